This design comes from an exercise in tuning for small area, a short achievable clock period and few clock cycles per item on the open sky130 flow, not from production work.
RTL that was checked went through simulation tests only; none was proved equivalent to the original.
The runs stand in the order in which they began. Some may have run side by side, so a run need not build on the results above it, and the first need not be the original design.
The series may have gaps, and a smaller design here may also do less where the tests do not look.
For runs 3, 4, 8, 15, 18, 21 to 23, 27 and 35, only the layout was checked, not whether the RTL still works.
Power and IR drop assume default switching activity.

## flow/config.mk

```make
export PLATFORM = sky130hd
export DESIGN_NAME = el2_exu_div_ctl
export DESIGN_NICKNAME = el2_exu_div_ctl
export VERILOG_FILES = /design/flow/design.v
export SDC_FILE = /design/flow/constraint.sdc
export NUM_CORES = 4
export LEC_CHECK = 0
export CAP_MARGIN = 20
export CORE_MARGIN = 2
export CORE_UTILIZATION = 30
export PLACE_DENSITY = 0.5
export SLEW_MARGIN = 20
```

## flow/constraint.sdc

```tcl
create_clock -name core_clock -period 15.0 [get_ports {clk}]
set_input_delay 3.0000 -clock core_clock [delete_from_list [all_inputs] [get_ports {clk}]]
set_output_delay 3.0000 -clock core_clock [all_outputs]
set_load 0.01 [all_outputs]
```

## flow/design.v

```verilog
module rvdff #( parameter WIDTH=1, SHORT=0 )
   (
     input logic [WIDTH-1:0] din,
     input logic           clk,
     input logic                   rst_l,
     output logic [WIDTH-1:0] dout
     );
if (SHORT == 1) begin
   assign dout = din;
end
else begin
   always_ff @(posedge clk or negedge rst_l) begin
      if (rst_l == 0)
        dout[WIDTH-1:0] <= 0;
      else
        dout[WIDTH-1:0] <= din[WIDTH-1:0];
   end
end
endmodule
module rvdffs #( parameter WIDTH=1, SHORT=0 )
   (
     input logic [WIDTH-1:0] din,
     input logic             en,
     input logic           clk,
     input logic                   rst_l,
     output logic [WIDTH-1:0] dout
     );
if (SHORT == 1) begin : genblock
   assign dout = din;
end
else begin : genblock
   rvdff #(WIDTH) dffs (.din((en) ? din[WIDTH-1:0] : dout[WIDTH-1:0]), .*);
end
endmodule
module rvdffe #( parameter WIDTH=1, SHORT=0, OVERRIDE=0 )
   (
     input  logic [WIDTH-1:0] din,
     input  logic           en,
     input  logic           clk,
     input  logic           rst_l,
     input  logic             scan_mode,
     output logic [WIDTH-1:0] dout
     );
if (SHORT == 1) begin : genblock
   if (1) begin : genblock
      assign dout = din;
   end
end
else begin : genblock
   if (1) begin: genblock
      rvdffs #(WIDTH) dff ( .* );
   end
end  
endmodule  
module rvtwoscomp #( parameter WIDTH=32 )
   (
     input logic [WIDTH-1:0] din,
     output logic [WIDTH-1:0] dout
     );
   logic [WIDTH-1:1]          dout_temp;    
   genvar                     i;
   for ( i = 1; i < WIDTH; i++ )  begin : flip_after_first_one
      assign dout_temp[i] = (|din[i-1:0]) ? ~din[i] : din[i];
   end : flip_after_first_one
   assign dout[WIDTH-1:0]  = { dout_temp[WIDTH-1:1], din[0] };
endmodule   
module el2_exu_div_ctl
  (
   input logic           clk,                        
   input logic           rst_l,                      
   input logic           valid,                      
   input logic           unsign,                     
   input logic           rem,                        
   input logic  [31:0]   dividend,                   
   input logic  [31:0]   divisor,                    
   input logic           cancel,                     
   output logic          finish_dly,                 
   output logic [31:0]   out                         
  );
   logic [31:0]          out_raw;
   logic                 scan_mode;
   assign scan_mode = 1'b0;
   assign out[31:0] = {32{finish_dly}} & out_raw[31:0];      
        el2_exu_div_new_4bit_fullshortq         i_new_4bit_div_fullshortq       (
            .clk              ( clk                      ),    
            .rst_l            ( rst_l                    ),    
            .scan_mode        ( scan_mode                ),    
            .cancel           ( cancel                   ),    
            .valid_in         ( valid                    ),    
            .signed_in        (~unsign                   ),    
            .rem_in           ( rem                      ),    
            .dividend_in      ( dividend[31:0]           ),    
            .divisor_in       ( divisor[31:0]            ),    
            .valid_out        ( finish_dly               ),    
            .data_out         ( out_raw[31:0]            ));   
endmodule  
module el2_exu_div_new_4bit_fullshortq
  (
   input  logic            clk,                        
   input  logic            rst_l,                      
   input  logic            scan_mode,                  
   input  logic            cancel,                     
   input  logic            valid_in,
   input  logic            signed_in,
   input  logic            rem_in,
   input  logic [31:0]     dividend_in,
   input  logic [31:0]     divisor_in,
   output logic            valid_out,
   output logic [31:0]     data_out
  );
   logic                   valid_ff_in, valid_ff;
   logic                   finish_raw, finish, finish_ff;
   logic                   running_state;
   logic                   misc_enable;
   logic         [2:0]     control_in, control_ff;
   logic                   dividend_sign_ff, divisor_sign_ff, rem_ff;
   logic                   count_enable;
   logic         [6:0]     count_in, count_ff;
   logic                   smallnum_case;
   logic         [3:0]     smallnum;
   logic                   a_enable, a_shift;
   logic        [31:0]     a_in, a_ff;
   logic                   b_enable, b_twos_comp;
   logic        [32:0]     b_in;
   logic        [37:0]     b_ff;
   logic        [31:0]     q_in, q_ff;
   logic                   rq_enable;
   logic                   r_sign_sel;
   logic                   r_restore_sel;
   logic                   r_adder01_sel, r_adder02_sel, r_adder03_sel;
   logic                   r_adder04_sel, r_adder05_sel, r_adder06_sel, r_adder07_sel;
   logic                   r_adder08_sel, r_adder09_sel, r_adder10_sel, r_adder11_sel;
   logic                   r_adder12_sel, r_adder13_sel, r_adder14_sel, r_adder15_sel;
   logic        [32:0]     r_in, r_ff;
   logic                   twos_comp_q_sel, twos_comp_b_sel;
   logic        [31:0]     twos_comp_in, twos_comp_out;
   logic        [15:1]     quotient_raw;
   logic         [3:0]     quotient_new;
   logic        [34:0]     adder01_out;
   logic        [35:0]     adder02_out;
   logic        [36:0]     adder03_out;
   logic        [37:0]     adder04_out;
   logic        [37:0]     adder05_out;
   logic        [37:0]     adder06_out;
   logic        [37:0]     adder07_out;
   logic        [37:0]     adder08_out;
   logic        [37:0]     adder09_out;
   logic        [37:0]     adder10_out;
   logic        [37:0]     adder11_out;
   logic        [37:0]     adder12_out;
   logic        [37:0]     adder13_out;
   logic        [37:0]     adder14_out;
   logic        [37:0]     adder15_out;
   logic        [64:0]     ar_shifted;
   logic         [5:0]     shortq;
   logic         [4:0]     shortq_shift;
   logic         [4:0]     shortq_decode;
   logic         [4:0]     shortq_shift_ff;
   logic                   shortq_enable;
   logic                   shortq_enable_ff;
   logic        [32:0]     shortq_dividend;
   logic                   by_zero_case;
   logic                   by_zero_case_ff;
   rvdffe #(19) i_misc_ff        (.*, .clk(clk), .en(misc_enable),     .din ({valid_ff_in, control_in[2:0], by_zero_case,    shortq_enable,    shortq_shift[4:0],    finish,    count_in[6:0]}),
                                                                       .dout({valid_ff,    control_ff[2:0], by_zero_case_ff, shortq_enable_ff, shortq_shift_ff[4:0], finish_ff, count_ff[6:0]}));  
   rvdffe #(32) i_a_ff           (.*, .clk(clk), .en(a_enable),        .din(a_in[31:0]),           .dout(a_ff[31:0]));
   rvdffe #(33) i_b_ff           (.*, .clk(clk), .en(b_enable),        .din(b_in[32:0]),           .dout(b_ff[32:0]));
   rvdffe #(33) i_r_ff           (.*, .clk(clk), .en(rq_enable),       .din(r_in[32:0]),           .dout(r_ff[32:0]));
   rvdffe #(32) i_q_ff           (.*, .clk(clk), .en(rq_enable),       .din(q_in[31:0]),           .dout(q_ff[31:0]));
   assign valid_ff_in            =  valid_in  & ~cancel;
   assign control_in[2]          = (~valid_in & control_ff[2]) | (valid_in & signed_in  & dividend_in[31]);
   assign control_in[1]          = (~valid_in & control_ff[1]) | (valid_in & signed_in  &  divisor_in[31]);
   assign control_in[0]          = (~valid_in & control_ff[0]) | (valid_in & rem_in);
   assign dividend_sign_ff       =  control_ff[2];
   assign divisor_sign_ff        =  control_ff[1];
   assign rem_ff                 =  control_ff[0];
   assign by_zero_case           =  valid_ff & (b_ff[31:0] == 32'b0);
   assign misc_enable            =  valid_in | valid_ff | cancel | running_state | finish_ff;
   assign running_state          = (| count_ff[6:0]) | shortq_enable_ff;
   assign finish_raw             =   smallnum_case      |
                                     by_zero_case       |
                                    (count_ff[6:0] == 7'd32);
   assign finish                 =  finish_raw & ~cancel;
   assign count_enable           = (valid_ff | running_state) & ~finish & ~finish_ff & ~cancel & ~shortq_enable;
   assign count_in[6:0]          = {7{count_enable}} & (count_ff[6:0] + 7'd4 + {2'b0,shortq_shift_ff[4:0]});
   assign a_enable               =  valid_in | running_state;
   assign a_shift                =  running_state & ~shortq_enable_ff;
   assign ar_shifted[64:0]       = { {33{dividend_sign_ff}} , a_ff[31:0]} << {shortq_shift_ff[4:0]};
   assign a_in[31:0]             = ( {32{~a_shift & ~shortq_enable_ff}} &  dividend_in[31:0] ) |
                                   ( {32{ a_shift                    }} & {a_ff[27:0],4'b0}  ) |
                                   ( {32{            shortq_enable_ff}} &  ar_shifted[31:0]  );
   assign b_enable               =    valid_in | b_twos_comp;
   assign b_twos_comp            =    valid_ff & ~(dividend_sign_ff ^ divisor_sign_ff);
   assign b_in[32:0]             = ( {33{~b_twos_comp}} & { (signed_in & divisor_in[31]),divisor_in[31:0] } ) |
                                   ( {33{ b_twos_comp}} & {~divisor_sign_ff,twos_comp_out[31:0] } );
   assign rq_enable              =  valid_in | valid_ff | running_state;
   assign r_sign_sel             =  valid_ff      &  dividend_sign_ff & ~by_zero_case;
   assign r_restore_sel          =  running_state & (quotient_new[3:0] == 4'd00) & ~shortq_enable_ff;
   assign r_adder01_sel          =  running_state & (quotient_new[3:0] == 4'd01) & ~shortq_enable_ff;
   assign r_adder02_sel          =  running_state & (quotient_new[3:0] == 4'd02) & ~shortq_enable_ff;
   assign r_adder03_sel          =  running_state & (quotient_new[3:0] == 4'd03) & ~shortq_enable_ff;
   assign r_adder04_sel          =  running_state & (quotient_new[3:0] == 4'd04) & ~shortq_enable_ff;
   assign r_adder05_sel          =  running_state & (quotient_new[3:0] == 4'd05) & ~shortq_enable_ff;
   assign r_adder06_sel          =  running_state & (quotient_new[3:0] == 4'd06) & ~shortq_enable_ff;
   assign r_adder07_sel          =  running_state & (quotient_new[3:0] == 4'd07) & ~shortq_enable_ff;
   assign r_adder08_sel          =  running_state & (quotient_new[3:0] == 4'd08) & ~shortq_enable_ff;
   assign r_adder09_sel          =  running_state & (quotient_new[3:0] == 4'd09) & ~shortq_enable_ff;
   assign r_adder10_sel          =  running_state & (quotient_new[3:0] == 4'd10) & ~shortq_enable_ff;
   assign r_adder11_sel          =  running_state & (quotient_new[3:0] == 4'd11) & ~shortq_enable_ff;
   assign r_adder12_sel          =  running_state & (quotient_new[3:0] == 4'd12) & ~shortq_enable_ff;
   assign r_adder13_sel          =  running_state & (quotient_new[3:0] == 4'd13) & ~shortq_enable_ff;
   assign r_adder14_sel          =  running_state & (quotient_new[3:0] == 4'd14) & ~shortq_enable_ff;
   assign r_adder15_sel          =  running_state & (quotient_new[3:0] == 4'd15) & ~shortq_enable_ff;
   assign r_in[32:0]             = ( {33{r_sign_sel      }} & {33{1'b1}}               ) |
                                   ( {33{r_restore_sel   }} & {r_ff[28:0],a_ff[31:28]} ) |
                                   ( {33{r_adder01_sel   }} &  adder01_out[32:0]       ) |
                                   ( {33{r_adder02_sel   }} &  adder02_out[32:0]       ) |
                                   ( {33{r_adder03_sel   }} &  adder03_out[32:0]       ) |
                                   ( {33{r_adder04_sel   }} &  adder04_out[32:0]       ) |
                                   ( {33{r_adder05_sel   }} &  adder05_out[32:0]       ) |
                                   ( {33{r_adder06_sel   }} &  adder06_out[32:0]       ) |
                                   ( {33{r_adder07_sel   }} &  adder07_out[32:0]       ) |
                                   ( {33{r_adder08_sel   }} &  adder08_out[32:0]       ) |
                                   ( {33{r_adder09_sel   }} &  adder09_out[32:0]       ) |
                                   ( {33{r_adder10_sel   }} &  adder10_out[32:0]       ) |
                                   ( {33{r_adder11_sel   }} &  adder11_out[32:0]       ) |
                                   ( {33{r_adder12_sel   }} &  adder12_out[32:0]       ) |
                                   ( {33{r_adder13_sel   }} &  adder13_out[32:0]       ) |
                                   ( {33{r_adder14_sel   }} &  adder14_out[32:0]       ) |
                                   ( {33{r_adder15_sel   }} &  adder15_out[32:0]       ) |
                                   ( {33{shortq_enable_ff}} &  ar_shifted[64:32]       ) |
                                   ( {33{by_zero_case    }} & {1'b0,a_ff[31:0]}        );
   assign q_in[31:0]             = ( {32{~valid_ff     }} & {q_ff[27:0], quotient_new[3:0]} ) |
                                   ( {32{ smallnum_case}} & {28'b0     , smallnum[3:0]}     ) |
                                   ( {32{ by_zero_case }} & {32{1'b1}}                      );
   assign b_ff[37:33]            = {b_ff[32],b_ff[32],b_ff[32],b_ff[32],b_ff[32]};
   assign adder01_out[34:0]      = {         r_ff[30:0],a_ff[31:28]}  +                                                                   b_ff[34:0];
   assign adder02_out[35:0]      = {         r_ff[31:0],a_ff[31:28]}  +                                             {b_ff[34:0],1'b0};
   assign adder03_out[36:0]      = {         r_ff[32:0],a_ff[31:28]}  +                                             {b_ff[35:0],1'b0}  +  b_ff[36:0];
   assign adder04_out[37:0]      = {r_ff[32],r_ff[32:0],a_ff[31:28]}  +                       {b_ff[35:0],2'b0};
   assign adder05_out[37:0]      = {r_ff[32],r_ff[32:0],a_ff[31:28]}  +                       {b_ff[35:0],2'b0}  +                        b_ff[37:0];
   assign adder06_out[37:0]      = {r_ff[32],r_ff[32:0],a_ff[31:28]}  +                       {b_ff[35:0],2'b0}  +  {b_ff[36:0],1'b0};
   assign adder07_out[37:0]      = {r_ff[32],r_ff[32:0],a_ff[31:28]}  +                       {b_ff[35:0],2'b0}  +  {b_ff[36:0],1'b0}  +  b_ff[37:0];
   assign adder08_out[37:0]      = {r_ff[32],r_ff[32:0],a_ff[31:28]}  +  {b_ff[34:0],3'b0};
   assign adder09_out[37:0]      = {r_ff[32],r_ff[32:0],a_ff[31:28]}  +  {b_ff[34:0],3'b0} +                                              b_ff[37:0];
   assign adder10_out[37:0]      = {r_ff[32],r_ff[32:0],a_ff[31:28]}  +  {b_ff[34:0],3'b0} +                        {b_ff[36:0],1'b0};
   assign adder11_out[37:0]      = {r_ff[32],r_ff[32:0],a_ff[31:28]}  +  {b_ff[34:0],3'b0} +                        {b_ff[36:0],1'b0}  +  b_ff[37:0];
   assign adder12_out[37:0]      = {r_ff[32],r_ff[32:0],a_ff[31:28]}  +  {b_ff[34:0],3'b0} +  {b_ff[35:0],2'b0};
   assign adder13_out[37:0]      = {r_ff[32],r_ff[32:0],a_ff[31:28]}  +  {b_ff[34:0],3'b0} +  {b_ff[35:0],2'b0}  +                        b_ff[37:0];
   assign adder14_out[37:0]      = {r_ff[32],r_ff[32:0],a_ff[31:28]}  +  {b_ff[34:0],3'b0} +  {b_ff[35:0],2'b0}  +  {b_ff[36:0],1'b0};
   assign adder15_out[37:0]      = {r_ff[32],r_ff[32:0],a_ff[31:28]}  +  {b_ff[34:0],3'b0} +  {b_ff[35:0],2'b0}  +  {b_ff[36:0],1'b0}  +  b_ff[37:0];
   assign quotient_raw[01]       = (~adder01_out[34] ^ dividend_sign_ff) | ( (a_ff[27:0] == 28'b0) & (adder01_out[34:0] == 35'b0) );
   assign quotient_raw[02]       = (~adder02_out[35] ^ dividend_sign_ff) | ( (a_ff[27:0] == 28'b0) & (adder02_out[35:0] == 36'b0) );
   assign quotient_raw[03]       = (~adder03_out[36] ^ dividend_sign_ff) | ( (a_ff[27:0] == 28'b0) & (adder03_out[36:0] == 37'b0) );
   assign quotient_raw[04]       = (~adder04_out[37] ^ dividend_sign_ff) | ( (a_ff[27:0] == 28'b0) & (adder04_out[37:0] == 38'b0) );
   assign quotient_raw[05]       = (~adder05_out[37] ^ dividend_sign_ff) | ( (a_ff[27:0] == 28'b0) & (adder05_out[37:0] == 38'b0) );
   assign quotient_raw[06]       = (~adder06_out[37] ^ dividend_sign_ff) | ( (a_ff[27:0] == 28'b0) & (adder06_out[37:0] == 38'b0) );
   assign quotient_raw[07]       = (~adder07_out[37] ^ dividend_sign_ff) | ( (a_ff[27:0] == 28'b0) & (adder07_out[37:0] == 38'b0) );
   assign quotient_raw[08]       = (~adder08_out[37] ^ dividend_sign_ff) | ( (a_ff[27:0] == 28'b0) & (adder08_out[37:0] == 38'b0) );
   assign quotient_raw[09]       = (~adder09_out[37] ^ dividend_sign_ff) | ( (a_ff[27:0] == 28'b0) & (adder09_out[37:0] == 38'b0) );
   assign quotient_raw[10]       = (~adder10_out[37] ^ dividend_sign_ff) | ( (a_ff[27:0] == 28'b0) & (adder10_out[37:0] == 38'b0) );
   assign quotient_raw[11]       = (~adder11_out[37] ^ dividend_sign_ff) | ( (a_ff[27:0] == 28'b0) & (adder11_out[37:0] == 38'b0) );
   assign quotient_raw[12]       = (~adder12_out[37] ^ dividend_sign_ff) | ( (a_ff[27:0] == 28'b0) & (adder12_out[37:0] == 38'b0) );
   assign quotient_raw[13]       = (~adder13_out[37] ^ dividend_sign_ff) | ( (a_ff[27:0] == 28'b0) & (adder13_out[37:0] == 38'b0) );
   assign quotient_raw[14]       = (~adder14_out[37] ^ dividend_sign_ff) | ( (a_ff[27:0] == 28'b0) & (adder14_out[37:0] == 38'b0) );
   assign quotient_raw[15]       = (~adder15_out[37] ^ dividend_sign_ff) | ( (a_ff[27:0] == 28'b0) & (adder15_out[37:0] == 38'b0) );
   assign quotient_new[0]        = ( quotient_raw[15:01] == 15'b000_0000_0000_0001 ) |   
                                   ( quotient_raw[15:03] == 13'b000_0000_0000_01   ) |   
                                   ( quotient_raw[15:05] == 11'b000_0000_0001      ) |   
                                   ( quotient_raw[15:07] ==  9'b000_0000_01        ) |   
                                   ( quotient_raw[15:09] ==  7'b000_0001           ) |   
                                   ( quotient_raw[15:11] ==  5'b000_01             ) |   
                                   ( quotient_raw[15:13] ==  3'b001                ) |   
                                   ( quotient_raw[   15] ==  1'b1                  );    
   assign quotient_new[1]        = ( quotient_raw[15:02] == 14'b000_0000_0000_001  ) |   
                                   ( quotient_raw[15:03] == 13'b000_0000_0000_01   ) |   
                                   ( quotient_raw[15:06] == 10'b000_0000_001       ) |   
                                   ( quotient_raw[15:07] ==  9'b000_0000_01        ) |   
                                   ( quotient_raw[15:10] ==  6'b000_001            ) |   
                                   ( quotient_raw[15:11] ==  5'b000_01             ) |   
                                   ( quotient_raw[15:14] ==  2'b01                 ) |   
                                   ( quotient_raw[   15] ==  1'b1                  );    
   assign quotient_new[2]        = ( quotient_raw[15:04] == 12'b000_0000_0000_1    ) |   
                                   ( quotient_raw[15:05] == 11'b000_0000_0001      ) |   
                                   ( quotient_raw[15:06] == 10'b000_0000_001       ) |   
                                   ( quotient_raw[15:07] ==  9'b000_0000_01        ) |   
                                   ( quotient_raw[15:12] ==  4'b000_1              ) |   
                                   ( quotient_raw[15:13] ==  3'b001                ) |   
                                   ( quotient_raw[15:14] ==  2'b01                 ) |   
                                   ( quotient_raw[   15] ==  1'b1                  );    
   assign quotient_new[3]        = ( quotient_raw[15:08] ==  8'b000_0000_1         ) |   
                                   ( quotient_raw[15:09] ==  7'b000_0001           ) |   
                                   ( quotient_raw[15:10] ==  6'b000_001            ) |   
                                   ( quotient_raw[15:11] ==  5'b000_01             ) |   
                                   ( quotient_raw[15:12] ==  4'b000_1              ) |   
                                   ( quotient_raw[15:13] ==  3'b001                ) |   
                                   ( quotient_raw[15:14] ==  2'b01                 ) |   
                                   ( quotient_raw[   15] ==  1'b1                  );    
   assign twos_comp_b_sel        =  valid_ff           & ~(dividend_sign_ff ^ divisor_sign_ff);
   assign twos_comp_q_sel        = ~valid_ff & ~rem_ff &  (dividend_sign_ff ^ divisor_sign_ff) & ~by_zero_case_ff;
   assign twos_comp_in[31:0]     = ( {32{twos_comp_q_sel}} & q_ff[31:0] ) |
                                   ( {32{twos_comp_b_sel}} & b_ff[31:0] );
   rvtwoscomp #(32) i_twos_comp  (.din(twos_comp_in[31:0]), .dout(twos_comp_out[31:0]));
   assign valid_out              =  finish_ff & ~cancel;
   assign data_out[31:0]         = ( {32{~rem_ff & ~twos_comp_q_sel}} & q_ff[31:0]          ) |
                                   ( {32{ rem_ff                   }} & r_ff[31:0]          ) |
                                   ( {32{           twos_comp_q_sel}} & twos_comp_out[31:0] );
   assign smallnum_case          = ( (a_ff[31:4]  == 28'b0) & (b_ff[31:4] == 28'b0) & ~by_zero_case & ~rem_ff & valid_ff & ~cancel) |
                                   ( (a_ff[31:0]  == 32'b0) &                         ~by_zero_case & ~rem_ff & valid_ff & ~cancel);
   assign smallnum[3]            = ( a_ff[3] &                                  ~b_ff[3] & ~b_ff[2] & ~b_ff[1]           );
   assign smallnum[2]            = ( a_ff[3] &                                  ~b_ff[3] & ~b_ff[2] &            ~b_ff[0]) |
                                   (            a_ff[2] &                       ~b_ff[3] & ~b_ff[2] & ~b_ff[1]           ) |
                                   ( a_ff[3] &  a_ff[2] &                       ~b_ff[3] & ~b_ff[2]                      );
   assign smallnum[1]            = (            a_ff[2] &                       ~b_ff[3] & ~b_ff[2] &            ~b_ff[0]) |
                                   (                       a_ff[1] &            ~b_ff[3] & ~b_ff[2] & ~b_ff[1]           ) |
                                   ( a_ff[3] &                                  ~b_ff[3] &            ~b_ff[1] & ~b_ff[0]) |
                                   ( a_ff[3] & ~a_ff[2] &                       ~b_ff[3] & ~b_ff[2] &  b_ff[1] &  b_ff[0]) |
                                   (~a_ff[3] &  a_ff[2] &  a_ff[1] &            ~b_ff[3] & ~b_ff[2]                      ) |
                                   ( a_ff[3] &  a_ff[2] &                       ~b_ff[3] &                       ~b_ff[0]) |
                                   ( a_ff[3] &  a_ff[2] &                       ~b_ff[3] &  b_ff[2] & ~b_ff[1]           ) |
                                   ( a_ff[3] &             a_ff[1] &            ~b_ff[3] &            ~b_ff[1]           ) |
                                   ( a_ff[3] &  a_ff[2] &  a_ff[1] &            ~b_ff[3] &  b_ff[2]                      );
   assign smallnum[0]            = (            a_ff[2] &  a_ff[1] &  a_ff[0] & ~b_ff[3] &            ~b_ff[1]           ) |
                                   ( a_ff[3] & ~a_ff[2] &             a_ff[0] & ~b_ff[3] &             b_ff[1] &  b_ff[0]) |
                                   (            a_ff[2] &                       ~b_ff[3] &            ~b_ff[1] & ~b_ff[0]) |
                                   (                       a_ff[1] &            ~b_ff[3] & ~b_ff[2] &            ~b_ff[0]) |
                                   (                                  a_ff[0] & ~b_ff[3] & ~b_ff[2] & ~b_ff[1]           ) |
                                   (~a_ff[3] &  a_ff[2] & ~a_ff[1] &            ~b_ff[3] & ~b_ff[2] &  b_ff[1] &  b_ff[0]) |
                                   (~a_ff[3] &  a_ff[2] &  a_ff[1] &            ~b_ff[3] &                       ~b_ff[0]) |
                                   ( a_ff[3] &                                             ~b_ff[2] & ~b_ff[1] & ~b_ff[0]) |
                                   ( a_ff[3] & ~a_ff[2] &                       ~b_ff[3] &  b_ff[2] &  b_ff[1]           ) |
                                   (~a_ff[3] &  a_ff[2] &  a_ff[1] &            ~b_ff[3] &  b_ff[2] & ~b_ff[1]           ) |
                                   (~a_ff[3] &  a_ff[2] &             a_ff[0] & ~b_ff[3] &            ~b_ff[1]           ) |
                                   ( a_ff[3] & ~a_ff[2] & ~a_ff[1] &            ~b_ff[3] &  b_ff[2] &             b_ff[0]) |
                                   (           ~a_ff[2] &  a_ff[1] &  a_ff[0] & ~b_ff[3] & ~b_ff[2]                      ) |
                                   ( a_ff[3] &  a_ff[2] &                                             ~b_ff[1] & ~b_ff[0]) |
                                   ( a_ff[3] &             a_ff[1] &                       ~b_ff[2] &            ~b_ff[0]) |
                                   (~a_ff[3] &  a_ff[2] &  a_ff[1] &  a_ff[0] & ~b_ff[3] &  b_ff[2]                      ) |
                                   ( a_ff[3] &  a_ff[2] &                        b_ff[3] & ~b_ff[2]                      ) |
                                   ( a_ff[3] &             a_ff[1] &             b_ff[3] & ~b_ff[2] & ~b_ff[1]           ) |
                                   ( a_ff[3] &                        a_ff[0] &            ~b_ff[2] & ~b_ff[1]           ) |
                                   ( a_ff[3] &            ~a_ff[1] &            ~b_ff[3] &  b_ff[2] &  b_ff[1] &  b_ff[0]) |
                                   ( a_ff[3] &  a_ff[2] &  a_ff[1] &             b_ff[3] &                       ~b_ff[0]) |
                                   ( a_ff[3] &  a_ff[2] &  a_ff[1] &             b_ff[3] &            ~b_ff[1]           ) |
                                   ( a_ff[3] &  a_ff[2] &             a_ff[0] &  b_ff[3] &            ~b_ff[1]           ) |
                                   ( a_ff[3] & ~a_ff[2] &  a_ff[1] &            ~b_ff[3] &             b_ff[1]           ) |
                                   ( a_ff[3] &             a_ff[1] &  a_ff[0] &            ~b_ff[2]                      ) |
                                   ( a_ff[3] &  a_ff[2] &  a_ff[1] &  a_ff[0] &  b_ff[3]                                 );
   assign shortq_dividend[32:0]   = {dividend_sign_ff,a_ff[31:0]};
   logic [5:0]  dw_a_enc;
   logic [5:0]  dw_b_enc;
   logic [6:0]  dw_shortq_raw;
   el2_exu_div_cls i_a_cls  (
       .operand  ( shortq_dividend[32:0]  ),
       .cls      ( dw_a_enc[4:0]          ));
   el2_exu_div_cls i_b_cls  (
       .operand  ( b_ff[32:0]             ),
       .cls      ( dw_b_enc[4:0]          ));
   assign dw_a_enc[5]             =  1'b0;
   assign dw_b_enc[5]             =  1'b0;
   assign dw_shortq_raw[6:0]      =  {1'b0,dw_b_enc[5:0]} - {1'b0,dw_a_enc[5:0]} + 7'd1;
   assign shortq[5:0]             =  dw_shortq_raw[6]  ?  6'd0  :  dw_shortq_raw[5:0];
   assign shortq_enable           =  valid_ff & ~shortq[5] & ~(shortq[4:2] ==  3'b111) & ~cancel;
   assign shortq_decode[4:0]      = ( {5{shortq[4:0] == 5'd31}} & 5'd00) |
                                    ( {5{shortq[4:0] == 5'd30}} & 5'd00) |
                                    ( {5{shortq[4:0] == 5'd29}} & 5'd00) |
                                    ( {5{shortq[4:0] == 5'd28}} & 5'd00) |
                                    ( {5{shortq[4:0] == 5'd27}} & 5'd04) |
                                    ( {5{shortq[4:0] == 5'd26}} & 5'd04) |
                                    ( {5{shortq[4:0] == 5'd25}} & 5'd04) |
                                    ( {5{shortq[4:0] == 5'd24}} & 5'd04) |
                                    ( {5{shortq[4:0] == 5'd23}} & 5'd08) |
                                    ( {5{shortq[4:0] == 5'd22}} & 5'd08) |
                                    ( {5{shortq[4:0] == 5'd21}} & 5'd08) |
                                    ( {5{shortq[4:0] == 5'd20}} & 5'd08) |
                                    ( {5{shortq[4:0] == 5'd19}} & 5'd12) |
                                    ( {5{shortq[4:0] == 5'd18}} & 5'd12) |
                                    ( {5{shortq[4:0] == 5'd17}} & 5'd12) |
                                    ( {5{shortq[4:0] == 5'd16}} & 5'd12) |
                                    ( {5{shortq[4:0] == 5'd15}} & 5'd16) |
                                    ( {5{shortq[4:0] == 5'd14}} & 5'd16) |
                                    ( {5{shortq[4:0] == 5'd13}} & 5'd16) |
                                    ( {5{shortq[4:0] == 5'd12}} & 5'd16) |
                                    ( {5{shortq[4:0] == 5'd11}} & 5'd20) |
                                    ( {5{shortq[4:0] == 5'd10}} & 5'd20) |
                                    ( {5{shortq[4:0] == 5'd09}} & 5'd20) |
                                    ( {5{shortq[4:0] == 5'd08}} & 5'd20) |
                                    ( {5{shortq[4:0] == 5'd07}} & 5'd24) |
                                    ( {5{shortq[4:0] == 5'd06}} & 5'd24) |
                                    ( {5{shortq[4:0] == 5'd05}} & 5'd24) |
                                    ( {5{shortq[4:0] == 5'd04}} & 5'd24) |
                                    ( {5{shortq[4:0] == 5'd03}} & 5'd28) |
                                    ( {5{shortq[4:0] == 5'd02}} & 5'd28) |
                                    ( {5{shortq[4:0] == 5'd01}} & 5'd28) |
                                    ( {5{shortq[4:0] == 5'd00}} & 5'd28);
   assign shortq_shift[4:0]       = ~shortq_enable     ?  5'd0  :  shortq_decode[4:0];
endmodule  
module el2_exu_div_cls
  (
   input  logic [32:0] operand,
   output logic [4:0]  cls                   
   );
   logic [4:0]   cls_zeros;
   logic [4:0]   cls_ones;
assign cls_zeros[4:0]             = ({5{operand[31]    ==  {           1'b1} }} & 5'd00) |
                                    ({5{operand[31:30] ==  {{ 1{1'b0}},1'b1} }} & 5'd01) |
                                    ({5{operand[31:29] ==  {{ 2{1'b0}},1'b1} }} & 5'd02) |
                                    ({5{operand[31:28] ==  {{ 3{1'b0}},1'b1} }} & 5'd03) |
                                    ({5{operand[31:27] ==  {{ 4{1'b0}},1'b1} }} & 5'd04) |
                                    ({5{operand[31:26] ==  {{ 5{1'b0}},1'b1} }} & 5'd05) |
                                    ({5{operand[31:25] ==  {{ 6{1'b0}},1'b1} }} & 5'd06) |
                                    ({5{operand[31:24] ==  {{ 7{1'b0}},1'b1} }} & 5'd07) |
                                    ({5{operand[31:23] ==  {{ 8{1'b0}},1'b1} }} & 5'd08) |
                                    ({5{operand[31:22] ==  {{ 9{1'b0}},1'b1} }} & 5'd09) |
                                    ({5{operand[31:21] ==  {{10{1'b0}},1'b1} }} & 5'd10) |
                                    ({5{operand[31:20] ==  {{11{1'b0}},1'b1} }} & 5'd11) |
                                    ({5{operand[31:19] ==  {{12{1'b0}},1'b1} }} & 5'd12) |
                                    ({5{operand[31:18] ==  {{13{1'b0}},1'b1} }} & 5'd13) |
                                    ({5{operand[31:17] ==  {{14{1'b0}},1'b1} }} & 5'd14) |
                                    ({5{operand[31:16] ==  {{15{1'b0}},1'b1} }} & 5'd15) |
                                    ({5{operand[31:15] ==  {{16{1'b0}},1'b1} }} & 5'd16) |
                                    ({5{operand[31:14] ==  {{17{1'b0}},1'b1} }} & 5'd17) |
                                    ({5{operand[31:13] ==  {{18{1'b0}},1'b1} }} & 5'd18) |
                                    ({5{operand[31:12] ==  {{19{1'b0}},1'b1} }} & 5'd19) |
                                    ({5{operand[31:11] ==  {{20{1'b0}},1'b1} }} & 5'd20) |
                                    ({5{operand[31:10] ==  {{21{1'b0}},1'b1} }} & 5'd21) |
                                    ({5{operand[31:09] ==  {{22{1'b0}},1'b1} }} & 5'd22) |
                                    ({5{operand[31:08] ==  {{23{1'b0}},1'b1} }} & 5'd23) |
                                    ({5{operand[31:07] ==  {{24{1'b0}},1'b1} }} & 5'd24) |
                                    ({5{operand[31:06] ==  {{25{1'b0}},1'b1} }} & 5'd25) |
                                    ({5{operand[31:05] ==  {{26{1'b0}},1'b1} }} & 5'd26) |
                                    ({5{operand[31:04] ==  {{27{1'b0}},1'b1} }} & 5'd27) |
                                    ({5{operand[31:03] ==  {{28{1'b0}},1'b1} }} & 5'd28) |
                                    ({5{operand[31:02] ==  {{29{1'b0}},1'b1} }} & 5'd29) |
                                    ({5{operand[31:01] ==  {{30{1'b0}},1'b1} }} & 5'd30) |
                                    ({5{operand[31:00] ==  {{31{1'b0}},1'b1} }} & 5'd31) |
                                    ({5{operand[31:00] ==  {{32{1'b0}}     } }} & 5'd00);     
assign cls_ones[4:0]              = ({5{operand[31:30] ==  {{ 1{1'b1}},1'b0} }} & 5'd00) |
                                    ({5{operand[31:29] ==  {{ 2{1'b1}},1'b0} }} & 5'd01) |
                                    ({5{operand[31:28] ==  {{ 3{1'b1}},1'b0} }} & 5'd02) |
                                    ({5{operand[31:27] ==  {{ 4{1'b1}},1'b0} }} & 5'd03) |
                                    ({5{operand[31:26] ==  {{ 5{1'b1}},1'b0} }} & 5'd04) |
                                    ({5{operand[31:25] ==  {{ 6{1'b1}},1'b0} }} & 5'd05) |
                                    ({5{operand[31:24] ==  {{ 7{1'b1}},1'b0} }} & 5'd06) |
                                    ({5{operand[31:23] ==  {{ 8{1'b1}},1'b0} }} & 5'd07) |
                                    ({5{operand[31:22] ==  {{ 9{1'b1}},1'b0} }} & 5'd08) |
                                    ({5{operand[31:21] ==  {{10{1'b1}},1'b0} }} & 5'd09) |
                                    ({5{operand[31:20] ==  {{11{1'b1}},1'b0} }} & 5'd10) |
                                    ({5{operand[31:19] ==  {{12{1'b1}},1'b0} }} & 5'd11) |
                                    ({5{operand[31:18] ==  {{13{1'b1}},1'b0} }} & 5'd12) |
                                    ({5{operand[31:17] ==  {{14{1'b1}},1'b0} }} & 5'd13) |
                                    ({5{operand[31:16] ==  {{15{1'b1}},1'b0} }} & 5'd14) |
                                    ({5{operand[31:15] ==  {{16{1'b1}},1'b0} }} & 5'd15) |
                                    ({5{operand[31:14] ==  {{17{1'b1}},1'b0} }} & 5'd16) |
                                    ({5{operand[31:13] ==  {{18{1'b1}},1'b0} }} & 5'd17) |
                                    ({5{operand[31:12] ==  {{19{1'b1}},1'b0} }} & 5'd18) |
                                    ({5{operand[31:11] ==  {{20{1'b1}},1'b0} }} & 5'd19) |
                                    ({5{operand[31:10] ==  {{21{1'b1}},1'b0} }} & 5'd20) |
                                    ({5{operand[31:09] ==  {{22{1'b1}},1'b0} }} & 5'd21) |
                                    ({5{operand[31:08] ==  {{23{1'b1}},1'b0} }} & 5'd22) |
                                    ({5{operand[31:07] ==  {{24{1'b1}},1'b0} }} & 5'd23) |
                                    ({5{operand[31:06] ==  {{25{1'b1}},1'b0} }} & 5'd24) |
                                    ({5{operand[31:05] ==  {{26{1'b1}},1'b0} }} & 5'd25) |
                                    ({5{operand[31:04] ==  {{27{1'b1}},1'b0} }} & 5'd26) |
                                    ({5{operand[31:03] ==  {{28{1'b1}},1'b0} }} & 5'd27) |
                                    ({5{operand[31:02] ==  {{29{1'b1}},1'b0} }} & 5'd28) |
                                    ({5{operand[31:01] ==  {{30{1'b1}},1'b0} }} & 5'd29) |
                                    ({5{operand[31:00] ==  {{31{1'b1}},1'b0} }} & 5'd30) |
                                    ({5{operand[31:00] ==  {{32{1'b1}}     } }} & 5'd31);
assign cls[4:0]                   =  operand[32]  ?  cls_ones[4:0]  :  cls_zeros[4:0];
endmodule  
```

## flow/run.sh

```bash
#!/bin/bash
# synth_recipe.tcl (not shown) runs the flow's synth.tcl, then flattens the netlist and writes it again
# the make line also repeats each setting of config.mk as NAME=value (left out here)
make -C /OpenROAD-flow-scripts/flow DESIGN_CONFIG=/design/flow/config.mk WORK_HOME=/design/flow/orfs CLKGATE_MAP_FILE= SYNTH_SCRIPT=/design/flow/synth_recipe.tcl finish
```

==> impl_metrics.json, run 1 <==
{
  "grt_overflow": 0,
  "drtIter0Drc": 9793,
  "fmax_ghz": 0.0687,
  "yosys_most_used_dff": "sky130_fd_sc_hd__dfrtp_1",
  "grt_start_max_net_pins": 75,
  "drt_drc_violations_left": 0,
  "die-height_microns": 418,
  "area.growth.synth_to_final_pct": 11.4,
  "criticalPathCategory": "flip-flop to flip-flop",
  "clkLatencyLatePin_ns": 0.54,
  "cts_max_path_buffers": 2,
  "route.antenna.remaining_nets": 0,
  "crit_path_end_kind": "flip-flop",
  "clock_skew_ns": 0.0236,
  "setup_viol": 0,
  "post_synth.cell_area_avg_sq_um": 6.88,
  "fin_area_sq_um": 57400,
  "cts_repair_resize_count": 0,
  "instances_no_fill": 9818,
  "hp-class": "flip-flop to flip-flop",
  "cp.required_ns": 15.45,
  "worst_path_max_delay_cell": "sky130_fd_sc_hd__xnor2_1",
  "cts_tree": "yes",
  "maxCapViolCount": 0,
  "layout-drive-gt1-share_pct": 7.93,
  "ys_ff_latch": 147,
  "maximum_level_of_the_cts_h_tree": 4,
  "syn_inst": 7489,
  "global_route.usage.total_pct": 42.9,
  "drt-wirelength-per-cell_microns": 39.8,
  "clk_pin_slew_ns": 0.10,
  "syn-cell-area_sq_um": 51500,
  "outcome": "timing/DRC/antenna clean",
  "timing.critical_path.buf_inv": 4,
  "postCtsSetupBuffers": 0,
  "dieArea_sq_um": 175000,
  "synthMuxAreaShare_pct": 2.88,
  "antenna_violations_before_repair": 60,
  "synth-adder-area-share_pct": 14.5,
  "design.core.area_sq_um": 171000,
  "synthDistinctLibCells": 116,
  "initial_utilization_pct": 30.1,
  "global_placer_s_final_weighted_congestion": 1.15,
  "fp.dieW_microns": 418,
  "placed_cells": 9753,
  "crit_fanout": 21,
  "synthesized_area_fraction_occupied_by_ao_oa_aoi_and_oai_cells_pct": 38.3,
  "tightestPinTransition_ns": 1.42,
  "critPathMaxStageDelay_ns": 0.95,
  "totalWireLength_microns": 391000,
  "drt-vias-per-instance": 6.99,
  "synth_top_family_by_area": "compound AO/OA/AOI/OAI gates",
  "ys_warn_count": 3,
  "first_global_vias": 62500,
  "via_count": 68700,
  "post_synth_edffs": 0,
  "post_detail_place_hpwl_microns": 319000,
  "fin_util_pct": 33.5,
  "io_buffers": 102,
  "mappedNetlistNets": 8129,
  "timing.final.hold_violations": 0,
  "worst_setup_path_start_kind": "flip-flop",
  "simple_gate_fraction_of_synth_area_pct": 25.4,
  "cp.arrival_ns": 15.01,
  "unrepaired_setup_endpoints_after_global_routing": "false",
  "cts-buffers-inserted": 17,
  "asyncSetResetFlopFracSynth_pct": 100,
  "post_cts_hold_buffer_count": 0,
  "layout_commonest_cell": "sky130_fd_sc_hd__nand2_1",
  "max_slew_margin_vs_limit_pct": 4.44,
  "num-nets-final": 8180,
  "most-common-layout-cells": "776 x sky130_fd_sc_hd__nand2_1, 753 x sky130_fd_sc_hd__a21oi_1, 687 x sky130_fd_sc_hd__nor2_1",
  "fill_cells": 18700,
  "core.rowCount": 152,
  "timing.final.crit_share_pct": 97.1,
  "final_max_slew_viol_count": 0,
  "placement.cell_area_sq_um": 56600,
  "period_needed_ns": 14.56,
  "cts_root_buffer": "sky130_fd_sc_hd__clkbuf_16",
  "seq_area_frac_synth_pct": 7.14,
  "cp_top_family": "compound AO/OA/AOI/OAI gates",
  "final.setup.tns_ns": 0,
  "cts_sinks": 147,
  "grt_first_pass_wirelength_microns": 525000,
  "io_pins": 103,
  "synth_xor_xnor_area_share_pct": 7.01,
  "1st_pass_router_iterations": 12
}
[metal layers]
layer,vias to the layer above,share of wire [%],routed length [microns],track usage [%]
li1,29000,-,-,-
met1,33700,39,153000,53.2
met2,4750,40,156000,61.1
met3,1254,11,44300,13.2
met4,30,9.7,37800,33.7
met5,-,0.058,227,0.194
[cell type report]
| type | count | area, sq um | area share, % |
|---|---|---|---|
| inverters | 220 | 826 | 1.44 |
| repair buffers | 450 | 3720 | 6.48 |
| clock buffers | 17 | 425 | 0.741 |
| clock inverters | 15 | 201 | 0.351 |
| diodes | 32 | 80.1 | 0.140 |
| well taps | 2233 | 2790 | 4.87 |
| multi-input cells | 6704 | 45600 | 79.5 |
| flip-flops and latches | 147 | 3700 | 6.45 |
[Yosys cell counts, types with 28 or more instances]
library cell	instances	share of area (%)
sky130_fd_sc_hd__a2111oi_0	46	0.78
sky130_fd_sc_hd__a31oi_1	109	1.3
sky130_fd_sc_hd__nor4_1	107	1.3
sky130_fd_sc_hd__a21o_1	177	2.6
sky130_fd_sc_hd__a21boi_0	38	0.55
sky130_fd_sc_hd__o21a_1	117	1.7
sky130_fd_sc_hd__and3_1	62	0.75
sky130_fd_sc_hd__a211o_1	42	0.71
sky130_fd_sc_hd__a21oi_1	754	7.3
sky130_fd_sc_hd__and2_1	86	1.0
sky130_fd_sc_hd__o21bai_1	62	0.90
sky130_fd_sc_hd__o22ai_1	42	0.51
sky130_fd_sc_hd__o2111ai_1	50	0.85
sky130_fd_sc_hd__nand3_1	175	1.7
sky130_fd_sc_hd__a221oi_1	96	1.6
sky130_fd_sc_hd__dfrtp_1	147	7.1
sky130_fd_sc_hd__or4_1	41	0.60
sky130_fd_sc_hd__and4_1	39	0.66
sky130_fd_sc_hd__nor3_1	206	2.0
sky130_fd_sc_hd__a211oi_1	134	2.0
sky130_fd_sc_hd__nand4_1	136	1.7
sky130_fd_sc_hd__or3_1	62	0.75
sky130_fd_sc_hd__ha_1	526	13
sky130_fd_sc_hd__o21ai_0	497	4.8
sky130_fd_sc_hd__nor3b_1	28	0.41
sky130_fd_sc_hd__a22o_1	30	0.51
sky130_fd_sc_hd__nand2b_1	67	0.81
sky130_fd_sc_hd__xor2_1	194	3.3
sky130_fd_sc_hd__mux2i_1	118	2.3
sky130_fd_sc_hd__nor2_1	693	5.1
sky130_fd_sc_hd__fa_1	44	1.7
sky130_fd_sc_hd__o22a_1	33	0.56
sky130_fd_sc_hd__nor2b_1	56	0.68
sky130_fd_sc_hd__o31ai_1	61	0.89
sky130_fd_sc_hd__inv_1	217	1.6
sky130_fd_sc_hd__or2_2	34	0.41
sky130_fd_sc_hd__clkbuf_1	346	2.5
sky130_fd_sc_hd__nand2_1	778	5.7
sky130_fd_sc_hd__a221o_1	41	0.80
sky130_fd_sc_hd__a22oi_1	81	1.2
sky130_fd_sc_hd__buf_2	39	0.38
sky130_fd_sc_hd__xnor2_1	213	3.6
sky130_fd_sc_hd__buf_1	28	0.20
sky130_fd_sc_hd__o211ai_1	118	1.7
[kinds of logic (layout without fill, tap and decap cells)]
| logic type | after synthesis | in the layout |
|---|---|---|
| AOI/OAI and AO/OA | 2907 | 2907 |
| buffers and inverters | 638 | 702 |
| other | 0 | 32 |
| adders and majority gates | 570 | 570 |
| and+or+nand+nor | 2674 | 2674 |
| muxes | 144 | 144 |
| xor gates and xnor gates | 409 | 409 |
| DFF | 147 | 147 |
[stage by stage]
stage                     hold WS, ns  setup WS (ns)
after floorplan                 0.465           5.18
after global placement          0.497           1.32
after detailed placement        0.502           1.26
after CTS                       0.529           1.22
after global routing            0.550          0.355
final                           0.517          0.438
[path summary, 6_finish.rpt]
check / from / to / slack (ns) / depth (start not counted)
setup / recovery: flip-flop / flip-flop / 0.44 / 41
hold / removal: flip-flop / flip-flop / 0.52 / 1
setup reg to reg: flip-flop / flip-flop / 0.44 / 41
hold reg to reg: flip-flop / flip-flop / 0.52 / 1
max in group asynchronous: rst_l / async pin / 10.28 / 3
min in group asynchronous: rst_l / async pin / 2.37 / 1
Testbench counts, summed over its fixed seeds: cycles 19,892, items 3,200.
Power of run 1 is left out: the tool's default activity adds up to more than one toggle a clock period on the data nets, which glitch-free logic cannot reach.
==> inputs of run 2 (changes only) <==
==> flow/design.v (replaced) <==
module rvdff #( parameter WIDTH=1, SHORT=0 )
   (
     input logic [WIDTH-1:0] din,
     input logic           clk,
     input logic                   rst_l,
     output logic [WIDTH-1:0] dout
     );
if (SHORT == 1) begin
   assign dout = din;
end
else begin
   always_ff @(posedge clk or negedge rst_l) begin
      if (rst_l == 0)
        dout[WIDTH-1:0] <= 0;
      else
        dout[WIDTH-1:0] <= din[WIDTH-1:0];
   end
end
endmodule
module rvdffs #( parameter WIDTH=1, SHORT=0 )
   (
     input logic [WIDTH-1:0] din,
     input logic             en,
     input logic           clk,
     input logic                   rst_l,
     output logic [WIDTH-1:0] dout
     );
if (SHORT == 1) begin : genblock
   assign dout = din;
end
else begin : genblock
   rvdff #(WIDTH) dffs (.din((en) ? din[WIDTH-1:0] : dout[WIDTH-1:0]), .*);
end
endmodule
module rvdffe #( parameter WIDTH=1, SHORT=0, OVERRIDE=0 )
   (
     input  logic [WIDTH-1:0] din,
     input  logic           en,
     input  logic           clk,
     input  logic           rst_l,
     input  logic             scan_mode,
     output logic [WIDTH-1:0] dout
     );
if (SHORT == 1) begin : genblock
   if (1) begin : genblock
      assign dout = din;
   end
end
else begin : genblock
   if (1) begin: genblock
      rvdffs #(WIDTH) dff ( .* );
   end
end  
endmodule  
module rvtwoscomp #( parameter WIDTH=32 )
   (
     input logic [WIDTH-1:0] din,
     output logic [WIDTH-1:0] dout
     );
   logic [WIDTH-1:1]          dout_temp;    
   genvar                     i;
   for ( i = 1; i < WIDTH; i++ )  begin : flip_after_first_one
      assign dout_temp[i] = (|din[i-1:0]) ? ~din[i] : din[i];
   end : flip_after_first_one
   assign dout[WIDTH-1:0]  = { dout_temp[WIDTH-1:1], din[0] };
endmodule   
module el2_exu_div_ctl
  (
   input logic           clk,                        
   input logic           rst_l,                      
   input logic           valid,                      
   input logic           unsign,                     
   input logic           rem,                        
   input logic  [31:0]   dividend,                   
   input logic  [31:0]   divisor,                    
   input logic           cancel,                     
   output logic          finish_dly,                 
   output logic [31:0]   out                         
  );
   function automatic logic [5:0] clz32(input logic [31:0] x);
      logic [31:0] v;
      logic [4:0]  z;
      v = x;
      z[4] = (v[31:16] == 16'b0);  v = z[4] ? {v[15:0], 16'b0} : v;
      z[3] = (v[31:24] ==  8'b0);  v = z[3] ? {v[23:0],  8'b0} : v;
      z[2] = (v[31:28] ==  4'b0);  v = z[2] ? {v[27:0],  4'b0} : v;
      z[1] = (v[31:30] ==  2'b0);  v = z[1] ? {v[29:0],  2'b0} : v;
      z[0] = ~v[31];
      clz32 = (x == 32'b0) ? 6'd32 : {1'b0, z};
   endfunction
   logic        a_neg, b_neg;
   logic [31:0] a_abs, b_abs;
   logic [5:0]  za, zb;
   logic [6:0]  t;
   logic        dz, quick;
   logic [4:0]  shift;
   logic [32:0] d_init;
   logic        busy_ff, fin_ff;
   logic [3:0]  cnt_ff;
   logic        rem_ff, negq_ff, negr_ff;
   logic [31:0] r_ff, q_ff;
   logic [32:0] d_ff;
   logic [33:0] diff1, diff2;
   logic        ge1, ge2;
   logic [31:0] r1, r2;
   assign a_neg  = ~unsign & dividend[31];
   assign b_neg  = ~unsign & divisor[31];
   assign a_abs  = a_neg ? -dividend : dividend;
   assign b_abs  = b_neg ? -divisor  : divisor;
   assign za     = clz32(dividend ^ {32{a_neg}});
   assign zb     = clz32((divisor ^ {32{b_neg}}) | 32'b1);
   assign t      = {1'b0, zb} - {1'b0, za} + {6'b0, a_neg};    
   assign dz     = (divisor == 32'b0);
   assign quick  = dz | t[6];
   assign shift  = {t[4:1], 1'b0};
   assign d_init = {1'b0, b_abs} << shift;
   assign diff1  = {2'b0, r_ff} - {d_ff, 1'b0};
   assign ge1    = ~diff1[33];
   assign r1     = ge1 ? diff1[31:0] : r_ff;
   assign diff2  = {2'b0, r1} - {1'b0, d_ff};
   assign ge2    = ~diff2[33];
   assign r2     = ge2 ? diff2[31:0] : r1;
   always_ff @(posedge clk or negedge rst_l) begin
      if (!rst_l) begin
         busy_ff <= 1'b0;
         fin_ff  <= 1'b0;
      end
      else begin
         busy_ff <= ~cancel & (valid ? ~quick : (busy_ff & (cnt_ff != 4'd0)));
         fin_ff  <= ~cancel & (valid ? quick  : (busy_ff & (cnt_ff == 4'd0)));
      end
   end
   always_ff @(posedge clk) begin
      if (valid) begin
         cnt_ff  <= t[4:1];
         rem_ff  <= rem;
         negq_ff <= ~unsign & (dividend[31] ^ divisor[31]) & ~dz;
         negr_ff <= a_neg;
         r_ff    <= a_abs;
         q_ff    <= {32{dz}};
         d_ff    <= d_init;
      end
      else begin
         cnt_ff  <= cnt_ff - 4'd1;
         r_ff    <= r2;
         q_ff    <= {q_ff[29:0], ge1, ge2};
         d_ff    <= {2'b0, d_ff[32:2]};
      end
   end
   logic [31:0] res;
   logic        neg;
   assign res        = rem_ff ? r_ff : q_ff;
   assign neg        = rem_ff ? negr_ff : negq_ff;
   assign finish_dly = fin_ff & ~cancel;
   assign out        = {32{finish_dly}} & ((res ^ {32{neg}}) + {31'b0, neg});
endmodule  
==> run 2 against run 1 <==
Net effect:
- synthesized cell count decreased by 74%
- via count decreased by 80%
- core utilization increased by 0.66 points
- highest routed layer is now met4
- die area decreased by 73%
- sequential share of layout area increased by 7.9 points
- count of clock-buffer cells in the layout decreased by 8
- cell count decreased by 74%
- critical path depth decreased by 17
- setup slack improved by 3.9 ns
- clock skew decreased by 0.011 ns
- still clean
- sequential cell count decreased by 41
- global-route usage decreased by 22 points
==> impl_metrics.json, run 2 <==
{
  "outcome": "timing/DRC/antenna clean",
  "grt_start_max_net_pins": 63,
  "fill_cells": 4817,
  "cts-buffers-inserted": 9,
  "grt_overflow": 0,
  "max_slew_margin_vs_limit_pct": 33.4,
  "largest_register": "d_ff",
  "cts_repair_resize_count": 0,
  "setup_viol": 0,
  "post_detail_place_hpwl_microns": 38500,
  "unrepaired_setup_endpoints_after_global_routing": "false",
  "global_route.usage.total_pct": 20.6,
  "drtIter0Drc": 1053,
  "post-synth-top-area-fraction_pct": 14.8,
  "cts_max_path_buffers": 2,
  "global_placer_s_final_weighted_congestion": 0.925,
  "drt-wirelength-per-cell_microns": 19.6,
  "die-height_microns": 216,
  "critPathLaunch": "unsign",
  "simple_gate_fraction_of_synth_area_pct": 22.5,
  "layout.area.seq_sq_um": 2170,
  "synth_xor_xnor_area_share_pct": 10.6,
  "via_count": 14000,
  "maximum_level_of_the_cts_h_tree": 3,
  "post_cts_hold_buffer_count": 0,
  "synth_top_family_by_area": "compound AO/OA/AOI/OAI gates",
  "initial_utilization_pct": 30.4,
  "crit_fanout": 51,
  "timing.final.hold_violations": 0,
  "postCtsSetupBuffers": 0,
  "clock_skew_ns": 0.0124,
  "timing.final.crit_share_pct": 71.1,
  "seq_area_frac_synth_pct": 16.1,
  "drt-vias-per-instance": 5.59,
  "totalWireLength_microns": 49000,
  "syn_inst": 1911,
  "min_from": "q_ff[28]",
  "route.antenna.remaining_nets": 0,
  "flip_flop_count_of_the_largest_register_after_layout": 33,
  "cts_tree": "yes",
  "num-nets-final": 2054,
  "dieArea_sq_um": 46700,
  "antenna_violations_before_repair": 0,
  "multi_input_area_sq_um": 10300,
  "1st_pass_router_iterations": 7,
  "crit_path_end_kind": "flip-flop",
  "criticalPathCategory": "input pin to flip-flop",
  "worst_setup_path_start_kind": "input pin",
  "grt_first_pass_wirelength_microns": 77000,
  "tightestPinTransition_ns": 0.992,
  "synthesized_area_fraction_occupied_by_ao_oa_aoi_and_oai_cells_pct": 29.6,
  "asyncSetResetFlopFracSynth_pct": 1.89,
  "reg_top3": "d_ff (33), q_ff (32), r_ff (32)",
  "fin_util_pct": 34.2,
  "dp_worst_setup_slack_ns": 4.07,
  "hp-class": "flip-flop to flip-flop",
  "ys_ff_latch": 106,
  "cp.required_ns": 15.23,
  "clk_pin_slew_ns": 0.09,
  "maxCapViolCount": 0,
  "timing.rr.start": "r_ff[1]",
  "yosys_most_used_dff": "sky130_fd_sc_hd__dfxtp_1",
  "drt_drc_violations_left": 0,
  "synthMuxAreaShare_pct": 6.09,
  "ys_warn_count": 1,
  "io_pins": 103,
  "most-common-layout-cells": "183 x sky130_fd_sc_hd__nor2_1, 151 x sky130_fd_sc_hd__nand2_1, 150 x sky130_fd_sc_hd__o21ai_0",
  "yosys.area.top_type": "sky130_fd_sc_hd__dfxtp_1",
  "synthDistinctLibCells": 87,
  "first_global_vias": 13200,
  "netlist_top_cells_area": "sky130_fd_sc_hd__dfxtp_1 15%, sky130_fd_sc_hd__xnor2_1 7.4%, sky130_fd_sc_hd__ha_1 7.1%",
  "period_needed_ns": 10.67,
  "io_buffers": 102,
  "synthTopCellsByCount": "183 x sky130_fd_sc_hd__nor2_1, 151 x sky130_fd_sc_hd__nand2_1, 150 x sky130_fd_sc_hd__o21ai_0",
  "fp.dieW_microns": 216,
  "final.setup.worst_slack_ns": 4.34,
  "core.rowCount": 77,
  "post_synth.cell_area_avg_sq_um": 7.06,
  "area.growth.synth_to_final_pct": 12.3,
  "clkLatencyLatePin_ns": 0.37,
  "synth-adder-area-share_pct": 7.44,
  "syn-cell-area_sq_um": 13500,
  "cts_root_buffer": "sky130_fd_sc_hd__clkbuf_16",
  "cts_sinks": 106,
  "post_synth_edffs": 4,
  "design.core.area_sq_um": 44300,
  "layout-drive-gt1-share_pct": 5.24,
  "fmax_ghz": 0.0938,
  "mappedNetlistNets": 2060,
  "layout_commonest_cell": "sky130_fd_sc_hd__nor2_1",
  "final.setup.tns_ns": 0,
  "cp.arrival_ns": 10.90,
  "most_common_cell_in_the_netlist": "sky130_fd_sc_hd__nor2_1",
  "final_max_slew_viol_count": 0
}
-- run 2: changes by cell type in the layout (fill, tap and decap cells not counted), moves of 320 or more --
| cell | delta |
|---|---|
| sky130_fd_sc_hd__a21oi_1 | -616 |
| sky130_fd_sc_hd__buf_4 | -320 |
| sky130_fd_sc_hd__ha_1 | -449 |
| sky130_fd_sc_hd__o21ai_0 | -344 |
| sky130_fd_sc_hd__nor2_1 | -504 |
| sky130_fd_sc_hd__nand2_1 | -625 |
-- run 2: per-layer routing --
metal | GRT usage, % | routed length, microns | up-vias
met5 | 0 | 0 | -
met4 | 5.09 | 1080 | 0
met3 | 2.20 | 2700 | 38
met2 | 31.8 | 21000 | 463
met1 | 30.3 | 24200 | 6592
li1 | - | - | 6911
-- run 2: cells by family (layout without fill, tap and decap cells) --
kind of cell    Yosys count  after routing
xor+xnor                162            162
flops                   106            106
other cells               0              2
simple gates            618            618
fa+ha+maj                79             79
compound gates          613            613
buf+inv                 254            253
mux                      79             79
-- run 2: final timing paths --
check,depth (start not counted),slack [ns],endpoint
max,24,4.34,d_ff[29]
min reg2reg,2,0.46,q_ff[30]
max in group asynchronous,1,12.10,fin_ff
min,2,0.46,q_ff[30]
max reg2reg,25,7.33,r_ff[24]
min in group asynchronous,1,2.79,busy_ff
-- run 2: cell type report --
cell class,count,area share (%)
antenna,2,0.0330
clock inverter,7,0.611
clock buffer,9,1.49
inverter,115,2.85
timing repair buffer,122,7.75
multi-input combinational,1551,68.0
sequential,106,14.3
tap,592,4.89
-- run 2: through the flow --
step / std cells / area [sq um] / hold slack (ns)
global placement: 2485 / 14800 / 0.436
detailed placement: 2486 / 14800 / 0.444
global route: 2502 / 15100 / 0.487
floorplan: 1911 / 13500 / 0.429
finish: 2504 / 15100 / 0.458
CTS: 2502 / 15100 / 0.456
-- run 2: critical path, cell delays in order --
cell	delay, ns
sky130_fd_sc_hd__clkdlybuf4s50_1	0.74
sky130_fd_sc_hd__nand2b_1	0.65
sky130_fd_sc_hd__inv_2	0.52
sky130_fd_sc_hd__and3_1	0.33
sky130_fd_sc_hd__o22ai_1	0.70
sky130_fd_sc_hd__or2_1	0.44
sky130_fd_sc_hd__nor2_1	0.08
sky130_fd_sc_hd__or3_1	0.31
sky130_fd_sc_hd__o22ai_1	0.16
sky130_fd_sc_hd__o221ai_1	0.21
sky130_fd_sc_hd__a2111oi_0	0.46
sky130_fd_sc_hd__a211oi_1	0.11
sky130_fd_sc_hd__ha_1	0.32
sky130_fd_sc_hd__nor3b_2	0.44
sky130_fd_sc_hd__xnor2_2	0.16
sky130_fd_sc_hd__buf_4	0.45
sky130_fd_sc_hd__nand2_1	0.52
sky130_fd_sc_hd__a21oi_1	0.26
sky130_fd_sc_hd__nor3_1	0.09
sky130_fd_sc_hd__mux2_2	0.29
sky130_fd_sc_hd__mux2i_1	0.21
sky130_fd_sc_hd__nor2_1	0.07
sky130_fd_sc_hd__o21ai_0	0.19
sky130_fd_sc_hd__o221ai_1	0.13
Testbench counts for the RTL of run 2, summed over its fixed seeds: cycles 16,481, items 3,200.
Power of run 2 is not shown: the default activity estimate is doubtful for this run.
==> inputs of run 3 (changes only) <==
--- a/flow/design.v
+++ b/flow/design.v
@@ -89,23 +89,52 @@
       clz32 = (x == 32'b0) ? 6'd32 : {1'b0, z};
    endfunction
+   function automatic logic [31:0] cneg32(input logic [31:0] x, input logic n);
+      logic [31:0] o;
+      integer d, i;
+      o = x;
+      for (d = 1; d < 32; d = d * 2)
+         for (i = 0; i < 32; i = i + 1)
+            if ((i / d) % 2 == 1)
+               o[i] = o[i] | o[(i / d) * d - 1];
+      cneg32 = x ^ ({o[30:0], 1'b0} & {32{n}});
+   endfunction
+   function automatic logic [32:0] add32(input logic [31:0] a, input logic [31:0] b, input logic ci);
+      logic [31:0] g, p, gg, pp;
+      logic [32:0] c;
+      integer d, i;
+      g  = a & b;
+      p  = a ^ b;
+      gg = g;
+      pp = p;
+      gg[0] = g[0] | (p[0] & ci);
+      for (d = 1; d < 32; d = d * 2)
+         for (i = 2 * d - 1; i < 32; i = i + 2 * d) begin
+            gg[i] = gg[i] | (pp[i] & gg[i - d]);
+            pp[i] = pp[i] & pp[i - d];
+         end
+      for (d = 8; d >= 1; d = d / 2)
+         for (i = 3 * d - 1; i < 32; i = i + 2 * d) begin
+            gg[i] = gg[i] | (pp[i] & gg[i - d]);
+            pp[i] = pp[i] & pp[i - d];
+         end
+      c = {gg, ci};
+      add32 = {c[32], p ^ c[31:0]};
+   endfunction
    logic        a_neg, b_neg;
-   logic [31:0] a_abs, b_abs;
    logic [5:0]  za, zb;
    logic [6:0]  t;
    logic        dz, quick;
    logic [4:0]  shift;
-   logic [32:0] d_init;
+   logic [33:0] e_init;
    logic        busy_ff, fin_ff;
    logic [3:0]  cnt_ff;
-   logic        rem_ff, negq_ff, negr_ff;
+   logic        rem_ff, neg_ff, bneg_ff;
    logic [31:0] r_ff, q_ff;
-   logic [32:0] d_ff;
-   logic [33:0] diff1, diff2;
+   logic [32:0] e_ff;                                    
+   logic [32:0] s1, s2;
    logic        ge1, ge2;
    logic [31:0] r1, r2;
    assign a_neg  = ~unsign & dividend[31];
    assign b_neg  = ~unsign & divisor[31];
-   assign a_abs  = a_neg ? -dividend : dividend;
-   assign b_abs  = b_neg ? -divisor  : divisor;
    assign za     = clz32(dividend ^ {32{a_neg}});
    assign zb     = clz32((divisor ^ {32{b_neg}}) | 32'b1);
@@ -114,11 +143,11 @@
    assign quick  = dz | t[6];
    assign shift  = {t[4:1], 1'b0};
-   assign d_init = {1'b0, b_abs} << shift;
-   assign diff1  = {2'b0, r_ff} - {d_ff, 1'b0};
-   assign ge1    = ~diff1[33];
-   assign r1     = ge1 ? diff1[31:0] : r_ff;
-   assign diff2  = {2'b0, r1} - {1'b0, d_ff};
-   assign ge2    = ~diff2[33];
-   assign r2     = ge2 ? diff2[31:0] : r1;
+   assign e_init = ({{2{b_neg}}, divisor} ^ {34{~b_neg}}) << shift | ~({34{1'b1}} << shift) & {34{~b_neg}};
+   assign s1     = add32(r_ff, {e_ff[30:0], ~bneg_ff}, ~bneg_ff);
+   assign ge1    = e_ff[32] & e_ff[31] & s1[32];
+   assign r1     = ge1 ? s1[31:0] : r_ff;
+   assign s2     = add32(r1, e_ff[31:0], ~bneg_ff);
+   assign ge2    = e_ff[32] & s2[32];
+   assign r2     = ge2 ? s2[31:0] : r1;
    always_ff @(posedge clk or negedge rst_l) begin
       if (!rst_l) begin
@@ -135,9 +164,9 @@
          cnt_ff  <= t[4:1];
          rem_ff  <= rem;
-         negq_ff <= ~unsign & (dividend[31] ^ divisor[31]) & ~dz;
-         negr_ff <= a_neg;
-         r_ff    <= a_abs;
+         neg_ff  <= rem ? a_neg : (~unsign & (dividend[31] ^ divisor[31]) & ~dz);
+         bneg_ff <= b_neg;
+         r_ff    <= cneg32(dividend, a_neg);
          q_ff    <= {32{dz}};
-         d_ff    <= d_init;
+         e_ff    <= e_init[32:0];
       end
       else begin
@@ -145,12 +174,8 @@
          r_ff    <= r2;
          q_ff    <= {q_ff[29:0], ge1, ge2};
-         d_ff    <= {2'b0, d_ff[32:2]};
+         e_ff    <= {2'b11, e_ff[32:2]};
       end
    end
-   logic [31:0] res;
-   logic        neg;
-   assign res        = rem_ff ? r_ff : q_ff;
-   assign neg        = rem_ff ? negr_ff : negq_ff;
    assign finish_dly = fin_ff & ~cancel;
-   assign out        = {32{finish_dly}} & ((res ^ {32{neg}}) + {31'b0, neg});
+   assign out        = {32{finish_dly}} & cneg32(rem_ff ? r_ff : q_ff, neg_ff);
 endmodule  
--- a/flow/config.mk
+++ b/flow/config.mk
@@ -10,3 +10,4 @@
 export CORE_UTILIZATION = 30
 export PLACE_DENSITY = 0.5
+export SETUP_SLACK_MARGIN = 5
 export SLEW_MARGIN = 20
==> run 3 against run 2 <==
Net effect:
- routed wire length shrank 13%
- worst hold slack got worse by 0.0049 ns
- non-clock buffer count up 1
- die area is 9.0% lower
- final area down 7.0%
- synthesized cell count decreased by 19%
- setup slack gained 1.1 ns
- sequential cell count unchanged
- critical path depth decreased by 2
- still clean on timing, DRC and antenna
- fmax up 11%
==> impl_metrics.json, run 3 <==
{
  "cp.required_ns": 15.23,
  "die-height_microns": 206,
  "seq_area_frac_synth_pct": 17.7,
  "io_pins": 103,
  "drt-wirelength-per-cell_microns": 20.2,
  "totalWireLength_microns": 42700,
  "yosys.area.top_type": "sky130_fd_sc_hd__dfxtp_1",
  "ys_warn_count": 1,
  "layout-drive-gt1-share_pct": 7.44,
  "io_buffers": 102,
  "area.growth.synth_to_final_pct": 14.9,
  "reg2reg_slack_ns": 7.05,
  "post_synth.cell_area_avg_sq_um": 7.90,
  "global_placer_s_final_weighted_congestion": 0.917,
  "period_needed_ns": 9.57,
  "fmax_ghz": 0.104,
  "worst_ir_drop_vdd_mv": 0.0951,
  "global_route.usage.met1_pct": 29.0,
  "syn-cell-area_sq_um": 12300,
  "instances_no_fill": 2119,
  "num-nets-final": 1761,
  "asyncSetResetFlopFracSynth_pct": 1.89,
  "cts_sinks": 106,
  "maximum_level_of_the_cts_h_tree": 3,
  "final.setup.worst_slack_ns": 5.43,
  "syn_inst": 1551,
  "cts_root_buffer": "sky130_fd_sc_hd__clkbuf_16",
  "ys_ff_latch": 106,
  "cp.arrival_ns": 9.81,
  "grt_first_pass_wirelength_microns": 66200,
  "fin_util_pct": 34.7,
  "number_of_antenna_repair_diodes": 0,
  "1st_pass_router_iterations": 5,
  "clkLatencyLatePin_ns": 0.37,
  "hp-class": "flip-flop to flip-flop",
  "hold-worst-slack_ns": 0.453,
  "drt-vias-per-instance": 5.52,
  "drt_drc_violations_left": 0,
  "clk_pin_slew_ns": 0.07,
  "route.antenna.remaining_nets": 0,
  "ff2ff_path_depth": 22,
  "worst_setup_path_start_kind": "input pin",
  "timing.rr.start": "e_ff[8]",
  "post_synth_edffs": 4,
  "drtIter0Drc": 693,
  "dp_worst_setup_slack_ns": 4.31,
  "cts_max_path_buffers": 2,
  "yosys_most_used_dff": "sky130_fd_sc_hd__dfxtp_1",
  "setup_viol": 0,
  "final.setup.tns_ns": 0,
  "netlist_top_cells_area": "sky130_fd_sc_hd__dfxtp_1 16%, sky130_fd_sc_hd__xnor2_1 7.9%, sky130_fd_sc_hd__ha_1 7.6%",
  "multi_input_area_sq_um": 9370,
  "grt_start_max_net_pins": 71,
  "cts-buffers-inserted": 9,
  "placed_cells": 2104,
  "design.core.area_sq_um": 40600,
  "final_max_slew_viol_count": 0,
  "synthDistinctLibCells": 94,
  "post_cts_hold_buffer_count": 0,
  "hold_end": "q_ff[5]",
  "timing.final.crit_share_pct": 63.8,
  "post_detail_place_hpwl_microns": 33900,
  "global_route.usage.total_pct": 20.2,
  "hold_path_depth": 2,
  "synthTopCellsByCount": "122 x sky130_fd_sc_hd__o21ai_0, 121 x sky130_fd_sc_hd__nand2_1, 110 x sky130_fd_sc_hd__xnor2_1",
  "crit_path_end_kind": "flip-flop",
  "crit_fanout": 42,
  "r2r-end": "r_ff[26]",
  "layout.area.seq_sq_um": 2170,
  "dieArea_sq_um": 42500,
  "initial_utilization_pct": 30.2,
  "clock_skew_ns": 0.0113,
  "flip_flop_count_of_the_largest_register_after_layout": 33,
  "fill_cells": 4275,
  "most_common_cell_in_the_netlist": "sky130_fd_sc_hd__o21ai_0",
  "min_from": "q_ff[3]",
  "core.rowCount": 74,
  "grt_most_used_layer": "met2",
  "p_per_area_nw_per_um2": 230,
  "reg_top3": "e_ff (33), q_ff (32), r_ff (31)",
  "fp.dieW_microns": 206,
  "outcome": "timing/DRC/antenna clean",
  "grt_use_met2_pct": 31.9,
  "layout_commonest_cell": "sky130_fd_sc_hd__o21ai_0",
  "unrepaired_setup_endpoints_after_global_routing": "false",
  "most-common-layout-cells": "122 x sky130_fd_sc_hd__o21ai_0, 121 x sky130_fd_sc_hd__nand2_1, 107 x sky130_fd_sc_hd__nor2_1, 107 x sky130_fd_sc_hd__xnor2_1, 104 x sky130_fd_sc_hd__inv_1",
  "grt_overflow": 0,
  "timing.final.hold_violations": 0,
  "groute.layer.met3.usage_pct": 2.35,
  "mappedNetlistNets": 1729,
  "tightestPinTransition_ns": 1.01,
  "first_global_vias": 11000,
  "antenna_violations_before_repair": 0,
  "p_leak_nw": 5.49,
  "cts_tree": "yes",
  "largest_register": "e_ff",
  "maxCapViolCount": 0,
  "post-synth-top-area-fraction_pct": 16.3,
  "criticalPathCategory": "input pin to flip-flop",
  "max_slew_margin_vs_limit_pct": 32.9,
  "via_count": 11700
}
## run 3: area by class of cell
| cell class | count | area share, % |
|---|---|---|
| Clock inverter | 5 | 0.275 |
| Clock buffer | 10 | 1.70 |
| Tap cell | 532 | 4.73 |
| Multi-Input combinational cell | 1235 | 66.5 |
| Inverter | 108 | 2.91 |
| Sequential cell | 106 | 15.4 |
| Timing Repair Buffer | 123 | 8.42 |
## run 3: critical path, stage by stage
cell and delay, ns:
sky130_fd_sc_hd__clkdlybuf4s50_1 0.54, sky130_fd_sc_hd__nand2b_4 0.30, sky130_fd_sc_hd__inv_6 0.30, sky130_fd_sc_hd__nor2_1 0.14
sky130_fd_sc_hd__a41oi_4 0.49, sky130_fd_sc_hd__o31ai_1 0.21, sky130_fd_sc_hd__a221oi_4 0.55, sky130_fd_sc_hd__a22oi_1 0.15
sky130_fd_sc_hd__o311a_1 0.35, sky130_fd_sc_hd__a221o_1 0.33, sky130_fd_sc_hd__a211oi_1 0.40, sky130_fd_sc_hd__ha_1 0.31
sky130_fd_sc_hd__nor3b_1 0.37, sky130_fd_sc_hd__fa_1 0.38, sky130_fd_sc_hd__xnor2_2 0.13, sky130_fd_sc_hd__buf_4 0.33
sky130_fd_sc_hd__mux4_2 0.56, sky130_fd_sc_hd__xnor2_1 0.15, sky130_fd_sc_hd__nand2_1 0.08, sky130_fd_sc_hd__o21ai_0 0.12
sky130_fd_sc_hd__a2111oi_0 0.51, sky130_fd_sc_hd__a21oi_1 0.08
## run 3: repair_timing
action / CTS / global route
setup endpoints to repair: 18 / 26
pin swaps: 0 / 0
setup buffers: 0 / 0
gates resized for setup: 3 / 10
## run 3: cell families after synthesis
kind of cell,synth area share [%]
mux,9.49
fa+ha+maj,13.1
simple gates,17.4
xor+xnor,10.4
compound gates,25.0
buf+inv,6.83
flops,17.7
## run 3: worst max path at each step
stage	slack, ns	endpoint	start	cells after the start
after CTS	5.01	e_ff[21]	dividend[31]	22
after global placement	4.42	e_ff[26]	unsign	25
after floorplan	6.66	e_ff[25]	dividend[29]	23
final	5.43	e_ff[21]	unsign	22
after global routing	5.01	e_ff[21]	unsign	22
after detailed placement	4.31	e_ff[21]	dividend[31]	22
## run 3: power breakdown
| part | internal (mW) | total (mW) | switching [mW] |
|---|---|---|---|
| registers | 0.387 | 0.534 | 0.147 |
| logic | 1.06 | 2.47 | 1.40 |
| clock network | 0.118 | 0.234 | 0.116 |
| total | 1.57 | 3.24 | 1.67 |
## run 3: through the flow
stage	area, sq um	power [mW]
after detailed placement	13700	2.98
final	14100	3.24
after CTS	14000	3.24
after global routing	14100	3.58
after global placement	13700	2.98
after floorplan	12300	2.36
## run 3: per-layer routing
layer	vias up	share of wire [%]
met4	0	2.2
met5	-	0
met1	5606	48
li1	5716	-
met3	48	5.0
met2	320	45
==> inputs of run 4 (changes only) <==
--- a/flow/config.mk
+++ b/flow/config.mk
@@ -6,4 +6,5 @@
 export NUM_CORES = 4
 export LEC_CHECK = 0
+export ABC_AREA = 1
 export CAP_MARGIN = 20
 export CORE_MARGIN = 2
==> run 4 against run 3 <==
Net effect:
- highest routed layer unchanged
- setup slack gained 0.43 ns
- final area shrank 5.5%
- synthesized cell count increased by 20%
- sequential share of layout area grew 0.90 points
- still clean on timing, DRC and antenna
- die area shrank 5.8%
- sequential power fell by 4.7%
- non-clock buffer count is 9 lower
- largest power group unchanged
- clock power grew about 10%
- largest cell class unchanged
- count of clock-buffer cells in the layout increased by 2
- global-route usage grew 0.71 points
==> impl_metrics.json, run 4 <==
{
  "outcome": "timing/DRC/antenna clean",
  "largest_register": "e_ff",
  "synthTopCellsByCount": "555 x sky130_fd_sc_hd__nand2_1, 239 x sky130_fd_sc_hd__inv_1, 192 x sky130_fd_sc_hd__o21ai_0",
  "seq_area_frac_synth_pct": 18.8,
  "ys_warn_count": 1,
  "most-common-layout-cells": "554 x sky130_fd_sc_hd__nand2_1, 238 x sky130_fd_sc_hd__inv_1, 192 x sky130_fd_sc_hd__o21ai_0",
  "dp_worst_setup_slack_ns": 4.48,
  "grt_overflow": 0,
  "timing.final.hold_violations": 0,
  "dieArea_sq_um": 40000,
  "cts_max_path_buffers": 2,
  "worst_ir_drop_vdd_mv": 0.118,
  "clkLatencyLatePin_ns": 0.36,
  "maxCapViolCount": 0,
  "cp_top_family": "simple AND/OR/NAND/NOR gates",
  "number_of_antenna_repair_diodes": 0,
  "layout-drive-gt1-share_pct": 3.96,
  "setup_viol": 0,
  "instances_no_fill": 2428,
  "design.core.area_sq_um": 37800,
  "route.antenna.remaining_nets": 0,
  "timing.final.crit_share_pct": 61.0,
  "most_common_cell_in_the_netlist": "sky130_fd_sc_hd__nand2_1",
  "crit_path_end_kind": "flip-flop",
  "hp-class": "flip-flop to flip-flop",
  "syn_inst": 1862,
  "grt_start_max_net_pins": 65,
  "yosys.area.top_type": "sky130_fd_sc_hd__nand2_1",
  "period_needed_ns": 9.15,
  "cts_root_buffer": "sky130_fd_sc_hd__clkbuf_16",
  "worst_path_max_delay_cell": "sky130_fd_sc_hd__clkdlybuf4s50_1",
  "syn-cell-area_sq_um": 11500,
  "layout_commonest_cell": "sky130_fd_sc_hd__nand2_1",
  "first_global_vias": 11700,
  "post_cts_hold_buffer_count": 0,
  "power.share.combinational_pct": 73.6,
  "num-nets-final": 2090,
  "p_leak_nw": 6.42,
  "cts-buffers-inserted": 9,
  "reg2reg_slack_ns": 8.72,
  "drt_drc_violations_left": 0,
  "worst_setup_path_start_kind": "input pin",
  "global_placer_s_final_weighted_congestion": 0.931,
  "p_seq_share_pct": 17.5,
  "criticalPathCategory": "input pin to flip-flop",
  "total_power_mw": 2.91,
  "mappedNetlistNets": 2040,
  "critPathMaxStageDelay_ns": 0.49,
  "core.rowCount": 71,
  "max_slew_margin_vs_limit_pct": 35.2,
  "synthDistinctLibCells": 56,
  "clk_pin_slew_ns": 0.07,
  "critical_path.most_common_cell": "sky130_fd_sc_hd__nand2_1",
  "clock_skew_ns": 0.00933,
  "netlist_top_cells_area": "sky130_fd_sc_hd__nand2_1 18%, sky130_fd_sc_hd__dfxtp_1 17%, sky130_fd_sc_hd__o21ai_0 8.3%",
  "fin_util_pct": 35.2,
  "grt_first_pass_wirelength_microns": 64700,
  "maximum_level_of_the_cts_h_tree": 3,
  "crit_fanout": 33,
  "antenna_violations_before_repair": 0,
  "cts_sinks": 106,
  "drtIter0Drc": 891,
  "fp.dieW_microns": 200,
  "flip_flop_count_of_the_largest_register_after_layout": 33,
  "p_int_mw": 1.35,
  "1st_pass_router_iterations": 7,
  "unrepaired_setup_endpoints_after_global_routing": "false",
  "hold-worst-slack_ns": 0.446,
  "drt-vias-per-instance": 4.95,
  "post_synth.cell_area_avg_sq_um": 6.19,
  "yosys_most_used_dff": "sky130_fd_sc_hd__dfxtp_1",
  "asyncSetResetFlopFracSynth_pct": 1.89,
  "ys_ff_latch": 106,
  "p_per_area_nw_per_um2": 219,
  "power_switching_share_pct": 53.6,
  "reg_top3": "e_ff (33), q_ff (32), r_ff (31)",
  "io_pins": 103,
  "area.growth.synth_to_final_pct": 15.4,
  "tightestPinTransition_ns": 0.970,
  "io_buffers": 102,
  "timing.critical_path.buf_inv": 5,
  "post-synth-top-area-fraction_pct": 18.1,
  "final.setup.worst_slack_ns": 5.85,
  "placement.cell_area_sq_um": 13000,
  "cts_tree": "yes",
  "totalWireLength_microns": 40300,
  "fmax_ghz": 0.109,
  "placed_cells": 2412,
  "postCtsSetupBuffers": 0,
  "final.setup.tns_ns": 0,
  "post_synth_edffs": 4,
  "initial_utilization_pct": 30.5,
  "net_switching_power_figure_mw": 1.56,
  "fin_area_sq_um": 13300,
  "global_route.usage.total_pct": 20.9,
  "final_max_slew_viol_count": 0,
  "via_count": 12000,
  "die-height_microns": 200,
  "power.clock.fraction_pct": 8.9,
  "post_detail_place_hpwl_microns": 32900,
  "drt-wirelength-per-cell_microns": 16.6,
  "cp.arrival_ns": 9.43,
  "cp.required_ns": 15.28
}
[run 4: cell count changes after synthesis, moves of 22 or more]
cell                       previous run  this run
sky130_fd_sc_hd__a21o_1              42        10
sky130_fd_sc_hd__a22oi_1             36         1
sky130_fd_sc_hd__clkbuf_1            70        44
sky130_fd_sc_hd__inv_1              104       239
sky130_fd_sc_hd__mux2_2              23         1
sky130_fd_sc_hd__mux2i_1             44         7
sky130_fd_sc_hd__nand2_1            121       555
sky130_fd_sc_hd__nand3_1             20       108
sky130_fd_sc_hd__nor3_1              41        14
sky130_fd_sc_hd__o21ai_0            122       192
sky130_fd_sc_hd__xnor2_1            110        28
[run 4: worst min-delay path, stage by stage (launching register included)]
cell and delay, ns:
sky130_fd_sc_hd__dfxtp_1 0.31, sky130_fd_sc_hd__nand2_1 0.06, sky130_fd_sc_hd__nand2_1 0.04
[run 4: final timing paths]
| check | from | cells past startpoint | end |
|---|---|---|---|
| max | unsign | 32 | e_ff[28] |
| min | q_ff[11] | 2 | q_ff[13] |
| max reg2reg | bneg_ff | 30 | r_ff[28] |
| min reg2reg | q_ff[11] | 2 | q_ff[13] |
| max in group asynchronous | rst_l | 1 | busy_ff |
| min in group asynchronous | rst_l | 1 | fin_ff |
[run 4: what timing repair did]
item,CTS,global route
setup endpoints to repair,4,22
resized for setup,1,4
hold endpoints to repair,0,0
[run 4: area by class of cell]
class | instances | area, sq um
Fill cell | 4235 | 24400
Multi-Input combinational cell | 1437 | 8150
Sequential cell | 106 | 2170
Timing Repair Buffer | 114 | 1110
Inverter | 244 | 916
Tap cell | 511 | 639
Clock buffer | 12 | 268
Clock inverter | 4 | 56.3
[run 4: power by group through the flow]
| stage | Combinational, mW | Clock [mW] | Sequential, mW |
|---|---|---|---|
| global placement | 2.08 | 0 | 0.516 |
| CTS | 2.14 | 0.268 | 0.509 |
| detailed placement | 2.12 | 0 | 0.515 |
| floorplan | 1.62 | 0 | 0.464 |
| global route | 2.48 | 0.278 | 0.523 |
| finish | 2.14 | 0.258 | 0.509 |
[run 4: kinds of logic (layout without fill, tap and decap cells)]
kind of cell | after synthesis | count (layout) | share of synthesized area [%]
buf+inv | 319 | 374 | 10.9
mux | 8 | 8 | 0.706
flops | 106 | 106 | 18.8
compound gates | 381 | 381 | 18.6
simple gates | 876 | 876 | 32.0
fa+ha+maj | 108 | 108 | 13.9
xor+xnor | 64 | 64 | 4.99
[run 4: routing by layer]
layer | track usage (%) | up-vias | wire length, microns
li1 | - | 6177 | -
met1 | 29.6 | 5507 | 20000
met2 | 34.1 | 291 | 17800
met3 | 2.25 | 48 | 1750
met4 | 4.99 | 0 | 746
met5 | 0 | - | 0
==> inputs of run 5 (changes only) <==
--- a/flow/design.v
+++ b/flow/design.v
@@ -121,15 +121,17 @@
       add32 = {c[32], p ^ c[31:0]};
    endfunction
-   logic        a_neg, b_neg;
+   logic        a_neg, b_neg, a_top, b_top;
+   logic [31:0] wa, wb;
    logic [5:0]  za, zb;
    logic [6:0]  t;
    logic        dz, quick;
-   logic [4:0]  shift;
-   logic [33:0] e_init;
+   logic [32:0] e_init;
    logic        busy_ff, fin_ff;
    logic [3:0]  cnt_ff;
+   logic [1:0]  crs_ff;
    logic        rem_ff, neg_ff, bneg_ff;
    logic [31:0] r_ff, q_ff;
    logic [32:0] e_ff;                                    
+   logic [32:0] e_cur;
    logic [32:0] s1, s2;
    logic        ge1, ge2;
@@ -137,16 +139,36 @@
    assign a_neg  = ~unsign & dividend[31];
    assign b_neg  = ~unsign & divisor[31];
-   assign za     = clz32(dividend ^ {32{a_neg}});
-   assign zb     = clz32((divisor ^ {32{b_neg}}) | 32'b1);
+   assign a_top  =  unsign & dividend[31];
+   assign b_top  =  unsign & divisor[31];
+   assign wa     = {a_top, {31{~a_top}} & (dividend[31:1] ^ dividend[30:0])};
+   assign wb     = {b_top, {30{~b_top}} & (divisor[31:2] ^ divisor[30:1]), 1'b1};
+   assign za     = clz32(wa);                            
+   assign zb     = clz32(wb);                            
    assign t      = {1'b0, zb} - {1'b0, za} + {6'b0, a_neg};    
    assign dz     = (divisor == 32'b0);
    assign quick  = dz | t[6];
-   assign shift  = {t[4:1], 1'b0};
-   assign e_init = ({{2{b_neg}}, divisor} ^ {34{~b_neg}}) << shift | ~({34{1'b1}} << shift) & {34{~b_neg}};
-   assign s1     = add32(r_ff, {e_ff[30:0], ~bneg_ff}, ~bneg_ff);
-   assign ge1    = e_ff[32] & e_ff[31] & s1[32];
+   logic [33:0] b_x;
+   assign b_x    = {{2{b_neg}}, divisor} ^ {34{~b_neg}};
+   always_comb begin
+      case (t[2:1])
+         2'd0: e_init = b_x[32:0];
+         2'd1: e_init = {b_x[30:0], {2{~b_neg}}};
+         2'd2: e_init = {b_x[28:0], {4{~b_neg}}};
+         default: e_init = {b_x[26:0], {6{~b_neg}}};
+      endcase
+   end
+   always_comb begin
+      case (crs_ff)
+         2'd0: e_cur = e_ff;
+         2'd1: e_cur = {e_ff[24:0], {8{~bneg_ff}}};
+         2'd2: e_cur = {e_ff[16:0], {16{~bneg_ff}}};
+         default: e_cur = {e_ff[8:0], {24{~bneg_ff}}};
+      endcase
+   end
+   assign s1     = add32(r_ff, {e_cur[30:0], ~bneg_ff}, ~bneg_ff);
+   assign ge1    = e_cur[32] & e_cur[31] & s1[32];
    assign r1     = ge1 ? s1[31:0] : r_ff;
-   assign s2     = add32(r1, e_ff[31:0], ~bneg_ff);
-   assign ge2    = e_ff[32] & s2[32];
+   assign s2     = add32(r1, e_cur[31:0], ~bneg_ff);
+   assign ge2    = e_cur[32] & s2[32];
    assign r2     = ge2 ? s2[31:0] : r1;
    always_ff @(posedge clk or negedge rst_l) begin
@@ -163,4 +185,5 @@
       if (valid) begin
          cnt_ff  <= t[4:1];
+         crs_ff  <= t[4:3];
          rem_ff  <= rem;
          neg_ff  <= rem ? a_neg : (~unsign & (dividend[31] ^ divisor[31]) & ~dz);
@@ -168,11 +191,12 @@
          r_ff    <= cneg32(dividend, a_neg);
          q_ff    <= {32{dz}};
-         e_ff    <= e_init[32:0];
+         e_ff    <= e_init;
       end
       else begin
          cnt_ff  <= cnt_ff - 4'd1;
+         crs_ff  <= 2'd0;
          r_ff    <= r2;
          q_ff    <= {q_ff[29:0], ge1, ge2};
-         e_ff    <= {2'b11, e_ff[32:2]};
+         e_ff    <= {2'b11, e_cur[32:2]};
       end
    end
==> flow/flow/run.sh (new file) <==
#!/bin/bash
set -e
echo "export SETUP_SLACK_MARGIN = 7.5" >> config.mk
echo "export BUFFER_PORTS_ARGS = -buffer_cell sky130_fd_sc_hd__buf_2" >> config.mk
cp config.mk config_used.log
bash standard.sh > standard.log 2>&1
==> flow/standard.sh (new file) <==
#!/bin/bash
# synth_recipe.tcl (not shown) runs the flow's synth.tcl, then flattens the netlist and writes it again
# the make line also repeats each setting of config.mk as NAME=value (left out here)
make -C /OpenROAD-flow-scripts/flow DESIGN_CONFIG=/design/flow/config.mk WORK_HOME=/design/flow/orfs CLKGATE_MAP_FILE= SYNTH_SCRIPT=/design/flow/synth_recipe.tcl "${@:-finish}"
--- a/flow/config.mk
+++ b/flow/config.mk
@@ -11,4 +11,5 @@
 export CORE_UTILIZATION = 30
 export PLACE_DENSITY = 0.5
-export SETUP_SLACK_MARGIN = 5
 export SLEW_MARGIN = 20
+export SETUP_SLACK_MARGIN = 7.5
+export BUFFER_PORTS_ARGS = -buffer_cell sky130_fd_sc_hd__buf_2
removed: flow/run.sh
==> run 5 against run 4 <==
Net effect:
- clock skew is 0.00062 ns lower
- routed wire length grew 9.8%
- synthesized cell count rose by 1.7%
- sequential cell count grew 2
- critical path type is now input pin to output pin
- worst hold slack got worse by 0.0021 ns
- global-route usage about the same
- die area increased by 5.2%
==> impl_metrics.json, run 5 <==
{
  "max_slew_margin_vs_limit_pct": 37.8,
  "cts_root_buffer": "sky130_fd_sc_hd__clkbuf_16",
  "cp.required_ns": 12.00,
  "route.antenna.remaining_nets": 0,
  "grt_start_max_net_pins": 69,
  "ys_ff_latch": 108,
  "period_needed_ns": 7.31,
  "cts_max_path_buffers": 2,
  "number_of_antenna_repair_diodes": 0,
  "hold_path_depth": 1,
  "maximum_level_of_the_cts_h_tree": 3,
  "syn-cell-area_sq_um": 12100,
  "critPathMaxStageDelay_ns": 0.27,
  "cts_sinks": 108,
  "final_max_slew_viol_count": 0,
  "criticalPathCategory": "input pin to output pin",
  "cp.arrival_ns": 4.31,
  "maxCapViolCount": 0,
  "synthTopCellsByCount": "476 x sky130_fd_sc_hd__nand2_1, 279 x sky130_fd_sc_hd__inv_1, 134 x sky130_fd_sc_hd__a21oi_1",
  "die-height_microns": 205,
  "timing.final.hold_violations": 0,
  "synthDistinctLibCells": 62,
  "drt-wirelength-per-cell_microns": 17.6,
  "worst_setup_path_start_kind": "input pin",
  "fp.dieW_microns": 205,
  "global_route.usage.total_pct": 20.9,
  "most_common_cell_in_the_netlist": "sky130_fd_sc_hd__nand2_1",
  "crit_path_end_kind": "output pin",
  "worst_path_max_delay_cell": "sky130_fd_sc_hd__nand2_2",
  "hp-class": "flip-flop to flip-flop",
  "drt-vias-per-instance": 5.08,
  "clock_skew_ns": 0.00872,
  "critical_path.most_common_cell": "sky130_fd_sc_hd__buf_2",
  "post-synth-top-area-fraction_pct": 17.0,
  "largest_register": "e_ff",
  "dieArea_sq_um": 42100,
  "fmax_ghz": 0.137,
  "antenna_violations_before_repair": 0,
  "post_synth_edffs": 3,
  "grt_first_pass_wirelength_microns": 68200,
  "post_synth.cell_area_avg_sq_um": 6.41,
  "initial_utilization_pct": 30.5,
  "layout_commonest_cell": "sky130_fd_sc_hd__nand2_1",
  "ys_warn_count": 1,
  "cts_tree": "yes",
  "seq_area_frac_synth_pct": 18.1,
  "clkLatencyLatePin_ns": 0.37,
  "crit_fanout": 19,
  "clk_pin_slew_ns": 0.08,
  "tightestPinTransition_ns": 0.924,
  "io_buffers": 102,
  "global_placer_s_final_weighted_congestion": 0.927,
  "yosys.area.top_type": "sky130_fd_sc_hd__dfxtp_1",
  "first_global_vias": 11900,
  "fill_cells": 4484,
  "outcome": "timing/DRC/antenna clean",
  "drt_drc_violations_left": 0,
  "reg_top3": "e_ff (33), q_ff (32), r_ff (32)",
  "timing.final.crit_share_pct": 48.7,
  "post_detail_place_hpwl_microns": 35300,
  "grt_overflow": 0,
  "netlist_top_cells_area": "sky130_fd_sc_hd__dfxtp_1 17%, sky130_fd_sc_hd__nand2_1 15%, sky130_fd_sc_hd__ha_1 11%",
  "totalWireLength_microns": 44300,
  "via_count": 12800,
  "drtIter0Drc": 945,
  "core.rowCount": 73,
  "ff2ff_path_depth": 37,
  "asyncSetResetFlopFracSynth_pct": 1.85,
  "yosys_most_used_dff": "sky130_fd_sc_hd__dfxtp_1",
  "flip_flop_count_of_the_largest_register_after_layout": 33,
  "most-common-layout-cells": "467 x sky130_fd_sc_hd__nand2_1, 268 x sky130_fd_sc_hd__inv_1, 131 x sky130_fd_sc_hd__a21oi_1",
  "cts-buffers-inserted": 9,
  "setup_viol": 0,
  "mappedNetlistNets": 2100,
  "final.setup.tns_ns": 0,
  "unrepaired_setup_endpoints_after_global_routing": "true",
  "area.growth.synth_to_final_pct": 14.2,
  "io_pins": 103,
  "num-nets-final": 2193,
  "design.core.area_sq_um": 39800,
  "syn_inst": 1893,
  "layout-drive-gt1-share_pct": 13.5,
  "crit_chain": "buf_2 > inv_1 > nand2_2 > clkinvlp_4 > buf_4 > o21ai_0 > a21oi_1 > buf_2",
  "1st_pass_router_iterations": 6
}
[run 5: changes by cell type in the layout (fill, tap and decap cells not counted), moves of 12 or more]
cell | before | now
sky130_fd_sc_hd__a21oi_1 | 84 | 131
sky130_fd_sc_hd__clkdlybuf4s50_1 | 100 | 0
sky130_fd_sc_hd__o21ai_0 | 192 | 125
sky130_fd_sc_hd__ha_1 | 74 | 103
sky130_fd_sc_hd__xor2_1 | 33 | 64
sky130_fd_sc_hd__o22ai_1 | 9 | 27
sky130_fd_sc_hd__buf_4 | 12 | 43
sky130_fd_sc_hd__nor2_1 | 118 | 89
sky130_fd_sc_hd__o211ai_1 | 25 | 11
sky130_fd_sc_hd__o21ai_1 | 10 | 22
sky130_fd_sc_hd__buf_2 | 1 | 104
sky130_fd_sc_hd__inv_1 | 238 | 268
sky130_fd_sc_hd__nand2_1 | 554 | 467
[run 5: routing by layer]
metal	GRT usage, %	vias to the layer above	part of all wire (%)
met5	0	-	0
met3	1.80	55	4.8
met4	6.17	0	2.6
li1	-	6404	-
met1	30.8	5928	49
met2	32.3	391	43
[run 5: cell type report]
class	count	area, sq um	share of cell area, %
clock buffer	10	239	1.72
clock inverter	6	46.3	0.334
tap	525	657	4.74
sequential	108	2200	15.9
multi-input combinational	1429	8710	62.9
timing repair buffer	149	870	6.28
inverter	286	1100	7.96
timing repair inverter	3	22.5	0.163
[run 5: critical path: cells and delay by family]
family	cells	cell delay, ns
buf+inv	5	0.72
simple gates	1	0.27
compound gates	2	0.30
[run 5: kinds of logic after synthesis]
kind of cell	count (synthesis)	share of synthesized area [%]
simple gates	797	28.4
compound gates	405	19.3
buf+inv	358	11.6
fa+ha+maj	137	16.2
flops	108	18.1
xor+xnor	85	6.13
mux	3	0.247
[run 5: final timing paths]
check,slack (ns),start,endpoint
max,7.69,cancel,out[6]
min,0.44,cnt_ff[0],cnt_ff[0]
max reg2reg,8.01,crs_ff[1],r_ff[23]
min reg2reg,0.44,cnt_ff[0],cnt_ff[0]
max in group asynchronous,12.47,rst_l,fin_ff
min in group asynchronous,2.42,rst_l,busy_ff
[run 5: timing repair]
| action | in CTS | in global routing |
|---|---|---|
| endpoints found under the setup margin | 84 | 76 |
| gates resized for setup | 20 | 56 |
| pin swaps | 2 | 6 |
| gates cloned | 1 | 5 |
| hold buffers | 0 | 0 |
| buffers inserted | 7 | 20 |
[run 5: metrics by stage]
| stage | utilization [%] | cells | instance area [sq um] | hold WS [ns] | setup WS, ns |
|---|---|---|---|---|---|
| finish | 34.8 | 2516 | 13900 | 0.443 | 7.69 |
| global route | 34.8 | 2516 | 13900 | 0.468 | 7.47 |
| CTS | 34.0 | 2491 | 13500 | 0.447 | 7.54 |
| detailed placement | 33.0 | 2467 | 13100 | 0.434 | 6.21 |
| global placement | 33.0 | 2467 | 13100 | 0.427 | 6.35 |
| floorplan | - | 1893 | 12100 | 0.411 | 7.88 |
Testbench counts for the RTL of run 5, summed over its fixed seeds: cycles 16,481, items 3,200.
Power of run 5 is not shown: the default activity estimate is doubtful for this run.
==> inputs of run 6 (changes only) <==
==> flow/flow/run.sh (replaced) <==
#!/bin/bash
set -e
echo "export SETUP_SLACK_MARGIN = 8.0" >> config.mk
echo "export BUFFER_PORTS_ARGS = -buffer_cell sky130_fd_sc_hd__buf_2" >> config.mk
cp config.mk config_used.log
bash standard.sh > standard.log 2>&1
--- a/flow/config.mk
+++ b/flow/config.mk
@@ -9,7 +9,7 @@
 export CAP_MARGIN = 20
 export CORE_MARGIN = 2
-export CORE_UTILIZATION = 30
-export PLACE_DENSITY = 0.5
+export CORE_UTILIZATION = 50
+export PLACE_DENSITY = 0.7
 export SLEW_MARGIN = 20
-export SETUP_SLACK_MARGIN = 7.5
+export SETUP_SLACK_MARGIN = 8.0
 export BUFFER_PORTS_ARGS = -buffer_cell sky130_fd_sc_hd__buf_2
==> run 6 against run 5 <==
Net effect:
- area after synthesis unchanged
- die area is 39% lower
- first-iteration DRC count rose by 33%
- critical endpoint is now out[10]
==> impl_metrics.json, run 6 <==
{
  "asyncSetResetFlopFracSynth_pct": 1.85,
  "cts_max_path_buffers": 2,
  "global_route.usage.met1_pct": 42.5,
  "grt_use_met2_pct": 47.9,
  "post_synth_edffs": 3,
  "grt_overflow": 0,
  "yosys.area.top_type": "sky130_fd_sc_hd__dfxtp_1",
  "tightestPinTransition_ns": 1.17,
  "yosys_most_used_dff": "sky130_fd_sc_hd__dfxtp_1",
  "synth_xor_xnor_area_share_pct": 6.13,
  "die-height_microns": 160,
  "num-nets-final": 2202,
  "initial_utilization_pct": 50.3,
  "fmax_ghz": 0.144,
  "timing.final.crit_share_pct": 46.2,
  "criticalPathCategory": "input pin to output pin",
  "1st_pass_router_iterations": 6,
  "seq_area_frac_synth_pct": 18.1,
  "crit_chain": "buf_2 > inv_1 > nand2_4 > clkinvlp_4 > buf_4 > o21ai_0 > a21oi_1 > buf_2",
  "hp-class": "flip-flop to flip-flop",
  "global_placer_s_final_weighted_congestion": 1.01,
  "reg_top3": "e_ff (33), q_ff (32), r_ff (32)",
  "grt_most_used_layer": "met2",
  "timing.final.hold_violations": 0,
  "groute.layer.met3.usage_pct": 3.17,
  "fin_area_sq_um": 14500,
  "post_detail_place_hpwl_microns": 30900,
  "maximum_level_of_the_cts_h_tree": 3,
  "most-common-layout-cells": "442 x sky130_fd_sc_hd__nand2_1, 239 x sky130_fd_sc_hd__inv_1, 119 x sky130_fd_sc_hd__a21oi_1",
  "cp.required_ns": 12.00,
  "syn-cell-area_sq_um": 12100,
  "synthTopCellsByCount": "476 x sky130_fd_sc_hd__nand2_1, 279 x sky130_fd_sc_hd__inv_1, 134 x sky130_fd_sc_hd__a21oi_1",
  "grt_first_pass_wirelength_microns": 62500,
  "io_buffers": 102,
  "critical_path.most_common_cell": "sky130_fd_sc_hd__buf_2",
  "placement.cell_area_sq_um": 12800,
  "first_global_vias": 12000,
  "final.setup.tns_ns": 0,
  "flip_flop_count_of_the_largest_register_after_layout": 33,
  "drtIter0Drc": 1261,
  "most_common_cell_in_the_netlist": "sky130_fd_sc_hd__nand2_1",
  "cp_top_family": "buffers and inverters",
  "clk_pin_slew_ns": 0.08,
  "outcome": "timing/DRC/antenna clean",
  "synthesized_area_fraction_occupied_by_ao_oa_aoi_and_oai_cells_pct": 19.3,
  "max_slew_margin_vs_limit_pct": 21.2,
  "number_of_antenna_repair_diodes": 0,
  "cts_root_buffer": "sky130_fd_sc_hd__clkbuf_16",
  "synth-adder-area-share_pct": 16.2,
  "maxCapViolCount": 0,
  "clkLatencyLatePin_ns": 0.37,
  "route.antenna.remaining_nets": 0,
  "layout_commonest_cell": "sky130_fd_sc_hd__nand2_1",
  "antenna_violations_before_repair": 1,
  "drt-vias-per-instance": 5.65,
  "cp.arrival_ns": 3.94,
  "simple_gate_fraction_of_synth_area_pct": 28.4,
  "cts-buffers-inserted": 9,
  "crit_path_end_kind": "output pin",
  "mappedNetlistNets": 2100,
  "crit_fanout": 5,
  "ys_warn_count": 1,
  "worst_setup_path_start_kind": "input pin",
  "setup_viol": 0,
  "unrepaired_setup_endpoints_after_global_routing": "false",
  "grt_start_max_net_pins": 69,
  "ys_ff_latch": 108,
  "critPathMaxStageDelay_ns": 0.16,
  "netlist_top_cells_area": "sky130_fd_sc_hd__dfxtp_1 17%, sky130_fd_sc_hd__nand2_1 15%, sky130_fd_sc_hd__ha_1 11%",
  "dieArea_sq_um": 25500,
  "final_max_slew_viol_count": 0,
  "post-synth-top-area-fraction_pct": 17.0,
  "design.core.area_sq_um": 24100,
  "syn_inst": 1893,
  "post_synth.cell_area_avg_sq_um": 6.41,
  "timing.critical_path.buf_inv": 5,
  "fill_cells": 2370,
  "synthDistinctLibCells": 62,
  "drt-wirelength-per-cell_microns": 17.5,
  "post_cts_hold_buffer_count": 0,
  "layout-drive-gt1-share_pct": 19.7,
  "period_needed_ns": 6.94,
  "via_count": 13100,
  "cts_sinks": 108,
  "core.rowCount": 57,
  "global_route.usage.total_pct": 30.4,
  "cts_tree": "yes",
  "io_pins": 103,
  "synthMuxAreaShare_pct": 0.247,
  "clock_skew_ns": 0.00843,
  "area.growth.synth_to_final_pct": 19.4,
  "worst_path_max_delay_cell": "sky130_fd_sc_hd__a21oi_1",
  "largest_register": "e_ff",
  "totalWireLength_microns": 40700,
  "fp.dieW_microns": 160,
  "drt_drc_violations_left": 0,
  "synth_top_family_by_area": "simple AND/OR/NAND/NOR gates"
}
run 6: cell counts after synthesis:
Identical to the previous run, type by type.
run 6: kinds of logic (layout without fill, tap and decap cells):
| kind of cell | after synthesis | after routing |
|---|---|---|
| compound gates | 405 | 405 |
| xor+xnor | 85 | 85 |
| fa+ha+maj | 137 | 137 |
| buf+inv | 358 | 462 |
| flops | 108 | 108 |
| mux | 3 | 3 |
| simple gates | 797 | 800 |
run 6: cell type report:
cell class	instances	area, sq um	share of cell area, %
clock inverters	6	62.6	0.432
multi-input cells	1430	9340	64.5
repair inverters	3	22.5	0.155
inverters	286	1130	7.81
flip-flops and latches	108	2210	15.2
clock buffers	10	239	1.65
well taps	324	405	2.80
repair buffers	157	1080	7.46
run 6: through the flow:
step / cells / utilization [%] / hold slack (ns) / worst slack, ns
2_1_floorplan: 1893 / - / 0.411 / 7.99
3_3_place_gp: 2256 / 53.1 / 0.426 / 6.56
3_5_place_dp: 2256 / 53.1 / 0.434 / 6.51
4_1_cts: 2290 / 55.7 / 0.448 / 8.01
5_1_grt: 2324 / 60.1 / 0.461 / 7.91
6_report: 2324 / 60.1 / 0.447 / 8.06
run 6: timing repair:
item	4_1_cts	5_1_grt
setup endpoints to repair	95	74
hold endpoints to repair	0	0
resized for setup	55	209
gates cloned	3	5
pin swaps	9	59
buffers inserted	15	28
run 6: per-layer routing:
| layer | part of all wire (%) | vias to the layer above |
|---|---|---|
| met3 | 7.6 | 90 |
| met5 | 0.034 | - |
| li1 | - | 6434 |
| met1 | 44 | 6028 |
| met2 | 45 | 587 |
| met4 | 4.2 | 2 |
run 6: worst paths after layout:
kind | cells after the start | end | slack [ns] | from
max | 8 | out[10] | 8.06 | cancel
min | 2 | q_ff[26] | 0.45 | q_ff[24]
max reg2reg | 39 | r_ff[31] | 8.50 | crs_ff[0]
min reg2reg | 2 | q_ff[26] | 0.45 | q_ff[24]
max in group asynchronous | 1 | fin_ff | 12.46 | rst_l
min in group asynchronous | 1 | busy_ff | 2.42 | rst_l
run 6: worst register-to-register path, delay by kind of cell, from the launching register on:
| family | cells | cell delay (ns) |
|---|---|---|
| AND/OR/NAND/NOR | 22 | 2.34 |
| XOR/XNOR | 1 | 0.16 |
| buffers and inverters | 5 | 0.71 |
| AO/OA/AOI/OAI | 7 | 1.15 |
| adder cells (fa/ha/maj) | 4 | 1.58 |
| flip-flops | 1 | 0.44 |
Power of run 6 is not shown: the default activity estimate is doubtful for this run.
==> inputs of run 7 (changes only) <==
==> flow/flow/run.sh (replaced) <==
#!/bin/bash
set -e
echo "export SETUP_SLACK_MARGIN = 7.5" >> config.mk
echo "export BUFFER_PORTS_ARGS = -buffer_cell sky130_fd_sc_hd__buf_2" >> config.mk
cp config.mk config_used.log
bash standard.sh > standard.log 2>&1
--- a/flow/config.mk
+++ b/flow/config.mk
@@ -12,4 +12,4 @@
 export PLACE_DENSITY = 0.7
 export SLEW_MARGIN = 20
-export SETUP_SLACK_MARGIN = 8.0
+export SETUP_SLACK_MARGIN = 7.5
 export BUFFER_PORTS_ARGS = -buffer_cell sky130_fd_sc_hd__buf_2
==> run 7 against run 6 <==
Net effect:
- still clean
- sequential share of layout area increased by 0.91 points
- register-to-register slack worse by 0.29 ns
- non-clock buffer count is 22 lower
- setup slack lost 0.42 ns
- global-route usage shrank 0.35 points
- clock skew is 0.00096 ns lower
- fmax shrank 5.7%
- via count fell by 0.77%
- largest cell class unchanged
==> impl_metrics.json, run 7 <==
{
  "outcome": "timing/DRC/antenna clean",
  "num-nets-final": 2179,
  "dieArea_sq_um": 25500,
  "synthDistinctLibCells": 62,
  "clk_pin_slew_ns": 0.07,
  "number_of_antenna_repair_diodes": 0,
  "drt-vias-per-instance": 5.67,
  "seq_area_frac_synth_pct": 18.1,
  "grt_first_pass_wirelength_microns": 62100,
  "hold-worst-slack_ns": 0.446,
  "most_common_cell_in_the_netlist": "sky130_fd_sc_hd__nand2_1",
  "cts_root_buffer": "sky130_fd_sc_hd__clkbuf_16",
  "cts_tree": "yes",
  "ys_ff_latch": 108,
  "ys_warn_count": 1,
  "asyncSetResetFlopFracSynth_pct": 1.85,
  "syn_inst": 1893,
  "global_route.usage.total_pct": 30.0,
  "placement.cell_area_sq_um": 12800,
  "post_synth_edffs": 3,
  "io_pins": 103,
  "first_global_vias": 12000,
  "drt_drc_violations_left": 0,
  "netlist_top_cells_area": "sky130_fd_sc_hd__dfxtp_1 17%, sky130_fd_sc_hd__nand2_1 15%, sky130_fd_sc_hd__ha_1 11%",
  "antenna_violations_before_repair": 0,
  "fill_cells": 2419,
  "cp.required_ns": 12.00,
  "synthTopCellsByCount": "476 x sky130_fd_sc_hd__nand2_1, 279 x sky130_fd_sc_hd__inv_1, 134 x sky130_fd_sc_hd__a21oi_1",
  "route.antenna.remaining_nets": 0,
  "drtIter0Drc": 1011,
  "layout_commonest_cell": "sky130_fd_sc_hd__nand2_1",
  "grt_start_max_net_pins": 104,
  "hp-class": "flip-flop to flip-flop",
  "worst_setup_path_start_kind": "input pin",
  "timing.critical_path.buf_inv": 4,
  "crit_path_end_kind": "output pin",
  "io_buffers": 102,
  "criticalPathCategory": "input pin to output pin",
  "totalWireLength_microns": 39500,
  "fin_area_sq_um": 13600,
  "critPathMaxStageDelay_ns": 0.43,
  "largest_register": "e_ff",
  "post-synth-top-area-fraction_pct": 17.0,
  "final.setup.tns_ns": 0,
  "1st_pass_router_iterations": 11,
  "fp.dieW_microns": 160,
  "reg_top3": "e_ff (33), q_ff (32), r_ff (32)",
  "post_detail_place_hpwl_microns": 31000,
  "yosys_most_used_dff": "sky130_fd_sc_hd__dfxtp_1",
  "crit_fanout": 19,
  "layout-drive-gt1-share_pct": 13.2,
  "timing.final.hold_violations": 0,
  "crit_chain": "buf_2 > inv_1 > nand2_2 > clkinvlp_4 > o21ai_0 > a21oi_1 > buf_2",
  "die-height_microns": 160,
  "fmax_ghz": 0.136,
  "yosys.area.top_type": "sky130_fd_sc_hd__dfxtp_1",
  "max_slew_margin_vs_limit_pct": 23.6,
  "via_count": 13000,
  "cts_sinks": 108,
  "clkLatencyLatePin_ns": 0.36,
  "grt_overflow": 0,
  "maximum_level_of_the_cts_h_tree": 3,
  "area.growth.synth_to_final_pct": 12.4,
  "global_placer_s_final_weighted_congestion": 1.01,
  "post_cts_hold_buffer_count": 0,
  "mappedNetlistNets": 2100,
  "cts_max_path_buffers": 2,
  "syn-cell-area_sq_um": 12100,
  "drt-wirelength-per-cell_microns": 17.2,
  "design.core.area_sq_um": 24100,
  "timing.final.crit_share_pct": 49.1,
  "initial_utilization_pct": 50.3,
  "cp_top_family": "buffers and inverters",
  "period_needed_ns": 7.36,
  "final_max_slew_viol_count": 0,
  "worst_path_max_delay_cell": "sky130_fd_sc_hd__clkinvlp_4",
  "cts-buffers-inserted": 9,
  "tightestPinTransition_ns": 1.15,
  "most-common-layout-cells": "466 x sky130_fd_sc_hd__nand2_1, 269 x sky130_fd_sc_hd__inv_1, 130 x sky130_fd_sc_hd__a21oi_1",
  "post_synth.cell_area_avg_sq_um": 6.41,
  "maxCapViolCount": 0,
  "fin_util_pct": 56.6,
  "flip_flop_count_of_the_largest_register_after_layout": 33,
  "cp.arrival_ns": 4.36,
  "unrepaired_setup_endpoints_after_global_routing": "false",
  "setup_viol": 0,
  "critical_path.most_common_cell": "sky130_fd_sc_hd__buf_2",
  "core.rowCount": 57,
  "clock_skew_ns": 0.00747
}
[run 7: cell types whose count changed in the layout (fill, tap and decap cells not counted), moves of 15 or more]
cell,delta
sky130_fd_sc_hd__buf_2,+15
sky130_fd_sc_hd__buf_4,-27
sky130_fd_sc_hd__inv_1,+30
sky130_fd_sc_hd__inv_2,-19
sky130_fd_sc_hd__nand2_1,+24
sky130_fd_sc_hd__nand2_2,-20
[run 7: worst min-delay path, cell delays in order (launching register included)]
cell                      delay, ns
sky130_fd_sc_hd__dfxtp_1       0.31
sky130_fd_sc_hd__nand2_1       0.06
sky130_fd_sc_hd__nand2_1       0.04
[run 7: logic make-up (layout without fill, tap and decap cells)]
kind of cell / after synthesis / in the layout / synth area share (%)
compound gates: 405 / 405 / 19.3
xor+xnor: 85 / 85 / 6.13
fa+ha+maj: 137 / 137 / 16.2
buf+inv: 358 / 441 / 11.6
flops: 108 / 108 / 18.1
mux: 3 / 3 / 0.247
simple gates: 797 / 798 / 28.4
[run 7: worst paths after layout]
path                                start        to  slack (ns)  cells after the start
min in group asynchronous           rst_l    fin_ff        2.42                      1
worst min register to register   q_ff[23]  q_ff[25]        0.45                      2
max in group asynchronous           rst_l   busy_ff       12.47                      1
worst max-delay path               cancel   out[10]        7.64                      7
worst max register to register  crs_ff[0]  r_ff[29]        8.21                     36
worst min-delay path             q_ff[23]  q_ff[25]        0.45                      2
[run 7: what timing repair did]
item                                    CTS  global route
cloned                                    3             3
buffers inserted                         10            11
endpoints found under the setup margin   83            65
pin swaps                                 3             6
gates resized for setup                  27            59
[run 7: cell type report]
| type | instances | area, sq um | share of cell area (%) |
|---|---|---|---|
| flip-flops and latches | 108 | 2200 | 16.2 |
| multi-input cells | 1428 | 8780 | 64.4 |
| well taps | 324 | 405 | 2.97 |
| clock inverters | 6 | 76.3 | 0.560 |
| repair inverters | 4 | 30.0 | 0.220 |
| clock buffers | 10 | 250 | 1.84 |
| repair buffers | 135 | 788 | 5.78 |
| inverters | 286 | 1100 | 8.07 |
[run 7: metal layers]
metal	routed length (microns)	vias to the layer above	GRT usage [%]
met5	0	-	0
met4	1380	0	10.6
met3	2900	112	3.38
met2	17900	585	49.3
met1	17300	5958	41.1
li1	-	6385	-
[run 7: stage by stage]
step	setup slack, ns	instances
floorplan	7.88	1893
global placement	5.87	2257
detailed placement	5.93	2257
CTS	7.50	2286
global route	7.52	2301
finish	7.64	2301
Power of run 7 is not shown: the default activity estimate is doubtful for this run.
==> inputs of run 8 (changes only) <==
--- a/flow/design.v
+++ b/flow/design.v
@@ -79,13 +79,19 @@
   );
    function automatic logic [5:0] clz32(input logic [31:0] x);
-      logic [31:0] v;
-      logic [4:0]  z;
+      logic [31:0]      v;
+      logic [31:0][4:0] c;
+      integer l, i, n;
       v = x;
-      z[4] = (v[31:16] == 16'b0);  v = z[4] ? {v[15:0], 16'b0} : v;
-      z[3] = (v[31:24] ==  8'b0);  v = z[3] ? {v[23:0],  8'b0} : v;
-      z[2] = (v[31:28] ==  4'b0);  v = z[2] ? {v[27:0],  4'b0} : v;
-      z[1] = (v[31:30] ==  2'b0);  v = z[1] ? {v[29:0],  2'b0} : v;
-      z[0] = ~v[31];
-      clz32 = (x == 32'b0) ? 6'd32 : {1'b0, z};
+      c = '0;
+      n = 32;
+      for (l = 0; l < 5; l = l + 1) begin
+         for (i = 0; i < 16; i = i + 1)
+            if (i < n / 2) begin
+               c[i] = v[2*i+1] ? c[2*i+1] : (c[2*i] | (5'd1 << l));
+               v[i] = v[2*i+1] | v[2*i];
+            end
+         n = n / 2;
+      end
+      clz32 = v[0] ? {1'b0, c[0]} : 6'd32;
    endfunction
    function automatic logic [31:0] cneg32(input logic [31:0] x, input logic n);
@@ -129,5 +135,5 @@
    logic        busy_ff, fin_ff;
    logic [3:0]  cnt_ff;
-   logic [1:0]  crs_ff;
+   logic [3:0]  crs_ff;                                  
    logic        rem_ff, neg_ff, bneg_ff;
    logic [31:0] r_ff, q_ff;
@@ -158,12 +164,8 @@
       endcase
    end
-   always_comb begin
-      case (crs_ff)
-         2'd0: e_cur = e_ff;
-         2'd1: e_cur = {e_ff[24:0], {8{~bneg_ff}}};
-         2'd2: e_cur = {e_ff[16:0], {16{~bneg_ff}}};
-         default: e_cur = {e_ff[8:0], {24{~bneg_ff}}};
-      endcase
-   end
+   assign e_cur  = ({33{crs_ff[0]}} &  e_ff                           ) |
+                   ({33{crs_ff[1]}} & {e_ff[24:0], {8{~bneg_ff}}}  ) |
+                   ({33{crs_ff[2]}} & {e_ff[16:0], {16{~bneg_ff}}} ) |
+                   ({33{crs_ff[3]}} & {e_ff[8:0], {24{~bneg_ff}}}  );
    assign s1     = add32(r_ff, {e_cur[30:0], ~bneg_ff}, ~bneg_ff);
    assign ge1    = e_cur[32] & e_cur[31] & s1[32];
@@ -185,5 +187,5 @@
       if (valid) begin
          cnt_ff  <= t[4:1];
-         crs_ff  <= t[4:3];
+         crs_ff  <= 4'b1 << t[4:3];
          rem_ff  <= rem;
          neg_ff  <= rem ? a_neg : (~unsign & (dividend[31] ^ divisor[31]) & ~dz);
@@ -195,5 +197,5 @@
       else begin
          cnt_ff  <= cnt_ff - 4'd1;
-         crs_ff  <= 2'd0;
+         crs_ff  <= 4'b0001;
          r_ff    <= r2;
          q_ff    <= {q_ff[29:0], ge1, ge2};
@@ -202,4 +204,4 @@
    end
    assign finish_dly = fin_ff & ~cancel;
-   assign out        = {32{finish_dly}} & cneg32(rem_ff ? r_ff : q_ff, neg_ff);
+   assign out        = {32{~cancel}} & ({32{fin_ff}} & cneg32(rem_ff ? r_ff : q_ff, neg_ff));
 endmodule  
--- a/flow/config.mk
+++ b/flow/config.mk
@@ -9,6 +9,6 @@
 export CAP_MARGIN = 20
 export CORE_MARGIN = 2
-export CORE_UTILIZATION = 50
-export PLACE_DENSITY = 0.7
+export CORE_UTILIZATION = 30
+export PLACE_DENSITY = 0.5
 export SLEW_MARGIN = 20
 export SETUP_SLACK_MARGIN = 7.5
==> run 8 against run 7 <==
Net effect:
- still clean on timing, DRC and antenna
- routed wire length is 6.2% higher
- highest routed layer is now met5
- die area is 67% higher
- via count is 2.7% lower
==> impl_metrics.json, run 8 <==
{
  "outcome": "timing/DRC/antenna clean",
  "clock_skew_ns": 0.0183,
  "final_max_slew_viol_count": 0,
  "flip_flop_count_of_the_largest_register_after_layout": 33,
  "placement.cell_area_sq_um": 13300,
  "timing.final.hold_violations": 0,
  "die-height_microns": 207,
  "p_int_mw": 1.38,
  "io_buffers": 102,
  "met3RoutedLength_microns": 2470,
  "drt-vias-per-instance": 4.98,
  "criticalPathCategory": "input pin to output pin",
  "antenna_violations_before_repair": 1,
  "global_placer_s_final_weighted_congestion": 0.901,
  "post_synth.cell_area_avg_sq_um": 6.32,
  "crit_fanout": 28,
  "drt-wirelength-per-cell_microns": 16.4,
  "post_cts_hold_buffer_count": 0,
  "asyncSetResetFlopFracSynth_pct": 1.82,
  "num-nets-final": 2219,
  "first_global_vias": 12000,
  "grt_start_max_net_pins": 77,
  "post_detail_place_hpwl_microns": 33100,
  "reg_top3": "e_ff (33), q_ff (32), r_ff (32)",
  "power.clock.fraction_pct": 7.8,
  "fill_cells": 4563,
  "clk_pin_slew_ns": 0.07,
  "worst_setup_path_start_kind": "input pin",
  "cts_sinks": 110,
  "p_per_area_nw_per_um2": 228,
  "hp-class": "flip-flop to flip-flop",
  "critPathMaxStageDelay_ns": 0.37,
  "layout-drive-gt1-share_pct": 10.0,
  "yosys.area.top_type": "sky130_fd_sc_hd__dfxtp_1",
  "syn-cell-area_sq_um": 12300,
  "power.share.combinational_pct": 75.9,
  "dieArea_sq_um": 42700,
  "dr_wl_met2_microns": 17900,
  "initial_utilization_pct": 30.3,
  "global_route.usage.total_pct": 19.7,
  "post_synth_edffs": 3,
  "fin_util_pct": 33.6,
  "ys_ff_latch": 110,
  "drt_drc_violations_left": 0,
  "timing.final.crit_share_pct": 48.7,
  "cts-buffers-inserted": 9,
  "timing.critical_path.buf_inv": 4,
  "cp_top_family": "buffers and inverters",
  "io_pins": 103,
  "max_slew_margin_vs_limit_pct": 33.6,
  "power_switching_share_pct": 55.6,
  "maximum_level_of_the_cts_h_tree": 3,
  "crit_path_end_kind": "output pin",
  "worst_ir_drop_vdd_mv": 0.133,
  "critical_path.most_common_cell": "sky130_fd_sc_hd__buf_2",
  "largest_register": "e_ff",
  "number_of_antenna_repair_diodes": 0,
  "unrepaired_setup_endpoints_after_global_routing": "false",
  "fmax_ghz": 0.137,
  "totalWireLength_microns": 41900,
  "yosys_most_used_dff": "sky130_fd_sc_hd__dfxtp_1",
  "synthDistinctLibCells": 58,
  "cp.required_ns": 12.00,
  "fp.dieW_microns": 207,
  "crit_chain": "buf_2 > inv_1 > nand2_1 > inv_4 > o21ai_0 > a21oi_1 > buf_2",
  "ys_warn_count": 1,
  "cts_tree": "yes",
  "cp.arrival_ns": 4.31,
  "maxCapViolCount": 0,
  "instances_no_fill": 2549,
  "synthTopCellsByCount": "434 x sky130_fd_sc_hd__nand2_1, 286 x sky130_fd_sc_hd__inv_1, 193 x sky130_fd_sc_hd__nor2_1",
  "via_count": 12700,
  "mappedNetlistNets": 2155,
  "final.setup.tns_ns": 0,
  "route.antenna.remaining_nets": 0,
  "grt_overflow": 0,
  "grt_first_pass_wirelength_microns": 65700,
  "setup_viol": 0,
  "syn_inst": 1948,
  "layout_commonest_cell": "sky130_fd_sc_hd__nand2_1",
  "worst_path_max_delay_cell": "sky130_fd_sc_hd__inv_4",
  "core.rowCount": 74,
  "p_leak_nw": 6.99,
  "placed_cells": 2527,
  "p_seq_share_pct": 16.3,
  "net_switching_power_figure_mw": 1.73,
  "drtIter0Drc": 964,
  "post-synth-top-area-fraction_pct": 17.1,
  "area.growth.synth_to_final_pct": 11.0,
  "m1WireLength_microns": 20800,
  "clkLatencyLatePin_ns": 0.38,
  "cts_max_path_buffers": 2,
  "period_needed_ns": 7.31,
  "most-common-layout-cells": "430 x sky130_fd_sc_hd__nand2_1, 282 x sky130_fd_sc_hd__inv_1, 191 x sky130_fd_sc_hd__nor2_1",
  "seq_area_frac_synth_pct": 18.2,
  "top_routing_layer_in_use": "met5",
  "cts_root_buffer": "sky130_fd_sc_hd__clkbuf_16",
  "netlist_top_cells_area": "sky130_fd_sc_hd__dfxtp_1 17%, sky130_fd_sc_hd__nand2_1 13%, sky130_fd_sc_hd__ha_1 10%",
  "most_common_cell_in_the_netlist": "sky130_fd_sc_hd__nand2_1",
  "1st_pass_router_iterations": 5,
  "design.core.area_sq_um": 40600,
  "fin_area_sq_um": 13700,
  "tightestPinTransition_ns": 0.997
}
## run 8: cell count changes after synthesis, sizes merged, moves of 7 or more
cell	delta
a21oi	+25
a31oi	-7
buf	+15
clkbuf	-14
nand2	-44
nand3	+30
nand3b	-7
nand4	-18
nor2	+84
o2111ai	-8
o211ai	-7
o22ai	+8
or2	-8
xnor2	+8
## run 8: metal layers
| layer | GRT usage [%] | up-vias |
|---|---|---|
| met5 | 0 | - |
| met2 | 30.8 | 374 |
| met4 | 4.59 | 2 |
| met1 | 28.7 | 5806 |
| li1 | - | 6473 |
| met3 | 2.42 | 30 |
## run 8: logic make-up after synthesis
kind of cell             after synthesis  synth area share [%]
AND/OR/NAND/NOR                      823                  27.8
XOR/XNOR                              94                  6.69
flip-flops                           110                  18.2
AO/OA/AOI/OAI                        415                  19.2
multiplexers                           1                0.0915
adder cells (fa/ha/maj)              137                  16.0
buffers and inverters                368                  12.0
## run 8: per-stage QoR
stage	setup WS, ns	total power, mW	hold WS, ns
final	7.69	3.12	0.451
after global routing	7.51	3.50	0.486
after CTS	7.52	3.10	0.447
after detailed placement	7.03	2.83	0.435
after global placement	7.01	2.80	0.432
after floorplan	8.14	2.22	0.411
## run 8: worst register-to-register path: cells and delay by family, from the launching register on
family                   cells  cell delay (ns)
buffers and inverters        6             1.17
AND/OR/NAND/NOR             20             2.32
adder cells (fa/ha/maj)      4             1.46
AO/OA/AOI/OAI                4             1.01
XOR/XNOR                     1             0.21
flip-flops                   1             0.51
## run 8: worst paths after layout
path                           start   endpoint  slack, ns  cells after the start
max reg2reg                crs_ff[2]   r_ff[27]       8.22                     35
min                        cnt_ff[0]  cnt_ff[0]       0.45                      1
min in group asynchronous      rst_l    busy_ff       2.43                      1
max in group asynchronous      rst_l     fin_ff      12.45                      1
max                           cancel     out[8]       7.69                      7
min reg2reg                cnt_ff[0]  cnt_ff[0]       0.45                      1
## run 8: area by class of cell
class | count | area (sq um) | area share [%]
clock buffers | 9 | 225 | 1.65
clock inverters | 7 | 58.8 | 0.431
inverters | 295 | 1130 | 8.27
multi-input cells | 1471 | 8650 | 63.3
flip-flops and latches | 110 | 2240 | 16.4
well taps | 532 | 666 | 4.87
repair buffers | 124 | 676 | 4.95
repair inverters | 1 | 7.51 | 0.0550
## run 8: power by group through the flow
stage	sequential, mW	combinational, mW	clock (mW)
finish	0.508	2.37	0.243
global route	0.521	2.72	0.261
CTS	0.506	2.34	0.249
detailed placement	0.512	2.32	0
global placement	0.515	2.28	0
floorplan	0.464	1.75	0
## run 8: repair_timing
action / 4_1_cts / 5_1_grt
cloned: 0 / 2
endpoints found under the setup margin: 43 / 46
buffers inserted: 0 / 4
pin swaps: 0 / 2
gates resized for setup: 6 / 13
==> inputs of run 9 (changes only) <==
--- a/flow/design.v
+++ b/flow/design.v
@@ -135,5 +135,5 @@
    logic        busy_ff, fin_ff;
    logic [3:0]  cnt_ff;
-   logic [3:0]  crs_ff;                                  
+   logic [1:0]  crs_ff;
    logic        rem_ff, neg_ff, bneg_ff;
    logic [31:0] r_ff, q_ff;
@@ -164,8 +164,12 @@
       endcase
    end
-   assign e_cur  = ({33{crs_ff[0]}} &  e_ff                           ) |
-                   ({33{crs_ff[1]}} & {e_ff[24:0], {8{~bneg_ff}}}  ) |
-                   ({33{crs_ff[2]}} & {e_ff[16:0], {16{~bneg_ff}}} ) |
-                   ({33{crs_ff[3]}} & {e_ff[8:0], {24{~bneg_ff}}}  );
+   always_comb begin
+      case (crs_ff)
+         2'd0: e_cur = e_ff;
+         2'd1: e_cur = {e_ff[24:0], {8{~bneg_ff}}};
+         2'd2: e_cur = {e_ff[16:0], {16{~bneg_ff}}};
+         default: e_cur = {e_ff[8:0], {24{~bneg_ff}}};
+      endcase
+   end
    assign s1     = add32(r_ff, {e_cur[30:0], ~bneg_ff}, ~bneg_ff);
    assign ge1    = e_cur[32] & e_cur[31] & s1[32];
@@ -187,5 +191,5 @@
       if (valid) begin
          cnt_ff  <= t[4:1];
-         crs_ff  <= 4'b1 << t[4:3];
+         crs_ff  <= t[4:3];
          rem_ff  <= rem;
          neg_ff  <= rem ? a_neg : (~unsign & (dividend[31] ^ divisor[31]) & ~dz);
@@ -197,5 +201,5 @@
       else begin
          cnt_ff  <= cnt_ff - 4'd1;
-         crs_ff  <= 4'b0001;
+         crs_ff  <= 2'd0;
          r_ff    <= r2;
          q_ff    <= {q_ff[29:0], ge1, ge2};
@@ -204,4 +208,4 @@
    end
    assign finish_dly = fin_ff & ~cancel;
-   assign out        = {32{~cancel}} & ({32{fin_ff}} & cneg32(rem_ff ? r_ff : q_ff, neg_ff));
+   assign out        = {32{finish_dly}} & cneg32(rem_ff ? r_ff : q_ff, neg_ff);
 endmodule  
==> run 9 against run 8 <==
Net effect:
- combinational power is essentially flat
- synthesized cell count is 3.3% higher
- critical path depth unchanged
- global-route usage decreased by 0.32 points
- sequential power shrank 3%
- largest cell class unchanged
==> impl_metrics.json, run 9 <==
{
  "worst_path_max_delay_cell": "sky130_fd_sc_hd__clkinvlp_4",
  "most-common-layout-cells": "546 x sky130_fd_sc_hd__nand2_1, 285 x sky130_fd_sc_hd__inv_1, 156 x sky130_fd_sc_hd__a21oi_1",
  "reg2reg_slack_ns": 8.00,
  "ys_ff_latch": 108,
  "layout_commonest_cell": "sky130_fd_sc_hd__nand2_1",
  "grt_overflow": 0,
  "post_synth_edffs": 3,
  "cp.arrival_ns": 4.23,
  "fin_util_pct": 33.5,
  "grt_start_max_net_pins": 101,
  "cts_sinks": 108,
  "met3RoutedLength_microns": 2540,
  "via_count": 12900,
  "period_needed_ns": 7.23,
  "cts_max_path_buffers": 2,
  "cp_top_family": "buffers and inverters",
  "first_global_vias": 12100,
  "synthTopCellsByCount": "549 x sky130_fd_sc_hd__nand2_1, 287 x sky130_fd_sc_hd__inv_1, 157 x sky130_fd_sc_hd__a21oi_1",
  "global_placer_s_final_weighted_congestion": 0.887,
  "design.core.area_sq_um": 41000,
  "mappedNetlistNets": 2219,
  "worst_ir_drop_vdd_mv": 0.132,
  "setup_viol": 0,
  "critical_path.most_common_cell": "sky130_fd_sc_hd__buf_2",
  "post-synth-top-area-fraction_pct": 16.4,
  "dp_worst_setup_slack_ns": 7.06,
  "netlist_top_cells_area": "sky130_fd_sc_hd__dfxtp_1 16%, sky130_fd_sc_hd__nand2_1 16%, sky130_fd_sc_hd__ha_1 10%",
  "io_pins": 103,
  "clk_pin_slew_ns": 0.07,
  "dr_wl_met2_microns": 17900,
  "syn-cell-area_sq_um": 12500,
  "drt-vias-per-instance": 4.95,
  "timing.final.hold_violations": 0,
  "synthDistinctLibCells": 55,
  "criticalPathCategory": "input pin to output pin",
  "fmax_ghz": 0.138,
  "largest_register": "e_ff",
  "route.antenna.remaining_nets": 0,
  "most_common_cell_in_the_netlist": "sky130_fd_sc_hd__nand2_1",
  "maximum_level_of_the_cts_h_tree": 3,
  "worstSetupEndpoint": "out[6]",
  "synthesized_area_fraction_occupied_by_ao_oa_aoi_and_oai_cells_pct": 18.2,
  "cts_tree": "yes",
  "worst_setup_path_start_kind": "input pin",
  "drt-wirelength-per-cell_microns": 16.4,
  "unrepaired_setup_endpoints_after_global_routing": "true",
  "synth_xor_xnor_area_share_pct": 6.01,
  "cp.depth": 7,
  "yosys.area.top_type": "sky130_fd_sc_hd__dfxtp_1",
  "cts_root_buffer": "sky130_fd_sc_hd__clkbuf_16",
  "drtIter0Drc": 1024,
  "flip_flop_count_of_the_largest_register_after_layout": 33,
  "clock_skew_ns": 0.0112,
  "ys_warn_count": 1,
  "cts-buffers-inserted": 9,
  "io_buffers": 102,
  "outcome": "timing/DRC/antenna clean",
  "r2r-end": "r_ff[31]",
  "core.rowCount": 74,
  "post_cts_hold_buffer_count": 0,
  "tightestPinTransition_ns": 0.948,
  "synth-adder-area-share_pct": 15.7,
  "maxCapViolCount": 0,
  "post_synth.cell_area_avg_sq_um": 6.23,
  "hp-class": "flip-flop to flip-flop",
  "ff2ff_path_depth": 37,
  "syn_inst": 2012,
  "p_leak_nw": 7.15,
  "post_detail_place_hpwl_microns": 34300,
  "timing.critical_path.buf_inv": 4,
  "total_power_mw": 3.08,
  "antenna_violations_before_repair": 1,
  "cp.required_ns": 12.00,
  "layout-drive-gt1-share_pct": 9.62,
  "global_route.usage.total_pct": 19.4,
  "crit_fanout": 13,
  "final.setup.worst_slack_ns": 7.77,
  "drt_drc_violations_left": 0,
  "crit_path_end_kind": "output pin",
  "final_max_slew_viol_count": 0,
  "num-nets-final": 2270,
  "m1WireLength_microns": 21300,
  "die-height_microns": 208,
  "area.growth.synth_to_final_pct": 9.73,
  "critPathLaunch": "cancel",
  "grt_first_pass_wirelength_microns": 67000,
  "hold-worst-slack_ns": 0.443,
  "final.setup.tns_ns": 0,
  "yosys_most_used_dff": "sky130_fd_sc_hd__dfxtp_1",
  "top_routing_layer_in_use": "met5",
  "p_per_area_nw_per_um2": 224,
  "number_of_antenna_repair_diodes": 0,
  "initial_utilization_pct": 30.6,
  "reg_top3": "e_ff (33), q_ff (32), r_ff (32)",
  "simple_gate_fraction_of_synth_area_pct": 30.4,
  "max_slew_margin_vs_limit_pct": 36.8,
  "synth_top_family_by_area": "simple AND/OR/NAND/NOR gates",
  "asyncSetResetFlopFracSynth_pct": 1.85,
  "timing.final.crit_share_pct": 48.2,
  "totalWireLength_microns": 42500,
  "1st_pass_router_iterations": 5,
  "fp.dieW_microns": 208,
  "clkLatencyLatePin_ns": 0.37,
  "crit_chain": "buf_2 > inv_1 > nand2_2 > clkinvlp_4 > o21ai_0 > a21oi_1 > buf_2",
  "critPathMaxStageDelay_ns": 0.28,
  "timing.rr.start": "crs_ff[0]",
  "dieArea_sq_um": 43400,
  "postCtsSetupBuffers": 0,
  "synthMuxAreaShare_pct": 0,
  "seq_area_frac_synth_pct": 17.6
}
==> run 9: area by class of cell <==
type | count | area [sq um]
flip-flops and latches | 108 | 2200
well taps | 532 | 666
multi-input cells | 1532 | 8830
clock buffers | 10 | 239
clock inverters | 6 | 51.3
repair buffers | 119 | 651
inverters | 292 | 1110
repair inverters | 1 | 7.51
fillers | 4606 | 27300
==> run 9: cell families after synthesis <==
logic type               Yosys count
AO/OA/AOI/OAI                    398
XOR/XNOR                          86
adder cells (fa/ha/maj)          137
buffers and inverters            372
flip-flops                       108
AND/OR/NAND/NOR                  911
==> run 9: how the worst min path moves through the flow <==
stage,cells after the start,endpoint,start
2_1_floorplan,1,cnt_ff[0],cnt_ff[0]
3_3_place_gp,1,cnt_ff[0],cnt_ff[0]
3_5_place_dp,1,cnt_ff[0],cnt_ff[0]
4_1_cts,1,cnt_ff[0],cnt_ff[0]
5_1_grt,1,cnt_ff[0],cnt_ff[0]
6_report,1,cnt_ff[0],cnt_ff[0]
==> run 9: per-layer routing <==
metal	up-vias	global-route usage, %
li1	6614	-
met1	5845	28.4
met2	370	29.5
met3	43	2.57
met4	2	5.46
met5	-	0
==> run 9: power breakdown <==
part	leakage [nW]	switching, mW	internal, mW
sequential	0.913	0.0995	0.392
combinational	6.09	1.50	0.844
clock	0.142	0.124	0.120
total	7.15	1.73	1.36
==> run 9: worst register-to-register path, delay by kind of cell, from the launching register on <==
kind | cells | cell delay, ns
and+or+nand+nor | 23 | 3.12
buffers and inverters | 5 | 0.92
DFF | 1 | 0.66
adders and majority gates | 4 | 1.52
AOI/OAI and AO/OA | 5 | 0.62
==> run 9: repair_timing <==
action	CTS	global route
hold endpoints to repair	0	0
endpoints found under the setup margin	22	86
cloned	0	1
gates resized for setup	2	8
==> run 9: stage by stage <==
step	std cells	area (sq um)
2_1_floorplan	2012	12500
3_3_place_gp	2582	13400
3_5_place_dp	2582	13400
4_1_cts	2598	13700
5_1_grt	2600	13800
6_report	2600	13800
Testbench counts for the RTL of run 9, summed over its fixed seeds: cycles 16,481, items 3,200.
==> inputs of run 10 (changes only) <==
==> flow/flow/run.sh (replaced) <==
#!/bin/bash
set -e
echo "export SETUP_SLACK_MARGIN = 8.0" >> config.mk
echo "export BUFFER_PORTS_ARGS = -buffer_cell sky130_fd_sc_hd__buf_2" >> config.mk
cp config.mk config_used.log
bash standard.sh > standard.log 2>&1
--- a/flow/config.mk
+++ b/flow/config.mk
@@ -12,4 +12,4 @@
 export PLACE_DENSITY = 0.5
 export SLEW_MARGIN = 20
-export SETUP_SLACK_MARGIN = 7.5
+export SETUP_SLACK_MARGIN = 8.0
 export BUFFER_PORTS_ARGS = -buffer_cell sky130_fd_sc_hd__buf_2
==> run 10 against run 9 <==
Net effect:
- sequential share of layout area shrank 0.25 points
- largest power group unchanged
- sequential power hardly changed
- setup slack better by 0.29 ns
- final area grew 1.7%
- synthesized cell count unchanged
- clock power about the same
==> impl_metrics.json, run 10 <==
{
  "num-nets-final": 2286,
  "die-height_microns": 208,
  "r2r-end": "r_ff[31]",
  "1st_pass_router_iterations": 5,
  "drt-wirelength-per-cell_microns": 16.5,
  "setup_viol": 0,
  "outcome": "timing/DRC/antenna clean",
  "fin_util_pct": 34.1,
  "tightestPinTransition_ns": 0.949,
  "min_from": "cnt_ff[0]",
  "syn_inst": 2012,
  "dieArea_sq_um": 43400,
  "antenna_violations_before_repair": 1,
  "post_cts_hold_buffer_count": 0,
  "timing.final.crit_share_pct": 46.3,
  "global_placer_s_final_weighted_congestion": 0.887,
  "reg2reg_slack_ns": 8.45,
  "synthTopCellsByCount": "549 x sky130_fd_sc_hd__nand2_1, 287 x sky130_fd_sc_hd__inv_1, 157 x sky130_fd_sc_hd__a21oi_1",
  "critPathMaxStageDelay_ns": 0.15,
  "p_per_area_nw_per_um2": 225,
  "post_synth_edffs": 3,
  "criticalPathCategory": "input pin to output pin",
  "maxCapViolCount": 0,
  "period_needed_ns": 6.95,
  "crit_chain": "buf_2 > clkinv_4 > nand2_8 > clkinvlp_4 > buf_12 > nand2_1 > nor2_1 > buf_2",
  "flip_flop_count_of_the_largest_register_after_layout": 33,
  "final.setup.worst_slack_ns": 8.05,
  "max_slew_margin_vs_limit_pct": 36.7,
  "most_common_cell_in_the_netlist": "sky130_fd_sc_hd__nand2_1",
  "clkLatencyLatePin_ns": 0.37,
  "initial_utilization_pct": 30.6,
  "p_leak_nw": 7.20,
  "cts_max_path_buffers": 2,
  "global_route.usage.total_pct": 19.5,
  "timing.critical_path.buf_inv": 5,
  "timing.final.hold_violations": 0,
  "hp-class": "flip-flop to flip-flop",
  "largest_register": "e_ff",
  "yosys.area.top_type": "sky130_fd_sc_hd__dfxtp_1",
  "cp_top_family": "buffers and inverters",
  "asyncSetResetFlopFracSynth_pct": 1.85,
  "cts_sinks": 108,
  "drt_drc_violations_left": 0,
  "hold_path_depth": 1,
  "ys_ff_latch": 108,
  "final.setup.tns_ns": 0,
  "post-synth-top-area-fraction_pct": 16.4,
  "netlist_top_cells_area": "sky130_fd_sc_hd__dfxtp_1 16%, sky130_fd_sc_hd__nand2_1 16%, sky130_fd_sc_hd__ha_1 10%",
  "fp.dieW_microns": 208,
  "cts_root_buffer": "sky130_fd_sc_hd__clkbuf_16",
  "cts_tree": "yes",
  "core.rowCount": 74,
  "grt_first_pass_wirelength_microns": 67200,
  "layout_commonest_cell": "sky130_fd_sc_hd__nand2_1",
  "crit_fanout": 11,
  "dp_worst_setup_slack_ns": 7.06,
  "critical_path.most_common_cell": "sky130_fd_sc_hd__buf_2",
  "ys_warn_count": 1,
  "io_pins": 103,
  "synthDistinctLibCells": 55,
  "clk_pin_slew_ns": 0.07,
  "totalWireLength_microns": 43100,
  "yosys_most_used_dff": "sky130_fd_sc_hd__dfxtp_1",
  "worst_path_max_delay_cell": "sky130_fd_sc_hd__buf_2",
  "first_global_vias": 12100,
  "io_buffers": 102,
  "syn-cell-area_sq_um": 12500,
  "area.growth.synth_to_final_pct": 11.6,
  "clock_skew_ns": 0.0131,
  "drtIter0Drc": 1055,
  "post_detail_place_hpwl_microns": 34300,
  "ff2ff_path_depth": 37,
  "mappedNetlistNets": 2219,
  "cp.required_ns": 12.00,
  "hold_end": "cnt_ff[0]",
  "via_count": 13000,
  "most-common-layout-cells": "542 x sky130_fd_sc_hd__nand2_1, 281 x sky130_fd_sc_hd__inv_1, 156 x sky130_fd_sc_hd__a21oi_1",
  "final_max_slew_viol_count": 0,
  "unrepaired_setup_endpoints_after_global_routing": "true",
  "grt_start_max_net_pins": 101,
  "route.antenna.remaining_nets": 0,
  "worst_setup_path_start_kind": "input pin",
  "grt_overflow": 0,
  "crit_path_end_kind": "output pin",
  "worst_ir_drop_vdd_mv": 0.105,
  "number_of_antenna_repair_diodes": 0,
  "reg_top3": "e_ff (33), q_ff (32), r_ff (32)",
  "cts-buffers-inserted": 9,
  "fmax_ghz": 0.144,
  "layout-drive-gt1-share_pct": 10.8,
  "drt-vias-per-instance": 4.98,
  "timing.rr.start": "crs_ff[1]",
  "seq_area_frac_synth_pct": 17.6,
  "maximum_level_of_the_cts_h_tree": 3,
  "post_synth.cell_area_avg_sq_um": 6.23,
  "cp.arrival_ns": 3.95,
  "design.core.area_sq_um": 41000
}
run 10: cell counts after synthesis:
Identical to the previous run, type by type.
run 10: through the flow:
step / cells / cell area [sq um] / power, mW / hold slack (ns)
finish: 2616 / 14000 / 3.15 / 0.444
floorplan: 2012 / 12500 / 2.23 / 0.411
global placement: 2582 / 13400 / 2.79 / 0.433
detailed placement: 2582 / 13400 / 2.82 / 0.435
CTS: 2601 / 13800 / 3.09 / 0.448
global route: 2616 / 14000 / 3.52 / 0.460
run 10: worst max-delay path by stage:
| stage | cells past startpoint | end | startpoint | slack [ns] |
|---|---|---|---|---|
| 2_1_floorplan | 6 | out[12] | cancel | 8.35 |
| 3_3_place_gp | 22 | e_ff[29] | unsign | 7.34 |
| 3_5_place_dp | 22 | e_ff[29] | unsign | 7.06 |
| 4_1_cts | 8 | out[19] | cancel | 8.01 |
| 5_1_grt | 37 | r_ff[31] | crs_ff[1] | 7.96 |
| 6_report | 8 | out[19] | cancel | 8.05 |
run 10: worst reg2reg max path, delay by kind of cell (launching register included):
family	cells	cell delay, ns
fa+ha+maj	4	1.51
simple gates	23	2.86
compound gates	5	0.62
flops	1	0.52
buf+inv	5	0.89
run 10: per-layer routing:
metal | vias up | GRT usage (%) | wire length, microns
met5 | - | 0 | 9
li1 | 6650 | - | -
met2 | 373 | 29.8 | 18300
met4 | 2 | 5.46 | 854
met1 | 5968 | 28.4 | 21500
met3 | 45 | 2.57 | 2440
run 10: repair_timing:
item	CTS	global route
buffers inserted	1	10
resized for setup	12	23
endpoints found under the setup margin	79	87
cloned	2	4
pin swaps	1	0
run 10: logic make-up (layout without fill, tap and decap cells):
family          count (synthesis)  in the layout  share of synthesized area [%]
compound gates                398            398                           18.2
xor+xnor                       86             86                           6.01
simple gates                  911            911                           30.4
buf+inv                       372            444                           12.1
flops                         108            108                           17.6
fa+ha+maj                     137            137                           15.7
run 10: report_power, final:
group / internal [mW] / switching, mW / total, mW
logic: 0.881 / 1.54 / 2.42
registers: 0.392 / 0.0997 / 0.492
clock network: 0.121 / 0.125 / 0.246
total: 1.39 / 1.76 / 3.15
run 10: final cells by class:
cell class	instances	area, sq um
fillers	4586	27000
clock buffers	10	239
flip-flops and latches	108	2200
multi-input cells	1532	8890
well taps	532	666
repair buffers	130	778
inverters	292	1120
repair inverters	6	40.0
clock inverters	6	51.3
==> inputs of run 11 (changes only) <==
==> flow/flow/run.sh (replaced) <==
#!/bin/bash
set -e
echo "export SETUP_SLACK_MARGIN = 7.5" >> config.mk
echo "export BUFFER_PORTS_ARGS = -buffer_cell sky130_fd_sc_hd__buf_2" >> config.mk
cp config.mk config_used.log
bash standard.sh > standard.log 2>&1
--- a/flow/config.mk
+++ b/flow/config.mk
@@ -12,4 +12,5 @@
 export PLACE_DENSITY = 0.5
 export SLEW_MARGIN = 20
-export SETUP_SLACK_MARGIN = 8.0
+export TNS_END_PERCENT = 0
+export SETUP_SLACK_MARGIN = 7.5
 export BUFFER_PORTS_ARGS = -buffer_cell sky130_fd_sc_hd__buf_2
==> run 11 against run 10 <==
Net effect:
- non-clock buffer count is 11 lower
- fmax down 4.0%
- still clean
- count of clock-buffer cells in the layout unchanged
- clock skew fell by 0.0021 ns
- worst hold slack worse by 0.00061 ns
- first-iteration DRC count down 3.8%
- global-route usage decreased by 0.071 points
- critical path depth fell by 1
- critical path type unchanged
- critical endpoint is now out[6]
- area after synthesis unchanged
- routed wire length decreased by 1.4%
==> impl_metrics.json, run 11 <==
{
  "first_global_vias": 12100,
  "clkLatencyLatePin_ns": 0.37,
  "cts_tree": "yes",
  "fmax_ghz": 0.138,
  "criticalPathCategory": "input pin to output pin",
  "min_from": "cnt_ff[0]",
  "power_switching_share_pct": 56.0,
  "maximum_level_of_the_cts_h_tree": 3,
  "grt_start_max_net_pins": 101,
  "hold_path_depth": 1,
  "largest_register": "e_ff",
  "p_int_mw": 1.36,
  "design.core.area_sq_um": 41000,
  "p_leak_nw": 7.15,
  "io_pins": 103,
  "grt_overflow": 0,
  "timing.final.hold_violations": 0,
  "asyncSetResetFlopFracSynth_pct": 1.85,
  "timing.final.crit_share_pct": 48.2,
  "worst_ir_drop_vdd_mv": 0.133,
  "number_of_antenna_repair_diodes": 0,
  "post_detail_place_hpwl_microns": 34300,
  "cts-buffers-inserted": 9,
  "p_per_area_nw_per_um2": 224,
  "worst_setup_path_start_kind": "input pin",
  "power.clock.fraction_pct": 8.0,
  "1st_pass_router_iterations": 5,
  "maxCapViolCount": 0,
  "cp.arrival_ns": 4.24,
  "ys_ff_latch": 108,
  "global_placer_s_final_weighted_congestion": 0.887,
  "ys_warn_count": 1,
  "most_common_cell_in_the_netlist": "sky130_fd_sc_hd__nand2_1",
  "most-common-layout-cells": "547 x sky130_fd_sc_hd__nand2_1, 285 x sky130_fd_sc_hd__inv_1, 156 x sky130_fd_sc_hd__a21oi_1",
  "drt-wirelength-per-cell_microns": 16.3,
  "clk_pin_slew_ns": 0.07,
  "die-height_microns": 208,
  "crit_fanout": 13,
  "crit_path_end_kind": "output pin",
  "clock_skew_ns": 0.0110,
  "p_seq_share_pct": 15.9,
  "reg_top3": "e_ff (33), q_ff (32), r_ff (32)",
  "route.antenna.remaining_nets": 0,
  "mappedNetlistNets": 2219,
  "r2r-end": "r_ff[31]",
  "cts_sinks": 108,
  "seq_area_frac_synth_pct": 17.6,
  "yosys.area.top_type": "sky130_fd_sc_hd__dfxtp_1",
  "grt_first_pass_wirelength_microns": 67000,
  "tightestPinTransition_ns": 0.950,
  "outcome": "timing/DRC/antenna clean",
  "global_route.usage.total_pct": 19.4,
  "critPathMaxStageDelay_ns": 0.28,
  "totalWireLength_microns": 42500,
  "period_needed_ns": 7.24,
  "layout-drive-gt1-share_pct": 9.53,
  "via_count": 12900,
  "synthDistinctLibCells": 55,
  "fp.dieW_microns": 208,
  "post_synth_edffs": 3,
  "ff2ff_path_depth": 37,
  "hp-class": "flip-flop to flip-flop",
  "crit_chain": "buf_2 > inv_1 > nand2_2 > clkinvlp_4 > o21ai_0 > a21oi_1 > buf_2",
  "dieArea_sq_um": 43400,
  "initial_utilization_pct": 30.6,
  "max_slew_margin_vs_limit_pct": 36.7,
  "syn_inst": 2012,
  "reg2reg_slack_ns": 7.91,
  "final_max_slew_viol_count": 0,
  "drt-vias-per-instance": 4.97,
  "num-nets-final": 2270,
  "flip_flop_count_of_the_largest_register_after_layout": 33,
  "drtIter0Drc": 1015,
  "core.rowCount": 74,
  "cp.required_ns": 12.00,
  "io_buffers": 102,
  "final.setup.tns_ns": 0,
  "hold-worst-slack_ns": 0.443,
  "netlist_top_cells_area": "sky130_fd_sc_hd__dfxtp_1 16%, sky130_fd_sc_hd__nand2_1 16%, sky130_fd_sc_hd__ha_1 10%",
  "antenna_violations_before_repair": 1,
  "area.growth.synth_to_final_pct": 9.70,
  "total_power_mw": 3.08,
  "net_switching_power_figure_mw": 1.73,
  "hold_end": "cnt_ff[0]",
  "post_synth.cell_area_avg_sq_um": 6.23,
  "yosys_most_used_dff": "sky130_fd_sc_hd__dfxtp_1",
  "drt_drc_violations_left": 0,
  "setup_viol": 0,
  "synthTopCellsByCount": "549 x sky130_fd_sc_hd__nand2_1, 287 x sky130_fd_sc_hd__inv_1, 157 x sky130_fd_sc_hd__a21oi_1",
  "cts_root_buffer": "sky130_fd_sc_hd__clkbuf_16",
  "layout_commonest_cell": "sky130_fd_sc_hd__nand2_1",
  "critical_path.most_common_cell": "sky130_fd_sc_hd__buf_2",
  "syn-cell-area_sq_um": 12500,
  "power.share.combinational_pct": 76.1,
  "timing.rr.start": "crs_ff[1]",
  "post-synth-top-area-fraction_pct": 16.4,
  "cts_max_path_buffers": 2,
  "unrepaired_setup_endpoints_after_global_routing": "true",
  "worst_path_max_delay_cell": "sky130_fd_sc_hd__clkinvlp_4"
}
==> run 11: kinds of logic after synthesis <==
| logic type | after synthesis | share of synthesized area (%) |
|---|---|---|
| DFF | 108 | 17.6 |
| xor gates and xnor gates | 86 | 6.01 |
| and+or+nand+nor | 911 | 30.4 |
| buffers and inverters | 372 | 12.1 |
| adders and majority gates | 137 | 15.7 |
| AOI/OAI and AO/OA | 398 | 18.2 |
==> run 11: final cells by class <==
class                           count  area, sq um
Fill cell                        4607        27300
Multi-Input combinational cell   1532         8830
Sequential cell                   108         2200
Inverter                          292         1110
Tap cell                          532          666
Timing Repair Buffer              119          651
Clock buffer                       10          239
Clock inverter                      6         51.3
Timing Repair inverter              1         7.51
==> run 11: power groups by stage <==
| stage | logic (mW) | clock network, mW | registers, mW |
|---|---|---|---|
| after global placement | 2.29 | 0 | 0.497 |
| final | 2.35 | 0.246 | 0.491 |
| after CTS | 2.34 | 0.253 | 0.489 |
| after floorplan | 1.78 | 0 | 0.453 |
| after global routing | 2.68 | 0.260 | 0.503 |
| after detailed placement | 2.32 | 0 | 0.496 |
==> run 11: how the worst max path moves through the flow <==
stage          endpoint  cells after the start  slack (ns)      start
4_1_cts          out[6]                      7        7.48     cancel
5_1_grt        r_ff[31]                     37        7.32  crs_ff[1]
3_3_place_gp   e_ff[29]                     22        7.34     unsign
3_5_place_dp   e_ff[29]                     22        7.06     unsign
6_report         out[6]                      7        7.76     cancel
2_1_floorplan   out[12]                      6        8.35     cancel
==> run 11: worst max-delay path: cells and delay by family <==
kind / cells / cell delay, ns
buffers and inverters: 4 / 0.73
AND/OR/NAND/NOR: 1 / 0.26
AO/OA/AOI/OAI: 2 / 0.24
==> run 11: metrics by stage <==
| step | setup slack, ns | area [sq um] | cells | utilization, % |
|---|---|---|---|---|
| after CTS | 7.48 | 13700 | 2598 | 33.4 |
| after detailed placement | 7.06 | 13400 | 2582 | 32.7 |
| after global placement | 7.34 | 13400 | 2582 | 32.7 |
| after floorplan | 8.35 | 12500 | 2012 | - |
| after global routing | 7.32 | 13800 | 2600 | 33.5 |
| final | 7.76 | 13800 | 2600 | 33.5 |
==> run 11: what timing repair did <==
action	in CTS	in global routing
gates cloned	0	1
hold buffers	0	0
setup endpoints to repair	22	86
resized for setup	2	6
hold endpoints to repair	0	0
setup buffers	0	0
==> run 11: per-layer routing <==
layer  global-route usage [%]  up-vias  wire length (microns)
met5                        0        -                      9
met4                     5.46        2                    839
met3                     2.57       43                   2400
met2                     29.5      359                  17900
met1                     28.4     5898                  21300
li1                         -     6623                      -
==> inputs of run 12 (changes only) <==
--- a/flow/design.v
+++ b/flow/design.v
@@ -78,5 +78,5 @@
    output logic [31:0]   out                         
   );
-   function automatic logic [5:0] clz32(input logic [31:0] x);
+   function automatic logic [5:0] lzc32(input logic [31:0] x);
       logic [31:0]      v;
       logic [31:0][4:0] c;
@@ -93,5 +93,5 @@
          n = n / 2;
       end
-      clz32 = v[0] ? {1'b0, c[0]} : 6'd32;
+      lzc32 = {v[0], c[0]};
    endfunction
    function automatic logic [31:0] cneg32(input logic [31:0] x, input logic n);
@@ -127,7 +127,7 @@
       add32 = {c[32], p ^ c[31:0]};
    endfunction
-   logic        a_neg, b_neg, a_top, b_top;
-   logic [31:0] wa, wb;
-   logic [5:0]  za, zb;
+   logic        a_neg, b_neg, a_top;
+   logic [31:0] wa;
+   logic [5:0]  za, zb, la, lb;
    logic [6:0]  t;
    logic        dz, quick;
@@ -146,14 +146,14 @@
    assign b_neg  = ~unsign & divisor[31];
    assign a_top  =  unsign & dividend[31];
-   assign b_top  =  unsign & divisor[31];
-   assign wa     = {a_top, {31{~a_top}} & (dividend[31:1] ^ dividend[30:0])};
-   assign wb     = {b_top, {30{~b_top}} & (divisor[31:2] ^ divisor[30:1]), 1'b1};
-   assign za     = clz32(wa);                            
-   assign zb     = clz32(wb);                            
-   assign t      = {1'b0, zb} - {1'b0, za} + {6'b0, a_neg};    
-   assign dz     = (divisor == 32'b0);
-   assign quick  = dz | t[6];
    logic [33:0] b_x;
    assign b_x    = {{2{b_neg}}, divisor} ^ {34{~b_neg}};
+   assign wa     = {a_top, dividend[31:1] ^ dividend[30:0]};
+   assign la     = lzc32(wa);
+   assign za     = la[5] ? {1'b0, la[4:0]} : 6'd32;                            
+   assign lb     = lzc32(~b_x[31:0]);
+   assign zb     = {1'b0, lb[4:0]};                      
+   assign t      = {1'b0, zb} - {1'b0, za} + {6'b0, a_neg};    
+   assign dz     = ~lb[5] & ~b_neg;
+   assign quick  = dz | t[6];
    always_comb begin
       case (t[2:1])
@@ -193,8 +193,8 @@
          crs_ff  <= t[4:3];
          rem_ff  <= rem;
-         neg_ff  <= rem ? a_neg : (~unsign & (dividend[31] ^ divisor[31]) & ~dz);
+         neg_ff  <= rem ? a_neg : (dz | (~unsign & (dividend[31] ^ divisor[31])));
          bneg_ff <= b_neg;
          r_ff    <= cneg32(dividend, a_neg);
-         q_ff    <= {32{dz}};
+         q_ff    <= {31'b0, dz};                      
          e_ff    <= e_init;
       end
==> flow/flow/run.sh (replaced) <==
#!/bin/bash
set -e
echo "export SETUP_SLACK_MARGIN = 8.5" >> config.mk
echo "export BUFFER_PORTS_ARGS = -buffer_cell sky130_fd_sc_hd__buf_2" >> config.mk
cp config.mk config_used.log
bash standard.sh > standard.log 2>&1
--- a/flow/config.mk
+++ b/flow/config.mk
@@ -12,5 +12,4 @@
 export PLACE_DENSITY = 0.5
 export SLEW_MARGIN = 20
-export TNS_END_PERCENT = 0
-export SETUP_SLACK_MARGIN = 7.5
+export SETUP_SLACK_MARGIN = 8.5
 export BUFFER_PORTS_ARGS = -buffer_cell sky130_fd_sc_hd__buf_2
==> run 12 against run 11 <==
Net effect:
- first-iteration DRC count grew 1.6%
- register-to-register slack better by 1.0 ns
- area after synthesis is 5.3% lower
- sequential share of layout area decreased by 0.28 points
- global-route usage rose by 2.1 points
- combinational power about the same
- sequential cell count unchanged
- total power is 2.4% higher
- final area is 2.1% higher
- critical path type unchanged
==> impl_metrics.json, run 12 <==
{
  "via_count": 12500,
  "timing.critical_path.buf_inv": 4,
  "maximum_level_of_the_cts_h_tree": 3,
  "synthDistinctLibCells": 57,
  "asyncSetResetFlopFracSynth_pct": 1.85,
  "cp.arrival_ns": 3.75,
  "post_cts_hold_buffer_count": 0,
  "total_power_mw": 3.16,
  "grt_first_pass_wirelength_microns": 68300,
  "timing.final.crit_share_pct": 45.0,
  "mappedNetlistNets": 2049,
  "cts_root_buffer": "sky130_fd_sc_hd__clkbuf_16",
  "first_global_vias": 11700,
  "grt_overflow": 0,
  "clk_pin_slew_ns": 0.09,
  "p_leak_nw": 6.84,
  "global_route.usage.total_pct": 21.5,
  "drt_drc_violations_left": 0,
  "ys_ff_latch": 108,
  "fp.dieW_microns": 203,
  "layout-drive-gt1-share_pct": 17.8,
  "crit_chain": "buf_8 > inv_8 > nand2_8 > inv_12 > o21ai_2 > a21oi_2 > buf_2",
  "grt_start_max_net_pins": 64,
  "final.setup.tns_ns": 0,
  "min_from": "q_ff[3]",
  "criticalPathCategory": "input pin to output pin",
  "hold_path_depth": 2,
  "drt-wirelength-per-cell_microns": 17.8,
  "hp-class": "flip-flop to flip-flop",
  "route.antenna.remaining_nets": 0,
  "yosys_most_used_dff": "sky130_fd_sc_hd__dfxtp_1",
  "worst_ir_drop_vdd_mv": 0.106,
  "global_placer_s_final_weighted_congestion": 0.965,
  "drtIter0Drc": 1031,
  "totalWireLength_microns": 44200,
  "num-nets-final": 2153,
  "p_per_area_nw_per_um2": 225,
  "syn-cell-area_sq_um": 11900,
  "antenna_violations_before_repair": 0,
  "netlist_top_cells_area": "sky130_fd_sc_hd__dfxtp_1 17%, sky130_fd_sc_hd__nand2_1 14%, sky130_fd_sc_hd__ha_1 9.3%",
  "io_pins": 103,
  "syn_inst": 1857,
  "cts_sinks": 108,
  "most_common_cell_in_the_netlist": "sky130_fd_sc_hd__nand2_1",
  "outcome": "timing/DRC/antenna clean",
  "most-common-layout-cells": "427 x sky130_fd_sc_hd__nand2_1, 267 x sky130_fd_sc_hd__inv_1, 145 x sky130_fd_sc_hd__a21oi_1",
  "worst_path_max_delay_cell": "sky130_fd_sc_hd__buf_2",
  "cts_tree": "yes",
  "cts-buffers-inserted": 9,
  "crit_path_end_kind": "output pin",
  "cp_top_family": "buffers and inverters",
  "die-height_microns": 203,
  "r2r-end": "r_ff[31]",
  "fmax_ghz": 0.148,
  "post_detail_place_hpwl_microns": 33400,
  "synthTopCellsByCount": "441 x sky130_fd_sc_hd__nand2_1, 274 x sky130_fd_sc_hd__inv_1, 154 x sky130_fd_sc_hd__nor2_1",
  "yosys.area.top_type": "sky130_fd_sc_hd__dfxtp_1",
  "drt-vias-per-instance": 5.02,
  "final_max_slew_viol_count": 0,
  "tightestPinTransition_ns": 0.778,
  "area.growth.synth_to_final_pct": 18.3,
  "post_synth.cell_area_avg_sq_um": 6.40,
  "io_buffers": 102,
  "instances_no_fill": 2484,
  "hold_end": "q_ff[5]",
  "clock_skew_ns": 0.0133,
  "post-synth-top-area-fraction_pct": 17.4,
  "ff2ff_path_depth": 36,
  "setup_viol": 0,
  "ys_warn_count": 1,
  "worst_setup_path_start_kind": "input pin",
  "max_slew_margin_vs_limit_pct": 47.6,
  "flip_flop_count_of_the_largest_register_after_layout": 33,
  "crit_fanout": 6,
  "number_of_antenna_repair_diodes": 0,
  "initial_utilization_pct": 30.6,
  "cts_max_path_buffers": 2,
  "critPathMaxStageDelay_ns": 0.14,
  "core.rowCount": 72,
  "placed_cells": 2427,
  "fill_cells": 4303,
  "period_needed_ns": 6.75,
  "clkLatencyLatePin_ns": 0.39,
  "largest_register": "e_ff",
  "timing.rr.start": "crs_ff[1]",
  "cp.required_ns": 12.00,
  "unrepaired_setup_endpoints_after_global_routing": "true",
  "post_synth_edffs": 3,
  "reg_top3": "e_ff (33), q_ff (32), r_ff (32)",
  "layout_commonest_cell": "sky130_fd_sc_hd__nand2_1",
  "design.core.area_sq_um": 38800,
  "1st_pass_router_iterations": 5,
  "reg2reg_slack_ns": 8.91,
  "timing.final.hold_violations": 0,
  "dieArea_sq_um": 41200,
  "maxCapViolCount": 0,
  "seq_area_frac_synth_pct": 18.5
}
run 12: cell count changes in the layout (fill, tap and decap cells not counted), moves of 11 or more:
cell                      delta
sky130_fd_sc_hd__nor2_2     +27
sky130_fd_sc_hd__xor2_1     -29
sky130_fd_sc_hd__a21oi_1    -11
sky130_fd_sc_hd__o21ai_0    -44
sky130_fd_sc_hd__ha_1       -15
sky130_fd_sc_hd__inv_1      -18
sky130_fd_sc_hd__nand2_1   -120
sky130_fd_sc_hd__buf_4      +24
sky130_fd_sc_hd__nor2_1     -19
sky130_fd_sc_hd__xor2_2     +20
run 12: worst reg2reg max path: cells and delay by family (launching register included):
family	cells	cell delay, ns
adders and majority gates	4	1.53
and+or+nand+nor	24	2.65
xor gates and xnor gates	1	0.16
DFF	1	0.43
buffers and inverters	5	0.87
AOI/OAI and AO/OA	2	0.37
run 12: worst max path at each step:
| stage | from | endpoint | cells past startpoint |
|---|---|---|---|
| floorplan | cancel | out[16] | 6 |
| global placement | unsign | e_ff[3] | 20 |
| detailed placement | unsign | e_ff[12] | 19 |
| CTS | cancel | out[8] | 7 |
| global route | cancel | out[24] | 7 |
| finish | cancel | out[5] | 7 |
run 12: kinds of logic (layout without fill, tap and decap cells):
kind of cell / after synthesis / in the layout / share of synthesized area [%]
and+or+nand+nor: 812 / 817 / 29.1
AOI/OAI and AO/OA: 373 / 373 / 18.1
buffers and inverters: 352 / 456 / 12.3
adders and majority gates: 122 / 122 / 15.0
DFF: 108 / 108 / 18.5
xor gates and xnor gates: 89 / 89 / 6.88
muxes: 1 / 1 / 0.0948
run 12: metrics by stage:
step | cell area (sq um) | hold WS [ns] | setup WS [ns] | utilization (%)
global route | 14000 | 0.444 | 8.22 | 36.2
floorplan | 12000 | 0.399 | 8.49 | -
global placement | 12900 | 0.409 | 7.26 | 33.1
finish | 14000 | 0.409 | 8.25 | 36.2
detailed placement | 12900 | 0.410 | 7.23 | 33.1
CTS | 13700 | 0.413 | 8.25 | 35.3
run 12: final cells by class:
type,count,area [sq um],area share (%)
multi-input combinational,1402,8800,62.6
sequential,108,2210,15.7
inverter,285,1110,7.93
timing repair buffer,149,893,6.36
tap,518,648,4.61
clock buffer,9,225,1.60
clock inverter,7,106,0.757
timing repair inverter,6,52.6,0.374
run 12: routing by layer:
| metal | share of wire [%] | global-route usage [%] | vias to the layer above |
|---|---|---|---|
| met3 | 6.0 | 2.39 | 50 |
| met5 | 0 | 0 | - |
| li1 | - | - | 6220 |
| met2 | 42 | 33.2 | 443 |
| met4 | 2.3 | 6.33 | 0 |
| met1 | 49 | 31.2 | 5758 |
run 12: what timing repair did:
action / 4_1_cts / 5_1_grt
gates resized for setup: 87 / 45
pin swaps: 6 / 7
setup buffers: 11 / 17
endpoints found under the hold margin: 0 / 0
setup endpoints to repair: 99 / 98
cloned: 9 / 4
run 12: power breakdown:
| group | total (mW) | internal (mW) | switching [mW] |
|---|---|---|---|
| logic | 2.37 | 0.861 | 1.51 |
| registers | 0.501 | 0.388 | 0.112 |
| clock network | 0.289 | 0.150 | 0.139 |
| total | 3.16 | 1.40 | 1.76 |
Testbench counts for the RTL of run 12, summed over its fixed seeds: cycles 16,481, items 3,200.
==> inputs of run 13 (changes only) <==
==> flow/flow/run.sh (replaced) <==
#!/bin/bash
set -e
echo "export SETUP_SLACK_MARGIN = 8.0" >> config.mk
echo "export BUFFER_PORTS_ARGS = -buffer_cell sky130_fd_sc_hd__buf_2" >> config.mk
cp config.mk config_used.log
bash standard.sh > standard.log 2>&1
--- a/flow/config.mk
+++ b/flow/config.mk
@@ -12,4 +12,4 @@
 export PLACE_DENSITY = 0.5
 export SLEW_MARGIN = 20
-export SETUP_SLACK_MARGIN = 8.5
+export SETUP_SLACK_MARGIN = 8.0
 export BUFFER_PORTS_ARGS = -buffer_cell sky130_fd_sc_hd__buf_2
==> run 13 against run 12 <==
Net effect:
- via count is 1.9% lower
- die area stayed put
- still clean on timing, DRC and antenna
- critical path depth is 1 higher
- sequential share of layout area is 0.76 points higher
==> impl_metrics.json, run 13 <==
{
  "outcome": "timing/DRC/antenna clean",
  "layout-drive-gt1-share_pct": 13.0,
  "global_placer_s_final_weighted_congestion": 0.919,
  "cp.required_ns": 12.00,
  "period_needed_ns": 6.91,
  "placed_cells": 2427,
  "synth_top_family_by_area": "simple AND/OR/NAND/NOR gates",
  "antenna_violations_before_repair": 0,
  "most_common_cell_in_the_netlist": "sky130_fd_sc_hd__nand2_1",
  "global_route.usage.total_pct": 20.3,
  "drtIter0Drc": 1169,
  "maximum_level_of_the_cts_h_tree": 3,
  "ys_ff_latch": 108,
  "io_pins": 103,
  "asyncSetResetFlopFracSynth_pct": 1.85,
  "netlist_top_cells_area": "sky130_fd_sc_hd__dfxtp_1 17%, sky130_fd_sc_hd__nand2_1 14%, sky130_fd_sc_hd__ha_1 9.3%",
  "initial_utilization_pct": 30.6,
  "yosys.area.top_type": "sky130_fd_sc_hd__dfxtp_1",
  "final.setup.tns_ns": 0,
  "clk_pin_slew_ns": 0.09,
  "p_leak_nw": 6.65,
  "syn-cell-area_sq_um": 11900,
  "criticalPathCategory": "input pin to output pin",
  "fmax_ghz": 0.145,
  "layout_commonest_cell": "sky130_fd_sc_hd__nand2_1",
  "hp-class": "flip-flop to flip-flop",
  "design.core.area_sq_um": 38800,
  "cts_root_buffer": "sky130_fd_sc_hd__clkbuf_16",
  "number_of_antenna_repair_diodes": 0,
  "clkLatencyLatePin_ns": 0.37,
  "critical_path.most_common_cell": "sky130_fd_sc_hd__buf_2",
  "ys_warn_count": 1,
  "synth_xor_xnor_area_share_pct": 6.88,
  "grt_start_max_net_pins": 83,
  "route.antenna.remaining_nets": 0,
  "largest_register": "e_ff",
  "area.growth.synth_to_final_pct": 12.6,
  "post_synth_edffs": 3,
  "post_detail_place_hpwl_microns": 33000,
  "cts_tree": "yes",
  "core.rowCount": 72,
  "seq_area_frac_synth_pct": 18.5,
  "total_power_mw": 3.07,
  "p_per_area_nw_per_um2": 229,
  "most-common-layout-cells": "438 x sky130_fd_sc_hd__nand2_1, 268 x sky130_fd_sc_hd__inv_1, 150 x sky130_fd_sc_hd__a21oi_1",
  "syn_inst": 1857,
  "post_synth.cell_area_avg_sq_um": 6.40,
  "crit_path_end_kind": "output pin",
  "drt_drc_violations_left": 0,
  "worst_ir_drop_vdd_mv": 0.0975,
  "yosys_most_used_dff": "sky130_fd_sc_hd__dfxtp_1",
  "synthMuxAreaShare_pct": 0.0948,
  "clock_skew_ns": 0.0207,
  "tightestPinTransition_ns": 0.983,
  "final_max_slew_viol_count": 0,
  "simple_gate_fraction_of_synth_area_pct": 29.1,
  "dieArea_sq_um": 41200,
  "1st_pass_router_iterations": 6,
  "io_buffers": 102,
  "cp.arrival_ns": 3.91,
  "critPathMaxStageDelay_ns": 0.16,
  "grt_first_pass_wirelength_microns": 64900,
  "layout.area.seq_sq_um": 2200,
  "grt_overflow": 0,
  "synthDistinctLibCells": 57,
  "post_cts_hold_buffer_count": 0,
  "synthTopCellsByCount": "441 x sky130_fd_sc_hd__nand2_1, 274 x sky130_fd_sc_hd__inv_1, 154 x sky130_fd_sc_hd__nor2_1",
  "flip_flop_count_of_the_largest_register_after_layout": 33,
  "drt-wirelength-per-cell_microns": 17.1,
  "maxCapViolCount": 0,
  "die-height_microns": 203,
  "fill_cells": 4281,
  "mappedNetlistNets": 2049,
  "fp.dieW_microns": 203,
  "drt-vias-per-instance": 4.96,
  "unrepaired_setup_endpoints_after_global_routing": "true",
  "crit_fanout": 8,
  "totalWireLength_microns": 42100,
  "timing.final.crit_share_pct": 46.0,
  "synth-adder-area-share_pct": 15.0,
  "timing.critical_path.buf_inv": 5,
  "multi_input_area_sq_um": 8310,
  "crit_chain": "buf_2 > inv_2 > nand2_8 > clkinvlp_4 > buf_4 > nand2_1 > nor2_1 > buf_2",
  "worst_path_max_delay_cell": "sky130_fd_sc_hd__buf_4",
  "reg_top3": "e_ff (33), q_ff (32), r_ff (32)",
  "via_count": 12200,
  "first_global_vias": 11400,
  "synthesized_area_fraction_occupied_by_ao_oa_aoi_and_oai_cells_pct": 18.1,
  "setup_viol": 0,
  "cp_top_family": "buffers and inverters",
  "cts_sinks": 108,
  "instances_no_fill": 2464,
  "num-nets-final": 2133,
  "cts-buffers-inserted": 9,
  "max_slew_margin_vs_limit_pct": 33.6,
  "post-synth-top-area-fraction_pct": 17.4,
  "cts_max_path_buffers": 2,
  "timing.final.hold_violations": 0,
  "worst_setup_path_start_kind": "input pin"
}
==> run 13: routing by layer <==
metal,routed length (microns),global-route usage (%)
met4,1260,6.96
met3,2900,3.21
met1,20400,29.0
met2,17600,30.9
met5,0,0
==> run 13: timing repair <==
item / 4_1_cts / 5_1_grt
buffers inserted: 4 / 13
resized for setup: 11 / 28
setup endpoints to repair: 89 / 79
pin swaps: 0 / 3
gates cloned: 1 / 3
==> run 13: cell families after synthesis <==
group	after synthesis
AND/OR/NAND/NOR	812
multiplexers	1
flip-flops	108
buffers and inverters	352
XOR/XNOR	89
AO/OA/AOI/OAI	373
adder cells (fa/ha/maj)	122
==> run 13: final timing paths <==
kind                            from        to  slack (ns)  cells past startpoint
min reg2reg                 q_ff[19]  q_ff[21]        0.41                      2
max                           cancel    out[1]        8.09                      8
min                         q_ff[19]  q_ff[21]        0.41                      2
min in group asynchronous      rst_l    fin_ff        2.39                      1
max reg2reg                crs_ff[1]  r_ff[30]        8.55                     36
max in group asynchronous      rst_l   busy_ff       12.52                      1
==> run 13: worst min-delay path: cells and delay by family, from the launching register on <==
kind	cells	cell delay (ns)
buffers and inverters	1	0.05
flip-flops	1	0.32
AND/OR/NAND/NOR	1	0.03
==> run 13: power breakdown <==
| part | switching [mW] | internal (mW) | leakage, nW |
|---|---|---|---|
| Clock | 0.127 | 0.143 | 0.158 |
| Sequential | 0.111 | 0.388 | 0.913 |
| Combinational | 1.47 | 0.826 | 5.58 |
==> run 13: stage by stage <==
step / util [%] / instance area, sq um / setup WS, ns / hold WS (ns)
2_1_floorplan: - / 11900 / 8.24 / 0.399
3_3_place_gp: 32.9 / 12800 / 7.16 / 0.409
3_5_place_dp: 32.9 / 12800 / 7.08 / 0.411
4_1_cts: 33.9 / 13200 / 7.96 / 0.419
5_1_grt: 34.4 / 13400 / 7.93 / 0.443
6_report: 34.4 / 13400 / 8.09 / 0.413
==> run 13: cell type report <==
type / instances / area share (%)
Clock buffer: 11 / 1.90
Inverter: 285 / 8.12
Multi-Input combinational cell: 1397 / 62.2
Timing Repair Buffer: 137 / 5.82
Timing Repair inverter: 3 / 0.168
Clock inverter: 5 / 0.487
Sequential cell: 108 / 16.5
Tap cell: 518 / 4.85
==> inputs of run 14 (changes only) <==
==> flow/flow/run.sh (replaced) <==
#!/bin/bash
set -e
echo "export SETUP_SLACK_MARGIN = 8.0" >> config.mk
echo "export BUFFER_PORTS_ARGS = -buffer_cell sky130_fd_sc_hd__buf_1" >> config.mk
cp config.mk config_used.log
bash standard.sh > standard.log 2>&1
--- a/flow/config.mk
+++ b/flow/config.mk
@@ -13,3 +13,3 @@
 export SLEW_MARGIN = 20
 export SETUP_SLACK_MARGIN = 8.0
-export BUFFER_PORTS_ARGS = -buffer_cell sky130_fd_sc_hd__buf_2
+export BUFFER_PORTS_ARGS = -buffer_cell sky130_fd_sc_hd__buf_1
==> run 14 against run 13 <==
Net effect:
- count of clock-buffer cells in the layout stayed put
- still clean on timing, DRC and antenna
- via count rose by 1.1%
- synthesized cell count stayed put
- clock skew decreased by 0.013 ns
- final area is 0.90% lower
==> impl_metrics.json, run 14 <==
{
  "most-common-layout-cells": "437 x sky130_fd_sc_hd__nand2_1, 268 x sky130_fd_sc_hd__inv_1, 150 x sky130_fd_sc_hd__a21oi_1",
  "fp.dieW_microns": 203,
  "post_cts_hold_buffer_count": 0,
  "criticalPathCategory": "input pin to output pin",
  "post_detail_place_hpwl_microns": 33300,
  "fmax_ghz": 0.144,
  "ys_warn_count": 1,
  "mappedNetlistNets": 2049,
  "seq_area_frac_synth_pct": 18.5,
  "multi_input_area_sq_um": 8350,
  "initial_utilization_pct": 30.6,
  "final_max_slew_viol_count": 0,
  "ys_ff_latch": 108,
  "post_synth.cell_area_avg_sq_um": 6.40,
  "drt_drc_violations_left": 0,
  "drt-vias-per-instance": 5.03,
  "clk_pin_slew_ns": 0.07,
  "cts_root_buffer": "sky130_fd_sc_hd__clkbuf_16",
  "1st_pass_router_iterations": 6,
  "grt_first_pass_wirelength_microns": 65400,
  "tightestPinTransition_ns": 0.988,
  "first_global_vias": 11400,
  "post_synth_edffs": 3,
  "design.core.area_sq_um": 38800,
  "final.setup.tns_ns": 0,
  "via_count": 12400,
  "layout-drive-gt1-share_pct": 7.74,
  "cp.arrival_ns": 3.94,
  "hp-class": "flip-flop to flip-flop",
  "dieArea_sq_um": 41200,
  "period_needed_ns": 6.94,
  "grt_overflow": 0,
  "post-synth-top-area-fraction_pct": 17.4,
  "reg_top3": "e_ff (33), q_ff (32), r_ff (32)",
  "syn_inst": 1857,
  "clock_skew_ns": 0.00786,
  "syn-cell-area_sq_um": 11900,
  "io_pins": 103,
  "crit_path_end_kind": "output pin",
  "worst_setup_path_start_kind": "input pin",
  "core.rowCount": 72,
  "fill_cells": 4307,
  "largest_register": "e_ff",
  "area.growth.synth_to_final_pct": 11.6,
  "grt_start_max_net_pins": 85,
  "asyncSetResetFlopFracSynth_pct": 1.85,
  "unrepaired_setup_endpoints_after_global_routing": "true",
  "global_route.usage.total_pct": 20.3,
  "synthTopCellsByCount": "441 x sky130_fd_sc_hd__nand2_1, 274 x sky130_fd_sc_hd__inv_1, 154 x sky130_fd_sc_hd__nor2_1",
  "flip_flop_count_of_the_largest_register_after_layout": 33,
  "synthDistinctLibCells": 57,
  "cts_sinks": 108,
  "global_placer_s_final_weighted_congestion": 0.939,
  "layout_commonest_cell": "sky130_fd_sc_hd__nand2_1",
  "antenna_violations_before_repair": 0,
  "yosys.area.top_type": "sky130_fd_sc_hd__dfxtp_1",
  "cp.required_ns": 12.00,
  "die-height_microns": 203,
  "route.antenna.remaining_nets": 0,
  "cts_tree": "yes",
  "num-nets-final": 2126,
  "most_common_cell_in_the_netlist": "sky130_fd_sc_hd__nand2_1",
  "maximum_level_of_the_cts_h_tree": 3,
  "crit_fanout": 12,
  "setup_viol": 0,
  "outcome": "timing/DRC/antenna clean",
  "io_buffers": 102,
  "cts_max_path_buffers": 2,
  "totalWireLength_microns": 42200,
  "timing.final.hold_violations": 0,
  "clkLatencyLatePin_ns": 0.37,
  "maxCapViolCount": 0,
  "max_slew_margin_vs_limit_pct": 34.2,
  "layout.area.seq_sq_um": 2200,
  "drtIter0Drc": 1164,
  "number_of_antenna_repair_diodes": 0,
  "yosys_most_used_dff": "sky130_fd_sc_hd__dfxtp_1",
  "drt-wirelength-per-cell_microns": 17.2,
  "cts-buffers-inserted": 9,
  "timing.final.crit_share_pct": 46.2,
  "netlist_top_cells_area": "sky130_fd_sc_hd__dfxtp_1 17%, sky130_fd_sc_hd__nand2_1 14%, sky130_fd_sc_hd__ha_1 9.3%"
}
-- run 14: cell counts after synthesis --
Identical to the previous run, type by type.
-- run 14: worst max-delay path: stages --
cell and delay [ns]:
sky130_fd_sc_hd__buf_1 0.10, sky130_fd_sc_hd__inv_2 0.10, sky130_fd_sc_hd__nand2_8 0.10, sky130_fd_sc_hd__clkinvlp_4 0.11, sky130_fd_sc_hd__buf_8 0.14, sky130_fd_sc_hd__o21ai_0 0.09
sky130_fd_sc_hd__a21oi_1 0.12, sky130_fd_sc_hd__clkbuf_2 0.15
-- run 14: path summary, 6_finish.rpt --
| kind | from | endpoint | slack, ns | cells past startpoint |
|---|---|---|---|---|
| setup / recovery | cancel | out[8] | 8.06 | 8 |
| hold reg to reg | q_ff[15] | q_ff[17] | 0.42 | 2 |
| setup reg to reg | crs_ff[1] | r_ff[31] | 8.48 | 31 |
| max in group asynchronous | rst_l | fin_ff | 12.47 | 1 |
| hold / removal | q_ff[15] | q_ff[17] | 0.42 | 2 |
| min in group asynchronous | rst_l | busy_ff | 2.41 | 1 |
-- run 14: routing by layer --
layer / vias to the layer above / part of all wire [%] / GRT usage [%]
met1: 5636 / 48 / 29.6
li1: 6168 / - / -
met2: 504 / 42 / 30.7
met4: 0 / 2.4 / 5.87
met5: - / 0 / 0
met3: 53 / 7.3 / 2.95
-- run 14: final cells by class --
class / count / share of cell area, %
flip-flops and latches: 108 / 16.6
multi-input cells: 1398 / 63.0
clock buffers: 11 / 1.83
repair inverters: 3 / 0.170
well taps: 518 / 4.89
repair buffers: 129 / 4.61
inverters: 285 / 8.21
clock inverters: 5 / 0.633
-- run 14: repair_timing --
action | 4_1_cts | 5_1_grt
cloned | 3 | 2
pin swaps | 0 | 2
endpoints found under the setup margin | 90 | 69
setup buffers | 5 | 5
gates resized for setup | 26 | 27
-- run 14: through the flow --
step           util (%)  setup slack, ns  instance area (sq um)  hold slack, ns  instances
2_1_floorplan         -             8.24                  11900           0.399       1857
3_3_place_gp       32.6             7.11                  12600           0.407       2426
3_5_place_dp       32.6             6.96                  12600           0.411       2426
4_1_cts            33.8             8.01                  13100           0.421       2450
5_1_grt            34.1             7.97                  13300           0.438       2457
6_report           34.1             8.06                  13300           0.418       2457
-- run 14: kinds of logic after synthesis --
kind of cell	after synthesis	share of synthesized area, %
muxes	1	0.0948
AOI/OAI and AO/OA	373	18.1
xor gates and xnor gates	89	6.88
and+or+nand+nor	812	29.1
adders and majority gates	122	15.0
DFF	108	18.5
buffers and inverters	352	12.3
Power of run 14 is not shown: the default activity estimate is doubtful for this run.
==> inputs of run 15 (changes only) <==
--- a/flow/design.v
+++ b/flow/design.v
@@ -207,5 +207,8 @@
       end
    end
+   logic [31:0] res;
+   assign res        = ({32{fin_ff &  rem_ff}} & r_ff) |
+                       ({32{fin_ff & ~rem_ff}} & q_ff);
    assign finish_dly = fin_ff & ~cancel;
-   assign out        = {32{finish_dly}} & cneg32(rem_ff ? r_ff : q_ff, neg_ff);
+   assign out        = {32{~cancel}} & cneg32(res, fin_ff & neg_ff);
 endmodule  
==> run 15 against run 14 <==
Net effect:
- area after synthesis grew 1.3%
- largest cell class unchanged
- sequential cell count is the same
- register-to-register slack hardly changed
- first-iteration DRC count decreased by 4.3%
- routed wire length grew 0.99%
- synthesized cell count increased by 0.92%
- critical path depth shrank 3
- clock skew is 0.0027 ns higher
- via count is 0.38% lower
- critical path type unchanged
- still clean
==> impl_metrics.json, run 15 <==
{
  "yosys.area.top_type": "sky130_fd_sc_hd__dfxtp_1",
  "1st_pass_router_iterations": 6,
  "drt_drc_violations_left": 0,
  "first_global_vias": 11400,
  "antenna_violations_before_repair": 0,
  "io_pins": 103,
  "criticalPathCategory": "input pin to output pin",
  "post_synth_edffs": 3,
  "global_route.usage.total_pct": 20.3,
  "timing.final.hold_violations": 0,
  "mappedNetlistNets": 2066,
  "drt-vias-per-instance": 4.98,
  "dieArea_sq_um": 41700,
  "route.antenna.remaining_nets": 0,
  "unrepaired_setup_endpoints_after_global_routing": "true",
  "ff2ff_path_depth": 33,
  "final.setup.tns_ns": 0,
  "cp.required_ns": 12.00,
  "totalWireLength_microns": 42600,
  "grt_first_pass_wirelength_microns": 65400,
  "instances_no_fill": 2471,
  "post_detail_place_hpwl_microns": 33500,
  "clk_pin_slew_ns": 0.07,
  "grt_start_max_net_pins": 92,
  "maximum_level_of_the_cts_h_tree": 3,
  "fin_util_pct": 33.7,
  "max_slew_margin_vs_limit_pct": 28.3,
  "crit_fanout": 27,
  "num-nets-final": 2134,
  "global_placer_s_final_weighted_congestion": 0.943,
  "final_max_slew_viol_count": 0,
  "synthTopCellsByCount": "436 x sky130_fd_sc_hd__nand2_1, 286 x sky130_fd_sc_hd__inv_1, 164 x sky130_fd_sc_hd__a21oi_1",
  "largest_register": "e_ff",
  "reg_top3": "e_ff (33), q_ff (32), r_ff (32)",
  "cp.arrival_ns": 3.89,
  "ys_ff_latch": 108,
  "number_of_antenna_repair_diodes": 0,
  "cts-buffers-inserted": 9,
  "io_buffers": 102,
  "cts_root_buffer": "sky130_fd_sc_hd__clkbuf_16",
  "most_common_cell_in_the_netlist": "sky130_fd_sc_hd__nand2_1",
  "drtIter0Drc": 1114,
  "tightestPinTransition_ns": 1.08,
  "fp.dieW_microns": 204,
  "hold_path_depth": 2,
  "worst_setup_path_start_kind": "input pin",
  "fmax_ghz": 0.145,
  "flip_flop_count_of_the_largest_register_after_layout": 33,
  "fill_cells": 4438,
  "layout-drive-gt1-share_pct": 7.61,
  "post-synth-top-area-fraction_pct": 17.1,
  "final.setup.worst_slack_ns": 8.11,
  "syn_inst": 1874,
  "cts_tree": "yes",
  "outcome": "timing/DRC/antenna clean",
  "crit_path_end_kind": "output pin",
  "drt-wirelength-per-cell_microns": 17.3,
  "cts_sinks": 108,
  "most-common-layout-cells": "431 x sky130_fd_sc_hd__nand2_1, 283 x sky130_fd_sc_hd__inv_1, 162 x sky130_fd_sc_hd__a21oi_1",
  "yosys_most_used_dff": "sky130_fd_sc_hd__dfxtp_1",
  "core.rowCount": 73,
  "via_count": 12300,
  "clkLatencyLatePin_ns": 0.36,
  "initial_utilization_pct": 30.3,
  "layout_commonest_cell": "sky130_fd_sc_hd__nand2_1",
  "period_needed_ns": 6.89,
  "setup_viol": 0,
  "post_synth.cell_area_avg_sq_um": 6.42,
  "die-height_microns": 204,
  "asyncSetResetFlopFracSynth_pct": 1.85,
  "placed_cells": 2446,
  "seq_area_frac_synth_pct": 18.3,
  "dp_worst_setup_slack_ns": 6.37,
  "grt_overflow": 0,
  "maxCapViolCount": 0,
  "ys_warn_count": 1,
  "cts_max_path_buffers": 2,
  "area.growth.synth_to_final_pct": 11.1,
  "netlist_top_cells_area": "sky130_fd_sc_hd__dfxtp_1 17%, sky130_fd_sc_hd__nand2_1 14%, sky130_fd_sc_hd__ha_1 9.2%",
  "syn-cell-area_sq_um": 12000,
  "design.core.area_sq_um": 39600,
  "timing.final.crit_share_pct": 46.0,
  "hp-class": "flip-flop to flip-flop",
  "clock_skew_ns": 0.0105,
  "synthDistinctLibCells": 57
}
==> run 15: layer usage <==
| layer | global-route usage, % | routed length, microns | part of all wire [%] |
|---|---|---|---|
| met5 | 0 | 0 | 0 |
| met4 | 6.55 | 1270 | 3.0 |
| met3 | 3.94 | 3370 | 7.9 |
| met2 | 30.3 | 17600 | 41 |
| met1 | 29.0 | 20400 | 48 |
==> run 15: area by class of cell <==
type                       count  area (sq um)  area share, %
clock buffer                  10           229           1.71
timing repair inverter         1          7.51         0.0561
clock inverter                 5          61.3          0.459
sequential                   108          2200           16.5
timing repair buffer         124           566           4.23
multi-input combinational   1399          8500           63.6
tap                          525           657           4.91
inverter                     299          1150           8.57
==> run 15: kinds of logic (layout without fill, tap and decap cells) <==
family / Yosys count / count (layout) / share of synthesized area (%)
adders and majority gates: 122 / 122 / 14.8
AOI/OAI and AO/OA: 387 / 387 / 19.0
and+or+nand+nor: 802 / 803 / 28.6
DFF: 108 / 108 / 18.3
buffers and inverters: 368 / 439 / 12.7
xor gates and xnor gates: 87 / 87 / 6.52
==> run 15: what timing repair did <==
item | in CTS | in global routing
setup endpoints to repair | 70 | 66
gates resized for setup | 22 | 27
buffers inserted | 3 | 4
hold buffers | 0 | 0
pin swaps | 1 | 2
gates cloned | 2 | 1
==> run 15: per-stage QoR <==
step,instance area (sq um),hold WS [ns]
finish,13400,0.431
global route,13400,0.459
CTS,13200,0.435
detailed placement,12800,0.423
global placement,12800,0.417
floorplan,12000,0.405
==> run 15: critical path, cell delays in order <==
cell and delay (ns):
sky130_fd_sc_hd__buf_2 0.29, sky130_fd_sc_hd__clkinv_4 0.26, sky130_fd_sc_hd__o21ai_0 0.14, sky130_fd_sc_hd__a21oi_1 0.06, sky130_fd_sc_hd__buf_1 0.14
==> run 15: final timing paths <==
| check | start | endpoint | slack (ns) |
|---|---|---|---|
| min in group asynchronous | rst_l | busy_ff | 2.44 |
| worst max-delay path | cancel | out[8] | 8.11 |
| worst min-delay path | q_ff[6] | q_ff[8] | 0.43 |
| max in group asynchronous | rst_l | fin_ff | 12.40 |
| worst min register to register | q_ff[6] | q_ff[8] | 0.43 |
| worst max register to register | crs_ff[0] | r_ff[27] | 8.49 |
Power of run 15 is not shown: the default activity estimate is doubtful for this run.
==> inputs of run 16 (changes only) <==
--- a/flow/design.v
+++ b/flow/design.v
@@ -207,8 +207,5 @@
       end
    end
-   logic [31:0] res;
-   assign res        = ({32{fin_ff &  rem_ff}} & r_ff) |
-                       ({32{fin_ff & ~rem_ff}} & q_ff);
    assign finish_dly = fin_ff & ~cancel;
-   assign out        = {32{~cancel}} & cneg32(res, fin_ff & neg_ff);
+   assign out        = {32{finish_dly}} & cneg32(rem_ff ? r_ff : q_ff, neg_ff);
 endmodule  
--- a/flow/config.mk
+++ b/flow/config.mk
@@ -6,5 +6,4 @@
 export NUM_CORES = 4
 export LEC_CHECK = 0
-export ABC_AREA = 1
 export CAP_MARGIN = 20
 export CORE_MARGIN = 2
==> run 16 against run 15 <==
Net effect:
- core utilization up 0.90 points
- area after synthesis down 0.83%
- clock skew grew 0.0015 ns
- non-clock buffer count rose by 14
- cell count fell by 15%
- count of clock-buffer cells in the layout decreased by 1
- setup slack worse by 0.021 ns
- register-to-register slack lost 0.26 ns
- via count decreased by 10%
- worst hold slack improved by 0.037 ns
- critical path depth did not move
- synthesized cell count down 20%
==> impl_metrics.json, run 16 <==
{
  "seq_area_frac_synth_pct": 18.5,
  "period_needed_ns": 6.91,
  "clkLatencyLatePin_ns": 0.38,
  "reg2reg_slack_ns": 8.23,
  "initial_utilization_pct": 30.2,
  "cts_tree": "yes",
  "worst_path_max_delay_cell": "sky130_fd_sc_hd__nor3b_1",
  "final_max_slew_viol_count": 0,
  "global_placer_s_final_weighted_congestion": 0.898,
  "core.rowCount": 73,
  "drt-wirelength-per-cell_microns": 18.8,
  "post_synth_edffs": 3,
  "design.core.area_sq_um": 39500,
  "post_cts_hold_buffer_count": 0,
  "reg_top3": "e_ff (33), q_ff (32), r_ff (32)",
  "synthMuxAreaShare_pct": 12.0,
  "ff2ff_path_depth": 25,
  "fmax_ghz": 0.145,
  "post_detail_place_hpwl_microns": 31500,
  "fp.dieW_microns": 203,
  "crit_path_end_kind": "output pin",
  "outcome": "timing/DRC/antenna clean",
  "cts-buffers-inserted": 9,
  "cts_max_path_buffers": 2,
  "drt-vias-per-instance": 5.28,
  "asyncSetResetFlopFracSynth_pct": 1.85,
  "criticalPathCategory": "input pin to output pin",
  "clock_skew_ns": 0.0121,
  "critical_path.most_common_cell": "sky130_fd_sc_hd__buf_1",
  "totalWireLength_microns": 39500,
  "final.setup.tns_ns": 0,
  "setup_viol": 0,
  "instances_no_fill": 2101,
  "simple_gate_fraction_of_synth_area_pct": 17.5,
  "via_count": 11100,
  "grt_start_max_net_pins": 86,
  "layout-drive-gt1-share_pct": 11.7,
  "p_leak_nw": 5.84,
  "cts_root_buffer": "sky130_fd_sc_hd__clkbuf_16",
  "ys_warn_count": 1,
  "netlist_top_cells_area": "sky130_fd_sc_hd__dfxtp_1 17%, sky130_fd_sc_hd__ha_1 9.2%, sky130_fd_sc_hd__xnor2_1 8.1%",
  "maxCapViolCount": 0,
  "crit_chain": "buf_1 > nand2b_1 > buf_8 > nor3b_1 > buf_1",
  "synth-adder-area-share_pct": 14.9,
  "yosys.area.top_type": "sky130_fd_sc_hd__dfxtp_1",
  "placed_cells": 2070,
  "mappedNetlistNets": 1692,
  "synthDistinctLibCells": 73,
  "critPathMaxStageDelay_ns": 0.21,
  "area.growth.synth_to_final_pct": 14.5,
  "io_buffers": 102,
  "syn-cell-area_sq_um": 11900,
  "timing.final.hold_violations": 0,
  "most-common-layout-cells": "137 x sky130_fd_sc_hd__nor2_1, 121 x sky130_fd_sc_hd__inv_1, 109 x sky130_fd_sc_hd__xnor2_1",
  "largest_register": "e_ff",
  "synthTopCellsByCount": "141 x sky130_fd_sc_hd__nor2_1, 122 x sky130_fd_sc_hd__inv_1, 110 x sky130_fd_sc_hd__xnor2_1",
  "yosys_most_used_dff": "sky130_fd_sc_hd__dfxtp_1",
  "dieArea_sq_um": 41400,
  "post-synth-top-area-fraction_pct": 17.3,
  "layout_commonest_cell": "sky130_fd_sc_hd__nor2_1",
  "hold_end": "q_ff[24]",
  "synth_xor_xnor_area_share_pct": 10.1,
  "placement.cell_area_sq_um": 12900,
  "crit_fanout": 32,
  "num-nets-final": 1763,
  "io_pins": 103,
  "drtIter0Drc": 816,
  "synth_top_family_by_area": "compound AO/OA/AOI/OAI gates",
  "post_synth.cell_area_avg_sq_um": 7.95,
  "cts_sinks": 108,
  "synthesized_area_fraction_occupied_by_ao_oa_aoi_and_oai_cells_pct": 20.4,
  "worst_setup_path_start_kind": "input pin",
  "tightestPinTransition_ns": 1.09,
  "worst_ir_drop_vdd_mv": 0.0955,
  "cp.required_ns": 12.00,
  "cp_top_family": "buffers and inverters",
  "clk_pin_slew_ns": 0.08,
  "drt_drc_violations_left": 0,
  "fin_area_sq_um": 13700,
  "flip_flop_count_of_the_largest_register_after_layout": 33,
  "cp.arrival_ns": 3.91,
  "grt_overflow": 0,
  "route.antenna.remaining_nets": 0,
  "maximum_level_of_the_cts_h_tree": 3,
  "r2r-end": "r_ff[31]",
  "antenna_violations_before_repair": 0,
  "max_slew_margin_vs_limit_pct": 27.5,
  "timing.critical_path.buf_inv": 3,
  "cp.depth": 5,
  "global_route.usage.total_pct": 18.8,
  "grt_first_pass_wirelength_microns": 60400,
  "timing.rr.start": "crs_ff[0]",
  "syn_inst": 1500,
  "unrepaired_setup_endpoints_after_global_routing": "true",
  "die-height_microns": 203,
  "min_from": "q_ff[22]",
  "p_per_area_nw_per_um2": 218,
  "hold_path_depth": 1,
  "1st_pass_router_iterations": 5,
  "ys_ff_latch": 108,
  "first_global_vias": 10100,
  "number_of_antenna_repair_diodes": 0,
  "most_common_cell_in_the_netlist": "sky130_fd_sc_hd__nor2_1",
  "hp-class": "flip-flop to flip-flop",
  "timing.final.crit_share_pct": 46.1
}
[run 16: changes by cell type in the layout (fill, tap and decap cells not counted), sizes merged, moves of 35 or more]
cell and change:
nand2 -356, inv -170, nor2b +35, a21oi -83
a21o +40, mux2 +57, xnor2 +84, nand3 -126
o22ai -37, mux2i +68
[run 16: report_power, final]
group / leakage (nW) / switching, mW / total (mW) / internal, mW
Combinational: 4.78 / 1.24 / 2.23 / 0.989
Sequential: 0.912 / 0.111 / 0.498 / 0.387
Clock: 0.145 / 0.133 / 0.251 / 0.118
Total: 5.84 / 1.49 / 2.98 / 1.49
[run 16: worst reg2reg max path, stage by stage (launching register included)]
cell,delay [ns]
sky130_fd_sc_hd__dfxtp_1,0.33
sky130_fd_sc_hd__clkbuf_8,0.29
sky130_fd_sc_hd__mux2_2,0.42
sky130_fd_sc_hd__o21ai_2,0.28
sky130_fd_sc_hd__inv_1,0.24
sky130_fd_sc_hd__ha_1,0.33
sky130_fd_sc_hd__nand2_1,0.08
sky130_fd_sc_hd__nor3_1,0.17
sky130_fd_sc_hd__or3b_2,0.52
sky130_fd_sc_hd__a211oi_2,0.29
sky130_fd_sc_hd__nor2_4,0.12
sky130_fd_sc_hd__mux2_2,0.26
sky130_fd_sc_hd__inv_1,0.05
sky130_fd_sc_hd__fa_1,0.37
sky130_fd_sc_hd__fa_1,0.44
sky130_fd_sc_hd__a211oi_2,0.27
sky130_fd_sc_hd__o211ai_1,0.14
sky130_fd_sc_hd__and3_1,0.23
sky130_fd_sc_hd__o21ai_2,0.26
sky130_fd_sc_hd__nand2_1,0.16
sky130_fd_sc_hd__a311o_1,0.38
sky130_fd_sc_hd__a31o_2,0.27
sky130_fd_sc_hd__fa_1,0.38
sky130_fd_sc_hd__xor2_1,0.16
sky130_fd_sc_hd__nand2_1,0.06
sky130_fd_sc_hd__o221ai_1,0.19
[run 16: final cells by class]
cell class                      count  area, sq um
Sequential cell                   108         2200
Timing Repair Buffer              138          788
Tap cell                          525          657
Fill cell                        4203        25800
Multi-Input combinational cell   1190         9250
Clock buffer                        9          225
Clock inverter                      7         67.6
Inverter                          124          472
[run 16: worst max-delay path by stage]
stage / startpoint / end / slack [ns]
5_1_grt: crs_ff[0] / r_ff[31] / 7.96
6_report: cancel / out[4] / 8.09
3_3_place_gp: unsign / e_ff[5] / 6.99
3_5_place_dp: unsign / e_ff[5] / 6.91
2_1_floorplan: divisor[31] / e_ff[27] / 8.04
4_1_cts: crs_ff[0] / r_ff[31] / 7.99
[run 16: cell families (layout without fill, tap and decap cells)]
family | Yosys count | after routing
xor gates and xnor gates | 138 | 138
buffers and inverters | 202 | 278
muxes | 130 | 130
AOI/OAI and AO/OA | 366 | 366
DFF | 108 | 108
and+or+nand+nor | 434 | 434
adders and majority gates | 122 | 122
[run 16: routing by layer]
layer	global-route usage, %	wire, microns	vias up
met3	1.55	1780	33
met4	4.48	691	0
met2	28.7	17200	275
li1	-	-	5445
met5	0	0	-
met1	28.5	19800	5334
[run 16: per-stage QoR]
stage               hold slack, ns  total power, mW  worst slack, ns  util (%)
detailed placement           0.457             2.62             6.91      32.6
global placement             0.448             2.60             6.99      32.6
global route                 0.484             3.29             7.96      34.6
floorplan                    0.434             2.09             8.04         -
CTS                          0.472             2.91             7.99      33.6
finish                       0.468             2.98             8.09      34.6
[run 16: timing repair]
action	4_1_cts	5_1_grt
endpoints found under the setup margin	69	49
resized for setup	37	52
pin swaps	1	10
buffers inserted	0	12
gates cloned	0	3
Testbench counts for the RTL of run 16, summed over its fixed seeds: cycles 16,481, items 3,200.
==> inputs of run 17 (changes only) <==
--- a/flow/config.mk
+++ b/flow/config.mk
@@ -6,7 +6,10 @@
 export NUM_CORES = 4
 export LEC_CHECK = 0
+export ABC_AREA = 1
 export CAP_MARGIN = 20
 export CORE_MARGIN = 2
 export CORE_UTILIZATION = 30
+export CTS_BUF_LIST = sky130_fd_sc_hd__clkbuf_8
+export CTS_CLUSTER_SIZE = 30
 export PLACE_DENSITY = 0.5
 export SLEW_MARGIN = 20
==> run 17 against run 16 <==
Net effect:
- non-clock buffer count down 9
- register-to-register slack improved by 0.26 ns
- global-route usage grew 1.4 points
- sequential share of layout area rose by 0.63 points
- sequential cell count unchanged
- die area fell by 0.42%
- synthesized cell count grew 24%
- via count is 12% higher
- core utilization down 0.77 points
==> impl_metrics.json, run 17 <==
{
  "io_pins": 103,
  "crit_fanout": 8,
  "post_synth_edffs": 3,
  "flip_flop_count_of_the_largest_register_after_layout": 33,
  "post_detail_place_hpwl_microns": 33300,
  "hp-class": "flip-flop to flip-flop",
  "drt-vias-per-instance": 5.03,
  "crit_path_end_kind": "output pin",
  "number_of_antenna_repair_diodes": 0,
  "post_synth.cell_area_avg_sq_um": 6.40,
  "clock_skew_ns": 0.0115,
  "timing.final.hold_violations": 0,
  "clkLatencyLatePin_ns": 0.40,
  "netlist_top_cells_area": "sky130_fd_sc_hd__dfxtp_1 17%, sky130_fd_sc_hd__nand2_1 14%, sky130_fd_sc_hd__ha_1 9.3%",
  "drt_drc_violations_left": 0,
  "most-common-layout-cells": "437 x sky130_fd_sc_hd__nand2_1, 269 x sky130_fd_sc_hd__inv_1, 150 x sky130_fd_sc_hd__a21oi_1",
  "fp.dieW_microns": 203,
  "fmax_ghz": 0.144,
  "num-nets-final": 2126,
  "crit_chain": "buf_1 > inv_2 > nand2_8 > buf_4 > buf_4 > nor3_1 > buf_1",
  "syn_inst": 1857,
  "cts_root_buffer": "sky130_fd_sc_hd__clkbuf_8",
  "final_max_slew_viol_count": 0,
  "multi_input_area_sq_um": 8350,
  "critPathMaxStageDelay_ns": 0.17,
  "reg_top3": "e_ff (33), q_ff (32), r_ff (32)",
  "1st_pass_router_iterations": 7,
  "largest_register": "e_ff",
  "global_route.usage.total_pct": 20.2,
  "layout-drive-gt1-share_pct": 7.63,
  "cts_sinks": 108,
  "maxCapViolCount": 0,
  "drt-wirelength-per-cell_microns": 17.1,
  "fill_cells": 4319,
  "max_slew_margin_vs_limit_pct": 34.0,
  "area.growth.synth_to_final_pct": 10.7,
  "outcome": "timing/DRC/antenna clean",
  "fin_util_pct": 33.9,
  "most_common_cell_in_the_netlist": "sky130_fd_sc_hd__nand2_1",
  "syn-cell-area_sq_um": 11900,
  "cts-buffers-inserted": 9,
  "cp.arrival_ns": 3.94,
  "dieArea_sq_um": 41200,
  "period_needed_ns": 6.94,
  "grt_first_pass_wirelength_microns": 65300,
  "cts_max_path_buffers": 2,
  "route.antenna.remaining_nets": 0,
  "design.core.area_sq_um": 38800,
  "layout_commonest_cell": "sky130_fd_sc_hd__nand2_1",
  "unrepaired_setup_endpoints_after_global_routing": "true",
  "asyncSetResetFlopFracSynth_pct": 1.85,
  "initial_utilization_pct": 30.6,
  "global_placer_s_final_weighted_congestion": 0.939,
  "ys_warn_count": 1,
  "maximum_level_of_the_cts_h_tree": 3,
  "worst_path_max_delay_cell": "sky130_fd_sc_hd__buf_4",
  "antenna_violations_before_repair": 0,
  "post-synth-top-area-fraction_pct": 17.4,
  "timing.final.crit_share_pct": 46.3,
  "clk_pin_slew_ns": 0.10,
  "cts_tree": "yes",
  "cp.required_ns": 12.00,
  "yosys_most_used_dff": "sky130_fd_sc_hd__dfxtp_1",
  "final.setup.tns_ns": 0,
  "ys_ff_latch": 108,
  "mappedNetlistNets": 2049,
  "via_count": 12400,
  "totalWireLength_microns": 42100,
  "worst_setup_path_start_kind": "input pin",
  "grt_overflow": 0,
  "yosys.area.top_type": "sky130_fd_sc_hd__dfxtp_1",
  "synthDistinctLibCells": 57,
  "layout.area.seq_sq_um": 2200,
  "seq_area_frac_synth_pct": 18.5,
  "die-height_microns": 203,
  "tightestPinTransition_ns": 0.990,
  "hold-worst-slack_ns": 0.426,
  "setup_viol": 0,
  "synthTopCellsByCount": "441 x sky130_fd_sc_hd__nand2_1, 274 x sky130_fd_sc_hd__inv_1, 154 x sky130_fd_sc_hd__nor2_1",
  "drtIter0Drc": 1089,
  "grt_start_max_net_pins": 85,
  "io_buffers": 102,
  "core.rowCount": 72,
  "criticalPathCategory": "input pin to output pin",
  "first_global_vias": 11400
}
[run 17: cell type report]
class / instances / share of cell area (%)
Inverter: 285 / 8.28
Tap cell: 518 / 4.93
Timing Repair Buffer: 129 / 4.65
Timing Repair inverter: 3 / 0.171
Clock inverter: 6 / 0.666
Clock buffer: 10 / 1.05
Sequential cell: 108 / 16.7
Multi-Input combinational cell: 1398 / 63.5
[run 17: metrics by stage]
step / setup WS [ns] / area (sq um) / std cells
2_1_floorplan: 8.24 / 11900 / 1857
3_3_place_gp: 7.11 / 12600 / 2426
3_5_place_dp: 6.96 / 12600 / 2426
4_1_cts: 8.01 / 13000 / 2448
5_1_grt: 7.97 / 13200 / 2457
6_report: 8.06 / 13200 / 2457
[run 17: cell families after synthesis]
family | Yosys count | synth area share (%)
adder cells (fa/ha/maj) | 122 | 15.0
multiplexers | 1 | 0.0948
flip-flops | 108 | 18.5
AO/OA/AOI/OAI | 373 | 18.1
buffers and inverters | 352 | 12.3
AND/OR/NAND/NOR | 812 | 29.1
XOR/XNOR | 89 | 6.88
[run 17: repair_timing]
action	CTS	global route
pin swaps	0	3
endpoints found under the setup margin	90	73
buffers inserted	3	8
cloned	3	1
hold buffers	0	0
gates resized for setup	22	29
[run 17: layer usage]
metal	up-vias	wire length, microns	GRT usage [%]
met5	-	0	0
met4	0	1070	5.74
met3	51	3210	3.02
met2	510	17600	30.6
met1	5645	20200	29.6
li1	6161	-	-
[run 17: critical path, delay by kind of cell]
| family | cells | cell delay [ns] |
|---|---|---|
| buffers and inverters | 5 | 0.66 |
| AND/OR/NAND/NOR | 2 | 0.27 |
[run 17: worst paths after layout]
path,start,end,slack (ns),depth (start not counted)
worst max-delay path,cancel,out[7],8.06,7
worst min-delay path,q_ff[26],q_ff[28],0.43,2
worst max register to register,crs_ff[1],r_ff[31],8.49,31
worst min register to register,q_ff[26],q_ff[28],0.43,2
max in group asynchronous,rst_l,busy_ff,12.52,1
min in group asynchronous,rst_l,busy_ff,2.36,1
Power of run 17 is not shown: the default activity estimate is doubtful for this run.
==> inputs of run 18 (changes only) <==
--- a/flow/design.v
+++ b/flow/design.v
@@ -127,13 +127,11 @@
       add32 = {c[32], p ^ c[31:0]};
    endfunction
-   logic        a_neg, b_neg, a_top;
-   logic [31:0] wa;
+   logic        a_neg, b_neg;
+   logic [31:0] a_abs;
    logic [5:0]  za, zb, la, lb;
    logic [6:0]  t;
    logic        dz, quick;
-   logic [32:0] e_init;
    logic        busy_ff, fin_ff;
    logic [3:0]  cnt_ff;
-   logic [1:0]  crs_ff;
    logic        rem_ff, neg_ff, bneg_ff;
    logic [31:0] r_ff, q_ff;
@@ -145,31 +143,15 @@
    assign a_neg  = ~unsign & dividend[31];
    assign b_neg  = ~unsign & divisor[31];
-   assign a_top  =  unsign & dividend[31];
+   assign a_abs  = cneg32(dividend, a_neg);
    logic [33:0] b_x;
    assign b_x    = {{2{b_neg}}, divisor} ^ {34{~b_neg}};
-   assign wa     = {a_top, dividend[31:1] ^ dividend[30:0]};
-   assign la     = lzc32(wa);
-   assign za     = la[5] ? {1'b0, la[4:0]} : 6'd32;                            
+   assign la     = lzc32(a_abs);
+   assign za     = la[5] ? {1'b0, la[4:0]} : 6'd32;        
    assign lb     = lzc32(~b_x[31:0]);
    assign zb     = {1'b0, lb[4:0]};                      
-   assign t      = {1'b0, zb} - {1'b0, za} + {6'b0, a_neg};    
+   assign t      = {1'b0, zb} - {1'b0, za};              
    assign dz     = ~lb[5] & ~b_neg;
    assign quick  = dz | t[6];
-   always_comb begin
-      case (t[2:1])
-         2'd0: e_init = b_x[32:0];
-         2'd1: e_init = {b_x[30:0], {2{~b_neg}}};
-         2'd2: e_init = {b_x[28:0], {4{~b_neg}}};
-         default: e_init = {b_x[26:0], {6{~b_neg}}};
-      endcase
-   end
-   always_comb begin
-      case (crs_ff)
-         2'd0: e_cur = e_ff;
-         2'd1: e_cur = {e_ff[24:0], {8{~bneg_ff}}};
-         2'd2: e_cur = {e_ff[16:0], {16{~bneg_ff}}};
-         default: e_cur = {e_ff[8:0], {24{~bneg_ff}}};
-      endcase
-   end
+   assign e_cur  = (e_ff << {cnt_ff, 1'b0}) | (~({33{1'b1}} << {cnt_ff, 1'b0}) & {33{~bneg_ff}});
    assign s1     = add32(r_ff, {e_cur[30:0], ~bneg_ff}, ~bneg_ff);
    assign ge1    = e_cur[32] & e_cur[31] & s1[32];
@@ -191,18 +173,15 @@
       if (valid) begin
          cnt_ff  <= t[4:1];
-         crs_ff  <= t[4:3];
          rem_ff  <= rem;
          neg_ff  <= rem ? a_neg : (dz | (~unsign & (dividend[31] ^ divisor[31])));
          bneg_ff <= b_neg;
-         r_ff    <= cneg32(dividend, a_neg);
+         r_ff    <= a_abs;
          q_ff    <= {31'b0, dz};                      
-         e_ff    <= e_init;
+         e_ff    <= b_x[32:0];
       end
       else begin
          cnt_ff  <= cnt_ff - 4'd1;
-         crs_ff  <= 2'd0;
          r_ff    <= r2;
          q_ff    <= {q_ff[29:0], ge1, ge2};
-         e_ff    <= {2'b11, e_cur[32:2]};
       end
    end
--- a/flow/config.mk
+++ b/flow/config.mk
@@ -10,6 +10,4 @@
 export CORE_MARGIN = 2
 export CORE_UTILIZATION = 30
-export CTS_BUF_LIST = sky130_fd_sc_hd__clkbuf_8
-export CTS_CLUSTER_SIZE = 30
 export PLACE_DENSITY = 0.5
 export SLEW_MARGIN = 20
==> run 18 against run 17 <==
Net effect:
- register-to-register slack got worse by 0.07 ns
- fmax about the same
- via count decreased by 4.4%
- highest routed layer unchanged
==> impl_metrics.json, run 18 <==
{
  "outcome": "timing/DRC/antenna clean",
  "grt_start_max_net_pins": 67,
  "netlist_top_cells_area": "sky130_fd_sc_hd__nand2_1 17%, sky130_fd_sc_hd__dfxtp_1 12%, sky130_fd_sc_hd__edfxtp_1 9.1%",
  "tightestPinTransition_ns": 0.865,
  "post_cts_hold_buffer_count": 0,
  "drtIter0Drc": 952,
  "most-common-layout-cells": "509 x sky130_fd_sc_hd__nand2_1, 225 x sky130_fd_sc_hd__inv_1, 126 x sky130_fd_sc_hd__nand3_1, 126 x sky130_fd_sc_hd__o21ai_0, 123 x sky130_fd_sc_hd__nor2_1",
  "drt-wirelength-per-cell_microns": 16.0,
  "ff2ff_path_depth": 32,
  "post_synth_edffs": 35,
  "timing.rr.start": "cnt_ff[0]",
  "fmax_ghz": 0.144,
  "critPathLaunch": "cancel",
  "hp-class": "flip-flop to flip-flop",
  "timing.final.hold_violations": 0,
  "max_slew_margin_vs_limit_pct": 42.3,
  "cts_max_path_buffers": 2,
  "fin_area_sq_um": 13000,
  "syn_inst": 1780,
  "yosys_most_used_dff": "sky130_fd_sc_hd__dfxtp_1",
  "design.core.area_sq_um": 37800,
  "asyncSetResetFlopFracSynth_pct": 1.90,
  "crit_path_end_kind": "output pin",
  "antenna_violations_before_repair": 0,
  "worstSetupEndpoint": "out[15]",
  "global_route.usage.total_pct": 19.0,
  "final_max_slew_viol_count": 0,
  "clkLatencyLatePin_ns": 0.37,
  "1st_pass_router_iterations": 5,
  "unrepaired_setup_endpoints_after_global_routing": "true",
  "maxCapViolCount": 0,
  "most_common_cell_in_the_netlist": "sky130_fd_sc_hd__nand2_1",
  "dp_worst_setup_slack_ns": 6.41,
  "cts_root_buffer": "sky130_fd_sc_hd__clkbuf_16",
  "post_synth.cell_area_avg_sq_um": 6.47,
  "core.rowCount": 71,
  "fp.dieW_microns": 200,
  "global_placer_s_final_weighted_congestion": 0.965,
  "cp.required_ns": 12.00,
  "dieArea_sq_um": 40000,
  "placement.cell_area_sq_um": 12200,
  "reg_top3": "e_ff (32), q_ff (32), r_ff (32)",
  "drt_drc_violations_left": 0,
  "period_needed_ns": 6.95,
  "cts_tree": "yes",
  "cp.arrival_ns": 3.95,
  "post_detail_place_hpwl_microns": 29800,
  "hold_path_depth": 2,
  "criticalPathCategory": "input pin to output pin",
  "cts_sinks": 105,
  "ys_ff_latch": 105,
  "crit_chain": "buf_2 > inv_4 > nand2_8 > clkinvlp_4 > clkbuf_16 > o21ai_0 > a21oi_1 > buf_1",
  "crit_fanout": 7,
  "final.setup.tns_ns": 0,
  "grt_first_pass_wirelength_microns": 59300,
  "maximum_level_of_the_cts_h_tree": 3,
  "io_buffers": 102,
  "worst_setup_path_start_kind": "input pin",
  "totalWireLength_microns": 38100,
  "mappedNetlistNets": 1952,
  "io_pins": 103,
  "area.growth.synth_to_final_pct": 13.1,
  "clock_skew_ns": 0.0168,
  "die-height_microns": 200,
  "yosys.area.top_type": "sky130_fd_sc_hd__nand2_1",
  "worst_path_max_delay_cell": "sky130_fd_sc_hd__buf_1",
  "timing.final.crit_share_pct": 46.3,
  "r2r-end": "r_ff[23]",
  "synthTopCellsByCount": "512 x sky130_fd_sc_hd__nand2_1, 231 x sky130_fd_sc_hd__inv_1, 131 x sky130_fd_sc_hd__o21ai_0",
  "first_global_vias": 10900,
  "route.antenna.remaining_nets": 0,
  "synthDistinctLibCells": 61,
  "seq_area_frac_synth_pct": 21.4,
  "via_count": 11800,
  "layout_commonest_cell": "sky130_fd_sc_hd__nand2_1",
  "clk_pin_slew_ns": 0.07,
  "ys_warn_count": 1,
  "cts-buffers-inserted": 9,
  "fill_cells": 4158,
  "post-synth-top-area-fraction_pct": 16.7,
  "setup_viol": 0,
  "grt_overflow": 0,
  "syn-cell-area_sq_um": 11500,
  "drt-vias-per-instance": 4.97,
  "reg2reg_slack_ns": 8.42,
  "timing.critical_path.buf_inv": 5,
  "num-nets-final": 2038,
  "number_of_antenna_repair_diodes": 0,
  "layout-drive-gt1-share_pct": 8.98,
  "cp.depth": 8,
  "hold-worst-slack_ns": 0.421,
  "cp_top_family": "buffers and inverters",
  "critPathMaxStageDelay_ns": 0.17,
  "initial_utilization_pct": 30.5,
  "final.setup.worst_slack_ns": 8.05
}
-- run 18: changes by cell type after synthesis, moves of 26 or more --
cell / delta
sky130_fd_sc_hd__a21oi_1: -52
sky130_fd_sc_hd__dfxtp_1: -35
sky130_fd_sc_hd__edfxtp_1: +32
sky130_fd_sc_hd__inv_1: -43
sky130_fd_sc_hd__nand2_1: +71
sky130_fd_sc_hd__nor2_1: -26
sky130_fd_sc_hd__o21ai_0: +36
sky130_fd_sc_hd__xor2_1: -31
-- run 18: kinds of logic (layout without fill, tap and decap cells) --
logic type | count (synthesis) | count (layout) | synth area share, %
simple gates | 852 | 854 | 31.7
fa+ha+maj | 102 | 102 | 13.3
flops | 105 | 105 | 21.4
xor+xnor | 54 | 54 | 4.17
buf+inv | 306 | 395 | 11.1
compound gates | 356 | 356 | 17.9
mux | 5 | 5 | 0.435
-- run 18: what timing repair did --
action                                  in CTS  in global routing
pin swaps                                    5                  3
resized for setup                           33                 42
gates cloned                                 3                  3
endpoints found under the setup margin      66                 53
setup buffers                                8                 19
-- run 18: metrics by stage --
| step | cells | util, % |
|---|---|---|
| after global placement | 2333 | 32.4 |
| after global routing | 2382 | 34.5 |
| final | 2382 | 34.5 |
| after floorplan | 1780 | - |
| after CTS | 2360 | 33.7 |
| after detailed placement | 2333 | 32.4 |
-- run 18: final cells by class --
class | count | area (sq um) | area share [%]
multi-input combinational | 1371 | 7940 | 60.9
sequential | 105 | 2470 | 19.0
inverter | 240 | 930 | 7.14
timing repair buffer | 137 | 744 | 5.72
tap | 511 | 639 | 4.91
clock buffer | 10 | 229 | 1.76
clock inverter | 6 | 57.6 | 0.442
timing repair inverter | 2 | 12.5 | 0.0961
-- run 18: per-layer routing --
layer,track usage (%),part of all wire [%]
met5,0,0
met4,4.50,2.1
met3,1.78,4.7
met1,28.4,51
met2,29.4,42
-- run 18: worst min path at each step --
stage	startpoint	end	slack [ns]
floorplan	q_ff[15]	q_ff[17]	0.40
global placement	q_ff[11]	q_ff[13]	0.41
detailed placement	q_ff[28]	q_ff[30]	0.41
CTS	q_ff[15]	q_ff[17]	0.42
global route	q_ff[15]	q_ff[17]	0.44
finish	q_ff[28]	q_ff[30]	0.42
-- run 18: worst register-to-register path, delay by kind of cell, from the launching register on --
| kind | cells | cell delay, ns |
|---|---|---|
| AOI/OAI and AO/OA | 16 | 3.48 |
| adders and majority gates | 4 | 1.28 |
| buffers and inverters | 4 | 0.50 |
| DFF | 1 | 0.39 |
| and+or+nand+nor | 8 | 0.83 |
Power of run 18 is not shown: the default activity estimate is doubtful for this run.
==> inputs of run 19 (changes only) <==
--- a/flow/design.v
+++ b/flow/design.v
@@ -134,4 +134,5 @@
    logic        busy_ff, fin_ff;
    logic [3:0]  cnt_ff;
+   logic [3:0]  sh_ff;                                   
    logic        rem_ff, neg_ff, bneg_ff;
    logic [31:0] r_ff, q_ff;
@@ -153,5 +154,5 @@
    assign dz     = ~lb[5] & ~b_neg;
    assign quick  = dz | t[6];
-   assign e_cur  = (e_ff << {cnt_ff, 1'b0}) | (~({33{1'b1}} << {cnt_ff, 1'b0}) & {33{~bneg_ff}});
+   assign e_cur  = (e_ff << {sh_ff, 1'b0}) | (~({33{1'b1}} << {sh_ff, 1'b0}) & {33{~bneg_ff}});
    assign s1     = add32(r_ff, {e_cur[30:0], ~bneg_ff}, ~bneg_ff);
    assign ge1    = e_cur[32] & e_cur[31] & s1[32];
@@ -173,4 +174,5 @@
       if (valid) begin
          cnt_ff  <= t[4:1];
+         sh_ff   <= t[4:1];
          rem_ff  <= rem;
          neg_ff  <= rem ? a_neg : (dz | (~unsign & (dividend[31] ^ divisor[31])));
@@ -182,6 +184,8 @@
       else begin
          cnt_ff  <= cnt_ff - 4'd1;
+         sh_ff   <= 4'd0;
          r_ff    <= r2;
          q_ff    <= {q_ff[29:0], ge1, ge2};
+         e_ff    <= {2'b11, e_cur[32:2]};
       end
    end
==> run 19 against run 18 <==
Net effect:
- first-iteration DRC count down 11%
- critical path depth unchanged
- synthesized cell count grew 1.7%
- critical endpoint is now out[26]
==> impl_metrics.json, run 19 <==
{
  "design.core.area_sq_um": 37600,
  "maxCapViolCount": 0,
  "timing.critical_path.buf_inv": 5,
  "syn-cell-area_sq_um": 11400,
  "fp.dieW_microns": 199,
  "crit_path_end_kind": "output pin",
  "io_pins": 103,
  "fin_area_sq_um": 13000,
  "timing.final.crit_share_pct": 46.3,
  "synth-adder-area-share_pct": 13.2,
  "die-height_microns": 199,
  "simple_gate_fraction_of_synth_area_pct": 33.9,
  "post_cts_hold_buffer_count": 0,
  "post_synth.cell_area_avg_sq_um": 6.29,
  "instances_no_fill": 2411,
  "placed_cells": 2372,
  "placement.cell_area_sq_um": 12200,
  "fmax_ghz": 0.144,
  "cts_root_buffer": "sky130_fd_sc_hd__clkbuf_16",
  "criticalPathCategory": "input pin to output pin",
  "layout-drive-gt1-share_pct": 10.7,
  "dp_worst_setup_slack_ns": 6.13,
  "totalWireLength_microns": 39900,
  "seq_area_frac_synth_pct": 19.5,
  "post_detail_place_hpwl_microns": 31400,
  "post_synth_edffs": 3,
  "most-common-layout-cells": "523 x sky130_fd_sc_hd__nand2_1, 197 x sky130_fd_sc_hd__inv_1, 144 x sky130_fd_sc_hd__o21ai_0",
  "grt_overflow": 0,
  "p_leak_nw": 6.18,
  "clkLatencyLatePin_ns": 0.38,
  "synthDistinctLibCells": 56,
  "num-nets-final": 2065,
  "p_per_area_nw_per_um2": 202,
  "drt-wirelength-per-cell_microns": 16.5,
  "synthesized_area_fraction_occupied_by_ao_oa_aoi_and_oai_cells_pct": 17.4,
  "period_needed_ns": 6.94,
  "crit_fanout": 19,
  "global_placer_s_final_weighted_congestion": 0.890,
  "drt_drc_violations_left": 0,
  "initial_utilization_pct": 30.3,
  "clk_pin_slew_ns": 0.08,
  "setup_viol": 0,
  "reg_top3": "e_ff (32), q_ff (32), r_ff (32)",
  "outcome": "timing/DRC/antenna clean",
  "global_route.usage.total_pct": 20.2,
  "final.setup.worst_slack_ns": 8.06,
  "yosys.area.top_type": "sky130_fd_sc_hd__dfxtp_1",
  "final.setup.tns_ns": 0,
  "synth_top_family_by_area": "simple AND/OR/NAND/NOR gates",
  "clock_skew_ns": 0.0130,
  "grt_start_max_net_pins": 84,
  "cts-buffers-inserted": 9,
  "synthMuxAreaShare_pct": 0.439,
  "1st_pass_router_iterations": 5,
  "worst_path_max_delay_cell": "sky130_fd_sc_hd__a21oi_1",
  "layout_commonest_cell": "sky130_fd_sc_hd__nand2_1",
  "ys_warn_count": 1,
  "first_global_vias": 11200,
  "dieArea_sq_um": 39600,
  "most_common_cell_in_the_netlist": "sky130_fd_sc_hd__nand2_1",
  "number_of_antenna_repair_diodes": 0,
  "cp.required_ns": 12.00,
  "total_power_mw": 2.63,
  "route.antenna.remaining_nets": 0,
  "core.rowCount": 71,
  "asyncSetResetFlopFracSynth_pct": 1.83,
  "fill_cells": 4117,
  "via_count": 11800,
  "antenna_violations_before_repair": 0,
  "syn_inst": 1811,
  "final_max_slew_viol_count": 0,
  "drt-vias-per-instance": 4.89,
  "tightestPinTransition_ns": 0.872,
  "mappedNetlistNets": 1981,
  "synthTopCellsByCount": "525 x sky130_fd_sc_hd__nand2_1, 203 x sky130_fd_sc_hd__inv_1, 155 x sky130_fd_sc_hd__o21ai_0",
  "cts_sinks": 109,
  "unrepaired_setup_endpoints_after_global_routing": "true",
  "worst_ir_drop_vdd_mv": 0.0780,
  "cp.arrival_ns": 3.94,
  "maximum_level_of_the_cts_h_tree": 3,
  "grt_first_pass_wirelength_microns": 61600,
  "io_buffers": 102,
  "hp-class": "flip-flop to flip-flop",
  "timing.final.hold_violations": 0,
  "critPathMaxStageDelay_ns": 0.15,
  "cts_tree": "yes",
  "area.growth.synth_to_final_pct": 14.2,
  "netlist_top_cells_area": "sky130_fd_sc_hd__dfxtp_1 18%, sky130_fd_sc_hd__nand2_1 17%, sky130_fd_sc_hd__ha_1 7.2%",
  "crit_chain": "buf_1 > inv_2 > nand2_8 > clkinvlp_4 > buf_12 > o21ai_0 > a21oi_1 > buf_2",
  "cp_top_family": "buffers and inverters",
  "post-synth-top-area-fraction_pct": 18.3,
  "yosys_most_used_dff": "sky130_fd_sc_hd__dfxtp_1",
  "cts_max_path_buffers": 2,
  "ys_ff_latch": 109,
  "worst_setup_path_start_kind": "input pin",
  "max_slew_margin_vs_limit_pct": 41.8,
  "drtIter0Drc": 850,
  "synth_xor_xnor_area_share_pct": 5.14
}
## run 19: cell types whose count changed in the layout (fill, tap and decap cells not counted), moves of 9 or more
cell                       before  now
sky130_fd_sc_hd__a21oi_1       95   83
sky130_fd_sc_hd__xnor2_1       26   43
sky130_fd_sc_hd__inv_1        225  197
sky130_fd_sc_hd__nand2_1      509  523
sky130_fd_sc_hd__o21ai_0      126  144
sky130_fd_sc_hd__inv_2          5   15
sky130_fd_sc_hd__dfxtp_1       64  100
sky130_fd_sc_hd__nand3_1      126  113
sky130_fd_sc_hd__a21o_1        13    4
sky130_fd_sc_hd__edfxtp_1      35    3
## run 19: stage by stage
stage | hold slack (ns) | utilization [%]
floorplan | 0.399 | -
global placement | 0.401 | 32.5
detailed placement | 0.407 | 32.5
CTS | 0.418 | 33.7
global route | 0.425 | 34.6
finish | 0.416 | 34.6
## run 19: final cells by class
type	count	area (sq um)	area share, %
Clock inverter	6	48.8	0.375
Timing Repair Buffer	140	805	6.18
Clock buffer	10	229	1.76
Sequential cell	109	2240	17.2
Inverter	220	856	6.58
Timing Repair inverter	3	20.0	0.154
Multi-Input combinational cell	1412	8180	62.8
Tap cell	511	639	4.91
## run 19: path summary, 6_finish.rpt
| kind | start | end | slack (ns) | cells past startpoint |
|---|---|---|---|---|
| min | q_ff[27] | q_ff[29] | 0.42 | 2 |
| min in group asynchronous | rst_l | fin_ff | 2.41 | 1 |
| min reg2reg | q_ff[27] | q_ff[29] | 0.42 | 2 |
| max in group asynchronous | rst_l | busy_ff | 12.46 | 1 |
| max reg2reg | sh_ff[0] | r_ff[23] | 8.42 | 38 |
| max | cancel | out[26] | 8.06 | 8 |
## run 19: where the power goes
part | switching [mW] | internal, mW | total (mW)
logic | 1.19 | 0.745 | 1.93
registers | 0.0896 | 0.372 | 0.461
clock network | 0.121 | 0.114 | 0.235
## run 19: cells by family (layout without fill, tap and decap cells)
kind of cell / count (synthesis) / count (layout)
flip-flops: 109 / 109
AND/OR/NAND/NOR: 887 / 887
AO/OA/AOI/OAI: 354 / 354
multiplexers: 5 / 5
buffers and inverters: 290 / 379
adder cells (fa/ha/maj): 100 / 100
XOR/XNOR: 66 / 66
## run 19: timing repair
action / in CTS / in global routing
setup endpoints to repair: 66 / 51
cloned: 2 / 4
gates resized for setup: 41 / 65
pin swaps: 2 / 4
setup buffers: 6 / 11
## run 19: layer usage
metal  share of wire [%]  GRT usage (%)
met5                   0              0
met4                 3.6           8.51
met3                 4.9           2.59
met2                  46           33.6
met1                  45           26.4
## run 19: worst register-to-register path: cells and delay by family, from the launching register on
kind	cells	cell delay, ns
DFF	1	0.40
adders and majority gates	4	1.48
xor gates and xnor gates	1	0.15
and+or+nand+nor	12	1.21
AOI/OAI and AO/OA	14	2.28
buffers and inverters	7	0.96
Testbench counts for the RTL of run 19, summed over its fixed seeds: cycles 16,266, items 3,200.
==> inputs of run 20 (changes only) <==
--- a/flow/config.mk
+++ b/flow/config.mk
@@ -10,4 +10,6 @@
 export CORE_MARGIN = 2
 export CORE_UTILIZATION = 30
+export CTS_BUF_LIST = sky130_fd_sc_hd__clkbuf_8
+export CTS_CLUSTER_SIZE = 20
 export PLACE_DENSITY = 0.5
 export SLEW_MARGIN = 20
==> run 20 against run 19 <==
Net effect:
- largest cell class unchanged
- clock power shrank 25%
- clock skew grew 0.0064 ns
- setup slack lost 0.026 ns
- sequential cell count is the same
- synthesized cell count is the same
- sequential power is essentially flat
- fmax shrank 0.37%
- critical endpoint is now out[17]
==> impl_metrics.json, run 20 <==
{
  "p_per_area_nw_per_um2": 198,
  "cts_root_buffer": "sky130_fd_sc_hd__clkbuf_8",
  "global_route.usage.total_pct": 20.2,
  "dieArea_sq_um": 39600,
  "area.growth.synth_to_final_pct": 14.4,
  "placed_cells": 2372,
  "mappedNetlistNets": 1981,
  "antenna_violations_before_repair": 0,
  "max_slew_margin_vs_limit_pct": 41.5,
  "grt_overflow": 0,
  "final.setup.tns_ns": 0,
  "first_global_vias": 11200,
  "1st_pass_router_iterations": 5,
  "post_synth.cell_area_avg_sq_um": 6.29,
  "timing.final.hold_violations": 0,
  "instances_no_fill": 2420,
  "drt-vias-per-instance": 4.91,
  "ys_ff_latch": 109,
  "num-nets-final": 2074,
  "tightestPinTransition_ns": 0.878,
  "initial_utilization_pct": 30.3,
  "outcome": "timing/DRC/antenna clean",
  "most_common_cell_in_the_netlist": "sky130_fd_sc_hd__nand2_1",
  "hold_path_depth": 2,
  "criticalPathCategory": "input pin to output pin",
  "post_detail_place_hpwl_microns": 31400,
  "synthTopCellsByCount": "525 x sky130_fd_sc_hd__nand2_1, 203 x sky130_fd_sc_hd__inv_1, 155 x sky130_fd_sc_hd__o21ai_0",
  "totalWireLength_microns": 40100,
  "multi_input_area_sq_um": 8200,
  "fill_cells": 4133,
  "seq_area_frac_synth_pct": 19.5,
  "cp.arrival_ns": 3.97,
  "via_count": 11900,
  "worst_setup_path_start_kind": "input pin",
  "final.setup.worst_slack_ns": 8.03,
  "ys_warn_count": 1,
  "io_buffers": 102,
  "p_leak_nw": 6.19,
  "route.antenna.remaining_nets": 0,
  "post-synth-top-area-fraction_pct": 18.3,
  "die-height_microns": 199,
  "yosys_most_used_dff": "sky130_fd_sc_hd__dfxtp_1",
  "clock_skew_ns": 0.0195,
  "worst_ir_drop_vdd_mv": 0.0770,
  "cts_sinks": 109,
  "core.rowCount": 71,
  "netlist_top_cells_area": "sky130_fd_sc_hd__dfxtp_1 18%, sky130_fd_sc_hd__nand2_1 17%, sky130_fd_sc_hd__ha_1 7.2%",
  "maxCapViolCount": 0,
  "number_of_antenna_repair_diodes": 0,
  "asyncSetResetFlopFracSynth_pct": 1.83,
  "global_placer_s_final_weighted_congestion": 0.890,
  "layout-drive-gt1-share_pct": 11.7,
  "crit_path_end_kind": "output pin",
  "hp-class": "flip-flop to flip-flop",
  "synthDistinctLibCells": 56,
  "syn_inst": 1811,
  "unrepaired_setup_endpoints_after_global_routing": "true",
  "clk_pin_slew_ns": 0.12,
  "layout_commonest_cell": "sky130_fd_sc_hd__nand2_1",
  "ff2ff_path_depth": 37,
  "timing.final.crit_share_pct": 46.4,
  "io_pins": 103,
  "grt_first_pass_wirelength_microns": 61500,
  "crit_fanout": 5,
  "fmax_ghz": 0.144,
  "cts-buffers-inserted": 9,
  "syn-cell-area_sq_um": 11400,
  "cp.required_ns": 12.00,
  "drt_drc_violations_left": 0,
  "grt_start_max_net_pins": 84,
  "drt-wirelength-per-cell_microns": 16.6,
  "design.core.area_sq_um": 37600,
  "cts_max_path_buffers": 2,
  "maximum_level_of_the_cts_h_tree": 3,
  "most-common-layout-cells": "522 x sky130_fd_sc_hd__nand2_1, 198 x sky130_fd_sc_hd__inv_1, 130 x sky130_fd_sc_hd__nor2_1",
  "cts_tree": "yes",
  "period_needed_ns": 6.97,
  "dp_worst_setup_slack_ns": 6.13,
  "drtIter0Drc": 821,
  "setup_viol": 0,
  "reg_top3": "e_ff (32), q_ff (32), r_ff (32)",
  "layout.area.seq_sq_um": 2240,
  "post_synth_edffs": 3,
  "fp.dieW_microns": 199,
  "yosys.area.top_type": "sky130_fd_sc_hd__dfxtp_1",
  "final_max_slew_viol_count": 0,
  "clkLatencyLatePin_ns": 0.43
}
[run 20: cell types whose count changed in the layout (fill, tap and decap cells not counted), sizes merged]
cell,previous run,this run
buf,131,141
clkbuf,19,17
inv,215,216
[run 20: worst max-delay path, stage by stage]
cell	delay, ns
sky130_fd_sc_hd__buf_6	0.10
sky130_fd_sc_hd__inv_4	0.06
sky130_fd_sc_hd__nand2_8	0.07
sky130_fd_sc_hd__clkinvlp_4	0.19
sky130_fd_sc_hd__clkbuf_16	0.17
sky130_fd_sc_hd__o21ai_0	0.07
sky130_fd_sc_hd__a21oi_1	0.14
sky130_fd_sc_hd__buf_2	0.15
[run 20: cell families (layout without fill, tap and decap cells)]
kind of cell    after synthesis  after routing  share of synthesized area (%)
compound gates              354            354                           17.4
mux                           5              5                          0.439
buf+inv                     290            388                           10.4
simple gates                887            887                           33.9
flops                       109            109                           19.5
fa+ha+maj                   100            100                           13.2
xor+xnor                     66             66                           5.14
[run 20: per-stage QoR]
step / util (%) / cell area, sq um / hold WS, ns / power [mW]
CTS: 33.4 / 12600 / 0.424 / 2.48
global route: 34.7 / 13000 / 0.431 / 2.85
floorplan: - / 11400 / 0.399 / 1.77
global placement: 32.5 / 12200 / 0.401 / 2.26
finish: 34.7 / 13000 / 0.414 / 2.57
detailed placement: 32.5 / 12200 / 0.407 / 2.25
[run 20: final timing paths]
check / slack [ns] / endpoint / start
worst max register to register: 8.35 / r_ff[23] / sh_ff[0]
max in group asynchronous: 12.51 / busy_ff / rst_l
min in group asynchronous: 2.36 / fin_ff / rst_l
worst min register to register: 0.41 / q_ff[29] / q_ff[27]
worst max-delay path: 8.03 / out[17] / cancel
worst min-delay path: 0.41 / q_ff[29] / q_ff[27]
[run 20: layout make-up]
type | instances | area share (%)
Clock buffer | 9 | 0.950
Clock inverter | 7 | 0.403
Inverter | 220 | 6.57
Multi-Input combinational cell | 1412 | 62.9
Sequential cell | 109 | 17.2
Tap cell | 511 | 4.90
Timing Repair Buffer | 149 | 6.97
Timing Repair inverter | 3 | 0.134
[run 20: repair_timing]
| item | 4_1_cts | 5_1_grt |
|---|---|---|
| hold buffers | 0 | 0 |
| resized for setup | 40 | 96 |
| setup buffers | 5 | 19 |
| pin swaps | 2 | 1 |
| gates cloned | 2 | 6 |
| setup endpoints to repair | 66 | 51 |
[run 20: report_power, final]
| part | switching (mW) | internal, mW |
|---|---|---|
| combinational | 1.19 | 0.746 |
| clock | 0.116 | 0.0609 |
| sequential | 0.0885 | 0.371 |
| total | 1.40 | 1.18 |
[run 20: layer usage]
metal,up-vias,GRT usage (%),share of wire (%)
met2,311,33.6,46
met4,0,8.26,3.4
met1,5444,26.4,46
li1,6065,-,-
met3,56,2.58,4.9
met5,-,0,0
==> inputs of run 21 (changes only) <==
--- a/flow/design.v
+++ b/flow/design.v
@@ -134,8 +134,7 @@
    logic        busy_ff, fin_ff;
    logic [3:0]  cnt_ff;
-   logic [3:0]  sh_ff;                                   
    logic        rem_ff, neg_ff, bneg_ff;
    logic [31:0] r_ff, q_ff;
-   logic [32:0] e_ff;                                    
+   logic [31:0] e_ff;                                    
    logic [32:0] e_cur;
    logic [32:0] s1, s2;
@@ -154,5 +153,5 @@
    assign dz     = ~lb[5] & ~b_neg;
    assign quick  = dz | t[6];
-   assign e_cur  = (e_ff << {sh_ff, 1'b0}) | (~({33{1'b1}} << {sh_ff, 1'b0}) & {33{~bneg_ff}});
+   assign e_cur  = ({1'b1, e_ff} << {cnt_ff, 1'b0}) | (~({33{1'b1}} << {cnt_ff, 1'b0}) & {33{~bneg_ff}});
    assign s1     = add32(r_ff, {e_cur[30:0], ~bneg_ff}, ~bneg_ff);
    assign ge1    = e_cur[32] & e_cur[31] & s1[32];
@@ -174,5 +173,4 @@
       if (valid) begin
          cnt_ff  <= t[4:1];
-         sh_ff   <= t[4:1];
          rem_ff  <= rem;
          neg_ff  <= rem ? a_neg : (dz | (~unsign & (dividend[31] ^ divisor[31])));
@@ -180,12 +178,10 @@
          r_ff    <= a_abs;
          q_ff    <= {31'b0, dz};                      
-         e_ff    <= b_x[32:0];
+         e_ff    <= b_x[31:0];
       end
       else begin
          cnt_ff  <= cnt_ff - 4'd1;
-         sh_ff   <= 4'd0;
          r_ff    <= r2;
          q_ff    <= {q_ff[29:0], ge1, ge2};
-         e_ff    <= {2'b11, e_cur[32:2]};
       end
    end
--- a/flow/config.mk
+++ b/flow/config.mk
@@ -10,6 +10,4 @@
 export CORE_MARGIN = 2
 export CORE_UTILIZATION = 30
-export CTS_BUF_LIST = sky130_fd_sc_hd__clkbuf_8
-export CTS_CLUSTER_SIZE = 20
 export PLACE_DENSITY = 0.5
 export SLEW_MARGIN = 20
==> run 21 against run 20 <==
Net effect:
- non-clock buffer count down 22
- largest cell class unchanged
- sequential cell count down 4
- count of clock-buffer cells in the layout unchanged
- clock skew down 0.0018 ns
- final area up 1.1%
- still clean
- die area up 3.0%
- routed wire length down 4.6%
- first-iteration DRC count up 7.8%
- register-to-register slack better by 0.11 ns
- setup slack better by 0.0073 ns
- area after synthesis up 3.1%
==> impl_metrics.json, run 21 <==
{
  "final.setup.tns_ns": 0,
  "dp_worst_setup_slack_ns": 6.60,
  "post_detail_place_hpwl_microns": 30400,
  "clk_pin_slew_ns": 0.08,
  "clock_skew_ns": 0.0177,
  "syn_inst": 1776,
  "criticalPathCategory": "input pin to output pin",
  "mappedNetlistNets": 1948,
  "period_needed_ns": 6.96,
  "syn-cell-area_sq_um": 11700,
  "tightestPinTransition_ns": 0.894,
  "most-common-layout-cells": "472 x sky130_fd_sc_hd__nand2_1, 225 x sky130_fd_sc_hd__inv_1, 124 x sky130_fd_sc_hd__nor2_1",
  "cts_max_path_buffers": 2,
  "clkLatencyLatePin_ns": 0.39,
  "global_route.usage.total_pct": 18.7,
  "grt_use_met2_pct": 28.5,
  "grt_first_pass_wirelength_microns": 60300,
  "post-synth-top-area-fraction_pct": 15.2,
  "crit_fanout": 11,
  "cts_root_buffer": "sky130_fd_sc_hd__clkbuf_16",
  "ys_warn_count": 1,
  "timing.final.hold_violations": 0,
  "grt_overflow": 0,
  "setup_viol": 0,
  "post_synth_edffs": 35,
  "post_synth.cell_area_avg_sq_um": 6.62,
  "drtIter0Drc": 885,
  "io_buffers": 102,
  "critPathLaunch": "cancel",
  "reg2reg_slack_ns": 8.46,
  "global_placer_s_final_weighted_congestion": 0.902,
  "cts_tree": "yes",
  "dieArea_sq_um": 40800,
  "design.core.area_sq_um": 38600,
  "min_from": "q_ff[29]",
  "layout_commonest_cell": "sky130_fd_sc_hd__nand2_1",
  "core.rowCount": 72,
  "final_max_slew_viol_count": 0,
  "synthTopCellsByCount": "476 x sky130_fd_sc_hd__nand2_1, 230 x sky130_fd_sc_hd__inv_1, 128 x sky130_fd_sc_hd__nor2_1",
  "num-nets-final": 2024,
  "outcome": "timing/DRC/antenna clean",
  "layout-drive-gt1-share_pct": 10.8,
  "fin_util_pct": 34.1,
  "totalWireLength_microns": 38300,
  "1st_pass_router_iterations": 5,
  "ys_ff_latch": 105,
  "area.growth.synth_to_final_pct": 12.2,
  "reg_top3": "e_ff (32), q_ff (32), r_ff (32)",
  "seq_area_frac_synth_pct": 21.0,
  "grt_start_max_net_pins": 69,
  "initial_utilization_pct": 30.4,
  "asyncSetResetFlopFracSynth_pct": 1.90,
  "cts-buffers-inserted": 9,
  "crit_path_end_kind": "output pin",
  "drt-wirelength-per-cell_microns": 16.1,
  "drt-vias-per-instance": 4.88,
  "max_slew_margin_vs_limit_pct": 39.8,
  "worst_setup_path_start_kind": "input pin",
  "via_count": 11600,
  "final.setup.worst_slack_ns": 8.04,
  "hp-class": "flip-flop to flip-flop",
  "yosys_most_used_dff": "sky130_fd_sc_hd__dfxtp_1",
  "first_global_vias": 10900,
  "synthDistinctLibCells": 65,
  "fp.dieW_microns": 202,
  "timing.final.crit_share_pct": 46.4,
  "cp.required_ns": 12.00,
  "io_pins": 103,
  "cts_sinks": 105,
  "die-height_microns": 202,
  "global_route.usage.met1_pct": 27.5,
  "maximum_level_of_the_cts_h_tree": 3,
  "unrepaired_setup_endpoints_after_global_routing": "true",
  "fmax_ghz": 0.144,
  "cp.arrival_ns": 3.96,
  "yosys.area.top_type": "sky130_fd_sc_hd__nand2_1",
  "groute.layer.met3.usage_pct": 2.55,
  "timing.rr.start": "cnt_ff[0]",
  "netlist_top_cells_area": "sky130_fd_sc_hd__nand2_1 15%, sky130_fd_sc_hd__dfxtp_1 12%, sky130_fd_sc_hd__edfxtp_1 8.9%",
  "number_of_antenna_repair_diodes": 0,
  "drt_drc_violations_left": 0,
  "grt_most_used_layer": "met2",
  "antenna_violations_before_repair": 0,
  "most_common_cell_in_the_netlist": "sky130_fd_sc_hd__nand2_1",
  "post_cts_hold_buffer_count": 0,
  "route.antenna.remaining_nets": 0,
  "maxCapViolCount": 0
}
-- run 21: cell types whose count changed after synthesis, moves of 7 or more --
cell	previous run	this run
sky130_fd_sc_hd__o21a_1	9	19
sky130_fd_sc_hd__o21ai_2	2	17
sky130_fd_sc_hd__dfxtp_1	104	68
sky130_fd_sc_hd__buf_2	21	9
sky130_fd_sc_hd__inv_1	203	230
sky130_fd_sc_hd__o21ai_0	155	121
sky130_fd_sc_hd__or2_2	14	7
sky130_fd_sc_hd__xnor2_1	43	32
sky130_fd_sc_hd__a21o_1	4	12
sky130_fd_sc_hd__nand2_1	525	476
sky130_fd_sc_hd__a21oi_1	87	96
sky130_fd_sc_hd__edfxtp_1	3	35
sky130_fd_sc_hd__nor2_1	137	128
-- run 21: area by class of cell --
type | instances | area, sq um
multi-input combinational | 1363 | 8160
tap | 518 | 648
timing repair inverter | 1 | 5.00
sequential | 105 | 2470
clock inverter | 7 | 88.8
clock buffer | 9 | 225
inverter | 245 | 948
timing repair buffer | 127 | 629
fill | 4274 | 25500
-- run 21: repair_timing --
| item | in CTS | in global routing |
|---|---|---|
| gates cloned | 2 | 2 |
| endpoints found under the setup margin | 66 | 43 |
| gates resized for setup | 41 | 36 |
| setup buffers | 11 | 7 |
| pin swaps | 4 | 6 |
-- run 21: cells by family after synthesis --
family / Yosys count / share of synthesized area [%]
AO/OA/AOI/OAI: 355 / 17.8
XOR/XNOR: 56 / 4.43
adder cells (fa/ha/maj): 102 / 13.0
buffers and inverters: 310 / 11.1
flip-flops: 105 / 21.0
multiplexers: 6 / 0.511
AND/OR/NAND/NOR: 842 / 32.2
-- run 21: path summary, 6_finish.rpt --
| path | end | cells past startpoint |
|---|---|---|
| worst max-delay path | out[1] | 9 |
| worst min-delay path | q_ff[31] | 2 |
| worst max register to register | r_ff[23] | 35 |
| worst min register to register | q_ff[31] | 2 |
| max in group asynchronous | busy_ff | 1 |
| min in group asynchronous | fin_ff | 1 |
-- run 21: layer usage --
layer / vias up / share of wire (%)
met1: 5281 / 50
li1: 5950 / -
met3: 53 / 5.4
met2: 302 / 43
met5: - / 0
met4: 0 / 2.1
-- run 21: critical path, cell delays in order --
cell                         delay, ns
sky130_fd_sc_hd__buf_2            0.14
sky130_fd_sc_hd__inv_4            0.08
sky130_fd_sc_hd__nand2_8          0.08
sky130_fd_sc_hd__clkinvlp_4       0.11
sky130_fd_sc_hd__buf_6            0.13
sky130_fd_sc_hd__buf_4            0.11
sky130_fd_sc_hd__nand2_1          0.04
sky130_fd_sc_hd__nor2_1           0.08
sky130_fd_sc_hd__buf_1            0.17
-- run 21: through the flow --
step	hold WS, ns	instances	cell area [sq um]
floorplan	0.399	1776	11700
global placement	0.403	2337	12500
detailed placement	0.411	2337	12500
CTS	0.423	2366	13000
global route	0.453	2375	13200
finish	0.421	2375	13200
Power of run 21 is not shown: the default activity estimate is doubtful for this run.
==> inputs of run 22 (changes only) <==
--- a/flow/config.mk
+++ b/flow/config.mk
@@ -10,5 +10,5 @@
 export CORE_MARGIN = 2
 export CORE_UTILIZATION = 30
-export PLACE_DENSITY = 0.5
+export PLACE_DENSITY = 0.65
 export SLEW_MARGIN = 20
 export SETUP_SLACK_MARGIN = 8.0
==> run 22 against run 21 <==
Net effect:
- still clean on timing, DRC and antenna
- first-iteration DRC count rose by 22%
- critical path depth fell by 1
- final area barely moved
- area after synthesis did not move
- cell count rose by 0.25%
- register-to-register slack barely moved
- routed wire length fell by 4.7%
- critical endpoint is now out[11]
- largest cell class unchanged
- highest routed layer unchanged
==> impl_metrics.json, run 22 <==
{
  "synth_top_family_by_area": "simple AND/OR/NAND/NOR gates",
  "met3RoutedLength_microns": 3030,
  "cts_max_path_buffers": 2,
  "cts_tree": "yes",
  "tightestPinTransition_ns": 0.879,
  "drt-vias-per-instance": 5.01,
  "clock_skew_ns": 0.0151,
  "post_synth_edffs": 35,
  "initial_utilization_pct": 30.4,
  "cts_sinks": 105,
  "clk_pin_slew_ns": 0.08,
  "most_common_cell_in_the_netlist": "sky130_fd_sc_hd__nand2_1",
  "syn_inst": 1776,
  "dr_wl_met2_microns": 15200,
  "post_detail_place_hpwl_microns": 29000,
  "worst_path_max_delay_cell": "sky130_fd_sc_hd__buf_1",
  "num-nets-final": 2030,
  "via_count": 11900,
  "antenna_violations_before_repair": 0,
  "asyncSetResetFlopFracSynth_pct": 1.90,
  "max_slew_margin_vs_limit_pct": 41.4,
  "layout_commonest_cell": "sky130_fd_sc_hd__nand2_1",
  "criticalPathCategory": "input pin to output pin",
  "number_of_antenna_repair_diodes": 0,
  "syn-cell-area_sq_um": 11700,
  "maximum_level_of_the_cts_h_tree": 3,
  "crit_path_end_kind": "output pin",
  "route.antenna.remaining_nets": 0,
  "hp-class": "flip-flop to flip-flop",
  "cp.arrival_ns": 3.95,
  "layout-drive-gt1-share_pct": 10.5,
  "top_routing_layer_in_use": "met4",
  "post_synth.cell_area_avg_sq_um": 6.62,
  "synthMuxAreaShare_pct": 0.511,
  "ys_warn_count": 1,
  "maxCapViolCount": 0,
  "totalWireLength_microns": 36500,
  "fmax_ghz": 0.144,
  "fp.dieW_microns": 202,
  "ys_ff_latch": 105,
  "core.rowCount": 72,
  "timing.rr.start": "cnt_ff[0]",
  "seq_area_frac_synth_pct": 21.0,
  "global_route.usage.total_pct": 17.8,
  "setup_viol": 0,
  "design.core.area_sq_um": 38600,
  "r2r-end": "r_ff[27]",
  "synth_xor_xnor_area_share_pct": 4.43,
  "yosys.area.top_type": "sky130_fd_sc_hd__nand2_1",
  "grt_start_max_net_pins": 71,
  "most-common-layout-cells": "474 x sky130_fd_sc_hd__nand2_1, 225 x sky130_fd_sc_hd__inv_1, 123 x sky130_fd_sc_hd__nor2_1",
  "grt_overflow": 0,
  "cp.required_ns": 12.00,
  "1st_pass_router_iterations": 5,
  "synthDistinctLibCells": 65,
  "clkLatencyLatePin_ns": 0.37,
  "m1WireLength_microns": 17000,
  "final_max_slew_viol_count": 0,
  "die-height_microns": 202,
  "reg_top3": "e_ff (32), q_ff (32), r_ff (32)",
  "mappedNetlistNets": 1948,
  "timing.final.hold_violations": 0,
  "synthesized_area_fraction_occupied_by_ao_oa_aoi_and_oai_cells_pct": 17.8,
  "simple_gate_fraction_of_synth_area_pct": 32.2,
  "area.growth.synth_to_final_pct": 12.1,
  "hold_path_depth": 2,
  "reg2reg_slack_ns": 8.46,
  "yosys_most_used_dff": "sky130_fd_sc_hd__dfxtp_1",
  "crit_fanout": 5,
  "min_from": "q_ff[29]",
  "outcome": "timing/DRC/antenna clean",
  "drt-wirelength-per-cell_microns": 15.3,
  "unrepaired_setup_endpoints_after_global_routing": "true",
  "drt_drc_violations_left": 0,
  "first_global_vias": 11100,
  "hold_end": "q_ff[31]",
  "global_placer_s_final_weighted_congestion": 0.916,
  "drtIter0Drc": 1077,
  "final.setup.tns_ns": 0,
  "critPathMaxStageDelay_ns": 0.17,
  "timing.final.crit_share_pct": 46.3,
  "cts-buffers-inserted": 9,
  "cts_root_buffer": "sky130_fd_sc_hd__clkbuf_16",
  "crit_chain": "buf_2 > inv_4 > nand2_8 > clkinvlp_4 > buf_4 > o21ai_0 > a21oi_1 > buf_1",
  "grt_first_pass_wirelength_microns": 58600,
  "ff2ff_path_depth": 34,
  "worst_setup_path_start_kind": "input pin",
  "period_needed_ns": 6.95,
  "netlist_top_cells_area": "sky130_fd_sc_hd__nand2_1 15%, sky130_fd_sc_hd__dfxtp_1 12%, sky130_fd_sc_hd__edfxtp_1 8.9%",
  "synth-adder-area-share_pct": 13.0,
  "fill_cells": 4184,
  "post-synth-top-area-fraction_pct": 15.2,
  "dieArea_sq_um": 40800,
  "io_buffers": 102,
  "io_pins": 103,
  "synthTopCellsByCount": "476 x sky130_fd_sc_hd__nand2_1, 230 x sky130_fd_sc_hd__inv_1, 128 x sky130_fd_sc_hd__nor2_1"
}
==> run 22: kinds of logic (layout without fill, tap and decap cells) <==
group / Yosys count / count (layout)
XOR/XNOR: 56 / 56
AND/OR/NAND/NOR: 842 / 844
AO/OA/AOI/OAI: 355 / 355
adder cells (fa/ha/maj): 102 / 102
flip-flops: 105 / 105
multiplexers: 6 / 6
buffers and inverters: 310 / 395
==> run 22: worst max-delay path by stage <==
stage                    from       end  slack [ns]  depth (start not counted)
finish                 cancel   out[11]        8.05                          8
CTS                 cnt_ff[0]  r_ff[30]        8.02                         37
detailed placement  cnt_ff[1]  r_ff[21]        7.25                         36
global route        cnt_ff[0]  r_ff[27]        7.91                         41
global placement       cancel   out[11]        7.36                          7
floorplan              cancel   out[18]        8.05                          6
==> run 22: timing repair <==
item	in CTS	in global routing
buffers inserted	5	17
pin swaps	3	8
resized for setup	23	42
cloned	2	2
setup endpoints to repair	66	45
hold buffers	0	0
==> run 22: cell type report <==
| class | instances | area [sq um] | share of cell area (%) |
|---|---|---|---|
| Clock buffer | 10 | 229 | 1.74 |
| Clock inverter | 6 | 48.8 | 0.370 |
| Inverter | 245 | 946 | 7.18 |
| Multi-Input combinational cell | 1363 | 8170 | 62.0 |
| Sequential cell | 105 | 2470 | 18.8 |
| Tap cell | 518 | 648 | 4.92 |
| Timing Repair Buffer | 133 | 658 | 5.00 |
| Timing Repair inverter | 1 | 5.00 | 0.0380 |
==> run 22: per-layer routing <==
layer | GRT usage [%] | vias to the layer above
met2 | 26.9 | 456
met5 | 0 | -
met3 | 2.77 | 65
met4 | 6.09 | 0
met1 | 25.7 | 5450
li1 | - | 5957
==> run 22: critical path: cells and delay by family <==
| family | cells | cell delay (ns) |
|---|---|---|
| buf+inv | 5 | 0.64 |
| compound gates | 2 | 0.22 |
| simple gates | 1 | 0.08 |
==> run 22: per-stage QoR <==
| stage | instances | area, sq um | setup WS [ns] | utilization (%) | hold WS, ns |
|---|---|---|---|---|---|
| CTS | 2362 | 12900 | 8.02 | 33.3 | 0.424 |
| finish | 2381 | 13200 | 8.05 | 34.1 | 0.421 |
| floorplan | 1776 | 11700 | 8.05 | - | 0.399 |
| detailed placement | 2339 | 12500 | 7.25 | 32.3 | 0.412 |
| global route | 2381 | 13200 | 7.91 | 34.1 | 0.441 |
| global placement | 2339 | 12500 | 7.36 | 32.3 | 0.406 |
Power of run 22 is not shown: the default activity estimate is doubtful for this run.
==> inputs of run 23 (changes only) <==
==> flow/flow/run.sh (replaced) <==
#!/bin/bash
set -e
echo "export SETUP_SLACK_MARGIN = 8.25" >> config.mk
echo "export BUFFER_PORTS_ARGS = -buffer_cell sky130_fd_sc_hd__buf_1" >> config.mk
cp config.mk config_used.log
bash standard.sh > standard.log 2>&1
--- a/flow/config.mk
+++ b/flow/config.mk
@@ -10,6 +10,6 @@
 export CORE_MARGIN = 2
 export CORE_UTILIZATION = 30
-export PLACE_DENSITY = 0.65
+export PLACE_DENSITY = 0.5
 export SLEW_MARGIN = 20
-export SETUP_SLACK_MARGIN = 8.0
+export SETUP_SLACK_MARGIN = 8.25
 export BUFFER_PORTS_ARGS = -buffer_cell sky130_fd_sc_hd__buf_1
==> run 23 against run 22 <==
Net effect:
- critical path type unchanged
- setup slack gained 0.18 ns
- clock skew grew 0.0044 ns
- area after synthesis is the same
- global-route usage grew 0.72 points
- routed wire length grew 4.7%
- worst hold slack lost 0.0019 ns
- fmax grew 2.7%
- final area grew 3.2%
- synthesized cell count is the same
- cell count grew 0.34%
- first-iteration DRC count shrank 24%
==> impl_metrics.json, run 23 <==
{
  "synthDistinctLibCells": 65,
  "crit_path_end_kind": "output pin",
  "critical_path.most_common_cell": "sky130_fd_sc_hd__clkinv_8",
  "synth_top_family_by_area": "simple AND/OR/NAND/NOR gates",
  "crit_fanout": 5,
  "drt_drc_violations_left": 0,
  "grt_start_max_net_pins": 67,
  "ff2ff_path_depth": 35,
  "io_pins": 103,
  "worst_setup_path_start_kind": "input pin",
  "synthMuxAreaShare_pct": 0.511,
  "post_synth.cell_area_avg_sq_um": 6.62,
  "timing.final.hold_violations": 0,
  "clkLatencyLatePin_ns": 0.37,
  "die-height_microns": 202,
  "criticalPathCategory": "input pin to output pin",
  "drtIter0Drc": 822,
  "critPathMaxStageDelay_ns": 0.15,
  "fmax_ghz": 0.148,
  "mappedNetlistNets": 1948,
  "route.antenna.remaining_nets": 0,
  "cts_root_buffer": "sky130_fd_sc_hd__clkbuf_16",
  "fp.dieW_microns": 202,
  "core.rowCount": 72,
  "maximum_level_of_the_cts_h_tree": 3,
  "multi_input_area_sq_um": 8380,
  "clock_skew_ns": 0.0195,
  "tightestPinTransition_ns": 0.944,
  "timing.final.crit_share_pct": 45.1,
  "yosys_most_used_dff": "sky130_fd_sc_hd__dfxtp_1",
  "syn-cell-area_sq_um": 11700,
  "totalWireLength_microns": 38200,
  "dieArea_sq_um": 40800,
  "post_synth_edffs": 35,
  "cts_tree": "yes",
  "drt-vias-per-instance": 4.90,
  "layout-drive-gt1-share_pct": 14.7,
  "cp.arrival_ns": 3.77,
  "1st_pass_router_iterations": 5,
  "post-synth-top-area-fraction_pct": 15.2,
  "simple_gate_fraction_of_synth_area_pct": 32.2,
  "layout.area.seq_sq_um": 2470,
  "max_slew_margin_vs_limit_pct": 37.1,
  "global_placer_s_final_weighted_congestion": 0.923,
  "fill_cells": 4178,
  "period_needed_ns": 6.77,
  "final.setup.tns_ns": 0,
  "clk_pin_slew_ns": 0.08,
  "r2r-end": "r_ff[23]",
  "outcome": "timing/DRC/antenna clean",
  "synthesized_area_fraction_occupied_by_ao_oa_aoi_and_oai_cells_pct": 17.8,
  "synthTopCellsByCount": "476 x sky130_fd_sc_hd__nand2_1, 230 x sky130_fd_sc_hd__inv_1, 128 x sky130_fd_sc_hd__nor2_1",
  "synth-adder-area-share_pct": 13.0,
  "reg_top3": "e_ff (32), q_ff (32), r_ff (32)",
  "io_buffers": 102,
  "seq_area_frac_synth_pct": 21.0,
  "crit_chain": "buf_12 > clkinv_8 > nand2_8 > clkinv_8 > o21ai_2 > a21oi_1 > buf_2",
  "most_common_cell_in_the_netlist": "sky130_fd_sc_hd__nand2_1",
  "cts_max_path_buffers": 2,
  "post_detail_place_hpwl_microns": 29900,
  "syn_inst": 1776,
  "via_count": 11700,
  "worst_path_max_delay_cell": "sky130_fd_sc_hd__buf_2",
  "initial_utilization_pct": 30.4,
  "timing.rr.start": "cnt_ff[0]",
  "cp.required_ns": 12.00,
  "area.growth.synth_to_final_pct": 15.7,
  "drt-wirelength-per-cell_microns": 16.0,
  "grt_overflow": 0,
  "ys_ff_latch": 105,
  "unrepaired_setup_endpoints_after_global_routing": "true",
  "hp-class": "flip-flop to flip-flop",
  "reg2reg_slack_ns": 8.65,
  "first_global_vias": 10900,
  "yosys.area.top_type": "sky130_fd_sc_hd__nand2_1",
  "cts-buffers-inserted": 9,
  "synth_xor_xnor_area_share_pct": 4.43,
  "final_max_slew_viol_count": 0,
  "worstSetupEndpoint": "out[21]",
  "global_route.usage.total_pct": 18.5,
  "num-nets-final": 2037,
  "maxCapViolCount": 0,
  "asyncSetResetFlopFracSynth_pct": 1.90,
  "design.core.area_sq_um": 38600,
  "netlist_top_cells_area": "sky130_fd_sc_hd__nand2_1 15%, sky130_fd_sc_hd__dfxtp_1 12%, sky130_fd_sc_hd__edfxtp_1 8.9%",
  "layout_commonest_cell": "sky130_fd_sc_hd__nand2_1",
  "critPathLaunch": "cancel",
  "grt_first_pass_wirelength_microns": 59800,
  "cts_sinks": 105,
  "setup_viol": 0,
  "antenna_violations_before_repair": 1,
  "ys_warn_count": 1,
  "most-common-layout-cells": "472 x sky130_fd_sc_hd__nand2_1, 224 x sky130_fd_sc_hd__inv_1, 119 x sky130_fd_sc_hd__nor2_1"
}
[run 23: layout make-up]
type,count,area share (%)
Tap cell,518,4.77
Timing Repair inverter,3,0.239
Timing Repair Buffer,136,5.76
Clock buffer,10,1.76
Multi-Input combinational cell,1365,61.7
Clock inverter,6,0.414
Sequential cell,105,18.2
Inverter,245,7.14
Antenna cell,1,0.0184
[run 23: worst min path at each step]
stage	from	end	slack, ns	cells after the start
after floorplan	q_ff[19]	q_ff[21]	0.40	2
after global placement	q_ff[28]	q_ff[30]	0.41	2
after detailed placement	q_ff[28]	q_ff[30]	0.41	2
after CTS	q_ff[28]	q_ff[30]	0.42	2
after global routing	q_ff[18]	q_ff[20]	0.44	2
final	q_ff[28]	q_ff[30]	0.42	2
[run 23: what timing repair did]
action / CTS / global route
endpoints found under the setup margin: 66 / 67
gates resized for setup: 107 / 73
pin swaps: 12 / 11
cloned: 6 / 2
hold buffers: 0 / 0
buffers inserted: 9 / 18
[run 23: metal layers]
metal  GRT usage (%)  vias to the layer above  wire length (microns)
met3            2.68                       46                   2230
met4            5.44                        0                    927
met1            27.4                     5363                  19100
met2            27.8                      320                  16000
met5               0                        -                      0
li1                -                     5986                      -
[run 23: through the flow]
| step | utilization (%) | hold WS, ns | setup WS (ns) | std cells | instance area [sq um] |
|---|---|---|---|---|---|
| 3_3_place_gp | 32.2 | 0.410 | 7.31 | 2337 | 12500 |
| 6_report | 35.2 | 0.419 | 8.23 | 2389 | 13600 |
| 5_1_grt | 35.2 | 0.436 | 8.19 | 2388 | 13600 |
| 4_1_cts | 34.1 | 0.421 | 8.22 | 2368 | 13200 |
| 3_5_place_dp | 32.2 | 0.409 | 7.15 | 2337 | 12500 |
| 2_1_floorplan | - | 0.399 | 8.29 | 1776 | 11800 |
[run 23: logic make-up after synthesis]
logic type	Yosys count
xor+xnor	56
mux	6
compound gates	355
buf+inv	310
simple gates	842
fa+ha+maj	102
flops	105
[run 23: critical path: cells and delay by family]
kind	cells	cell delay (ns)
buffers and inverters	4	0.45
AO/OA/AOI/OAI	2	0.17
AND/OR/NAND/NOR	1	0.12
Power of run 23 is not shown: the default activity estimate is doubtful for this run.
==> inputs of run 24 (changes only) <==
--- a/flow/design.v
+++ b/flow/design.v
@@ -186,5 +186,8 @@
       end
    end
+   logic [31:0] res;
+   assign res        = ({32{fin_ff &  rem_ff}} & r_ff) |
+                       ({32{fin_ff & ~rem_ff}} & q_ff);
    assign finish_dly = fin_ff & ~cancel;
-   assign out        = {32{finish_dly}} & cneg32(rem_ff ? r_ff : q_ff, neg_ff);
+   assign out        = {32{~cancel}} & cneg32(res, fin_ff & neg_ff);
 endmodule  
==> flow/flow/run.sh (replaced) <==
#!/bin/bash
set -e
echo "export SETUP_SLACK_MARGIN = 8.0" >> config.mk
echo "export BUFFER_PORTS_ARGS = -buffer_cell sky130_fd_sc_hd__buf_1" >> config.mk
cp config.mk config_used.log
bash standard.sh > standard.log 2>&1
--- a/flow/config.mk
+++ b/flow/config.mk
@@ -12,4 +12,4 @@
 export PLACE_DENSITY = 0.5
 export SLEW_MARGIN = 20
-export SETUP_SLACK_MARGIN = 8.25
+export SETUP_SLACK_MARGIN = 8.0
 export BUFFER_PORTS_ARGS = -buffer_cell sky130_fd_sc_hd__buf_1
==> run 24 against run 23 <==
Net effect:
- sequential cell count is the same
- clock skew decreased by 0.0027 ns
- area after synthesis shrank 1.2%
- cell count is 0.80% lower
- sequential share of layout area grew 0.74 points
- first-iteration DRC count rose by 9.5%
- global-route usage up 0.58 points
- routed wire length rose by 1.5%
- worst hold slack gained 0.0093 ns
- setup slack worse by 0.11 ns
- largest cell class unchanged
==> impl_metrics.json, run 24 <==
{
  "fp.dieW_microns": 201,
  "io_buffers": 102,
  "drt_drc_violations_left": 0,
  "drt-wirelength-per-cell_microns": 16.4,
  "synthTopCellsByCount": "453 x sky130_fd_sc_hd__nand2_1, 249 x sky130_fd_sc_hd__inv_1, 138 x sky130_fd_sc_hd__nand3_1",
  "ys_warn_count": 1,
  "grt_first_pass_wirelength_microns": 60900,
  "global_placer_s_final_weighted_congestion": 0.955,
  "via_count": 11600,
  "crit_path_end_kind": "output pin",
  "tightestPinTransition_ns": 0.964,
  "global_route.usage.met1_pct": 29.2,
  "cp.required_ns": 12.00,
  "first_global_vias": 10900,
  "cts_root_buffer": "sky130_fd_sc_hd__clkbuf_16",
  "hold_path_depth": 2,
  "seq_area_frac_synth_pct": 21.2,
  "yosys_most_used_dff": "sky130_fd_sc_hd__dfxtp_1",
  "final_max_slew_viol_count": 0,
  "crit_fanout": 17,
  "post_synth.cell_area_avg_sq_um": 6.56,
  "clk_pin_slew_ns": 0.08,
  "drtIter0Drc": 900,
  "groute.layer.met3.usage_pct": 2.19,
  "clkLatencyLatePin_ns": 0.37,
  "area.growth.synth_to_final_pct": 12.4,
  "initial_utilization_pct": 30.2,
  "mappedNetlistNets": 1940,
  "most-common-layout-cells": "448 x sky130_fd_sc_hd__nand2_1, 244 x sky130_fd_sc_hd__inv_1, 137 x sky130_fd_sc_hd__nand3_1",
  "cts_max_path_buffers": 2,
  "ys_ff_latch": 105,
  "layout-drive-gt1-share_pct": 9.23,
  "grt_use_met2_pct": 28.2,
  "antenna_violations_before_repair": 0,
  "dieArea_sq_um": 40300,
  "timing.final.hold_violations": 0,
  "asyncSetResetFlopFracSynth_pct": 1.90,
  "totalWireLength_microns": 38800,
  "period_needed_ns": 6.88,
  "worst_setup_path_start_kind": "input pin",
  "unrepaired_setup_endpoints_after_global_routing": "true",
  "grt_start_max_net_pins": 67,
  "min_from": "q_ff[13]",
  "multi_input_area_sq_um": 8000,
  "cts_sinks": 105,
  "route.antenna.remaining_nets": 0,
  "layout_commonest_cell": "sky130_fd_sc_hd__nand2_1",
  "timing.final.crit_share_pct": 45.9,
  "outcome": "timing/DRC/antenna clean",
  "post_cts_hold_buffer_count": 0,
  "fill_cells": 4289,
  "post_detail_place_hpwl_microns": 31000,
  "clock_skew_ns": 0.0168,
  "setup_viol": 0,
  "netlist_top_cells_area": "sky130_fd_sc_hd__nand2_1 15%, sky130_fd_sc_hd__dfxtp_1 12%, sky130_fd_sc_hd__edfxtp_1 9.1%",
  "num-nets-final": 2019,
  "syn_inst": 1768,
  "hp-class": "flip-flop to flip-flop",
  "max_slew_margin_vs_limit_pct": 35.0,
  "io_pins": 103,
  "ff2ff_path_depth": 37,
  "synthDistinctLibCells": 58,
  "syn-cell-area_sq_um": 11600,
  "post_synth_edffs": 35,
  "final.setup.tns_ns": 0,
  "global_route.usage.total_pct": 19.1,
  "cp.arrival_ns": 3.88,
  "drt-vias-per-instance": 4.91,
  "number_of_antenna_repair_diodes": 0,
  "fmax_ghz": 0.145,
  "criticalPathCategory": "input pin to output pin",
  "timing.rr.start": "cnt_ff[0]",
  "die-height_microns": 201,
  "maximum_level_of_the_cts_h_tree": 3,
  "1st_pass_router_iterations": 5,
  "grt_most_used_layer": "met1",
  "post-synth-top-area-fraction_pct": 14.7,
  "most_common_cell_in_the_netlist": "sky130_fd_sc_hd__nand2_1",
  "grt_overflow": 0,
  "maxCapViolCount": 0,
  "reg_top3": "e_ff (32), q_ff (32), r_ff (32)",
  "cts_tree": "yes",
  "yosys.area.top_type": "sky130_fd_sc_hd__nand2_1",
  "critPathLaunch": "cancel",
  "layout.area.seq_sq_um": 2470,
  "cts-buffers-inserted": 9,
  "core.rowCount": 72,
  "design.core.area_sq_um": 38400
}
==> run 24: layout make-up <==
cell class	instances	share of cell area [%]
Clock buffer	10	1.76
Timing Repair Buffer	126	4.61
Clock inverter	6	0.556
Timing Repair inverter	4	0.192
Sequential cell	105	18.9
Inverter	259	7.65
Multi-Input combinational cell	1342	61.3
Tap cell	518	4.97
==> run 24: worst paths after layout <==
kind | endpoint | slack [ns]
max | out[19] | 8.12
min | q_ff[15] | 0.43
max reg2reg | r_ff[27] | 8.41
min reg2reg | q_ff[15] | 0.43
max in group asynchronous | fin_ff | 12.22
min in group asynchronous | busy_ff | 2.51
==> run 24: cell families (layout without fill, tap and decap cells) <==
logic type / after synthesis / in the layout / share of synthesized area (%)
AOI/OAI and AO/OA: 363 / 363 / 18.1
xor gates and xnor gates: 57 / 57 / 4.56
adders and majority gates: 102 / 102 / 13.2
buffers and inverters: 323 / 405 / 11.8
DFF: 105 / 105 / 21.2
muxes: 5 / 5 / 0.431
and+or+nand+nor: 813 / 815 / 30.6
==> run 24: timing repair <==
item,in CTS,in global routing
setup endpoints to repair,55,40
gates cloned,5,2
resized for setup,19,48
buffers inserted,4,13
pin swaps,1,9
==> run 24: critical path, stage by stage <==
cell	delay, ns
sky130_fd_sc_hd__buf_4	0.19
sky130_fd_sc_hd__clkinvlp_4	0.09
sky130_fd_sc_hd__buf_4	0.17
sky130_fd_sc_hd__o21ai_0	0.11
sky130_fd_sc_hd__a21oi_1	0.14
sky130_fd_sc_hd__buf_1	0.17
==> run 24: layer usage <==
metal / up-vias / part of all wire [%]
met5: - / 0
met4: 0 / 2.0
met3: 40 / 6.0
met2: 346 / 41
met1: 5312 / 51
li1: 5941 / -
==> run 24: stage by stage <==
stage	util, %	setup WS (ns)	hold slack [ns]	cells	area [sq um]
floorplan	-	8.38	0.405	1768	11600
detailed placement	32.0	7.28	0.418	2330	12300
finish	34.0	8.12	0.428	2370	13000
global placement	32.0	7.46	0.417	2330	12300
global route	34.0	7.91	0.447	2370	13000
CTS	33.1	8.00	0.429	2355	12700
Testbench counts for the RTL of run 24, summed over its fixed seeds: cycles 16,266, items 3,200.
Power of run 24 is not shown: the default activity estimate is doubtful for this run.
==> inputs of run 25 (changes only) <==
==> flow/flow/run.sh (replaced) <==
#!/bin/bash
set -e
echo "export SETUP_SLACK_MARGIN = 8.5" >> config.mk
echo "export BUFFER_PORTS_ARGS = -buffer_cell sky130_fd_sc_hd__buf_1" >> config.mk
cp config.mk config_used.log
bash standard.sh > standard.log 2>&1
--- a/flow/config.mk
+++ b/flow/config.mk
@@ -12,4 +12,4 @@
 export PLACE_DENSITY = 0.5
 export SLEW_MARGIN = 20
-export SETUP_SLACK_MARGIN = 8.0
+export SETUP_SLACK_MARGIN = 8.5
 export BUFFER_PORTS_ARGS = -buffer_cell sky130_fd_sc_hd__buf_1
==> run 25 against run 24 <==
Net effect:
- count of clock-buffer cells in the layout fell by 1
- final area rose by 5.2%
- register-to-register slack improved by 0.39 ns
- first-iteration DRC count fell by 11%
- core utilization rose by 1.8 points
- worst hold slack got worse by 0.0079 ns
- clock skew fell by 0.0055 ns
- routed wire length rose by 2.2%
- cell count rose by 0.76%
- sequential cell count did not move
- non-clock buffer count rose by 18
- global-route usage rose by 0.21 points
==> impl_metrics.json, run 25 <==
{
  "outcome": "timing/DRC/antenna clean",
  "route.antenna.remaining_nets": 0,
  "final.setup.worst_slack_ns": 8.44,
  "hp-class": "flip-flop to flip-flop",
  "num-nets-final": 2038,
  "syn-cell-area_sq_um": 11600,
  "initial_utilization_pct": 30.2,
  "post_synth.cell_area_avg_sq_um": 6.56,
  "yosys_most_used_dff": "sky130_fd_sc_hd__dfxtp_1",
  "layout_commonest_cell": "sky130_fd_sc_hd__nand2_1",
  "final_max_slew_viol_count": 0,
  "seq_area_frac_synth_pct": 21.2,
  "number_of_antenna_repair_diodes": 0,
  "cts_tree": "yes",
  "period_needed_ns": 6.56,
  "setup_viol": 0,
  "tightestPinTransition_ns": 0.863,
  "fmax_ghz": 0.153,
  "cp.required_ns": 12.00,
  "crit_chain": "buf_16 > clkinv_8 > o21ai_2 > a21oi_1 > buf_2",
  "worst_path_max_delay_cell": "sky130_fd_sc_hd__buf_2",
  "fin_area_sq_um": 13700,
  "ys_ff_latch": 105,
  "layout-drive-gt1-share_pct": 15.1,
  "dieArea_sq_um": 40300,
  "synthTopCellsByCount": "453 x sky130_fd_sc_hd__nand2_1, 249 x sky130_fd_sc_hd__inv_1, 138 x sky130_fd_sc_hd__nand3_1",
  "via_count": 11900,
  "global_route.usage.total_pct": 19.3,
  "post_synth_edffs": 35,
  "drtIter0Drc": 801,
  "cts-buffers-inserted": 9,
  "clkLatencyLatePin_ns": 0.37,
  "critPathMaxStageDelay_ns": 0.15,
  "post-synth-top-area-fraction_pct": 14.7,
  "final.setup.tns_ns": 0,
  "drt-vias-per-instance": 4.97,
  "most-common-layout-cells": "441 x sky130_fd_sc_hd__nand2_1, 242 x sky130_fd_sc_hd__inv_1, 136 x sky130_fd_sc_hd__nand3_1",
  "synthDistinctLibCells": 58,
  "unrepaired_setup_endpoints_after_global_routing": "true",
  "max_slew_margin_vs_limit_pct": 41.8,
  "cp_top_family": "buffers and inverters",
  "timing.critical_path.buf_inv": 3,
  "io_buffers": 102,
  "mappedNetlistNets": 1940,
  "cts_max_path_buffers": 2,
  "drt-wirelength-per-cell_microns": 16.6,
  "grt_start_max_net_pins": 67,
  "syn_inst": 1768,
  "antenna_violations_before_repair": 0,
  "fp.dieW_microns": 201,
  "die-height_microns": 201,
  "clock_skew_ns": 0.0113,
  "crit_fanout": 8,
  "timing.final.hold_violations": 0,
  "ys_warn_count": 1,
  "core.rowCount": 72,
  "yosys.area.top_type": "sky130_fd_sc_hd__nand2_1",
  "global_placer_s_final_weighted_congestion": 0.951,
  "maxCapViolCount": 0,
  "first_global_vias": 11100,
  "1st_pass_router_iterations": 5,
  "clk_pin_slew_ns": 0.08,
  "dp_worst_setup_slack_ns": 7.20,
  "worst_setup_path_start_kind": "input pin",
  "netlist_top_cells_area": "sky130_fd_sc_hd__nand2_1 15%, sky130_fd_sc_hd__dfxtp_1 12%, sky130_fd_sc_hd__edfxtp_1 9.1%",
  "cts_root_buffer": "sky130_fd_sc_hd__clkbuf_16",
  "io_pins": 103,
  "grt_overflow": 0,
  "asyncSetResetFlopFracSynth_pct": 1.90,
  "reg_top3": "e_ff (32), q_ff (32), r_ff (32)",
  "most_common_cell_in_the_netlist": "sky130_fd_sc_hd__nand2_1",
  "cp.arrival_ns": 3.56,
  "criticalPathCategory": "input pin to output pin",
  "cts_sinks": 105,
  "crit_path_end_kind": "output pin",
  "placement.cell_area_sq_um": 12300,
  "drt_drc_violations_left": 0,
  "post_cts_hold_buffer_count": 0,
  "post_detail_place_hpwl_microns": 30900,
  "design.core.area_sq_um": 38400,
  "area.growth.synth_to_final_pct": 18.3,
  "grt_first_pass_wirelength_microns": 61500,
  "timing.final.crit_share_pct": 43.7,
  "totalWireLength_microns": 39600,
  "maximum_level_of_the_cts_h_tree": 3
}
[run 25: cell counts after synthesis]
Identical to the previous run, type by type.
[run 25: metrics by stage]
step | utilization, % | std cells | hold slack, ns
detailed placement | 32.0 | 2330 | 0.416
floorplan | - | 1768 | 0.405
finish | 35.8 | 2388 | 0.420
global route | 35.8 | 2388 | 0.446
global placement | 32.0 | 2330 | 0.421
CTS | 34.2 | 2372 | 0.425
[run 25: layer usage]
metal / vias to the layer above / global-route usage, % / share of wire [%]
li1: 5988 / - / -
met1: 5472 / 28.2 / 49
met2: 365 / 29.4 / 42
met3: 48 / 3.23 / 6.3
met4: 0 / 5.00 / 2.4
met5: - / 0 / 0
[run 25: cell type report]
cell class	count	area, sq um
timing repair inverter	5	53.8
sequential	105	2470
multi-input combinational	1342	8350
timing repair buffer	144	876
inverter	259	1020
clock buffer	9	225
tap	518	648
fill	4229	24700
clock inverter	6	80.1
[run 25: worst register-to-register path, delay by kind of cell (launching register included)]
family | cells | cell delay [ns]
AO/OA/AOI/OAI | 15 | 2.92
adder cells (fa/ha/maj) | 3 | 1.11
buffers and inverters | 4 | 0.67
flip-flops | 1 | 0.37
AND/OR/NAND/NOR | 9 | 1.04
[run 25: cell families after synthesis]
logic type	share of synthesized area, %
buffers and inverters	11.8
xor gates and xnor gates	4.56
AOI/OAI and AO/OA	18.1
muxes	0.431
and+or+nand+nor	30.6
adders and majority gates	13.2
DFF	21.2
[run 25: repair_timing]
action                                  in CTS  in global routing
pin swaps                                   13                 14
endpoints found under the setup margin      66                 65
resized for setup                          119                104
endpoints found under the hold margin        0                  0
gates cloned                                 9                  1
setup buffers                               18                 15
[run 25: final timing paths]
check                           from        to  slack [ns]  cells past startpoint
setup / recovery              cancel   out[27]        8.44                      5
hold / removal              q_ff[16]  q_ff[18]        0.42                      2
setup reg to reg           cnt_ff[0]  r_ff[29]        8.80                     31
hold reg to reg             q_ff[16]  q_ff[18]        0.42                      2
max in group asynchronous      rst_l    fin_ff       12.29                      1
min in group asynchronous      rst_l    fin_ff        2.47                      1
Power of run 25 is not shown: the default activity estimate is doubtful for this run.
==> inputs of run 26 (changes only) <==
==> flow/flow/run.sh (replaced) <==
#!/bin/bash
set -e
echo "export SETUP_SLACK_MARGIN = 8.25" >> config.mk
echo "export BUFFER_PORTS_ARGS = -buffer_cell sky130_fd_sc_hd__buf_1" >> config.mk
cp config.mk config_used.log
bash standard.sh > standard.log 2>&1
--- a/flow/config.mk
+++ b/flow/config.mk
@@ -12,4 +12,4 @@
 export PLACE_DENSITY = 0.5
 export SLEW_MARGIN = 20
-export SETUP_SLACK_MARGIN = 8.5
+export SETUP_SLACK_MARGIN = 8.25
 export BUFFER_PORTS_ARGS = -buffer_cell sky130_fd_sc_hd__buf_1
==> run 26 against run 25 <==
Net effect:
- still clean on timing, DRC and antenna
- count of clock-buffer cells in the layout is 1 higher
- first-iteration DRC count increased by 17%
- clock skew is 0.0066 ns higher
- cell count down 0.29%
- via count fell by 1.4%
- final area fell by 3.2%
- critical path depth grew 1
- routed wire length decreased by 0.59%
- register-to-register slack got worse by 0.13 ns
==> impl_metrics.json, run 26 <==
{
  "outcome": "timing/DRC/antenna clean",
  "crit_path_end_kind": "output pin",
  "dieArea_sq_um": 40300,
  "first_global_vias": 11000,
  "syn-cell-area_sq_um": 11600,
  "drt-vias-per-instance": 4.91,
  "ys_warn_count": 1,
  "asyncSetResetFlopFracSynth_pct": 1.90,
  "most_common_cell_in_the_netlist": "sky130_fd_sc_hd__nand2_1",
  "period_needed_ns": 6.74,
  "clkLatencyLatePin_ns": 0.38,
  "mappedNetlistNets": 1940,
  "unrepaired_setup_endpoints_after_global_routing": "true",
  "fmax_ghz": 0.148,
  "post-synth-top-area-fraction_pct": 14.7,
  "grt_start_max_net_pins": 67,
  "post_detail_place_hpwl_microns": 31000,
  "grt_overflow": 0,
  "hold-worst-slack_ns": 0.428,
  "drtIter0Drc": 937,
  "critPathMaxStageDelay_ns": 0.15,
  "timing.critical_path.buf_inv": 4,
  "route.antenna.remaining_nets": 0,
  "via_count": 11700,
  "synthDistinctLibCells": 58,
  "final.setup.worst_slack_ns": 8.26,
  "drt_drc_violations_left": 0,
  "yosys_most_used_dff": "sky130_fd_sc_hd__dfxtp_1",
  "cts_sinks": 105,
  "maxCapViolCount": 0,
  "number_of_antenna_repair_diodes": 0,
  "criticalPathCategory": "input pin to output pin",
  "crit_chain": "buf_16 > clkinvlp_4 > buf_4 > o21ai_0 > a21oi_1 > buf_2",
  "tightestPinTransition_ns": 0.938,
  "fin_area_sq_um": 13300,
  "fill_cells": 4263,
  "design.core.area_sq_um": 38400,
  "num-nets-final": 2030,
  "cp.required_ns": 12.00,
  "core.rowCount": 72,
  "totalWireLength_microns": 39400,
  "cts-buffers-inserted": 9,
  "seq_area_frac_synth_pct": 21.2,
  "area.growth.synth_to_final_pct": 14.5,
  "timing.final.hold_violations": 0,
  "global_route.usage.total_pct": 19.2,
  "most-common-layout-cells": "447 x sky130_fd_sc_hd__nand2_1, 243 x sky130_fd_sc_hd__inv_1, 137 x sky130_fd_sc_hd__nand3_1",
  "post_synth.cell_area_avg_sq_um": 6.56,
  "synthTopCellsByCount": "453 x sky130_fd_sc_hd__nand2_1, 249 x sky130_fd_sc_hd__inv_1, 138 x sky130_fd_sc_hd__nand3_1",
  "layout_commonest_cell": "sky130_fd_sc_hd__nand2_1",
  "layout-drive-gt1-share_pct": 11.1,
  "antenna_violations_before_repair": 0,
  "final_max_slew_viol_count": 0,
  "1st_pass_router_iterations": 5,
  "ys_ff_latch": 105,
  "crit_fanout": 8,
  "io_buffers": 102,
  "reg_top3": "e_ff (32), q_ff (32), r_ff (32)",
  "placement.cell_area_sq_um": 12300,
  "yosys.area.top_type": "sky130_fd_sc_hd__nand2_1",
  "final.setup.tns_ns": 0,
  "post_cts_hold_buffer_count": 0,
  "worst_setup_path_start_kind": "input pin",
  "die-height_microns": 201,
  "cp.arrival_ns": 3.74,
  "hp-class": "flip-flop to flip-flop",
  "cts_max_path_buffers": 2,
  "worst_path_max_delay_cell": "sky130_fd_sc_hd__buf_4",
  "syn_inst": 1768,
  "post_synth_edffs": 35,
  "netlist_top_cells_area": "sky130_fd_sc_hd__nand2_1 15%, sky130_fd_sc_hd__dfxtp_1 12%, sky130_fd_sc_hd__edfxtp_1 9.1%",
  "drt-wirelength-per-cell_microns": 16.5,
  "io_pins": 103,
  "maximum_level_of_the_cts_h_tree": 3,
  "global_placer_s_final_weighted_congestion": 0.955,
  "clock_skew_ns": 0.0179,
  "timing.final.crit_share_pct": 44.9,
  "cts_root_buffer": "sky130_fd_sc_hd__clkbuf_16",
  "cts_tree": "yes",
  "dp_worst_setup_slack_ns": 7.28,
  "clk_pin_slew_ns": 0.07,
  "setup_viol": 0,
  "grt_first_pass_wirelength_microns": 61000,
  "max_slew_margin_vs_limit_pct": 36.8,
  "fp.dieW_microns": 201,
  "initial_utilization_pct": 30.2,
  "cp_top_family": "buffers and inverters"
}
[run 26: cell count changes in the layout (fill, tap and decap cells not counted), sizes merged]
cell      previous run  this run
buf                139       133
bufbuf               2         0
bufinv               2         1
clkbuf              12        14
clkinv               6         3
clkinvlp             6         9
[run 26: timing repair]
| action | in CTS | in global routing |
|---|---|---|
| resized for setup | 43 | 70 |
| buffers inserted | 7 | 19 |
| endpoints found under the hold margin | 0 | 0 |
| gates cloned | 5 | 4 |
| pin swaps | 2 | 13 |
| endpoints found under the setup margin | 66 | 50 |
[run 26: area by class of cell]
class                   instances  area [sq um]  area share, %
multi-input cells            1342          8070           60.7
flip-flops and latches        105          2470           18.6
inverters                     259          1000           7.56
repair buffers                137           759           5.72
well taps                     518           648           4.88
clock buffers                  10           229           1.72
clock inverters                 6          72.6          0.546
repair inverters                4          27.5          0.207
[run 26: worst register-to-register path, delay by kind of cell, from the launching register on]
| kind | cells | cell delay [ns] |
|---|---|---|
| adders and majority gates | 4 | 1.58 |
| and+or+nand+nor | 16 | 1.40 |
| buffers and inverters | 6 | 0.75 |
| AOI/OAI and AO/OA | 12 | 2.16 |
| DFF | 1 | 0.41 |
[run 26: path summary, 6_finish.rpt]
| kind | from | to | slack (ns) | cells past startpoint |
|---|---|---|---|---|
| setup / recovery | cancel | out[15] | 8.26 | 6 |
| max in group asynchronous | rst_l | fin_ff | 12.23 | 1 |
| hold reg to reg | q_ff[1] | q_ff[3] | 0.43 | 2 |
| hold / removal | q_ff[1] | q_ff[3] | 0.43 | 2 |
| setup reg to reg | cnt_ff[0] | r_ff[30] | 8.67 | 38 |
| min in group asynchronous | rst_l | busy_ff | 2.50 | 1 |
[run 26: stage by stage]
stage | utilization [%] | instances
floorplan | - | 1768
global placement | 32.0 | 2330
detailed placement | 32.0 | 2330
CTS | 33.4 | 2358
global route | 34.6 | 2381
finish | 34.6 | 2381
[run 26: routing by layer]
metal	GRT usage (%)	routed length [microns]	up-vias
met3	2.40	2540	50
li1	-	-	5970
met2	28.3	16100	346
met5	0	0	-
met4	5.19	875	0
met1	29.1	19900	5336
[run 26: kinds of logic (layout without fill, tap and decap cells)]
family                   Yosys count  in the layout  share of synthesized area, %
AND/OR/NAND/NOR                  813            815                          30.6
AO/OA/AOI/OAI                    363            363                          18.1
buffers and inverters            323            416                          11.8
flip-flops                       105            105                          21.2
adder cells (fa/ha/maj)          102            102                          13.2
XOR/XNOR                          57             57                          4.56
multiplexers                       5              5                         0.431
Power of run 26 is not shown: the default activity estimate is doubtful for this run.
==> inputs of run 27 (changes only) <==
--- a/flow/design.v
+++ b/flow/design.v
@@ -100,7 +100,9 @@
       o = x;
       for (d = 1; d < 32; d = d * 2)
-         for (i = 0; i < 32; i = i + 1)
-            if ((i / d) % 2 == 1)
-               o[i] = o[i] | o[(i / d) * d - 1];
+         for (i = 2 * d - 1; i < 32; i = i + 2 * d)
+            o[i] = o[i] | o[i - d];
+      for (d = 8; d >= 1; d = d / 2)
+         for (i = 3 * d - 1; i < 32; i = i + 2 * d)
+            o[i] = o[i] | o[i - d];
       cneg32 = x ^ ({o[30:0], 1'b0} & {32{n}});
    endfunction
==> run 27 against run 26 <==
Net effect:
- still clean on timing, DRC and antenna
- cell count decreased by 0.42%
- sequential cell count unchanged
- worst hold slack got worse by 0.0026 ns
- core utilization increased by 0.94 points
- area after synthesis decreased by 1.3%
- clock skew increased by 0.0013 ns
- setup slack got worse by 0.085 ns
- synthesized cell count decreased by 0.90%
- final area increased by 0.82%
- count of clock-buffer cells in the layout decreased by 1
==> impl_metrics.json, run 27 <==
{
  "dieArea_sq_um": 39700,
  "drt-wirelength-per-cell_microns": 16.3,
  "grt_first_pass_wirelength_microns": 60100,
  "post_cts_hold_buffer_count": 0,
  "cp.required_ns": 12.00,
  "cp.arrival_ns": 3.83,
  "worst_setup_path_start_kind": "input pin",
  "timing.final.crit_share_pct": 45.5,
  "design.core.area_sq_um": 37700,
  "io_pins": 103,
  "tightestPinTransition_ns": 0.782,
  "die-height_microns": 199,
  "clock_skew_ns": 0.0192,
  "post_synth_edffs": 35,
  "post_detail_place_hpwl_microns": 29800,
  "drt_drc_violations_left": 0,
  "timing.final.hold_violations": 0,
  "ys_ff_latch": 105,
  "number_of_antenna_repair_diodes": 0,
  "grt_start_max_net_pins": 63,
  "netlist_top_cells_area": "sky130_fd_sc_hd__nand2_1 15%, sky130_fd_sc_hd__dfxtp_1 12%, sky130_fd_sc_hd__edfxtp_1 9.2%",
  "drtIter0Drc": 738,
  "max_slew_margin_vs_limit_pct": 47.9,
  "yosys_most_used_dff": "sky130_fd_sc_hd__dfxtp_1",
  "critPathMaxStageDelay_ns": 0.15,
  "clk_pin_slew_ns": 0.08,
  "criticalPathCategory": "input pin to output pin",
  "outcome": "timing/DRC/antenna clean",
  "setup_viol": 0,
  "cts_root_buffer": "sky130_fd_sc_hd__clkbuf_16",
  "io_buffers": 102,
  "clkLatencyLatePin_ns": 0.37,
  "reg_top3": "e_ff (32), q_ff (32), r_ff (32)",
  "hp-class": "flip-flop to flip-flop",
  "synthDistinctLibCells": 59,
  "crit_chain": "buf_8 > buf_12 > clkinvlp_4 > buf_6 > o21ai_0 > a21oi_1 > buf_2",
  "layout_commonest_cell": "sky130_fd_sc_hd__nand2_1",
  "cp_top_family": "buffers and inverters",
  "route.antenna.remaining_nets": 0,
  "global_placer_s_final_weighted_congestion": 0.912,
  "drt-vias-per-instance": 4.91,
  "cts_tree": "yes",
  "grt_overflow": 0,
  "totalWireLength_microns": 38700,
  "num-nets-final": 2027,
  "fp.dieW_microns": 199,
  "worst_path_max_delay_cell": "sky130_fd_sc_hd__buf_2",
  "synthTopCellsByCount": "444 x sky130_fd_sc_hd__nand2_1, 251 x sky130_fd_sc_hd__inv_1, 156 x sky130_fd_sc_hd__nor2_1",
  "antenna_violations_before_repair": 3,
  "final.setup.tns_ns": 0,
  "final_max_slew_viol_count": 0,
  "yosys.area.top_type": "sky130_fd_sc_hd__nand2_1",
  "post-synth-top-area-fraction_pct": 14.6,
  "post_synth.cell_area_avg_sq_um": 6.53,
  "maximum_level_of_the_cts_h_tree": 3,
  "initial_utilization_pct": 30.4,
  "syn_inst": 1752,
  "most_common_cell_in_the_netlist": "sky130_fd_sc_hd__nand2_1",
  "period_needed_ns": 6.83,
  "asyncSetResetFlopFracSynth_pct": 1.90,
  "crit_path_end_kind": "output pin",
  "maxCapViolCount": 0,
  "most-common-layout-cells": "439 x sky130_fd_sc_hd__nand2_1, 245 x sky130_fd_sc_hd__inv_1, 150 x sky130_fd_sc_hd__nor2_1",
  "ys_warn_count": 1,
  "1st_pass_router_iterations": 5,
  "fmax_ghz": 0.147,
  "cts_sinks": 105,
  "first_global_vias": 10800,
  "syn-cell-area_sq_um": 11400,
  "global_route.usage.total_pct": 19.6,
  "unrepaired_setup_endpoints_after_global_routing": "true",
  "via_count": 11600,
  "cts_max_path_buffers": 2,
  "timing.critical_path.buf_inv": 5,
  "cts-buffers-inserted": 9,
  "layout-drive-gt1-share_pct": 12.4,
  "seq_area_frac_synth_pct": 21.5,
  "core.rowCount": 71,
  "area.growth.synth_to_final_pct": 17.0,
  "crit_fanout": 7,
  "mappedNetlistNets": 1924
}
## run 27: area by class of cell
type | count | area [sq um]
Multi-Input combinational cell | 1325 | 8040
Clock buffer | 9 | 225
Tap cell | 511 | 639
Timing Repair Buffer | 150 | 902
Timing Repair inverter | 4 | 27.5
Clock inverter | 7 | 83.8
Inverter | 260 | 998
Fill cell | 4150 | 24300
Sequential cell | 105 | 2470
## run 27: metal layers
layer	wire [microns]	GRT usage, %
met2	16600	30.7
met5	0	0
met3	2340	2.19
met1	18900	28.4
met4	860	5.13
## run 27: timing repair
action,4_1_cts,5_1_grt
gates resized for setup,67,96
gates cloned,8,2
setup buffers,12,23
pin swaps,5,11
hold endpoints to repair,0,0
endpoints found under the setup margin,53,66
## run 27: worst reg2reg max path, delay by kind of cell (launching register included)
family | cells | cell delay [ns]
buffers and inverters | 10 | 1.14
XOR/XNOR | 1 | 0.15
adder cells (fa/ha/maj) | 3 | 1.16
AO/OA/AOI/OAI | 9 | 1.80
flip-flops | 1 | 0.41
AND/OR/NAND/NOR | 14 | 1.70
## run 27: worst paths after layout
check	start	to	slack [ns]	depth (start not counted)
worst min register to register	q_ff[22]	q_ff[24]	0.43	2
worst min-delay path	q_ff[22]	q_ff[24]	0.43	2
worst max-delay path	cancel	out[26]	8.17	7
max in group asynchronous	rst_l	fin_ff	12.33	1
min in group asynchronous	rst_l	busy_ff	2.45	1
worst max register to register	cnt_ff[0]	r_ff[31]	8.57	37
## run 27: logic make-up (layout without fill, tap and decap cells)
kind of cell               after synthesis  count (layout)  share of synthesized area [%]
and+or+nand+nor                        820             822                           31.2
AOI/OAI and AO/OA                      333             333                           16.8
buffers and inverters                  324             430                           11.4
DFF                                    105             105                           21.5
adders and majority gates              102             102                           13.4
xor gates and xnor gates                63              63                           5.28
muxes                                    5               5                          0.437
## run 27: per-stage QoR
step | utilization [%] | hold WS [ns] | setup slack (ns) | cells | area [sq um]
floorplan | - | 0.405 | 8.27 | 1752 | 11400
global placement | 32.4 | 0.416 | 7.12 | 2310 | 12200
detailed placement | 32.4 | 0.417 | 6.87 | 2310 | 12200
CTS | 34.2 | 0.428 | 8.17 | 2346 | 12900
global route | 35.6 | 0.446 | 8.10 | 2371 | 13400
finish | 35.6 | 0.425 | 8.17 | 2371 | 13400
Power of run 27 is not shown: the default activity estimate is doubtful for this run.
==> inputs of run 28 (changes only) <==
--- a/flow/design.v
+++ b/flow/design.v
@@ -100,9 +100,7 @@
       o = x;
       for (d = 1; d < 32; d = d * 2)
-         for (i = 2 * d - 1; i < 32; i = i + 2 * d)
-            o[i] = o[i] | o[i - d];
-      for (d = 8; d >= 1; d = d / 2)
-         for (i = 3 * d - 1; i < 32; i = i + 2 * d)
-            o[i] = o[i] | o[i - d];
+         for (i = 0; i < 32; i = i + 1)
+            if ((i / d) % 2 == 1)
+               o[i] = o[i] | o[(i / d) * d - 1];
       cneg32 = x ^ ({o[30:0], 1'b0} & {32{n}});
    endfunction
==> flow/flow/run.sh (replaced) <==
#!/bin/bash
set -e
cp -r "$FLOW_HOME/scripts" scripts_mod
cp flow/abc_area.script scripts_mod/abc_area.script
export SCRIPTS_DIR="$PWD/scripts_mod"
echo "export SETUP_SLACK_MARGIN = 8.25" >> config.mk
echo "export BUFFER_PORTS_ARGS = -buffer_cell sky130_fd_sc_hd__buf_1" >> config.mk
cp config.mk config_used.log
bash standard.sh > standard.log 2>&1
==> flow/flow/abc_area.script (new file) <==
strash
dch -f
map -a
topo
stime -c
buffer -c
upsize -c
dnsize -c
==> run 28 against run 27 <==
Net effect:
- routed wire length is 3.5% lower
- setup slack worse by 1.7 ns
- cell count is 10% lower
- first-iteration DRC count is 31% higher
- non-clock buffer count is 64 higher
- highest routed layer is now met5
==> impl_metrics.json, run 28 <==
{
  "outcome": "timing/DRC/antenna clean",
  "global_route.usage.total_pct": 20.6,
  "unrepaired_setup_endpoints_after_global_routing": "true",
  "1st_pass_router_iterations": 5,
  "post_synth_edffs": 35,
  "io_pins": 103,
  "grt_overflow": 0,
  "cts_root_buffer": "sky130_fd_sc_hd__clkbuf_16",
  "crit_path_end_kind": "flip-flop",
  "mappedNetlistNets": 1667,
  "cp.required_ns": 15.30,
  "route.antenna.remaining_nets": 0,
  "maxCapViolCount": 0,
  "post-synth-top-area-fraction_pct": 13.0,
  "first_global_vias": 10200,
  "ys_ff_latch": 105,
  "final.setup.tns_ns": 0,
  "cts-buffers-inserted": 9,
  "tightestPinTransition_ns": 1.03,
  "max_slew_margin_vs_limit_pct": 31.5,
  "clk_pin_slew_ns": 0.08,
  "period_needed_ns": 8.49,
  "criticalPathCategory": "input pin to flip-flop",
  "antenna_violations_before_repair": 2,
  "yosys_most_used_dff": "sky130_fd_sc_hd__dfxtp_1",
  "asyncSetResetFlopFracSynth_pct": 1.90,
  "core.rowCount": 68,
  "initial_utilization_pct": 30.4,
  "cts_max_path_buffers": 2,
  "timing.final.crit_share_pct": 56.6,
  "fp.dieW_microns": 191,
  "totalWireLength_microns": 37400,
  "seq_area_frac_synth_pct": 23.4,
  "netlist_top_cells_area": "sky130_fd_sc_hd__dfxtp_1 13%, sky130_fd_sc_hd__edfxtp_1 10%, sky130_fd_sc_hd__ha_1 8.1%",
  "design.core.area_sq_um": 34500,
  "post_synth.cell_area_avg_sq_um": 7.03,
  "num-nets-final": 1838,
  "timing.final.hold_violations": 0,
  "area.growth.synth_to_final_pct": 26.8,
  "cts_tree": "yes",
  "fmax_ghz": 0.118,
  "drtIter0Drc": 970,
  "clkLatencyLatePin_ns": 0.38,
  "worst_setup_path_start_kind": "input pin",
  "most_common_cell_in_the_netlist": "sky130_fd_sc_hd__inv_1",
  "drt_drc_violations_left": 0,
  "maximum_level_of_the_cts_h_tree": 3,
  "setup_viol": 0,
  "die-height_microns": 191,
  "cts_sinks": 105,
  "critPathMaxStageDelay_ns": 0.39,
  "synthDistinctLibCells": 54,
  "layout_commonest_cell": "sky130_fd_sc_hd__nand2_1",
  "ys_warn_count": 1,
  "most-common-layout-cells": "204 x sky130_fd_sc_hd__nand2_1, 202 x sky130_fd_sc_hd__inv_1, 134 x sky130_fd_sc_hd__o21ai_0",
  "post_detail_place_hpwl_microns": 28200,
  "syn_inst": 1495,
  "io_buffers": 102,
  "syn-cell-area_sq_um": 10500,
  "synthTopCellsByCount": "221 x sky130_fd_sc_hd__inv_1, 212 x sky130_fd_sc_hd__nand2_1, 165 x sky130_fd_sc_hd__o21ai_0",
  "layout-drive-gt1-share_pct": 20.6,
  "grt_first_pass_wirelength_microns": 58400,
  "clock_skew_ns": 0.0161,
  "grt_start_max_net_pins": 66,
  "drt-vias-per-instance": 5.09,
  "via_count": 10800,
  "critical_path.most_common_cell": "sky130_fd_sc_hd__nor2_4",
  "global_placer_s_final_weighted_congestion": 0.926,
  "hp-class": "flip-flop to flip-flop",
  "crit_fanout": 6,
  "final_max_slew_viol_count": 0,
  "reg_top3": "e_ff (32), q_ff (32), r_ff (32)",
  "dieArea_sq_um": 36500,
  "worst_path_max_delay_cell": "sky130_fd_sc_hd__xor2_1",
  "cp.arrival_ns": 8.79,
  "drt-wirelength-per-cell_microns": 17.6,
  "yosys.area.top_type": "sky130_fd_sc_hd__dfxtp_1"
}
## run 28: metrics by stage
| stage | cells | hold slack [ns] | util (%) | worst slack [ns] | instance area (sq um) |
|---|---|---|---|---|---|
| 3_5_place_dp | 2003 | 0.412 | 33.5 | 4.68 | 11600 |
| 6_report | 2127 | 0.419 | 38.6 | 6.51 | 13300 |
| 5_1_grt | 2126 | 0.439 | 38.6 | 6.02 | 13300 |
| 2_1_floorplan | 1495 | 0.403 | - | 6.56 | 10800 |
| 3_3_place_gp | 2003 | 0.408 | 33.5 | 4.93 | 11600 |
| 4_1_cts | 2098 | 0.424 | 37.0 | 6.50 | 12800 |
## run 28: worst paths after layout
| path | startpoint | endpoint | slack (ns) | cells past startpoint |
|---|---|---|---|---|
| max | unsign | busy_ff | 6.51 | 45 |
| min | q_ff[20] | q_ff[22] | 0.42 | 2 |
| max reg2reg | cnt_ff[3] | r_ff[15] | 6.98 | 40 |
| min reg2reg | q_ff[20] | q_ff[22] | 0.42 | 2 |
| max in group asynchronous | rst_l | busy_ff | 12.38 | 1 |
| min in group asynchronous | rst_l | fin_ff | 2.44 | 1 |
## run 28: timing repair
action | in CTS | in global routing
buffers inserted | 76 | 27
hold buffers | 0 | 0
resized for setup | 94 | 86
cloned | 3 | 1
pin swaps | 42 | 60
setup endpoints to repair | 72 | 57
## run 28: layout make-up
| type | count | area, sq um |
|---|---|---|
| clock inverter | 5 | 45.0 |
| timing repair inverter | 1 | 5.00 |
| antenna | 1 | 2.50 |
| multi-input combinational | 1099 | 7680 |
| timing repair buffer | 214 | 1370 |
| fill | 3663 | 21200 |
| inverter | 236 | 943 |
| sequential | 105 | 2470 |
| tap | 455 | 569 |
| clock buffer | 11 | 243 |
## run 28: cell families (layout without fill, tap and decap cells)
| group | after synthesis | count (layout) | share of synthesized area [%] |
|---|---|---|---|
| flops | 105 | 105 | 23.4 |
| xor+xnor | 90 | 90 | 7.65 |
| simple gates | 486 | 489 | 20.1 |
| other cells | 0 | 1 | 0 |
| buf+inv | 294 | 467 | 10.5 |
| mux | 2 | 2 | 0.191 |
| fa+ha+maj | 102 | 102 | 14.6 |
| compound gates | 416 | 416 | 23.5 |
## run 28: routing by layer
layer | vias up | global-route usage, % | wire length [microns]
met5 | - | 0 | 11
met4 | 2 | 5.27 | 658
met3 | 49 | 2.52 | 2180
met2 | 341 | 33.0 | 17300
met1 | 5090 | 29.1 | 17200
li1 | 5336 | - | -
## run 28: critical path: cells and delay by family
| family | cells | cell delay [ns] |
|---|---|---|
| buf+inv | 14 | 1.38 |
| compound gates | 10 | 1.29 |
| simple gates | 16 | 1.79 |
| xor+xnor | 4 | 0.96 |
| fa+ha+maj | 1 | 0.33 |
Testbench counts for the RTL of run 28, summed over its fixed seeds: cycles 16,266, items 3,200.
Power of run 28 is not shown: the default activity estimate is doubtful for this run.
==> inputs of run 29 (changes only) <==
==> flow/flow/abc_area.script (replaced) <==
strash
dc2
dch -f
amap
topo
stime -c
buffer -c
upsize -c
dnsize -c
==> run 29 against run 28 <==
Net effect:
- still clean
- sequential cell count is the same
- final area grew 23%
- routed wire length grew 21%
- highest routed layer is now met4
==> impl_metrics.json, run 29 <==
{
  "fmax_ghz": 0.104,
  "crit_path_end_kind": "output pin",
  "first_global_vias": 11300,
  "worstSetupEndpoint": "out[30]",
  "reg2reg_slack_ns": 5.71,
  "outcome": "timing/DRC/antenna clean",
  "instances_no_fill": 2216,
  "grt_use_met2_pct": 39.3,
  "clkLatencyLatePin_ns": 0.38,
  "final.setup.tns_ns": 0,
  "syn-cell-area_sq_um": 9850,
  "grt_first_pass_wirelength_microns": 64400,
  "criticalPathCategory": "flip-flop to output pin",
  "worst_path_max_delay_cell": "sky130_fd_sc_hd__dfrtp_2",
  "maxCapViolCount": 0,
  "netlist_top_cells_area": "sky130_fd_sc_hd__dfxtp_1 14%, sky130_fd_sc_hd__edfxtp_1 11%, sky130_fd_sc_hd__ha_1 8.6%",
  "ys_ff_latch": 105,
  "crit_fanout": 5,
  "post_synth.cell_area_avg_sq_um": 7.42,
  "critical_path.most_common_cell": "sky130_fd_sc_hd__o21ai_2",
  "fin_area_sq_um": 16400,
  "ff2ff_path_depth": 72,
  "yosys.area.top_type": "sky130_fd_sc_hd__dfxtp_1",
  "1st_pass_router_iterations": 5,
  "placed_cells": 1819,
  "drt_drc_violations_left": 0,
  "post_synth_edffs": 35,
  "via_count": 12000,
  "yosys_most_used_dff": "sky130_fd_sc_hd__dfxtp_1",
  "synthTopCellsByCount": "210 x sky130_fd_sc_hd__nor2_1, 142 x sky130_fd_sc_hd__a21oi_1, 137 x sky130_fd_sc_hd__inv_1",
  "asyncSetResetFlopFracSynth_pct": 1.90,
  "global_route.usage.total_pct": 24.5,
  "initial_utilization_pct": 30.3,
  "period_needed_ns": 9.63,
  "global_placer_s_final_weighted_congestion": 0.919,
  "cts_sinks": 105,
  "global_route.usage.met1_pct": 33.7,
  "groute.layer.met3.usage_pct": 3.58,
  "cp.required_ns": 12.00,
  "cp.arrival_ns": 6.63,
  "p_per_area_nw_per_um2": 239,
  "totalWireLength_microns": 45400,
  "fp.dieW_microns": 185,
  "hp-class": "flip-flop to flip-flop",
  "p_leak_nw": 6.79,
  "cts-buffers-inserted": 9,
  "io_buffers": 102,
  "grt_most_used_layer": "met2",
  "hold-worst-slack_ns": 0.434,
  "unrepaired_setup_endpoints_after_global_routing": "true",
  "cts_max_path_buffers": 2,
  "route.antenna.remaining_nets": 0,
  "max_slew_margin_vs_limit_pct": 31.8,
  "antenna_violations_before_repair": 0,
  "ys_warn_count": 1,
  "clock_skew_ns": 0.0205,
  "reg_top3": "e_ff (32), q_ff (32), r_ff (32)",
  "design.core.area_sq_um": 32500,
  "final.setup.worst_slack_ns": 5.37,
  "num-nets-final": 1941,
  "setup_viol": 0,
  "area.growth.synth_to_final_pct": 66.4,
  "worst_setup_path_start_kind": "flip-flop",
  "layout_commonest_cell": "sky130_fd_sc_hd__buf_4",
  "timing.final.crit_share_pct": 64.2,
  "core.rowCount": 66,
  "grt_start_max_net_pins": 74,
  "layout-drive-gt1-share_pct": 42.2,
  "seq_area_frac_synth_pct": 25.0,
  "maximum_level_of_the_cts_h_tree": 3,
  "post_detail_place_hpwl_microns": 25400,
  "r2r-end": "r_ff[11]",
  "worst_ir_drop_vdd_mv": 0.158,
  "syn_inst": 1327,
  "drtIter0Drc": 1086,
  "most_common_cell_in_the_netlist": "sky130_fd_sc_hd__nor2_1",
  "tightestPinTransition_ns": 1.01,
  "synthDistinctLibCells": 67,
  "total_power_mw": 3.92,
  "dieArea_sq_um": 34300,
  "io_pins": 103,
  "dp_worst_setup_slack_ns": 2.49,
  "most-common-layout-cells": "231 x sky130_fd_sc_hd__buf_4, 180 x sky130_fd_sc_hd__nor2_1, 132 x sky130_fd_sc_hd__buf_6",
  "critPathLaunch": "fin_ff",
  "timing.rr.start": "cnt_ff[0]",
  "cts_tree": "yes",
  "drt-vias-per-instance": 5.42,
  "number_of_antenna_repair_diodes": 0,
  "placement.cell_area_sq_um": 10900,
  "drt-wirelength-per-cell_microns": 20.5,
  "cts_root_buffer": "sky130_fd_sc_hd__clkbuf_16",
  "grt_overflow": 0,
  "final_max_slew_viol_count": 0,
  "die-height_microns": 185,
  "mappedNetlistNets": 1499,
  "critPathMaxStageDelay_ns": 0.43,
  "post-synth-top-area-fraction_pct": 13.8,
  "fin_util_pct": 50.5,
  "timing.final.hold_violations": 0,
  "clk_pin_slew_ns": 0.09
}
run 29: changes by cell type after synthesis, moves of 36 or more:
cell and delta:
sky130_fd_sc_hd__inv_1 -84, sky130_fd_sc_hd__nand2_1 -125, sky130_fd_sc_hd__o22a_1 +36, sky130_fd_sc_hd__o21ai_0 -86, sky130_fd_sc_hd__o22ai_1 +72, sky130_fd_sc_hd__a21oi_1 +37
sky130_fd_sc_hd__nor2_1 +62, sky130_fd_sc_hd__xor2_1 -69
run 29: worst max-delay path: cells and delay by family, from the launching register on:
family                 cells  cell delay, ns
AND/OR/NAND/NOR            5            0.53
buffers and inverters      9            0.96
AO/OA/AOI/OAI             29            4.31
flip-flops                 1            0.43
run 29: final cells by class:
| cell class | instances | area [sq um] |
|---|---|---|
| Fill cell | 2956 | 16100 |
| Timing Repair Buffer | 486 | 4170 |
| Timing Repair inverter | 7 | 110 |
| Sequential cell | 105 | 2480 |
| Multi-Input combinational cell | 1002 | 8040 |
| Clock buffer | 9 | 225 |
| Clock inverter | 7 | 86.3 |
| Inverter | 158 | 722 |
| Tap cell | 442 | 553 |
run 29: worst min path at each step:
stage | from | end | slack, ns | cells after the start
after detailed placement | q_ff[3] | q_ff[5] | 0.42 | 2
after global routing | q_ff[10] | q_ff[12] | 0.45 | 2
after CTS | q_ff[6] | q_ff[8] | 0.44 | 2
after floorplan | q_ff[9] | q_ff[11] | 0.41 | 2
final | q_ff[16] | q_ff[18] | 0.43 | 2
after global placement | q_ff[3] | q_ff[5] | 0.42 | 2
run 29: logic make-up (layout without fill, tap and decap cells):
family,after synthesis,count (layout),synth area share (%)
xor gates and xnor gates,1,1,0.0890
adders and majority gates,102,102,15.6
AOI/OAI and AO/OA,503,503,32.9
and+or+nand+nor,395,396,17.6
buffers and inverters,221,667,8.91
DFF,105,105,25.0
run 29: metal layers:
layer	vias to the layer above	wire length (microns)
li1	5661	-
met1	5699	20000
met2	552	20700
met3	93	3300
met4	0	1400
met5	-	0
run 29: power breakdown:
part | total, mW | switching, mW | internal, mW
Clock | 0.256 | 0.136 | 0.120
Combinational | 3.20 | 1.72 | 1.48
Sequential | 0.459 | 0.0950 | 0.364
run 29: repair_timing:
item	4_1_cts	5_1_grt
buffers inserted	304	59
setup endpoints to repair	62	71
pin swaps	114	101
hold buffers	0	0
resized for setup	288	221
gates cloned	17	1
==> inputs of run 30 (changes only) <==
==> flow/flow/run.sh (replaced) <==
#!/bin/bash
set -e
echo "export SETUP_SLACK_MARGIN = 8.25" >> config.mk
echo "export BUFFER_PORTS_ARGS = -buffer_cell sky130_fd_sc_hd__buf_1" >> config.mk
cp config.mk config_used.log
bash standard.sh > standard.log 2>&1
--- a/flow/config.mk
+++ b/flow/config.mk
@@ -9,6 +9,6 @@
 export CAP_MARGIN = 20
 export CORE_MARGIN = 2
-export CORE_UTILIZATION = 30
-export PLACE_DENSITY = 0.5
+export CORE_UTILIZATION = 40
+export PLACE_DENSITY = 0.6
 export SLEW_MARGIN = 20
 export SETUP_SLACK_MARGIN = 8.25
removed: flow/flow/abc_area.script
==> run 30 against run 29 <==
Net effect:
- worst hold slack worse by 0.0097 ns
- via count down 2.2%
- area after synthesis up 18%
- register-to-register slack better by 2.9 ns
- final area down 20%
==> impl_metrics.json, run 30 <==
{
  "global_placer_s_final_weighted_congestion": 0.993,
  "post_detail_place_hpwl_microns": 28900,
  "cts_max_path_buffers": 2,
  "unrepaired_setup_endpoints_after_global_routing": "true",
  "hold-worst-slack_ns": 0.424,
  "yosys.area.top_type": "sky130_fd_sc_hd__nand2_1",
  "grt_most_used_layer": "met1",
  "reg2reg_slack_ns": 8.65,
  "cp.required_ns": 12.00,
  "drtIter0Drc": 1032,
  "via_count": 11700,
  "global_route.usage.total_pct": 23.9,
  "clock_skew_ns": 0.0112,
  "synthDistinctLibCells": 58,
  "asyncSetResetFlopFracSynth_pct": 1.90,
  "ys_ff_latch": 105,
  "hp-class": "flip-flop to flip-flop",
  "setup_viol": 0,
  "timing.final.hold_violations": 0,
  "final.setup.tns_ns": 0,
  "drt_drc_violations_left": 0,
  "design.core.area_sq_um": 28600,
  "netlist_top_cells_area": "sky130_fd_sc_hd__nand2_1 15%, sky130_fd_sc_hd__dfxtp_1 12%, sky130_fd_sc_hd__edfxtp_1 9.1%",
  "layout-drive-gt1-share_pct": 10.8,
  "post_synth.cell_area_avg_sq_um": 6.56,
  "antenna_violations_before_repair": 0,
  "max_slew_margin_vs_limit_pct": 37.9,
  "drt-wirelength-per-cell_microns": 16.3,
  "route.antenna.remaining_nets": 0,
  "maximum_level_of_the_cts_h_tree": 3,
  "fp.dieW_microns": 174,
  "mappedNetlistNets": 1940,
  "area.growth.synth_to_final_pct": 12.6,
  "cts-buffers-inserted": 9,
  "period_needed_ns": 6.72,
  "clk_pin_slew_ns": 0.09,
  "most-common-layout-cells": "444 x sky130_fd_sc_hd__nand2_1, 242 x sky130_fd_sc_hd__inv_1, 137 x sky130_fd_sc_hd__nand3_1",
  "worst_setup_path_start_kind": "input pin",
  "initial_utilization_pct": 40.5,
  "crit_fanout": 17,
  "timing.final.crit_share_pct": 44.8,
  "dieArea_sq_um": 30400,
  "worst_path_max_delay_cell": "sky130_fd_sc_hd__buf_1",
  "grt_use_met2_pct": 33.9,
  "grt_overflow": 0,
  "io_buffers": 102,
  "1st_pass_router_iterations": 7,
  "cts_sinks": 105,
  "outcome": "timing/DRC/antenna clean",
  "syn-cell-area_sq_um": 11600,
  "ys_warn_count": 1,
  "fmax_ghz": 0.149,
  "most_common_cell_in_the_netlist": "sky130_fd_sc_hd__nand2_1",
  "post_cts_hold_buffer_count": 0,
  "cts_tree": "yes",
  "synthTopCellsByCount": "453 x sky130_fd_sc_hd__nand2_1, 249 x sky130_fd_sc_hd__inv_1, 138 x sky130_fd_sc_hd__nand3_1",
  "core.rowCount": 62,
  "number_of_antenna_repair_diodes": 0,
  "tightestPinTransition_ns": 0.922,
  "cp.arrival_ns": 3.72,
  "crit_chain": "buf_12 > clkinvlp_4 > buf_6 > o21ai_0 > a21oi_1 > buf_1",
  "post_synth_edffs": 35,
  "first_global_vias": 10600,
  "criticalPathCategory": "input pin to output pin",
  "final_max_slew_viol_count": 0,
  "totalWireLength_microns": 36500,
  "grt_start_max_net_pins": 67,
  "num-nets-final": 2022,
  "drt-vias-per-instance": 5.24,
  "clkLatencyLatePin_ns": 0.36,
  "maxCapViolCount": 0,
  "crit_path_end_kind": "output pin",
  "io_pins": 103,
  "grt_first_pass_wirelength_microns": 57700,
  "layout_commonest_cell": "sky130_fd_sc_hd__nand2_1",
  "seq_area_frac_synth_pct": 21.2,
  "global_route.usage.met1_pct": 37.1,
  "yosys_most_used_dff": "sky130_fd_sc_hd__dfxtp_1",
  "critPathMaxStageDelay_ns": 0.16,
  "cts_root_buffer": "sky130_fd_sc_hd__clkbuf_16",
  "die-height_microns": 174,
  "groute.layer.met3.usage_pct": 3.06,
  "syn_inst": 1768,
  "post-synth-top-area-fraction_pct": 14.7,
  "reg_top3": "e_ff (32), q_ff (32), r_ff (32)"
}
==> run 30: cell count changes after synthesis, moves of 15 or more <==
| cell | change |
|---|---|
| sky130_fd_sc_hd__o22ai_1 | -57 |
| sky130_fd_sc_hd__o22a_1 | -36 |
| sky130_fd_sc_hd__clkbuf_1 | -21 |
| sky130_fd_sc_hd__inv_1 | +112 |
| sky130_fd_sc_hd__nand3_1 | +120 |
| sky130_fd_sc_hd__o21ai_0 | +46 |
| sky130_fd_sc_hd__nand2_1 | +366 |
| sky130_fd_sc_hd__xnor2_1 | +29 |
| sky130_fd_sc_hd__a21oi_1 | -43 |
| sky130_fd_sc_hd__nor2_1 | -73 |
| sky130_fd_sc_hd__o32a_1 | -15 |
| sky130_fd_sc_hd__xor2_1 | +23 |
==> run 30: final timing paths <==
check                                from  cells past startpoint       end
worst min-delay path              q_ff[3]                      2   q_ff[5]
worst min register to register    q_ff[3]                      2   q_ff[5]
worst max register to register  cnt_ff[0]                     36  r_ff[29]
min in group asynchronous           rst_l                      1    fin_ff
max in group asynchronous           rst_l                      1   busy_ff
worst max-delay path               cancel                      6   out[10]
==> run 30: logic make-up after synthesis <==
family                   Yosys count  synth area share [%]
AO/OA/AOI/OAI                    363                  18.1
XOR/XNOR                          57                  4.56
adder cells (fa/ha/maj)          102                  13.2
buffers and inverters            323                  11.8
flip-flops                       105                  21.2
multiplexers                       5                 0.431
AND/OR/NAND/NOR                  813                  30.6
==> run 30: critical path: cells and delay by family <==
kind / cells / cell delay (ns)
buffers and inverters: 4 / 0.50
AO/OA/AOI/OAI: 2 / 0.21
==> run 30: stage by stage <==
| step | instances | area (sq um) | util (%) | setup WS (ns) |
|---|---|---|---|---|
| detailed placement | 2196 | 12100 | 42.4 | 7.32 |
| CTS | 2224 | 12600 | 44.1 | 8.25 |
| finish | 2239 | 13100 | 45.6 | 8.28 |
| global route | 2239 | 13100 | 45.6 | 8.17 |
| global placement | 2196 | 12100 | 42.4 | 7.52 |
| floorplan | 1768 | 11600 | - | 8.38 |
==> run 30: timing repair <==
action / CTS / global route
setup buffers: 7 / 12
gates cloned: 5 / 3
endpoints found under the setup margin: 66 / 47
pin swaps: 3 / 16
gates resized for setup: 36 / 80
==> run 30: layout make-up <==
| class | count | area, sq um |
|---|---|---|
| fillers | 3005 | 15600 |
| multi-input cells | 1342 | 8120 |
| flip-flops and latches | 105 | 2470 |
| inverters | 259 | 995 |
| repair buffers | 129 | 666 |
| well taps | 384 | 480 |
| clock buffers | 9 | 225 |
| clock inverters | 7 | 77.6 |
| repair inverters | 4 | 27.5 |
==> run 30: routing by layer <==
layer	wire [microns]	vias to the layer above
met3	2780	39
met4	907	0
met5	0	-
li1	-	5958
met2	14700	408
met1	18100	5331
Power of run 30 is not shown: the default activity estimate is doubtful for this run.
==> inputs of run 31 (changes only) <==
--- a/flow/config.mk
+++ b/flow/config.mk
@@ -10,4 +10,5 @@
 export CORE_MARGIN = 2
 export CORE_UTILIZATION = 40
+export GPL_ROUTABILITY_DRIVEN = 0
 export PLACE_DENSITY = 0.6
 export SLEW_MARGIN = 20
==> run 31 against run 30 <==
Net effect:
- clock skew rose by 0.0039 ns
- sequential cell count unchanged
- global-route usage is 1.0 points lower
- count of clock-buffer cells in the layout stayed put
- first-iteration DRC count up 14%
- worst hold slack gained 0.0054 ns
- largest cell class unchanged
==> impl_metrics.json, run 31 <==
{
  "yosys.area.top_type": "sky130_fd_sc_hd__nand2_1",
  "drtIter0Drc": 1180,
  "crit_path_end_kind": "output pin",
  "ff2ff_path_depth": 39,
  "clock_skew_ns": 0.0151,
  "maxCapViolCount": 0,
  "dieArea_sq_um": 30400,
  "timing.rr.start": "cnt_ff[0]",
  "hold_end": "q_ff[28]",
  "first_global_vias": 10300,
  "route.antenna.remaining_nets": 0,
  "cp.required_ns": 12.00,
  "totalWireLength_microns": 35300,
  "most-common-layout-cells": "446 x sky130_fd_sc_hd__nand2_1, 245 x sky130_fd_sc_hd__inv_1, 136 x sky130_fd_sc_hd__nand3_1",
  "reg_top3": "e_ff (32), q_ff (32), r_ff (32)",
  "ys_warn_count": 1,
  "fill_cells": 2973,
  "reg2reg_slack_ns": 8.62,
  "fmax_ghz": 0.147,
  "layout_commonest_cell": "sky130_fd_sc_hd__nand2_1",
  "layout-drive-gt1-share_pct": 11.2,
  "setup_viol": 0,
  "ys_ff_latch": 105,
  "hold_path_depth": 2,
  "grt_start_max_net_pins": 67,
  "drt_drc_violations_left": 0,
  "via_count": 11700,
  "syn-cell-area_sq_um": 11600,
  "hp-class": "flip-flop to flip-flop",
  "core.rowCount": 62,
  "io_pins": 103,
  "post_cts_hold_buffer_count": 0,
  "synthTopCellsByCount": "453 x sky130_fd_sc_hd__nand2_1, 249 x sky130_fd_sc_hd__inv_1, 138 x sky130_fd_sc_hd__nand3_1",
  "post_detail_place_hpwl_microns": 27800,
  "yosys_most_used_dff": "sky130_fd_sc_hd__dfxtp_1",
  "cts_root_buffer": "sky130_fd_sc_hd__clkbuf_16",
  "tightestPinTransition_ns": 0.922,
  "design.core.area_sq_um": 28600,
  "max_slew_margin_vs_limit_pct": 37.9,
  "fp.dieW_microns": 174,
  "asyncSetResetFlopFracSynth_pct": 1.90,
  "io_buffers": 102,
  "crit_fanout": 6,
  "worst_path_max_delay_cell": "sky130_fd_sc_hd__clkinvlp_4",
  "drt-vias-per-instance": 5.20,
  "antenna_violations_before_repair": 1,
  "mappedNetlistNets": 1940,
  "number_of_antenna_repair_diodes": 0,
  "unrepaired_setup_endpoints_after_global_routing": "true",
  "clkLatencyLatePin_ns": 0.37,
  "clk_pin_slew_ns": 0.07,
  "final.setup.tns_ns": 0,
  "post_synth.cell_area_avg_sq_um": 6.56,
  "seq_area_frac_synth_pct": 21.2,
  "1st_pass_router_iterations": 8,
  "num-nets-final": 2026,
  "post-synth-top-area-fraction_pct": 14.7,
  "crit_chain": "buf_1 > buf_6 > clkinvlp_4 > o21ai_1 > a21oi_1 > buf_2",
  "netlist_top_cells_area": "sky130_fd_sc_hd__nand2_1 15%, sky130_fd_sc_hd__dfxtp_1 12%, sky130_fd_sc_hd__edfxtp_1 9.1%",
  "timing.final.crit_share_pct": 45.3,
  "most_common_cell_in_the_netlist": "sky130_fd_sc_hd__nand2_1",
  "outcome": "timing/DRC/antenna clean",
  "r2r-end": "r_ff[27]",
  "die-height_microns": 174,
  "drt-wirelength-per-cell_microns": 15.7,
  "post_synth_edffs": 35,
  "cts_tree": "yes",
  "synthDistinctLibCells": 58,
  "cts_max_path_buffers": 2,
  "cts_sinks": 105,
  "timing.final.hold_violations": 0,
  "criticalPathCategory": "input pin to output pin",
  "area.growth.synth_to_final_pct": 11.8,
  "cp.arrival_ns": 3.79,
  "cts-buffers-inserted": 9,
  "worst_setup_path_start_kind": "input pin",
  "critPathMaxStageDelay_ns": 0.19,
  "grt_overflow": 0,
  "syn_inst": 1768,
  "period_needed_ns": 6.79,
  "global_route.usage.total_pct": 22.8,
  "initial_utilization_pct": 40.5,
  "grt_first_pass_wirelength_microns": 55300,
  "maximum_level_of_the_cts_h_tree": 3,
  "min_from": "q_ff[26]",
  "final_max_slew_viol_count": 0
}
==> run 31: worst max-delay path by stage <==
| stage | cells past startpoint | startpoint | end |
|---|---|---|---|
| after floorplan | 4 | cancel | out[19] |
| after CTS | 6 | cancel | out[11] |
| after detailed placement | 36 | cnt_ff[0] | r_ff[15] |
| after global routing | 6 | cancel | out[16] |
| after global placement | 36 | cnt_ff[0] | r_ff[29] |
| final | 6 | cancel | out[12] |
==> run 31: routing by layer <==
metal	global-route usage [%]	share of wire, %	vias to the layer above
met5	0	0.043	-
met4	8.30	2.8	2
met3	3.43	8.0	45
met2	32.3	40	466
met1	34.7	49	5191
li1	-	-	5964
==> run 31: worst max-delay path, delay by kind of cell <==
family,cells,cell delay (ns)
compound gates,2,0.19
buf+inv,4,0.59
==> run 31: timing repair <==
action,4_1_cts,5_1_grt
cloned,5,3
resized for setup,27,96
pin swaps,1,9
setup endpoints to repair,60,64
buffers inserted,5,17
endpoints found under the hold margin,0,0
==> run 31: cell type report <==
cell class / instances / area (sq um) / share of cell area, %
repair buffers: 132 / 687 / 5.29
multi-input cells: 1342 / 8020 / 61.8
flip-flops and latches: 105 / 2470 / 19.0
repair inverters: 5 / 35.0 / 0.270
inverters: 259 / 995 / 7.67
clock buffers: 9 / 225 / 1.74
clock inverters: 7 / 67.6 / 0.521
well taps: 384 / 480 / 3.70
==> run 31: kinds of logic after synthesis <==
kind of cell | Yosys count | share of synthesized area (%)
DFF | 105 | 21.2
xor gates and xnor gates | 57 | 4.56
adders and majority gates | 102 | 13.2
AOI/OAI and AO/OA | 363 | 18.1
buffers and inverters | 323 | 11.8
and+or+nand+nor | 813 | 30.6
muxes | 5 | 0.431
==> run 31: stage by stage <==
| step | hold WS (ns) | worst slack [ns] | utilization, % | instances | area, sq um |
|---|---|---|---|---|---|
| 2_1_floorplan | 0.405 | 8.38 | - | 1768 | 11600 |
| 3_3_place_gp | 0.416 | 7.58 | 42.4 | 2197 | 12100 |
| 3_5_place_dp | 0.421 | 7.40 | 42.4 | 2197 | 12100 |
| 4_1_cts | 0.433 | 8.21 | 43.9 | 2223 | 12600 |
| 5_1_grt | 0.448 | 8.17 | 45.3 | 2243 | 13000 |
| 6_report | 0.429 | 8.21 | 45.3 | 2243 | 13000 |
Power of run 31 is not shown: the default activity estimate is doubtful for this run.
==> inputs of run 32 (changes only) <==
==> flow/flow/run.sh (replaced) <==
#!/bin/bash
set -e
echo "export SETUP_SLACK_MARGIN = 8.5" >> config.mk
echo "export BUFFER_PORTS_ARGS = -buffer_cell sky130_fd_sc_hd__buf_1" >> config.mk
cp config.mk config_used.log
bash standard.sh > standard.log 2>&1
--- a/flow/config.mk
+++ b/flow/config.mk
@@ -13,4 +13,4 @@
 export PLACE_DENSITY = 0.6
 export SLEW_MARGIN = 20
-export SETUP_SLACK_MARGIN = 8.25
+export SETUP_SLACK_MARGIN = 8.5
 export BUFFER_PORTS_ARGS = -buffer_cell sky130_fd_sc_hd__buf_1
==> run 32 against run 31 <==
Net effect:
- die area did not move
- first-iteration DRC count is 9.0% lower
- cell count is 0.53% higher
- non-clock buffer count grew 11
- sequential share of layout area fell by 0.44 points
- clock skew is 0.0024 ns lower
- final area rose by 2.7%
- still clean
- worst hold slack better by 0.00098 ns
- critical endpoint is now out[31]
- routed wire length increased by 1.9%
- critical path depth shrank 1
- global-route usage up 0.41 points
==> impl_metrics.json, run 32 <==
{
  "via_count": 11800,
  "min_from": "q_ff[15]",
  "maxCapViolCount": 0,
  "fmax_ghz": 0.151,
  "clk_pin_slew_ns": 0.08,
  "final.setup.tns_ns": 0,
  "fp.dieW_microns": 174,
  "groute.layer.met3.usage_pct": 3.96,
  "area.growth.synth_to_final_pct": 14.8,
  "reg2reg_slack_ns": 8.71,
  "cts_max_path_buffers": 2,
  "outcome": "timing/DRC/antenna clean",
  "drt_drc_violations_left": 0,
  "max_slew_margin_vs_limit_pct": 44.2,
  "syn-cell-area_sq_um": 11600,
  "period_needed_ns": 6.61,
  "cts-buffers-inserted": 9,
  "cts_sinks": 105,
  "hold_path_depth": 2,
  "ys_ff_latch": 105,
  "num-nets-final": 2038,
  "drt-wirelength-per-cell_microns": 15.9,
  "post_synth_edffs": 35,
  "post_detail_place_hpwl_microns": 27700,
  "timing.final.crit_share_pct": 44.0,
  "cp_top_family": "buffers and inverters",
  "post_synth.cell_area_avg_sq_um": 6.56,
  "crit_fanout": 5,
  "clkLatencyLatePin_ns": 0.37,
  "asyncSetResetFlopFracSynth_pct": 1.90,
  "clock_skew_ns": 0.0127,
  "timing.final.hold_violations": 0,
  "drt-vias-per-instance": 5.24,
  "cts_tree": "yes",
  "unrepaired_setup_endpoints_after_global_routing": "true",
  "1st_pass_router_iterations": 5,
  "crit_path_end_kind": "output pin",
  "ys_warn_count": 1,
  "initial_utilization_pct": 40.5,
  "grt_use_met2_pct": 34.3,
  "grt_most_used_layer": "met1",
  "first_global_vias": 10700,
  "timing.critical_path.buf_inv": 3,
  "synthDistinctLibCells": 58,
  "timing.rr.start": "cnt_ff[0]",
  "dieArea_sq_um": 30400,
  "cp.required_ns": 12.00,
  "r2r-end": "r_ff[29]",
  "placed_cells": 2196,
  "core.rowCount": 62,
  "route.antenna.remaining_nets": 0,
  "instances_no_fill": 2255,
  "syn_inst": 1768,
  "io_buffers": 102,
  "worst_setup_path_start_kind": "input pin",
  "criticalPathCategory": "input pin to output pin",
  "setup_viol": 0,
  "seq_area_frac_synth_pct": 21.2,
  "number_of_antenna_repair_diodes": 0,
  "reg_top3": "e_ff (32), q_ff (32), r_ff (32)",
  "ff2ff_path_depth": 35,
  "fill_cells": 2923,
  "grt_start_max_net_pins": 70,
  "maximum_level_of_the_cts_h_tree": 3,
  "crit_chain": "buf_16 > clkinvlp_4 > o21ai_1 > a21oi_1 > buf_2",
  "hp-class": "flip-flop to flip-flop",
  "critPathMaxStageDelay_ns": 0.15,
  "grt_overflow": 0,
  "design.core.area_sq_um": 28600,
  "cts_root_buffer": "sky130_fd_sc_hd__clkbuf_16",
  "global_route.usage.met1_pct": 34.5,
  "layout-drive-gt1-share_pct": 13.3,
  "grt_first_pass_wirelength_microns": 56600,
  "layout_commonest_cell": "sky130_fd_sc_hd__nand2_1",
  "drtIter0Drc": 1074,
  "netlist_top_cells_area": "sky130_fd_sc_hd__nand2_1 15%, sky130_fd_sc_hd__dfxtp_1 12%, sky130_fd_sc_hd__edfxtp_1 9.1%",
  "hold_end": "q_ff[17]",
  "worst_path_max_delay_cell": "sky130_fd_sc_hd__buf_2",
  "tightestPinTransition_ns": 0.828,
  "synthTopCellsByCount": "453 x sky130_fd_sc_hd__nand2_1, 249 x sky130_fd_sc_hd__inv_1, 138 x sky130_fd_sc_hd__nand3_1",
  "antenna_violations_before_repair": 1,
  "mappedNetlistNets": 1940,
  "yosys.area.top_type": "sky130_fd_sc_hd__nand2_1",
  "most-common-layout-cells": "451 x sky130_fd_sc_hd__nand2_1, 244 x sky130_fd_sc_hd__inv_1, 137 x sky130_fd_sc_hd__nand3_1",
  "die-height_microns": 174,
  "hold-worst-slack_ns": 0.430,
  "final_max_slew_viol_count": 0,
  "post-synth-top-area-fraction_pct": 14.7,
  "most_common_cell_in_the_netlist": "sky130_fd_sc_hd__nand2_1",
  "io_pins": 103,
  "global_route.usage.total_pct": 23.3,
  "cp.arrival_ns": 3.61,
  "yosys_most_used_dff": "sky130_fd_sc_hd__dfxtp_1",
  "totalWireLength_microns": 35900,
  "post_cts_hold_buffer_count": 0
}
==> run 32: cell counts after synthesis <==
Identical to the previous run, type by type.
==> run 32: layer usage <==
layer	routed length [microns]	share of wire, %
met4	1260	3.5
met3	2710	7.5
met2	14700	41
met1	17300	48
met5	0	0
==> run 32: how the worst max path moves through the flow <==
stage,from,end,slack (ns),cells after the start
floorplan,cancel,out[13],8.49,2
detailed placement,cnt_ff[0],r_ff[21],7.51,37
global placement,cnt_ff[0],r_ff[13],7.62,36
finish,cancel,out[31],8.39,5
global route,cnt_ff[0],r_ff[29],8.32,38
CTS,cancel,out[10],8.42,5
==> run 32: what timing repair did <==
item,4_1_cts,5_1_grt
gates resized for setup,78,87
pin swaps,8,10
gates cloned,8,4
endpoints found under the hold margin,0,0
endpoints found under the setup margin,66,64
setup buffers,10,21
==> run 32: cells by family after synthesis <==
kind of cell               Yosys count  share of synthesized area (%)
AOI/OAI and AO/OA                  363                           18.1
xor gates and xnor gates            57                           4.56
adders and majority gates          102                           13.2
buffers and inverters              323                           11.8
DFF                                105                           21.2
muxes                                5                          0.431
and+or+nand+nor                    813                           30.6
==> run 32: metrics by stage <==
stage	utilization (%)	cell area, sq um	worst slack [ns]
2_1_floorplan	-	11600	8.49
3_3_place_gp	42.4	12100	7.62
3_5_place_dp	42.4	12100	7.51
4_1_cts	44.6	12800	8.42
5_1_grt	46.6	13300	8.32
6_report	46.6	13300	8.39
==> run 32: layout make-up <==
class | count | area [sq um] | share of cell area [%]
Multi-Input combinational cell | 1342 | 8160 | 61.2
Sequential cell | 105 | 2480 | 18.6
Inverter | 259 | 1010 | 7.60
Timing Repair Buffer | 143 | 867 | 6.51
Tap cell | 384 | 480 | 3.61
Clock buffer | 10 | 229 | 1.72
Clock inverter | 6 | 55.1 | 0.413
Timing Repair inverter | 6 | 42.5 | 0.319
==> run 32: tightest hold or removal path: cells and delay by family, from the launching register on <==
family                 cells  cell delay [ns]
buffers and inverters      1             0.06
and+or+nand+nor            1             0.04
DFF                        1             0.30
Power of run 32 is not shown: the default activity estimate is doubtful for this run.
==> inputs of run 33 (changes only) <==
==> flow/flow/run.sh (replaced) <==
#!/bin/bash
set -e
echo "export SETUP_SLACK_MARGIN = 8.25" >> config.mk
echo "export BUFFER_PORTS_ARGS = -buffer_cell sky130_fd_sc_hd__buf_1" >> config.mk
cp config.mk config_used.log
bash standard.sh > standard.log 2>&1
--- a/flow/config.mk
+++ b/flow/config.mk
@@ -9,8 +9,8 @@
 export CAP_MARGIN = 20
 export CORE_MARGIN = 2
-export CORE_UTILIZATION = 40
+export CORE_UTILIZATION = 30
 export GPL_ROUTABILITY_DRIVEN = 0
-export PLACE_DENSITY = 0.6
+export PLACE_DENSITY = 0.5
 export SLEW_MARGIN = 20
-export SETUP_SLACK_MARGIN = 8.5
+export SETUP_SLACK_MARGIN = 8.25
 export BUFFER_PORTS_ARGS = -buffer_cell sky130_fd_sc_hd__buf_1
==> run 33 against run 32 <==
Net effect:
- still clean
- final area fell by 0.85%
- die area rose by 33%
- via count fell by 0.22%
- critical path depth rose by 1
- critical path type unchanged
- largest cell class unchanged
==> impl_metrics.json, run 33 <==
{
  "reg_top3": "e_ff (32), q_ff (32), r_ff (32)",
  "fin_area_sq_um": 13200,
  "antenna_violations_before_repair": 0,
  "maximum_level_of_the_cts_h_tree": 3,
  "initial_utilization_pct": 30.2,
  "timing.final.hold_violations": 0,
  "num-nets-final": 2028,
  "layout-drive-gt1-share_pct": 10.5,
  "ys_warn_count": 1,
  "layout_commonest_cell": "sky130_fd_sc_hd__nand2_1",
  "dp_worst_setup_slack_ns": 7.35,
  "criticalPathCategory": "input pin to output pin",
  "setup_viol": 0,
  "dieArea_sq_um": 40300,
  "mappedNetlistNets": 1940,
  "number_of_antenna_repair_diodes": 0,
  "syn-cell-area_sq_um": 11600,
  "via_count": 11800,
  "maxCapViolCount": 0,
  "synthDistinctLibCells": 58,
  "clkLatencyLatePin_ns": 0.38,
  "outcome": "timing/DRC/antenna clean",
  "design.core.area_sq_um": 38400,
  "worst_setup_path_start_kind": "input pin",
  "route.antenna.remaining_nets": 0,
  "grt_first_pass_wirelength_microns": 60300,
  "cts_max_path_buffers": 2,
  "yosys.area.top_type": "sky130_fd_sc_hd__nand2_1",
  "cts_sinks": 105,
  "area.growth.synth_to_final_pct": 13.9,
  "unrepaired_setup_endpoints_after_global_routing": "false",
  "final.setup.worst_slack_ns": 8.30,
  "cts_tree": "yes",
  "hp-class": "flip-flop to flip-flop",
  "critPathMaxStageDelay_ns": 0.15,
  "grt_overflow": 0,
  "io_buffers": 102,
  "fill_cells": 4211,
  "crit_fanout": 12,
  "layout.area.seq_sq_um": 2470,
  "placement.cell_area_sq_um": 12300,
  "crit_path_end_kind": "output pin",
  "ys_ff_latch": 105,
  "yosys_most_used_dff": "sky130_fd_sc_hd__dfxtp_1",
  "multi_input_area_sq_um": 8020,
  "post_detail_place_hpwl_microns": 30600,
  "first_global_vias": 10800,
  "fmax_ghz": 0.149,
  "max_slew_margin_vs_limit_pct": 40.6,
  "timing.final.crit_share_pct": 44.7,
  "clk_pin_slew_ns": 0.07,
  "drt-wirelength-per-cell_microns": 16.3,
  "post_synth_edffs": 35,
  "seq_area_frac_synth_pct": 21.2,
  "post_synth.cell_area_avg_sq_um": 6.56,
  "final_max_slew_viol_count": 0,
  "cp.arrival_ns": 3.70,
  "cts-buffers-inserted": 9,
  "netlist_top_cells_area": "sky130_fd_sc_hd__nand2_1 15%, sky130_fd_sc_hd__dfxtp_1 12%, sky130_fd_sc_hd__edfxtp_1 9.1%",
  "fp.dieW_microns": 201,
  "cts_root_buffer": "sky130_fd_sc_hd__clkbuf_16",
  "drt_drc_violations_left": 0,
  "tightestPinTransition_ns": 0.882,
  "period_needed_ns": 6.70,
  "post-synth-top-area-fraction_pct": 14.7,
  "worst_path_max_delay_cell": "sky130_fd_sc_hd__buf_2",
  "core.rowCount": 72,
  "synthTopCellsByCount": "453 x sky130_fd_sc_hd__nand2_1, 249 x sky130_fd_sc_hd__inv_1, 138 x sky130_fd_sc_hd__nand3_1",
  "grt_start_max_net_pins": 67,
  "drt-vias-per-instance": 4.95,
  "most_common_cell_in_the_netlist": "sky130_fd_sc_hd__nand2_1",
  "clock_skew_ns": 0.0110,
  "totalWireLength_microns": 38800,
  "hold-worst-slack_ns": 0.425,
  "global_route.usage.total_pct": 18.9,
  "asyncSetResetFlopFracSynth_pct": 1.90,
  "die-height_microns": 201,
  "post_cts_hold_buffer_count": 0,
  "1st_pass_router_iterations": 6,
  "cp.required_ns": 12.00,
  "crit_chain": "buf_16 > clkinvlp_4 > buf_4 > o21ai_0 > a21oi_1 > buf_2",
  "syn_inst": 1768,
  "drtIter0Drc": 1078,
  "final.setup.tns_ns": 0,
  "io_pins": 103,
  "most-common-layout-cells": "448 x sky130_fd_sc_hd__nand2_1, 244 x sky130_fd_sc_hd__inv_1, 136 x sky130_fd_sc_hd__nand3_1"
}
[run 33: per-layer routing]
layer | wire (microns) | GRT usage, % | vias to the layer above
li1 | - | - | 5962
met1 | 19100 | 28.5 | 5383
met2 | 15500 | 26.9 | 394
met3 | 2980 | 3.36 | 44
met4 | 1140 | 5.93 | 0
met5 | 0 | 0 | -
[run 33: path summary, 6_finish.rpt]
kind / start / endpoint / slack (ns) / cells past startpoint
max: cancel / out[16] / 8.30 / 6
min: q_ff[26] / q_ff[28] / 0.43 / 2
max reg2reg: cnt_ff[0] / r_ff[19] / 8.63 / 33
min reg2reg: q_ff[26] / q_ff[28] / 0.43 / 2
max in group asynchronous: rst_l / fin_ff / 12.18 / 1
min in group asynchronous: rst_l / busy_ff / 2.53 / 1
[run 33: per-stage QoR]
step | util (%) | instances
after floorplan | - | 1768
after global placement | 32.0 | 2329
after detailed placement | 32.0 | 2329
after CTS | 33.4 | 2357
after global routing | 34.4 | 2379
final | 34.4 | 2379
[run 33: final cells by class]
cell class / count / share of cell area (%)
multi-input combinational: 1342 / 60.7
tap: 518 / 4.91
clock buffer: 12 / 2.03
timing repair buffer: 136 / 5.51
timing repair inverter: 3 / 0.152
clock inverter: 4 / 0.426
sequential: 105 / 18.7
inverter: 259 / 7.58
[run 33: kinds of logic after synthesis]
family / synth area share, %
simple gates: 30.6
xor+xnor: 4.56
buf+inv: 11.8
flops: 21.2
fa+ha+maj: 13.2
mux: 0.431
compound gates: 18.1
[run 33: timing repair]
action,CTS,global route
gates cloned,4,3
endpoints found under the setup margin,66,53
resized for setup,38,65
pin swaps,1,9
buffers inserted,8,19
[run 33: critical path, delay by kind of cell]
kind                   cells  cell delay [ns]
buffers and inverters      4             0.48
AOI/OAI and AO/OA          2             0.22
Power of run 33 is not shown: the default activity estimate is doubtful for this run.
==> inputs of run 34 (changes only) <==
==> flow/flow/run.sh (replaced) <==
#!/bin/bash
set -e
echo "export SETUP_SLACK_MARGIN = 8.5" >> config.mk
echo "export BUFFER_PORTS_ARGS = -buffer_cell sky130_fd_sc_hd__buf_1" >> config.mk
cp config.mk config_used.log
bash standard.sh > standard.log 2>&1
--- a/flow/config.mk
+++ b/flow/config.mk
@@ -13,4 +13,4 @@
 export PLACE_DENSITY = 0.5
 export SLEW_MARGIN = 20
-export SETUP_SLACK_MARGIN = 8.25
+export SETUP_SLACK_MARGIN = 8.5
 export BUFFER_PORTS_ARGS = -buffer_cell sky130_fd_sc_hd__buf_1
==> run 34 against run 33 <==
Net effect:
- fmax is 2.1% higher
- sequential cell count unchanged
- core utilization increased by 1.3 points
- sequential share of layout area is 0.65 points lower
- via count up 0.33%
- register-to-register slack better by 0.14 ns
- clock skew about the same
==> impl_metrics.json, run 34 <==
{
  "final_max_slew_viol_count": 0,
  "num-nets-final": 2042,
  "timing.final.crit_share_pct": 43.8,
  "drt_drc_violations_left": 0,
  "global_route.usage.total_pct": 18.8,
  "number_of_antenna_repair_diodes": 0,
  "crit_fanout": 6,
  "setup_viol": 0,
  "route.antenna.remaining_nets": 0,
  "1st_pass_router_iterations": 7,
  "ys_warn_count": 1,
  "layout.area.seq_sq_um": 2480,
  "syn-cell-area_sq_um": 11600,
  "post_detail_place_hpwl_microns": 29900,
  "design.core.area_sq_um": 38400,
  "drt-wirelength-per-cell_microns": 16.2,
  "syn_inst": 1768,
  "simple_gate_fraction_of_synth_area_pct": 30.6,
  "post_cts_hold_buffer_count": 0,
  "tightestPinTransition_ns": 0.826,
  "max_slew_margin_vs_limit_pct": 44.9,
  "cp.required_ns": 12.00,
  "outcome": "timing/DRC/antenna clean",
  "io_pins": 103,
  "fill_cells": 4225,
  "synthesized_area_fraction_occupied_by_ao_oa_aoi_and_oai_cells_pct": 18.1,
  "antenna_violations_before_repair": 0,
  "period_needed_ns": 6.56,
  "most-common-layout-cells": "441 x sky130_fd_sc_hd__nand2_1, 242 x sky130_fd_sc_hd__inv_1, 138 x sky130_fd_sc_hd__nand3_1",
  "ys_ff_latch": 105,
  "worst_setup_path_start_kind": "input pin",
  "synth-adder-area-share_pct": 13.2,
  "mappedNetlistNets": 1940,
  "clk_pin_slew_ns": 0.07,
  "grt_first_pass_wirelength_microns": 59700,
  "initial_utilization_pct": 30.2,
  "cts_tree": "yes",
  "fp.dieW_microns": 201,
  "most_common_cell_in_the_netlist": "sky130_fd_sc_hd__nand2_1",
  "crit_path_end_kind": "output pin",
  "post-synth-top-area-fraction_pct": 14.7,
  "synth_xor_xnor_area_share_pct": 4.56,
  "unrepaired_setup_endpoints_after_global_routing": "true",
  "cts_root_buffer": "sky130_fd_sc_hd__clkbuf_16",
  "cts_max_path_buffers": 2,
  "critPathLaunch": "cancel",
  "synth_top_family_by_area": "simple AND/OR/NAND/NOR gates",
  "criticalPathCategory": "input pin to output pin",
  "synthDistinctLibCells": 58,
  "clock_skew_ns": 0.0112,
  "cts-buffers-inserted": 9,
  "final.setup.tns_ns": 0,
  "timing.rr.start": "cnt_ff[0]",
  "clkLatencyLatePin_ns": 0.38,
  "post_synth.cell_area_avg_sq_um": 6.56,
  "hp-class": "flip-flop to flip-flop",
  "grt_start_max_net_pins": 67,
  "drt-vias-per-instance": 4.94,
  "cp.arrival_ns": 3.56,
  "min_from": "q_ff[11]",
  "asyncSetResetFlopFracSynth_pct": 1.90,
  "io_buffers": 102,
  "yosys_most_used_dff": "sky130_fd_sc_hd__dfxtp_1",
  "netlist_top_cells_area": "sky130_fd_sc_hd__nand2_1 15%, sky130_fd_sc_hd__dfxtp_1 12%, sky130_fd_sc_hd__edfxtp_1 9.1%",
  "fmax_ghz": 0.152,
  "die-height_microns": 201,
  "timing.final.hold_violations": 0,
  "cts_sinks": 105,
  "yosys.area.top_type": "sky130_fd_sc_hd__nand2_1",
  "dieArea_sq_um": 40300,
  "maxCapViolCount": 0,
  "first_global_vias": 10800,
  "grt_overflow": 0,
  "reg_top3": "e_ff (32), q_ff (32), r_ff (32)",
  "core.rowCount": 72,
  "multi_input_area_sq_um": 8290,
  "drtIter0Drc": 1025,
  "synthMuxAreaShare_pct": 0.431,
  "via_count": 11800,
  "synthTopCellsByCount": "453 x sky130_fd_sc_hd__nand2_1, 249 x sky130_fd_sc_hd__inv_1, 138 x sky130_fd_sc_hd__nand3_1",
  "seq_area_frac_synth_pct": 21.2,
  "post_synth_edffs": 35,
  "maximum_level_of_the_cts_h_tree": 3,
  "area.growth.synth_to_final_pct": 18.1,
  "layout-drive-gt1-share_pct": 14.9,
  "layout_commonest_cell": "sky130_fd_sc_hd__nand2_1",
  "totalWireLength_microns": 38900
}
-- run 34: worst paths after layout --
| kind | cells past startpoint | slack [ns] | to |
|---|---|---|---|
| setup / recovery | 5 | 8.44 | out[16] |
| hold / removal | 2 | 0.43 | q_ff[13] |
| setup reg to reg | 38 | 8.77 | r_ff[31] |
| hold reg to reg | 2 | 0.43 | q_ff[13] |
| max in group asynchronous | 1 | 12.33 | fin_ff |
| min in group asynchronous | 1 | 2.46 | busy_ff |
-- run 34: worst max-delay path: stages --
cell,delay (ns)
sky130_fd_sc_hd__buf_16,0.14
sky130_fd_sc_hd__inv_12,0.08
sky130_fd_sc_hd__o21ai_2,0.05
sky130_fd_sc_hd__a21oi_1,0.14
sky130_fd_sc_hd__buf_2,0.15
-- run 34: cell families (layout without fill, tap and decap cells) --
logic type / after synthesis / after routing
adders and majority gates: 102 / 102
xor gates and xnor gates: 57 / 57
AOI/OAI and AO/OA: 363 / 363
buffers and inverters: 323 / 428
and+or+nand+nor: 813 / 815
muxes: 5 / 5
DFF: 105 / 105
-- run 34: metrics by stage --
step,std cells,util [%],setup WS (ns),instance area (sq um),hold WS (ns)
final,2393,35.7,8.44,13700,0.427
after global routing,2393,35.7,8.40,13700,0.446
after CTS,2370,34.0,8.45,13100,0.429
after detailed placement,2329,32.0,6.79,12300,0.420
after global placement,2329,32.0,6.97,12300,0.416
after floorplan,1768,-,8.49,11600,0.405
-- run 34: per-layer routing --
metal,global-route usage [%],part of all wire [%]
met1,26.5,48
met2,29.2,43
met3,3.70,6.5
met4,5.58,2.4
met5,0,0
-- run 34: cell type report --
cell class	count	area share, %
clock buffers	9	1.64
clock inverters	7	0.402
inverters	259	7.42
multi-input cells	1342	60.4
flip-flops and latches	105	18.1
well taps	518	4.73
repair buffers	147	6.78
repair inverters	6	0.502
-- run 34: timing repair --
item,CTS,global route
setup buffers,15,20
resized for setup,107,111
setup endpoints to repair,66,63
cloned,10,3
pin swaps,10,15
Power of run 34 is not shown: the default activity estimate is doubtful for this run.
==> inputs of run 35 (changes only) <==
--- a/flow/design.v
+++ b/flow/design.v
@@ -134,7 +134,8 @@
    logic        busy_ff, fin_ff;
    logic [3:0]  cnt_ff;
+   logic [3:0]  sh_ff;                                   
    logic        rem_ff, neg_ff, bneg_ff;
    logic [31:0] r_ff, q_ff;
-   logic [31:0] e_ff;                                    
+   logic [32:0] e_ff;                                    
    logic [32:0] e_cur;
    logic [32:0] s1, s2;
@@ -153,5 +154,5 @@
    assign dz     = ~lb[5] & ~b_neg;
    assign quick  = dz | t[6];
-   assign e_cur  = ({1'b1, e_ff} << {cnt_ff, 1'b0}) | (~({33{1'b1}} << {cnt_ff, 1'b0}) & {33{~bneg_ff}});
+   assign e_cur  = (e_ff << {sh_ff, 1'b0}) | (~({33{1'b1}} << {sh_ff, 1'b0}) & {33{~bneg_ff}});
    assign s1     = add32(r_ff, {e_cur[30:0], ~bneg_ff}, ~bneg_ff);
    assign ge1    = e_cur[32] & e_cur[31] & s1[32];
@@ -173,4 +174,5 @@
       if (valid) begin
          cnt_ff  <= t[4:1];
+         sh_ff   <= t[4:1];
          rem_ff  <= rem;
          neg_ff  <= rem ? a_neg : (dz | (~unsign & (dividend[31] ^ divisor[31])));
@@ -178,10 +180,12 @@
          r_ff    <= a_abs;
          q_ff    <= {31'b0, dz};                      
-         e_ff    <= b_x[31:0];
+         e_ff    <= b_x[32:0];
       end
       else begin
          cnt_ff  <= cnt_ff - 4'd1;
+         sh_ff   <= 4'd0;
          r_ff    <= r2;
          q_ff    <= {q_ff[29:0], ge1, ge2};
+         e_ff    <= {2'b11, e_cur[32:2]};
       end
    end
==> flow/flow/run.sh (replaced) <==
#!/bin/bash
set -e
echo "export SETUP_SLACK_MARGIN = 8.25" >> config.mk
echo "export BUFFER_PORTS_ARGS = -buffer_cell sky130_fd_sc_hd__buf_1" >> config.mk
cp config.mk config_used.log
bash standard.sh > standard.log 2>&1
--- a/flow/config.mk
+++ b/flow/config.mk
@@ -13,4 +13,4 @@
 export PLACE_DENSITY = 0.5
 export SLEW_MARGIN = 20
-export SETUP_SLACK_MARGIN = 8.5
+export SETUP_SLACK_MARGIN = 8.25
 export BUFFER_PORTS_ARGS = -buffer_cell sky130_fd_sc_hd__buf_1
==> run 35 against run 34 <==
Net effect:
- still clean
- setup slack got worse by 0.17 ns
- sequential share of layout area decreased by 1.0 points
- area after synthesis down 1.4%
- final area shrank 4.4%
- cell count rose by 0.96%
- fmax is 2.5% lower
- sequential cell count rose by 4
- first-iteration DRC count up 0.68%
- via count rose by 2.2%
- critical path type unchanged
- largest cell class unchanged
==> impl_metrics.json, run 35 <==
{
  "outcome": "timing/DRC/antenna clean",
  "power.clock.fraction_pct": 9.4,
  "route.antenna.remaining_nets": 0,
  "1st_pass_router_iterations": 5,
  "clk_pin_slew_ns": 0.08,
  "grt_first_pass_wirelength_microns": 62600,
  "p_seq_share_pct": 17.7,
  "p_int_mw": 1.21,
  "power_switching_share_pct": 53.2,
  "drtIter0Drc": 1032,
  "final_max_slew_viol_count": 0,
  "post_detail_place_hpwl_microns": 31100,
  "num-nets-final": 2069,
  "placed_cells": 2366,
  "max_slew_margin_vs_limit_pct": 27.1,
  "unrepaired_setup_endpoints_after_global_routing": "true",
  "cts_tree": "yes",
  "maxCapViolCount": 0,
  "cts_max_path_buffers": 2,
  "core.rowCount": 71,
  "crit_chain": "buf_16 > clkinvlp_4 > buf_6 > o21ai_1 > a21oi_1 > buf_2",
  "cts-buffers-inserted": 9,
  "hp-class": "flip-flop to flip-flop",
  "post-synth-top-area-fraction_pct": 18.2,
  "most-common-layout-cells": "468 x sky130_fd_sc_hd__nand2_1, 230 x sky130_fd_sc_hd__inv_1, 140 x sky130_fd_sc_hd__o21ai_0",
  "total_power_mw": 2.59,
  "netlist_top_cells_area": "sky130_fd_sc_hd__dfxtp_1 18%, sky130_fd_sc_hd__nand2_1 15%, sky130_fd_sc_hd__inv_1 7.8%",
  "fp.dieW_microns": 199,
  "seq_area_frac_synth_pct": 19.4,
  "post_cts_hold_buffer_count": 0,
  "area.growth.synth_to_final_pct": 14.6,
  "ys_ff_latch": 109,
  "cts_root_buffer": "sky130_fd_sc_hd__clkbuf_16",
  "crit_fanout": 6,
  "most_common_cell_in_the_netlist": "sky130_fd_sc_hd__nand2_1",
  "drt_drc_violations_left": 0,
  "syn_inst": 1806,
  "worst_setup_path_start_kind": "input pin",
  "die-height_microns": 199,
  "grt_start_max_net_pins": 67,
  "post_synth_edffs": 3,
  "io_buffers": 102,
  "dieArea_sq_um": 39700,
  "via_count": 12100,
  "totalWireLength_microns": 40600,
  "setup_viol": 0,
  "layout-drive-gt1-share_pct": 10.5,
  "clock_skew_ns": 0.00666,
  "worst_ir_drop_vdd_mv": 0.0840,
  "critPathMaxStageDelay_ns": 0.16,
  "timing.final.crit_share_pct": 44.9,
  "p_leak_nw": 6.19,
  "final.setup.tns_ns": 0,
  "fin_area_sq_um": 13100,
  "first_global_vias": 11400,
  "mappedNetlistNets": 1976,
  "asyncSetResetFlopFracSynth_pct": 1.83,
  "crit_path_end_kind": "output pin",
  "post_synth.cell_area_avg_sq_um": 6.33,
  "yosys.area.top_type": "sky130_fd_sc_hd__dfxtp_1",
  "placement.cell_area_sq_um": 12200,
  "design.core.area_sq_um": 37600,
  "clkLatencyLatePin_ns": 0.37,
  "layout_commonest_cell": "sky130_fd_sc_hd__nand2_1",
  "criticalPathCategory": "input pin to output pin",
  "tightestPinTransition_ns": 1.09,
  "cp.required_ns": 12.00,
  "cp.arrival_ns": 3.73,
  "net_switching_power_figure_mw": 1.38,
  "fin_util_pct": 34.9,
  "ys_warn_count": 1,
  "yosys_most_used_dff": "sky130_fd_sc_hd__dfxtp_1",
  "synthTopCellsByCount": "471 x sky130_fd_sc_hd__nand2_1, 237 x sky130_fd_sc_hd__inv_1, 160 x sky130_fd_sc_hd__o21ai_0",
  "global_route.usage.total_pct": 20.4,
  "synthDistinctLibCells": 53,
  "cts_sinks": 109,
  "grt_overflow": 0,
  "p_per_area_nw_per_um2": 197,
  "antenna_violations_before_repair": 2,
  "syn-cell-area_sq_um": 11400,
  "drt-wirelength-per-cell_microns": 16.8,
  "power.share.combinational_pct": 72.8,
  "initial_utilization_pct": 30.4,
  "io_pins": 103,
  "maximum_level_of_the_cts_h_tree": 3,
  "worst_path_max_delay_cell": "sky130_fd_sc_hd__a21oi_1",
  "instances_no_fill": 2416,
  "reg_top3": "e_ff (32), q_ff (32), r_ff (32)",
  "period_needed_ns": 6.73,
  "fmax_ghz": 0.148,
  "drt-vias-per-instance": 5.00,
  "timing.final.hold_violations": 0
}
[run 35: critical path, delay by kind of cell]
| kind | cells | cell delay, ns |
|---|---|---|
| AOI/OAI and AO/OA | 2 | 0.23 |
| buffers and inverters | 4 | 0.50 |
[run 35: cell families after synthesis]
kind of cell / share of synthesized area (%)
buf+inv: 11.3
xor+xnor: 5.27
flops: 19.4
compound gates: 18.1
simple gates: 32.4
fa+ha+maj: 13.2
mux: 0.350
[run 35: path summary, 6_finish.rpt]
kind	startpoint	to	slack (ns)	cells past startpoint
max	cancel	out[31]	8.27	6
max reg2reg	sh_ff[3]	r_ff[23]	8.59	37
min reg2reg	q_ff[20]	q_ff[22]	0.42	2
max in group asynchronous	rst_l	busy_ff	12.42	1
min in group asynchronous	rst_l	fin_ff	2.42	1
min	q_ff[20]	q_ff[22]	0.42	2
[run 35: area by class of cell]
cell class,count,area [sq um]
diodes,1,2.50
fillers,4187,24500
multi-input cells,1384,8170
clock inverters,6,48.8
repair buffers,146,812
flip-flops and latches,109,2240
inverters,246,952
well taps,511,639
clock buffers,10,229
repair inverters,3,20.0
[run 35: power by group through the flow]
stage	Clock, mW	Combinational (mW)	Sequential (mW)
after detailed placement	0	1.72	0.460
after global routing	0.259	2.14	0.468
final	0.244	1.88	0.459
after floorplan	0	1.31	0.421
after global placement	0	1.71	0.461
after CTS	0.250	1.79	0.457
[run 35: per-layer routing]
layer | track usage (%) | vias up | wire length [microns]
li1 | - | 6072 | -
met1 | 27.1 | 5587 | 18600
met2 | 34.6 | 356 | 18900
met3 | 1.89 | 64 | 1840
met4 | 6.94 | 2 | 1280
met5 | 0 | - | 12
[run 35: repair_timing]
action                                  CTS  global route
buffers inserted                          7            18
gates resized for setup                  55            65
pin swaps                                 2             7
endpoints found under the setup margin   66            50
gates cloned                              6             2
endpoints found under the hold margin     0             0
[run 35: per-stage QoR]
step / setup WS (ns) / hold WS, ns
floorplan: 8.38 / 0.405
global placement: 7.02 / 0.406
detailed placement: 6.90 / 0.413
CTS: 8.27 / 0.425
global route: 8.17 / 0.440
finish: 8.27 / 0.418
==> inputs of run 36 (changes only) <==
--- a/flow/design.v
+++ b/flow/design.v
@@ -134,8 +134,7 @@
    logic        busy_ff, fin_ff;
    logic [3:0]  cnt_ff;
-   logic [3:0]  sh_ff;                                   
    logic        rem_ff, neg_ff, bneg_ff;
    logic [31:0] r_ff, q_ff;
-   logic [32:0] e_ff;                                    
+   logic [31:0] e_ff;                                    
    logic [32:0] e_cur;
    logic [32:0] s1, s2;
@@ -154,5 +153,5 @@
    assign dz     = ~lb[5] & ~b_neg;
    assign quick  = dz | t[6];
-   assign e_cur  = (e_ff << {sh_ff, 1'b0}) | (~({33{1'b1}} << {sh_ff, 1'b0}) & {33{~bneg_ff}});
+   assign e_cur  = ({1'b1, e_ff} << {cnt_ff, 1'b0}) | (~({33{1'b1}} << {cnt_ff, 1'b0}) & {33{~bneg_ff}});
    assign s1     = add32(r_ff, {e_cur[30:0], ~bneg_ff}, ~bneg_ff);
    assign ge1    = e_cur[32] & e_cur[31] & s1[32];
@@ -174,5 +173,4 @@
       if (valid) begin
          cnt_ff  <= t[4:1];
-         sh_ff   <= t[4:1];
          rem_ff  <= rem;
          neg_ff  <= rem ? a_neg : (dz | (~unsign & (dividend[31] ^ divisor[31])));
@@ -180,12 +178,10 @@
          r_ff    <= a_abs;
          q_ff    <= {31'b0, dz};                      
-         e_ff    <= b_x[32:0];
+         e_ff    <= b_x[31:0];
       end
       else begin
          cnt_ff  <= cnt_ff - 4'd1;
-         sh_ff   <= 4'd0;
          r_ff    <= r2;
          q_ff    <= {q_ff[29:0], ge1, ge2};
-         e_ff    <= {2'b11, e_cur[32:2]};
       end
    end
==> flow/flow/run.sh (replaced) <==
#!/bin/bash
set -e
echo "export SETUP_SLACK_MARGIN = 8.0" >> config.mk
echo "export BUFFER_PORTS_ARGS = -buffer_cell sky130_fd_sc_hd__buf_1" >> config.mk
cp config.mk config_used.log
bash standard.sh > standard.log 2>&1
--- a/flow/config.mk
+++ b/flow/config.mk
@@ -13,4 +13,4 @@
 export PLACE_DENSITY = 0.5
 export SLEW_MARGIN = 20
-export SETUP_SLACK_MARGIN = 8.25
+export SETUP_SLACK_MARGIN = 8.0
 export BUFFER_PORTS_ARGS = -buffer_cell sky130_fd_sc_hd__buf_1
==> run 36 against run 35 <==
Net effect:
- via count is 3.0% lower
- setup slack worse by 0.17 ns
- global-route usage shrank 1.6 points
- non-clock buffer count down 20
- fmax shrank 2.5%
- area after synthesis rose by 1.5%
- sequential cell count decreased by 4
- routed wire length is 5.4% lower
- final area shrank 1.1%
- still clean
==> impl_metrics.json, run 36 <==
{
  "synthDistinctLibCells": 58,
  "totalWireLength_microns": 38400,
  "clk_pin_slew_ns": 0.08,
  "die-height_microns": 201,
  "grt_first_pass_wirelength_microns": 60100,
  "syn-cell-area_sq_um": 11600,
  "dieArea_sq_um": 40300,
  "io_pins": 103,
  "reg2reg_slack_ns": 8.45,
  "cts_max_path_buffers": 2,
  "netlist_top_cells_area": "sky130_fd_sc_hd__nand2_1 15%, sky130_fd_sc_hd__dfxtp_1 12%, sky130_fd_sc_hd__edfxtp_1 9.1%",
  "maxCapViolCount": 0,
  "fmax_ghz": 0.145,
  "drt-wirelength-per-cell_microns": 16.2,
  "timing.rr.start": "cnt_ff[3]",
  "hp-class": "flip-flop to flip-flop",
  "max_slew_margin_vs_limit_pct": 37.1,
  "post_detail_place_hpwl_microns": 30600,
  "cts_tree": "yes",
  "layout.area.seq_sq_um": 2470,
  "post-synth-top-area-fraction_pct": 14.7,
  "via_count": 11700,
  "num-nets-final": 2018,
  "grt_overflow": 0,
  "antenna_violations_before_repair": 0,
  "hold_path_depth": 2,
  "first_global_vias": 10700,
  "reg_top3": "e_ff (32), q_ff (32), r_ff (32)",
  "maximum_level_of_the_cts_h_tree": 3,
  "post_synth_edffs": 35,
  "mappedNetlistNets": 1940,
  "1st_pass_router_iterations": 5,
  "drt_drc_violations_left": 0,
  "clkLatencyLatePin_ns": 0.37,
  "most-common-layout-cells": "452 x sky130_fd_sc_hd__nand2_1, 245 x sky130_fd_sc_hd__inv_1, 137 x sky130_fd_sc_hd__nand3_1",
  "worst_path_max_delay_cell": "sky130_fd_sc_hd__clkbuf_4",
  "global_route.usage.total_pct": 18.8,
  "cp.arrival_ns": 3.91,
  "area.growth.synth_to_final_pct": 11.7,
  "asyncSetResetFlopFracSynth_pct": 1.90,
  "r2r-end": "r_ff[29]",
  "layout-drive-gt1-share_pct": 8.37,
  "cts-buffers-inserted": 9,
  "route.antenna.remaining_nets": 0,
  "drt-vias-per-instance": 4.95,
  "cp.required_ns": 12.00,
  "seq_area_frac_synth_pct": 21.2,
  "final.setup.tns_ns": 0,
  "initial_utilization_pct": 30.2,
  "post_cts_hold_buffer_count": 0,
  "timing.final.hold_violations": 0,
  "ys_ff_latch": 105,
  "setup_viol": 0,
  "critPathMaxStageDelay_ns": 0.22,
  "timing.final.crit_share_pct": 46.1,
  "worstSetupEndpoint": "out[26]",
  "yosys.area.top_type": "sky130_fd_sc_hd__nand2_1",
  "tightestPinTransition_ns": 0.933,
  "io_buffers": 102,
  "crit_fanout": 16,
  "yosys_most_used_dff": "sky130_fd_sc_hd__dfxtp_1",
  "drtIter0Drc": 1152,
  "criticalPathCategory": "input pin to output pin",
  "fill_cells": 4225,
  "layout_commonest_cell": "sky130_fd_sc_hd__nand2_1",
  "synthTopCellsByCount": "453 x sky130_fd_sc_hd__nand2_1, 249 x sky130_fd_sc_hd__inv_1, 138 x sky130_fd_sc_hd__nand3_1",
  "outcome": "timing/DRC/antenna clean",
  "multi_input_area_sq_um": 7890,
  "critPathLaunch": "cancel",
  "fp.dieW_microns": 201,
  "crit_chain": "clkbuf_4 > clkinvlp_4 > buf_4 > o21ai_0 > a21oi_1 > buf_1",
  "cts_root_buffer": "sky130_fd_sc_hd__clkbuf_16",
  "period_needed_ns": 6.91,
  "ys_warn_count": 1,
  "unrepaired_setup_endpoints_after_global_routing": "true",
  "worst_setup_path_start_kind": "input pin",
  "core.rowCount": 72,
  "grt_start_max_net_pins": 67,
  "post_synth.cell_area_avg_sq_um": 6.56,
  "final_max_slew_viol_count": 0,
  "clock_skew_ns": 0.0113,
  "crit_path_end_kind": "output pin",
  "design.core.area_sq_um": 38400,
  "number_of_antenna_repair_diodes": 0,
  "cts_sinks": 105,
  "most_common_cell_in_the_netlist": "sky130_fd_sc_hd__nand2_1",
  "ff2ff_path_depth": 34,
  "syn_inst": 1768
}
-- run 36: cell count changes in the layout (fill, tap and decap cells not counted), sizes merged, moves of 10 or more --
cell | previous run | this run
nand2 | 499 | 476
o22ai | 32 | 42
o21ai | 172 | 159
dfxtp | 104 | 68
buf | 139 | 122
inv | 240 | 256
edfxtp | 3 | 35
-- run 36: through the flow --
| step | setup slack, ns | area (sq um) | utilization [%] | hold WS [ns] | std cells |
|---|---|---|---|---|---|
| after floorplan | 8.38 | 11600 | - | 0.405 | 1768 |
| final | 8.09 | 13000 | 33.8 | 0.427 | 2369 |
| after global routing | 7.96 | 13000 | 33.8 | 0.443 | 2369 |
| after CTS | 8.02 | 12700 | 33.1 | 0.428 | 2354 |
| after detailed placement | 7.35 | 12300 | 32.0 | 0.415 | 2329 |
| after global placement | 7.35 | 12300 | 32.0 | 0.413 | 2329 |
-- run 36: cells by family after synthesis --
family          Yosys count  synth area share [%]
fa+ha+maj               102                  13.2
mux                       5                 0.431
buf+inv                 323                  11.8
flops                   105                  21.2
compound gates          363                  18.1
xor+xnor                 57                  4.56
simple gates            813                  30.6
-- run 36: what timing repair did --
action	CTS	global route
setup buffers	5	13
endpoints found under the setup margin	55	54
cloned	4	2
pin swaps	1	4
gates resized for setup	17	29
-- run 36: how the worst min path moves through the flow --
stage / start / end
floorplan: q_ff[13] / q_ff[15]
global placement: q_ff[26] / q_ff[28]
detailed placement: q_ff[26] / q_ff[28]
CTS: q_ff[26] / q_ff[28]
global route: q_ff[26] / q_ff[28]
finish: q_ff[26] / q_ff[28]
-- run 36: cell type report --
cell class / instances / share of cell area, %
Multi-Input combinational cell: 1342 / 60.9
Sequential cell: 105 / 19.1
Inverter: 259 / 7.67
Tap cell: 518 / 5.00
Timing Repair Buffer: 126 / 4.74
Clock buffer: 12 / 2.07
Clock inverter: 4 / 0.434
Timing Repair inverter: 3 / 0.154
-- run 36: layer usage --
| metal | part of all wire, % | GRT usage [%] |
|---|---|---|
| met1 | 50 | 28.7 |
| met2 | 40 | 26.8 |
| met3 | 7.2 | 3.05 |
| met5 | 0 | 0 |
| met4 | 2.6 | 5.53 |
-- run 36: worst max-delay path: cells and delay by family --
kind | cells | cell delay (ns)
buffers and inverters | 4 | 0.65
AO/OA/AOI/OAI | 2 | 0.26
Testbench counts for the RTL of run 36, summed over its fixed seeds: cycles 16,266, items 3,200.
Power of run 36 is not shown: the default activity estimate is doubtful for this run.
==> inputs of run 37 (changes only) <==
==> flow/flow/run.sh (replaced) <==
#!/bin/bash
set -e
echo "export SETUP_SLACK_MARGIN = 8.25" >> config.mk
echo "export BUFFER_PORTS_ARGS = -buffer_cell sky130_fd_sc_hd__buf_1" >> config.mk
cp config.mk config_used.log
bash standard.sh > standard.log 2>&1
--- a/flow/config.mk
+++ b/flow/config.mk
@@ -10,7 +10,9 @@
 export CORE_MARGIN = 2
 export CORE_UTILIZATION = 30
+export CTS_CLUSTER_DIAMETER = 300
+export CTS_CLUSTER_SIZE = 60
 export GPL_ROUTABILITY_DRIVEN = 0
 export PLACE_DENSITY = 0.5
 export SLEW_MARGIN = 20
-export SETUP_SLACK_MARGIN = 8.0
+export SETUP_SLACK_MARGIN = 8.25
 export BUFFER_PORTS_ARGS = -buffer_cell sky130_fd_sc_hd__buf_1
==> run 37 against run 36 <==
Net effect:
- sequential cell count did not move
- area after synthesis did not move
- die area unchanged
- global-route usage is 0.077 points higher
- routed wire length rose by 1.1%
- via count grew 0.50%
- core utilization increased by 0.65 points
- non-clock buffer count is 10 higher
- worst hold slack got worse by 0.0016 ns
- setup slack gained 0.21 ns
- count of clock-buffer cells in the layout stayed put
- final area up 1.9%
- critical endpoint is now out[16]
- largest cell class unchanged
==> impl_metrics.json, run 37 <==
{
  "number_of_antenna_repair_diodes": 0,
  "via_count": 11800,
  "grt_start_max_net_pins": 67,
  "cts_tree": "yes",
  "hp-class": "flip-flop to flip-flop",
  "mappedNetlistNets": 1940,
  "cp.arrival_ns": 3.70,
  "layout_commonest_cell": "sky130_fd_sc_hd__nand2_1",
  "criticalPathCategory": "input pin to output pin",
  "crit_chain": "buf_16 > clkinvlp_4 > buf_4 > o21ai_0 > a21oi_1 > buf_2",
  "most-common-layout-cells": "448 x sky130_fd_sc_hd__nand2_1, 244 x sky130_fd_sc_hd__inv_1, 136 x sky130_fd_sc_hd__nand3_1",
  "syn-cell-area_sq_um": 11600,
  "1st_pass_router_iterations": 6,
  "layout-drive-gt1-share_pct": 10.5,
  "cp.required_ns": 12.00,
  "totalWireLength_microns": 38800,
  "outcome": "timing/DRC/antenna clean",
  "tightestPinTransition_ns": 0.882,
  "placement.cell_area_sq_um": 12300,
  "cts-buffers-inserted": 9,
  "yosys_most_used_dff": "sky130_fd_sc_hd__dfxtp_1",
  "io_buffers": 102,
  "timing.final.hold_violations": 0,
  "cts_root_buffer": "sky130_fd_sc_hd__clkbuf_16",
  "asyncSetResetFlopFracSynth_pct": 1.90,
  "ys_warn_count": 1,
  "final.setup.tns_ns": 0,
  "setup_viol": 0,
  "drt-wirelength-per-cell_microns": 16.3,
  "seq_area_frac_synth_pct": 21.2,
  "dieArea_sq_um": 40300,
  "grt_first_pass_wirelength_microns": 60300,
  "cts_max_path_buffers": 2,
  "num-nets-final": 2028,
  "synthTopCellsByCount": "453 x sky130_fd_sc_hd__nand2_1, 249 x sky130_fd_sc_hd__inv_1, 138 x sky130_fd_sc_hd__nand3_1",
  "crit_fanout": 12,
  "max_slew_margin_vs_limit_pct": 40.6,
  "area.growth.synth_to_final_pct": 13.9,
  "critPathMaxStageDelay_ns": 0.15,
  "clk_pin_slew_ns": 0.07,
  "grt_overflow": 0,
  "global_route.usage.total_pct": 18.9,
  "syn_inst": 1768,
  "core.rowCount": 72,
  "design.core.area_sq_um": 38400,
  "initial_utilization_pct": 30.2,
  "route.antenna.remaining_nets": 0,
  "synthDistinctLibCells": 58,
  "post_synth_edffs": 35,
  "post_detail_place_hpwl_microns": 30600,
  "most_common_cell_in_the_netlist": "sky130_fd_sc_hd__nand2_1",
  "worst_setup_path_start_kind": "input pin",
  "reg_top3": "e_ff (32), q_ff (32), r_ff (32)",
  "post_cts_hold_buffer_count": 0,
  "drt-vias-per-instance": 4.95,
  "worst_path_max_delay_cell": "sky130_fd_sc_hd__buf_2",
  "final_max_slew_viol_count": 0,
  "fp.dieW_microns": 201,
  "timing.final.crit_share_pct": 44.7,
  "yosys.area.top_type": "sky130_fd_sc_hd__nand2_1",
  "drt_drc_violations_left": 0,
  "clock_skew_ns": 0.0110,
  "unrepaired_setup_endpoints_after_global_routing": "false",
  "crit_path_end_kind": "output pin",
  "cts_sinks": 105,
  "first_global_vias": 10800,
  "post_synth.cell_area_avg_sq_um": 6.56,
  "period_needed_ns": 6.70,
  "io_pins": 103,
  "fin_area_sq_um": 13200,
  "die-height_microns": 201,
  "netlist_top_cells_area": "sky130_fd_sc_hd__nand2_1 15%, sky130_fd_sc_hd__dfxtp_1 12%, sky130_fd_sc_hd__edfxtp_1 9.1%",
  "maxCapViolCount": 0,
  "drtIter0Drc": 1078,
  "antenna_violations_before_repair": 0,
  "post-synth-top-area-fraction_pct": 14.7,
  "clkLatencyLatePin_ns": 0.38,
  "maximum_level_of_the_cts_h_tree": 3,
  "ys_ff_latch": 105,
  "fmax_ghz": 0.149
}
run 37: cell count changes in the layout (fill, tap and decap cells not counted), moves of 4 or more:
| cell | change |
|---|---|
| sky130_fd_sc_hd__o21ai_1 | +8 |
| sky130_fd_sc_hd__buf_1 | -9 |
| sky130_fd_sc_hd__buf_2 | +8 |
| sky130_fd_sc_hd__nand2_1 | -4 |
| sky130_fd_sc_hd__buf_4 | +8 |
| sky130_fd_sc_hd__o21ai_0 | -11 |
run 37: cells by family (layout without fill, tap and decap cells):
group	after synthesis	after routing	synth area share, %
and+or+nand+nor	813	815	30.6
adders and majority gates	102	102	13.2
buffers and inverters	323	414	11.8
AOI/OAI and AO/OA	363	363	18.1
muxes	5	5	0.431
xor gates and xnor gates	57	57	4.56
DFF	105	105	21.2
run 37: per-stage QoR:
stage | utilization, % | cells | hold slack (ns) | worst slack (ns)
final | 34.4 | 2379 | 0.425 | 8.30
after global routing | 34.4 | 2379 | 0.443 | 8.21
after CTS | 33.4 | 2357 | 0.428 | 8.25
after detailed placement | 32.0 | 2329 | 0.415 | 7.35
after global placement | 32.0 | 2329 | 0.413 | 7.35
after floorplan | - | 1768 | 0.405 | 8.38
run 37: cell type report:
cell class | instances | area [sq um]
clock buffers | 12 | 268
multi-input cells | 1342 | 8020
repair buffers | 136 | 728
clock inverters | 4 | 56.3
well taps | 518 | 648
fillers | 4211 | 25200
repair inverters | 3 | 20.0
inverters | 259 | 1000
flip-flops and latches | 105 | 2470
run 37: critical path: cells and delay by family:
family	cells	cell delay, ns
buffers and inverters	4	0.48
AO/OA/AOI/OAI	2	0.22
run 37: metal layers:
metal | vias up | GRT usage (%) | wire length, microns
met4 | 0 | 5.93 | 1140
li1 | 5962 | - | -
met3 | 44 | 3.36 | 2980
met5 | - | 0 | 0
met1 | 5383 | 28.5 | 19100
met2 | 394 | 26.9 | 15500
run 37: path summary, 6_finish.rpt:
kind,start,endpoint,slack [ns],cells past startpoint
setup / recovery,cancel,out[16],8.30,6
hold / removal,q_ff[26],q_ff[28],0.43,2
setup reg to reg,cnt_ff[0],r_ff[19],8.63,33
hold reg to reg,q_ff[26],q_ff[28],0.43,2
max in group asynchronous,rst_l,fin_ff,12.18,1
min in group asynchronous,rst_l,busy_ff,2.53,1
run 37: repair_timing:
| item | in CTS | in global routing |
|---|---|---|
| buffers inserted | 8 | 19 |
| endpoints found under the setup margin | 66 | 53 |
| resized for setup | 38 | 65 |
| pin swaps | 1 | 9 |
| cloned | 4 | 3 |
Power of run 37 is not shown: the default activity estimate is doubtful for this run.
==> inputs of run 38 (changes only) <==
--- a/flow/config.mk
+++ b/flow/config.mk
@@ -10,6 +10,6 @@
 export CORE_MARGIN = 2
 export CORE_UTILIZATION = 30
-export CTS_CLUSTER_DIAMETER = 300
-export CTS_CLUSTER_SIZE = 60
+export CTS_CLUSTER_DIAMETER = 150
+export CTS_CLUSTER_SIZE = 40
 export GPL_ROUTABILITY_DRIVEN = 0
 export PLACE_DENSITY = 0.5
==> run 38 against run 37 <==
Net effect:
- still clean
- count of clock-buffer cells in the layout stayed put
- area after synthesis did not move
- clock skew stayed put
- fmax stayed put
- routed wire length unchanged
==> impl_metrics.json, run 38 <==
{
  "post_synth_edffs": 35,
  "dieArea_sq_um": 40300,
  "maxCapViolCount": 0,
  "min_from": "q_ff[26]",
  "timing.rr.start": "cnt_ff[0]",
  "cts_max_path_buffers": 2,
  "ys_warn_count": 1,
  "mappedNetlistNets": 1940,
  "layout_commonest_cell": "sky130_fd_sc_hd__nand2_1",
  "ys_ff_latch": 105,
  "drt-vias-per-instance": 4.95,
  "timing.final.crit_share_pct": 44.7,
  "totalWireLength_microns": 38800,
  "global_route.usage.total_pct": 18.9,
  "cts_tree": "yes",
  "criticalPathCategory": "input pin to output pin",
  "asyncSetResetFlopFracSynth_pct": 1.90,
  "num-nets-final": 2028,
  "io_buffers": 102,
  "seq_area_frac_synth_pct": 21.2,
  "cp.required_ns": 12.00,
  "reg2reg_slack_ns": 8.63,
  "core.rowCount": 72,
  "via_count": 11800,
  "hp-class": "flip-flop to flip-flop",
  "cp_top_family": "buffers and inverters",
  "final.setup.tns_ns": 0,
  "first_global_vias": 10800,
  "timing.critical_path.buf_inv": 4,
  "clkLatencyLatePin_ns": 0.38,
  "yosys.area.top_type": "sky130_fd_sc_hd__nand2_1",
  "netlist_top_cells_area": "sky130_fd_sc_hd__nand2_1 15%, sky130_fd_sc_hd__dfxtp_1 12%, sky130_fd_sc_hd__edfxtp_1 9.1%",
  "yosys_most_used_dff": "sky130_fd_sc_hd__dfxtp_1",
  "drtIter0Drc": 1078,
  "layout-drive-gt1-share_pct": 10.5,
  "outcome": "timing/DRC/antenna clean",
  "post-synth-top-area-fraction_pct": 14.7,
  "worst_setup_path_start_kind": "input pin",
  "die-height_microns": 201,
  "drt_drc_violations_left": 0,
  "initial_utilization_pct": 30.2,
  "hold_end": "q_ff[28]",
  "most_common_cell_in_the_netlist": "sky130_fd_sc_hd__nand2_1",
  "route.antenna.remaining_nets": 0,
  "syn-cell-area_sq_um": 11600,
  "hold_path_depth": 2,
  "worst_path_max_delay_cell": "sky130_fd_sc_hd__buf_2",
  "post_cts_hold_buffer_count": 0,
  "final_max_slew_viol_count": 0,
  "area.growth.synth_to_final_pct": 13.9,
  "clk_pin_slew_ns": 0.07,
  "tightestPinTransition_ns": 0.882,
  "post_detail_place_hpwl_microns": 30600,
  "antenna_violations_before_repair": 0,
  "crit_chain": "buf_16 > clkinvlp_4 > buf_4 > o21ai_0 > a21oi_1 > buf_2",
  "io_pins": 103,
  "reg_top3": "e_ff (32), q_ff (32), r_ff (32)",
  "crit_path_end_kind": "output pin",
  "maximum_level_of_the_cts_h_tree": 3,
  "timing.final.hold_violations": 0,
  "grt_start_max_net_pins": 67,
  "cts_root_buffer": "sky130_fd_sc_hd__clkbuf_16",
  "number_of_antenna_repair_diodes": 0,
  "design.core.area_sq_um": 38400,
  "cp.arrival_ns": 3.70,
  "ff2ff_path_depth": 33,
  "setup_viol": 0,
  "syn_inst": 1768,
  "grt_overflow": 0,
  "synthDistinctLibCells": 58,
  "unrepaired_setup_endpoints_after_global_routing": "false",
  "fp.dieW_microns": 201,
  "post_synth.cell_area_avg_sq_um": 6.56,
  "drt-wirelength-per-cell_microns": 16.3,
  "clock_skew_ns": 0.0110,
  "1st_pass_router_iterations": 6,
  "cts_sinks": 105,
  "critPathMaxStageDelay_ns": 0.15,
  "crit_fanout": 12,
  "period_needed_ns": 6.70,
  "cts-buffers-inserted": 9,
  "grt_first_pass_wirelength_microns": 60300,
  "max_slew_margin_vs_limit_pct": 40.6,
  "r2r-end": "r_ff[19]",
  "fmax_ghz": 0.149,
  "synthTopCellsByCount": "453 x sky130_fd_sc_hd__nand2_1, 249 x sky130_fd_sc_hd__inv_1, 138 x sky130_fd_sc_hd__nand3_1",
  "most-common-layout-cells": "448 x sky130_fd_sc_hd__nand2_1, 244 x sky130_fd_sc_hd__inv_1, 136 x sky130_fd_sc_hd__nand3_1"
}
## run 38: cell counts in the layout (fill, tap and decap cells not counted)
No cell type changed its count.
## run 38: layout make-up
type,instances,area (sq um)
clock inverters,4,56.3
repair inverters,3,20.0
repair buffers,136,728
clock buffers,12,268
inverters,259,1000
fillers,4211,25200
flip-flops and latches,105,2470
multi-input cells,1342,8020
well taps,518,648
## run 38: per-stage QoR
step	hold WS (ns)	setup WS, ns	cell area (sq um)	instances	util (%)
after global placement	0.413	7.35	12300	2329	32.0
after CTS	0.428	8.25	12800	2357	33.4
final	0.425	8.30	13200	2379	34.4
after detailed placement	0.415	7.35	12300	2329	32.0
after global routing	0.443	8.21	13200	2379	34.4
after floorplan	0.405	8.38	11600	1768	-
## run 38: how the worst max path moves through the flow
stage	slack, ns	start	endpoint	cells after the start
detailed placement	7.35	cnt_ff[0]	r_ff[9]	35
floorplan	8.38	cancel	out[19]	4
global route	8.21	cnt_ff[0]	r_ff[29]	36
global placement	7.35	cnt_ff[0]	r_ff[29]	35
finish	8.30	cancel	out[16]	6
CTS	8.25	cancel	out[12]	6
## run 38: tightest hold or removal path, stage by stage, from the launching register on
cell and delay, ns:
sky130_fd_sc_hd__dfxtp_1 0.30, sky130_fd_sc_hd__inv_1 0.05, sky130_fd_sc_hd__nor2_1 0.03
## run 38: kinds of logic after synthesis
| kind of cell | synth area share, % |
|---|---|
| compound gates | 18.1 |
| xor+xnor | 4.56 |
| fa+ha+maj | 13.2 |
| buf+inv | 11.8 |
| flops | 21.2 |
| mux | 0.431 |
| simple gates | 30.6 |
## run 38: metal layers
metal  GRT usage [%]  share of wire (%)  vias to the layer above
met5               0                  0                        -
met4            5.93                2.9                        0
met3            3.36                7.7                       44
met2            26.9                 40                      394
met1            28.5                 49                     5383
li1                -                  -                     5962
## run 38: what timing repair did
item | in CTS | in global routing
cloned | 4 | 3
resized for setup | 38 | 65
setup buffers | 8 | 19
pin swaps | 1 | 9
setup endpoints to repair | 66 | 53
Power of run 38 is not shown: the default activity estimate is doubtful for this run.

-- separate check: timing with driven ports --
No port has a modelled driver above. Below, the same layouts with a new extraction and two added sets of constraints. Step 1 sets driving cells, clkbuf_16 on the clock port and buf_2 on the other inputs (assumed; they add their load-dependent delay and slew). Step 2 adds t to the input delays and takes it off the output delays; t is the mean of the earliest and latest rising clock arrival at the registers after step 1. Input paths then give back, and output paths get back, about the clock's delay inside the block. Three values: ideal ports, drivers, drivers and shift; two values: the first two.
run	shift t [ns]	slack for setup (ns)	slew at the worst register clock pin (ns)	worst slew at a driven data input, ns	pins driven straight from the clock port
run 1	0.585	0.438 / 0.438 / 0.438	0.10 / 0.10	0.08	1
run 2	0.409	4.335 / 4.361 / 3.952	0.09 / 0.09	0.05	1
run 3	0.410	5.426 / 5.454 / 5.044	0.08 / 0.08	0.08	1
run 4	0.407	5.853 / 5.882 / 5.475	0.08 / 0.08	0.04	1
run 5	0.412	7.693 / 7.664 / 7.459	0.08 / 0.08	0.05	1
run 6	0.402	8.063 / 8.042 / 7.715	0.08 / 0.08	0.04	1
run 7	0.406	7.642 / 7.619 / 7.449	0.08 / 0.08	0.04	1
run 8	0.415	7.689 / 7.669 / 7.474	0.09 / 0.09	0.04	1
run 9	0.414	7.765 / 7.728 / 7.669	0.09 / 0.09	0.05	1
run 10	0.415	8.051 / 8.006 / 7.974	0.08 / 0.08	0.05	1
run 11	0.413	7.763 / 7.727 / 7.514	0.09 / 0.09	0.05	1
run 12	0.441	8.253 / 8.211 / 8.168	0.09 / 0.09	0.05	1
run 13	0.417	8.094 / 8.076 / 7.847	0.09 / 0.09	0.04	1
run 14	0.416	8.064 / 8.045 / 7.879	0.08 / 0.08	0.04	1
run 15	0.404	8.107 / 8.086 / 7.839	0.08 / 0.08	0.05	1
run 16	0.423	8.087 / 8.060 / 7.721	0.09 / 0.09	0.04	1
run 17	0.444	8.056 / 8.037 / 7.904	0.12 / 0.12	0.04	1
run 18	0.409	8.050 / 8.023 / 8.023	0.09 / 0.09	0.04	1
run 19	0.419	8.059 / 8.038 / 8.038	0.08 / 0.08	0.06	1
run 20	0.460	8.033 / 8.000 / 8.000	0.12 / 0.12	0.06	1
run 21	0.425	8.041 / 8.014 / 8.014	0.09 / 0.09	0.05	1
run 22	0.407	8.055 / 8.032 / 7.883	0.08 / 0.08	0.05	1
run 23	0.411	8.234 / 8.187 / 8.186	0.09 / 0.09	0.06	1
run 24	0.410	8.120 / 8.097 / 8.097	0.09 / 0.09	0.05	1
run 25	0.411	8.443 / 8.347 / 8.347	0.08 / 0.08	0.14	1
run 26	0.415	8.259 / 8.193 / 8.193	0.09 / 0.09	0.09	1
run 27	0.407	8.174 / 8.129 / 8.129	0.09 / 0.09	0.06	1
run 28	0.416	6.506 / 6.505 / 6.089	0.08 / 0.08	0.06	1
run 29	0.414	5.368 / 5.324 / 5.034	0.10 / 0.10	0.07	1
run 30	0.407	8.276 / 8.223 / 8.223	0.09 / 0.09	0.07	1
run 31	0.409	8.212 / 8.189 / 8.189	0.09 / 0.09	0.05	1
run 32	0.413	8.395 / 8.224 / 8.224	0.08 / 0.08	0.19	1
run 33	0.422	8.299 / 8.237 / 8.237	0.08 / 0.08	0.08	1
run 34	0.417	8.435 / 8.325 / 8.325	0.08 / 0.08	0.17	1
run 35	0.419	8.266 / 8.196 / 8.169	0.08 / 0.08	0.10	1
run 36	0.416	8.091 / 8.070 / 8.070	0.09 / 0.09	0.06	1
run 37	0.422	8.299 / 8.237 / 8.237	0.08 / 0.08	0.08	1
run 38	0.422	8.299 / 8.237 / 8.237	0.08 / 0.08	0.08	1
After both steps setup and hold are still met in every run listed. For run 28, which loses most, drivers alone change the setup slack by -0.001 ns; drivers and shift together by -0.417 ns.
